Context: an optimization exercise on an open-source flow, tuned for small area and a short achievable clock period. The choices shown serve that exercise and are no tape-out recipe. At most, simulation tests tie the RTL to the original design; equivalence was not proved. Order is by start time. A run may have started before the one above it ended, and the first run may already hold edits. Some runs may be left out. An edit can pass the tests and still lose a function that they never use. No functional check of the RTL was part of runs 2 to 9, 14, 21 to 27, 30, 32, 34 and 35. No activity file was given, so power comes from the tool's default toggle rates.

==> design/flow/constraint.sdc <==
create_clock -name core_clock -period 8.0 [get_ports {clk}]
set_input_delay 1.6000 -clock core_clock [delete_from_list [all_inputs] [get_ports {clk}]]
set_output_delay 1.6000 -clock core_clock [all_outputs]
set_load 0.01 [all_outputs]
==> design/flow/run.sh <==
#!/bin/bash
# synth_recipe.tcl (not shown) runs the flow's synth.tcl, then flattens the netlist and writes it again
# the make line also repeats each setting of config.mk as NAME=value (left out here)
make -C /OpenROAD-flow-scripts/flow DESIGN_CONFIG=/design/flow/config.mk WORK_HOME=/design/flow/orfs CLKGATE_MAP_FILE= SYNTH_SCRIPT=/design/flow/synth_recipe.tcl finish
==> design/flow/design.v <==
module iq_comp (
	input clk, RESETn,
	input freeze_iqcomp,				 
	input [1:0] op_mode,
	input [3:0] Ix, Qx,
	input signed [12:0] Wr_in, Wj_in,	 
	output reg signed [3:0] Iy, Qy,		 
	output wire settled,				 
	output reg signed [12:0] Wr, Wj
);
localparam BYPASS = 2'b00;
localparam INT_W = 2'b01;
localparam EXT_W = 2'b10;
localparam CONT_W = 2'b11;				 
wire signed [3:0] Ix_s;
wire signed [3:0] Qx_s;
wire [3:0] M;
wire signed [12:0] Wr_use;
wire signed [12:0] Wj_use;
reg signed [3:0] I_math;
reg signed [3:0] Q_math;
wire signed [12:0] Wr_math;
wire signed [12:0] Wj_math;
wire signed [25:0] I_math_intermediate1;
wire signed [25:0] Q_math_intermediate1;
wire signed [4:0] I_math_intermediate2;
wire signed [4:0] Q_math_intermediate2;
wire signed [25:0] Ix_s_shifted;
wire signed [25:0] Qx_s_shifted;
assign settled = freeze_iqcomp;		 
assign M = 4'd9;					 
assign Ix_s = Ix - 4'd8;
assign Qx_s = Qx - 4'd8;
assign Wr_use = (op_mode == INT_W) ? Wr : Wr_in;
assign Wj_use = (op_mode == INT_W) ? Wj : Wj_in;
assign Ix_s_shifted = $signed(Ix_s) <<< M;
assign Qx_s_shifted = $signed(Qx_s) <<< M;
assign I_math_intermediate1 = Ix_s_shifted + $signed(((Wr_use * Ix_s) + (Wj_use * Qx_s)));
assign Q_math_intermediate1 = Qx_s_shifted + $signed(((Wj_use * Ix_s) - (Wr_use * Qx_s)));
assign I_math_intermediate2 = $signed(I_math_intermediate1) >>> M;
assign Q_math_intermediate2 = $signed(Q_math_intermediate1) >>> M;
always @(*) begin
	if($signed(I_math_intermediate2) < $signed(0-5'd8)) begin
		I_math = $signed(-4'd8);
	end
	else if($signed(I_math_intermediate2) > $signed(5'd7)) begin
		I_math = $signed(4'd7);
	end
	else begin
		I_math = $signed(I_math_intermediate2);
	end
	if($signed(Q_math_intermediate2) < $signed(0-5'd8)) begin
		Q_math = $signed(-4'd8);
	end
	else if($signed(Q_math_intermediate2) > $signed(5'd7)) begin
		Q_math = $signed(4'd7);
	end
	else begin
		Q_math = $signed(Q_math_intermediate2);
	end
end
assign Wr_math = $signed(Wr - ((Iy + Qy) * (Iy - Qy)));
assign Wj_math = $signed(Wj - 2 * Iy * Qy);
always @(posedge clk) begin
	if(~RESETn) begin
		Iy <= 0;
		Qy <= 0;
		Wr <= 0;
		Wj <= 0;
	end else begin
		case (op_mode)
			BYPASS: begin
				Iy <= Ix_s;
				Qy <= Qx_s;
				Wr <= 0;
				Wj <= 0;
			end
			INT_W: begin 
				Iy <= I_math;
				Qy <= Q_math;
				if(freeze_iqcomp) begin 
					Wr <= Wr;
					Wj <= Wj;
				end else begin
					Wr <= Wr_math;
					Wj <= Wj_math;
				end
			end
			EXT_W: begin
				Iy <= I_math;
				Qy <= Q_math;
				Wr <= Wr_use;	 
				Wj <= Wj_use;	 
			end
			CONT_W: begin		 
				Iy <= Ix_s;
				Qy <= Qx_s;
				Wr <= 0;
				Wj <= 0;
			end
			default :  ;
		endcase
	end
end
endmodule  
==> design/flow/config.mk <==
export PLATFORM = sky130hd
export DESIGN_NAME = iq_comp
export DESIGN_NICKNAME = iq_comp
export VERILOG_FILES = /design/flow/design.v
export SDC_FILE = /design/flow/constraint.sdc
export NUM_CORES = 4
export LEC_CHECK = 0
export CAP_MARGIN = 20
export CORE_MARGIN = 2
export CORE_UTILIZATION = 40
export SLEW_MARGIN = 20
==> reports/metrics.cfg, run 1 <==
[global_route]
grt.total_usage = 0.214
global_route.overflow_total = 0
first_global_vias = 8671
antenna_found_initial = 1
grt_first_pass_wirelength_um = 45000
grt_start_max_net_pins = 46

[critical_path]
r2r.worst_path.cells = 22
cp.required_ns = 8.19
worstSetupStartpointType = primary input
regToRegSetupSlack_ns = 2.09
crit_arrival_ns = 7.87
worst-path-max-fanout = 15
regToRegEndpoint = Qy[2]
rr_startpoint = Wr[1]
critPathCaptureType = flip-flop
setup.worst_path.class = in -> reg

[route]
route.detailed.vias_per_inst = 5.10
m1WireLength_um = 12100
detail_route.iter0.violations = 389
met2WireLength_um = 13500
drt.antenna.violating_nets = 0
drt-total-wl_um = 27600
wl_per_cell_um = 16.7
vias = 8426
routed.top_layer = met4
drc = 0
met3WireLength_um = 1120
drt_first_pass_iters = 5

[timing]
fin_skew_ns = 0.00776
max_freq_ghz = 0.130
slew_viol_final = 0
final.hold.worst_slack_ns = 0.550
timing.final.crit_share = 0.960
timing_worst_slew_pin_value_ns = 0.587
fin_ws_ns = 0.316
finalWorstPathRequiredPeriod_ns = 7.68
rsz0062_at_grt = no
slew_headroom = 0.607
timing.final.hold_violations = 0
timing.final.setup_violations = 0

[floorplan]
floorplan.initialDensity = 0.408
floorplan.die.width_um = 164
floorplan.io_pins = 74
die_y_um = 164
floorplan.die_area_mm2 = 0.0270
rows = 58
core-area_mm2 = 0.0252

[logic_synthesis]
synth_enable_flop_cells = 0
synthFlopType = sky130_fd_sc_hd__dfxtp_1
synth_top_cells_by_area = sky130_fd_sc_hd__fa_1, sky130_fd_sc_hd__ha_1, sky130_fd_sc_hd__inv_1, sky130_fd_sc_hd__dfxtp_1, sky130_fd_sc_hd__and2_1
synth_top_area_cell = sky130_fd_sc_hd__fa_1
netlist.area_leader.share = 0.300
synth_async_sr_flop_share = 0
syn_avg_cell_area_um2 = 8.52
seq_area_frac_synth = 0.0663
mappedNetlistArea_mm2 = 0.0103
synthesized_instance_count = 1204
yosys.cell_types.count = 61
synth-warning-count = 1
yosys_register_bits = 34

[finish]
final_design_area_no_fill_mm2 = 0.0121
finalNetCount = 1650
n_antenna_cell = 0
fillers = 2496
final_core_util = 0.481
area.growth.synth_to_final_pct = 18.1
drive_above_1_share = 0.102
mostFrequentLayoutCell = sky130_fd_sc_hd__inv_1
most-common-layout-cells = sky130_fd_sc_hd__inv_1, sky130_fd_sc_hd__fa_1, sky130_fd_sc_hd__ha_1

[place]
placedInstanceArea_mm2 = 0.0119
detailedPlace.worstSlack_ns = -0.298
place.port_buffers = 73
dpl.hpwl_um = 23400
gp_congestion = 0.891

[worst_hold_path]
hold_depth = 2
holdCritPathClass = reg -> reg
hold_path_startpoint = Wj[12]
worst_hold_path.endpoint = Wj[12]

[clocking]
clockRootBuffer = sky130_fd_sc_hd__clkbuf_16
clk_transition_reported_paths_ns = 0.06
cts_max_path_buffers = 2
cts_buffers = 5
cts_tree = yes
cts_max_level = 2
clkLatencyLatePin_ns = 0.29
cts.sink_count = 34
postCtsHoldBufs = 0

[run]
drv.max_cap_violation_count = 0

[run_status]
status = complete, no violations

-- through the flow --
stage	setup TNS, ns	cells
final	0	1653
after detailed placement	-1.14	1644
after floorplan	0	1204
after global routing	0	1653
after global placement	-0.420	1644
after CTS	0	1652
-- worst max-delay path by stage --
stage                     depth (start not counted)    end       start  slack, ns
after CTS                                        28  Qy[1]  op_mode[1]       0.03
after floorplan                                  25  Qy[0]  op_mode[1]       0.19
after detailed placement                         28  Qy[1]  op_mode[1]      -0.30
final                                            27  Qy[3]  op_mode[0]       0.32
after global placement                           28  Qy[0]  op_mode[1]      -0.14
after global routing                             26  Iy[2]  op_mode[0]       0.01
-- worst max-delay path, cell delays in order --
cell and delay, ns:
sky130_fd_sc_hd__clkdlybuf4s50_1 0.48, sky130_fd_sc_hd__ha_2 0.20, sky130_fd_sc_hd__buf_12 0.16, sky130_fd_sc_hd__buf_4 0.21, sky130_fd_sc_hd__mux2_2 0.48, sky130_fd_sc_hd__and2_1 0.22, sky130_fd_sc_hd__fa_1 0.50, sky130_fd_sc_hd__inv_1 0.06
sky130_fd_sc_hd__fa_1 0.47, sky130_fd_sc_hd__fa_1 0.50, sky130_fd_sc_hd__inv_1 0.06, sky130_fd_sc_hd__fa_1 0.48, sky130_fd_sc_hd__ha_1 0.22, sky130_fd_sc_hd__xor2_1 0.16, sky130_fd_sc_hd__xnor2_1 0.25, sky130_fd_sc_hd__xnor2_1 0.12
sky130_fd_sc_hd__buf_4 0.15, sky130_fd_sc_hd__xnor2_1 0.12, sky130_fd_sc_hd__xnor2_1 0.13, sky130_fd_sc_hd__buf_4 0.14, sky130_fd_sc_hd__xnor2_1 0.12, sky130_fd_sc_hd__ha_1 0.29, sky130_fd_sc_hd__inv_1 0.08, sky130_fd_sc_hd__buf_4 0.14
sky130_fd_sc_hd__a21oi_2 0.25, sky130_fd_sc_hd__mux2i_1 0.11, sky130_fd_sc_hd__and2_1 0.16
-- synth_stat cells, types with 3 or more instances --
cell type / instances
sky130_fd_sc_hd__a21oi_1: 49
sky130_fd_sc_hd__xnor2_1: 49
sky130_fd_sc_hd__dfxtp_1: 34
sky130_fd_sc_hd__a21boi_0: 3
sky130_fd_sc_hd__nand3_1: 9
sky130_fd_sc_hd__nor2_1: 63
sky130_fd_sc_hd__o211ai_1: 5
sky130_fd_sc_hd__a22oi_1: 11
sky130_fd_sc_hd__inv_1: 211
sky130_fd_sc_hd__a211oi_1: 8
sky130_fd_sc_hd__mux2i_1: 4
sky130_fd_sc_hd__clkbuf_1: 34
sky130_fd_sc_hd__nor2b_1: 32
sky130_fd_sc_hd__o21bai_1: 3
sky130_fd_sc_hd__and2_1: 75
sky130_fd_sc_hd__a2111oi_0: 4
sky130_fd_sc_hd__o21a_1: 11
sky130_fd_sc_hd__fa_1: 154
sky130_fd_sc_hd__o21ai_0: 46
sky130_fd_sc_hd__o21ai_1: 3
sky130_fd_sc_hd__or2_2: 4
sky130_fd_sc_hd__nor3_1: 7
sky130_fd_sc_hd__a31oi_1: 5
sky130_fd_sc_hd__or3_1: 3
sky130_fd_sc_hd__mux2_2: 26
sky130_fd_sc_hd__nand2_1: 121
sky130_fd_sc_hd__xor2_1: 19
sky130_fd_sc_hd__ha_1: 135
sky130_fd_sc_hd__nand2b_1: 17
sky130_fd_sc_hd__o31ai_1: 5
sky130_fd_sc_hd__a21o_1: 11
sky130_fd_sc_hd__and3b_1: 4
-- area by class of cell --
class,count,area (um^2),share of cell area
clock buffer,7,143,0.0118
clock inverter,1,5.00,0.000413
inverter,212,796,0.0657
multi-input combinational,919,8720,0.720
sequential,34,681,0.0562
tap,330,413,0.0341
timing repair buffer,150,1360,0.112
-- cells by family (layout without fill, tap and decap cells) --
family,after synthesis,count (layout),share of synthesized area
flops,34,34,0.0663
fa+ha+maj,289,289,0.465
compound gates,181,181,0.111
buf+inv,251,370,0.0940
xor+xnor,70,70,0.0618
mux,32,32,0.0352
simple gates,347,347,0.167
-- registers in the layout, summed over array words and instances, names as in the netlist --
signal  cells
Qy          4
Wj         13
Iy          4
Wr         13
-- timing repair --
action                                  in CTS  in global routing
setup buffers                                0                  1
endpoints found under the hold margin        0                  0
resized for setup                            1                 27
endpoints found under the setup margin       2                  8
pin swaps                                    0                 10
-- layer usage --
layer  vias to the layer above  global-route usage
met5                         -                   0
met4                         0              0.0662
met3                        37              0.0245
met2                       161               0.373
met1                      4157               0.278
li1                       4071                   -
Power of run 1 is left out: the tool's default activity adds up to more than one toggle a clock period on the data nets, which glitch-free logic cannot reach.
==> run 2, diff against run 1 <==
==> design/flow/design.v (replaced) <==
module iq_comp (
	input clk, RESETn,
	input freeze_iqcomp,
	input [1:0] op_mode,
	input [3:0] Ix, Qx,
	input signed [12:0] Wr_in, Wj_in,
	output reg signed [3:0] Iy, Qy,
	output wire settled,
	output reg signed [12:0] Wr, Wj
);
assign settled = freeze_iqcomp;
wire [3:0] xi = {~Ix[3], Ix[2:0]};
wire [3:0] xq = {~Qx[3], Qx[2:0]};
wire int_w = ~op_mode[1] & op_mode[0];
wire [12:0] ur = int_w ? Wr : Wr_in;
wire [12:0] uj = int_w ? Wj : Wj_in;
wire [2:0] ei0 = {xi[1], xi[1] & ~xi[0], xi[0]};
wire [2:0] ei1 = {xi[3], (xi[3] ^ xi[2]) & ~(xi[2] ^ xi[1]), xi[2] ^ xi[1]};
wire [2:0] eq0 = {xq[1], xq[1] & ~xq[0], xq[0]};
wire [2:0] eq1 = {xq[3], (xq[3] ^ xq[2]) & ~(xq[2] ^ xq[1]), xq[2] ^ xq[1]};
wire [2:0] nq0 = {~eq0[2], eq0[1:0]};
wire [2:0] nq1 = {~eq1[2], eq1[1:0]};
wire [12:0] ei0_ur;
assign ei0_ur[0] = ((ei0[0] & ur[0]) | (ei0[1] & 1'b0)) ^ ei0[2];
assign ei0_ur[1] = ((ei0[0] & ur[1]) | (ei0[1] & ur[0])) ^ ei0[2];
assign ei0_ur[2] = ((ei0[0] & ur[2]) | (ei0[1] & ur[1])) ^ ei0[2];
assign ei0_ur[3] = ((ei0[0] & ur[3]) | (ei0[1] & ur[2])) ^ ei0[2];
assign ei0_ur[4] = ((ei0[0] & ur[4]) | (ei0[1] & ur[3])) ^ ei0[2];
assign ei0_ur[5] = ((ei0[0] & ur[5]) | (ei0[1] & ur[4])) ^ ei0[2];
assign ei0_ur[6] = ((ei0[0] & ur[6]) | (ei0[1] & ur[5])) ^ ei0[2];
assign ei0_ur[7] = ((ei0[0] & ur[7]) | (ei0[1] & ur[6])) ^ ei0[2];
assign ei0_ur[8] = ((ei0[0] & ur[8]) | (ei0[1] & ur[7])) ^ ei0[2];
assign ei0_ur[9] = ((ei0[0] & ur[9]) | (ei0[1] & ur[8])) ^ ei0[2];
assign ei0_ur[10] = ((ei0[0] & ur[10]) | (ei0[1] & ur[9])) ^ ei0[2];
assign ei0_ur[11] = ((ei0[0] & ur[11]) | (ei0[1] & ur[10])) ^ ei0[2];
assign ei0_ur[12] = ((ei0[0] & ur[12]) | (ei0[1] & ur[11])) ^ ei0[2];
wire [12:0] ei0_uj;
assign ei0_uj[0] = ((ei0[0] & uj[0]) | (ei0[1] & 1'b0)) ^ ei0[2];
assign ei0_uj[1] = ((ei0[0] & uj[1]) | (ei0[1] & uj[0])) ^ ei0[2];
assign ei0_uj[2] = ((ei0[0] & uj[2]) | (ei0[1] & uj[1])) ^ ei0[2];
assign ei0_uj[3] = ((ei0[0] & uj[3]) | (ei0[1] & uj[2])) ^ ei0[2];
assign ei0_uj[4] = ((ei0[0] & uj[4]) | (ei0[1] & uj[3])) ^ ei0[2];
assign ei0_uj[5] = ((ei0[0] & uj[5]) | (ei0[1] & uj[4])) ^ ei0[2];
assign ei0_uj[6] = ((ei0[0] & uj[6]) | (ei0[1] & uj[5])) ^ ei0[2];
assign ei0_uj[7] = ((ei0[0] & uj[7]) | (ei0[1] & uj[6])) ^ ei0[2];
assign ei0_uj[8] = ((ei0[0] & uj[8]) | (ei0[1] & uj[7])) ^ ei0[2];
assign ei0_uj[9] = ((ei0[0] & uj[9]) | (ei0[1] & uj[8])) ^ ei0[2];
assign ei0_uj[10] = ((ei0[0] & uj[10]) | (ei0[1] & uj[9])) ^ ei0[2];
assign ei0_uj[11] = ((ei0[0] & uj[11]) | (ei0[1] & uj[10])) ^ ei0[2];
assign ei0_uj[12] = ((ei0[0] & uj[12]) | (ei0[1] & uj[11])) ^ ei0[2];
wire [10:0] ei1_ur;
assign ei1_ur[0] = ((ei1[0] & ur[0]) | (ei1[1] & 1'b0)) ^ ei1[2];
assign ei1_ur[1] = ((ei1[0] & ur[1]) | (ei1[1] & ur[0])) ^ ei1[2];
assign ei1_ur[2] = ((ei1[0] & ur[2]) | (ei1[1] & ur[1])) ^ ei1[2];
assign ei1_ur[3] = ((ei1[0] & ur[3]) | (ei1[1] & ur[2])) ^ ei1[2];
assign ei1_ur[4] = ((ei1[0] & ur[4]) | (ei1[1] & ur[3])) ^ ei1[2];
assign ei1_ur[5] = ((ei1[0] & ur[5]) | (ei1[1] & ur[4])) ^ ei1[2];
assign ei1_ur[6] = ((ei1[0] & ur[6]) | (ei1[1] & ur[5])) ^ ei1[2];
assign ei1_ur[7] = ((ei1[0] & ur[7]) | (ei1[1] & ur[6])) ^ ei1[2];
assign ei1_ur[8] = ((ei1[0] & ur[8]) | (ei1[1] & ur[7])) ^ ei1[2];
assign ei1_ur[9] = ((ei1[0] & ur[9]) | (ei1[1] & ur[8])) ^ ei1[2];
assign ei1_ur[10] = ((ei1[0] & ur[10]) | (ei1[1] & ur[9])) ^ ei1[2];
wire [10:0] ei1_uj;
assign ei1_uj[0] = ((ei1[0] & uj[0]) | (ei1[1] & 1'b0)) ^ ei1[2];
assign ei1_uj[1] = ((ei1[0] & uj[1]) | (ei1[1] & uj[0])) ^ ei1[2];
assign ei1_uj[2] = ((ei1[0] & uj[2]) | (ei1[1] & uj[1])) ^ ei1[2];
assign ei1_uj[3] = ((ei1[0] & uj[3]) | (ei1[1] & uj[2])) ^ ei1[2];
assign ei1_uj[4] = ((ei1[0] & uj[4]) | (ei1[1] & uj[3])) ^ ei1[2];
assign ei1_uj[5] = ((ei1[0] & uj[5]) | (ei1[1] & uj[4])) ^ ei1[2];
assign ei1_uj[6] = ((ei1[0] & uj[6]) | (ei1[1] & uj[5])) ^ ei1[2];
assign ei1_uj[7] = ((ei1[0] & uj[7]) | (ei1[1] & uj[6])) ^ ei1[2];
assign ei1_uj[8] = ((ei1[0] & uj[8]) | (ei1[1] & uj[7])) ^ ei1[2];
assign ei1_uj[9] = ((ei1[0] & uj[9]) | (ei1[1] & uj[8])) ^ ei1[2];
assign ei1_uj[10] = ((ei1[0] & uj[10]) | (ei1[1] & uj[9])) ^ ei1[2];
wire [12:0] eq0_uj;
assign eq0_uj[0] = ((eq0[0] & uj[0]) | (eq0[1] & 1'b0)) ^ eq0[2];
assign eq0_uj[1] = ((eq0[0] & uj[1]) | (eq0[1] & uj[0])) ^ eq0[2];
assign eq0_uj[2] = ((eq0[0] & uj[2]) | (eq0[1] & uj[1])) ^ eq0[2];
assign eq0_uj[3] = ((eq0[0] & uj[3]) | (eq0[1] & uj[2])) ^ eq0[2];
assign eq0_uj[4] = ((eq0[0] & uj[4]) | (eq0[1] & uj[3])) ^ eq0[2];
assign eq0_uj[5] = ((eq0[0] & uj[5]) | (eq0[1] & uj[4])) ^ eq0[2];
assign eq0_uj[6] = ((eq0[0] & uj[6]) | (eq0[1] & uj[5])) ^ eq0[2];
assign eq0_uj[7] = ((eq0[0] & uj[7]) | (eq0[1] & uj[6])) ^ eq0[2];
assign eq0_uj[8] = ((eq0[0] & uj[8]) | (eq0[1] & uj[7])) ^ eq0[2];
assign eq0_uj[9] = ((eq0[0] & uj[9]) | (eq0[1] & uj[8])) ^ eq0[2];
assign eq0_uj[10] = ((eq0[0] & uj[10]) | (eq0[1] & uj[9])) ^ eq0[2];
assign eq0_uj[11] = ((eq0[0] & uj[11]) | (eq0[1] & uj[10])) ^ eq0[2];
assign eq0_uj[12] = ((eq0[0] & uj[12]) | (eq0[1] & uj[11])) ^ eq0[2];
wire [10:0] eq1_uj;
assign eq1_uj[0] = ((eq1[0] & uj[0]) | (eq1[1] & 1'b0)) ^ eq1[2];
assign eq1_uj[1] = ((eq1[0] & uj[1]) | (eq1[1] & uj[0])) ^ eq1[2];
assign eq1_uj[2] = ((eq1[0] & uj[2]) | (eq1[1] & uj[1])) ^ eq1[2];
assign eq1_uj[3] = ((eq1[0] & uj[3]) | (eq1[1] & uj[2])) ^ eq1[2];
assign eq1_uj[4] = ((eq1[0] & uj[4]) | (eq1[1] & uj[3])) ^ eq1[2];
assign eq1_uj[5] = ((eq1[0] & uj[5]) | (eq1[1] & uj[4])) ^ eq1[2];
assign eq1_uj[6] = ((eq1[0] & uj[6]) | (eq1[1] & uj[5])) ^ eq1[2];
assign eq1_uj[7] = ((eq1[0] & uj[7]) | (eq1[1] & uj[6])) ^ eq1[2];
assign eq1_uj[8] = ((eq1[0] & uj[8]) | (eq1[1] & uj[7])) ^ eq1[2];
assign eq1_uj[9] = ((eq1[0] & uj[9]) | (eq1[1] & uj[8])) ^ eq1[2];
assign eq1_uj[10] = ((eq1[0] & uj[10]) | (eq1[1] & uj[9])) ^ eq1[2];
wire [12:0] nq0_ur;
assign nq0_ur[0] = ((nq0[0] & ur[0]) | (nq0[1] & 1'b0)) ^ nq0[2];
assign nq0_ur[1] = ((nq0[0] & ur[1]) | (nq0[1] & ur[0])) ^ nq0[2];
assign nq0_ur[2] = ((nq0[0] & ur[2]) | (nq0[1] & ur[1])) ^ nq0[2];
assign nq0_ur[3] = ((nq0[0] & ur[3]) | (nq0[1] & ur[2])) ^ nq0[2];
assign nq0_ur[4] = ((nq0[0] & ur[4]) | (nq0[1] & ur[3])) ^ nq0[2];
assign nq0_ur[5] = ((nq0[0] & ur[5]) | (nq0[1] & ur[4])) ^ nq0[2];
assign nq0_ur[6] = ((nq0[0] & ur[6]) | (nq0[1] & ur[5])) ^ nq0[2];
assign nq0_ur[7] = ((nq0[0] & ur[7]) | (nq0[1] & ur[6])) ^ nq0[2];
assign nq0_ur[8] = ((nq0[0] & ur[8]) | (nq0[1] & ur[7])) ^ nq0[2];
assign nq0_ur[9] = ((nq0[0] & ur[9]) | (nq0[1] & ur[8])) ^ nq0[2];
assign nq0_ur[10] = ((nq0[0] & ur[10]) | (nq0[1] & ur[9])) ^ nq0[2];
assign nq0_ur[11] = ((nq0[0] & ur[11]) | (nq0[1] & ur[10])) ^ nq0[2];
assign nq0_ur[12] = ((nq0[0] & ur[12]) | (nq0[1] & ur[11])) ^ nq0[2];
wire [10:0] nq1_ur;
assign nq1_ur[0] = ((nq1[0] & ur[0]) | (nq1[1] & 1'b0)) ^ nq1[2];
assign nq1_ur[1] = ((nq1[0] & ur[1]) | (nq1[1] & ur[0])) ^ nq1[2];
assign nq1_ur[2] = ((nq1[0] & ur[2]) | (nq1[1] & ur[1])) ^ nq1[2];
assign nq1_ur[3] = ((nq1[0] & ur[3]) | (nq1[1] & ur[2])) ^ nq1[2];
assign nq1_ur[4] = ((nq1[0] & ur[4]) | (nq1[1] & ur[3])) ^ nq1[2];
assign nq1_ur[5] = ((nq1[0] & ur[5]) | (nq1[1] & ur[4])) ^ nq1[2];
assign nq1_ur[6] = ((nq1[0] & ur[6]) | (nq1[1] & ur[5])) ^ nq1[2];
assign nq1_ur[7] = ((nq1[0] & ur[7]) | (nq1[1] & ur[6])) ^ nq1[2];
assign nq1_ur[8] = ((nq1[0] & ur[8]) | (nq1[1] & ur[7])) ^ nq1[2];
assign nq1_ur[9] = ((nq1[0] & ur[9]) | (nq1[1] & ur[8])) ^ nq1[2];
assign nq1_ur[10] = ((nq1[0] & ur[10]) | (nq1[1] & ur[9])) ^ nq1[2];
wire ta_1, ta_2; iq_fa u_ta_1 (.a(ei1[2]), .b(eq1[2]), .c(ei0_ur[2]), .s(ta_1), .co(ta_2));
wire ta_3, ta_4; iq_ha u_ta_3 (.a(ei0_ur[3]), .b(ei1_ur[1]), .s(ta_3), .co(ta_4));
wire ta_5, ta_6; iq_ha u_ta_5 (.a(ei0_ur[4]), .b(ei1_ur[2]), .s(ta_5), .co(ta_6));
wire ta_7, ta_8; iq_ha u_ta_7 (.a(ei0_ur[5]), .b(ei1_ur[3]), .s(ta_7), .co(ta_8));
wire ta_9, ta_10; iq_ha u_ta_9 (.a(ei0_ur[6]), .b(ei1_ur[4]), .s(ta_9), .co(ta_10));
wire ta_11, ta_12; iq_ha u_ta_11 (.a(ei0_ur[7]), .b(ei1_ur[5]), .s(ta_11), .co(ta_12));
wire ta_13, ta_14; iq_ha u_ta_13 (.a(ei0_ur[8]), .b(ei1_ur[6]), .s(ta_13), .co(ta_14));
wire ta_15, ta_16; iq_ha u_ta_15 (.a(ei0_ur[9]), .b(ei1_ur[7]), .s(ta_15), .co(ta_16));
wire ta_17, ta_18; iq_ha u_ta_17 (.a(ei0_ur[10]), .b(ei1_ur[8]), .s(ta_17), .co(ta_18));
wire ta_19, ta_20; iq_ha u_ta_19 (.a(ei0_ur[11]), .b(ei1_ur[9]), .s(ta_19), .co(ta_20));
wire ta_21 = ei0_ur[12] ^ ei1_ur[10];
wire ta_23, ta_24; iq_ha u_ta_23 (.a(ei0[2]), .b(eq0[2]), .s(ta_23), .co(ta_24));
wire ta_25, ta_26; iq_ha u_ta_25 (.a(ei1_ur[0]), .b(eq0_uj[2]), .s(ta_25), .co(ta_26));
wire ta_27, ta_28; iq_fa u_ta_27 (.a(eq0_uj[3]), .b(eq1_uj[1]), .c(ta_3), .s(ta_27), .co(ta_28));
wire ta_29, ta_30; iq_fa u_ta_29 (.a(eq0_uj[4]), .b(eq1_uj[2]), .c(ta_5), .s(ta_29), .co(ta_30));
wire ta_31, ta_32; iq_fa u_ta_31 (.a(eq0_uj[5]), .b(eq1_uj[3]), .c(ta_7), .s(ta_31), .co(ta_32));
wire ta_33, ta_34; iq_fa u_ta_33 (.a(eq0_uj[6]), .b(eq1_uj[4]), .c(ta_9), .s(ta_33), .co(ta_34));
wire ta_35, ta_36; iq_fa u_ta_35 (.a(eq0_uj[7]), .b(eq1_uj[5]), .c(ta_11), .s(ta_35), .co(ta_36));
wire ta_37, ta_38; iq_fa u_ta_37 (.a(eq0_uj[8]), .b(eq1_uj[6]), .c(ta_13), .s(ta_37), .co(ta_38));
wire ta_39, ta_40; iq_fa u_ta_39 (.a(eq0_uj[9]), .b(eq1_uj[7]), .c(ta_15), .s(ta_39), .co(ta_40));
wire ta_41, ta_42; iq_fa u_ta_41 (.a(eq0_uj[10]), .b(eq1_uj[8]), .c(ta_17), .s(ta_41), .co(ta_42));
wire ta_43, ta_44; iq_fa u_ta_43 (.a(eq0_uj[11]), .b(eq1_uj[9]), .c(ta_19), .s(ta_43), .co(ta_44));
wire ta_45 = eq0_uj[12] ^ eq1_uj[10] ^ ta_21;
wire ta_47, ta_48; iq_ha u_ta_47 (.a(ta_23), .b(ei0_ur[0]), .s(ta_47), .co(ta_48));
wire ta_49, ta_50; iq_fa u_ta_49 (.a(ta_24), .b(ei0_ur[1]), .c(eq0_uj[1]), .s(ta_49), .co(ta_50));
wire ta_51, ta_52; iq_fa u_ta_51 (.a(eq1_uj[0]), .b(ta_25), .c(ta_1), .s(ta_51), .co(ta_52));
wire ta_53, ta_54; iq_fa u_ta_53 (.a(ta_26), .b(ta_2), .c(ta_27), .s(ta_53), .co(ta_54));
wire ta_55, ta_56; iq_fa u_ta_55 (.a(ta_4), .b(ta_29), .c(ta_28), .s(ta_55), .co(ta_56));
wire ta_57, ta_58; iq_fa u_ta_57 (.a(ta_6), .b(ta_31), .c(ta_30), .s(ta_57), .co(ta_58));
wire ta_59, ta_60; iq_fa u_ta_59 (.a(ta_8), .b(ta_33), .c(ta_32), .s(ta_59), .co(ta_60));
wire ta_61, ta_62; iq_fa u_ta_61 (.a(ta_10), .b(ta_35), .c(ta_34), .s(ta_61), .co(ta_62));
wire ta_63, ta_64; iq_fa u_ta_63 (.a(ta_12), .b(ta_37), .c(ta_36), .s(ta_63), .co(ta_64));
wire ta_65, ta_66; iq_fa u_ta_65 (.a(ta_14), .b(ta_39), .c(ta_38), .s(ta_65), .co(ta_66));
wire ta_67, ta_68; iq_fa u_ta_67 (.a(ta_16), .b(ta_41), .c(ta_40), .s(ta_67), .co(ta_68));
wire ta_69, ta_70; iq_fa u_ta_69 (.a(ta_18), .b(ta_43), .c(ta_42), .s(ta_69), .co(ta_70));
wire ta_71 = ta_20 ^ ta_45 ^ ta_44;
wire [12:0] taA = {ta_71, ta_69, ta_67, ta_65, ta_63, ta_61, ta_59, ta_57, ta_55, ta_52, ta_50, ta_48, eq0_uj[0]};
wire [12:0] taB = {ta_70, ta_68, ta_66, ta_64, ta_62, ta_60, ta_58, ta_56, ta_54, ta_53, ta_51, ta_49, ta_47};
wire tb_1, tb_2; iq_fa u_tb_1 (.a(ei1[2]), .b(nq1[2]), .c(ei0_uj[2]), .s(tb_1), .co(tb_2));
wire tb_3, tb_4; iq_ha u_tb_3 (.a(ei0_uj[3]), .b(ei1_uj[1]), .s(tb_3), .co(tb_4));
wire tb_5, tb_6; iq_ha u_tb_5 (.a(ei0_uj[4]), .b(ei1_uj[2]), .s(tb_5), .co(tb_6));
wire tb_7, tb_8; iq_ha u_tb_7 (.a(ei0_uj[5]), .b(ei1_uj[3]), .s(tb_7), .co(tb_8));
wire tb_9, tb_10; iq_ha u_tb_9 (.a(ei0_uj[6]), .b(ei1_uj[4]), .s(tb_9), .co(tb_10));
wire tb_11, tb_12; iq_ha u_tb_11 (.a(ei0_uj[7]), .b(ei1_uj[5]), .s(tb_11), .co(tb_12));
wire tb_13, tb_14; iq_ha u_tb_13 (.a(ei0_uj[8]), .b(ei1_uj[6]), .s(tb_13), .co(tb_14));
wire tb_15, tb_16; iq_ha u_tb_15 (.a(ei0_uj[9]), .b(ei1_uj[7]), .s(tb_15), .co(tb_16));
wire tb_17, tb_18; iq_ha u_tb_17 (.a(ei0_uj[10]), .b(ei1_uj[8]), .s(tb_17), .co(tb_18));
wire tb_19, tb_20; iq_ha u_tb_19 (.a(ei0_uj[11]), .b(ei1_uj[9]), .s(tb_19), .co(tb_20));
wire tb_21 = ei0_uj[12] ^ ei1_uj[10];
wire tb_23, tb_24; iq_ha u_tb_23 (.a(ei0[2]), .b(nq0[2]), .s(tb_23), .co(tb_24));
wire tb_25, tb_26; iq_ha u_tb_25 (.a(ei1_uj[0]), .b(nq0_ur[2]), .s(tb_25), .co(tb_26));
wire tb_27, tb_28; iq_fa u_tb_27 (.a(nq0_ur[3]), .b(nq1_ur[1]), .c(tb_3), .s(tb_27), .co(tb_28));
wire tb_29, tb_30; iq_fa u_tb_29 (.a(nq0_ur[4]), .b(nq1_ur[2]), .c(tb_5), .s(tb_29), .co(tb_30));
wire tb_31, tb_32; iq_fa u_tb_31 (.a(nq0_ur[5]), .b(nq1_ur[3]), .c(tb_7), .s(tb_31), .co(tb_32));
wire tb_33, tb_34; iq_fa u_tb_33 (.a(nq0_ur[6]), .b(nq1_ur[4]), .c(tb_9), .s(tb_33), .co(tb_34));
wire tb_35, tb_36; iq_fa u_tb_35 (.a(nq0_ur[7]), .b(nq1_ur[5]), .c(tb_11), .s(tb_35), .co(tb_36));
wire tb_37, tb_38; iq_fa u_tb_37 (.a(nq0_ur[8]), .b(nq1_ur[6]), .c(tb_13), .s(tb_37), .co(tb_38));
wire tb_39, tb_40; iq_fa u_tb_39 (.a(nq0_ur[9]), .b(nq1_ur[7]), .c(tb_15), .s(tb_39), .co(tb_40));
wire tb_41, tb_42; iq_fa u_tb_41 (.a(nq0_ur[10]), .b(nq1_ur[8]), .c(tb_17), .s(tb_41), .co(tb_42));
wire tb_43, tb_44; iq_fa u_tb_43 (.a(nq0_ur[11]), .b(nq1_ur[9]), .c(tb_19), .s(tb_43), .co(tb_44));
wire tb_45 = nq0_ur[12] ^ nq1_ur[10] ^ tb_21;
wire tb_47, tb_48; iq_ha u_tb_47 (.a(tb_23), .b(ei0_uj[0]), .s(tb_47), .co(tb_48));
wire tb_49, tb_50; iq_fa u_tb_49 (.a(tb_24), .b(ei0_uj[1]), .c(nq0_ur[1]), .s(tb_49), .co(tb_50));
wire tb_51, tb_52; iq_fa u_tb_51 (.a(nq1_ur[0]), .b(tb_25), .c(tb_1), .s(tb_51), .co(tb_52));
wire tb_53, tb_54; iq_fa u_tb_53 (.a(tb_26), .b(tb_2), .c(tb_27), .s(tb_53), .co(tb_54));
wire tb_55, tb_56; iq_fa u_tb_55 (.a(tb_4), .b(tb_29), .c(tb_28), .s(tb_55), .co(tb_56));
wire tb_57, tb_58; iq_fa u_tb_57 (.a(tb_6), .b(tb_31), .c(tb_30), .s(tb_57), .co(tb_58));
wire tb_59, tb_60; iq_fa u_tb_59 (.a(tb_8), .b(tb_33), .c(tb_32), .s(tb_59), .co(tb_60));
wire tb_61, tb_62; iq_fa u_tb_61 (.a(tb_10), .b(tb_35), .c(tb_34), .s(tb_61), .co(tb_62));
wire tb_63, tb_64; iq_fa u_tb_63 (.a(tb_12), .b(tb_37), .c(tb_36), .s(tb_63), .co(tb_64));
wire tb_65, tb_66; iq_fa u_tb_65 (.a(tb_14), .b(tb_39), .c(tb_38), .s(tb_65), .co(tb_66));
wire tb_67, tb_68; iq_fa u_tb_67 (.a(tb_16), .b(tb_41), .c(tb_40), .s(tb_67), .co(tb_68));
wire tb_69, tb_70; iq_fa u_tb_69 (.a(tb_18), .b(tb_43), .c(tb_42), .s(tb_69), .co(tb_70));
wire tb_71 = tb_20 ^ tb_45 ^ tb_44;
wire [12:0] tbA = {tb_71, tb_69, tb_67, tb_65, tb_63, tb_61, tb_59, tb_57, tb_55, tb_52, tb_50, tb_48, nq0_ur[0]};
wire [12:0] tbB = {tb_70, tb_68, tb_66, tb_64, tb_62, tb_60, tb_58, tb_56, tb_54, tb_53, tb_51, tb_49, tb_47};
wire tr_1, tr_2; iq_fa u_tr_1 (.a(Wr[4]), .b(Qy[2]), .c((Qy[1] & Qy[2])), .s(tr_1), .co(tr_2));
wire tr_3, tr_4; iq_fa u_tr_3 (.a(Wr[2]), .b(Qy[1]), .c((Qy[0] & Qy[1])), .s(tr_3), .co(tr_4));
wire tr_5, tr_6; iq_ha u_tr_5 (.a(Wr[3]), .b((Qy[0] & Qy[2])), .s(tr_5), .co(tr_6));
wire tr_7, tr_8; iq_fa u_tr_7 (.a(~(Qy[0] & Qy[3])), .b(~Iy[2]), .c(~(Iy[1] & Iy[2])), .s(tr_7), .co(tr_8));
wire tr_9, tr_10; iq_ha u_tr_9 (.a((Iy[0] & Iy[3])), .b(tr_1), .s(tr_9), .co(tr_10));
wire tr_11, tr_12; iq_fa u_tr_11 (.a(Wr[5]), .b(~(Qy[1] & Qy[3])), .c((Iy[1] & Iy[3])), .s(tr_11), .co(tr_12));
wire tr_13, tr_14; iq_ha u_tr_13 (.a(Wr[6]), .b((Qy[3] & ~Qy[2])), .s(tr_13), .co(tr_14));
wire tr_15, tr_16; iq_ha u_tr_15 (.a(Wr[0]), .b(Qy[0]), .s(tr_15), .co(tr_16));
wire tr_17, tr_18; iq_ha u_tr_17 (.a(~Iy[1]), .b(~(Iy[0] & Iy[1])), .s(tr_17), .co(tr_18));
wire tr_19, tr_20; iq_fa u_tr_19 (.a(~(Iy[0] & Iy[2])), .b(tr_5), .c(tr_4), .s(tr_19), .co(tr_20));
wire tr_21, tr_22; iq_fa u_tr_21 (.a(tr_6), .b(tr_7), .c(tr_9), .s(tr_21), .co(tr_22));
wire tr_23, tr_24; iq_fa u_tr_23 (.a(tr_11), .b(tr_2), .c(tr_8), .s(tr_23), .co(tr_24));
wire tr_25, tr_26; iq_fa u_tr_25 (.a(~(Iy[3] & ~Iy[2])), .b(tr_13), .c(tr_12), .s(tr_25), .co(tr_26));
wire tr_27, tr_28; iq_ha u_tr_27 (.a(~Iy[0]), .b(tr_15), .s(tr_27), .co(tr_28));
wire tr_29 = ~(Wr[1] ^ tr_16);
wire tr_30 = Wr[1] | tr_16;
wire tr_31 = ~(tr_17 ^ tr_3);
wire tr_32 = tr_17 | tr_3;
wire tr_33 = ~(tr_18 ^ tr_19);
wire tr_34 = tr_18 | tr_19;
wire tr_35 = ~(tr_20 ^ tr_21);
wire tr_36 = tr_20 | tr_21;
wire tr_37, tr_38; iq_fa u_tr_37 (.a(tr_10), .b(tr_23), .c(tr_22), .s(tr_37), .co(tr_38));
wire tr_39 = ~(tr_25 ^ tr_24);
wire tr_40 = tr_25 | tr_24;
wire tr_41, tr_42; iq_fa u_tr_41 (.a(Wr[7]), .b(tr_14), .c(tr_26), .s(tr_41), .co(tr_42));
wire tr_43 = ~Wr[8];
wire tr_44 = Wr[8];
wire tr_45 = ~Wr[9];
wire tr_46 = Wr[9];
wire tr_47 = ~Wr[10];
wire tr_48 = Wr[10];
wire tr_49 = ~Wr[11];
wire tr_50 = Wr[11];
wire tr_51 = ~Wr[12];
wire [12:0] wrA = {tr_51, tr_49, tr_47, tr_45, tr_42, tr_41, tr_38, tr_37, tr_35, tr_33, tr_31, tr_28, tr_27};
wire [12:0] wrB = {tr_50, tr_48, tr_46, tr_44, tr_43, tr_40, tr_39, tr_36, tr_34, tr_32, tr_30, tr_29, 1'b1};
wire tj_1, tj_2; iq_ha u_tj_1 (.a(Wj[3]), .b(~(Iy[0] & Qy[2])), .s(tj_1), .co(tj_2));
wire tj_3, tj_4; iq_fa u_tj_3 (.a(Wj[4]), .b((Iy[0] & Qy[3])), .c(~(Iy[1] & Qy[2])), .s(tj_3), .co(tj_4));
wire tj_5, tj_6; iq_ha u_tj_5 (.a(~(Iy[2] & Qy[1])), .b((Iy[3] & Qy[0])), .s(tj_5), .co(tj_6));
wire tj_7, tj_8; iq_fa u_tj_7 (.a(Wj[5]), .b((Iy[1] & Qy[3])), .c(~(Iy[2] & Qy[2])), .s(tj_7), .co(tj_8));
wire tj_9, tj_10; iq_ha u_tj_9 (.a(Wj[2]), .b(~(Iy[0] & Qy[1])), .s(tj_9), .co(tj_10));
wire tj_11, tj_12; iq_fa u_tj_11 (.a(~(Iy[1] & Qy[1])), .b(~(Iy[2] & Qy[0])), .c(tj_1), .s(tj_11), .co(tj_12));
wire tj_13, tj_14; iq_fa u_tj_13 (.a(tj_5), .b(tj_2), .c(tj_3), .s(tj_13), .co(tj_14));
wire tj_15, tj_16; iq_fa u_tj_15 (.a((Iy[3] & Qy[1])), .b(tj_6), .c(tj_7), .s(tj_15), .co(tj_16));
wire tj_17, tj_18; iq_fa u_tj_17 (.a(Wj[6]), .b((Iy[2] & Qy[3])), .c((Iy[3] & Qy[2])), .s(tj_17), .co(tj_18));
wire tj_19, tj_20; iq_ha u_tj_19 (.a(Wj[1]), .b(~(Iy[0] & Qy[0])), .s(tj_19), .co(tj_20));
wire tj_21 = ~(~(Iy[1] & Qy[0]) ^ tj_9);
wire tj_22 = ~(Iy[1] & Qy[0]) | tj_9;
wire tj_23 = ~(tj_10 ^ tj_11);
wire tj_24 = tj_10 | tj_11;
wire tj_25 = ~(tj_12 ^ tj_13);
wire tj_26 = tj_12 | tj_13;
wire tj_27, tj_28; iq_fa u_tj_27 (.a(tj_4), .b(tj_15), .c(tj_14), .s(tj_27), .co(tj_28));
wire tj_29, tj_30; iq_fa u_tj_29 (.a(tj_17), .b(tj_8), .c(tj_16), .s(tj_29), .co(tj_30));
wire tj_31, tj_32; iq_fa u_tj_31 (.a(Wj[7]), .b(~(Iy[3] & Qy[3])), .c(tj_18), .s(tj_31), .co(tj_32));
wire tj_33 = ~Wj[8];
wire tj_34 = Wj[8];
wire tj_35 = ~Wj[9];
wire tj_36 = Wj[9];
wire tj_37 = ~Wj[10];
wire tj_38 = Wj[10];
wire tj_39 = ~Wj[11];
wire tj_40 = Wj[11];
wire tj_41 = ~Wj[12];
wire [12:0] wjA = {tj_41, tj_39, tj_37, tj_35, tj_32, tj_31, tj_29, tj_27, tj_25, tj_23, tj_20, tj_19, Wj[0]};
wire [12:0] wjB = {tj_40, tj_38, tj_36, tj_34, tj_33, tj_30, tj_28, tj_26, tj_24, tj_22, tj_21, 1'b1, 1'b0};
wire [12:0] a = taA + taB;
wire [12:0] b = tbA + tbB;
wire [12:0] wr_nx = wrA + wrB;
wire [12:0] wj_nx = wjA + wjB;
wire [4:0] ti = {xi[3], xi} + {a[12], a[12:9]};
wire [4:0] tq = {xq[3], xq} + {b[12], b[12:9]};
wire [3:0] ci = (ti[4] != ti[3]) ? {ti[4], {3{~ti[4]}}} : ti[3:0];
wire [3:0] cq = (tq[4] != tq[3]) ? {tq[4], {3{~tq[4]}}} : tq[3:0];
always @(posedge clk) begin
	if (~RESETn) begin
		Iy <= 0; Qy <= 0; Wr <= 0; Wj <= 0;
	end else begin
		if (op_mode[0] ^ op_mode[1]) begin
			Iy <= ci; Qy <= cq;
		end else begin
			Iy <= xi; Qy <= xq;
		end
		case (op_mode)
			2'b01: if (!freeze_iqcomp) begin
				Wr <= wr_nx;
				Wj <= wj_nx;
			end
			2'b10: begin Wr <= Wr_in; Wj <= Wj_in; end
			default: begin Wr <= 0; Wj <= 0; end
		endcase
	end
end
endmodule
module iq_fa (input a, b, c, output s, co);
assign {co, s} = a + b + c;
endmodule
module iq_ha (input a, b, output s, co);
assign {co, s} = a + b;
endmodule
--- a/design/flow/config.mk
+++ b/design/flow/config.mk
@@ -9,3 +9,5 @@
 export CORE_MARGIN = 2
 export CORE_UTILIZATION = 40
 export SLEW_MARGIN = 20
+export SYNTH_HIERARCHICAL = 1
+export SYNTH_MINIMUM_KEEP_SIZE = 0
==> reports/metrics.cfg, run 2 <==
[run_status]
status = complete, no violations

[finish]
drive_above_1_share = 0.0864
most-common-layout-cells = sky130_fd_sc_hd__a21oi_1, sky130_fd_sc_hd__o21ai_0, sky130_fd_sc_hd__nand2_1
fillers = 2237
finalNetCount = 1414
largest_registers_ranked_by_flip_flop_count = Wj x13, Wr x13
final_core_util = 0.462
mostFrequentLayoutCell = sky130_fd_sc_hd__a21oi_1
area.growth.synth_to_final_pct = 12.4

[timing]
slew_viol_final = 0
finalWorstPathRequiredPeriod_ns = 7.39
timing.final.hold_violations = 0
timing_worst_slew_pin_value_ns = 0.944
timing.final.setup_violations = 0
timing.setup.tns_ns = 0
max_freq_ghz = 0.135
timing.final.crit_share = 0.924
slew_headroom = 0.371
fin_skew_ns = 0.00654
rsz0062_at_grt = no

[logic_synthesis]
post-synth-top-count-cell = sky130_fd_sc_hd__a21oi_1
seq_area_frac_synth = 0.0755
yosys-mux-area-fraction = 0.0659
compound_cell_area_share_of_the_yosys_netlist = 0.289
yosys.cell_types.count = 68
netlist.area_leader.share = 0.144
synthesized_instance_count = 1182
leading_cell_types_by_count_after_synthesis = sky130_fd_sc_hd__a21oi_1, sky130_fd_sc_hd__o21ai_0, sky130_fd_sc_hd__nand2_1
synth_enable_flop_cells = 0
mappedNetlistArea_mm2 = 0.00902
synth_top_cells_by_area = sky130_fd_sc_hd__fa_1, sky130_fd_sc_hd__ha_1, sky130_fd_sc_hd__dfxtp_1, sky130_fd_sc_hd__a21oi_1, sky130_fd_sc_hd__o21ai_0
synth_top_family_by_area = adder cells
yosys.area_share.xor_xnor = 0.0535
yosys_register_bits = 34
yosys.area_share.adder = 0.301
synth-warning-count = 7
synth_async_sr_flop_share = 0
synth_simple_gate_area_share = 0.139
syn_avg_cell_area_um2 = 7.63
synth_top_area_cell = sky130_fd_sc_hd__fa_1
synthFlopType = sky130_fd_sc_hd__dfxtp_1

[place]
dpl.hpwl_um = 23100
place.port_buffers = 73
gp_congestion = 0.899

[floorplan]
floorplan.io_pins = 74
floorplan.die.width_um = 154
die_y_um = 154
rows = 54
floorplan.die_area_mm2 = 0.0238
floorplan.initialDensity = 0.411
core-area_mm2 = 0.0220

[critical_path]
critPathCaptureType = flip-flop
regToRegSetupSlack_ns = 2.42
worstSetupStartpointType = primary input
crit_arrival_ns = 7.57
r2r.worst_path.cells = 21
critical_path.endpoint = Qy[3]
worst-path-max-fanout = 33
timing.critical_path.from = op_mode[0]
cp.required_ns = 8.18
rr_startpoint = Wj[2]
regToRegEndpoint = Qy[3]
setup.worst_path.class = in -> reg

[clocking]
post_cts.repair.setup_buffers = 0
cts_resized = 0
cts_buffers = 5
clk_transition_reported_paths_ns = 0.06
cts_max_path_buffers = 2
cts.sink_count = 34
postCtsHoldBufs = 0
clockRootBuffer = sky130_fd_sc_hd__clkbuf_16
clkLatencyLatePin_ns = 0.29
cts_max_level = 2
cts_tree = yes

[global_route]
first_global_vias = 8369
global_route.overflow_total = 0
antenna_found_initial = 1
grt.total_usage = 0.252
grt_first_pass_wirelength_um = 47600
grt_start_max_net_pins = 72

[worst_hold_path]
holdCritPathClass = reg -> reg

[route]
drt-total-wl_um = 30400
wl_per_cell_um = 20.3
drt_first_pass_iters = 6
detail_route.iter0.violations = 903
route.detailed.vias_per_inst = 6.06
drc = 0
drt.antenna.violating_nets = 0
vias = 9063

[pwr]
share_clk_of_total_power = 0.047
switchingPower_mw = 2.31
p_int_mw = 2.09
leakagePower_nw = 4.07
switching_share = 0.526
combinationalPowerShare = 0.879
p_seq_frac = 0.074
total_power_mw = 4.40
worst_ir_drop_vdd_uv = 400
power_density_over_the_cells_mw_per_mm2 = 434

[run]
drv.max_cap_violation_count = 0

run 2: cell count changes in the layout (fill, tap and decap cells not counted), sizes merged, moves of 19 or more:
| cell | change |
|---|---|
| o22ai | +24 |
| inv | -149 |
| and2 | -60 |
| a22oi | +19 |
| a31oi | +32 |
| ha | -39 |
| nor3 | +28 |
| maj3 | +21 |
| buf | -23 |
| o21ai | +67 |
| nand2 | -23 |
| a21oi | +78 |
| fa | -89 |
| mux2i | +24 |
run 2: cell type report:
cell class | count | area [um^2] | share of cell area
diodes | 1 | 2.50 | 0.000247
flip-flops and latches | 34 | 681 | 0.0672
well taps | 280 | 350 | 0.0346
multi-input cells | 989 | 7660 | 0.756
clock buffers | 7 | 143 | 0.0141
clock inverters | 1 | 5.00 | 0.000494
inverters | 65 | 244 | 0.0241
repair buffers | 119 | 1050 | 0.103
run 2: power groups by stage:
stage | Clock (mW) | Sequential, mW | Combinational (mW)
2_1_floorplan | 0 | 0.293 | 2.96
3_3_place_gp | 0 | 0.327 | 3.80
3_5_place_dp | 0 | 0.327 | 3.83
4_1_cts | 0.207 | 0.323 | 3.87
5_1_grt | 0.212 | 0.333 | 4.33
6_report | 0.205 | 0.326 | 3.87
run 2: worst min path at each step:
stage | start | end | slack (ns) | cells after the start
5_1_grt | Wj[6] | Wj[6] | 0.62 | 2
4_1_cts | Wj[6] | Wj[6] | 0.58 | 2
2_1_floorplan | Wj[0] | Wj[0] | 0.51 | 2
6_report | Wj[6] | Wj[6] | 0.58 | 2
3_5_place_dp | Wj[6] | Wj[6] | 0.57 | 2
3_3_place_gp | Wj[6] | Wj[6] | 0.56 | 2
run 2: critical path, stage by stage:
cell and delay, ns:
sky130_fd_sc_hd__clkdlybuf4s50_1 0.51, sky130_fd_sc_hd__ha_2 0.21, sky130_fd_sc_hd__buf_12 0.22, sky130_fd_sc_hd__mux2_2 0.46, sky130_fd_sc_hd__nand2_1 0.11, sky130_fd_sc_hd__o31ai_1 0.09
sky130_fd_sc_hd__a22oi_1 0.16, sky130_fd_sc_hd__o21ai_0 0.11, sky130_fd_sc_hd__ha_1 0.30, sky130_fd_sc_hd__fa_1 0.52, sky130_fd_sc_hd__fa_1 0.44, sky130_fd_sc_hd__ha_1 0.31
sky130_fd_sc_hd__and3_1 0.19, sky130_fd_sc_hd__a221o_1 0.34, sky130_fd_sc_hd__nand2_1 0.14, sky130_fd_sc_hd__a31oi_4 0.13, sky130_fd_sc_hd__nor2_2 0.16, sky130_fd_sc_hd__xnor2_1 0.17
sky130_fd_sc_hd__inv_1 0.09, sky130_fd_sc_hd__fa_1 0.42, sky130_fd_sc_hd__nand2b_1 0.16, sky130_fd_sc_hd__a31oi_1 0.39, sky130_fd_sc_hd__mux2i_1 0.13, sky130_fd_sc_hd__and2_1 0.18
run 2: cells by family after synthesis:
kind of cell,Yosys count
flip-flops,34
XOR/XNOR,53
multiplexers,55
adder cells (fa/ha/maj),182
buffers and inverters,159
AND/OR/NAND/NOR,273
AO/OA/AOI/OAI,426
run 2: layer usage:
layer,GRT usage,up-vias,routed length (um)
li1,-,4344,-
met4,0.0708,0,741
met3,0.0249,44,2040
met1,0.355,4323,13700
met5,0,-,0
met2,0.410,352,14000
run 2: Yosys stat by module (local to each module, per instance):
module / cells inside / cell area [um^2] / flops+latches
iq_comp: 1087 / 7370 / 34
iq_ha: 1 / 12.5 / 0
iq_fa: 1 / 20.0 / 0
run 2: stage by stage:
step	std cells	instance area, um^2	hold WS, ns	setup WS (ns)
global route	1496	10100	0.618	0.245
floorplan	1182	9020	0.508	1.06
CTS	1495	10100	0.577	0.635
global placement	1487	9990	0.559	0.440
finish	1496	10100	0.576	0.608
detailed placement	1487	9990	0.568	0.357
==> run 3, diff against run 2 <==
--- a/design/flow/design.v
+++ b/design/flow/design.v
@@ -21,109 +21,109 @@
 wire [2:0] nq0 = {~eq0[2], eq0[1:0]};
 wire [2:0] nq1 = {~eq1[2], eq1[1:0]};
 wire [12:0] ei0_ur;
-assign ei0_ur[0] = ((ei0[0] & ur[0]) | (ei0[1] & 1'b0)) ^ ei0[2];
-assign ei0_ur[1] = ((ei0[0] & ur[1]) | (ei0[1] & ur[0])) ^ ei0[2];
-assign ei0_ur[2] = ((ei0[0] & ur[2]) | (ei0[1] & ur[1])) ^ ei0[2];
-assign ei0_ur[3] = ((ei0[0] & ur[3]) | (ei0[1] & ur[2])) ^ ei0[2];
-assign ei0_ur[4] = ((ei0[0] & ur[4]) | (ei0[1] & ur[3])) ^ ei0[2];
-assign ei0_ur[5] = ((ei0[0] & ur[5]) | (ei0[1] & ur[4])) ^ ei0[2];
-assign ei0_ur[6] = ((ei0[0] & ur[6]) | (ei0[1] & ur[5])) ^ ei0[2];
-assign ei0_ur[7] = ((ei0[0] & ur[7]) | (ei0[1] & ur[6])) ^ ei0[2];
-assign ei0_ur[8] = ((ei0[0] & ur[8]) | (ei0[1] & ur[7])) ^ ei0[2];
-assign ei0_ur[9] = ((ei0[0] & ur[9]) | (ei0[1] & ur[8])) ^ ei0[2];
-assign ei0_ur[10] = ((ei0[0] & ur[10]) | (ei0[1] & ur[9])) ^ ei0[2];
-assign ei0_ur[11] = ((ei0[0] & ur[11]) | (ei0[1] & ur[10])) ^ ei0[2];
-assign ei0_ur[12] = ((ei0[0] & ur[12]) | (ei0[1] & ur[11])) ^ ei0[2];
+iq_bpp u_ei0_ur_0 (.e(ei0), .u1(ur[0]), .u0(1'b0), .p(ei0_ur[0]));
+iq_bpp u_ei0_ur_1 (.e(ei0), .u1(ur[1]), .u0(ur[0]), .p(ei0_ur[1]));
+iq_bpp u_ei0_ur_2 (.e(ei0), .u1(ur[2]), .u0(ur[1]), .p(ei0_ur[2]));
+iq_bpp u_ei0_ur_3 (.e(ei0), .u1(ur[3]), .u0(ur[2]), .p(ei0_ur[3]));
+iq_bpp u_ei0_ur_4 (.e(ei0), .u1(ur[4]), .u0(ur[3]), .p(ei0_ur[4]));
+iq_bpp u_ei0_ur_5 (.e(ei0), .u1(ur[5]), .u0(ur[4]), .p(ei0_ur[5]));
+iq_bpp u_ei0_ur_6 (.e(ei0), .u1(ur[6]), .u0(ur[5]), .p(ei0_ur[6]));
+iq_bpp u_ei0_ur_7 (.e(ei0), .u1(ur[7]), .u0(ur[6]), .p(ei0_ur[7]));
+iq_bpp u_ei0_ur_8 (.e(ei0), .u1(ur[8]), .u0(ur[7]), .p(ei0_ur[8]));
+iq_bpp u_ei0_ur_9 (.e(ei0), .u1(ur[9]), .u0(ur[8]), .p(ei0_ur[9]));
+iq_bpp u_ei0_ur_10 (.e(ei0), .u1(ur[10]), .u0(ur[9]), .p(ei0_ur[10]));
+iq_bpp u_ei0_ur_11 (.e(ei0), .u1(ur[11]), .u0(ur[10]), .p(ei0_ur[11]));
+iq_bpp u_ei0_ur_12 (.e(ei0), .u1(ur[12]), .u0(ur[11]), .p(ei0_ur[12]));
 wire [12:0] ei0_uj;
-assign ei0_uj[0] = ((ei0[0] & uj[0]) | (ei0[1] & 1'b0)) ^ ei0[2];
-assign ei0_uj[1] = ((ei0[0] & uj[1]) | (ei0[1] & uj[0])) ^ ei0[2];
-assign ei0_uj[2] = ((ei0[0] & uj[2]) | (ei0[1] & uj[1])) ^ ei0[2];
-assign ei0_uj[3] = ((ei0[0] & uj[3]) | (ei0[1] & uj[2])) ^ ei0[2];
-assign ei0_uj[4] = ((ei0[0] & uj[4]) | (ei0[1] & uj[3])) ^ ei0[2];
-assign ei0_uj[5] = ((ei0[0] & uj[5]) | (ei0[1] & uj[4])) ^ ei0[2];
-assign ei0_uj[6] = ((ei0[0] & uj[6]) | (ei0[1] & uj[5])) ^ ei0[2];
-assign ei0_uj[7] = ((ei0[0] & uj[7]) | (ei0[1] & uj[6])) ^ ei0[2];
-assign ei0_uj[8] = ((ei0[0] & uj[8]) | (ei0[1] & uj[7])) ^ ei0[2];
-assign ei0_uj[9] = ((ei0[0] & uj[9]) | (ei0[1] & uj[8])) ^ ei0[2];
-assign ei0_uj[10] = ((ei0[0] & uj[10]) | (ei0[1] & uj[9])) ^ ei0[2];
-assign ei0_uj[11] = ((ei0[0] & uj[11]) | (ei0[1] & uj[10])) ^ ei0[2];
-assign ei0_uj[12] = ((ei0[0] & uj[12]) | (ei0[1] & uj[11])) ^ ei0[2];
+iq_bpp u_ei0_uj_0 (.e(ei0), .u1(uj[0]), .u0(1'b0), .p(ei0_uj[0]));
+iq_bpp u_ei0_uj_1 (.e(ei0), .u1(uj[1]), .u0(uj[0]), .p(ei0_uj[1]));
+iq_bpp u_ei0_uj_2 (.e(ei0), .u1(uj[2]), .u0(uj[1]), .p(ei0_uj[2]));
+iq_bpp u_ei0_uj_3 (.e(ei0), .u1(uj[3]), .u0(uj[2]), .p(ei0_uj[3]));
+iq_bpp u_ei0_uj_4 (.e(ei0), .u1(uj[4]), .u0(uj[3]), .p(ei0_uj[4]));
+iq_bpp u_ei0_uj_5 (.e(ei0), .u1(uj[5]), .u0(uj[4]), .p(ei0_uj[5]));
+iq_bpp u_ei0_uj_6 (.e(ei0), .u1(uj[6]), .u0(uj[5]), .p(ei0_uj[6]));
+iq_bpp u_ei0_uj_7 (.e(ei0), .u1(uj[7]), .u0(uj[6]), .p(ei0_uj[7]));
+iq_bpp u_ei0_uj_8 (.e(ei0), .u1(uj[8]), .u0(uj[7]), .p(ei0_uj[8]));
+iq_bpp u_ei0_uj_9 (.e(ei0), .u1(uj[9]), .u0(uj[8]), .p(ei0_uj[9]));
+iq_bpp u_ei0_uj_10 (.e(ei0), .u1(uj[10]), .u0(uj[9]), .p(ei0_uj[10]));
+iq_bpp u_ei0_uj_11 (.e(ei0), .u1(uj[11]), .u0(uj[10]), .p(ei0_uj[11]));
+iq_bpp u_ei0_uj_12 (.e(ei0), .u1(uj[12]), .u0(uj[11]), .p(ei0_uj[12]));
 wire [10:0] ei1_ur;
-assign ei1_ur[0] = ((ei1[0] & ur[0]) | (ei1[1] & 1'b0)) ^ ei1[2];
-assign ei1_ur[1] = ((ei1[0] & ur[1]) | (ei1[1] & ur[0])) ^ ei1[2];
-assign ei1_ur[2] = ((ei1[0] & ur[2]) | (ei1[1] & ur[1])) ^ ei1[2];
-assign ei1_ur[3] = ((ei1[0] & ur[3]) | (ei1[1] & ur[2])) ^ ei1[2];
-assign ei1_ur[4] = ((ei1[0] & ur[4]) | (ei1[1] & ur[3])) ^ ei1[2];
-assign ei1_ur[5] = ((ei1[0] & ur[5]) | (ei1[1] & ur[4])) ^ ei1[2];
-assign ei1_ur[6] = ((ei1[0] & ur[6]) | (ei1[1] & ur[5])) ^ ei1[2];
-assign ei1_ur[7] = ((ei1[0] & ur[7]) | (ei1[1] & ur[6])) ^ ei1[2];
-assign ei1_ur[8] = ((ei1[0] & ur[8]) | (ei1[1] & ur[7])) ^ ei1[2];
-assign ei1_ur[9] = ((ei1[0] & ur[9]) | (ei1[1] & ur[8])) ^ ei1[2];
-assign ei1_ur[10] = ((ei1[0] & ur[10]) | (ei1[1] & ur[9])) ^ ei1[2];
+iq_bpp u_ei1_ur_0 (.e(ei1), .u1(ur[0]), .u0(1'b0), .p(ei1_ur[0]));
+iq_bpp u_ei1_ur_1 (.e(ei1), .u1(ur[1]), .u0(ur[0]), .p(ei1_ur[1]));
+iq_bpp u_ei1_ur_2 (.e(ei1), .u1(ur[2]), .u0(ur[1]), .p(ei1_ur[2]));
+iq_bpp u_ei1_ur_3 (.e(ei1), .u1(ur[3]), .u0(ur[2]), .p(ei1_ur[3]));
+iq_bpp u_ei1_ur_4 (.e(ei1), .u1(ur[4]), .u0(ur[3]), .p(ei1_ur[4]));
+iq_bpp u_ei1_ur_5 (.e(ei1), .u1(ur[5]), .u0(ur[4]), .p(ei1_ur[5]));
+iq_bpp u_ei1_ur_6 (.e(ei1), .u1(ur[6]), .u0(ur[5]), .p(ei1_ur[6]));
+iq_bpp u_ei1_ur_7 (.e(ei1), .u1(ur[7]), .u0(ur[6]), .p(ei1_ur[7]));
+iq_bpp u_ei1_ur_8 (.e(ei1), .u1(ur[8]), .u0(ur[7]), .p(ei1_ur[8]));
+iq_bpp u_ei1_ur_9 (.e(ei1), .u1(ur[9]), .u0(ur[8]), .p(ei1_ur[9]));
+iq_bpp u_ei1_ur_10 (.e(ei1), .u1(ur[10]), .u0(ur[9]), .p(ei1_ur[10]));
 wire [10:0] ei1_uj;
-assign ei1_uj[0] = ((ei1[0] & uj[0]) | (ei1[1] & 1'b0)) ^ ei1[2];
-assign ei1_uj[1] = ((ei1[0] & uj[1]) | (ei1[1] & uj[0])) ^ ei1[2];
-assign ei1_uj[2] = ((ei1[0] & uj[2]) | (ei1[1] & uj[1])) ^ ei1[2];
-assign ei1_uj[3] = ((ei1[0] & uj[3]) | (ei1[1] & uj[2])) ^ ei1[2];
-assign ei1_uj[4] = ((ei1[0] & uj[4]) | (ei1[1] & uj[3])) ^ ei1[2];
-assign ei1_uj[5] = ((ei1[0] & uj[5]) | (ei1[1] & uj[4])) ^ ei1[2];
-assign ei1_uj[6] = ((ei1[0] & uj[6]) | (ei1[1] & uj[5])) ^ ei1[2];
-assign ei1_uj[7] = ((ei1[0] & uj[7]) | (ei1[1] & uj[6])) ^ ei1[2];
-assign ei1_uj[8] = ((ei1[0] & uj[8]) | (ei1[1] & uj[7])) ^ ei1[2];
-assign ei1_uj[9] = ((ei1[0] & uj[9]) | (ei1[1] & uj[8])) ^ ei1[2];
-assign ei1_uj[10] = ((ei1[0] & uj[10]) | (ei1[1] & uj[9])) ^ ei1[2];
+iq_bpp u_ei1_uj_0 (.e(ei1), .u1(uj[0]), .u0(1'b0), .p(ei1_uj[0]));
+iq_bpp u_ei1_uj_1 (.e(ei1), .u1(uj[1]), .u0(uj[0]), .p(ei1_uj[1]));
+iq_bpp u_ei1_uj_2 (.e(ei1), .u1(uj[2]), .u0(uj[1]), .p(ei1_uj[2]));
+iq_bpp u_ei1_uj_3 (.e(ei1), .u1(uj[3]), .u0(uj[2]), .p(ei1_uj[3]));
+iq_bpp u_ei1_uj_4 (.e(ei1), .u1(uj[4]), .u0(uj[3]), .p(ei1_uj[4]));
+iq_bpp u_ei1_uj_5 (.e(ei1), .u1(uj[5]), .u0(uj[4]), .p(ei1_uj[5]));
+iq_bpp u_ei1_uj_6 (.e(ei1), .u1(uj[6]), .u0(uj[5]), .p(ei1_uj[6]));
+iq_bpp u_ei1_uj_7 (.e(ei1), .u1(uj[7]), .u0(uj[6]), .p(ei1_uj[7]));
+iq_bpp u_ei1_uj_8 (.e(ei1), .u1(uj[8]), .u0(uj[7]), .p(ei1_uj[8]));
+iq_bpp u_ei1_uj_9 (.e(ei1), .u1(uj[9]), .u0(uj[8]), .p(ei1_uj[9]));
+iq_bpp u_ei1_uj_10 (.e(ei1), .u1(uj[10]), .u0(uj[9]), .p(ei1_uj[10]));
 wire [12:0] eq0_uj;
-assign eq0_uj[0] = ((eq0[0] & uj[0]) | (eq0[1] & 1'b0)) ^ eq0[2];
-assign eq0_uj[1] = ((eq0[0] & uj[1]) | (eq0[1] & uj[0])) ^ eq0[2];
-assign eq0_uj[2] = ((eq0[0] & uj[2]) | (eq0[1] & uj[1])) ^ eq0[2];
-assign eq0_uj[3] = ((eq0[0] & uj[3]) | (eq0[1] & uj[2])) ^ eq0[2];
-assign eq0_uj[4] = ((eq0[0] & uj[4]) | (eq0[1] & uj[3])) ^ eq0[2];
-assign eq0_uj[5] = ((eq0[0] & uj[5]) | (eq0[1] & uj[4])) ^ eq0[2];
-assign eq0_uj[6] = ((eq0[0] & uj[6]) | (eq0[1] & uj[5])) ^ eq0[2];
-assign eq0_uj[7] = ((eq0[0] & uj[7]) | (eq0[1] & uj[6])) ^ eq0[2];
-assign eq0_uj[8] = ((eq0[0] & uj[8]) | (eq0[1] & uj[7])) ^ eq0[2];
-assign eq0_uj[9] = ((eq0[0] & uj[9]) | (eq0[1] & uj[8])) ^ eq0[2];
-assign eq0_uj[10] = ((eq0[0] & uj[10]) | (eq0[1] & uj[9])) ^ eq0[2];
-assign eq0_uj[11] = ((eq0[0] & uj[11]) | (eq0[1] & uj[10])) ^ eq0[2];
-assign eq0_uj[12] = ((eq0[0] & uj[12]) | (eq0[1] & uj[11])) ^ eq0[2];
+iq_bpp u_eq0_uj_0 (.e(eq0), .u1(uj[0]), .u0(1'b0), .p(eq0_uj[0]));
+iq_bpp u_eq0_uj_1 (.e(eq0), .u1(uj[1]), .u0(uj[0]), .p(eq0_uj[1]));
+iq_bpp u_eq0_uj_2 (.e(eq0), .u1(uj[2]), .u0(uj[1]), .p(eq0_uj[2]));
+iq_bpp u_eq0_uj_3 (.e(eq0), .u1(uj[3]), .u0(uj[2]), .p(eq0_uj[3]));
+iq_bpp u_eq0_uj_4 (.e(eq0), .u1(uj[4]), .u0(uj[3]), .p(eq0_uj[4]));
+iq_bpp u_eq0_uj_5 (.e(eq0), .u1(uj[5]), .u0(uj[4]), .p(eq0_uj[5]));
+iq_bpp u_eq0_uj_6 (.e(eq0), .u1(uj[6]), .u0(uj[5]), .p(eq0_uj[6]));
+iq_bpp u_eq0_uj_7 (.e(eq0), .u1(uj[7]), .u0(uj[6]), .p(eq0_uj[7]));
+iq_bpp u_eq0_uj_8 (.e(eq0), .u1(uj[8]), .u0(uj[7]), .p(eq0_uj[8]));
+iq_bpp u_eq0_uj_9 (.e(eq0), .u1(uj[9]), .u0(uj[8]), .p(eq0_uj[9]));
+iq_bpp u_eq0_uj_10 (.e(eq0), .u1(uj[10]), .u0(uj[9]), .p(eq0_uj[10]));
+iq_bpp u_eq0_uj_11 (.e(eq0), .u1(uj[11]), .u0(uj[10]), .p(eq0_uj[11]));
+iq_bpp u_eq0_uj_12 (.e(eq0), .u1(uj[12]), .u0(uj[11]), .p(eq0_uj[12]));
 wire [10:0] eq1_uj;
-assign eq1_uj[0] = ((eq1[0] & uj[0]) | (eq1[1] & 1'b0)) ^ eq1[2];
-assign eq1_uj[1] = ((eq1[0] & uj[1]) | (eq1[1] & uj[0])) ^ eq1[2];
-assign eq1_uj[2] = ((eq1[0] & uj[2]) | (eq1[1] & uj[1])) ^ eq1[2];
-assign eq1_uj[3] = ((eq1[0] & uj[3]) | (eq1[1] & uj[2])) ^ eq1[2];
-assign eq1_uj[4] = ((eq1[0] & uj[4]) | (eq1[1] & uj[3])) ^ eq1[2];
-assign eq1_uj[5] = ((eq1[0] & uj[5]) | (eq1[1] & uj[4])) ^ eq1[2];
-assign eq1_uj[6] = ((eq1[0] & uj[6]) | (eq1[1] & uj[5])) ^ eq1[2];
-assign eq1_uj[7] = ((eq1[0] & uj[7]) | (eq1[1] & uj[6])) ^ eq1[2];
-assign eq1_uj[8] = ((eq1[0] & uj[8]) | (eq1[1] & uj[7])) ^ eq1[2];
-assign eq1_uj[9] = ((eq1[0] & uj[9]) | (eq1[1] & uj[8])) ^ eq1[2];
-assign eq1_uj[10] = ((eq1[0] & uj[10]) | (eq1[1] & uj[9])) ^ eq1[2];
+iq_bpp u_eq1_uj_0 (.e(eq1), .u1(uj[0]), .u0(1'b0), .p(eq1_uj[0]));
+iq_bpp u_eq1_uj_1 (.e(eq1), .u1(uj[1]), .u0(uj[0]), .p(eq1_uj[1]));
+iq_bpp u_eq1_uj_2 (.e(eq1), .u1(uj[2]), .u0(uj[1]), .p(eq1_uj[2]));
+iq_bpp u_eq1_uj_3 (.e(eq1), .u1(uj[3]), .u0(uj[2]), .p(eq1_uj[3]));
+iq_bpp u_eq1_uj_4 (.e(eq1), .u1(uj[4]), .u0(uj[3]), .p(eq1_uj[4]));
+iq_bpp u_eq1_uj_5 (.e(eq1), .u1(uj[5]), .u0(uj[4]), .p(eq1_uj[5]));
+iq_bpp u_eq1_uj_6 (.e(eq1), .u1(uj[6]), .u0(uj[5]), .p(eq1_uj[6]));
+iq_bpp u_eq1_uj_7 (.e(eq1), .u1(uj[7]), .u0(uj[6]), .p(eq1_uj[7]));
+iq_bpp u_eq1_uj_8 (.e(eq1), .u1(uj[8]), .u0(uj[7]), .p(eq1_uj[8]));
+iq_bpp u_eq1_uj_9 (.e(eq1), .u1(uj[9]), .u0(uj[8]), .p(eq1_uj[9]));
+iq_bpp u_eq1_uj_10 (.e(eq1), .u1(uj[10]), .u0(uj[9]), .p(eq1_uj[10]));
 wire [12:0] nq0_ur;
-assign nq0_ur[0] = ((nq0[0] & ur[0]) | (nq0[1] & 1'b0)) ^ nq0[2];
-assign nq0_ur[1] = ((nq0[0] & ur[1]) | (nq0[1] & ur[0])) ^ nq0[2];
-assign nq0_ur[2] = ((nq0[0] & ur[2]) | (nq0[1] & ur[1])) ^ nq0[2];
-assign nq0_ur[3] = ((nq0[0] & ur[3]) | (nq0[1] & ur[2])) ^ nq0[2];
-assign nq0_ur[4] = ((nq0[0] & ur[4]) | (nq0[1] & ur[3])) ^ nq0[2];
-assign nq0_ur[5] = ((nq0[0] & ur[5]) | (nq0[1] & ur[4])) ^ nq0[2];
-assign nq0_ur[6] = ((nq0[0] & ur[6]) | (nq0[1] & ur[5])) ^ nq0[2];
-assign nq0_ur[7] = ((nq0[0] & ur[7]) | (nq0[1] & ur[6])) ^ nq0[2];
-assign nq0_ur[8] = ((nq0[0] & ur[8]) | (nq0[1] & ur[7])) ^ nq0[2];
-assign nq0_ur[9] = ((nq0[0] & ur[9]) | (nq0[1] & ur[8])) ^ nq0[2];
-assign nq0_ur[10] = ((nq0[0] & ur[10]) | (nq0[1] & ur[9])) ^ nq0[2];
-assign nq0_ur[11] = ((nq0[0] & ur[11]) | (nq0[1] & ur[10])) ^ nq0[2];
-assign nq0_ur[12] = ((nq0[0] & ur[12]) | (nq0[1] & ur[11])) ^ nq0[2];
+iq_bpp u_nq0_ur_0 (.e(nq0), .u1(ur[0]), .u0(1'b0), .p(nq0_ur[0]));
+iq_bpp u_nq0_ur_1 (.e(nq0), .u1(ur[1]), .u0(ur[0]), .p(nq0_ur[1]));
+iq_bpp u_nq0_ur_2 (.e(nq0), .u1(ur[2]), .u0(ur[1]), .p(nq0_ur[2]));
+iq_bpp u_nq0_ur_3 (.e(nq0), .u1(ur[3]), .u0(ur[2]), .p(nq0_ur[3]));
+iq_bpp u_nq0_ur_4 (.e(nq0), .u1(ur[4]), .u0(ur[3]), .p(nq0_ur[4]));
+iq_bpp u_nq0_ur_5 (.e(nq0), .u1(ur[5]), .u0(ur[4]), .p(nq0_ur[5]));
+iq_bpp u_nq0_ur_6 (.e(nq0), .u1(ur[6]), .u0(ur[5]), .p(nq0_ur[6]));
+iq_bpp u_nq0_ur_7 (.e(nq0), .u1(ur[7]), .u0(ur[6]), .p(nq0_ur[7]));
+iq_bpp u_nq0_ur_8 (.e(nq0), .u1(ur[8]), .u0(ur[7]), .p(nq0_ur[8]));
+iq_bpp u_nq0_ur_9 (.e(nq0), .u1(ur[9]), .u0(ur[8]), .p(nq0_ur[9]));
+iq_bpp u_nq0_ur_10 (.e(nq0), .u1(ur[10]), .u0(ur[9]), .p(nq0_ur[10]));
+iq_bpp u_nq0_ur_11 (.e(nq0), .u1(ur[11]), .u0(ur[10]), .p(nq0_ur[11]));
+iq_bpp u_nq0_ur_12 (.e(nq0), .u1(ur[12]), .u0(ur[11]), .p(nq0_ur[12]));
 wire [10:0] nq1_ur;
-assign nq1_ur[0] = ((nq1[0] & ur[0]) | (nq1[1] & 1'b0)) ^ nq1[2];
-assign nq1_ur[1] = ((nq1[0] & ur[1]) | (nq1[1] & ur[0])) ^ nq1[2];
-assign nq1_ur[2] = ((nq1[0] & ur[2]) | (nq1[1] & ur[1])) ^ nq1[2];
-assign nq1_ur[3] = ((nq1[0] & ur[3]) | (nq1[1] & ur[2])) ^ nq1[2];
-assign nq1_ur[4] = ((nq1[0] & ur[4]) | (nq1[1] & ur[3])) ^ nq1[2];
-assign nq1_ur[5] = ((nq1[0] & ur[5]) | (nq1[1] & ur[4])) ^ nq1[2];
-assign nq1_ur[6] = ((nq1[0] & ur[6]) | (nq1[1] & ur[5])) ^ nq1[2];
-assign nq1_ur[7] = ((nq1[0] & ur[7]) | (nq1[1] & ur[6])) ^ nq1[2];
-assign nq1_ur[8] = ((nq1[0] & ur[8]) | (nq1[1] & ur[7])) ^ nq1[2];
-assign nq1_ur[9] = ((nq1[0] & ur[9]) | (nq1[1] & ur[8])) ^ nq1[2];
-assign nq1_ur[10] = ((nq1[0] & ur[10]) | (nq1[1] & ur[9])) ^ nq1[2];
+iq_bpp u_nq1_ur_0 (.e(nq1), .u1(ur[0]), .u0(1'b0), .p(nq1_ur[0]));
+iq_bpp u_nq1_ur_1 (.e(nq1), .u1(ur[1]), .u0(ur[0]), .p(nq1_ur[1]));
+iq_bpp u_nq1_ur_2 (.e(nq1), .u1(ur[2]), .u0(ur[1]), .p(nq1_ur[2]));
+iq_bpp u_nq1_ur_3 (.e(nq1), .u1(ur[3]), .u0(ur[2]), .p(nq1_ur[3]));
+iq_bpp u_nq1_ur_4 (.e(nq1), .u1(ur[4]), .u0(ur[3]), .p(nq1_ur[4]));
+iq_bpp u_nq1_ur_5 (.e(nq1), .u1(ur[5]), .u0(ur[4]), .p(nq1_ur[5]));
+iq_bpp u_nq1_ur_6 (.e(nq1), .u1(ur[6]), .u0(ur[5]), .p(nq1_ur[6]));
+iq_bpp u_nq1_ur_7 (.e(nq1), .u1(ur[7]), .u0(ur[6]), .p(nq1_ur[7]));
+iq_bpp u_nq1_ur_8 (.e(nq1), .u1(ur[8]), .u0(ur[7]), .p(nq1_ur[8]));
+iq_bpp u_nq1_ur_9 (.e(nq1), .u1(ur[9]), .u0(ur[8]), .p(nq1_ur[9]));
+iq_bpp u_nq1_ur_10 (.e(nq1), .u1(ur[10]), .u0(ur[9]), .p(nq1_ur[10]));
 wire ta_1, ta_2; iq_fa u_ta_1 (.a(ei1[2]), .b(eq1[2]), .c(ei0_ur[2]), .s(ta_1), .co(ta_2));
 wire ta_3, ta_4; iq_ha u_ta_3 (.a(ei0_ur[3]), .b(ei1_ur[1]), .s(ta_3), .co(ta_4));
 wire ta_5, ta_6; iq_ha u_ta_5 (.a(ei0_ur[4]), .b(ei1_ur[2]), .s(ta_5), .co(ta_6));
@@ -267,10 +267,11 @@
 wire tj_41 = ~Wj[12];
 wire [12:0] wjA = {tj_41, tj_39, tj_37, tj_35, tj_32, tj_31, tj_29, tj_27, tj_25, tj_23, tj_20, tj_19, Wj[0]};
 wire [12:0] wjB = {tj_40, tj_38, tj_36, tj_34, tj_33, tj_30, tj_28, tj_26, tj_24, tj_22, tj_21, 1'b1, 1'b0};
-wire [12:0] a = taA + taB;
-wire [12:0] b = tbA + tbB;
-wire [12:0] wr_nx = wrA + wrB;
-wire [12:0] wj_nx = wjA + wjB;
+wire [12:0] a, b, wr_nx, wj_nx;
+iq_add13 u_adda (.x(taA), .y(taB), .s(a));
+iq_add13 u_addb (.x(tbA), .y(tbB), .s(b));
+iq_add13 u_addr (.x(wrA), .y(wrB), .s(wr_nx));
+iq_add13 u_addj (.x(wjA), .y(wjB), .s(wj_nx));
 wire [4:0] ti = {xi[3], xi} + {a[12], a[12:9]};
 wire [4:0] tq = {xq[3], xq} + {b[12], b[12:9]};
 wire [3:0] ci = (ti[4] != ti[3]) ? {ti[4], {3{~ti[4]}}} : ti[3:0];
@@ -298,6 +299,12 @@
 module iq_fa (input a, b, c, output s, co);
 assign {co, s} = a + b + c;
 endmodule
+module iq_bpp (input [2:0] e, input u1, u0, output p);
+assign p = ((e[0] & u1) | (e[1] & u0)) ^ e[2];
+endmodule
+module iq_add13 (input [12:0] x, y, output [12:0] s);
+assign s = x + y;
+endmodule
 module iq_ha (input a, b, output s, co);
 assign {co, s} = a + b;
 endmodule
==> reports/metrics.cfg, run 3 <==
[finish]
final_design_area_no_fill_mm2 = 0.00985
finalNetCount = 1144
largest_registers_ranked_by_flip_flop_count = Wj x13, Wr x13
drive_above_1_share = 0.198
fillers = 2078
ff_latch_area_um2 = 681
combined_area_of_the_multi_input_logic_cells_mm2 = 0.00758
instances_no_fill = 1214
area.growth.synth_to_final_pct = 15.1
n_antenna_cell = 0
final_core_util = 0.469
mostFrequentLayoutCell = sky130_fd_sc_hd__xnor2_1
most-common-layout-cells = sky130_fd_sc_hd__xnor2_1, sky130_fd_sc_hd__ha_1, sky130_fd_sc_hd__a22oi_2

[route]
drc = 0
wl_per_cell_um = 18.2
route.detailed.vias_per_inst = 5.58
drt_first_pass_iters = 4
vias = 6772
detail_route.iter0.violations = 296
met3WireLength_um = 836
routed.top_layer = met4
m1WireLength_um = 10800
drt-total-wl_um = 22000
met2WireLength_um = 10300
drt.antenna.violating_nets = 0

[critical_path]
critical-path-max-stage-delay_ns = 0.55
path_cells = clkdlybuf4s50_1, ha_2, buf_12, mux2_2, a22oi_2, xnor2_1, ha_1, fa_1, fa_1, ha_1, a21o_1, a31oi_1, o21ai_2, a21oi_1, xnor2_1, ha_1, fa_1, or4_1, o2111ai_1, nand3_1
worst-path-max-fanout = 26
r2r.worst_path.cells = 17
critPathCaptureType = flip-flop
regToRegSetupSlack_ns = 2.76
cp.required_ns = 8.17
crit_arrival_ns = 7.49
rr_startpoint = Wr[4]
setup.worst_path.class = in -> reg
regToRegEndpoint = Iy[1]
critical_path.slowest_cell = sky130_fd_sc_hd__ha_2
worstSetupStartpointType = primary input

[timing]
fin_skew_ns = 0.00940
timing.final.hold_violations = 0
timing.final.crit_share = 0.915
timing_worst_slew_pin_value_ns = 0.994
timing.setup.tns_ns = 0
finalWorstPathRequiredPeriod_ns = 7.32
slew_headroom = 0.338
timing.final.setup_violations = 0
max_freq_ghz = 0.137
slew_viol_final = 0
rsz0062_at_grt = no

[logic_synthesis]
synthesized_instance_count = 856
syn_avg_cell_area_um2 = 10.0
synth-warning-count = 7
mappedNetlistArea_mm2 = 0.00856

[clocking]
postCtsHoldBufs = 0
cts_max_path_buffers = 2
cts_tree = yes
cts_max_level = 2
clk_transition_reported_paths_ns = 0.06
cts.sink_count = 34
post_cts.repair.setup_buffers = 0
cts_buffers = 5
clockRootBuffer = sky130_fd_sc_hd__clkbuf_16
clkLatencyLatePin_ns = 0.29
cts_resized = 0

[floorplan]
floorplan.die_area_mm2 = 0.0226
core-area_mm2 = 0.0210
floorplan.initialDensity = 0.407
floorplan.io_pins = 74
floorplan.die.width_um = 150
rows = 53
die_y_um = 150

[place]
place.port_buffers = 73
gp_congestion = 0.841
dpl.hpwl_um = 17500
placedInstanceArea_mm2 = 0.00971
numPlacedInstances = 1206

[global_route]
grt_first_pass_wirelength_um = 35800
first_global_vias = 6614
grt.total_usage = 0.199
antenna_found_initial = 0
global_route.overflow_total = 0
grt_start_max_net_pins = 40

[run_status]
status = complete, no violations

[worst_hold_path]
hold_depth = 2
hold_path_startpoint = Wj[0]
worst_hold_path.endpoint = Wj[0]
holdCritPathClass = reg -> reg

[run]
drv.max_cap_violation_count = 0

-- run 3: stage by stage --
stage	hold WS [ns]	setup slack, ns
5_1_grt	0.635	0.425
3_3_place_gp	0.588	0.394
6_report	0.611	0.681
4_1_cts	0.614	0.690
3_5_place_dp	0.602	0.405
2_1_floorplan	0.571	0.640
-- run 3: worst max-delay path by stage --
| stage | start | to | cells after the start |
|---|---|---|---|
| 2_1_floorplan | Qx[1] | Qy[1] | 17 |
| 3_3_place_gp | op_mode[0] | Iy[1] | 20 |
| 3_5_place_dp | op_mode[0] | Iy[1] | 20 |
| 4_1_cts | op_mode[0] | Iy[1] | 20 |
| 5_1_grt | op_mode[0] | Qy[3] | 20 |
| 6_report | op_mode[0] | Iy[1] | 20 |
-- run 3: cell type report --
class,count,area share
Clock buffer,5,0.0127
Clock inverter,3,0.00216
Inverter,49,0.0187
Multi-Input combinational cell,754,0.769
Sequential cell,34,0.0691
Tap cell,275,0.0349
Timing Repair Buffer,94,0.0937
-- run 3: layer usage --
metal	track usage	up-vias
met5	0	-
met4	0.0330	0
met3	0.0136	11
met2	0.325	150
met1	0.291	3327
li1	-	3284
-- run 3: critical path, delay by kind of cell --
family / cells / cell delay (ns)
adder cells (fa/ha/maj): 7 / 2.83
AND/OR/NAND/NOR: 2 / 0.61
XOR/XNOR: 2 / 0.24
AO/OA/AOI/OAI: 6 / 1.01
buffers and inverters: 2 / 0.71
multiplexers: 1 / 0.46
Power of run 3 is not shown: the default activity estimate is doubtful for this run.
--- run 4: outline of the changes from run 3 ---
design/flow/design.v: 310 -> 528 lines; modules unchanged: 2
  iq_comp: edited, 298 -> 469 lines, shown in part
  iq_a21oi: new, 3 lines
  iq_a22oi: new, 3 lines
  iq_and2: new, 3 lines
  iq_buf4: new, 3 lines
  iq_inv: new, 3 lines
  iq_mux2i: new, 3 lines
  iq_nand2: new, 3 lines
  iq_nor2: new, 3 lines
  iq_xnor2: new, 3 lines
  iq_xor2: new, 3 lines
  iq_benc: new, 14 lines, not shown
  iq_fin: new, 6 lines, not shown
  iq_wfin: new, 3 lines, not shown
  removed: iq_bpp, iq_add13
==> module iq_comp as of run 4, first 23 of 469 lines <==
module iq_comp (
	input clk, RESETn,
	input freeze_iqcomp,
	input [1:0] op_mode,
	input [3:0] Ix, Qx,
	input signed [12:0] Wr_in, Wj_in,
	output reg signed [3:0] Iy, Qy,
	output wire settled,
	output reg signed [12:0] Wr, Wj
);
assign settled = freeze_iqcomp;
wire [3:0] xi = {~Ix[3], Ix[2:0]};
wire [3:0] xq = {~Qx[3], Qx[2:0]};
wire int_w = ~op_mode[1] & op_mode[0];                   
wire sel_c = op_mode[1] ^ op_mode[0];                    
wire upd   = RESETn & int_w & ~freeze_iqcomp;           
wire keep  = RESETn & (op_mode[1] ^ op_mode[0]);        
wire n1; iq_buf4 u_n1 (.a(int_w), .y(n1));
wire n2; iq_buf4 u_n2 (.a(int_w), .y(n2));
wire [12:0] nur, nuj;
iq_mux2i u_nur_0 (.a0(Wr_in[0]), .a1(Wr[0]), .s(n1), .y(nur[0]));
iq_mux2i u_nur_1 (.a0(Wr_in[1]), .a1(Wr[1]), .s(n1), .y(nur[1]));
iq_mux2i u_nur_2 (.a0(Wr_in[2]), .a1(Wr[2]), .s(n1), .y(nur[2]));
==> module iq_a21oi as of run 4 <==
module iq_a21oi (input a, b, c, output y);
assign y = ~((a & b) | c);
endmodule
==> module iq_a22oi as of run 4 <==
module iq_a22oi (input a, b, c, d, output y);
assign y = ~((a & b) | (c & d));
endmodule
==> module iq_and2 as of run 4 <==
module iq_and2 (input a, b, output y);
assign y = a & b;
endmodule
==> module iq_buf4 as of run 4 <==
module iq_buf4 (input a, output y);
assign y = a;
endmodule
==> module iq_inv as of run 4 <==
module iq_inv (input a, output y);
assign y = ~a;
endmodule
==> module iq_mux2i as of run 4 <==
module iq_mux2i (input a0, a1, s, output y);
assign y = ~(s ? a1 : a0);
endmodule
==> module iq_nand2 as of run 4 <==
module iq_nand2 (input a, b, output y);
assign y = ~(a & b);
endmodule
==> module iq_nor2 as of run 4 <==
module iq_nor2 (input a, b, output y);
assign y = ~(a | b);
endmodule
==> module iq_xnor2 as of run 4 <==
module iq_xnor2 (input a, b, output y);
assign y = ~(a ^ b);
endmodule
==> module iq_xor2 as of run 4 <==
module iq_xor2 (input a, b, output y);
assign y = a ^ b;
endmodule
new, not shown: design/flow/flow/cells_map.v
removed: design/flow/run.sh
==> design/flow/flow/run.sh (new file) <==
#!/bin/bash
# Layout flow: the standard flow, with two changes:
#  - synthesis maps the RTL's leaf modules to the cells given in
#    flow/cells_map.v (via ORFS's SYNTH_CANONICALIZE_TCL hook);
#  - port buffers are buf_2 cells.
set -euo pipefail
here=$(pwd)
export SYNTH_CANONICALIZE_TCL="$here/flow/canon.tcl"
export BUFFER_PORTS_ARGS="-buffer_cell sky130_fd_sc_hd__buf_2"
bash standard.sh > "$here/standard.log" 2>&1
==> design/flow/flow/canon.tcl (new file) <==
# Sourced by ORFS's synthesis canonicalize step (SYNTH_CANONICALIZE_TCL):
# replaces the leaf modules of the RTL by their cell-level views in
# cells_map.v (same functions, as sky130 cells).
set here [file dirname [file normalize [info script]]]
set f [open [file join $here leaf_modules.txt] r]
set leaves [string trim [read $f]]
close $f
foreach m $leaves {
  delete =$m
}
read_verilog [file join $here cells_map.v]
hierarchy -check -top $::env(DESIGN_NAME)
==> design/flow/flow/leaf_modules.txt (new file) <==
iq_a21oi iq_a22oi iq_and2 iq_buf4 iq_fa iq_ha iq_inv iq_mux2i iq_nand2 iq_nor2 iq_xnor2 iq_xor2 iq_benc iq_fin iq_wfin
==> design/flow/standard.sh (new file) <==
#!/bin/bash
# synth_recipe.tcl (not shown) runs the flow's synth.tcl, then flattens the netlist and writes it again
# the make line also repeats each setting of config.mk as NAME=value (left out here)
make -C /OpenROAD-flow-scripts/flow DESIGN_CONFIG=/design/flow/config.mk WORK_HOME=/design/flow/orfs CLKGATE_MAP_FILE= SYNTH_SCRIPT=/design/flow/synth_recipe.tcl "${@:-finish}"
==> reports/metrics.cfg, run 4 <==
[run_status]
status = complete, no violations

[run]
drv.max_cap_violation_count = 0

[clocking]
clkLatencyLatePin_ns = 0.30
cts_max_level = 2
cts_resized = 0
cts_tree = yes
clk_transition_reported_paths_ns = 0.06
postCtsHoldBufs = 0
clockRootBuffer = sky130_fd_sc_hd__clkbuf_16
cts.sink_count = 34
post_cts.repair.setup_buffers = 0
cts_max_path_buffers = 2
cts_buffers = 5

[timing]
slew_headroom = 0.319
timing.setup.tns_ns = 0
timing.final.hold_violations = 0
timing.final.setup_violations = 0
rsz0062_at_grt = no
max_freq_ghz = 0.147
finalWorstPathRequiredPeriod_ns = 6.82
timing_worst_slew_pin_value_ns = 1.02
timing.final.crit_share = 0.853
fin_skew_ns = 0.0107
slew_viol_final = 0

[critical_path]
critPathCaptureType = flip-flop
worst-path-max-fanout = 13
cp.required_ns = 8.23
worstSetupStartpointType = primary input
crit_arrival_ns = 7.05
setup.worst_path.class = in -> reg

[finish]
final_core_util = 0.452
largest_registers_ranked_by_flip_flop_count = Wj x13, Wr x13
instances_no_fill = 1072
drive_above_1_share = 0.131
area.growth.synth_to_final_pct = 11.5
n_antenna_cell = 0
most-common-layout-cells = sky130_fd_sc_hd__xor2_1, sky130_fd_sc_hd__a22oi_1, sky130_fd_sc_hd__nor2_1
finalNetCount = 985
mostFrequentLayoutCell = sky130_fd_sc_hd__xor2_1

[global_route]
grt_first_pass_wirelength_um = 29400
grt.total_usage = 0.205
antenna_found_initial = 0
global_route.overflow_total = 0
first_global_vias = 5612
top_usage_layer = met2
global_route.usage.met1 = 0.290
use_met3 = 0.0213
grt_start_max_net_pins = 53
met2_routing_resource_usage_after_global_routing = 0.338

[floorplan]
floorplan.die.width_um = 133
floorplan.die_area_mm2 = 0.0177
floorplan.io_pins = 74
core-area_mm2 = 0.0165
die_y_um = 133
rows = 47
floorplan.initialDensity = 0.406

[logic_synthesis]
synthesized_instance_count = 773
mappedNetlistArea_mm2 = 0.00668
synth-warning-count = 7
syn_avg_cell_area_um2 = 8.64

[route]
vias = 5788
drt-total-wl_um = 17800
drt.antenna.violating_nets = 0
wl_per_cell_um = 16.6
drc = 0
detail_route.iter0.violations = 337
route.detailed.vias_per_inst = 5.40
drt_first_pass_iters = 5

[place]
dpl.hpwl_um = 13000
gp_congestion = 0.824
numPlacedInstances = 1065
place.port_buffers = 73

[pwr]
power_density_over_the_cells_mw_per_mm2 = 411
leakagePower_nw = 3.17
worst_ir_drop_vdd_uv = 227

[worst_hold_path]
holdCritPathClass = reg -> reg

run 4: path summary, 6_finish.rpt:
kind | startpoint | cells past startpoint | slack [ns] | to
worst min register to register | Wj[0] | 2 | 0.61 | Wj[0]
worst min-delay path | Wj[0] | 2 | 0.61 | Wj[0]
worst max register to register | Wj[3] | 17 | 2.85 | Qy[0]
worst max-delay path | op_mode[1] | 20 | 1.18 | Qy[0]
run 4: routing by layer:
metal | part of all wire | vias up
li1 | - | 2830
met1 | 0.47 | 2796
met2 | 0.47 | 148
met3 | 0.044 | 14
met4 | 0.016 | 0
met5 | 0 | -
run 4: power breakdown:
part	switching, mW	internal [mW]	total, mW	leakage, nW
combinational	1.35	1.23	2.58	2.82
clock	0.0905	0.113	0.204	0.0694
sequential	0.0779	0.203	0.281	0.281
run 4: area by class of cell:
type / count / area [um^2]
timing repair buffer: 102 / 583
sequential: 34 / 681
multi-input combinational: 670 / 5630
clock inverter: 2 / 10.0
tap: 220 / 275
inverter: 39 / 146
clock buffer: 5 / 125
fill: 1653 / 9020
run 4: per-stage QoR:
step | total power [mW] | cell area (um^2) | setup slack (ns) | hold slack (ns)
finish | 3.07 | 7450 | 1.18 | 0.613
global route | 3.41 | 7450 | 0.771 | 0.634
CTS | 3.07 | 7450 | 1.24 | 0.608
detailed placement | 2.84 | 7310 | 0.975 | 0.599
global placement | 2.82 | 7310 | 1.04 | 0.582
floorplan | 2.41 | 6680 | 1.98 | 0.603
run 4: critical path, stage by stage:
cell and delay, ns:
sky130_fd_sc_hd__buf_2 0.10, sky130_fd_sc_hd__inv_1 0.05, sky130_fd_sc_hd__ha_2 0.48, sky130_fd_sc_hd__mux2i_1 0.79, sky130_fd_sc_hd__a22oi_1 0.22, sky130_fd_sc_hd__xor2_1 0.20, sky130_fd_sc_hd__ha_1 0.33, sky130_fd_sc_hd__fa_1 0.51
sky130_fd_sc_hd__fa_1 0.43, sky130_fd_sc_hd__o22ai_1 0.13, sky130_fd_sc_hd__a21o_1 0.11, sky130_fd_sc_hd__a21oi_1 0.06, sky130_fd_sc_hd__o21ai_0 0.34, sky130_fd_sc_hd__a311oi_1 0.19, sky130_fd_sc_hd__o21ai_0 0.39, sky130_fd_sc_hd__nand2_1 0.13
sky130_fd_sc_hd__xnor3_1 0.40, sky130_fd_sc_hd__o2111ai_1 0.30, sky130_fd_sc_hd__nand3_1 0.11, sky130_fd_sc_hd__a31oi_1 0.16
==> run 5, diff against run 4 <==
--- a/design/flow/config.mk
+++ b/design/flow/config.mk
@@ -8,6 +8,7 @@
 export CAP_MARGIN = 20
 export CORE_MARGIN = 2
 export CORE_UTILIZATION = 40
+export SETUP_SLACK_MARGIN = 1.5
 export SLEW_MARGIN = 20
 export SYNTH_HIERARCHICAL = 1
 export SYNTH_MINIMUM_KEEP_SIZE = 0
==> reports/metrics.cfg, run 5 <==
[run_status]
status = complete, no violations

[finish]
finalNetCount = 994
fillers = 1649
mostFrequentLayoutCell = sky130_fd_sc_hd__xor2_1
drive_above_1_share = 0.151
most-common-layout-cells = sky130_fd_sc_hd__xor2_1, sky130_fd_sc_hd__a22oi_1, sky130_fd_sc_hd__nor2_1
n_antenna_cell = 0
area.growth.synth_to_final_pct = 13.7
largest_registers_ranked_by_flip_flop_count = Wj x13, Wr x13

[critical_path]
rr_startpoint = Iy[1]
r2r.worst_path.cells = 13
regToRegSetupSlack_ns = 2.97
worst-path-max-fanout = 18
critPathCaptureType = flip-flop
worstSetupStartpointType = primary input
crit_arrival_ns = 6.40
cp.required_ns = 8.22
timing.critical_path.from = Ix[1]
regToRegEndpoint = Wr[12]
critical_path.endpoint = Iy[1]
setup.worst_path.class = in -> reg

[worst_hold_path]
hold_path_startpoint = Wj[0]
hold_depth = 2
holdCritPathClass = reg -> reg

[clocking]
clockRootBuffer = sky130_fd_sc_hd__clkbuf_16
cts_buffers = 5
cts.sink_count = 34
cts_tree = yes
cts_max_path_buffers = 2
cts_max_level = 2
clk_transition_reported_paths_ns = 0.06
clkLatencyLatePin_ns = 0.30

[pwr]
leakagePower_nw = 3.23
worst_ir_drop_vdd_uv = 229
total_power_mw = 3.13
power_density_over_the_cells_mw_per_mm2 = 412

[timing]
rsz0062_at_grt = yes
final.hold.worst_slack_ns = 0.613
timing.final.crit_share = 0.772
timing.final.setup_violations = 0
fin_skew_ns = 0.0102
timing_worst_slew_pin_value_ns = 0.938
slew_headroom = 0.375
slew_viol_final = 0
timing.setup.tns_ns = 0
finalWorstPathRequiredPeriod_ns = 6.17
timing.final.hold_violations = 0
max_freq_ghz = 0.162

[global_route]
grt.total_usage = 0.205
first_global_vias = 5616
global_route.overflow_total = 0
grt_start_max_net_pins = 53
antenna_found_initial = 0
grt_first_pass_wirelength_um = 29400

[logic_synthesis]
synthesized_instance_count = 773
mappedNetlistArea_mm2 = 0.00668
syn_avg_cell_area_um2 = 8.64
synth-warning-count = 7

[place]
place.port_buffers = 73
gp_congestion = 0.824
dpl.hpwl_um = 13000

[route]
drt-total-wl_um = 18200
wl_per_cell_um = 16.8
drt.antenna.violating_nets = 0
route.detailed.vias_per_inst = 5.39
drt_first_pass_iters = 5
vias = 5831
detail_route.iter0.violations = 369
drc = 0

[floorplan]
die_y_um = 133
floorplan.die.width_um = 133
core-area_mm2 = 0.0165
rows = 47
floorplan.initialDensity = 0.406
floorplan.io_pins = 74
floorplan.die_area_mm2 = 0.0177

[run]
drv.max_cap_violation_count = 0

## run 5: what timing repair did
action / CTS / global route
buffers inserted: 0 / 8
cloned: 0 / 1
gates resized for setup: 4 / 19
pin swaps: 0 / 1
hold buffers: 0 / 0
endpoints found under the setup margin: 8 / 8
## run 5: how the worst min path moves through the flow
| stage | end |
|---|---|
| 6_report | Wj[0] |
| 5_1_grt | Wj[0] |
| 4_1_cts | Wj[0] |
| 3_5_place_dp | Wj[0] |
| 3_3_place_gp | Wj[0] |
| 2_1_floorplan | Wj[0] |
## run 5: routing by layer
| layer | share of wire | vias up | track usage |
|---|---|---|---|
| li1 | - | 2851 | - |
| met4 | 0.016 | 0 | 0.0508 |
| met5 | 0 | - | 0 |
| met1 | 0.47 | 2818 | 0.290 |
| met2 | 0.47 | 149 | 0.338 |
| met3 | 0.044 | 13 | 0.0213 |
## run 5: stage by stage
stage	utilization	std cells	setup slack, ns	cell area [um^2]
2_1_floorplan	-	774	1.98	6680
3_3_place_gp	0.444	1065	1.04	7310
3_5_place_dp	0.444	1065	0.975	7310
4_1_cts	0.454	1072	1.51	7470
5_1_grt	0.461	1081	1.48	7590
6_report	0.461	1081	1.83	7590
## run 5: power breakdown
| group | switching (mW) | internal (mW) |
|---|---|---|
| clock | 0.0913 | 0.113 |
| combinational | 1.39 | 1.26 |
| sequential | 0.0786 | 0.203 |
## run 5: worst max-delay path, stage by stage
cell and delay, ns:
sky130_fd_sc_hd__clkbuf_4 0.30, sky130_fd_sc_hd__buf_8 0.25, sky130_fd_sc_hd__clkinv_1 0.10, sky130_fd_sc_hd__nor2_2 0.21
sky130_fd_sc_hd__buf_6 0.22, sky130_fd_sc_hd__a22oi_1 0.10, sky130_fd_sc_hd__xor2_1 0.21, sky130_fd_sc_hd__ha_1 0.33
sky130_fd_sc_hd__fa_1 0.45, sky130_fd_sc_hd__fa_1 0.52, sky130_fd_sc_hd__o22ai_1 0.07, sky130_fd_sc_hd__a21o_1 0.17
sky130_fd_sc_hd__a21oi_1 0.14, sky130_fd_sc_hd__o21ai_1 0.13, sky130_fd_sc_hd__a311oi_1 0.30, sky130_fd_sc_hd__nor2_1 0.09
sky130_fd_sc_hd__xor2_1 0.17, sky130_fd_sc_hd__maj3_1 0.40, sky130_fd_sc_hd__o21ai_0 0.27, sky130_fd_sc_hd__nand2_1 0.15
sky130_fd_sc_hd__a31oi_1 0.19
## run 5: layout make-up
cell class                 count  area [um^2]  share of cell area
multi-input combinational    670         5690               0.749
sequential                    34          681              0.0897
timing repair buffer         111          668              0.0880
tap                          220          275              0.0363
inverter                      39          146              0.0193
clock buffer                   5          125              0.0165
clock inverter                 2         10.0             0.00132
==> run 6, diff against run 5 <==
--- a/design/flow/config.mk
+++ b/design/flow/config.mk
@@ -8,7 +8,7 @@
 export CAP_MARGIN = 20
 export CORE_MARGIN = 2
 export CORE_UTILIZATION = 40
-export SETUP_SLACK_MARGIN = 1.5
+export SETUP_SLACK_MARGIN = 3
 export SLEW_MARGIN = 20
 export SYNTH_HIERARCHICAL = 1
 export SYNTH_MINIMUM_KEEP_SIZE = 0
==> reports/metrics.cfg, run 6 <==
[global_route]
grt.total_usage = 0.230
global_route.usage.met1 = 0.321
use_met3 = 0.0331
antenna_found_initial = 0
global_route.overflow_total = 0
grt_start_max_net_pins = 53
top_usage_layer = met2
first_global_vias = 6250
grt_first_pass_wirelength_um = 33000
met2_routing_resource_usage_after_global_routing = 0.379

[place]
detailedPlace.worstSlack_ns = 1.25
gp_congestion = 0.833
dpl.hpwl_um = 14200
place.port_buffers = 73

[route]
route.detailed.vias_per_inst = 5.52
wl_per_cell_um = 18.1
drt_first_pass_iters = 5
drc = 0
detail_route.iter0.violations = 464
drt.antenna.violating_nets = 0
vias = 6242
drt-total-wl_um = 20500

[critical_path]
worst-path-max-fanout = 5
r2r.worst_path.cells = 12
crit_arrival_ns = 6.04
critPathCaptureType = flip-flop
cp.required_ns = 8.20
setup.worst_path.class = in -> reg
worstSetupStartpointType = primary input

[finish]
area.growth.synth_to_final_pct = 26.4
fillers = 1576
finalNetCount = 1043
ff_latch_area_um2 = 684
most-common-layout-cells = sky130_fd_sc_hd__xor2_1, sky130_fd_sc_hd__a22oi_1, sky130_fd_sc_hd__nor2_1
drive_above_1_share = 0.243
mostFrequentLayoutCell = sky130_fd_sc_hd__xor2_1
combined_area_of_the_multi_input_logic_cells_mm2 = 0.00599
largest_registers_ranked_by_flip_flop_count = Wj x13, Wr x13
n_antenna_cell = 0

[pwr]
leakagePower_nw = 3.56
p_int_mw = 1.87
switchingPower_mw = 1.80
switching_share = 0.491
power_density_over_the_cells_mw_per_mm2 = 435
worst_ir_drop_vdd_uv = 253
p_seq_frac = 0.078
combinationalPowerShare = 0.869
share_clk_of_total_power = 0.053

[timing]
timing_worst_slew_pin_value_ns = 0.944
timing.final.hold_violations = 0
timing.setup.tns_ns = 0
max_freq_ghz = 0.171
timing.final.setup_violations = 0
slew_viol_final = 0
fin_ws_ns = 2.17
fin_skew_ns = 0.00477
rsz0062_at_grt = yes
finalWorstPathRequiredPeriod_ns = 5.83
timing.final.crit_share = 0.729
slew_headroom = 0.371

[clocking]
clockRootBuffer = sky130_fd_sc_hd__clkbuf_16
cts_tree = yes
cts_max_level = 2
clk_transition_reported_paths_ns = 0.06
cts_max_path_buffers = 2
clkLatencyLatePin_ns = 0.28
cts_buffers = 5
cts.sink_count = 34

[worst_hold_path]
holdCritPathClass = reg -> reg
hold_depth = 2

[floorplan]
core-area_mm2 = 0.0165
floorplan.io_pins = 74
rows = 47
floorplan.initialDensity = 0.406
die_y_um = 133
floorplan.die_area_mm2 = 0.0177
floorplan.die.width_um = 133

[logic_synthesis]
synth-warning-count = 7
mappedNetlistArea_mm2 = 0.00668
synthesized_instance_count = 773
syn_avg_cell_area_um2 = 8.64

[run_status]
status = complete, no violations

[run]
drv.max_cap_violation_count = 0

run 6: worst max-delay path, cell delays in order:
cell	delay, ns
sky130_fd_sc_hd__buf_8	0.11
sky130_fd_sc_hd__inv_12	0.04
sky130_fd_sc_hd__ha_4	0.17
sky130_fd_sc_hd__buf_16	0.15
sky130_fd_sc_hd__mux2i_4	0.37
sky130_fd_sc_hd__a22oi_2	0.10
sky130_fd_sc_hd__xor2_1	0.17
sky130_fd_sc_hd__ha_1	0.30
sky130_fd_sc_hd__fa_1	0.48
sky130_fd_sc_hd__fa_1	0.58
sky130_fd_sc_hd__o22ai_2	0.09
sky130_fd_sc_hd__a21o_1	0.17
sky130_fd_sc_hd__a21oi_2	0.18
sky130_fd_sc_hd__o21ai_2	0.10
sky130_fd_sc_hd__a311oi_2	0.26
sky130_fd_sc_hd__nor2_1	0.11
sky130_fd_sc_hd__xor2_1	0.17
sky130_fd_sc_hd__maj3_2	0.38
sky130_fd_sc_hd__o2111ai_4	0.23
sky130_fd_sc_hd__nand3_1	0.10
sky130_fd_sc_hd__a31oi_1	0.18
run 6: through the flow:
stage | instances | hold slack (ns) | instance area [um^2] | power [mW] | util
2_1_floorplan | 774 | 0.603 | 6890 | 2.50 | -
3_3_place_gp | 1059 | 0.629 | 7460 | 2.93 | 0.453
3_5_place_dp | 1059 | 0.621 | 7460 | 2.97 | 0.453
4_1_cts | 1118 | 0.634 | 8250 | 3.45 | 0.501
5_1_grt | 1130 | 0.660 | 8440 | 4.04 | 0.513
6_report | 1130 | 0.642 | 8440 | 3.67 | 0.513
run 6: worst paths after layout:
kind | start | end | slack, ns
worst max-delay path | op_mode[1] | Iy[0] | 2.17
worst min-delay path | Wj[0] | Wj[0] | 0.64
worst max register to register | Iy[0] | Wj[12] | 3.18
worst min register to register | Wj[0] | Wj[0] | 0.64
run 6: repair_timing:
action / in CTS / in global routing
setup endpoints to repair: 9 / 10
buffers inserted: 51 / 11
hold buffers: 0 / 0
cloned: 1 / 1
resized for setup: 30 / 24
pin swaps: 31 / 14
run 6: area by class of cell:
type	count	share of cell area
timing repair buffer	160	0.142
clock buffer	5	0.0148
inverter	39	0.0188
clock inverter	2	0.00119
sequential	34	0.0811
multi-input combinational	670	0.709
tap	220	0.0326
run 6: per-layer routing:
metal	routed length [um]	share of wire	vias up
li1	-	-	2943
met1	9240	0.45	3058
met2	9650	0.47	208
met3	1200	0.059	33
met4	397	0.019	0
met5	0	0	-
run 6: power by group through the flow:
stage                     combinational [mW]  sequential [mW]  clock (mW)
after floorplan                         2.24            0.266           0
after global placement                  2.65            0.286           0
after detailed placement                2.69            0.284           0
after CTS                               2.97            0.282       0.196
after global routing                    3.54            0.290       0.204
final                                   3.19            0.285       0.194
## Run 7: large edit since run 6, in outline
design/flow/design.v: 528 -> 702 lines; modules unchanged: 14
  iq_comp: edited, 469 -> 637 lines, shown in part
  iq_a21o: new, 3 lines
  iq_mux2: new, 3 lines
  iq_o21ai: new, 3 lines
  iq_or2: new, 3 lines
  removed: iq_fin
==> module iq_comp, changes in run 7, first 25 of 363 lines <==
@@ -340,95 +340,263 @@
 wire n359; iq_xor2 u_n359 (.a(tb309), .b(n334), .y(n359));
 wire n360; iq_xor2 u_n360 (.a(n359), .b(tb332), .y(n360));
 wire [3:0] Iy_d, Qy_d;
-iq_fin u_fin_i (.A({n289, ta285, ta283, ta281, ta279, ta277, ta275, ta273, ta271, ta269, ta267, ta265, n42}), .B({ta287, ta286, ta284, ta282, ta280, ta278, ta276, ta274, ta272, ta270, ta268, ta266, ta264}), .x(xi), .sel(sel_c), .rn(RESETn), .d(Iy_d));
-iq_fin u_fin_q (.A({n360, tb356, tb354, tb352, tb350, tb348, tb346, tb344, tb342, tb340, tb338, tb336, n94}), .B({tb358, tb357, tb355, tb353, tb351, tb349, tb347, tb345, tb343, tb341, tb339, tb337, tb335}), .x(xq), .sel(sel_c), .rn(RESETn), .d(Qy_d));
+wire selR = sel_c & RESETn;
+wire nselR = ~selR;
+wire [3:0] Iy_d_s = RESETn ? (sel_c ? {xi[3], {3{~xi[3]}}} : xi) : 4'd0;
+wire [3:0] Qy_d_s = RESETn ? (sel_c ? {xq[3], {3{~xq[3]}}} : xq) : 4'd0;
+wire n361; iq_nand2 u_n361 (.a(n42), .b(ta264), .y(n361));
+wire n362; iq_nor2 u_n362 (.a(n42), .b(ta264), .y(n362));
+wire n363; iq_nand2 u_n363 (.a(ta265), .b(ta266), .y(n363));
+wire n364; iq_nor2 u_n364 (.a(ta265), .b(ta266), .y(n364));
+wire n365; iq_nand2 u_n365 (.a(ta267), .b(ta268), .y(n365));
+wire n366; iq_nor2 u_n366 (.a(ta267), .b(ta268), .y(n366));
+wire n367; iq_nand2 u_n367 (.a(ta269), .b(ta270), .y(n367));
+wire n368; iq_nor2 u_n368 (.a(ta269), .b(ta270), .y(n368));
+wire n369; iq_nand2 u_n369 (.a(ta271), .b(ta272), .y(n369));
+wire n370; iq_nor2 u_n370 (.a(ta271), .b(ta272), .y(n370));
+wire n371; iq_nand2 u_n371 (.a(ta273), .b(ta274), .y(n371));
+wire n372; iq_nor2 u_n372 (.a(ta273), .b(ta274), .y(n372));
+wire n373; iq_nand2 u_n373 (.a(ta275), .b(ta276), .y(n373));
+wire n374; iq_nor2 u_n374 (.a(ta275), .b(ta276), .y(n374));
+wire n375; iq_nand2 u_n375 (.a(ta277), .b(ta278), .y(n375));
==> module iq_a21o as of run 7 <==
module iq_a21o (input a, b, c, output y);
assign y = (a & b) | c;
endmodule
==> module iq_mux2 as of run 7 <==
module iq_mux2 (input a0, a1, s, output y);
assign y = s ? a1 : a0;
endmodule
==> module iq_o21ai as of run 7 <==
module iq_o21ai (input a, b, c, output y);
assign y = ~((a | b) & c);
endmodule
==> module iq_or2 as of run 7 <==
module iq_or2 (input a, b, output y);
assign y = a | b;
endmodule
changed, not shown: design/flow/flow/cells_map.v
==> design/flow/flow/leaf_modules.txt (replaced) <==
iq_a21o iq_a21oi iq_a22oi iq_and2 iq_buf4 iq_fa iq_ha iq_inv iq_mux2 iq_mux2i iq_nand2 iq_nor2 iq_o21ai iq_or2 iq_xnor2 iq_xor2 iq_benc iq_wfin
--- a/design/flow/config.mk
+++ b/design/flow/config.mk
@@ -8,7 +8,6 @@
 export CAP_MARGIN = 20
 export CORE_MARGIN = 2
 export CORE_UTILIZATION = 40
-export SETUP_SLACK_MARGIN = 3
 export SLEW_MARGIN = 20
 export SYNTH_HIERARCHICAL = 1
 export SYNTH_MINIMUM_KEEP_SIZE = 0
==> reports/metrics.cfg, run 7 <==
[finish]
n_antenna_cell = 0
final_design_area_no_fill_mm2 = 0.00783
finalNetCount = 1050
drive_above_1_share = 0.126
mostFrequentLayoutCell = sky130_fd_sc_hd__xor2_1
fillers = 1743
area.growth.synth_to_final_pct = 10.7
most-common-layout-cells = sky130_fd_sc_hd__xor2_1, sky130_fd_sc_hd__nor2_1, sky130_fd_sc_hd__a22oi_1
largest_registers_ranked_by_flip_flop_count = Wj x13, Wr x13

[logic_synthesis]
synth-warning-count = 7
synthesized_instance_count = 838
mappedNetlistArea_mm2 = 0.00707
syn_avg_cell_area_um2 = 8.43

[floorplan]
floorplan.die_area_mm2 = 0.0187
floorplan.initialDensity = 0.409
die_y_um = 137
rows = 48
floorplan.io_pins = 74
core-area_mm2 = 0.0173
floorplan.die.width_um = 137

[clocking]
cts_tree = yes
cts_max_path_buffers = 2
cts_buffers = 5
cts.sink_count = 34
cts_max_level = 2
clockRootBuffer = sky130_fd_sc_hd__clkbuf_16
clk_transition_reported_paths_ns = 0.05
cts_resized = 0
post_cts.repair.setup_buffers = 0
clkLatencyLatePin_ns = 0.29
postCtsHoldBufs = 0

[critical_path]
critical_path.endpoint = Qy[3]
timing.critical_path.from = op_mode[1]
critical-path-max-stage-delay_ns = 0.79
crit_arrival_ns = 6.81
cp.required_ns = 8.16
worst-path-max-fanout = 15
worstSetupStartpointType = primary input
critPathCaptureType = flip-flop
regToRegSetupSlack_ns = 3.01
r2r.worst_path.cells = 13
setup.worst_path.class = in -> reg
rr_startpoint = Iy[1]
regToRegEndpoint = Wr[12]
path_cells = buf_2, inv_1, ha_2, buf_4, mux2i_1, a22oi_1, xor2_1, ha_1, fa_1, fa_1, fa_1, or2_1, and2_1, and2_1, a21o_1, xor2_1, a21o_1, mux2_1
critical_path.slowest_cell = sky130_fd_sc_hd__mux2i_1
timing.critical_path.mode_cell = sky130_fd_sc_hd__fa_1

[timing]
timing.final.setup_violations = 0
fin_skew_ns = 0.0148
rsz0062_at_grt = no
slew_viol_final = 0
max_freq_ghz = 0.150
finalWorstPathRequiredPeriod_ns = 6.65
timing_worst_slew_pin_value_ns = 0.996
slew_headroom = 0.317
timing.setup.tns_ns = 0
timing.final.crit_share = 0.831
timing.final.hold_violations = 0

[place]
placedInstanceArea_mm2 = 0.00766
place.port_buffers = 73
gp_congestion = 0.801
dpl.hpwl_um = 13600

[pwr]
power_density_over_the_cells_mw_per_mm2 = 401
leakagePower_nw = 3.48
worst_ir_drop_vdd_uv = 248

[route]
drc = 0
vias = 5897
route.detailed.vias_per_inst = 5.19
drt.antenna.violating_nets = 0
drt-total-wl_um = 18100
wl_per_cell_um = 15.9
detail_route.iter0.violations = 296
drt_first_pass_iters = 5

[run]
drv.max_cap_violation_count = 0

[global_route]
grt_start_max_net_pins = 53
antenna_found_initial = 0
first_global_vias = 5697
global_route.overflow_total = 0
grt_first_pass_wirelength_um = 29300
grt.total_usage = 0.195

[run_status]
status = complete, no violations

[worst_hold_path]
holdCritPathClass = reg -> reg

[run 7: how the worst min path moves through the flow]
stage / startpoint / depth (start not counted) / slack (ns) / endpoint
2_1_floorplan: Wj[0] / 2 / 0.60 / Wj[0]
3_3_place_gp: Wj[0] / 2 / 0.59 / Wj[0]
3_5_place_dp: Wj[0] / 2 / 0.60 / Wj[0]
4_1_cts: Wj[0] / 2 / 0.61 / Wj[0]
5_1_grt: Wj[0] / 2 / 0.66 / Wj[0]
6_report: Wj[0] / 2 / 0.63 / Wj[0]
[run 7: power by group]
| group | switching, mW | leakage, nW | internal [mW] |
|---|---|---|---|
| clock network | 0.0792 | 0.0739 | 0.124 |
| registers | 0.0783 | 0.281 | 0.206 |
| logic | 1.39 | 3.13 | 1.26 |
| total | 1.55 | 3.48 | 1.59 |
[run 7: routing by layer]
| layer | part of all wire | wire length (um) | vias to the layer above | global-route usage |
|---|---|---|---|---|
| met3 | 0.033 | 604 | 8 | 0.0200 |
| met2 | 0.48 | 8600 | 119 | 0.317 |
| met4 | 0.0094 | 170 | 0 | 0.0315 |
| li1 | - | - | 2937 | - |
| met1 | 0.48 | 8710 | 2833 | 0.283 |
| met5 | 0 | 0 | - | 0 |
[run 7: worst max-delay path, delay by kind of cell]
kind	cells	cell delay, ns
xor gates and xnor gates	2	0.35
and+or+nand+nor	3	0.52
buffers and inverters	3	0.50
adders and majority gates	5	2.09
muxes	2	1.11
AOI/OAI and AO/OA	3	0.60
[run 7: stage by stage]
step / power [mW] / cells / utilization / hold slack (ns) / setup WS, ns
2_1_floorplan: 2.46 / 839 / - / 0.603 / 1.98
3_3_place_gp: 2.89 / 1128 / 0.443 / 0.590 / 1.14
3_5_place_dp: 2.93 / 1128 / 0.443 / 0.601 / 1.10
4_1_cts: 3.15 / 1136 / 0.451 / 0.614 / 1.37
5_1_grt: 3.52 / 1137 / 0.452 / 0.661 / 1.02
6_report: 3.14 / 1137 / 0.452 / 0.628 / 1.35
[run 7: layout make-up]
class | instances | area, um^2 | area share
inverter | 56 | 210 | 0.0269
clock inverter | 1 | 5.00 | 0.000639
timing repair buffer | 97 | 558 | 0.0713
tap | 225 | 282 | 0.0360
sequential | 34 | 681 | 0.0870
multi-input combinational | 717 | 5950 | 0.760
clock buffer | 7 | 143 | 0.0182
==> run 8: too many edits to list; what changed since run 7 <==
design/flow/design.v: 702 -> 689 lines; modules unchanged: 13
  iq_comp: edited, 637 -> 619 lines, not shown
  iq_a22o: new, 3 lines
  iq_mux2x2: new, 3 lines
  iq_nor2b2: new, 3 lines
  iq_nor3: new, 3 lines
  iq_benc: edited, 14 -> 8 lines
  iq_bencn: new, 8 lines
  iq_add13: new, 3 lines
  removed: iq_buf4, iq_mux2i, iq_or2, iq_wfin
==> module iq_a22o as of run 8 <==
module iq_a22o (input a, b, c, d, output y);
assign y = (a & b) | (c & d);
endmodule
==> module iq_mux2x2 as of run 8 <==
module iq_mux2x2 (input a0, a1, s, output y);
assign y = s ? a1 : a0;
endmodule
==> module iq_nor2b2 as of run 8 <==
module iq_nor2b2 (input a, bn, output y);
assign y = ~a & bn;
endmodule
==> module iq_nor3 as of run 8 <==
module iq_nor3 (input a, b, c, output y);
assign y = ~(a | b | c);
endmodule
==> module iq_benc as of run 8 <==
module iq_benc (input [3:0] x, output [5:0] e);
assign e[0] = x[0];
assign e[1] = x[1] & ~x[0];
assign e[2] = x[1];
assign e[3] = x[1] ^ x[2];
assign e[4] = (x[3] & ~x[2] & ~x[1]) | (~x[3] & x[2] & x[1]);
assign e[5] = x[3];
endmodule
==> module iq_bencn as of run 8 <==
module iq_bencn (input [3:0] x, output [5:0] e);
assign e[0] = x[0];
assign e[1] = x[1] & ~x[0];
assign e[2] = ~x[1];
assign e[3] = x[1] ^ x[2];
assign e[4] = (x[3] & ~x[2] & ~x[1]) | (~x[3] & x[2] & x[1]);
assign e[5] = ~x[3];
endmodule
==> module iq_add13 as of run 8 <==
module iq_add13 (input [12:0] A, B, output [12:0] s);
assign s = A + B;
endmodule
changed, not shown: design/flow/flow/cells_map.v
==> design/flow/flow/leaf_modules.txt (replaced) <==
iq_a21o iq_a21oi iq_a22o iq_a22oi iq_and2 iq_fa iq_ha iq_inv iq_mux2 iq_mux2x2 iq_nand2 iq_nor2 iq_nor2b2 iq_nor3 iq_o21ai iq_xnor2 iq_xor2 iq_benc iq_bencn iq_add13
--- a/design/flow/config.mk
+++ b/design/flow/config.mk
@@ -8,6 +8,7 @@
 export CAP_MARGIN = 20
 export CORE_MARGIN = 2
 export CORE_UTILIZATION = 40
+export SETUP_SLACK_MARGIN = 2.0
 export SLEW_MARGIN = 20
 export SYNTH_HIERARCHICAL = 1
 export SYNTH_MINIMUM_KEEP_SIZE = 0
==> reports/metrics.cfg, run 8 <==
[clocking]
clk_transition_reported_paths_ns = 0.06
clkLatencyLatePin_ns = 0.28
postCtsHoldBufs = 0
cts.sink_count = 34
cts_buffers = 5
cts_max_level = 2
cts_max_path_buffers = 2
clockRootBuffer = sky130_fd_sc_hd__clkbuf_16
cts_tree = yes

[finish]
ff_latch_area_um2 = 681
mostFrequentLayoutCell = sky130_fd_sc_hd__xnor2_1
largest_registers_ranked_by_flip_flop_count = Wj x13, Wr x13
n_antenna_cell = 0
drive_above_1_share = 0.165
most-common-layout-cells = sky130_fd_sc_hd__xnor2_1, sky130_fd_sc_hd__a22oi_1, sky130_fd_sc_hd__nand2_1
finalNetCount = 992
area.growth.synth_to_final_pct = 12.8
combined_area_of_the_multi_input_logic_cells_mm2 = 0.00598
fillers = 1670

[global_route]
antenna_found_initial = 0
global_route.overflow_total = 0
grt_first_pass_wirelength_um = 29500
grt.total_usage = 0.206
first_global_vias = 5610
grt_start_max_net_pins = 39

[floorplan]
die_y_um = 135
floorplan.die_area_mm2 = 0.0183
floorplan.io_pins = 74
core-area_mm2 = 0.0167
floorplan.initialDensity = 0.412
rows = 47
floorplan.die.width_um = 135

[logic_synthesis]
yosys_register_bits = 34
netlist.area_leader.share = 0.207
synth_top_cells_by_area = sky130_fd_sc_hd__fa_1, sky130_fd_sc_hd__xnor2_1, sky130_fd_sc_hd__dfxtp_1, sky130_fd_sc_hd__a22oi_1, sky130_fd_sc_hd__xor2_1
synthesized_instance_count = 775
synth-warning-count = 7
post-synth-top-count-cell = sky130_fd_sc_hd__xnor2_1
synth_top_area_cell = sky130_fd_sc_hd__fa_1
syn_avg_cell_area_um2 = 8.88
synth_simple_gate_area_share = 0.115
synthFlopType = sky130_fd_sc_hd__dfxtp_1
synth_async_sr_flop_share = 0
compound_cell_area_share_of_the_yosys_netlist = 0.186
seq_area_frac_synth = 0.0989
synth_enable_flop_cells = 0
mappedNetlistArea_mm2 = 0.00688
yosys-mux-area-fraction = 0.0557
yosys.cell_types.count = 35
yosys.area_share.xor_xnor = 0.229
yosys.area_share.adder = 0.271
synth_top_family_by_area = adder cells
leading_cell_types_by_count_after_synthesis = sky130_fd_sc_hd__xnor2_1, sky130_fd_sc_hd__a22oi_1, sky130_fd_sc_hd__nand2_1

[run_status]
status = complete, no violations

[timing]
timing.final.hold_violations = 0
timing.final.setup_violations = 0
fin_skew_ns = 0.0103
finalWorstPathRequiredPeriod_ns = 5.76
slew_headroom = 0.516
max_freq_ghz = 0.174
slew_viol_final = 0
timing.setup.tns_ns = 0
rsz0062_at_grt = no
fin_ws_ns = 2.24
timing_worst_slew_pin_value_ns = 0.723
timing.final.crit_share = 0.720

[route]
drt-total-wl_um = 18500
wl_per_cell_um = 17.2
drt.antenna.violating_nets = 0
route.detailed.vias_per_inst = 5.38
detail_route.iter0.violations = 277
vias = 5781
drc = 0
drt_first_pass_iters = 5

[critical_path]
timing.critical_path.buf_inv = 1
critPathCaptureType = flip-flop
worst-path-max-fanout = 38
cp.required_ns = 8.16
cpLargestDelayFamily = adder cells
critical_path.slowest_cell = sky130_fd_sc_hd__fa_1
timing.critical_path.mode_cell = sky130_fd_sc_hd__fa_1
crit_arrival_ns = 5.92
worstSetupStartpointType = primary input
critical-path-max-stage-delay_ns = 0.57
setup.worst_path.class = in -> reg
path_cells = buf_4, a21oi_1, nor2_1, a22oi_1, xnor2_1, fa_1, fa_1, fa_1, nor2_1, nor3_1, a21o_1, xor2_1, a21o_1, mux2_1

[place]
detailedPlace.worstSlack_ns = 1.32
dpl.hpwl_um = 14400
gp_congestion = 0.847
place.port_buffers = 73

[worst_hold_path]
holdCritPathClass = reg -> reg

[run]
drv.max_cap_violation_count = 0

run 8: changes by cell type in the layout (fill, tap and decap cells not counted), sizes merged, moves of 26 or more:
cell / delta
mux2i: -26
xor2: -104
a21oi: -33
nor2: -44
xnor2: +108
a22o: +26
mux2: +26
run 8: final cells by class:
cell class	instances	share of cell area
Clock buffer	6	0.0179
Clock inverter	2	0.00161
Inverter	55	0.0273
Multi-Input combinational cell	675	0.771
Sequential cell	34	0.0877
Tap cell	220	0.0355
Timing Repair Buffer	81	0.0587
Timing Repair inverter	1	0.000645
run 8: logic make-up (layout without fill, tap and decap cells):
group,Yosys count,count (layout)
mux,34,34
flops,34,34
simple gates,178,178
buf+inv,67,145
other cells,1,2
compound gates,173,173
xor+xnor,180,180
fa+ha+maj,108,108
run 8: final timing paths:
kind	depth (start not counted)	from	slack (ns)	endpoint
worst max-delay path	14	Ix[1]	2.24	Iy[1]
worst min-delay path	2	Wj[12]	0.72	Wj[12]
worst max register to register	13	Qy[1]	3.27	Wr[12]
worst min register to register	2	Wj[12]	0.72	Wj[12]
run 8: layer usage:
layer / track usage / part of all wire
met5: 0 / 0
met1: 0.293 / 0.46
met2: 0.343 / 0.47
met4: 0.0446 / 0.018
met3: 0.0195 / 0.052
run 8: worst register-to-register path: cells and delay by family, from the launching register on:
family / cells / cell delay, ns
compound gates: 5 / 1.31
simple gates: 1 / 0.20
fa+ha+maj: 6 / 2.39
flops: 1 / 0.59
xor+xnor: 1 / 0.14
run 8: metrics by stage:
step / util / instance area, um^2 / cells / hold slack (ns)
final: 0.464 / 7760 / 1074 / 0.716
after floorplan: - / 6880 / 776 / 0.692
after detailed placement: 0.447 / 7460 / 1061 / 0.701
after global routing: 0.464 / 7760 / 1074 / 0.742
after global placement: 0.447 / 7460 / 1061 / 0.697
after CTS: 0.457 / 7640 / 1070 / 0.715
run 8: Yosys stat by module, one instance, submodules excluded, a selection:
module     cell area [um^2]  flops+latches  copies in the design
iq_fa                  20.0              0                    71
iq_and2                6.26              0                    14
iq_ha                  12.5              0                    28
iq_a21oi               5.00              0                     8
iq_comp                 897             34                     1
iq_add13                357              0                     2
iq_nor3                5.00              0                     2
iq_mux2x2              11.3              0                    26
iq_xnor2               8.76              0                   102
iq_a21o                7.51              0                     8
iq_nor2b2              8.76              0                     2
iq_xor2                8.76              0                    34
iq_benc                53.8              0                     3
iq_nand2               3.75              0                    56
run 8: what timing repair did:
action	CTS	global route
resized for setup	8	12
buffers inserted	0	4
hold endpoints to repair	0	0
gates cloned	1	0
endpoints found under the setup margin	8	8
Power of run 8 is not shown: the default activity estimate is doubtful for this run.
==> run 9, diff against run 8 <==
--- a/design/flow/config.mk
+++ b/design/flow/config.mk
@@ -8,7 +8,6 @@
 export CAP_MARGIN = 20
 export CORE_MARGIN = 2
 export CORE_UTILIZATION = 40
-export SETUP_SLACK_MARGIN = 2.0
 export SLEW_MARGIN = 20
 export SYNTH_HIERARCHICAL = 1
 export SYNTH_MINIMUM_KEEP_SIZE = 0
==> reports/metrics.cfg, run 9 <==
[run_status]
status = complete, no violations

[critical_path]
setup.worst_path.class = in -> reg
regToRegSetupSlack_ns = 3.26
regToRegEndpoint = Wr[12]
cp.required_ns = 8.16
worstSetupStartpointType = primary input
rr_startpoint = Qy[0]
crit_arrival_ns = 6.61
worst-path-max-fanout = 38
critPathCaptureType = flip-flop
r2r.worst_path.cells = 13

[timing]
timing.final.hold_violations = 0
slew_viol_final = 0
timing.setup.tns_ns = 0
finalWorstPathRequiredPeriod_ns = 6.45
timing_worst_slew_pin_value_ns = 1.11
slew_headroom = 0.260
max_freq_ghz = 0.155
rsz0062_at_grt = no
fin_skew_ns = 0.0113
timing.final.crit_share = 0.807
timing.final.setup_violations = 0

[route]
vias = 5712
drt-total-wl_um = 18300
drt.antenna.violating_nets = 0
drc = 0
drt_first_pass_iters = 6
wl_per_cell_um = 17.1
detail_route.iter0.violations = 304
route.detailed.vias_per_inst = 5.34

[floorplan]
floorplan.initialDensity = 0.412
floorplan.die.width_um = 135
core-area_mm2 = 0.0167
rows = 47
floorplan.die_area_mm2 = 0.0183
floorplan.io_pins = 74
die_y_um = 135

[finish]
drive_above_1_share = 0.146
fillers = 1679
finalNetCount = 987
most-common-layout-cells = sky130_fd_sc_hd__xnor2_1, sky130_fd_sc_hd__a22oi_1, sky130_fd_sc_hd__nand2_1
final_design_area_no_fill_mm2 = 0.00761
instances_no_fill = 1069
final_core_util = 0.456
largest_registers_ranked_by_flip_flop_count = Wj x13, Wr x13
ff_latch_area_um2 = 681
mostFrequentLayoutCell = sky130_fd_sc_hd__xnor2_1
n_antenna_cell = 0
area.growth.synth_to_final_pct = 10.7
combined_area_of_the_multi_input_logic_cells_mm2 = 0.00590

[clocking]
clkLatencyLatePin_ns = 0.28
clockRootBuffer = sky130_fd_sc_hd__clkbuf_16
cts_max_path_buffers = 2
cts_buffers = 5
cts_resized = 0
postCtsHoldBufs = 0
cts_max_level = 2
post_cts.repair.setup_buffers = 0
cts_tree = yes
clk_transition_reported_paths_ns = 0.06
cts.sink_count = 34

[worst_hold_path]
worst_hold_path.endpoint = Wj[12]
holdCritPathClass = reg -> reg
hold_path_startpoint = Wj[12]
hold_depth = 2

[logic_synthesis]
synth_top_area_cell = sky130_fd_sc_hd__fa_1
yosys.area_share.adder = 0.271
synthesized_instance_count = 775
synth_top_cells_by_area = sky130_fd_sc_hd__fa_1, sky130_fd_sc_hd__xnor2_1, sky130_fd_sc_hd__dfxtp_1, sky130_fd_sc_hd__a22oi_1, sky130_fd_sc_hd__xor2_1
mappedNetlistArea_mm2 = 0.00688
leading_cell_types_by_count_after_synthesis = sky130_fd_sc_hd__xnor2_1, sky130_fd_sc_hd__a22oi_1, sky130_fd_sc_hd__nand2_1
synth-warning-count = 7
post-synth-top-count-cell = sky130_fd_sc_hd__xnor2_1
synth_simple_gate_area_share = 0.115
synth_enable_flop_cells = 0
yosys-mux-area-fraction = 0.0557
yosys_register_bits = 34
syn_avg_cell_area_um2 = 8.88
compound_cell_area_share_of_the_yosys_netlist = 0.186
synth_top_family_by_area = adder cells
synthFlopType = sky130_fd_sc_hd__dfxtp_1
yosys.area_share.xor_xnor = 0.229
seq_area_frac_synth = 0.0989
synth_async_sr_flop_share = 0
yosys.cell_types.count = 35
netlist.area_leader.share = 0.207

[place]
dpl.hpwl_um = 14400
placedInstanceArea_mm2 = 0.00746
gp_congestion = 0.847
numPlacedInstances = 1061
place.port_buffers = 73

[global_route]
global_route.usage.met1 = 0.290
top_usage_layer = met2
grt_first_pass_wirelength_um = 29300
global_route.overflow_total = 0
first_global_vias = 5597
use_met3 = 0.0191
antenna_found_initial = 1
grt.total_usage = 0.204
grt_start_max_net_pins = 39
met2_routing_resource_usage_after_global_routing = 0.340

[run]
drv.max_cap_violation_count = 0

==> run 9: cell counts after synthesis <==
No cell type changed its count.
==> run 9: routing by layer <==
layer / share of wire / wire length (um) / up-vias
met3: 0.056 / 1020 / 13
li1: - / - / 2789
met2: 0.47 / 8620 / 139
met4: 0.017 / 314 / 2
met1: 0.46 / 8330 / 2769
met5: 0.00071 / 13 / -
==> run 9: worst max-delay path by stage <==
stage / start / end / slack, ns / depth (start not counted)
global route: Ix[1] / Qy[1] / 1.29 / 14
detailed placement: Ix[1] / Qy[2] / 1.32 / 14
finish: Ix[1] / Qy[1] / 1.55 / 14
CTS: Ix[1] / Qy[1] / 1.59 / 14
floorplan: Qx[1] / Qy[0] / 2.18 / 14
global placement: Ix[1] / Qy[1] / 1.34 / 14
==> run 9: metrics by stage <==
stage / setup slack (ns) / hold WS (ns)
final: 1.55 / 0.715
after global routing: 1.29 / 0.742
after floorplan: 2.18 / 0.692
after CTS: 1.59 / 0.715
after global placement: 1.34 / 0.697
after detailed placement: 1.32 / 0.701
==> run 9: cells by family after synthesis <==
family,count (synthesis)
AO/OA/AOI/OAI,173
XOR/XNOR,180
adder cells (fa/ha/maj),108
buffers and inverters,67
flip-flops,34
multiplexers,34
other,1
AND/OR/NAND/NOR,178
==> run 9: area by class of cell <==
| class | instances | area share |
|---|---|---|
| Multi-Input combinational cell | 675 | 0.775 |
| Sequential cell | 34 | 0.0894 |
| Timing Repair Buffer | 77 | 0.0519 |
| Tap cell | 220 | 0.0362 |
| Inverter | 55 | 0.0271 |
| Clock buffer | 6 | 0.0182 |
| Clock inverter | 2 | 0.00164 |
==> run 9: modules after synthesis, one instance, submodules excluded, a selection <==
module     flops+latches  times used  cell area (um^2)  cells
iq_xor2                0          34              8.76      1
iq_and2                0          14              6.26      1
iq_a22oi               0          88              7.51      1
iq_o21ai               0          14              5.00      1
iq_nor2b2              0           2              8.76      1
iq_ha                  0          28              12.5      1
iq_xnor2               0         102              8.76      1
iq_a21oi               0           8              5.00      1
iq_a22o                0          26              8.76      1
iq_inv                 0          47              3.75      1
iq_mux2x2              0          26              11.3      1
iq_benc                0           3              53.8      8
iq_nor3                0           2              5.00      1
==> run 9: critical path: stages <==
cell and delay [ns]:
sky130_fd_sc_hd__buf_2 0.74, sky130_fd_sc_hd__nor2b_1 0.76, sky130_fd_sc_hd__a22oi_1 0.17, sky130_fd_sc_hd__xnor2_1 0.35, sky130_fd_sc_hd__ha_1 0.30, sky130_fd_sc_hd__fa_1 0.50
sky130_fd_sc_hd__fa_1 0.46, sky130_fd_sc_hd__fa_1 0.56, sky130_fd_sc_hd__nor2_1 0.08, sky130_fd_sc_hd__nor3_1 0.18, sky130_fd_sc_hd__a21o_1 0.18, sky130_fd_sc_hd__xor2_1 0.15
sky130_fd_sc_hd__a21o_1 0.22, sky130_fd_sc_hd__mux2_1 0.33
Power of run 9 is not shown: the default activity estimate is doubtful for this run.
==> run 10, diff against run 9 <==
--- a/design/flow/design.v
+++ b/design/flow/design.v
@@ -45,10 +45,10 @@
 iq_mux2x2 u_uj_11 (.a0(Wj_in[11]), .a1(Wj[11]), .s(n2), .y(uj[11]));
 iq_mux2x2 u_uj_12 (.a0(Wj_in[12]), .a1(Wj[12]), .s(n2), .y(uj[12]));
 wire [5:0] e_ia, e_ib, e_qa, e_qb;
-iq_benc u_benc_ia (.x(xi), .e(e_ia));
-iq_benc u_benc_ib (.x(xi), .e(e_ib));
-iq_benc u_benc_qa (.x(xq), .e(e_qa));
-iq_bencn u_benc_qb (.x(xq), .e(e_qb));
+iq_benc u_benc_ia (.I(Ix), .e(e_ia));
+iq_benc u_benc_ib (.I(Ix), .e(e_ib));
+iq_benc u_benc_qa (.I(Qx), .e(e_qa));
+iq_bencn u_benc_qb (.I(Qx), .e(e_qb));
 wire n3; iq_nand2 u_n3 (.a(e_ia[0]), .b(ur[0]), .y(n3));
 wire n4; iq_xnor2 u_n4 (.a(n3), .b(e_ia[2]), .y(n4));
 wire n5; iq_a22oi u_n5 (.a(e_ia[0]), .b(ur[1]), .c(e_ia[1]), .d(ur[0]), .y(n5));
@@ -668,7 +668,8 @@
 module iq_xor2 (input a, b, output y);
 assign y = a ^ b;
 endmodule
-module iq_benc (input [3:0] x, output [5:0] e);
+module iq_benc (input [3:0] I, output [5:0] e);
+wire [3:0] x = {~I[3], I[2:0]};
 assign e[0] = x[0];
 assign e[1] = x[1] & ~x[0];
 assign e[2] = x[1];
@@ -676,7 +677,8 @@
 assign e[4] = (x[3] & ~x[2] & ~x[1]) | (~x[3] & x[2] & x[1]);
 assign e[5] = x[3];
 endmodule
-module iq_bencn (input [3:0] x, output [5:0] e);
+module iq_bencn (input [3:0] I, output [5:0] e);
+wire [3:0] x = {~I[3], I[2:0]};
 assign e[0] = x[0];
 assign e[1] = x[1] & ~x[0];
 assign e[2] = ~x[1];
--- a/design/flow/flow/cells_map.v
+++ b/design/flow/flow/cells_map.v
@@ -1,4 +1,4 @@
-// Generated by gen/gen6.py: cell-level views of the leaf modules of rtl/iq_comp.v
+// Generated by gen/gen7.py: cell-level views of the leaf modules of rtl/iq_comp.v
 
 module iq_a21o (input a, b, c, output y);
 sky130_fd_sc_hd__a21o_1 g (.A1(a), .A2(b), .B1(c), .X(y));
@@ -68,90 +68,33 @@
 sky130_fd_sc_hd__xor2_1 g (.A(a), .B(b), .X(y));
 endmodule
 
-
-
-module iq_benc(x, e);
-  input [3:0] x;
-  wire [3:0] x;
-  output [5:0] e;
-  wire [5:0] e;
-  wire _0_;
-  wire _1_;
-  sky130_fd_sc_hd__o21a_1 _2_ (
-    .A1(x[1]),
-    .A2(x[2]),
-    .B1(x[3]),
-    .X(_1_)
-  );
-  sky130_fd_sc_hd__nor2_1 _3_ (
-    .A(_0_),
-    .B(_1_),
-    .Y(e[4])
-  );
-  sky130_fd_sc_hd__xor2_1 _4_ (
-    .A(x[1]),
-    .B(x[2]),
-    .X(e[3])
-  );
-  sky130_fd_sc_hd__nor2b_1 _5_ (
-    .A(x[0]),
-    .B_N(x[1]),
-    .Y(e[1])
-  );
-  sky130_fd_sc_hd__a21oi_1 _6_ (
-    .A1(x[1]),
-    .A2(x[2]),
-    .B1(x[3]),
-    .Y(_0_)
-  );
-  assign { e[5], e[2], e[0] } = { x[3], x[1:0] };
-endmodule
-
-
-
-module iq_bencn(x, e);
-  input [3:0] x;
-  wire [3:0] x;
-  output [5:0] e;
-  wire [5:0] e;
-  wire _0_;
-  wire _1_;
-  sky130_fd_sc_hd__clkinv_1 _2_ (
-    .A(x[1]),
-    .Y(e[2])
-  );
-  sky130_fd_sc_hd__clkinv_1 _3_ (
-    .A(x[3]),
-    .Y(e[5])
-  );
-  sky130_fd_sc_hd__xor2_1 _4_ (
-    .A(x[1]),
-    .B(x[2]),
-    .X(e[3])
-  );
-  sky130_fd_sc_hd__a21oi_1 _5_ (
-    .A1(x[1]),
-    .A2(x[2]),
-    .B1(x[3]),
-    .Y(_0_)
-  );
-  sky130_fd_sc_hd__o21a_1 _6_ (
-    .A1(x[1]),
-    .A2(x[2]),
-    .B1(x[3]),
-    .X(_1_)
-  );
-  sky130_fd_sc_hd__nor2_1 _7_ (
-    .A(_0_),
-    .B(_1_),
-    .Y(e[4])
-  );
-  sky130_fd_sc_hd__nor2_1 _8_ (
-    .A(e[2]),
-    .B(x[0]),
-    .Y(e[1])
-  );
-  assign e[0] = x[0];
+module iq_benc (input [3:0] I, output [5:0] e);
+wire nI0, nI1, e1n, f;
+sky130_fd_sc_hd__inv_1 g0 (.A(I[0]), .Y(nI0));
+sky130_fd_sc_hd__inv_2 g1 (.A(nI0), .Y(e[0]));
+sky130_fd_sc_hd__inv_1 g2 (.A(I[1]), .Y(nI1));
+sky130_fd_sc_hd__nor2_2 g3 (.A(nI1), .B(I[0]), .Y(e[1]));
+sky130_fd_sc_hd__inv_2 g4 (.A(nI1), .Y(e[2]));
+sky130_fd_sc_hd__xnor2_1 g5 (.A(I[1]), .B(I[2]), .Y(e1n));
+sky130_fd_sc_hd__inv_2 g6 (.A(e1n), .Y(e[3]));
+sky130_fd_sc_hd__xor2_1 g7 (.A(I[3]), .B(I[2]), .X(f));
+sky130_fd_sc_hd__nor2b_2 g8 (.A(f), .B_N(e1n), .Y(e[4]));
+sky130_fd_sc_hd__inv_2 g9 (.A(I[3]), .Y(e[5]));
+endmodule
+
+module iq_bencn (input [3:0] I, output [5:0] e);
+wire nI0, nI1, nI3, e1n, f;
+sky130_fd_sc_hd__inv_1 g0 (.A(I[0]), .Y(nI0));
+sky130_fd_sc_hd__inv_2 g1 (.A(nI0), .Y(e[0]));
+sky130_fd_sc_hd__inv_1 g2 (.A(I[1]), .Y(nI1));
+sky130_fd_sc_hd__nor2_2 g3 (.A(nI1), .B(I[0]), .Y(e[1]));
+sky130_fd_sc_hd__inv_2 g4 (.A(I[1]), .Y(e[2]));
+sky130_fd_sc_hd__xnor2_1 g5 (.A(I[1]), .B(I[2]), .Y(e1n));
+sky130_fd_sc_hd__inv_2 g6 (.A(e1n), .Y(e[3]));
+sky130_fd_sc_hd__xor2_1 g7 (.A(I[3]), .B(I[2]), .X(f));
+sky130_fd_sc_hd__nor2b_2 g8 (.A(f), .B_N(e1n), .Y(e[4]));
+sky130_fd_sc_hd__inv_1 g9 (.A(I[3]), .Y(nI3));
+sky130_fd_sc_hd__inv_2 g10 (.A(nI3), .Y(e[5]));
 endmodule
 
 
--- a/design/flow/config.mk
+++ b/design/flow/config.mk
@@ -8,6 +8,7 @@
 export CAP_MARGIN = 20
 export CORE_MARGIN = 2
 export CORE_UTILIZATION = 40
+export SETUP_SLACK_MARGIN = 2.0
 export SLEW_MARGIN = 20
 export SYNTH_HIERARCHICAL = 1
 export SYNTH_MINIMUM_KEEP_SIZE = 0
==> reports/metrics.cfg, run 10 <==
[floorplan]
floorplan.die_area_mm2 = 0.0183
floorplan.die.width_um = 135
floorplan.io_pins = 74
rows = 48
floorplan.initialDensity = 0.404
core-area_mm2 = 0.0171
die_y_um = 135

[route]
vias = 5845
drc = 0
drt.antenna.violating_nets = 0
route.detailed.vias_per_inst = 5.32
wl_per_cell_um = 17.2
drt-total-wl_um = 18900
drt_first_pass_iters = 5
detail_route.iter0.violations = 421

[finish]
drive_above_1_share = 0.173
n_antenna_cell = 0
mostFrequentLayoutCell = sky130_fd_sc_hd__xnor2_1
largest_registers_ranked_by_flip_flop_count = Wj x13, Wr x13
final_core_util = 0.456
area.growth.synth_to_final_pct = 12.9
most-common-layout-cells = sky130_fd_sc_hd__xnor2_1, sky130_fd_sc_hd__a22oi_1, sky130_fd_sc_hd__nand2_1
final_design_area_no_fill_mm2 = 0.00779
fillers = 1711
finalNetCount = 1011

[critical_path]
critPathCaptureType = flip-flop
timing.critical_path.buf_inv = 2
timing.critical_path.mode_cell = sky130_fd_sc_hd__fa_1
worstSetupStartpointType = primary input
cp.required_ns = 8.16
worst-path-max-fanout = 9
critical-path-max-stage-delay_ns = 0.57
setup.worst_path.class = in -> reg
critical_path.slowest_cell = sky130_fd_sc_hd__fa_1
crit_arrival_ns = 5.89
cpLargestDelayFamily = adder cells
path_cells = buf_2, nor2b_4, buf_4, mux2_2, a22oi_1, xnor2_1, ha_1, fa_1, fa_1, fa_1, nor2_1, nor3_1, a21o_1, xor2_1, a21o_1, mux2_1

[clocking]
postCtsHoldBufs = 0
cts_max_path_buffers = 2
clockRootBuffer = sky130_fd_sc_hd__clkbuf_16
cts.sink_count = 34
clkLatencyLatePin_ns = 0.29
cts_tree = yes
clk_transition_reported_paths_ns = 0.06
cts_buffers = 5
cts_max_level = 2

[worst_hold_path]
holdCritPathClass = reg -> reg

[logic_synthesis]
yosys_register_bits = 34
mappedNetlistArea_mm2 = 0.00690
synth_async_sr_flop_share = 0
leading_cell_types_by_count_after_synthesis = sky130_fd_sc_hd__xnor2_1, sky130_fd_sc_hd__a22oi_1, sky130_fd_sc_hd__nand2_1
seq_area_frac_synth = 0.0987
syn_avg_cell_area_um2 = 8.80
synth-warning-count = 7
yosys.cell_types.count = 35
synth_enable_flop_cells = 0
synthesized_instance_count = 784
synth_top_family_by_area = adder cells
compound_cell_area_share_of_the_yosys_netlist = 0.178
synthFlopType = sky130_fd_sc_hd__dfxtp_1
synth_top_cells_by_area = sky130_fd_sc_hd__fa_1, sky130_fd_sc_hd__xnor2_1, sky130_fd_sc_hd__dfxtp_1, sky130_fd_sc_hd__a22oi_1, sky130_fd_sc_hd__xor2_1
yosys.area_share.xor_xnor = 0.234
post-synth-top-count-cell = sky130_fd_sc_hd__xnor2_1
yosys-mux-area-fraction = 0.0555
synth_top_area_cell = sky130_fd_sc_hd__fa_1
netlist.area_leader.share = 0.206
yosys.area_share.adder = 0.270
synth_simple_gate_area_share = 0.118

[timing]
finalWorstPathRequiredPeriod_ns = 5.72
slew_headroom = 0.600
rsz0062_at_grt = no
timing.setup.tns_ns = 0
timing.final.crit_share = 0.715
timing.final.hold_violations = 0
fin_skew_ns = 0.00996
slew_viol_final = 0
timing.final.setup_violations = 0
max_freq_ghz = 0.175
timing_worst_slew_pin_value_ns = 0.593

[run_status]
status = complete, no violations

[global_route]
first_global_vias = 5660
grt.total_usage = 0.210
antenna_found_initial = 0
global_route.overflow_total = 0
grt_start_max_net_pins = 20
grt_first_pass_wirelength_um = 30200

[place]
place.port_buffers = 73
placedInstanceArea_mm2 = 0.00754
dpl.hpwl_um = 15000
gp_congestion = 0.860

[run]
drv.max_cap_violation_count = 0

[run 10: cells by family after synthesis]
kind of cell | count (synthesis)
DFF | 34
AOI/OAI and AO/OA | 165
xor gates and xnor gates | 184
buffers and inverters | 80
adders and majority gates | 108
muxes | 34
and+or+nand+nor | 178
other | 1
[run 10: area by class of cell]
cell class / instances / area [um^2] / area share
Clock inverter: 2 / 37.5 / 0.00482
Sequential cell: 34 / 681 / 0.0874
Clock buffer: 6 / 129 / 0.0166
Timing Repair Buffer: 82 / 445 / 0.0572
Multi-Input combinational cell: 671 / 5920 / 0.760
Inverter: 78 / 293 / 0.0376
Tap cell: 225 / 282 / 0.0362
[run 10: layer usage]
metal,track usage,share of wire,vias to the layer above
li1,-,-,2828
met1,0.297,0.46,2801
met2,0.339,0.46,191
met3,0.0303,0.059,25
met4,0.0521,0.020,0
met5,0,0,-
[run 10: stage by stage]
step,setup slack [ns],cells,hold WS [ns]
final,2.28,1098,0.704
after global routing,2.04,1098,0.758
after CTS,2.04,1091,0.705
after detailed placement,1.61,1083,0.690
after global placement,1.66,1083,0.688
after floorplan,2.29,785,0.692
[run 10: worst paths after layout]
path	start	endpoint	slack, ns	depth (start not counted)
min reg2reg	Wj[0]	Wj[0]	0.70	2
min	Wj[0]	Wj[0]	0.70	2
max reg2reg	Qy[1]	Wr[12]	3.17	13
max	op_mode[1]	Iy[1]	2.28	16
[run 10: timing repair]
| action | CTS | global route |
|---|---|---|
| buffers inserted | 0 | 7 |
| endpoints found under the setup margin | 8 | 8 |
| resized for setup | 1 | 1 |
[run 10: per-module statistics from Yosys (local to each module, per instance), excerpt]
module	flops+latches	cells inside	copies in the design	cell area (um^2)
iq_a21oi	0	1	8	5.00
iq_a22o	0	1	26	8.76
iq_nand2	0	1	56	3.75
iq_xnor2	0	1	102	8.76
iq_a21o	0	1	8	7.51
iq_mux2	0	1	8	11.3
iq_nor2	0	1	42	3.75
iq_xor2	0	1	34	8.76
iq_mux2x2	0	1	26	11.3
iq_inv	0	1	47	3.75
iq_bencn	0	11	1	58.8
iq_a22oi	0	1	88	7.51
iq_o21ai	0	1	14	5.00
iq_benc	0	10	3	55.1
[run 10: tightest hold or removal path, delay by kind of cell, from the launching register on]
kind / cells / cell delay, ns
AOI/OAI and AO/OA: 1 / 0.14
DFF: 1 / 0.39
xor gates and xnor gates: 1 / 0.15
Power of run 10 is not shown: the default activity estimate is doubtful for this run.
==> run 11, diff against run 10 <==
--- a/design/flow/flow/run.sh
+++ b/design/flow/flow/run.sh
@@ -6,5 +6,5 @@
 set -euo pipefail
 here=$(pwd)
 export SYNTH_CANONICALIZE_TCL="$here/flow/canon.tcl"
-export BUFFER_PORTS_ARGS="-buffer_cell sky130_fd_sc_hd__buf_2"
+export BUFFER_PORTS_ARGS="-buffer_cell sky130_fd_sc_hd__buf_1"
 bash standard.sh > "$here/standard.log" 2>&1
--- a/design/flow/config.mk
+++ b/design/flow/config.mk
@@ -8,7 +8,8 @@
 export CAP_MARGIN = 20
 export CORE_MARGIN = 2
 export CORE_UTILIZATION = 40
-export SETUP_SLACK_MARGIN = 2.0
+export CTS_BUF_LIST = sky130_fd_sc_hd__clkbuf_8
+export SETUP_SLACK_MARGIN = 2.5
 export SLEW_MARGIN = 20
 export SYNTH_HIERARCHICAL = 1
 export SYNTH_MINIMUM_KEEP_SIZE = 0
==> reports/metrics.cfg, run 11 <==
[logic_synthesis]
syn_avg_cell_area_um2 = 8.80
seq_area_frac_synth = 0.0987
post-synth-top-count-cell = sky130_fd_sc_hd__xnor2_1
leading_cell_types_by_count_after_synthesis = sky130_fd_sc_hd__xnor2_1, sky130_fd_sc_hd__a22oi_1, sky130_fd_sc_hd__nand2_1
synthFlopType = sky130_fd_sc_hd__dfxtp_1
synth_top_cells_by_area = sky130_fd_sc_hd__fa_1, sky130_fd_sc_hd__xnor2_1, sky130_fd_sc_hd__dfxtp_1, sky130_fd_sc_hd__a22oi_1, sky130_fd_sc_hd__xor2_1
yosys.cell_types.count = 35
yosys_register_bits = 34
synth_enable_flop_cells = 0
mappedNetlistArea_mm2 = 0.00690
synthesized_instance_count = 784
synth_top_area_cell = sky130_fd_sc_hd__fa_1
synth_async_sr_flop_share = 0
synth-warning-count = 7
netlist.area_leader.share = 0.206

[critical_path]
setup.worst_path.class = in -> reg
critPathCaptureType = flip-flop
worstSetupStartpointType = primary input
critical_path.slowest_cell = sky130_fd_sc_hd__fa_1
regToRegSetupSlack_ns = 3.20
worst-path-max-fanout = 8
critical-path-max-stage-delay_ns = 0.51
cp.required_ns = 8.19
crit_arrival_ns = 5.72
path_cells = buf_8, nor2b_4, buf_6, buf_16, mux2_4, a22oi_2, xnor2_1, ha_1, fa_1, fa_2, nor2_1, nor2_2, a21oi_2, o21ai_2, a21oi_2, inv_2, a21o_1, xor2_1, a21o_1, mux2_1

[route]
drc = 0
drt.antenna.violating_nets = 0
route.detailed.vias_per_inst = 5.39
drt_first_pass_iters = 5
wl_per_cell_um = 18.4
detail_route.iter0.violations = 482
vias = 6070
drt-total-wl_um = 20700

[timing]
timing.setup.tns_ns = 0
fin_ws_ns = 2.47
timing_worst_slew_pin_value_ns = 0.622
fin_skew_ns = 0.0103
timing.final.setup_violations = 0
finalWorstPathRequiredPeriod_ns = 5.53
timing.final.hold_violations = 0
timing.final.crit_share = 0.691
rsz0062_at_grt = yes
slew_viol_final = 0
final.hold.worst_slack_ns = 0.727
slew_headroom = 0.586
max_freq_ghz = 0.181

[floorplan]
floorplan.io_pins = 74
floorplan.die.width_um = 135
rows = 48
floorplan.die_area_mm2 = 0.0183
floorplan.initialDensity = 0.404
die_y_um = 135
core-area_mm2 = 0.0171

[finish]
fillers = 1669
area.growth.synth_to_final_pct = 19.4
ff_latch_area_um2 = 681
drive_above_1_share = 0.189
finalNetCount = 1041
most-common-layout-cells = sky130_fd_sc_hd__xnor2_1, sky130_fd_sc_hd__nand2_1, sky130_fd_sc_hd__a22oi_1
n_antenna_cell = 0
largest_registers_ranked_by_flip_flop_count = Wj x13, Wr x13
combined_area_of_the_multi_input_logic_cells_mm2 = 0.00628
mostFrequentLayoutCell = sky130_fd_sc_hd__xnor2_1

[place]
dpl.hpwl_um = 14700
gp_congestion = 0.841
place.port_buffers = 73
detailedPlace.worstSlack_ns = 1.80

[clocking]
cts_tree = yes
cts_buffers = 5
clk_transition_reported_paths_ns = 0.08
cts.sink_count = 34
clockRootBuffer = sky130_fd_sc_hd__clkbuf_8
postCtsHoldBufs = 0
clkLatencyLatePin_ns = 0.30
cts_max_path_buffers = 2
cts_max_level = 2

[global_route]
global_route.usage.met1 = 0.311
antenna_found_initial = 1
use_met3 = 0.0382
first_global_vias = 5921
grt_first_pass_wirelength_um = 31900
grt.total_usage = 0.225
top_usage_layer = met2
met2_routing_resource_usage_after_global_routing = 0.375
global_route.overflow_total = 0
grt_start_max_net_pins = 27

[run_status]
status = complete, no violations

[worst_hold_path]
holdCritPathClass = reg -> reg

[run]
drv.max_cap_violation_count = 0

-- run 11: cell counts after synthesis --
Identical to the previous run, type by type.
-- run 11: metal layers --
layer	vias to the layer above	routed length (um)
li1	2890	-
met1	2975	9300
met2	184	9900
met3	21	1260
met4	0	226
met5	-	0
-- run 11: Yosys stat by module (local to each module, per instance), a selection --
module / times used / cells / flip-flops and latches / area [um^2]
iq_a21o: 8 / 1 / 0 / 7.51
iq_a21oi: 8 / 1 / 0 / 5.00
iq_add13: 2 / 52 / 0 / 357
iq_and2: 14 / 1 / 0 / 6.26
iq_comp: 1 / 63 / 34 / 897
iq_ha: 28 / 1 / 0 / 12.5
iq_inv: 47 / 1 / 0 / 3.75
iq_mux2: 8 / 1 / 0 / 11.3
iq_nand2: 56 / 1 / 0 / 3.75
iq_nor2: 42 / 1 / 0 / 3.75
iq_nor2b2: 2 / 1 / 0 / 8.76
iq_nor3: 2 / 1 / 0 / 5.00
iq_o21ai: 14 / 1 / 0 / 5.00
iq_xnor2: 102 / 1 / 0 / 8.76
-- run 11: cells by family after synthesis --
group           count (synthesis)  synth area share
compound gates                165             0.178
xor+xnor                      184             0.234
fa+ha+maj                     108             0.270
buf+inv                        80            0.0452
flops                          34            0.0987
mux                            34            0.0555
other cells                     1          0.000544
simple gates                  178             0.118
-- run 11: final timing paths --
| check | startpoint | endpoint | cells after the start |
|---|---|---|---|
| worst min-delay path | Wj[12] | Wj[12] | 2 |
| worst max-delay path | op_mode[1] | Iy[0] | 20 |
| worst min register to register | Wj[12] | Wj[12] | 2 |
| worst max register to register | Qy[1] | Wr[12] | 13 |
-- run 11: layout make-up --
class,count,share of cell area
inverters,78,0.0356
clock buffers,6,0.0100
multi-input cells,675,0.762
well taps,225,0.0342
flip-flops and latches,34,0.0826
repair buffers,108,0.0755
-- run 11: what timing repair did --
| item | 4_1_cts | 5_1_grt |
|---|---|---|
| cloned | 2 | 3 |
| setup endpoints to repair | 8 | 8 |
| resized for setup | 51 | 38 |
| setup buffers | 21 | 12 |
| pin swaps | 29 | 23 |
-- run 11: worst max-delay path: cells and delay by family --
family	cells	cell delay (ns)
adders and majority gates	3	1.22
AOI/OAI and AO/OA	6	1.02
muxes	2	0.70
buffers and inverters	4	0.48
and+or+nand+nor	3	0.37
xor gates and xnor gates	2	0.31
-- run 11: through the flow --
step / instance area [um^2] / util / std cells
floorplan: 6980 / - / 785
global placement: 7520 / 0.441 / 1082
detailed placement: 7520 / 0.441 / 1082
CTS: 8000 / 0.469 / 1111
global route: 8240 / 0.483 / 1126
finish: 8240 / 0.483 / 1126
Power of run 11 is not shown: the default activity estimate is doubtful for this run.
==> run 12, diff against run 11 <==
--- a/design/flow/config.mk
+++ b/design/flow/config.mk
@@ -9,7 +9,7 @@
 export CORE_MARGIN = 2
 export CORE_UTILIZATION = 40
 export CTS_BUF_LIST = sky130_fd_sc_hd__clkbuf_8
-export SETUP_SLACK_MARGIN = 2.5
+export SETUP_SLACK_MARGIN = 2.0
 export SLEW_MARGIN = 20
 export SYNTH_HIERARCHICAL = 1
 export SYNTH_MINIMUM_KEEP_SIZE = 0
==> reports/metrics.cfg, run 12 <==
[logic_synthesis]
seq_area_frac_synth = 0.0987
synth_top_area_cell = sky130_fd_sc_hd__fa_1
leading_cell_types_by_count_after_synthesis = sky130_fd_sc_hd__xnor2_1, sky130_fd_sc_hd__a22oi_1, sky130_fd_sc_hd__nand2_1
post-synth-top-count-cell = sky130_fd_sc_hd__xnor2_1
synthFlopType = sky130_fd_sc_hd__dfxtp_1
synth-warning-count = 7
netlist.area_leader.share = 0.206
syn_avg_cell_area_um2 = 8.80
synth_enable_flop_cells = 0
synth_async_sr_flop_share = 0
yosys_register_bits = 34
mappedNetlistArea_mm2 = 0.00690
yosys.cell_types.count = 35
synthesized_instance_count = 784
synth_top_cells_by_area = sky130_fd_sc_hd__fa_1, sky130_fd_sc_hd__xnor2_1, sky130_fd_sc_hd__dfxtp_1, sky130_fd_sc_hd__a22oi_1, sky130_fd_sc_hd__xor2_1

[clocking]
cts_max_level = 2
postCtsHoldBufs = 0
cts_buffers = 5
clkLatencyLatePin_ns = 0.31
cts_max_path_buffers = 2
cts_tree = yes
clk_transition_reported_paths_ns = 0.09
clockRootBuffer = sky130_fd_sc_hd__clkbuf_8
cts.sink_count = 34

[finish]
instances_no_fill = 1095
most-common-layout-cells = sky130_fd_sc_hd__xnor2_1, sky130_fd_sc_hd__a22oi_1, sky130_fd_sc_hd__nand2_1
drive_above_1_share = 0.0862
mostFrequentLayoutCell = sky130_fd_sc_hd__xnor2_1
n_antenna_cell = 0
area.growth.synth_to_final_pct = 10.7
largest_registers_ranked_by_flip_flop_count = Wj x13, Wr x13
combined_area_of_the_multi_input_logic_cells_mm2 = 0.00592
fillers = 1693
finalNetCount = 1008
ff_latch_area_um2 = 681

[global_route]
antenna_found_initial = 0
first_global_vias = 5601
grt_start_max_net_pins = 20
grt.total_usage = 0.212
global_route.overflow_total = 0
grt_first_pass_wirelength_um = 30300

[route]
wl_per_cell_um = 17.4
drc = 0
drt_first_pass_iters = 5
route.detailed.vias_per_inst = 5.34
detail_route.iter0.violations = 376
vias = 5845
drt.antenna.violating_nets = 0
drt-total-wl_um = 19100

[timing]
timing.setup.tns_ns = 0
max_freq_ghz = 0.172
finalWorstPathRequiredPeriod_ns = 5.82
fin_skew_ns = 0.00636
rsz0062_at_grt = no
timing.final.crit_share = 0.728
slew_headroom = 0.614
slew_viol_final = 0
timing.final.hold_violations = 0
final.hold.worst_slack_ns = 0.719
timing_worst_slew_pin_value_ns = 0.579
timing.final.setup_violations = 0

[worst_hold_path]
hold_path_startpoint = Wj[0]
holdCritPathClass = reg -> reg

[critical_path]
rr_startpoint = Qy[1]
critPathCaptureType = flip-flop
crit_arrival_ns = 6.02
setup.worst_path.class = in -> reg
worst-path-max-fanout = 12
cp.required_ns = 8.20
worstSetupStartpointType = primary input
timing.critical_path.from = Ix[1]

[run_status]
status = complete, no violations

[floorplan]
floorplan.initialDensity = 0.404
floorplan.die_area_mm2 = 0.0183
floorplan.die.width_um = 135
die_y_um = 135
floorplan.io_pins = 74
core-area_mm2 = 0.0171
rows = 48

[place]
dpl.hpwl_um = 14900
numPlacedInstances = 1083
gp_congestion = 0.866
place.port_buffers = 73

[run]
drv.max_cap_violation_count = 0

run 12: worst paths after layout:
kind	endpoint	slack, ns	depth (start not counted)
min reg2reg	Wj[0]	0.72	2
max	Iy[1]	2.18	15
max reg2reg	Wr[12]	3.17	13
min	Wj[0]	0.72	2
run 12: cell type report:
type / count / area share
clock buffers: 5 / 0.00901
flip-flops and latches: 34 / 0.0892
repair buffers: 79 / 0.0451
multi-input cells: 671 / 0.776
inverters: 78 / 0.0384
clock inverters: 3 / 0.00541
well taps: 225 / 0.0369
run 12: per-stage QoR:
stage | utilization | cell area [um^2] | worst slack [ns]
after global placement | 0.437 | 7450 | 1.64
after floorplan | - | 6900 | 2.29
final | 0.448 | 7630 | 2.18
after CTS | 0.444 | 7570 | 2.06
after detailed placement | 0.437 | 7450 | 1.62
after global routing | 0.448 | 7630 | 2.01
run 12: critical path: stages:
cell and delay (ns):
sky130_fd_sc_hd__buf_1 0.39, sky130_fd_sc_hd__inv_1 0.15, sky130_fd_sc_hd__nor2_2 0.49, sky130_fd_sc_hd__a22oi_1 0.16, sky130_fd_sc_hd__xnor2_1 0.17, sky130_fd_sc_hd__ha_1 0.33
sky130_fd_sc_hd__fa_1 0.51, sky130_fd_sc_hd__fa_1 0.46, sky130_fd_sc_hd__fa_1 0.56, sky130_fd_sc_hd__nor2_1 0.08, sky130_fd_sc_hd__nor3_1 0.20, sky130_fd_sc_hd__a21o_1 0.19
sky130_fd_sc_hd__xor2_1 0.16, sky130_fd_sc_hd__a21o_1 0.22, sky130_fd_sc_hd__mux2_1 0.34
run 12: cells by family (layout without fill, tap and decap cells):
| kind of cell | after synthesis | in the layout | share of synthesized area |
|---|---|---|---|
| xor gates and xnor gates | 184 | 184 | 0.234 |
| buffers and inverters | 80 | 165 | 0.0452 |
| DFF | 34 | 34 | 0.0987 |
| adders and majority gates | 108 | 108 | 0.270 |
| muxes | 34 | 34 | 0.0555 |
| other | 1 | 2 | 0.000544 |
| and+or+nand+nor | 178 | 178 | 0.118 |
| AOI/OAI and AO/OA | 165 | 165 | 0.178 |
run 12: routing by layer:
metal | routed length [um] | track usage
met1 | 8860 | 0.306
met2 | 8830 | 0.342
met3 | 1040 | 0.0236
met4 | 354 | 0.0492
met5 | 0 | 0
run 12: modules after synthesis, one instance, submodules excluded, a selection:
module | cells | times used
iq_mux2 | 1 | 8
iq_a21oi | 1 | 8
iq_nor3 | 1 | 2
iq_fa | 1 | 71
iq_add13 | 52 | 2
iq_ha | 1 | 28
iq_a22o | 1 | 26
iq_nor2b2 | 1 | 2
iq_bencn | 11 | 1
iq_comp | 63 | 1
iq_mux2x2 | 1 | 26
iq_nor2 | 1 | 42
iq_o21ai | 1 | 14
iq_a21o | 1 | 8
iq_benc | 10 | 3
run 12: timing repair:
item	4_1_cts	5_1_grt
setup endpoints to repair	8	8
resized for setup	1	2
buffers inserted	0	4
Power of run 12 is not shown: the default activity estimate is doubtful for this run.
## Run 13: large edit since run 12, in outline
design/flow/design.v: 691 -> 706 lines; modules unchanged: 20
  iq_comp: edited, 619 -> 631 lines, not shown
  iq_maj3: new, 3 lines, not shown
--- a/design/flow/flow/cells_map.v
+++ b/design/flow/flow/cells_map.v
@@ -1,4 +1,4 @@
-// Generated by gen/gen7.py: cell-level views of the leaf modules of rtl/iq_comp.v
+// Generated by gen/gen8.py: cell-level views of the leaf modules of rtl/iq_comp.v
 
 module iq_a21o (input a, b, c, output y);
 sky130_fd_sc_hd__a21o_1 g (.A1(a), .A2(b), .B1(c), .X(y));
@@ -32,6 +32,10 @@
 sky130_fd_sc_hd__inv_1 g (.A(a), .Y(y));
 endmodule
 
+module iq_maj3 (input a, b, c, output y);
+sky130_fd_sc_hd__maj3_1 g (.A(a), .B(b), .C(c), .X(y));
+endmodule
+
 module iq_mux2 (input a0, a1, s, output y);
 sky130_fd_sc_hd__mux2_1 g (.A0(a0), .A1(a1), .S(s), .X(y));
 endmodule
@@ -71,30 +75,30 @@
 module iq_benc (input [3:0] I, output [5:0] e);
 wire nI0, nI1, e1n, f;
 sky130_fd_sc_hd__inv_1 g0 (.A(I[0]), .Y(nI0));
-sky130_fd_sc_hd__inv_2 g1 (.A(nI0), .Y(e[0]));
+sky130_fd_sc_hd__inv_4 g1 (.A(nI0), .Y(e[0]));
 sky130_fd_sc_hd__inv_1 g2 (.A(I[1]), .Y(nI1));
-sky130_fd_sc_hd__nor2_2 g3 (.A(nI1), .B(I[0]), .Y(e[1]));
-sky130_fd_sc_hd__inv_2 g4 (.A(nI1), .Y(e[2]));
+sky130_fd_sc_hd__nor2_4 g3 (.A(nI1), .B(I[0]), .Y(e[1]));
+sky130_fd_sc_hd__inv_4 g4 (.A(nI1), .Y(e[2]));
 sky130_fd_sc_hd__xnor2_1 g5 (.A(I[1]), .B(I[2]), .Y(e1n));
-sky130_fd_sc_hd__inv_2 g6 (.A(e1n), .Y(e[3]));
+sky130_fd_sc_hd__inv_4 g6 (.A(e1n), .Y(e[3]));
 sky130_fd_sc_hd__xor2_1 g7 (.A(I[3]), .B(I[2]), .X(f));
-sky130_fd_sc_hd__nor2b_2 g8 (.A(f), .B_N(e1n), .Y(e[4]));
-sky130_fd_sc_hd__inv_2 g9 (.A(I[3]), .Y(e[5]));
+sky130_fd_sc_hd__nor2b_4 g8 (.A(f), .B_N(e1n), .Y(e[4]));
+sky130_fd_sc_hd__inv_4 g9 (.A(I[3]), .Y(e[5]));
 endmodule
 
 module iq_bencn (input [3:0] I, output [5:0] e);
 wire nI0, nI1, nI3, e1n, f;
 sky130_fd_sc_hd__inv_1 g0 (.A(I[0]), .Y(nI0));
-sky130_fd_sc_hd__inv_2 g1 (.A(nI0), .Y(e[0]));
+sky130_fd_sc_hd__inv_4 g1 (.A(nI0), .Y(e[0]));
 sky130_fd_sc_hd__inv_1 g2 (.A(I[1]), .Y(nI1));
-sky130_fd_sc_hd__nor2_2 g3 (.A(nI1), .B(I[0]), .Y(e[1]));
-sky130_fd_sc_hd__inv_2 g4 (.A(I[1]), .Y(e[2]));
+sky130_fd_sc_hd__nor2_4 g3 (.A(nI1), .B(I[0]), .Y(e[1]));
+sky130_fd_sc_hd__inv_4 g4 (.A(I[1]), .Y(e[2]));
 sky130_fd_sc_hd__xnor2_1 g5 (.A(I[1]), .B(I[2]), .Y(e1n));
-sky130_fd_sc_hd__inv_2 g6 (.A(e1n), .Y(e[3]));
+sky130_fd_sc_hd__inv_4 g6 (.A(e1n), .Y(e[3]));
 sky130_fd_sc_hd__xor2_1 g7 (.A(I[3]), .B(I[2]), .X(f));
-sky130_fd_sc_hd__nor2b_2 g8 (.A(f), .B_N(e1n), .Y(e[4]));
+sky130_fd_sc_hd__nor2b_4 g8 (.A(f), .B_N(e1n), .Y(e[4]));
 sky130_fd_sc_hd__inv_1 g9 (.A(I[3]), .Y(nI3));
-sky130_fd_sc_hd__inv_2 g10 (.A(nI3), .Y(e[5]));
+sky130_fd_sc_hd__inv_4 g10 (.A(nI3), .Y(e[5]));
 endmodule
 
 
==> design/flow/flow/leaf_modules.txt (replaced) <==
iq_a21o iq_a21oi iq_a22o iq_a22oi iq_and2 iq_fa iq_ha iq_inv iq_maj3 iq_mux2 iq_mux2x2 iq_nand2 iq_nor2 iq_nor2b2 iq_nor3 iq_o21ai iq_xnor2 iq_xor2 iq_benc iq_bencn iq_add13
--- a/design/flow/config.mk
+++ b/design/flow/config.mk
@@ -7,7 +7,7 @@
 export LEC_CHECK = 0
 export CAP_MARGIN = 20
 export CORE_MARGIN = 2
-export CORE_UTILIZATION = 40
+export CORE_UTILIZATION = 65
 export CTS_BUF_LIST = sky130_fd_sc_hd__clkbuf_8
 export SETUP_SLACK_MARGIN = 2.0
 export SLEW_MARGIN = 20
==> reports/metrics.cfg, run 13 <==
[place]
placedInstanceArea_mm2 = 0.00746
numPlacedInstances = 1005
place.port_buffers = 73
gp_congestion = 0.928
dpl.hpwl_um = 15200
detailedPlace.worstSlack_ns = 1.59

[clocking]
clk_transition_reported_paths_ns = 0.08
cts_buffers = 5
cts_max_level = 2
clkLatencyLatePin_ns = 0.29
cts_max_path_buffers = 2
cts.sink_count = 34
clockRootBuffer = sky130_fd_sc_hd__clkbuf_8
postCtsHoldBufs = 0
cts_tree = yes

[critical_path]
cp.required_ns = 8.17
worst-path-max-fanout = 13
setup.worst_path.class = in -> reg
critPathCaptureType = flip-flop
critical_path.slowest_cell = sky130_fd_sc_hd__fa_1
worstSetupStartpointType = primary input
timing.critical_path.mode_cell = sky130_fd_sc_hd__xor2_1
critical-path-max-stage-delay_ns = 0.58
path_cells = buf_1, nor2b_4, buf_12, mux2_2, a22oi_1, xnor2_1, ha_1, fa_1, fa_1, xor2_1, xor2_1, nand2_1, o21ai_0, a21o_1, xor2_1, a21o_1, mux2_1
crit_arrival_ns = 5.97

[global_route]
grt_first_pass_wirelength_um = 31000
grt_start_max_net_pins = 27
grt.total_usage = 0.338
global_route.overflow_total = 0
first_global_vias = 6391
antenna_found_initial = 0

[finish]
area.growth.synth_to_final_pct = 9.41
mostFrequentLayoutCell = sky130_fd_sc_hd__xnor2_1
instances_no_fill = 1021
finalNetCount = 1017
drive_above_1_share = 0.0972
most-common-layout-cells = sky130_fd_sc_hd__xnor2_1, sky130_fd_sc_hd__a22oi_1, sky130_fd_sc_hd__nand2_1
n_antenna_cell = 0
final_design_area_no_fill_mm2 = 0.00768
largest_registers_ranked_by_flip_flop_count = Wj x13, Wr x13

[timing]
timing.final.hold_violations = 0
timing.final.crit_share = 0.724
timing.final.setup_violations = 0
timing_worst_slew_pin_value_ns = 1.02
fin_ws_ns = 2.20
timing.setup.tns_ns = 0
finalWorstPathRequiredPeriod_ns = 5.80
fin_skew_ns = 0.0112
slew_viol_final = 0
slew_headroom = 0.319
max_freq_ghz = 0.173
rsz0062_at_grt = no

[floorplan]
rows = 37
die_y_um = 108
floorplan.io_pins = 74
floorplan.initialDensity = 0.674
floorplan.die_area_mm2 = 0.0117
core-area_mm2 = 0.0104
floorplan.die.width_um = 108

[logic_synthesis]
synth-warning-count = 7
seq_area_frac_synth = 0.0969
synthesized_instance_count = 796
mappedNetlistArea_mm2 = 0.00702
leading_cell_types_by_count_after_synthesis = sky130_fd_sc_hd__xnor2_1, sky130_fd_sc_hd__a22oi_1, sky130_fd_sc_hd__nand2_1
post-synth-top-count-cell = sky130_fd_sc_hd__xnor2_1
synth_async_sr_flop_share = 0
yosys.cell_types.count = 36
yosys_register_bits = 34
synthFlopType = sky130_fd_sc_hd__dfxtp_1
synth_enable_flop_cells = 0
syn_avg_cell_area_um2 = 8.82
netlist.area_leader.share = 0.185
synth_top_cells_by_area = sky130_fd_sc_hd__fa_1, sky130_fd_sc_hd__xnor2_1, sky130_fd_sc_hd__dfxtp_1, sky130_fd_sc_hd__a22oi_1, sky130_fd_sc_hd__xor2_1
synth_top_area_cell = sky130_fd_sc_hd__fa_1

[route]
vias = 6169
drt-total-wl_um = 19200
drt_first_pass_iters = 5
wl_per_cell_um = 18.8
drt.antenna.violating_nets = 0
drc = 0
route.detailed.vias_per_inst = 6.04
detail_route.iter0.violations = 436

[run]
drv.max_cap_violation_count = 0

[run_status]
status = complete, no violations

[worst_hold_path]
holdCritPathClass = reg -> reg

-- run 13: cell types whose count changed in the layout (fill, tap and decap cells not counted), sizes merged --
| cell | previous run | this run |
|---|---|---|
| buf | 79 | 81 |
| bufinv | 1 | 0 |
| clkbuf | 5 | 7 |
| clkinv | 0 | 1 |
| clkinvlp | 1 | 0 |
| fa | 71 | 65 |
| maj3 | 8 | 14 |
| xor2 | 44 | 56 |
-- run 13: cells by family (layout without fill, tap and decap cells) --
group                    Yosys count  after routing  share of synthesized area
other                              1              2                   0.000534
buffers and inverters             80            168                     0.0501
adder cells (fa/ha/maj)          108            108                      0.257
AND/OR/NAND/NOR                  178            178                      0.122
multiplexers                      34             34                     0.0545
XOR/XNOR                         196            196                      0.244
AO/OA/AOI/OAI                    165            165                      0.175
flip-flops                        34             34                     0.0969
-- run 13: worst paths after layout --
check | slack, ns | cells after the start | start | endpoint
max | 2.20 | 17 | op_mode[0] | Iy[1]
min reg2reg | 0.70 | 2 | Wj[0] | Wj[0]
max reg2reg | 3.19 | 13 | Qy[1] | Wr[12]
min | 0.70 | 2 | Wj[0] | Wj[0]
-- run 13: timing repair --
| action | in CTS | in global routing |
|---|---|---|
| hold endpoints to repair | 0 | 0 |
| setup buffers | 0 | 8 |
| gates resized for setup | 2 | 10 |
| setup endpoints to repair | 8 | 8 |
| pin swaps | 0 | 2 |
-- run 13: Yosys stat by module, one instance, submodules excluded, excerpt --
module     flops+latches  area [um^2]
iq_bencn               0         78.8
iq_a21oi               0         5.00
iq_ha                  0         12.5
iq_nor2                0         3.75
iq_a22oi               0         7.51
iq_nor3                0         5.00
iq_comp               34          897
iq_a21o                0         7.51
iq_mux2x2              0         11.3
iq_and2                0         6.26
iq_xnor2               0         8.76
-- run 13: layout make-up --
type	instances	area, um^2
clock buffer	6	82.6
clock inverter	2	8.76
fill	832	2730
inverter	78	333
multi-input combinational	683	6040
sequential	34	681
tap	136	170
timing repair buffer	82	368
-- run 13: through the flow --
step            util  hold slack [ns]
3_5_place_dp   0.716            0.685
6_report       0.738            0.703
3_3_place_gp   0.716            0.675
2_1_floorplan      -            0.692
5_1_grt        0.738            0.763
4_1_cts        0.726            0.709
-- run 13: per-layer routing --
metal,track usage,wire length (um),vias up
met3,0.0440,1140,34
met4,0.113,429,0
met2,0.605,9600,229
met5,0,0,-
li1,-,-,2869
met1,0.419,8010,3037
-- run 13: worst max-delay path, delay by kind of cell --
family	cells	cell delay, ns
adders and majority gates	3	1.30
AOI/OAI and AO/OA	4	0.85
xor gates and xnor gates	4	0.83
muxes	2	0.79
and+or+nand+nor	2	0.29
buffers and inverters	2	0.27
Power of run 13 is not shown: the default activity estimate is doubtful for this run.
==> run 14, diff against run 13 <==
--- a/design/flow/design.v
+++ b/design/flow/design.v
@@ -15,35 +15,35 @@
 wire sel_c = op_mode[1] ^ op_mode[0];                    
 wire upd   = RESETn & int_w & ~freeze_iqcomp;           
 wire keep  = RESETn & (op_mode[1] ^ op_mode[0]);        
-wire n1; iq_nor2b2 u_n1 (.a(op_mode[1]), .bn(op_mode[0]), .y(n1));
-wire n2; iq_nor2b2 u_n2 (.a(op_mode[1]), .bn(op_mode[0]), .y(n2));
+wire n1; iq_nor2b4 u_n1 (.a(op_mode[1]), .bn(op_mode[0]), .y(n1));
+wire n2; iq_nand2b4 u_n2 (.an(op_mode[1]), .b(op_mode[0]), .y(n2));
 wire [12:0] ur, uj;
-iq_mux2x2 u_ur_0 (.a0(Wr_in[0]), .a1(Wr[0]), .s(n1), .y(ur[0]));
-iq_mux2x2 u_ur_1 (.a0(Wr_in[1]), .a1(Wr[1]), .s(n1), .y(ur[1]));
-iq_mux2x2 u_ur_2 (.a0(Wr_in[2]), .a1(Wr[2]), .s(n1), .y(ur[2]));
-iq_mux2x2 u_ur_3 (.a0(Wr_in[3]), .a1(Wr[3]), .s(n1), .y(ur[3]));
-iq_mux2x2 u_ur_4 (.a0(Wr_in[4]), .a1(Wr[4]), .s(n1), .y(ur[4]));
-iq_mux2x2 u_ur_5 (.a0(Wr_in[5]), .a1(Wr[5]), .s(n1), .y(ur[5]));
-iq_mux2x2 u_ur_6 (.a0(Wr_in[6]), .a1(Wr[6]), .s(n1), .y(ur[6]));
-iq_mux2x2 u_ur_7 (.a0(Wr_in[7]), .a1(Wr[7]), .s(n1), .y(ur[7]));
-iq_mux2x2 u_ur_8 (.a0(Wr_in[8]), .a1(Wr[8]), .s(n1), .y(ur[8]));
-iq_mux2x2 u_ur_9 (.a0(Wr_in[9]), .a1(Wr[9]), .s(n1), .y(ur[9]));
-iq_mux2x2 u_ur_10 (.a0(Wr_in[10]), .a1(Wr[10]), .s(n1), .y(ur[10]));
-iq_mux2x2 u_ur_11 (.a0(Wr_in[11]), .a1(Wr[11]), .s(n1), .y(ur[11]));
-iq_mux2x2 u_ur_12 (.a0(Wr_in[12]), .a1(Wr[12]), .s(n1), .y(ur[12]));
-iq_mux2x2 u_uj_0 (.a0(Wj_in[0]), .a1(Wj[0]), .s(n2), .y(uj[0]));
-iq_mux2x2 u_uj_1 (.a0(Wj_in[1]), .a1(Wj[1]), .s(n2), .y(uj[1]));
-iq_mux2x2 u_uj_2 (.a0(Wj_in[2]), .a1(Wj[2]), .s(n2), .y(uj[2]));
-iq_mux2x2 u_uj_3 (.a0(Wj_in[3]), .a1(Wj[3]), .s(n2), .y(uj[3]));
-iq_mux2x2 u_uj_4 (.a0(Wj_in[4]), .a1(Wj[4]), .s(n2), .y(uj[4]));
-iq_mux2x2 u_uj_5 (.a0(Wj_in[5]), .a1(Wj[5]), .s(n2), .y(uj[5]));
-iq_mux2x2 u_uj_6 (.a0(Wj_in[6]), .a1(Wj[6]), .s(n2), .y(uj[6]));
-iq_mux2x2 u_uj_7 (.a0(Wj_in[7]), .a1(Wj[7]), .s(n2), .y(uj[7]));
-iq_mux2x2 u_uj_8 (.a0(Wj_in[8]), .a1(Wj[8]), .s(n2), .y(uj[8]));
-iq_mux2x2 u_uj_9 (.a0(Wj_in[9]), .a1(Wj[9]), .s(n2), .y(uj[9]));
-iq_mux2x2 u_uj_10 (.a0(Wj_in[10]), .a1(Wj[10]), .s(n2), .y(uj[10]));
-iq_mux2x2 u_uj_11 (.a0(Wj_in[11]), .a1(Wj[11]), .s(n2), .y(uj[11]));
-iq_mux2x2 u_uj_12 (.a0(Wj_in[12]), .a1(Wj[12]), .s(n2), .y(uj[12]));
+iq_a22ox2 u_ur_0 (.a(Wr[0]), .b(n1), .c(Wr_in[0]), .d(n2), .y(ur[0]));
+iq_a22ox2 u_ur_1 (.a(Wr[1]), .b(n1), .c(Wr_in[1]), .d(n2), .y(ur[1]));
+iq_a22ox2 u_ur_2 (.a(Wr[2]), .b(n1), .c(Wr_in[2]), .d(n2), .y(ur[2]));
+iq_a22ox2 u_ur_3 (.a(Wr[3]), .b(n1), .c(Wr_in[3]), .d(n2), .y(ur[3]));
+iq_a22ox2 u_ur_4 (.a(Wr[4]), .b(n1), .c(Wr_in[4]), .d(n2), .y(ur[4]));
+iq_a22ox2 u_ur_5 (.a(Wr[5]), .b(n1), .c(Wr_in[5]), .d(n2), .y(ur[5]));
+iq_a22ox2 u_ur_6 (.a(Wr[6]), .b(n1), .c(Wr_in[6]), .d(n2), .y(ur[6]));
+iq_a22ox2 u_ur_7 (.a(Wr[7]), .b(n1), .c(Wr_in[7]), .d(n2), .y(ur[7]));
+iq_a22ox2 u_ur_8 (.a(Wr[8]), .b(n1), .c(Wr_in[8]), .d(n2), .y(ur[8]));
+iq_a22ox2 u_ur_9 (.a(Wr[9]), .b(n1), .c(Wr_in[9]), .d(n2), .y(ur[9]));
+iq_a22ox2 u_ur_10 (.a(Wr[10]), .b(n1), .c(Wr_in[10]), .d(n2), .y(ur[10]));
+iq_a22ox2 u_ur_11 (.a(Wr[11]), .b(n1), .c(Wr_in[11]), .d(n2), .y(ur[11]));
+iq_a22ox2 u_ur_12 (.a(Wr[12]), .b(n1), .c(Wr_in[12]), .d(n2), .y(ur[12]));
+iq_a22ox2 u_uj_0 (.a(Wj[0]), .b(n1), .c(Wj_in[0]), .d(n2), .y(uj[0]));
+iq_a22ox2 u_uj_1 (.a(Wj[1]), .b(n1), .c(Wj_in[1]), .d(n2), .y(uj[1]));
+iq_a22ox2 u_uj_2 (.a(Wj[2]), .b(n1), .c(Wj_in[2]), .d(n2), .y(uj[2]));
+iq_a22ox2 u_uj_3 (.a(Wj[3]), .b(n1), .c(Wj_in[3]), .d(n2), .y(uj[3]));
+iq_a22ox2 u_uj_4 (.a(Wj[4]), .b(n1), .c(Wj_in[4]), .d(n2), .y(uj[4]));
+iq_a22ox2 u_uj_5 (.a(Wj[5]), .b(n1), .c(Wj_in[5]), .d(n2), .y(uj[5]));
+iq_a22ox2 u_uj_6 (.a(Wj[6]), .b(n1), .c(Wj_in[6]), .d(n2), .y(uj[6]));
+iq_a22ox2 u_uj_7 (.a(Wj[7]), .b(n1), .c(Wj_in[7]), .d(n2), .y(uj[7]));
+iq_a22ox2 u_uj_8 (.a(Wj[8]), .b(n1), .c(Wj_in[8]), .d(n2), .y(uj[8]));
+iq_a22ox2 u_uj_9 (.a(Wj[9]), .b(n1), .c(Wj_in[9]), .d(n2), .y(uj[9]));
+iq_a22ox2 u_uj_10 (.a(Wj[10]), .b(n1), .c(Wj_in[10]), .d(n2), .y(uj[10]));
+iq_a22ox2 u_uj_11 (.a(Wj[11]), .b(n1), .c(Wj_in[11]), .d(n2), .y(uj[11]));
+iq_a22ox2 u_uj_12 (.a(Wj[12]), .b(n1), .c(Wj_in[12]), .d(n2), .y(uj[12]));
 wire [5:0] e_ia, e_ib, e_qa, e_qb;
 iq_benc u_benc_ia (.I(Ix), .e(e_ia));
 iq_benc u_benc_ib (.I(Ix), .e(e_ib));
@@ -641,6 +641,9 @@
 module iq_a22oi (input a, b, c, d, output y);
 assign y = ~((a & b) | (c & d));
 endmodule
+module iq_a22ox2 (input a, b, c, d, output y);
+assign y = (a & b) | (c & d);
+endmodule
 module iq_and2 (input a, b, output y);
 assign y = a & b;
 endmodule
@@ -659,16 +662,16 @@
 module iq_mux2 (input a0, a1, s, output y);
 assign y = s ? a1 : a0;
 endmodule
-module iq_mux2x2 (input a0, a1, s, output y);
-assign y = s ? a1 : a0;
-endmodule
 module iq_nand2 (input a, b, output y);
 assign y = ~(a & b);
 endmodule
+module iq_nand2b4 (input an, b, output y);
+assign y = an | ~b;
+endmodule
 module iq_nor2 (input a, b, output y);
 assign y = ~(a | b);
 endmodule
-module iq_nor2b2 (input a, bn, output y);
+module iq_nor2b4 (input a, bn, output y);
 assign y = ~a & bn;
 endmodule
 module iq_nor3 (input a, b, c, output y);
--- a/design/flow/flow/cells_map.v
+++ b/design/flow/flow/cells_map.v
@@ -1,4 +1,4 @@
-// Generated by gen/gen8.py: cell-level views of the leaf modules of rtl/iq_comp.v
+// Generated by gen/gen9.py: cell-level views of the leaf modules of rtl/iq_comp.v
 
 module iq_a21o (input a, b, c, output y);
 sky130_fd_sc_hd__a21o_1 g (.A1(a), .A2(b), .B1(c), .X(y));
@@ -16,6 +16,10 @@
 sky130_fd_sc_hd__a22oi_1 g (.A1(a), .A2(b), .B1(c), .B2(d), .Y(y));
 endmodule
 
+module iq_a22ox2 (input a, b, c, d, output y);
+sky130_fd_sc_hd__a22o_2 g (.A1(a), .A2(b), .B1(c), .B2(d), .X(y));
+endmodule
+
 module iq_and2 (input a, b, output y);
 sky130_fd_sc_hd__and2_1 g (.A(a), .B(b), .X(y));
 endmodule
@@ -40,20 +44,20 @@
 sky130_fd_sc_hd__mux2_1 g (.A0(a0), .A1(a1), .S(s), .X(y));
 endmodule
 
-module iq_mux2x2 (input a0, a1, s, output y);
-sky130_fd_sc_hd__mux2_2 g (.A0(a0), .A1(a1), .S(s), .X(y));
-endmodule
-
 module iq_nand2 (input a, b, output y);
 sky130_fd_sc_hd__nand2_1 g (.A(a), .B(b), .Y(y));
 endmodule
 
+module iq_nand2b4 (input an, b, output y);
+sky130_fd_sc_hd__nand2b_4 g (.A_N(an), .B(b), .Y(y));
+endmodule
+
 module iq_nor2 (input a, b, output y);
 sky130_fd_sc_hd__nor2_1 g (.A(a), .B(b), .Y(y));
 endmodule
 
-module iq_nor2b2 (input a, bn, output y);
-sky130_fd_sc_hd__nor2b_2 g (.A(a), .B_N(bn), .Y(y));
+module iq_nor2b4 (input a, bn, output y);
+sky130_fd_sc_hd__nor2b_4 g (.A(a), .B_N(bn), .Y(y));
 endmodule
 
 module iq_nor3 (input a, b, c, output y);
==> design/flow/flow/leaf_modules.txt (replaced) <==
iq_a21o iq_a21oi iq_a22o iq_a22oi iq_a22ox2 iq_and2 iq_fa iq_ha iq_inv iq_maj3 iq_mux2 iq_nand2 iq_nand2b4 iq_nor2 iq_nor2b4 iq_nor3 iq_o21ai iq_xnor2 iq_xor2 iq_benc iq_bencn iq_add13
--- a/design/flow/config.mk
+++ b/design/flow/config.mk
@@ -7,7 +7,7 @@
 export LEC_CHECK = 0
 export CAP_MARGIN = 20
 export CORE_MARGIN = 2
-export CORE_UTILIZATION = 65
+export CORE_UTILIZATION = 40
 export CTS_BUF_LIST = sky130_fd_sc_hd__clkbuf_8
 export SETUP_SLACK_MARGIN = 2.0
 export SLEW_MARGIN = 20
==> reports/metrics.cfg, run 14 <==
[floorplan]
rows = 48
die_y_um = 136
floorplan.die_area_mm2 = 0.0186
core-area_mm2 = 0.0172
floorplan.die.width_um = 136
floorplan.initialDensity = 0.408
floorplan.io_pins = 74

[logic_synthesis]
synth-warning-count = 7
synth_top_cells_by_area = sky130_fd_sc_hd__fa_1, sky130_fd_sc_hd__xnor2_1, sky130_fd_sc_hd__dfxtp_1, sky130_fd_sc_hd__a22oi_1, sky130_fd_sc_hd__xor2_1
seq_area_frac_synth = 0.0972
leading_cell_types_by_count_after_synthesis = sky130_fd_sc_hd__xnor2_1, sky130_fd_sc_hd__a22oi_1, sky130_fd_sc_hd__nand2_1
synth_async_sr_flop_share = 0
yosys.cell_types.count = 35
netlist.area_leader.share = 0.186
syn_avg_cell_area_um2 = 8.79
mappedNetlistArea_mm2 = 0.00700
yosys_register_bits = 34
synthesized_instance_count = 796
synthFlopType = sky130_fd_sc_hd__dfxtp_1
synth_enable_flop_cells = 0
post-synth-top-count-cell = sky130_fd_sc_hd__xnor2_1
synth_top_area_cell = sky130_fd_sc_hd__fa_1

[timing]
timing_worst_slew_pin_value_ns = 0.675
slew_headroom = 0.550
rsz0062_at_grt = no
max_freq_ghz = 0.174
finalWorstPathRequiredPeriod_ns = 5.74
slew_viol_final = 0
timing.setup.tns_ns = 0
timing.final.crit_share = 0.718
timing.final.setup_violations = 0
timing.final.hold_violations = 0
fin_skew_ns = 0.0138

[finish]
most-common-layout-cells = sky130_fd_sc_hd__xnor2_1, sky130_fd_sc_hd__a22oi_1, sky130_fd_sc_hd__nand2_1
finalNetCount = 1015
area.growth.synth_to_final_pct = 11.1
drive_above_1_share = 0.0929
largest_registers_ranked_by_flip_flop_count = Wj x13, Wr x13
n_antenna_cell = 0
instances_no_fill = 1108
mostFrequentLayoutCell = sky130_fd_sc_hd__xnor2_1

[critical_path]
regToRegSetupSlack_ns = 2.94
setup.worst_path.class = in -> reg
worst-path-max-fanout = 13
crit_arrival_ns = 5.95
worstSetupStartpointType = primary input
critPathCaptureType = flip-flop
cp.required_ns = 8.21

[run_status]
status = complete, no violations

[global_route]
first_global_vias = 6144
grt_start_max_net_pins = 27
antenna_found_initial = 0
grt.total_usage = 0.226
grt_first_pass_wirelength_um = 32600
global_route.overflow_total = 0

[clocking]
clockRootBuffer = sky130_fd_sc_hd__clkbuf_8
cts_tree = yes
clk_transition_reported_paths_ns = 0.08
clkLatencyLatePin_ns = 0.33
cts_max_level = 2
cts.sink_count = 34
cts_max_path_buffers = 2
cts_buffers = 5

[route]
drt-total-wl_um = 20200
m1WireLength_um = 9290
routed.top_layer = met4
wl_per_cell_um = 18.2
met3WireLength_um = 1310
drt_first_pass_iters = 5
detail_route.iter0.violations = 533
drt.antenna.violating_nets = 0
drc = 0
met2WireLength_um = 9160
route.detailed.vias_per_inst = 5.51
vias = 6110

[place]
numPlacedInstances = 1094
place.port_buffers = 73
dpl.hpwl_um = 15100
gp_congestion = 0.876

[run]
drv.max_cap_violation_count = 0

[worst_hold_path]
holdCritPathClass = reg -> reg

run 14: changes by cell type in the layout (fill, tap and decap cells not counted), moves of 3 or more:
cell / previous run / this run
sky130_fd_sc_hd__a22o_2: 0 / 26
sky130_fd_sc_hd__a22oi_1: 83 / 88
sky130_fd_sc_hd__a22oi_2: 5 / 0
sky130_fd_sc_hd__buf_1: 72 / 69
sky130_fd_sc_hd__buf_4: 7 / 3
sky130_fd_sc_hd__clkbuf_2: 1 / 4
sky130_fd_sc_hd__mux2_2: 25 / 0
run 14: path summary, 6_finish.rpt:
check / endpoint / from / depth (start not counted)
max: Iy[1] / op_mode[0] / 17
min: Wj[0] / Wj[0] / 2
max reg2reg: Wr[12] / Qy[0] / 13
min reg2reg: Wj[0] / Wj[0] / 2
run 14: stage by stage:
step	setup slack [ns]	util	hold slack (ns)	cell area, um^2
final	2.26	0.453	0.714	7770
after global routing	2.01	0.453	0.769	7770
after CTS	2.06	0.448	0.724	7690
after detailed placement	1.74	0.440	0.705	7550
after global placement	1.80	0.439	0.698	7550
after floorplan	2.60	-	0.687	7000
run 14: cell type report:
cell class | count | area [um^2]
fill | 1757 | 9400
clock buffer | 5 | 68.8
clock inverter | 3 | 68.8
sequential | 34 | 681
multi-input combinational | 685 | 6000
timing repair buffer | 78 | 342
tap | 225 | 282
inverter | 78 | 333
run 14: repair_timing:
action,CTS,global route
endpoints found under the setup margin,0,8
buffers inserted,0,4
hold buffers,0,0
gates resized for setup,0,6
run 14: per-layer routing:
metal,vias to the layer above,GRT usage
met5,-,0
met4,0,0.0579
met3,27,0.0418
met2,222,0.363
met1,2967,0.313
li1,2894,-
run 14: per-module statistics from Yosys, one instance, submodules excluded, excerpt:
module     times used  area (um^2)
iq_a21o             8         7.51
iq_ha              28         12.5
iq_a21oi            8         5.00
iq_o21ai           14         5.00
iq_inv             47         3.75
iq_fa              65         20.0
iq_and2            14         6.26
iq_nand2           56         3.75
iq_nor2b4           1         13.8
iq_a22oi           88         7.51
iq_comp             1          897
run 14: kinds of logic after synthesis:
family / after synthesis / share of synthesized area
XOR/XNOR: 196 / 0.245
AO/OA/AOI/OAI: 191 / 0.213
AND/OR/NAND/NOR: 178 / 0.123
adder cells (fa/ha/maj): 108 / 0.258
buffers and inverters: 80 / 0.0502
flip-flops: 34 / 0.0972
multiplexers: 8 / 0.0129
other: 1 / 0.000536
run 14: worst max-delay path, cell delays in order:
cell and delay, ns:
sky130_fd_sc_hd__clkbuf_2 0.20, sky130_fd_sc_hd__nor2b_4 0.18, sky130_fd_sc_hd__buf_12 0.16, sky130_fd_sc_hd__a22o_2 0.32
sky130_fd_sc_hd__a22oi_1 0.23, sky130_fd_sc_hd__xnor2_1 0.16, sky130_fd_sc_hd__ha_1 0.27, sky130_fd_sc_hd__fa_1 0.48
sky130_fd_sc_hd__fa_1 0.64, sky130_fd_sc_hd__xor2_1 0.19, sky130_fd_sc_hd__xor2_1 0.27, sky130_fd_sc_hd__nor2_1 0.11
sky130_fd_sc_hd__nor3_1 0.22, sky130_fd_sc_hd__a21o_1 0.18, sky130_fd_sc_hd__xor2_1 0.17, sky130_fd_sc_hd__a21o_1 0.23
sky130_fd_sc_hd__mux2_1 0.34
Power of run 14 is not shown: the default activity estimate is doubtful for this run.
==> run 15, diff against run 14 <==
==> design/flow/design.v: back to that of run 13 <==
--- a/design/flow/flow/cells_map.v
+++ b/design/flow/flow/cells_map.v
@@ -1,4 +1,4 @@
-// Generated by gen/gen9.py: cell-level views of the leaf modules of rtl/iq_comp.v
+// Generated by gen/gen8.py: cell-level views of the leaf modules of rtl/iq_comp.v
 
 module iq_a21o (input a, b, c, output y);
 sky130_fd_sc_hd__a21o_1 g (.A1(a), .A2(b), .B1(c), .X(y));
@@ -16,10 +16,6 @@
 sky130_fd_sc_hd__a22oi_1 g (.A1(a), .A2(b), .B1(c), .B2(d), .Y(y));
 endmodule
 
-module iq_a22ox2 (input a, b, c, d, output y);
-sky130_fd_sc_hd__a22o_2 g (.A1(a), .A2(b), .B1(c), .B2(d), .X(y));
-endmodule
-
 module iq_and2 (input a, b, output y);
 sky130_fd_sc_hd__and2_1 g (.A(a), .B(b), .X(y));
 endmodule
@@ -44,20 +40,20 @@
 sky130_fd_sc_hd__mux2_1 g (.A0(a0), .A1(a1), .S(s), .X(y));
 endmodule
 
-module iq_nand2 (input a, b, output y);
-sky130_fd_sc_hd__nand2_1 g (.A(a), .B(b), .Y(y));
+module iq_mux2x2 (input a0, a1, s, output y);
+sky130_fd_sc_hd__mux2_2 g (.A0(a0), .A1(a1), .S(s), .X(y));
 endmodule
 
-module iq_nand2b4 (input an, b, output y);
-sky130_fd_sc_hd__nand2b_4 g (.A_N(an), .B(b), .Y(y));
+module iq_nand2 (input a, b, output y);
+sky130_fd_sc_hd__nand2_1 g (.A(a), .B(b), .Y(y));
 endmodule
 
 module iq_nor2 (input a, b, output y);
 sky130_fd_sc_hd__nor2_1 g (.A(a), .B(b), .Y(y));
 endmodule
 
-module iq_nor2b4 (input a, bn, output y);
-sky130_fd_sc_hd__nor2b_4 g (.A(a), .B_N(bn), .Y(y));
+module iq_nor2b2 (input a, bn, output y);
+sky130_fd_sc_hd__nor2b_2 g (.A(a), .B_N(bn), .Y(y));
 endmodule
 
 module iq_nor3 (input a, b, c, output y);
==> design/flow/flow/leaf_modules.txt (replaced) <==
iq_a21o iq_a21oi iq_a22o iq_a22oi iq_and2 iq_fa iq_ha iq_inv iq_maj3 iq_mux2 iq_mux2x2 iq_nand2 iq_nor2 iq_nor2b2 iq_nor3 iq_o21ai iq_xnor2 iq_xor2 iq_benc iq_bencn iq_add13
--- a/design/flow/config.mk
+++ b/design/flow/config.mk
@@ -13,3 +13,4 @@
 export SLEW_MARGIN = 20
 export SYNTH_HIERARCHICAL = 1
 export SYNTH_MINIMUM_KEEP_SIZE = 0
+export TNS_END_PERCENT = 0
==> reports/metrics.cfg, run 15 <==
[timing]
fin_skew_ns = 0.00949
finalWorstPathRequiredPeriod_ns = 5.69
timing.final.setup_violations = 0
slew_headroom = 0.522
rsz0062_at_grt = no
timing.final.hold_violations = 0
slew_viol_final = 0
final.hold.worst_slack_ns = 0.735
timing.final.crit_share = 0.711
timing_worst_slew_pin_value_ns = 0.717
max_freq_ghz = 0.176
timing.setup.tns_ns = 0

[logic_synthesis]
synthFlopType = sky130_fd_sc_hd__dfxtp_1
syn_avg_cell_area_um2 = 8.82
synth_top_area_cell = sky130_fd_sc_hd__fa_1
mappedNetlistArea_mm2 = 0.00702
synthesized_instance_count = 796
synth_async_sr_flop_share = 0
yosys_register_bits = 34
synth_top_cells_by_area = sky130_fd_sc_hd__fa_1, sky130_fd_sc_hd__xnor2_1, sky130_fd_sc_hd__dfxtp_1, sky130_fd_sc_hd__a22oi_1, sky130_fd_sc_hd__xor2_1
post-synth-top-count-cell = sky130_fd_sc_hd__xnor2_1
seq_area_frac_synth = 0.0969
yosys.cell_types.count = 36
netlist.area_leader.share = 0.185
synth_enable_flop_cells = 0
synth-warning-count = 7
leading_cell_types_by_count_after_synthesis = sky130_fd_sc_hd__xnor2_1, sky130_fd_sc_hd__a22oi_1, sky130_fd_sc_hd__nand2_1

[floorplan]
floorplan.die.width_um = 137
die_y_um = 137
floorplan.die_area_mm2 = 0.0186
rows = 48
floorplan.io_pins = 74
floorplan.initialDensity = 0.407
core-area_mm2 = 0.0172

[place]
placedInstanceArea_mm2 = 0.00757
gp_congestion = 0.841
place.port_buffers = 73
dpl.hpwl_um = 14900

[critical_path]
critical_path.slowest_cell = sky130_fd_sc_hd__fa_1
setup.worst_path.class = in -> reg
worst-path-max-fanout = 10
worstSetupStartpointType = primary input
critPathCaptureType = flip-flop
cp.required_ns = 8.21
timing.critical_path.mode_cell = sky130_fd_sc_hd__xor2_1
critical-path-max-stage-delay_ns = 0.64
path_cells = buf_1, nor2b_4, buf_12, mux2_2, a22oi_1, xnor2_1, ha_1, fa_1, fa_1, xor2_1, xor2_1, nor2_1, nor3_1, a21o_1, xor2_1, a21o_1, mux2_1
crit_arrival_ns = 5.89
regToRegSetupSlack_ns = 3.02

[finish]
fillers = 1700
n_antenna_cell = 0
mostFrequentLayoutCell = sky130_fd_sc_hd__xnor2_1
drive_above_1_share = 0.0851
area.growth.synth_to_final_pct = 10.0
largest_registers_ranked_by_flip_flop_count = Wj x13, Wr x13
final_core_util = 0.448
most-common-layout-cells = sky130_fd_sc_hd__xnor2_1, sky130_fd_sc_hd__a22oi_1, sky130_fd_sc_hd__nand2_1
finalNetCount = 1013
combined_area_of_the_multi_input_logic_cells_mm2 = 0.00601
ff_latch_area_um2 = 681
final_design_area_no_fill_mm2 = 0.00773

[clocking]
cts_buffers = 5
clk_transition_reported_paths_ns = 0.08
cts_tree = yes
clkLatencyLatePin_ns = 0.32
cts_max_path_buffers = 2
clockRootBuffer = sky130_fd_sc_hd__clkbuf_8
cts.sink_count = 34
cts_max_level = 2

[route]
drt-total-wl_um = 18400
met2WireLength_um = 8670
drt.antenna.violating_nets = 0
routed.top_layer = met4
met3WireLength_um = 957
route.detailed.vias_per_inst = 5.30
wl_per_cell_um = 16.6
detail_route.iter0.violations = 315
vias = 5863
drt_first_pass_iters = 5
drc = 0
m1WireLength_um = 8470

[global_route]
global_route.overflow_total = 0
grt_start_max_net_pins = 27
grt.total_usage = 0.206
first_global_vias = 5778
grt_first_pass_wirelength_um = 30000
antenna_found_initial = 0

[run]
drv.max_cap_violation_count = 0

[worst_hold_path]
holdCritPathClass = reg -> reg

[run_status]
status = complete, no violations

-- run 15: changes by cell type in the layout (fill, tap and decap cells not counted), moves of 2 or more --
cell / previous run / this run
sky130_fd_sc_hd__a22o_2: 26 / 0
sky130_fd_sc_hd__mux2_2: 0 / 26
sky130_fd_sc_hd__buf_1: 69 / 73
sky130_fd_sc_hd__clkbuf_2: 4 / 0
sky130_fd_sc_hd__bufinv_16: 2 / 0
sky130_fd_sc_hd__nand2b_4: 5 / 3
-- run 15: final timing paths --
path	cells after the start	start	to
setup / recovery	17	op_mode[0]	Qy[1]
hold / removal	2	Wr[12]	Wr[12]
setup reg to reg	13	Qy[1]	Wr[12]
hold reg to reg	2	Wr[12]	Wr[12]
-- run 15: logic make-up (layout without fill, tap and decap cells) --
| group | count (synthesis) | after routing | share of synthesized area |
|---|---|---|---|
| and+or+nand+nor | 178 | 178 | 0.122 |
| DFF | 34 | 34 | 0.0969 |
| other | 1 | 2 | 0.000534 |
| xor gates and xnor gates | 196 | 196 | 0.244 |
| muxes | 34 | 34 | 0.0545 |
| AOI/OAI and AO/OA | 165 | 165 | 0.175 |
| adders and majority gates | 108 | 108 | 0.257 |
| buffers and inverters | 80 | 164 | 0.0501 |
-- run 15: metrics by stage --
step	std cells	worst slack (ns)
3_3_place_gp	1094	1.59
6_report	1106	2.31
4_1_cts	1102	2.11
3_5_place_dp	1094	1.57
5_1_grt	1106	1.99
2_1_floorplan	797	2.33
-- run 15: worst max-delay path: cells and delay by family --
family | cells | cell delay (ns)
and+or+nand+nor | 3 | 0.46
buffers and inverters | 2 | 0.27
muxes | 2 | 0.78
AOI/OAI and AO/OA | 3 | 0.67
adders and majority gates | 3 | 1.36
xor gates and xnor gates | 4 | 0.75
-- run 15: cell type report --
type / instances / area share
Clock buffer: 6 / 0.0107
Timing Repair Buffer: 78 / 0.0435
Tap cell: 225 / 0.0364
Inverter: 78 / 0.0431
Sequential cell: 34 / 0.0881
Clock inverter: 2 / 0.00113
Multi-Input combinational cell: 683 / 0.777
-- run 15: timing repair --
action,4_1_cts,5_1_grt
buffers inserted,0,4
gates resized for setup,2,0
hold buffers,0,0
endpoints found under the setup margin,8,8
-- run 15: Yosys stat by module, one instance, submodules excluded, excerpt --
module     cells inside  times used  flip-flops and latches  cell area [um^2]
iq_and2               1          14                       0              6.26
iq_mux2               1           8                       0              11.3
iq_nor2b2             1           2                       0              8.76
iq_maj3               1           6                       0              10.0
iq_bencn             11           1                       0              78.8
iq_fa                 1          65                       0              20.0
iq_ha                 1          28                       0              12.5
iq_benc              10           3                       0              75.1
iq_a21oi              1           8                       0              5.00
iq_o21ai              1          14                       0              5.00
iq_xnor2              1         102                       0              8.76
iq_nand2              1          56                       0              3.75
iq_nor2               1          42                       0              3.75
iq_a22o               1          26                       0              8.76
iq_mux2x2             1          26                       0              11.3
iq_xor2               1          46                       0              8.76
-- run 15: routing by layer --
| metal | track usage | vias up |
|---|---|---|
| met4 | 0.0602 | 0 |
| met5 | 0 | - |
| met1 | 0.287 | 2819 |
| li1 | - | 2862 |
| met3 | 0.0230 | 21 |
| met2 | 0.336 | 161 |
Power of run 15 is not shown: the default activity estimate is doubtful for this run.
==> run 16, diff against run 15 <==
--- a/design/flow/config.mk
+++ b/design/flow/config.mk
@@ -13,4 +13,4 @@
 export SLEW_MARGIN = 20
 export SYNTH_HIERARCHICAL = 1
 export SYNTH_MINIMUM_KEEP_SIZE = 0
-export TNS_END_PERCENT = 0
+export TNS_END_PERCENT = 25
==> reports/metrics.cfg, run 16 <==
[floorplan]
rows = 48
floorplan.die_area_mm2 = 0.0186
floorplan.initialDensity = 0.407
core-area_mm2 = 0.0172
die_y_um = 137
floorplan.io_pins = 74
floorplan.die.width_um = 137

[logic_synthesis]
syn_avg_cell_area_um2 = 8.82
netlist.area_leader.share = 0.185
seq_area_frac_synth = 0.0969
synth_top_area_cell = sky130_fd_sc_hd__fa_1
synth-warning-count = 7
yosys-mux-area-fraction = 0.0545
yosys.area_share.adder = 0.257
synth_enable_flop_cells = 0
mappedNetlistArea_mm2 = 0.00702
yosys_register_bits = 34
post-synth-top-count-cell = sky130_fd_sc_hd__xnor2_1
compound_cell_area_share_of_the_yosys_netlist = 0.175
synthFlopType = sky130_fd_sc_hd__dfxtp_1
synth_top_family_by_area = adder cells
synth_top_cells_by_area = sky130_fd_sc_hd__fa_1, sky130_fd_sc_hd__xnor2_1, sky130_fd_sc_hd__dfxtp_1, sky130_fd_sc_hd__a22oi_1, sky130_fd_sc_hd__xor2_1
synth_async_sr_flop_share = 0
synthesized_instance_count = 796
yosys.area_share.xor_xnor = 0.244
yosys.cell_types.count = 36
leading_cell_types_by_count_after_synthesis = sky130_fd_sc_hd__xnor2_1, sky130_fd_sc_hd__a22oi_1, sky130_fd_sc_hd__nand2_1
synth_simple_gate_area_share = 0.122

[clocking]
cts_tree = yes
cts_buffers = 5
cts.sink_count = 34
cts_max_level = 2
cts_max_path_buffers = 2
clkLatencyLatePin_ns = 0.32
clk_transition_reported_paths_ns = 0.08
clockRootBuffer = sky130_fd_sc_hd__clkbuf_8

[global_route]
global_route.overflow_total = 0
antenna_found_initial = 0
grt_start_max_net_pins = 27
grt_first_pass_wirelength_um = 30000
first_global_vias = 5778
grt.total_usage = 0.206

[timing]
finalWorstPathRequiredPeriod_ns = 5.69
timing_worst_slew_pin_value_ns = 0.717
timing.setup.tns_ns = 0
rsz0062_at_grt = no
timing.final.setup_violations = 0
slew_viol_final = 0
final.hold.worst_slack_ns = 0.735
timing.final.hold_violations = 0
slew_headroom = 0.522
timing.final.crit_share = 0.711
max_freq_ghz = 0.176
fin_skew_ns = 0.00949

[finish]
area.growth.synth_to_final_pct = 10.0
largest_registers_ranked_by_flip_flop_count = Wj x13, Wr x13
n_antenna_cell = 0
mostFrequentLayoutCell = sky130_fd_sc_hd__xnor2_1
finalNetCount = 1013
most-common-layout-cells = sky130_fd_sc_hd__xnor2_1, sky130_fd_sc_hd__a22oi_1, sky130_fd_sc_hd__nand2_1
drive_above_1_share = 0.0851

[critical_path]
path_cells = buf_1, nor2b_4, buf_12, mux2_2, a22oi_1, xnor2_1, ha_1, fa_1, fa_1, xor2_1, xor2_1, nor2_1, nor3_1, a21o_1, xor2_1, a21o_1, mux2_1
crit_arrival_ns = 5.89
critical_path.slowest_cell = sky130_fd_sc_hd__fa_1
regToRegSetupSlack_ns = 3.02
timing.critical_path.buf_inv = 2
worstSetupStartpointType = primary input
cpLargestDelayFamily = adder cells
regToRegEndpoint = Wr[12]
timing.critical_path.mode_cell = sky130_fd_sc_hd__xor2_1
cp_num_cells = 17
critPathCaptureType = flip-flop
critical-path-max-stage-delay_ns = 0.64
setup.worst_path.class = in -> reg
worst-path-max-fanout = 10
cp.required_ns = 8.21
r2r.worst_path.cells = 13
rr_startpoint = Qy[1]

[worst_hold_path]
hold_depth = 2
worst_hold_path.endpoint = Wr[12]
holdCritPathClass = reg -> reg
hold_path_startpoint = Wr[12]

[route]
drc = 0
drt-total-wl_um = 18400
route.detailed.vias_per_inst = 5.30
wl_per_cell_um = 16.6
detail_route.iter0.violations = 315
vias = 5863
drt.antenna.violating_nets = 0
drt_first_pass_iters = 5

[place]
gp_congestion = 0.841
dpl.hpwl_um = 14900
place.port_buffers = 73

[run_status]
status = complete, no violations

[run]
drv.max_cap_violation_count = 0

==> run 16: cell counts in the layout (fill, tap and decap cells not counted) <==
No cell type changed its count.
==> run 16: worst max path at each step <==
stage                    start    end  slack (ns)
global route        op_mode[0]  Qy[1]        1.99
global placement    op_mode[0]  Qy[2]        1.59
CTS                 op_mode[0]  Qy[1]        2.11
floorplan           op_mode[0]  Iy[0]        2.33
detailed placement  op_mode[0]  Qy[0]        1.57
finish              op_mode[0]  Qy[1]        2.31
==> run 16: cells by family after synthesis <==
family | count (synthesis)
flip-flops | 34
other | 1
adder cells (fa/ha/maj) | 108
XOR/XNOR | 196
AND/OR/NAND/NOR | 178
buffers and inverters | 80
multiplexers | 34
AO/OA/AOI/OAI | 165
==> run 16: layout make-up <==
class	count	area, um^2
timing repair buffer	78	337
clock buffer	6	82.6
inverter	78	333
clock inverter	2	8.76
sequential	34	681
fill	1700	9510
tap	225	282
multi-input combinational	683	6010
==> run 16: repair_timing <==
| item | in CTS | in global routing |
|---|---|---|
| setup buffers | 0 | 4 |
| hold buffers | 0 | 0 |
| pin swaps | 0 | 0 |
| resized for setup | 2 | 0 |
| endpoints found under the setup margin | 8 | 8 |
==> run 16: per-stage QoR <==
stage	cells	utilization	instance area, um^2	setup slack [ns]
6_report	1106	0.448	7730	2.31
5_1_grt	1106	0.448	7730	1.99
4_1_cts	1102	0.445	7670	2.11
3_5_place_dp	1094	0.439	7570	1.57
3_3_place_gp	1094	0.439	7570	1.59
2_1_floorplan	797	-	7030	2.33
==> run 16: per-module statistics from Yosys (local to each module, per instance), a selection <==
module	cells inside	flip-flops and latches	cell area, um^2
iq_comp	63	34	897
iq_add13	52	0	357
iq_bencn	11	0	78.8
iq_benc	10	0	75.1
iq_mux2x2	1	0	11.3
iq_nor2b2	1	0	8.76
iq_a22o	1	0	8.76
iq_xnor2	1	0	8.76
iq_xor2	1	0	8.76
iq_a22oi	1	0	7.51
iq_nor3	1	0	5.00
iq_inv	1	0	3.75
iq_nor2	1	0	3.75
==> run 16: worst register-to-register path: cells and delay by family, from the launching register on <==
kind / cells / cell delay [ns]
flops: 1 / 0.67
xor+xnor: 1 / 0.14
compound gates: 5 / 1.46
simple gates: 1 / 0.22
fa+ha+maj: 6 / 2.38
==> run 16: per-layer routing <==
metal | track usage | wire length, um
met1 | 0.287 | 8470
met2 | 0.336 | 8670
met3 | 0.0230 | 957
met4 | 0.0602 | 311
met5 | 0 | 0
Power of run 16 is not shown: the default activity estimate is doubtful for this run.
==> run 17, diff against run 16 <==
--- a/design/flow/flow/run.sh
+++ b/design/flow/flow/run.sh
@@ -7,4 +7,5 @@
 here=$(pwd)
 export SYNTH_CANONICALIZE_TCL="$here/flow/canon.tcl"
 export BUFFER_PORTS_ARGS="-buffer_cell sky130_fd_sc_hd__buf_1"
+export RECOVER_POWER=100
 bash standard.sh > "$here/standard.log" 2>&1
--- a/design/flow/config.mk
+++ b/design/flow/config.mk
@@ -13,4 +13,3 @@
 export SLEW_MARGIN = 20
 export SYNTH_HIERARCHICAL = 1
 export SYNTH_MINIMUM_KEEP_SIZE = 0
-export TNS_END_PERCENT = 25
==> reports/metrics.cfg, run 17 <==
[floorplan]
rows = 48
die_y_um = 137
floorplan.io_pins = 74
floorplan.die_area_mm2 = 0.0186
floorplan.initialDensity = 0.407
floorplan.die.width_um = 137
core-area_mm2 = 0.0172

[critical_path]
critPathCaptureType = flip-flop
timing.critical_path.buf_inv = 2
worstSetupStartpointType = primary input
critical-path-max-stage-delay_ns = 0.61
regToRegEndpoint = Wr[12]
cp.required_ns = 8.21
rr_startpoint = Qy[1]
path_cells = buf_1, nor2b_2, clkbuf_1, mux2_1, a22oi_1, xnor2_1, ha_1, fa_1, fa_1, xor2_1, xor2_1, nor2_1, nor3_1, a21o_1, xor2_1, a21o_1, mux2_1
critical_path.slowest_cell = sky130_fd_sc_hd__fa_1
regToRegSetupSlack_ns = 3.03
crit_arrival_ns = 6.40
worst-path-max-fanout = 13
cpLargestDelayFamily = adder cells
setup.worst_path.class = in -> reg
r2r.worst_path.cells = 13
timing.critical_path.mode_cell = sky130_fd_sc_hd__xor2_1

[timing]
timing.final.setup_violations = 0
slew_viol_final = 0
finalWorstPathRequiredPeriod_ns = 6.19
fin_skew_ns = 0.00941
timing.final.crit_share = 0.774
rsz0062_at_grt = no
slew_headroom = 0.0678
timing.final.hold_violations = 0
timing.setup.tns_ns = 0
final.hold.worst_slack_ns = 0.739
max_freq_ghz = 0.162
timing_worst_slew_pin_value_ns = 1.40

[worst_hold_path]
hold_path_startpoint = Wr[12]
worst_hold_path.endpoint = Wr[12]
holdCritPathClass = reg -> reg
hold_depth = 2

[route]
vias = 5860
drt.antenna.violating_nets = 0
wl_per_cell_um = 16.6
route.detailed.vias_per_inst = 5.30
detail_route.iter0.violations = 330
drt-total-wl_um = 18400
drc = 0
drt_first_pass_iters = 7

[clocking]
cts_tree = yes
clk_transition_reported_paths_ns = 0.08
clockRootBuffer = sky130_fd_sc_hd__clkbuf_8
cts_max_level = 2
cts_buffers = 5
clkLatencyLatePin_ns = 0.33
cts.sink_count = 34
cts_max_path_buffers = 2

[place]
numPlacedInstances = 1094
place.port_buffers = 73
gp_congestion = 0.841
dpl.hpwl_um = 14900

[global_route]
grt.total_usage = 0.206
global_route.overflow_total = 0
first_global_vias = 5778
grt_start_max_net_pins = 27
grt_first_pass_wirelength_um = 30000
antenna_found_initial = 0

[logic_synthesis]
synth_top_cells_by_area = sky130_fd_sc_hd__fa_1, sky130_fd_sc_hd__xnor2_1, sky130_fd_sc_hd__dfxtp_1, sky130_fd_sc_hd__a22oi_1, sky130_fd_sc_hd__xor2_1
post-synth-top-count-cell = sky130_fd_sc_hd__xnor2_1
seq_area_frac_synth = 0.0969
synthesized_instance_count = 796
yosys_register_bits = 34
netlist.area_leader.share = 0.185
synth_enable_flop_cells = 0
syn_avg_cell_area_um2 = 8.82
synth-warning-count = 7
synth_top_area_cell = sky130_fd_sc_hd__fa_1
synthFlopType = sky130_fd_sc_hd__dfxtp_1
leading_cell_types_by_count_after_synthesis = sky130_fd_sc_hd__xnor2_1, sky130_fd_sc_hd__a22oi_1, sky130_fd_sc_hd__nand2_1
mappedNetlistArea_mm2 = 0.00702
synth_async_sr_flop_share = 0
yosys.cell_types.count = 36

[finish]
most-common-layout-cells = sky130_fd_sc_hd__xnor2_1, sky130_fd_sc_hd__a22oi_1, sky130_fd_sc_hd__nand2_1
finalNetCount = 1013
drive_above_1_share = 0.0806
n_antenna_cell = 0
area.growth.synth_to_final_pct = 9.58
mostFrequentLayoutCell = sky130_fd_sc_hd__xnor2_1
instances_no_fill = 1106
largest_registers_ranked_by_flip_flop_count = Wj x13, Wr x13

[run_status]
status = complete, no violations

[run]
drv.max_cap_violation_count = 0

[run 17: through the flow]
step,util,setup slack (ns),instance area [um^2]
3_3_place_gp,0.439,1.59,7570
6_report,0.447,1.81,7700
3_5_place_dp,0.439,1.57,7570
5_1_grt,0.447,1.42,7700
2_1_floorplan,-,2.33,7030
4_1_cts,0.445,2.11,7670
[run 17: logic make-up (layout without fill, tap and decap cells)]
family	count (synthesis)	count (layout)	share of synthesized area
adders and majority gates	108	108	0.257
DFF	34	34	0.0969
and+or+nand+nor	178	178	0.122
xor gates and xnor gates	196	196	0.244
other	1	2	0.000534
buffers and inverters	80	164	0.0501
AOI/OAI and AO/OA	165	165	0.175
muxes	34	34	0.0545
[run 17: routing by layer]
| layer | global-route usage | up-vias | routed length (um) |
|---|---|---|---|
| li1 | - | 2864 | - |
| met1 | 0.287 | 2815 | 8480 |
| met2 | 0.336 | 160 | 8610 |
| met3 | 0.0230 | 21 | 985 |
| met4 | 0.0602 | 0 | 313 |
| met5 | 0 | - | 0 |
[run 17: worst register-to-register path, stage by stage, from the launching register on]
cell	delay, ns
sky130_fd_sc_hd__dfxtp_1	0.68
sky130_fd_sc_hd__and2_0	0.22
sky130_fd_sc_hd__ha_1	0.24
sky130_fd_sc_hd__fa_1	0.47
sky130_fd_sc_hd__maj3_1	0.40
sky130_fd_sc_hd__maj3_1	0.42
sky130_fd_sc_hd__maj3_1	0.42
sky130_fd_sc_hd__maj3_1	0.44
sky130_fd_sc_hd__a211oi_1	0.52
sky130_fd_sc_hd__o311ai_0	0.26
sky130_fd_sc_hd__a31oi_1	0.30
sky130_fd_sc_hd__o21ai_0	0.14
sky130_fd_sc_hd__xnor2_1	0.14
sky130_fd_sc_hd__a22o_1	0.22
[run 17: final cells by class]
type,instances,area (um^2)
Tap cell,225,282
Clock buffer,6,82.6
Clock inverter,2,8.76
Sequential cell,34,681
Fill cell,1704,9540
Timing Repair Buffer,78,317
Inverter,78,333
Multi-Input combinational cell,683,5990
[run 17: how the worst max path moves through the flow]
| stage | startpoint | to | slack (ns) | cells after the start |
|---|---|---|---|---|
| 3_5_place_dp | op_mode[0] | Qy[0] | 1.57 | 16 |
| 2_1_floorplan | op_mode[0] | Iy[0] | 2.33 | 15 |
| 5_1_grt | op_mode[0] | Qy[1] | 1.42 | 17 |
| 3_3_place_gp | op_mode[0] | Qy[2] | 1.59 | 16 |
| 6_report | op_mode[0] | Qy[1] | 1.81 | 17 |
| 4_1_cts | op_mode[0] | Qy[1] | 2.11 | 16 |
[run 17: per-module statistics from Yosys (local to each module, per instance), a selection]
module,times used,flip-flops and latches,cells,cell area (um^2)
iq_benc,3,0,10,75.1
iq_bencn,1,0,11,78.8
iq_comp,1,34,63,897
iq_ha,28,0,1,12.5
iq_nor3,2,0,1,5.00
iq_xnor2,102,0,1,8.76
[run 17: what timing repair did]
item,in CTS,in global routing
gates cloned,0,0
hold buffers,0,0
buffers inserted,0,4
resized for setup,2,0
setup endpoints to repair,8,8
Power of run 17 is not shown: the default activity estimate is doubtful for this run.
==> run 18, diff against run 17 <==
--- a/design/flow/flow/run.sh
+++ b/design/flow/flow/run.sh
@@ -7,5 +7,4 @@
 here=$(pwd)
 export SYNTH_CANONICALIZE_TCL="$here/flow/canon.tcl"
 export BUFFER_PORTS_ARGS="-buffer_cell sky130_fd_sc_hd__buf_1"
-export RECOVER_POWER=100
 bash standard.sh > "$here/standard.log" 2>&1
--- a/design/flow/config.mk
+++ b/design/flow/config.mk
@@ -9,7 +9,7 @@
 export CORE_MARGIN = 2
 export CORE_UTILIZATION = 40
 export CTS_BUF_LIST = sky130_fd_sc_hd__clkbuf_8
-export SETUP_SLACK_MARGIN = 2.0
+export SETUP_SLACK_MARGIN = 2.25
 export SLEW_MARGIN = 20
 export SYNTH_HIERARCHICAL = 1
 export SYNTH_MINIMUM_KEEP_SIZE = 0
==> reports/metrics.cfg, run 18 <==
[floorplan]
die_y_um = 137
floorplan.initialDensity = 0.407
floorplan.die_area_mm2 = 0.0186
rows = 48
floorplan.io_pins = 74
core-area_mm2 = 0.0172
floorplan.die.width_um = 137

[logic_synthesis]
yosys_register_bits = 34
post-synth-top-count-cell = sky130_fd_sc_hd__xnor2_1
synth-warning-count = 7
netlist.area_leader.share = 0.185
mappedNetlistArea_mm2 = 0.00702
leading_cell_types_by_count_after_synthesis = sky130_fd_sc_hd__xnor2_1, sky130_fd_sc_hd__a22oi_1, sky130_fd_sc_hd__nand2_1
syn_avg_cell_area_um2 = 8.82
synth_top_cells_by_area = sky130_fd_sc_hd__fa_1, sky130_fd_sc_hd__xnor2_1, sky130_fd_sc_hd__dfxtp_1, sky130_fd_sc_hd__a22oi_1, sky130_fd_sc_hd__xor2_1
yosys.cell_types.count = 36
synthesized_instance_count = 796
seq_area_frac_synth = 0.0969
synth_top_area_cell = sky130_fd_sc_hd__fa_1
synth_async_sr_flop_share = 0
synth_enable_flop_cells = 0
synthFlopType = sky130_fd_sc_hd__dfxtp_1

[global_route]
grt.total_usage = 0.206
grt_first_pass_wirelength_um = 30100
first_global_vias = 5800
global_route.overflow_total = 0
antenna_found_initial = 0
grt_start_max_net_pins = 27

[finish]
largest_registers_ranked_by_flip_flop_count = Wj x13, Wr x13
finalNetCount = 1019
final_core_util = 0.462
drive_above_1_share = 0.121
most-common-layout-cells = sky130_fd_sc_hd__xnor2_1, sky130_fd_sc_hd__a22oi_1, sky130_fd_sc_hd__nand2_1
mostFrequentLayoutCell = sky130_fd_sc_hd__xnor2_1
area.growth.synth_to_final_pct = 13.4
n_antenna_cell = 0

[critical_path]
setup.worst_path.class = in -> reg
crit_arrival_ns = 5.80
worst-path-max-fanout = 6
worstSetupStartpointType = primary input
cp.required_ns = 8.21
critPathCaptureType = flip-flop

[timing]
fin_skew_ns = 0.0105
timing.final.setup_violations = 0
timing.final.hold_violations = 0
finalWorstPathRequiredPeriod_ns = 5.59
rsz0062_at_grt = yes
timing.setup.tns_ns = 0
slew_viol_final = 0
max_freq_ghz = 0.179
timing.final.crit_share = 0.699
timing_worst_slew_pin_value_ns = 0.618
slew_headroom = 0.588
final.hold.worst_slack_ns = 0.741

[place]
place.port_buffers = 73
gp_congestion = 0.841
dpl.hpwl_um = 14900

[clocking]
cts_buffers = 5
clkLatencyLatePin_ns = 0.32
cts.sink_count = 34
cts_tree = yes
clk_transition_reported_paths_ns = 0.08
cts_max_path_buffers = 2
clockRootBuffer = sky130_fd_sc_hd__clkbuf_8
cts_max_level = 2

[route]
detail_route.iter0.violations = 346
drt-total-wl_um = 18900
route.detailed.vias_per_inst = 5.32
drt_first_pass_iters = 5
drc = 0
wl_per_cell_um = 17.0
drt.antenna.violating_nets = 0
vias = 5921

[run]
drv.max_cap_violation_count = 0

[worst_hold_path]
holdCritPathClass = reg -> reg

[run_status]
status = complete, no violations

==> run 18: cell counts after synthesis <==
Identical to the previous run, type by type.
==> run 18: per-module statistics from Yosys (local to each module, per instance), excerpt <==
module     copies in the design  cell area [um^2]  cells  flip-flops and latches
iq_and2                      14              6.26      1                       0
iq_a22o                      26              8.76      1                       0
iq_nor2b2                     2              8.76      1                       0
iq_a21o                       8              7.51      1                       0
iq_mux2x2                    26              11.3      1                       0
iq_xor2                      46              8.76      1                       0
iq_comp                       1               897     63                      34
iq_inv                       47              3.75      1                       0
iq_nand2                     56              3.75      1                       0
iq_add13                      2               357     52                       0
iq_a22oi                     88              7.51      1                       0
iq_nor2                      42              3.75      1                       0
iq_bencn                      1              78.8     11                       0
==> run 18: cell type report <==
type                            count  area (um^2)
Fill cell                        1686         9270
Multi-Input combinational cell    683         6160
Sequential cell                    34          681
Timing Repair Buffer               84          419
Inverter                           78          333
Tap cell                          225          282
Clock buffer                        6         82.6
Clock inverter                      2         8.76
==> run 18: cells by family after synthesis <==
kind of cell | Yosys count | synth area share
xor+xnor | 196 | 0.244
simple gates | 178 | 0.122
compound gates | 165 | 0.175
fa+ha+maj | 108 | 0.257
buf+inv | 80 | 0.0501
mux | 34 | 0.0545
flops | 34 | 0.0969
other cells | 1 | 0.000534
==> run 18: path summary, 6_finish.rpt <==
path / startpoint / to / slack, ns / cells after the start
setup / recovery: op_mode[1] / Iy[1] / 2.41 / 17
hold / removal: Wr[12] / Wr[12] / 0.74 / 4
setup reg to reg: Qy[1] / Wr[12] / 3.07 / 13
hold reg to reg: Wr[12] / Wr[12] / 0.74 / 4
==> run 18: layer usage <==
layer	GRT usage	share of wire	vias to the layer above	wire length, um
met5	0	0	-	0
met4	0.0602	0.016	0	294
met3	0.0230	0.049	19	935
met2	0.337	0.47	162	8920
met1	0.288	0.46	2865	8760
li1	-	-	2875	-
==> run 18: metrics by stage <==
| step | cells | area (um^2) | setup slack [ns] |
|---|---|---|---|
| after global routing | 1112 | 7970 | 2.22 |
| after CTS | 1106 | 7730 | 2.30 |
| after global placement | 1094 | 7570 | 1.59 |
| final | 1112 | 7970 | 2.41 |
| after detailed placement | 1094 | 7570 | 1.57 |
| after floorplan | 797 | 7030 | 2.33 |
==> run 18: timing repair <==
action,in CTS,in global routing
gates resized for setup,2,52
hold buffers,0,0
pin swaps,0,7
buffers inserted,4,5
endpoints found under the setup margin,8,8
cloned,0,1
==> run 18: critical path, cell delays in order <==
cell	delay [ns]
sky130_fd_sc_hd__buf_6	0.11
sky130_fd_sc_hd__nor2b_4	0.22
sky130_fd_sc_hd__buf_12	0.17
sky130_fd_sc_hd__mux2_4	0.36
sky130_fd_sc_hd__a22oi_1	0.24
sky130_fd_sc_hd__xnor2_1	0.16
sky130_fd_sc_hd__ha_1	0.26
sky130_fd_sc_hd__fa_1	0.46
sky130_fd_sc_hd__fa_2	0.59
sky130_fd_sc_hd__xor2_1	0.18
sky130_fd_sc_hd__xor2_1	0.27
sky130_fd_sc_hd__nor2_1	0.10
sky130_fd_sc_hd__nor3_1	0.19
sky130_fd_sc_hd__a21o_1	0.18
sky130_fd_sc_hd__xor2_1	0.15
sky130_fd_sc_hd__a21o_1	0.22
sky130_fd_sc_hd__mux2_1	0.35
Power of run 18 is not shown: the default activity estimate is doubtful for this run.
==> run 19, diff against run 18 <==
--- a/design/flow/config.mk
+++ b/design/flow/config.mk
@@ -9,7 +9,7 @@
 export CORE_MARGIN = 2
 export CORE_UTILIZATION = 40
 export CTS_BUF_LIST = sky130_fd_sc_hd__clkbuf_8
-export SETUP_SLACK_MARGIN = 2.25
+export SETUP_SLACK_MARGIN = 2.0
 export SLEW_MARGIN = 20
 export SYNTH_HIERARCHICAL = 1
 export SYNTH_MINIMUM_KEEP_SIZE = 0
==> reports/metrics.cfg, run 19 <==
[timing]
timing.final.crit_share = 0.711
timing_worst_slew_pin_value_ns = 0.717
max_freq_ghz = 0.176
timing.final.setup_violations = 0
slew_headroom = 0.522
fin_skew_ns = 0.00949
finalWorstPathRequiredPeriod_ns = 5.69
timing.setup.tns_ns = 0
rsz0062_at_grt = no
timing.final.hold_violations = 0
slew_viol_final = 0

[critical_path]
r2r.worst_path.cells = 13
worstSetupStartpointType = primary input
cp.required_ns = 8.21
crit_arrival_ns = 5.89
critical_path.slowest_cell = sky130_fd_sc_hd__fa_1
setup.worst_path.class = in -> reg
worst-path-max-fanout = 10
timing.critical_path.mode_cell = sky130_fd_sc_hd__xor2_1
critPathCaptureType = flip-flop
critical-path-max-stage-delay_ns = 0.64
path_cells = buf_1, nor2b_4, buf_12, mux2_2, a22oi_1, xnor2_1, ha_1, fa_1, fa_1, xor2_1, xor2_1, nor2_1, nor3_1, a21o_1, xor2_1, a21o_1, mux2_1

[logic_synthesis]
synth-warning-count = 7
synth_top_family_by_area = adder cells
yosys.cell_types.count = 36
seq_area_frac_synth = 0.0969
synth_simple_gate_area_share = 0.122
synth_top_area_cell = sky130_fd_sc_hd__fa_1
yosys.area_share.xor_xnor = 0.244
synthesized_instance_count = 796
synth_enable_flop_cells = 0
synth_async_sr_flop_share = 0
netlist.area_leader.share = 0.185
syn_avg_cell_area_um2 = 8.82
yosys_register_bits = 34
yosys.area_share.adder = 0.257
yosys-mux-area-fraction = 0.0545
compound_cell_area_share_of_the_yosys_netlist = 0.175
synthFlopType = sky130_fd_sc_hd__dfxtp_1
synth_top_cells_by_area = sky130_fd_sc_hd__fa_1, sky130_fd_sc_hd__xnor2_1, sky130_fd_sc_hd__dfxtp_1, sky130_fd_sc_hd__a22oi_1, sky130_fd_sc_hd__xor2_1
leading_cell_types_by_count_after_synthesis = sky130_fd_sc_hd__xnor2_1, sky130_fd_sc_hd__a22oi_1, sky130_fd_sc_hd__nand2_1
mappedNetlistArea_mm2 = 0.00702
post-synth-top-count-cell = sky130_fd_sc_hd__xnor2_1

[finish]
fillers = 1700
mostFrequentLayoutCell = sky130_fd_sc_hd__xnor2_1
largest_registers_ranked_by_flip_flop_count = Wj x13, Wr x13
finalNetCount = 1013
most-common-layout-cells = sky130_fd_sc_hd__xnor2_1, sky130_fd_sc_hd__a22oi_1, sky130_fd_sc_hd__nand2_1
ff_latch_area_um2 = 681
n_antenna_cell = 0
area.growth.synth_to_final_pct = 10.0
combined_area_of_the_multi_input_logic_cells_mm2 = 0.00601
drive_above_1_share = 0.0851

[route]
route.detailed.vias_per_inst = 5.30
vias = 5863
drt.antenna.violating_nets = 0
wl_per_cell_um = 16.6
detail_route.iter0.violations = 315
drt_first_pass_iters = 5
drc = 0
drt-total-wl_um = 18400

[worst_hold_path]
holdCritPathClass = reg -> reg
hold_depth = 2

[floorplan]
die_y_um = 137
core-area_mm2 = 0.0172
floorplan.die.width_um = 137
rows = 48
floorplan.die_area_mm2 = 0.0186
floorplan.io_pins = 74
floorplan.initialDensity = 0.407

[clocking]
clk_transition_reported_paths_ns = 0.08
postCtsHoldBufs = 0
cts.sink_count = 34
cts_max_level = 2
cts_tree = yes
clkLatencyLatePin_ns = 0.32
clockRootBuffer = sky130_fd_sc_hd__clkbuf_8
cts_max_path_buffers = 2
cts_buffers = 5

[place]
place.port_buffers = 73
gp_congestion = 0.841
dpl.hpwl_um = 14900

[global_route]
grt_first_pass_wirelength_um = 30000
first_global_vias = 5778
grt_start_max_net_pins = 27
global_route.overflow_total = 0
antenna_found_initial = 0
grt.total_usage = 0.206

[run_status]
status = complete, no violations

[run]
drv.max_cap_violation_count = 0

run 19: cell counts after synthesis:
No cell type changed its count.
run 19: layout make-up:
| type | instances | share of cell area |
|---|---|---|
| clock buffers | 6 | 0.0107 |
| clock inverters | 2 | 0.00113 |
| inverters | 78 | 0.0431 |
| multi-input cells | 683 | 0.777 |
| flip-flops and latches | 34 | 0.0881 |
| well taps | 225 | 0.0364 |
| repair buffers | 78 | 0.0435 |
run 19: Yosys stat by module (local to each module, per instance), excerpt:
module     cell area [um^2]  flip-flops and latches  cells  copies in the design
iq_bencn               78.8                       0     11                     1
iq_ha                  12.5                       0      1                    28
iq_nor2b2              8.76                       0      1                     2
iq_a22o                8.76                       0      1                    26
iq_a22oi               7.51                       0      1                    88
iq_nor3                5.00                       0      1                     2
iq_a21oi               5.00                       0      1                     8
iq_inv                 3.75                       0      1                    47
run 19: final timing paths:
check	slack [ns]	from	endpoint
setup / recovery	2.31	op_mode[0]	Qy[1]
hold / removal	0.74	Wr[12]	Wr[12]
setup reg to reg	3.02	Qy[1]	Wr[12]
hold reg to reg	0.74	Wr[12]	Wr[12]
run 19: critical path: cells and delay by family:
kind / cells / cell delay [ns]
xor gates and xnor gates: 4 / 0.75
AOI/OAI and AO/OA: 3 / 0.67
and+or+nand+nor: 3 / 0.46
adders and majority gates: 3 / 1.36
buffers and inverters: 2 / 0.27
muxes: 2 / 0.78
run 19: logic make-up after synthesis:
kind of cell / after synthesis
xor+xnor: 196
simple gates: 178
fa+ha+maj: 108
buf+inv: 80
other cells: 1
compound gates: 165
mux: 34
flops: 34
run 19: what timing repair did:
| action | in CTS | in global routing |
|---|---|---|
| endpoints found under the setup margin | 8 | 8 |
| resized for setup | 2 | 0 |
| cloned | 0 | 0 |
| setup buffers | 0 | 4 |
run 19: routing by layer:
| layer | global-route usage | part of all wire |
|---|---|---|
| met1 | 0.287 | 0.46 |
| met2 | 0.336 | 0.47 |
| met3 | 0.0230 | 0.052 |
| met4 | 0.0602 | 0.017 |
| met5 | 0 | 0 |
run 19: through the flow:
step | hold WS (ns) | utilization | area [um^2] | worst slack [ns] | std cells
6_report | 0.735 | 0.448 | 7730 | 2.31 | 1106
5_1_grt | 0.766 | 0.448 | 7730 | 1.99 | 1106
4_1_cts | 0.736 | 0.445 | 7670 | 2.11 | 1102
3_5_place_dp | 0.719 | 0.439 | 7570 | 1.57 | 1094
3_3_place_gp | 0.715 | 0.439 | 7570 | 1.59 | 1094
2_1_floorplan | 0.692 | - | 7030 | 2.33 | 797
Power of run 19 is not shown: the default activity estimate is doubtful for this run.
==> run 20, diff against run 19 <==
--- a/design/flow/config.mk
+++ b/design/flow/config.mk
@@ -9,7 +9,7 @@
 export CORE_MARGIN = 2
 export CORE_UTILIZATION = 40
 export CTS_BUF_LIST = sky130_fd_sc_hd__clkbuf_8
-export SETUP_SLACK_MARGIN = 2.0
+export SETUP_SLACK_MARGIN = 1.75
 export SLEW_MARGIN = 20
 export SYNTH_HIERARCHICAL = 1
 export SYNTH_MINIMUM_KEEP_SIZE = 0
==> reports/metrics.cfg, run 20 <==
[logic_synthesis]
mappedNetlistArea_mm2 = 0.00702
post-synth-top-count-cell = sky130_fd_sc_hd__xnor2_1
synth_async_sr_flop_share = 0
synth-warning-count = 7
yosys_register_bits = 34
seq_area_frac_synth = 0.0969
synth_top_area_cell = sky130_fd_sc_hd__fa_1
yosys.cell_types.count = 36
synthFlopType = sky130_fd_sc_hd__dfxtp_1
netlist.area_leader.share = 0.185
synth_enable_flop_cells = 0
leading_cell_types_by_count_after_synthesis = sky130_fd_sc_hd__xnor2_1, sky130_fd_sc_hd__a22oi_1, sky130_fd_sc_hd__nand2_1
synthesized_instance_count = 796
synth_top_cells_by_area = sky130_fd_sc_hd__fa_1, sky130_fd_sc_hd__xnor2_1, sky130_fd_sc_hd__dfxtp_1, sky130_fd_sc_hd__a22oi_1, sky130_fd_sc_hd__xor2_1
syn_avg_cell_area_um2 = 8.82

[floorplan]
core-area_mm2 = 0.0172
floorplan.die.width_um = 137
die_y_um = 137
floorplan.die_area_mm2 = 0.0186
rows = 48
floorplan.io_pins = 74
floorplan.initialDensity = 0.407

[clocking]
clockRootBuffer = sky130_fd_sc_hd__clkbuf_8
clk_transition_reported_paths_ns = 0.08
clkLatencyLatePin_ns = 0.32
cts.sink_count = 34
cts_max_level = 2
cts_buffers = 5
cts_max_path_buffers = 2
cts_tree = yes
postCtsHoldBufs = 0

[critical_path]
rr_startpoint = Qy[1]
regToRegSetupSlack_ns = 3.05
regToRegEndpoint = Wr[12]
critPathCaptureType = flip-flop
worstSetupStartpointType = primary input
cp.required_ns = 8.21
crit_arrival_ns = 6.09
setup.worst_path.class = in -> reg
r2r.worst_path.cells = 13
worst-path-max-fanout = 13

[timing]
finalWorstPathRequiredPeriod_ns = 5.89
rsz0062_at_grt = no
timing.final.hold_violations = 0
timing.setup.tns_ns = 0
slew_headroom = 0.529
timing.final.setup_violations = 0
max_freq_ghz = 0.170
slew_viol_final = 0
timing_worst_slew_pin_value_ns = 0.707
timing.final.crit_share = 0.736
fin_skew_ns = 0.0111

[route]
met3WireLength_um = 902
drc = 0
detail_route.iter0.violations = 286
met2WireLength_um = 8570
drt-total-wl_um = 18300
drt.antenna.violating_nets = 0
drt_first_pass_iters = 9
route.detailed.vias_per_inst = 5.30
vias = 5845
wl_per_cell_um = 16.6
m1WireLength_um = 8570
routed.top_layer = met4

[finish]
n_antenna_cell = 0
area.growth.synth_to_final_pct = 9.26
final_core_util = 0.445
drive_above_1_share = 0.0810
most-common-layout-cells = sky130_fd_sc_hd__xnor2_1, sky130_fd_sc_hd__a22oi_1, sky130_fd_sc_hd__nand2_1
largest_registers_ranked_by_flip_flop_count = Wj x13, Wr x13
fillers = 1704
mostFrequentLayoutCell = sky130_fd_sc_hd__xnor2_1
finalNetCount = 1009
ff_latch_area_um2 = 681
combined_area_of_the_multi_input_logic_cells_mm2 = 0.00601

[worst_hold_path]
holdCritPathClass = reg -> reg
hold_depth = 2
hold_path_startpoint = Wr[12]
worst_hold_path.endpoint = Wr[12]

[global_route]
first_global_vias = 5779
grt_start_max_net_pins = 27
grt.total_usage = 0.206
grt_first_pass_wirelength_um = 30000
antenna_found_initial = 0
global_route.overflow_total = 0

[run_status]
status = complete, no violations

[place]
gp_congestion = 0.841
place.port_buffers = 73
dpl.hpwl_um = 14900

[run]
drv.max_cap_violation_count = 0

[run 20: cell counts after synthesis]
No cell type changed its count.
[run 20: logic make-up after synthesis]
group	Yosys count	share of synthesized area
other cells	1	0.000534
flops	34	0.0969
mux	34	0.0545
compound gates	165	0.175
xor+xnor	196	0.244
simple gates	178	0.122
fa+ha+maj	108	0.257
buf+inv	80	0.0501
[run 20: worst max-delay path by stage]
stage	start	to	slack, ns
after global placement	op_mode[0]	Qy[2]	1.59
after floorplan	op_mode[0]	Iy[0]	2.33
final	op_mode[0]	Qy[1]	2.11
after detailed placement	op_mode[0]	Qy[0]	1.57
after global routing	op_mode[0]	Qy[1]	1.80
after CTS	op_mode[0]	Qy[1]	1.87
[run 20: worst max-delay path: stages]
cell                      delay, ns
sky130_fd_sc_hd__buf_1         0.13
sky130_fd_sc_hd__nor2b_4       0.47
sky130_fd_sc_hd__mux2_2        0.50
sky130_fd_sc_hd__a22oi_1       0.27
sky130_fd_sc_hd__xnor2_1       0.12
sky130_fd_sc_hd__ha_1          0.32
sky130_fd_sc_hd__fa_1          0.40
sky130_fd_sc_hd__fa_1          0.64
sky130_fd_sc_hd__xor2_1        0.20
sky130_fd_sc_hd__xor2_1        0.27
sky130_fd_sc_hd__nor2_1        0.10
sky130_fd_sc_hd__nor3_1        0.17
sky130_fd_sc_hd__a21o_1        0.18
sky130_fd_sc_hd__xor2_1        0.16
sky130_fd_sc_hd__a21o_1        0.22
sky130_fd_sc_hd__mux2_1        0.34
[run 20: through the flow]
step | setup WS, ns | hold slack, ns | area, um^2 | cells
4_1_cts | 1.87 | 0.736 | 7660 | 1102
5_1_grt | 1.80 | 0.766 | 7670 | 1102
3_5_place_dp | 1.57 | 0.719 | 7570 | 1094
3_3_place_gp | 1.59 | 0.715 | 7570 | 1094
6_report | 2.11 | 0.737 | 7670 | 1102
2_1_floorplan | 2.33 | 0.692 | 7030 | 797
[run 20: repair_timing]
item	4_1_cts	5_1_grt
setup endpoints to repair	0	8
resized for setup	0	2
setup buffers	0	0
[run 20: final cells by class]
cell class	count	share of cell area
inverters	78	0.0434
clock inverters	2	0.00114
repair buffers	74	0.0367
flip-flops and latches	34	0.0887
well taps	225	0.0367
clock buffers	6	0.0108
multi-input cells	683	0.783
[run 20: per-layer routing]
metal	vias to the layer above	global-route usage
met5	-	0
met4	0	0.0602
met3	21	0.0230
met2	164	0.336
met1	2807	0.287
li1	2853	-
[run 20: modules after synthesis, one instance, submodules excluded, excerpt]
module,cell area [um^2],cells,flip-flops and latches,times used
iq_comp,897,63,34,1
iq_add13,357,52,0,2
iq_bencn,78.8,11,0,1
iq_benc,75.1,10,0,3
iq_fa,20.0,1,0,65
iq_ha,12.5,1,0,28
iq_mux2,11.3,1,0,8
iq_mux2x2,11.3,1,0,26
iq_xnor2,8.76,1,0,102
iq_a22o,8.76,1,0,26
iq_xor2,8.76,1,0,46
iq_a22oi,7.51,1,0,88
iq_nor3,5.00,1,0,2
Power of run 20 is not shown: the default activity estimate is doubtful for this run.
==> run 21, diff against run 20 <==
==> design/flow/design.v: back to that of run 14 <==
--- a/design/flow/flow/cells_map.v
+++ b/design/flow/flow/cells_map.v
@@ -1,4 +1,4 @@
-// Generated by gen/gen8.py: cell-level views of the leaf modules of rtl/iq_comp.v
+// Generated by gen/gen9.py: cell-level views of the leaf modules of rtl/iq_comp.v
 
 module iq_a21o (input a, b, c, output y);
 sky130_fd_sc_hd__a21o_1 g (.A1(a), .A2(b), .B1(c), .X(y));
@@ -16,6 +16,10 @@
 sky130_fd_sc_hd__a22oi_1 g (.A1(a), .A2(b), .B1(c), .B2(d), .Y(y));
 endmodule
 
+module iq_a22ox2 (input a, b, c, d, output y);
+sky130_fd_sc_hd__a22o_2 g (.A1(a), .A2(b), .B1(c), .B2(d), .X(y));
+endmodule
+
 module iq_and2 (input a, b, output y);
 sky130_fd_sc_hd__and2_1 g (.A(a), .B(b), .X(y));
 endmodule
@@ -40,20 +44,20 @@
 sky130_fd_sc_hd__mux2_1 g (.A0(a0), .A1(a1), .S(s), .X(y));
 endmodule
 
-module iq_mux2x2 (input a0, a1, s, output y);
-sky130_fd_sc_hd__mux2_2 g (.A0(a0), .A1(a1), .S(s), .X(y));
-endmodule
-
 module iq_nand2 (input a, b, output y);
 sky130_fd_sc_hd__nand2_1 g (.A(a), .B(b), .Y(y));
 endmodule
 
+module iq_nand2b4 (input an, b, output y);
+sky130_fd_sc_hd__nand2b_4 g (.A_N(an), .B(b), .Y(y));
+endmodule
+
 module iq_nor2 (input a, b, output y);
 sky130_fd_sc_hd__nor2_1 g (.A(a), .B(b), .Y(y));
 endmodule
 
-module iq_nor2b2 (input a, bn, output y);
-sky130_fd_sc_hd__nor2b_2 g (.A(a), .B_N(bn), .Y(y));
+module iq_nor2b4 (input a, bn, output y);
+sky130_fd_sc_hd__nor2b_4 g (.A(a), .B_N(bn), .Y(y));
 endmodule
 
 module iq_nor3 (input a, b, c, output y);
==> design/flow/flow/leaf_modules.txt (replaced) <==
iq_a21o iq_a21oi iq_a22o iq_a22oi iq_a22ox2 iq_and2 iq_fa iq_ha iq_inv iq_maj3 iq_mux2 iq_nand2 iq_nand2b4 iq_nor2 iq_nor2b4 iq_nor3 iq_o21ai iq_xnor2 iq_xor2 iq_benc iq_bencn iq_add13
==> reports/metrics.cfg, run 21 <==
[floorplan]
floorplan.initialDensity = 0.408
floorplan.die.width_um = 136
floorplan.io_pins = 74
core-area_mm2 = 0.0172
rows = 48
die_y_um = 136
floorplan.die_area_mm2 = 0.0186

[logic_synthesis]
post-synth-top-count-cell = sky130_fd_sc_hd__xnor2_1
mappedNetlistArea_mm2 = 0.00700
synth-warning-count = 7
leading_cell_types_by_count_after_synthesis = sky130_fd_sc_hd__xnor2_1, sky130_fd_sc_hd__a22oi_1, sky130_fd_sc_hd__nand2_1
synthFlopType = sky130_fd_sc_hd__dfxtp_1
synth_top_cells_by_area = sky130_fd_sc_hd__fa_1, sky130_fd_sc_hd__xnor2_1, sky130_fd_sc_hd__dfxtp_1, sky130_fd_sc_hd__a22oi_1, sky130_fd_sc_hd__xor2_1
synth_top_area_cell = sky130_fd_sc_hd__fa_1
netlist.area_leader.share = 0.186
synth_enable_flop_cells = 0
synth_async_sr_flop_share = 0
yosys.cell_types.count = 35
syn_avg_cell_area_um2 = 8.79
yosys_register_bits = 34
synthesized_instance_count = 796
seq_area_frac_synth = 0.0972

[clocking]
cts_max_level = 2
clk_transition_reported_paths_ns = 0.08
cts_buffers = 5
cts_max_path_buffers = 2
cts.sink_count = 34
cts_tree = yes
clockRootBuffer = sky130_fd_sc_hd__clkbuf_8
clkLatencyLatePin_ns = 0.33

[route]
vias = 6092
drt.antenna.violating_nets = 0
route.detailed.vias_per_inst = 5.52
drc = 0
wl_per_cell_um = 18.1
detail_route.iter0.violations = 425
drt_first_pass_iters = 5
drt-total-wl_um = 20000

[timing]
timing.final.setup_violations = 0
timing.final.crit_share = 0.746
timing.setup.tns_ns = 0
timing.final.hold_violations = 0
slew_viol_final = 0
rsz0062_at_grt = no
fin_ws_ns = 2.03
finalWorstPathRequiredPeriod_ns = 5.97
timing_worst_slew_pin_value_ns = 0.670
max_freq_ghz = 0.168
slew_headroom = 0.552
fin_skew_ns = 0.0144

[finish]
n_antenna_cell = 0
drive_above_1_share = 0.0842
fillers = 1757
mostFrequentLayoutCell = sky130_fd_sc_hd__xnor2_1
area.growth.synth_to_final_pct = 10.3
instances_no_fill = 1104
most-common-layout-cells = sky130_fd_sc_hd__xnor2_1, sky130_fd_sc_hd__a22oi_1, sky130_fd_sc_hd__nand2_1
finalNetCount = 1011
largest_registers_ranked_by_flip_flop_count = Wj x13, Wr x13

[place]
dpl.hpwl_um = 15100
place.port_buffers = 73
numPlacedInstances = 1094
detailedPlace.worstSlack_ns = 1.74
gp_congestion = 0.876

[critical_path]
critical-path-max-stage-delay_ns = 0.60
path_cells = buf_1, nand2b_4, a22o_2, a22oi_1, xnor2_1, ha_1, fa_1, fa_1, xor2_1, xor2_1, nor2_1, nor3_1, a21o_1, xor2_1, a21o_1, mux2_1
worstSetupStartpointType = primary input
critPathCaptureType = flip-flop
cp.required_ns = 8.21
setup.worst_path.class = in -> reg
critical_path.slowest_cell = sky130_fd_sc_hd__fa_1
crit_arrival_ns = 6.18
timing.critical_path.mode_cell = sky130_fd_sc_hd__xor2_1
worst-path-max-fanout = 26

[run]
drv.max_cap_violation_count = 0

[worst_hold_path]
holdCritPathClass = reg -> reg

[global_route]
grt_first_pass_wirelength_um = 32600
first_global_vias = 6144
grt_start_max_net_pins = 27
antenna_found_initial = 0
global_route.overflow_total = 0
grt.total_usage = 0.226

[run_status]
status = complete, no violations

run 21: cell families (layout without fill, tap and decap cells):
group / Yosys count / in the layout / synth area share
AOI/OAI and AO/OA: 191 / 191 / 0.213
xor gates and xnor gates: 196 / 196 / 0.245
adders and majority gates: 108 / 108 / 0.258
buffers and inverters: 80 / 161 / 0.0502
DFF: 34 / 34 / 0.0972
muxes: 8 / 8 / 0.0129
other: 1 / 2 / 0.000536
and+or+nand+nor: 178 / 179 / 0.123
run 21: metrics by stage:
step	instance area, um^2	utilization	hold WS, ns
CTS	7690	0.448	0.724
finish	7720	0.450	0.711
global placement	7550	0.439	0.698
floorplan	7000	-	0.687
global route	7720	0.450	0.769
detailed placement	7550	0.440	0.705
run 21: final timing paths:
| check | startpoint | end | slack (ns) | depth (start not counted) |
|---|---|---|---|---|
| max reg2reg | Qy[1] | Wr[12] | 2.93 | 13 |
| min reg2reg | Wj[0] | Wj[0] | 0.71 | 2 |
| min | Wj[0] | Wj[0] | 0.71 | 2 |
| max | op_mode[1] | Iy[1] | 2.03 | 16 |
run 21: critical path: cells and delay by family:
family	cells	cell delay, ns
buf+inv	1	0.39
fa+ha+maj	3	1.38
mux	1	0.34
simple gates	3	0.76
compound gates	4	0.89
xor+xnor	4	0.81
run 21: what timing repair did:
action / 4_1_cts / 5_1_grt
buffers inserted: 0 / 1
hold buffers: 0 / 0
gates resized for setup: 0 / 1
setup endpoints to repair: 0 / 4
run 21: final cells by class:
type,count,area (um^2),share of cell area
clock buffers,5,68.8,0.00891
clock inverters,3,68.8,0.00891
inverters,78,333,0.0431
multi-input cells,684,5990,0.775
flip-flops and latches,34,681,0.0882
well taps,225,282,0.0365
repair buffers,75,302,0.0391
run 21: routing by layer:
metal  up-vias  global-route usage  wire length, um
li1       2892                   -                -
met2       190               0.363             8970
met5         -                   0                0
met3        18              0.0418             1300
met4         0              0.0579              375
met1      2992               0.313             9330
run 21: Yosys stat by module (local to each module, per instance), a selection:
module,copies in the design,cells,cell area [um^2],flip-flops and latches
iq_xnor2,102,1,8.76,0
iq_o21ai,14,1,5.00,0
iq_nand2b4,1,1,13.8,0
iq_bencn,1,11,78.8,0
iq_a22oi,88,1,7.51,0
iq_nor2b4,1,1,13.8,0
iq_comp,1,63,897,34
iq_xor2,46,1,8.76,0
iq_nor3,2,1,5.00,0
iq_nor2,42,1,3.75,0
iq_ha,28,1,12.5,0
iq_a22o,26,1,8.76,0
iq_mux2,8,1,11.3,0
Power of run 21 is not shown: the default activity estimate is doubtful for this run.
==> run 22: too many edits to list; what changed since run 21 <==
design/flow/design.v: 709 -> 707 lines; modules unchanged: 22
  iq_comp: edited, 631 -> 629 lines, shown in part
==> module iq_comp as of run 22, first 35 of 629 lines <==
module iq_comp (
	input clk, RESETn,
	input freeze_iqcomp,
	input [1:0] op_mode,
	input [3:0] Ix, Qx,
	input signed [12:0] Wr_in, Wj_in,
	output reg signed [3:0] Iy, Qy,
	output wire settled,
	output reg signed [12:0] Wr, Wj
);
assign settled = freeze_iqcomp;
wire [3:0] xi = {~Ix[3], Ix[2:0]};
wire [3:0] xq = {~Qx[3], Qx[2:0]};
wire int_w = ~op_mode[1] & op_mode[0];                   
wire sel_c = op_mode[1] ^ op_mode[0];                    
wire upd   = RESETn & int_w & ~freeze_iqcomp;           
wire keep  = RESETn & (op_mode[1] ^ op_mode[0]);        
wire n1; iq_nor2b4 u_n1 (.a(op_mode[1]), .bn(op_mode[0]), .y(n1));
wire n2; iq_nand2b4 u_n2 (.an(op_mode[1]), .b(op_mode[0]), .y(n2));
wire [12:0] ur, uj;
iq_a22ox2 u_ur_0 (.a(Wr[0]), .b(n1), .c(Wr_in[0]), .d(n2), .y(ur[0]));
iq_a22ox2 u_ur_1 (.a(Wr[1]), .b(n1), .c(Wr_in[1]), .d(n2), .y(ur[1]));
iq_a22ox2 u_ur_2 (.a(Wr[2]), .b(n1), .c(Wr_in[2]), .d(n2), .y(ur[2]));
iq_a22ox2 u_ur_3 (.a(Wr[3]), .b(n1), .c(Wr_in[3]), .d(n2), .y(ur[3]));
iq_a22ox2 u_ur_4 (.a(Wr[4]), .b(n1), .c(Wr_in[4]), .d(n2), .y(ur[4]));
iq_a22ox2 u_ur_5 (.a(Wr[5]), .b(n1), .c(Wr_in[5]), .d(n2), .y(ur[5]));
iq_a22ox2 u_ur_6 (.a(Wr[6]), .b(n1), .c(Wr_in[6]), .d(n2), .y(ur[6]));
iq_a22ox2 u_ur_7 (.a(Wr[7]), .b(n1), .c(Wr_in[7]), .d(n2), .y(ur[7]));
iq_a22ox2 u_ur_8 (.a(Wr[8]), .b(n1), .c(Wr_in[8]), .d(n2), .y(ur[8]));
iq_a22ox2 u_ur_9 (.a(Wr[9]), .b(n1), .c(Wr_in[9]), .d(n2), .y(ur[9]));
iq_a22ox2 u_ur_10 (.a(Wr[10]), .b(n1), .c(Wr_in[10]), .d(n2), .y(ur[10]));
iq_a22ox2 u_ur_11 (.a(Wr[11]), .b(n1), .c(Wr_in[11]), .d(n2), .y(ur[11]));
iq_a22ox2 u_ur_12 (.a(Wr[12]), .b(n1), .c(Wr_in[12]), .d(n2), .y(ur[12]));
iq_a22ox2 u_uj_0 (.a(Wj[0]), .b(n1), .c(Wj_in[0]), .d(n2), .y(uj[0]));
iq_a22ox2 u_uj_1 (.a(Wj[1]), .b(n1), .c(Wj_in[1]), .d(n2), .y(uj[1]));
--- a/design/flow/flow/run.sh
+++ b/design/flow/flow/run.sh
@@ -2,7 +2,7 @@
 # Layout flow: the standard flow, with two changes:
 #  - synthesis maps the RTL's leaf modules to the cells given in
 #    flow/cells_map.v (via ORFS's SYNTH_CANONICALIZE_TCL hook);
-#  - port buffers are buf_2 cells.
+#  - port buffers are buf_1 cells.
 set -euo pipefail
 here=$(pwd)
 export SYNTH_CANONICALIZE_TCL="$here/flow/canon.tcl"
--- a/design/flow/flow/cells_map.v
+++ b/design/flow/flow/cells_map.v
@@ -1,4 +1,4 @@
-// Generated by gen/gen9.py: cell-level views of the leaf modules of rtl/iq_comp.v
+// Generated by gen/gen10.py: cell-level views of the leaf modules of rtl/iq_comp.v
 
 module iq_a21o (input a, b, c, output y);
 sky130_fd_sc_hd__a21o_1 g (.A1(a), .A2(b), .B1(c), .X(y));
--- a/design/flow/config.mk
+++ b/design/flow/config.mk
@@ -9,7 +9,9 @@
 export CORE_MARGIN = 2
 export CORE_UTILIZATION = 40
 export CTS_BUF_LIST = sky130_fd_sc_hd__clkbuf_8
-export SETUP_SLACK_MARGIN = 1.75
+export CTS_CLUSTER_DIAMETER = 200
+export CTS_CLUSTER_SIZE = 30
+export SETUP_SLACK_MARGIN = 2.0
 export SLEW_MARGIN = 20
 export SYNTH_HIERARCHICAL = 1
 export SYNTH_MINIMUM_KEEP_SIZE = 0
==> reports/metrics.cfg, run 22 <==
[run_status]
status = complete, no violations

[global_route]
first_global_vias = 6085
antenna_found_initial = 0
grt.total_usage = 0.223
global_route.overflow_total = 0
grt_start_max_net_pins = 27
grt_first_pass_wirelength_um = 32500

[clocking]
cts.sink_count = 34
clk_transition_reported_paths_ns = 0.08
cts_buffers = 5
clockRootBuffer = sky130_fd_sc_hd__clkbuf_8
cts_tree = yes
clkLatencyLatePin_ns = 0.31
cts_max_path_buffers = 2
cts_max_level = 2

[critical_path]
setup.worst_path.class = in -> reg
critical_path.slowest_cell = sky130_fd_sc_hd__fa_1
crit_arrival_ns = 5.87
worstSetupStartpointType = primary input
path_cells = clkbuf_2, nor2b_4, buf_12, a22o_2, a22oi_1, xnor2_1, ha_1, fa_1, fa_1, xor2_1, xor2_1, nor2_1, nor3_1, a21o_1, xor2_1, a21o_1, mux2_1
timing.critical_path.mode_cell = sky130_fd_sc_hd__xor2_1
cp.required_ns = 8.20
worst-path-max-fanout = 13
critPathCaptureType = flip-flop
critical-path-max-stage-delay_ns = 0.59

[run]
drv.max_cap_violation_count = 0

[timing]
timing_worst_slew_pin_value_ns = 0.650
slew_viol_final = 0
slew_headroom = 0.566
timing.final.hold_violations = 0
rsz0062_at_grt = no
timing.final.crit_share = 0.709
timing.final.setup_violations = 0
final.hold.worst_slack_ns = 0.726
fin_skew_ns = 0.00580
timing.setup.tns_ns = 0
fin_ws_ns = 2.33
max_freq_ghz = 0.176
finalWorstPathRequiredPeriod_ns = 5.67

[logic_synthesis]
netlist.area_leader.share = 0.186
yosys.cell_types.count = 35
synth_top_cells_by_area = sky130_fd_sc_hd__fa_1, sky130_fd_sc_hd__xnor2_1, sky130_fd_sc_hd__dfxtp_1, sky130_fd_sc_hd__a22oi_1, sky130_fd_sc_hd__xor2_1
synth_top_area_cell = sky130_fd_sc_hd__fa_1
yosys_register_bits = 34
synth-warning-count = 7
synthFlopType = sky130_fd_sc_hd__dfxtp_1
seq_area_frac_synth = 0.0972
leading_cell_types_by_count_after_synthesis = sky130_fd_sc_hd__xnor2_1, sky130_fd_sc_hd__a22oi_1, sky130_fd_sc_hd__nand2_1
synthesized_instance_count = 796
syn_avg_cell_area_um2 = 8.79
synth_async_sr_flop_share = 0
mappedNetlistArea_mm2 = 0.00700
synth_enable_flop_cells = 0
post-synth-top-count-cell = sky130_fd_sc_hd__xnor2_1

[finish]
n_antenna_cell = 0
fillers = 1762
area.growth.synth_to_final_pct = 10.4
largest_registers_ranked_by_flip_flop_count = Wj x13, Wr x13
finalNetCount = 1015
most-common-layout-cells = sky130_fd_sc_hd__xnor2_1, sky130_fd_sc_hd__a22oi_1, sky130_fd_sc_hd__nand2_1
mostFrequentLayoutCell = sky130_fd_sc_hd__xnor2_1
final_core_util = 0.450
drive_above_1_share = 0.0917

[floorplan]
die_y_um = 136
floorplan.initialDensity = 0.408
floorplan.die.width_um = 136
floorplan.die_area_mm2 = 0.0186
rows = 48
core-area_mm2 = 0.0172
floorplan.io_pins = 74

[place]
dpl.hpwl_um = 15000
place.port_buffers = 73
detailedPlace.worstSlack_ns = 1.70
gp_congestion = 0.843

[route]
wl_per_cell_um = 18.2
route.detailed.vias_per_inst = 5.48
detail_route.iter0.violations = 394
drt_first_pass_iters = 5
drc = 0
vias = 6071
drt.antenna.violating_nets = 0
drt-total-wl_um = 20200

[worst_hold_path]
holdCritPathClass = reg -> reg

## run 22: cells by family after synthesis
kind of cell               synth area share
AOI/OAI and AO/OA                     0.213
xor gates and xnor gates              0.245
adders and majority gates             0.258
buffers and inverters                0.0502
DFF                                  0.0972
muxes                                0.0129
other                              0.000536
and+or+nand+nor                       0.123
## run 22: path summary, 6_finish.rpt
kind	cells after the start	end	start	slack [ns]
setup / recovery	17	Iy[1]	op_mode[0]	2.33
setup reg to reg	13	Wr[12]	Qy[1]	3.04
hold reg to reg	2	Wj[0]	Wj[0]	0.73
hold / removal	2	Wj[0]	Wj[0]	0.73
## run 22: metrics by stage
stage	cells	instance area (um^2)
final	1108	7730
after global routing	1108	7730
after CTS	1103	7650
after detailed placement	1095	7560
after global placement	1095	7560
after floorplan	797	7000
## run 22: final cells by class
cell class / count / area, um^2 / share of cell area
Sequential cell: 34 / 681 / 0.0880
Multi-Input combinational cell: 685 / 6000 / 0.777
Tap cell: 225 / 282 / 0.0364
Timing Repair Buffer: 78 / 342 / 0.0442
Clock buffer: 6 / 82.6 / 0.0107
Inverter: 78 / 333 / 0.0430
Clock inverter: 2 / 8.76 / 0.00113
## run 22: timing repair
item	in CTS	in global routing
resized for setup	0	7
setup endpoints to repair	0	8
setup buffers	0	3
hold buffers	0	0
## run 22: critical path, delay by kind of cell
family          cells  cell delay (ns)
compound gates      4             0.95
xor+xnor            4             0.81
fa+ha+maj           3             1.33
buf+inv             2             0.36
mux                 1             0.34
simple gates        3             0.47
## run 22: per-module statistics from Yosys (local to each module, per instance), a selection
module     area (um^2)  copies in the design
iq_benc           75.1                     3
iq_add13           357                     2
iq_mux2           11.3                     8
iq_nor2b4         13.8                     1
iq_a22o           8.76                    26
iq_a22ox2         10.0                    26
iq_xnor2          8.76                   102
iq_nor2           3.75                    42
iq_comp            897                     1
iq_o21ai          5.00                    14
iq_maj3           10.0                     6
iq_ha             12.5                    28
iq_nor3           5.00                     2
iq_a22oi          7.51                    88
## run 22: per-layer routing
layer	vias up	share of wire	GRT usage
met5	-	0	0
met3	26	0.056	0.0224
met1	2953	0.48	0.324
li1	2894	-	-
met2	198	0.44	0.353
met4	0	0.023	0.0602
Power of run 22 is not shown: the default activity estimate is doubtful for this run.
==> run 23, diff against run 22 <==
--- a/design/flow/config.mk
+++ b/design/flow/config.mk
@@ -9,8 +9,6 @@
 export CORE_MARGIN = 2
 export CORE_UTILIZATION = 40
 export CTS_BUF_LIST = sky130_fd_sc_hd__clkbuf_8
-export CTS_CLUSTER_DIAMETER = 200
-export CTS_CLUSTER_SIZE = 30
 export SETUP_SLACK_MARGIN = 2.0
 export SLEW_MARGIN = 20
 export SYNTH_HIERARCHICAL = 1
==> reports/metrics.cfg, run 23 <==
[critical_path]
path_cells = clkbuf_2, nor2b_4, buf_12, a22o_2, a22oi_1, xnor2_1, ha_1, fa_1, fa_1, xor2_1, xor2_1, nor2_1, nor3_1, a21o_1, xor2_1, a21o_1, mux2_1
critPathCaptureType = flip-flop
critical-path-max-stage-delay_ns = 0.59
rr_startpoint = Qy[1]
timing.critical_path.mode_cell = sky130_fd_sc_hd__xor2_1
critical_path.slowest_cell = sky130_fd_sc_hd__fa_1
regToRegSetupSlack_ns = 3.04
crit_arrival_ns = 5.87
setup.worst_path.class = in -> reg
regToRegEndpoint = Wr[12]
timing.critical_path.buf_inv = 2
worst-path-max-fanout = 13
cpLargestDelayFamily = adder cells
r2r.worst_path.cells = 13
cp.required_ns = 8.20
worstSetupStartpointType = primary input

[clocking]
postCtsHoldBufs = 0
clkLatencyLatePin_ns = 0.31
cts_tree = yes
clk_transition_reported_paths_ns = 0.08
cts_max_path_buffers = 2
cts_buffers = 5
cts_max_level = 2
clockRootBuffer = sky130_fd_sc_hd__clkbuf_8
cts.sink_count = 34

[timing]
max_freq_ghz = 0.176
timing_worst_slew_pin_value_ns = 0.650
finalWorstPathRequiredPeriod_ns = 5.67
timing.setup.tns_ns = 0
slew_viol_final = 0
slew_headroom = 0.566
timing.final.crit_share = 0.709
rsz0062_at_grt = no
timing.final.hold_violations = 0
timing.final.setup_violations = 0
fin_skew_ns = 0.00580

[finish]
drive_above_1_share = 0.0917
finalNetCount = 1015
fillers = 1762
largest_registers_ranked_by_flip_flop_count = Wj x13, Wr x13
mostFrequentLayoutCell = sky130_fd_sc_hd__xnor2_1
most-common-layout-cells = sky130_fd_sc_hd__xnor2_1, sky130_fd_sc_hd__a22oi_1, sky130_fd_sc_hd__nand2_1
area.growth.synth_to_final_pct = 10.4
n_antenna_cell = 0

[route]
detail_route.iter0.violations = 394
vias = 6071
drc = 0
drt_first_pass_iters = 5
route.detailed.vias_per_inst = 5.48
drt-total-wl_um = 20200
wl_per_cell_um = 18.2
drt.antenna.violating_nets = 0

[logic_synthesis]
synth_top_area_cell = sky130_fd_sc_hd__fa_1
synthFlopType = sky130_fd_sc_hd__dfxtp_1
synth_top_cells_by_area = sky130_fd_sc_hd__fa_1, sky130_fd_sc_hd__xnor2_1, sky130_fd_sc_hd__dfxtp_1, sky130_fd_sc_hd__a22oi_1, sky130_fd_sc_hd__xor2_1
netlist.area_leader.share = 0.186
syn_avg_cell_area_um2 = 8.79
synth_enable_flop_cells = 0
seq_area_frac_synth = 0.0972
post-synth-top-count-cell = sky130_fd_sc_hd__xnor2_1
synth-warning-count = 7
synth_async_sr_flop_share = 0
leading_cell_types_by_count_after_synthesis = sky130_fd_sc_hd__xnor2_1, sky130_fd_sc_hd__a22oi_1, sky130_fd_sc_hd__nand2_1
yosys.cell_types.count = 35
yosys_register_bits = 34
mappedNetlistArea_mm2 = 0.00700
synthesized_instance_count = 796

[global_route]
first_global_vias = 6085
grt.total_usage = 0.223
antenna_found_initial = 0
grt_first_pass_wirelength_um = 32500
grt_start_max_net_pins = 27
global_route.overflow_total = 0

[worst_hold_path]
holdCritPathClass = reg -> reg
hold_path_startpoint = Wj[0]
worst_hold_path.endpoint = Wj[0]
hold_depth = 2

[floorplan]
floorplan.io_pins = 74
core-area_mm2 = 0.0172
floorplan.die.width_um = 136
die_y_um = 136
floorplan.initialDensity = 0.408
floorplan.die_area_mm2 = 0.0186
rows = 48

[run_status]
status = complete, no violations

[place]
place.port_buffers = 73
gp_congestion = 0.843
dpl.hpwl_um = 15000

[run]
drv.max_cap_violation_count = 0

-- run 23: cell type report --
type | instances | area [um^2] | share of cell area
timing repair buffer | 78 | 342 | 0.0442
multi-input combinational | 685 | 6000 | 0.777
inverter | 78 | 333 | 0.0430
tap | 225 | 282 | 0.0364
clock buffer | 6 | 82.6 | 0.0107
clock inverter | 2 | 8.76 | 0.00113
sequential | 34 | 681 | 0.0880
-- run 23: kinds of logic after synthesis --
group | after synthesis | share of synthesized area
buffers and inverters | 80 | 0.0502
AOI/OAI and AO/OA | 191 | 0.213
xor gates and xnor gates | 196 | 0.245
other | 1 | 0.000536
muxes | 8 | 0.0129
adders and majority gates | 108 | 0.258
and+or+nand+nor | 178 | 0.123
DFF | 34 | 0.0972
-- run 23: what timing repair did --
| item | in CTS | in global routing |
|---|---|---|
| buffers inserted | 0 | 3 |
| gates resized for setup | 0 | 7 |
| endpoints found under the setup margin | 0 | 8 |
-- run 23: worst max-delay path by stage --
stage	start	to	slack (ns)	depth (start not counted)
finish	op_mode[0]	Iy[1]	2.33	17
global route	op_mode[0]	Iy[1]	2.02	17
CTS	op_mode[0]	Iy[1]	2.01	18
detailed placement	op_mode[0]	Iy[1]	1.70	18
global placement	op_mode[0]	Iy[1]	1.75	18
floorplan	op_mode[0]	Iy[0]	2.60	15
-- run 23: per-module statistics from Yosys (local to each module, per instance), excerpt --
module | area [um^2] | copies in the design | flops+latches | cells
iq_comp | 897 | 1 | 34 | 63
iq_add13 | 357 | 2 | 0 | 52
iq_benc | 75.1 | 3 | 0 | 10
iq_fa | 20.0 | 65 | 0 | 1
iq_nand2b4 | 13.8 | 1 | 0 | 1
iq_nor2b4 | 13.8 | 1 | 0 | 1
iq_a22ox2 | 10.0 | 26 | 0 | 1
iq_maj3 | 10.0 | 6 | 0 | 1
iq_a22o | 8.76 | 26 | 0 | 1
iq_a21o | 7.51 | 8 | 0 | 1
iq_and2 | 6.26 | 14 | 0 | 1
iq_a21oi | 5.00 | 8 | 0 | 1
iq_nand2 | 3.75 | 56 | 0 | 1
iq_inv | 3.75 | 47 | 0 | 1
-- run 23: metrics by stage --
stage          setup WS (ns)  hold WS, ns   util  area, um^2  std cells
6_report                2.33        0.726  0.450        7730       1108
5_1_grt                 2.02        0.774  0.450        7730       1108
4_1_cts                 2.01        0.722  0.445        7650       1103
3_5_place_dp            1.70        0.701  0.440        7560       1095
3_3_place_gp            1.75        0.695  0.440        7560       1095
2_1_floorplan           2.60        0.687      -        7000        797
-- run 23: routing by layer --
metal	global-route usage	vias up	wire [um]
met2	0.353	198	8950
met3	0.0224	26	1140
met5	0	-	0
met4	0.0602	0	473
met1	0.324	2953	9640
li1	-	2894	-
-- run 23: worst min-delay path: stages, from the launching register on --
cell and delay (ns):
sky130_fd_sc_hd__dfxtp_1 0.40, sky130_fd_sc_hd__xor2_1 0.16, sky130_fd_sc_hd__a22o_1 0.14
Power of run 23 is not shown: the default activity estimate is doubtful for this run.
==> run 24: too many edits to list; what changed since run 23 <==
design/flow/design.v: 707 -> 699 lines; modules unchanged: 19
  iq_comp: edited, 629 -> 627 lines, not shown
  iq_mux2x2: new, 3 lines
  removed: iq_a22ox2, iq_nand2b4, iq_nor2b4
==> module iq_mux2x2 as of run 24 <==
module iq_mux2x2 (input a0, a1, s, output y);
assign y = s ? a1 : a0;
endmodule
--- a/design/flow/flow/cells_map.v
+++ b/design/flow/flow/cells_map.v
@@ -1,4 +1,4 @@
-// Generated by gen/gen10.py: cell-level views of the leaf modules of rtl/iq_comp.v
+// Generated by gen/gen11.py: cell-level views of the leaf modules of rtl/iq_comp.v
 
 module iq_a21o (input a, b, c, output y);
 sky130_fd_sc_hd__a21o_1 g (.A1(a), .A2(b), .B1(c), .X(y));
@@ -16,10 +16,6 @@
 sky130_fd_sc_hd__a22oi_1 g (.A1(a), .A2(b), .B1(c), .B2(d), .Y(y));
 endmodule
 
-module iq_a22ox2 (input a, b, c, d, output y);
-sky130_fd_sc_hd__a22o_2 g (.A1(a), .A2(b), .B1(c), .B2(d), .X(y));
-endmodule
-
 module iq_and2 (input a, b, output y);
 sky130_fd_sc_hd__and2_1 g (.A(a), .B(b), .X(y));
 endmodule
@@ -44,22 +40,18 @@
 sky130_fd_sc_hd__mux2_1 g (.A0(a0), .A1(a1), .S(s), .X(y));
 endmodule
 
-module iq_nand2 (input a, b, output y);
-sky130_fd_sc_hd__nand2_1 g (.A(a), .B(b), .Y(y));
+module iq_mux2x2 (input a0, a1, s, output y);
+sky130_fd_sc_hd__mux2_2 g (.A0(a0), .A1(a1), .S(s), .X(y));
 endmodule
 
-module iq_nand2b4 (input an, b, output y);
-sky130_fd_sc_hd__nand2b_4 g (.A_N(an), .B(b), .Y(y));
+module iq_nand2 (input a, b, output y);
+sky130_fd_sc_hd__nand2_1 g (.A(a), .B(b), .Y(y));
 endmodule
 
 module iq_nor2 (input a, b, output y);
 sky130_fd_sc_hd__nor2_1 g (.A(a), .B(b), .Y(y));
 endmodule
 
-module iq_nor2b4 (input a, bn, output y);
-sky130_fd_sc_hd__nor2b_4 g (.A(a), .B_N(bn), .Y(y));
-endmodule
-
 module iq_nor3 (input a, b, c, output y);
 sky130_fd_sc_hd__nor3_1 g (.A(a), .B(b), .C(c), .Y(y));
 endmodule
==> design/flow/flow/leaf_modules.txt (replaced) <==
iq_a21o iq_a21oi iq_a22o iq_a22oi iq_and2 iq_fa iq_ha iq_inv iq_maj3 iq_mux2 iq_mux2x2 iq_nand2 iq_nor2 iq_nor3 iq_o21ai iq_xnor2 iq_xor2 iq_benc iq_bencn iq_add13
==> reports/metrics.cfg, run 24 <==
[run_status]
status = complete, no violations

[logic_synthesis]
synth_top_cells_by_area = sky130_fd_sc_hd__fa_1, sky130_fd_sc_hd__xnor2_1, sky130_fd_sc_hd__dfxtp_1, sky130_fd_sc_hd__a22oi_1, sky130_fd_sc_hd__xor2_1
leading_cell_types_by_count_after_synthesis = sky130_fd_sc_hd__xnor2_1, sky130_fd_sc_hd__a22oi_1, sky130_fd_sc_hd__nand2_1
netlist.area_leader.share = 0.186
synth_enable_flop_cells = 0
post-synth-top-count-cell = sky130_fd_sc_hd__xnor2_1
syn_avg_cell_area_um2 = 8.82
synthFlopType = sky130_fd_sc_hd__dfxtp_1
synth_async_sr_flop_share = 0
synth-warning-count = 7
synth_top_area_cell = sky130_fd_sc_hd__fa_1
yosys_register_bits = 34
mappedNetlistArea_mm2 = 0.00701
seq_area_frac_synth = 0.0972
synthesized_instance_count = 794
yosys.cell_types.count = 35

[critical_path]
crit_arrival_ns = 5.90
worst-path-max-fanout = 12
cp.required_ns = 8.20
regToRegSetupSlack_ns = 3.03
worstSetupStartpointType = primary input
critPathCaptureType = flip-flop
setup.worst_path.class = in -> reg

[timing]
timing.final.hold_violations = 0
slew_headroom = 0.509
fin_skew_ns = 0.0123
timing.setup.tns_ns = 0
timing.final.setup_violations = 0
max_freq_ghz = 0.175
timing.final.crit_share = 0.713
finalWorstPathRequiredPeriod_ns = 5.70
rsz0062_at_grt = no
timing_worst_slew_pin_value_ns = 0.736
slew_viol_final = 0

[route]
drc = 0
route.detailed.vias_per_inst = 5.32
detail_route.iter0.violations = 401
drt_first_pass_iters = 7
drt.antenna.violating_nets = 0
drt-total-wl_um = 18700
vias = 5855
wl_per_cell_um = 17.0

[floorplan]
floorplan.die_area_mm2 = 0.0186
die_y_um = 136
core-area_mm2 = 0.0172
rows = 48
floorplan.initialDensity = 0.406
floorplan.die.width_um = 136
floorplan.io_pins = 74

[global_route]
antenna_found_initial = 0
first_global_vias = 5695
grt_first_pass_wirelength_um = 30200
grt.total_usage = 0.207
grt_start_max_net_pins = 28
global_route.overflow_total = 0

[run]
drv.max_cap_violation_count = 0

[clocking]
post_cts.repair.setup_buffers = 0
clk_transition_reported_paths_ns = 0.09
cts.sink_count = 34
cts_tree = yes
clkLatencyLatePin_ns = 0.32
cts_buffers = 5
postCtsHoldBufs = 0
clockRootBuffer = sky130_fd_sc_hd__clkbuf_8
cts_resized = 0
cts_max_path_buffers = 2
cts_max_level = 2

[finish]
finalNetCount = 1008
fillers = 1754
area.growth.synth_to_final_pct = 9.91
most-common-layout-cells = sky130_fd_sc_hd__xnor2_1, sky130_fd_sc_hd__a22oi_1, sky130_fd_sc_hd__nand2_1
combined_area_of_the_multi_input_logic_cells_mm2 = 0.00598
mostFrequentLayoutCell = sky130_fd_sc_hd__xnor2_1
ff_latch_area_um2 = 681
largest_registers_ranked_by_flip_flop_count = Wj x13, Wr x13
drive_above_1_share = 0.0811
n_antenna_cell = 0

[place]
dpl.hpwl_um = 14900
place.port_buffers = 73
gp_congestion = 0.933

[worst_hold_path]
holdCritPathClass = reg -> reg

## run 24: modules after synthesis (local to each module, per instance), a selection
module,cells inside,flip-flops and latches,area (um^2),times used
iq_comp,63,34,897,1
iq_benc,10,0,75.1,3
iq_ha,1,0,12.5,28
iq_mux2x2,1,0,11.3,26
iq_xnor2,1,0,8.76,102
iq_xor2,1,0,8.76,46
iq_a22o,1,0,8.76,26
iq_a21o,1,0,7.51,8
iq_nor3,1,0,5.00,2
iq_nand2,1,0,3.75,56
iq_inv,1,0,3.75,47
## run 24: per-layer routing
metal | part of all wire | up-vias | GRT usage | wire [um]
li1 | - | 2851 | - | -
met2 | 0.46 | 162 | 0.332 | 8530
met4 | 0.0093 | 0 | 0.0411 | 174
met5 | 0 | - | 0 | 0
met3 | 0.047 | 13 | 0.0201 | 873
met1 | 0.49 | 2829 | 0.304 | 9140
## run 24: layout make-up
class / instances / share of cell area
sequential: 34 / 0.0884
clock inverter: 3 / 0.00894
clock buffer: 5 / 0.00894
tap: 225 / 0.0366
multi-input combinational: 681 / 0.776
timing repair buffer: 75 / 0.0375
inverter: 78 / 0.0432
## run 24: cells by family (layout without fill, tap and decap cells)
family                   count (synthesis)  in the layout  share of synthesized area
XOR/XNOR                               196            196                      0.245
AND/OR/NAND/NOR                        176            176                      0.119
AO/OA/AOI/OAI                          165            165                      0.176
adder cells (fa/ha/maj)                108            108                      0.258
buffers and inverters                   80            161                     0.0502
multiplexers                            34             34                     0.0547
flip-flops                              34             34                     0.0972
other                                    1              2                   0.000535
## run 24: final timing paths
| path | end | depth (start not counted) | from |
|---|---|---|---|
| max | Qy[1] | 16 | Ix[1] |
| min | Wj[0] | 2 | Wj[0] |
| max reg2reg | Wr[12] | 13 | Qy[1] |
| min reg2reg | Wj[0] | 2 | Wj[0] |
## run 24: critical path, cell delays in order
cell and delay (ns):
sky130_fd_sc_hd__buf_1 0.39, sky130_fd_sc_hd__inv_1 0.21, sky130_fd_sc_hd__nor2_4 0.34, sky130_fd_sc_hd__a22oi_1 0.14, sky130_fd_sc_hd__xnor2_1 0.16, sky130_fd_sc_hd__ha_1 0.31
sky130_fd_sc_hd__fa_1 0.48, sky130_fd_sc_hd__fa_1 0.59, sky130_fd_sc_hd__xor2_1 0.20, sky130_fd_sc_hd__xor2_1 0.31, sky130_fd_sc_hd__nor2_1 0.10, sky130_fd_sc_hd__nor3_1 0.20
sky130_fd_sc_hd__a21o_1 0.18, sky130_fd_sc_hd__xor2_1 0.15, sky130_fd_sc_hd__a21o_1 0.22, sky130_fd_sc_hd__mux2_1 0.34
## run 24: through the flow
stage               hold slack, ns  utilization  setup WS (ns)  cell area, um^2  cells
CTS                          0.730        0.447           2.31             7700   1101
detailed placement           0.706        0.439           1.99             7560   1093
finish                       0.741        0.447           2.30             7700   1101
floorplan                    0.691            -           2.82             7010    795
global route                 0.791        0.447           2.01             7700   1101
global placement             0.719        0.439           2.02             7560   1093
Power of run 24 is not shown: the default activity estimate is doubtful for this run.
==> run 25, diff against run 24 <==
--- a/design/flow/config.mk
+++ b/design/flow/config.mk
@@ -9,7 +9,7 @@
 export CORE_MARGIN = 2
 export CORE_UTILIZATION = 40
 export CTS_BUF_LIST = sky130_fd_sc_hd__clkbuf_8
-export SETUP_SLACK_MARGIN = 2.0
+export SETUP_SLACK_MARGIN = 2.25
 export SLEW_MARGIN = 20
 export SYNTH_HIERARCHICAL = 1
 export SYNTH_MINIMUM_KEEP_SIZE = 0
==> reports/metrics.cfg, run 25 <==
[finish]
finalNetCount = 1013
most-common-layout-cells = sky130_fd_sc_hd__xnor2_1, sky130_fd_sc_hd__a22oi_1, sky130_fd_sc_hd__nand2_1
area.growth.synth_to_final_pct = 12.0
n_antenna_cell = 0
drive_above_1_share = 0.0976
largest_registers_ranked_by_flip_flop_count = Wj x13, Wr x13
mostFrequentLayoutCell = sky130_fd_sc_hd__xnor2_1
fillers = 1742

[logic_synthesis]
synth_top_area_cell = sky130_fd_sc_hd__fa_1
synth_enable_flop_cells = 0
synthFlopType = sky130_fd_sc_hd__dfxtp_1
synth_async_sr_flop_share = 0
netlist.area_leader.share = 0.186
synthesized_instance_count = 794
post-synth-top-count-cell = sky130_fd_sc_hd__xnor2_1
synth_top_cells_by_area = sky130_fd_sc_hd__fa_1, sky130_fd_sc_hd__xnor2_1, sky130_fd_sc_hd__dfxtp_1, sky130_fd_sc_hd__a22oi_1, sky130_fd_sc_hd__xor2_1
synth-warning-count = 7
yosys_register_bits = 34
syn_avg_cell_area_um2 = 8.82
leading_cell_types_by_count_after_synthesis = sky130_fd_sc_hd__xnor2_1, sky130_fd_sc_hd__a22oi_1, sky130_fd_sc_hd__nand2_1
seq_area_frac_synth = 0.0972
yosys.cell_types.count = 35
mappedNetlistArea_mm2 = 0.00701

[clocking]
cts_max_level = 2
clkLatencyLatePin_ns = 0.32
cts.sink_count = 34
cts_tree = yes
clk_transition_reported_paths_ns = 0.09
cts_max_path_buffers = 2
clockRootBuffer = sky130_fd_sc_hd__clkbuf_8
cts_buffers = 5

[timing]
slew_headroom = 0.577
timing.final.hold_violations = 0
timing.final.setup_violations = 0
slew_viol_final = 0
fin_skew_ns = 0.0124
timing.setup.tns_ns = 0
rsz0062_at_grt = yes
timing_worst_slew_pin_value_ns = 0.633
max_freq_ghz = 0.178
timing.final.crit_share = 0.701
finalWorstPathRequiredPeriod_ns = 5.61

[floorplan]
rows = 48
floorplan.die.width_um = 136
core-area_mm2 = 0.0172
floorplan.die_area_mm2 = 0.0186
floorplan.io_pins = 74
die_y_um = 136
floorplan.initialDensity = 0.406

[critical_path]
critPathCaptureType = flip-flop
worstSetupStartpointType = primary input
crit_arrival_ns = 5.81
cp.required_ns = 8.20
setup.worst_path.class = in -> reg
worst-path-max-fanout = 14
r2r.worst_path.cells = 13
regToRegSetupSlack_ns = 3.05
regToRegEndpoint = Wr[12]
timing.critical_path.from = op_mode[0]
rr_startpoint = Qy[1]

[run_status]
status = complete, no violations

[place]
gp_congestion = 0.933
place.port_buffers = 73
dpl.hpwl_um = 14900

[worst_hold_path]
hold_depth = 2
hold_path_startpoint = Wj[0]
holdCritPathClass = reg -> reg
worst_hold_path.endpoint = Wj[0]

[global_route]
antenna_found_initial = 0
first_global_vias = 5695
global_route.overflow_total = 0
grt_start_max_net_pins = 28
grt_first_pass_wirelength_um = 30200
grt.total_usage = 0.207

[route]
drt.antenna.violating_nets = 0
route.detailed.vias_per_inst = 5.32
vias = 5884
drt_first_pass_iters = 5
detail_route.iter0.violations = 426
wl_per_cell_um = 17.3
drt-total-wl_um = 19200
drc = 0

[run]
drv.max_cap_violation_count = 0

## run 25: cell counts after synthesis
Identical to the previous run, type by type.
## run 25: logic make-up after synthesis
logic type,Yosys count,share of synthesized area
fa+ha+maj,108,0.258
compound gates,165,0.176
flops,34,0.0972
mux,34,0.0547
xor+xnor,196,0.245
buf+inv,80,0.0502
other cells,1,0.000535
simple gates,176,0.119
## run 25: how the worst max path moves through the flow
stage / to / cells after the start / slack (ns)
after floorplan: Iy[0] / 14 / 2.82
after global placement: Qy[2] / 16 / 2.02
after detailed placement: Qy[1] / 16 / 1.99
after CTS: Qy[1] / 16 / 2.31
after global routing: Qy[0] / 16 / 2.20
final: Qy[1] / 16 / 2.39
## run 25: per-layer routing
| metal | share of wire | global-route usage | vias up |
|---|---|---|---|
| met5 | 0 | 0 | - |
| met4 | 0.015 | 0.0411 | 0 |
| li1 | - | - | 2862 |
| met1 | 0.48 | 0.304 | 2844 |
| met2 | 0.46 | 0.332 | 157 |
| met3 | 0.048 | 0.0201 | 21 |
## run 25: layout make-up
cell class | instances | area [um^2] | share of cell area
Timing Repair Buffer | 80 | 364 | 0.0464
Multi-Input combinational cell | 681 | 6050 | 0.771
Sequential cell | 34 | 681 | 0.0867
Clock buffer | 5 | 68.8 | 0.00877
Tap cell | 225 | 282 | 0.0359
Clock inverter | 3 | 68.8 | 0.00877
Inverter | 78 | 333 | 0.0424
## run 25: critical path, stage by stage
cell and delay [ns]:
sky130_fd_sc_hd__clkbuf_2 0.18, sky130_fd_sc_hd__buf_12 0.20, sky130_fd_sc_hd__mux2_2 0.40, sky130_fd_sc_hd__a22oi_1 0.23, sky130_fd_sc_hd__xnor2_1 0.11, sky130_fd_sc_hd__ha_1 0.31, sky130_fd_sc_hd__fa_1 0.48, sky130_fd_sc_hd__fa_2 0.60
sky130_fd_sc_hd__xor2_1 0.19, sky130_fd_sc_hd__xor2_1 0.30, sky130_fd_sc_hd__nor2_1 0.10, sky130_fd_sc_hd__nor3_1 0.21, sky130_fd_sc_hd__a21o_1 0.18, sky130_fd_sc_hd__xor2_1 0.15, sky130_fd_sc_hd__a21o_1 0.21, sky130_fd_sc_hd__mux2_1 0.34
## run 25: per-module statistics from Yosys, one instance, submodules excluded, a selection
| module | cells inside | flip-flops and latches |
|---|---|---|
| iq_a22o | 1 | 0 |
| iq_add13 | 52 | 0 |
| iq_a21oi | 1 | 0 |
| iq_and2 | 1 | 0 |
| iq_mux2x2 | 1 | 0 |
| iq_nor3 | 1 | 0 |
| iq_fa | 1 | 0 |
| iq_xnor2 | 1 | 0 |
## run 25: what timing repair did
item	in CTS	in global routing
hold buffers	0	0
hold endpoints to repair	0	0
buffers inserted	0	4
gates resized for setup	0	30
setup endpoints to repair	0	8
## run 25: per-stage QoR
stage	util	hold WS (ns)	cell area, um^2	instances	setup WS (ns)
6_report	0.455	0.740	7850	1106	2.39
5_1_grt	0.455	0.791	7850	1106	2.20
4_1_cts	0.447	0.730	7700	1101	2.31
3_5_place_dp	0.439	0.706	7560	1093	1.99
3_3_place_gp	0.439	0.719	7560	1093	2.02
2_1_floorplan	-	0.691	7010	795	2.82
Power of run 25 is not shown: the default activity estimate is doubtful for this run.
==> run 26, diff against run 25 <==
--- a/design/flow/flow/cells_map.v
+++ b/design/flow/flow/cells_map.v
@@ -1,4 +1,4 @@
-// Generated by gen/gen11.py: cell-level views of the leaf modules of rtl/iq_comp.v
+// Generated by gen/gen12.py: cell-level views of the leaf modules of rtl/iq_comp.v
 
 module iq_a21o (input a, b, c, output y);
 sky130_fd_sc_hd__a21o_1 g (.A1(a), .A2(b), .B1(c), .X(y));
@@ -73,7 +73,7 @@
 sky130_fd_sc_hd__inv_1 g0 (.A(I[0]), .Y(nI0));
 sky130_fd_sc_hd__inv_4 g1 (.A(nI0), .Y(e[0]));
 sky130_fd_sc_hd__inv_1 g2 (.A(I[1]), .Y(nI1));
-sky130_fd_sc_hd__nor2_4 g3 (.A(nI1), .B(I[0]), .Y(e[1]));
+sky130_fd_sc_hd__and2b_4 g3 (.A_N(I[0]), .B(I[1]), .X(e[1]));
 sky130_fd_sc_hd__inv_4 g4 (.A(nI1), .Y(e[2]));
 sky130_fd_sc_hd__xnor2_1 g5 (.A(I[1]), .B(I[2]), .Y(e1n));
 sky130_fd_sc_hd__inv_4 g6 (.A(e1n), .Y(e[3]));
@@ -83,11 +83,10 @@
 endmodule
 
 module iq_bencn (input [3:0] I, output [5:0] e);
-wire nI0, nI1, nI3, e1n, f;
+wire nI0, nI3, e1n, f;
 sky130_fd_sc_hd__inv_1 g0 (.A(I[0]), .Y(nI0));
 sky130_fd_sc_hd__inv_4 g1 (.A(nI0), .Y(e[0]));
-sky130_fd_sc_hd__inv_1 g2 (.A(I[1]), .Y(nI1));
-sky130_fd_sc_hd__nor2_4 g3 (.A(nI1), .B(I[0]), .Y(e[1]));
+sky130_fd_sc_hd__and2b_4 g3 (.A_N(I[0]), .B(I[1]), .X(e[1]));
 sky130_fd_sc_hd__inv_4 g4 (.A(I[1]), .Y(e[2]));
 sky130_fd_sc_hd__xnor2_1 g5 (.A(I[1]), .B(I[2]), .Y(e1n));
 sky130_fd_sc_hd__inv_4 g6 (.A(e1n), .Y(e[3]));
--- a/design/flow/config.mk
+++ b/design/flow/config.mk
@@ -9,7 +9,7 @@
 export CORE_MARGIN = 2
 export CORE_UTILIZATION = 40
 export CTS_BUF_LIST = sky130_fd_sc_hd__clkbuf_8
-export SETUP_SLACK_MARGIN = 2.25
+export SETUP_SLACK_MARGIN = 2.0
 export SLEW_MARGIN = 20
 export SYNTH_HIERARCHICAL = 1
 export SYNTH_MINIMUM_KEEP_SIZE = 0
==> reports/metrics.cfg, run 26 <==
[finish]
largest_registers_ranked_by_flip_flop_count = Wj x13, Wr x13
drive_above_1_share = 0.0811
combined_area_of_the_multi_input_logic_cells_mm2 = 0.00597
ff_latch_area_um2 = 681
n_antenna_cell = 0
fillers = 1754
mostFrequentLayoutCell = sky130_fd_sc_hd__xnor2_1
most-common-layout-cells = sky130_fd_sc_hd__xnor2_1, sky130_fd_sc_hd__a22oi_1, sky130_fd_sc_hd__nand2_1
finalNetCount = 1008
area.growth.synth_to_final_pct = 10.0

[clocking]
post_cts.repair.setup_buffers = 0
cts_max_path_buffers = 2
cts_tree = yes
cts_max_level = 2
cts_resized = 0
cts.sink_count = 34
cts_buffers = 5
clockRootBuffer = sky130_fd_sc_hd__clkbuf_8
clkLatencyLatePin_ns = 0.31
postCtsHoldBufs = 0
clk_transition_reported_paths_ns = 0.08

[logic_synthesis]
yosys.cell_types.count = 35
mappedNetlistArea_mm2 = 0.00700
netlist.area_leader.share = 0.186
synth_top_cells_by_area = sky130_fd_sc_hd__fa_1, sky130_fd_sc_hd__xnor2_1, sky130_fd_sc_hd__dfxtp_1, sky130_fd_sc_hd__a22oi_1, sky130_fd_sc_hd__xor2_1
yosys_register_bits = 34
synth-warning-count = 7
synthFlopType = sky130_fd_sc_hd__dfxtp_1
seq_area_frac_synth = 0.0973
synth_top_area_cell = sky130_fd_sc_hd__fa_1
synthesized_instance_count = 793
post-synth-top-count-cell = sky130_fd_sc_hd__xnor2_1
leading_cell_types_by_count_after_synthesis = sky130_fd_sc_hd__xnor2_1, sky130_fd_sc_hd__a22oi_1, sky130_fd_sc_hd__nand2_1
syn_avg_cell_area_um2 = 8.82
synth_enable_flop_cells = 0
synth_async_sr_flop_share = 0

[global_route]
first_global_vias = 5792
antenna_found_initial = 0
global_route.overflow_total = 0
grt_start_max_net_pins = 27
grt_first_pass_wirelength_um = 30300
grt.total_usage = 0.209

[route]
vias = 5940
drt_first_pass_iters = 5
drt.antenna.violating_nets = 0
wl_per_cell_um = 17.2
route.detailed.vias_per_inst = 5.40
detail_route.iter0.violations = 381
drc = 0
drt-total-wl_um = 18900

[timing]
timing.final.crit_share = 0.714
timing_worst_slew_pin_value_ns = 1.06
timing.final.setup_violations = 0
slew_headroom = 0.291
slew_viol_final = 0
timing.setup.tns_ns = 0
timing.final.hold_violations = 0
finalWorstPathRequiredPeriod_ns = 5.71
max_freq_ghz = 0.175
rsz0062_at_grt = no
fin_skew_ns = 0.00662

[critical_path]
path_cells = buf_1, buf_4, mux2_2, a22oi_1, xnor2_1, ha_1, fa_1, fa_1, nor2_1, o21ai_0, a21oi_1, inv_1, a21oi_1, inv_1, a21o_1, xor2_1, a21o_1, mux2_1
setup.worst_path.class = in -> reg
critPathCaptureType = flip-flop
cp.required_ns = 8.20
critical-path-max-stage-delay_ns = 0.52
worstSetupStartpointType = primary input
critical_path.slowest_cell = sky130_fd_sc_hd__fa_1
timing.critical_path.buf_inv = 4
cpLargestDelayFamily = adder cells
worst-path-max-fanout = 15
crit_arrival_ns = 5.91

[place]
place.port_buffers = 73
gp_congestion = 0.896
dpl.hpwl_um = 14900

[floorplan]
die_y_um = 136
floorplan.initialDensity = 0.407
rows = 48
core-area_mm2 = 0.0172
floorplan.die_area_mm2 = 0.0186
floorplan.die.width_um = 136
floorplan.io_pins = 74

[run]
drv.max_cap_violation_count = 0

[worst_hold_path]
holdCritPathClass = reg -> reg

[run_status]
status = complete, no violations

## run 26: area by class of cell
class / instances / share of cell area
clock inverters: 3 / 0.00894
flip-flops and latches: 34 / 0.0884
repair buffers: 76 / 0.0385
well taps: 225 / 0.0366
clock buffers: 5 / 0.00894
inverters: 77 / 0.0428
multi-input cells: 681 / 0.776
## run 26: layer usage
metal	part of all wire	GRT usage	vias up
li1	-	-	2840
met1	0.46	0.287	2912
met2	0.48	0.357	169
met3	0.050	0.0205	19
met4	0.013	0.0422	0
met5	0	0	-
## run 26: cell families after synthesis
group,share of synthesized area
AO/OA/AOI/OAI,0.176
XOR/XNOR,0.245
adder cells (fa/ha/maj),0.258
buffers and inverters,0.0497
flip-flops,0.0973
multiplexers,0.0547
other,0.000536
AND/OR/NAND/NOR,0.119
## run 26: path summary, 6_finish.rpt
kind / end / slack (ns) / start / cells after the start
min reg2reg: Wj[12] / 0.71 / Wj[12] / 2
min: Wj[12] / 0.71 / Wj[12] / 2
max: Qy[3] / 2.29 / op_mode[0] / 18
max reg2reg: Wr[12] / 3.12 / Qy[1] / 13
## run 26: per-module statistics from Yosys (local to each module, per instance), excerpt
module,area (um^2),copies in the design,flip-flops and latches,cells inside
iq_bencn,73.8,1,0,10
iq_ha,12.5,28,0,1
iq_mux2x2,11.3,26,0,1
iq_mux2,11.3,8,0,1
iq_maj3,10.0,6,0,1
iq_xnor2,8.76,102,0,1
iq_and2,6.26,14,0,1
iq_nor3,5.00,2,0,1
iq_o21ai,5.00,14,0,1
iq_a21oi,5.00,8,0,1
iq_nor2,3.75,42,0,1
iq_inv,3.75,47,0,1
## run 26: stage by stage
step                      setup WS (ns)  instances  cell area [um^2]  hold slack, ns   util
after global routing               2.05       1101              7700           0.758  0.448
final                              2.29       1101              7700           0.713  0.448
after detailed placement           1.94       1093              7560           0.698  0.440
after floorplan                    2.82        794              7000           0.691      -
after global placement             1.95       1093              7560           0.682  0.440
after CTS                          2.27       1101              7700           0.718  0.448
## run 26: tightest hold or removal path, stage by stage, from the launching register on
cell and delay, ns:
sky130_fd_sc_hd__dfxtp_1 0.35, sky130_fd_sc_hd__mux2_2 0.21, sky130_fd_sc_hd__a22o_1 0.13
Power of run 26 is not shown: the default activity estimate is doubtful for this run.
==> run 27, diff against run 26 <==
--- a/design/flow/config.mk
+++ b/design/flow/config.mk
@@ -9,7 +9,7 @@
 export CORE_MARGIN = 2
 export CORE_UTILIZATION = 40
 export CTS_BUF_LIST = sky130_fd_sc_hd__clkbuf_8
-export SETUP_SLACK_MARGIN = 2.0
+export SETUP_SLACK_MARGIN = 2.25
 export SLEW_MARGIN = 20
 export SYNTH_HIERARCHICAL = 1
 export SYNTH_MINIMUM_KEEP_SIZE = 0
==> reports/metrics.cfg, run 27 <==
[critical_path]
rr_startpoint = Qy[1]
critical-path-max-stage-delay_ns = 0.54
path_cells = clkbuf_2, clkbuf_4, buf_4, mux2_2, a22oi_1, xnor2_1, ha_1, fa_1, fa_1, nand2_1, o21ai_0, inv_1, o21ai_0, a21oi_2, inv_2, a21o_1, xor2_1, a21o_1, mux2_1
critPathCaptureType = flip-flop
worstSetupStartpointType = primary input
cpLargestDelayFamily = adder cells
critical_path.slowest_cell = sky130_fd_sc_hd__fa_1
timing.critical_path.buf_inv = 5
crit_arrival_ns = 5.78
setup.worst_path.class = in -> reg
worst-path-max-fanout = 9
timing.critical_path.from = op_mode[0]
cp.required_ns = 8.20

[logic_synthesis]
mappedNetlistArea_mm2 = 0.00700
yosys.area_share.xor_xnor = 0.245
synth_async_sr_flop_share = 0
synthesized_instance_count = 793
compound_cell_area_share_of_the_yosys_netlist = 0.176
synth_top_area_cell = sky130_fd_sc_hd__fa_1
yosys.cell_types.count = 35
leading_cell_types_by_count_after_synthesis = sky130_fd_sc_hd__xnor2_1, sky130_fd_sc_hd__a22oi_1, sky130_fd_sc_hd__nand2_1
yosys_register_bits = 34
synthFlopType = sky130_fd_sc_hd__dfxtp_1
synth_simple_gate_area_share = 0.119
netlist.area_leader.share = 0.186
synth_top_family_by_area = adder cells
seq_area_frac_synth = 0.0973
synth_enable_flop_cells = 0
yosys.area_share.adder = 0.258
syn_avg_cell_area_um2 = 8.82
synth_top_cells_by_area = sky130_fd_sc_hd__fa_1, sky130_fd_sc_hd__xnor2_1, sky130_fd_sc_hd__dfxtp_1, sky130_fd_sc_hd__a22oi_1, sky130_fd_sc_hd__xor2_1
yosys-mux-area-fraction = 0.0547
post-synth-top-count-cell = sky130_fd_sc_hd__xnor2_1
synth-warning-count = 7

[finish]
n_antenna_cell = 0
fillers = 1748
drive_above_1_share = 0.105
finalNetCount = 1017
area.growth.synth_to_final_pct = 12.0
most-common-layout-cells = sky130_fd_sc_hd__xnor2_1, sky130_fd_sc_hd__a22oi_1, sky130_fd_sc_hd__nand2_1
mostFrequentLayoutCell = sky130_fd_sc_hd__xnor2_1
largest_registers_ranked_by_flip_flop_count = Wj x13, Wr x13

[worst_hold_path]
holdCritPathClass = reg -> reg
hold_path_startpoint = Wj[12]

[clocking]
clkLatencyLatePin_ns = 0.31
postCtsHoldBufs = 0
cts_max_path_buffers = 2
clk_transition_reported_paths_ns = 0.08
cts_tree = yes
cts.sink_count = 34
cts_buffers = 5
cts_max_level = 2
clockRootBuffer = sky130_fd_sc_hd__clkbuf_8

[run]
drv.max_cap_violation_count = 0

[timing]
timing.setup.tns_ns = 0
timing.final.hold_violations = 0
finalWorstPathRequiredPeriod_ns = 5.59
slew_viol_final = 0
timing.final.crit_share = 0.699
timing.final.setup_violations = 0
timing_worst_slew_pin_value_ns = 1.07
slew_headroom = 0.284
rsz0062_at_grt = no
max_freq_ghz = 0.179
fin_skew_ns = 0.00559
final.hold.worst_slack_ns = 0.713

[place]
dpl.hpwl_um = 14900
gp_congestion = 0.896
place.port_buffers = 73

[route]
detail_route.iter0.violations = 337
vias = 5938
drt-total-wl_um = 19200
drc = 0
drt.antenna.violating_nets = 0
drt_first_pass_iters = 6
route.detailed.vias_per_inst = 5.35
wl_per_cell_um = 17.3

[global_route]
grt.total_usage = 0.209
grt_start_max_net_pins = 27
global_route.overflow_total = 0
grt_first_pass_wirelength_um = 30300
first_global_vias = 5792
antenna_found_initial = 0

[floorplan]
floorplan.die.width_um = 136
die_y_um = 136
rows = 48
core-area_mm2 = 0.0172
floorplan.io_pins = 74
floorplan.die_area_mm2 = 0.0186
floorplan.initialDensity = 0.407

[run_status]
status = complete, no violations

run 27: Yosys stat by module, one instance, submodules excluded, a selection:
module,cell area (um^2),cells inside
iq_a21oi,5.00,1
iq_a22o,8.76,1
iq_add13,357,52
iq_and2,6.26,1
iq_benc,73.8,10
iq_bencn,73.8,10
iq_comp,897,63
iq_fa,20.0,1
iq_ha,12.5,1
iq_inv,3.75,1
iq_maj3,10.0,1
iq_mux2x2,11.3,1
iq_nor2,3.75,1
iq_o21ai,5.00,1
iq_xor2,8.76,1
run 27: tightest hold or removal path: cells and delay by family (launching register included):
family | cells | cell delay, ns
AO/OA/AOI/OAI | 1 | 0.13
flip-flops | 1 | 0.35
multiplexers | 1 | 0.21
run 27: worst paths after layout:
check / slack (ns) / cells after the start / end
max: 2.41 / 19 / Qy[3]
min reg2reg: 0.71 / 2 / Wj[12]
min: 0.71 / 2 / Wj[12]
max reg2reg: 3.14 / 13 / Wr[12]
run 27: kinds of logic (layout without fill, tap and decap cells):
| group | after synthesis | after routing |
|---|---|---|
| other | 1 | 2 |
| AOI/OAI and AO/OA | 165 | 165 |
| xor gates and xnor gates | 196 | 196 |
| adders and majority gates | 108 | 108 |
| DFF | 34 | 34 |
| buffers and inverters | 79 | 170 |
| and+or+nand+nor | 176 | 176 |
| muxes | 34 | 34 |
run 27: per-stage QoR:
step           setup slack (ns)  cell area, um^2  instances  utilization
3_5_place_dp               1.94             7560       1093        0.440
4_1_cts                    2.27             7700       1101        0.448
6_report                   2.41             7840       1110        0.456
5_1_grt                    2.25             7840       1110        0.456
3_3_place_gp               1.95             7560       1093        0.440
2_1_floorplan              2.82             7000        794            -
run 27: cell type report:
type,count,area (um^2),area share
clock buffers,5,68.8,0.00878
inverters,77,329,0.0420
repair buffers,85,379,0.0484
flip-flops and latches,34,681,0.0869
clock inverters,3,68.8,0.00878
multi-input cells,681,6030,0.769
well taps,225,282,0.0359
run 27: per-layer routing:
layer	vias to the layer above	share of wire	global-route usage
met5	-	0	0
met4	0	0.011	0.0422
met3	16	0.052	0.0205
met2	157	0.48	0.357
met1	2903	0.45	0.287
li1	2862	-	-
run 27: what timing repair did:
item	4_1_cts	5_1_grt
buffers inserted	0	8
endpoints found under the setup margin	0	8
resized for setup	0	25
Power of run 27 is not shown: the default activity estimate is doubtful for this run.
## Run 28: large edit since run 27, in outline
design/flow/design.v: 699 -> 696 lines; modules unchanged: 19
  iq_comp: edited, 627 -> 621 lines, shown in part
  iq_mux2i: new, 3 lines
  iq_xor3: new, 3 lines
  removed: iq_mux2
==> module iq_comp, changes in run 28, first 31 of 444 lines <==
@@ -318,8 +318,8 @@
 wire [3:0] Iy_d, Qy_d;
 wire selR = sel_c & RESETn;
 wire nselR = ~selR;
-wire [3:0] Iy_d_s = RESETn ? (sel_c ? {xi[3], {3{~xi[3]}}} : xi) : 4'd0;
-wire [3:0] Qy_d_s = RESETn ? (sel_c ? {xq[3], {3{~xq[3]}}} : xq) : 4'd0;
+wire [3:0] Iy_d_ns = ~(RESETn ? (sel_c ? {xi[3], {3{~xi[3]}}} : xi) : 4'd0);
+wire [3:0] Qy_d_ns = ~(RESETn ? (sel_c ? {xq[3], {3{~xq[3]}}} : xq) : 4'd0);
 wire n335; iq_nor2 u_n335 (.a(ta253), .b(ta254), .y(n335));
 wire n336; iq_nor2 u_n336 (.a(ta251), .b(ta252), .y(n336));
 wire n337; iq_nor2 u_n337 (.a(n335), .b(n336), .y(n337));
@@ -374,224 +374,218 @@
 wire n386; iq_xor2 u_n386 (.a(n263), .b(ta261), .y(n386));
 wire n387; iq_xnor2 u_n387 (.a(xi[3]), .b(n386), .y(n387));
 wire n388; iq_xor2 u_n388 (.a(n387), .b(n385), .y(n388));
-wire n389; iq_xor2 u_n389 (.a(ta255), .b(ta256), .y(n389));
-wire n390; iq_xor2 u_n390 (.a(n389), .b(xi[0]), .y(n390));
-wire n391; iq_maj3 u_n391 (.a(ta255), .b(ta256), .c(xi[0]), .y(n391));
-wire n392; iq_xor2 u_n392 (.a(ta257), .b(ta258), .y(n392));
-wire n393; iq_xor2 u_n393 (.a(n392), .b(xi[1]), .y(n393));
-wire n394; iq_maj3 u_n394 (.a(ta257), .b(ta258), .c(xi[1]), .y(n394));
-wire n395; iq_xor2 u_n395 (.a(ta259), .b(ta260), .y(n395));
-wire n396; iq_xor2 u_n396 (.a(n395), .b(xi[2]), .y(n396));
-wire n397; iq_maj3 u_n397 (.a(ta259), .b(ta260), .c(xi[2]), .y(n397));
-wire n398; iq_xor2 u_n398 (.a(xi[3]), .b(n386), .y(n398));
-wire n399; iq_xor2 u_n399 (.a(n393), .b(n391), .y(n399));
-wire n400; iq_xor2 u_n400 (.a(n396), .b(n394), .y(n400));
-wire n401; iq_xor2 u_n401 (.a(n398), .b(n397), .y(n401));
-wire n402; iq_nand2 u_n402 (.a(n393), .b(n391), .y(n402));
-wire n403; iq_nor2 u_n403 (.a(n393), .b(n391), .y(n403));
-wire n404; iq_nand2 u_n404 (.a(n396), .b(n394), .y(n404));
==> module iq_mux2i as of run 28 <==
module iq_mux2i (input a0, a1, s, output y);
assign y = ~(s ? a1 : a0);
endmodule
==> module iq_xor3 as of run 28 <==
module iq_xor3 (input a, b, c, output y);
assign y = a ^ b ^ c;
endmodule
--- a/design/flow/flow/cells_map.v
+++ b/design/flow/flow/cells_map.v
@@ -1,4 +1,4 @@
-// Generated by gen/gen12.py: cell-level views of the leaf modules of rtl/iq_comp.v
+// Generated by gen/gen13.py: cell-level views of the leaf modules of rtl/iq_comp.v
 
 module iq_a21o (input a, b, c, output y);
 sky130_fd_sc_hd__a21o_1 g (.A1(a), .A2(b), .B1(c), .X(y));
@@ -36,8 +36,8 @@
 sky130_fd_sc_hd__maj3_1 g (.A(a), .B(b), .C(c), .X(y));
 endmodule
 
-module iq_mux2 (input a0, a1, s, output y);
-sky130_fd_sc_hd__mux2_1 g (.A0(a0), .A1(a1), .S(s), .X(y));
+module iq_mux2i (input a0, a1, s, output y);
+sky130_fd_sc_hd__mux2i_1 g (.A0(a0), .A1(a1), .S(s), .Y(y));
 endmodule
 
 module iq_mux2x2 (input a0, a1, s, output y);
@@ -68,6 +68,10 @@
 sky130_fd_sc_hd__xor2_1 g (.A(a), .B(b), .X(y));
 endmodule
 
+module iq_xor3 (input a, b, c, output y);
+sky130_fd_sc_hd__xor3_1 g (.A(a), .B(b), .C(c), .X(y));
+endmodule
+
 module iq_benc (input [3:0] I, output [5:0] e);
 wire nI0, nI1, e1n, f;
 sky130_fd_sc_hd__inv_1 g0 (.A(I[0]), .Y(nI0));
==> design/flow/flow/leaf_modules.txt (replaced) <==
iq_a21o iq_a21oi iq_a22o iq_a22oi iq_and2 iq_fa iq_ha iq_inv iq_maj3 iq_mux2i iq_mux2x2 iq_nand2 iq_nor2 iq_nor3 iq_o21ai iq_xnor2 iq_xor2 iq_xor3 iq_benc iq_bencn iq_add13
==> reports/metrics.cfg, run 28 <==
[run_status]
status = complete, no violations

[timing]
timing.final.crit_share = 0.686
timing.final.hold_violations = 0
slew_headroom = 0.253
fin_skew_ns = 0.00616
slew_viol_final = 0
finalWorstPathRequiredPeriod_ns = 5.49
timing.setup.tns_ns = 0
rsz0062_at_grt = no
max_freq_ghz = 0.182
fin_ws_ns = 2.51
timing_worst_slew_pin_value_ns = 1.12
timing.final.setup_violations = 0

[route]
drt_first_pass_iters = 5
detail_route.iter0.violations = 489
drt-total-wl_um = 19100
vias = 5798
wl_per_cell_um = 17.4
drc = 0
route.detailed.vias_per_inst = 5.29
drt.antenna.violating_nets = 0

[logic_synthesis]
yosys.area_share.xor_xnor = 0.252
seq_area_frac_synth = 0.0977
compound_cell_area_share_of_the_yosys_netlist = 0.171
synth_async_sr_flop_share = 0
synth_top_family_by_area = adder cells
synth-warning-count = 7
synth_enable_flop_cells = 0
synth_top_area_cell = sky130_fd_sc_hd__fa_1
post-synth-top-count-cell = sky130_fd_sc_hd__xnor2_1
yosys-mux-area-fraction = 0.0535
synthFlopType = sky130_fd_sc_hd__dfxtp_1
yosys.cell_types.count = 35
synth_top_cells_by_area = sky130_fd_sc_hd__fa_1, sky130_fd_sc_hd__xnor2_1, sky130_fd_sc_hd__dfxtp_1, sky130_fd_sc_hd__a22oi_1, sky130_fd_sc_hd__ha_1
netlist.area_leader.share = 0.187
synth_simple_gate_area_share = 0.118
syn_avg_cell_area_um2 = 8.86
yosys.area_share.adder = 0.259
mappedNetlistArea_mm2 = 0.00697
yosys_register_bits = 34
synthesized_instance_count = 786
leading_cell_types_by_count_after_synthesis = sky130_fd_sc_hd__xnor2_1, sky130_fd_sc_hd__a22oi_1, sky130_fd_sc_hd__nand2_1

[place]
numPlacedInstances = 1087
dpl.hpwl_um = 15200
detailedPlace.worstSlack_ns = 2.05
place.port_buffers = 73
gp_congestion = 0.964

[finish]
instances_no_fill = 1095
drive_above_1_share = 0.0759
n_antenna_cell = 0
largest_registers_ranked_by_flip_flop_count = Wj x13, Wr x13
fillers = 1749
area.growth.synth_to_final_pct = 9.66
mostFrequentLayoutCell = sky130_fd_sc_hd__xnor2_1
most-common-layout-cells = sky130_fd_sc_hd__xnor2_1, sky130_fd_sc_hd__a22oi_1, sky130_fd_sc_hd__nand2_1
finalNetCount = 1002

[critical_path]
cp.required_ns = 8.23
timing.critical_path.from = op_mode[0]
worst-path-max-fanout = 21
worstSetupStartpointType = primary input
regToRegEndpoint = Wr[12]
setup.worst_path.class = in -> reg
crit_arrival_ns = 5.72
rr_startpoint = Qy[1]
critical_path.endpoint = Qy[1]
regToRegSetupSlack_ns = 3.24
r2r.worst_path.cells = 13
critPathCaptureType = flip-flop

[global_route]
first_global_vias = 5672
antenna_found_initial = 0
grt_start_max_net_pins = 27
grt_first_pass_wirelength_um = 30600
grt.total_usage = 0.212
global_route.overflow_total = 0

[clocking]
cts_tree = yes
post_cts.repair.setup_buffers = 0
cts_resized = 0
cts_max_level = 2
postCtsHoldBufs = 0
cts_max_path_buffers = 2
clk_transition_reported_paths_ns = 0.08
clockRootBuffer = sky130_fd_sc_hd__clkbuf_8
clkLatencyLatePin_ns = 0.30
cts_buffers = 5
cts.sink_count = 34

[floorplan]
core-area_mm2 = 0.0172
rows = 48
floorplan.io_pins = 74
floorplan.die_area_mm2 = 0.0185
floorplan.die.width_um = 136
die_y_um = 136
floorplan.initialDensity = 0.406

[run]
drv.max_cap_violation_count = 0

[worst_hold_path]
holdCritPathClass = reg -> reg

run 28: modules after synthesis, one instance, submodules excluded, a selection:
module | copies in the design | flip-flops and latches | cells | cell area [um^2]
iq_fa | 65 | 0 | 1 | 20.0
iq_a21oi | 8 | 0 | 1 | 5.00
iq_comp | 1 | 34 | 62 | 838
iq_inv | 47 | 0 | 1 | 3.75
iq_nor3 | 2 | 0 | 1 | 5.00
iq_mux2x2 | 26 | 0 | 1 | 11.3
iq_a22o | 26 | 0 | 1 | 8.76
iq_a21o | 8 | 0 | 1 | 7.51
iq_ha | 28 | 0 | 1 | 12.5
iq_add13 | 2 | 0 | 52 | 357
iq_mux2i | 8 | 0 | 1 | 10.0
iq_xor2 | 26 | 0 | 1 | 8.76
iq_nand2 | 56 | 0 | 1 | 3.75
iq_benc | 3 | 0 | 10 | 73.8
iq_nor2 | 42 | 0 | 1 | 3.75
iq_xor3 | 6 | 0 | 1 | 23.8
run 28: worst max-delay path, stage by stage:
cell                      delay (ns)
sky130_fd_sc_hd__buf_4          0.28
sky130_fd_sc_hd__mux2_2         0.50
sky130_fd_sc_hd__a22oi_1        0.25
sky130_fd_sc_hd__xnor2_1        0.15
sky130_fd_sc_hd__ha_1           0.26
sky130_fd_sc_hd__fa_1           0.51
sky130_fd_sc_hd__fa_1           0.43
sky130_fd_sc_hd__nor2_1         0.14
sky130_fd_sc_hd__o21ai_0        0.10
sky130_fd_sc_hd__a21oi_1        0.20
sky130_fd_sc_hd__inv_1          0.07
sky130_fd_sc_hd__a21oi_1        0.23
sky130_fd_sc_hd__inv_1          0.15
sky130_fd_sc_hd__a21o_1         0.24
sky130_fd_sc_hd__xor2_1         0.14
sky130_fd_sc_hd__a21o_1         0.25
sky130_fd_sc_hd__mux2i_1        0.20
run 28: worst min-delay path by stage:
| stage | slack, ns | to | startpoint | depth (start not counted) |
|---|---|---|---|---|
| after floorplan | 0.69 | Wj[12] | Wj[12] | 2 |
| after global placement | 0.69 | Wr[12] | Wr[12] | 2 |
| after detailed placement | 0.72 | Wr[12] | Wr[12] | 2 |
| after CTS | 0.73 | Wr[12] | Wr[12] | 2 |
| after global routing | 0.77 | Wr[12] | Wr[12] | 2 |
| final | 0.73 | Wr[12] | Wr[12] | 2 |
run 28: per-stage QoR:
step	util	instance area, um^2	hold slack, ns
floorplan	-	6970	0.691
global placement	0.439	7540	0.694
detailed placement	0.439	7540	0.716
CTS	0.444	7630	0.725
global route	0.445	7640	0.770
finish	0.445	7640	0.726
run 28: cells by family (layout without fill, tap and decap cells):
kind of cell    Yosys count  after routing
mux                      34             34
fa+ha+maj               108            108
simple gates            176            176
buf+inv                  78            161
compound gates          165            165
xor+xnor                190            190
other cells               1              2
flops                    34             34
run 28: final cells by class:
type | instances | area, um^2 | area share
clock inverters | 2 | 8.76 | 0.00115
inverters | 77 | 329 | 0.0431
flip-flops and latches | 34 | 681 | 0.0891
repair buffers | 76 | 304 | 0.0398
clock buffers | 6 | 82.6 | 0.0108
multi-input cells | 675 | 5950 | 0.779
well taps | 225 | 282 | 0.0369
run 28: layer usage:
metal  GRT usage  part of all wire  vias to the layer above
li1            -                 -                     2841
met1       0.305              0.47                     2792
met2       0.354              0.47                      157
met3      0.0276             0.059                        8
met4      0.0191            0.0045                        0
met5           0                 0                        -
Power of run 28 is not shown: the default activity estimate is doubtful for this run.
==> run 29, diff against run 28 <==
--- a/design/flow/config.mk
+++ b/design/flow/config.mk
@@ -9,7 +9,7 @@
 export CORE_MARGIN = 2
 export CORE_UTILIZATION = 40
 export CTS_BUF_LIST = sky130_fd_sc_hd__clkbuf_8
-export SETUP_SLACK_MARGIN = 2.25
+export SETUP_SLACK_MARGIN = 2.0
 export SLEW_MARGIN = 20
 export SYNTH_HIERARCHICAL = 1
 export SYNTH_MINIMUM_KEEP_SIZE = 0
==> reports/metrics.cfg, run 29 <==
[logic_synthesis]
yosys.cell_types.count = 35
synth_top_area_cell = sky130_fd_sc_hd__fa_1
leading_cell_types_by_count_after_synthesis = sky130_fd_sc_hd__xnor2_1, sky130_fd_sc_hd__a22oi_1, sky130_fd_sc_hd__nand2_1
synth_async_sr_flop_share = 0
synth_top_cells_by_area = sky130_fd_sc_hd__fa_1, sky130_fd_sc_hd__xnor2_1, sky130_fd_sc_hd__dfxtp_1, sky130_fd_sc_hd__a22oi_1, sky130_fd_sc_hd__ha_1
synth_enable_flop_cells = 0
mappedNetlistArea_mm2 = 0.00697
post-synth-top-count-cell = sky130_fd_sc_hd__xnor2_1
syn_avg_cell_area_um2 = 8.86
synthesized_instance_count = 786
netlist.area_leader.share = 0.187
synthFlopType = sky130_fd_sc_hd__dfxtp_1
seq_area_frac_synth = 0.0977
synth-warning-count = 7
yosys_register_bits = 34

[timing]
finalWorstPathRequiredPeriod_ns = 5.66
timing_worst_slew_pin_value_ns = 1.12
timing.final.hold_violations = 0
rsz0062_at_grt = no
slew_viol_final = 0
timing.setup.tns_ns = 0
slew_headroom = 0.253
fin_skew_ns = 0.00617
timing.final.setup_violations = 0
max_freq_ghz = 0.177
timing.final.crit_share = 0.707

[critical_path]
timing.critical_path.buf_inv = 3
worstSetupStartpointType = primary input
worst-path-max-fanout = 21
rr_startpoint = Qy[1]
cpLargestDelayFamily = compound AO/OA/AOI/OAI gates
path_cells = buf_2, mux2_2, a22oi_1, xnor2_1, ha_1, fa_1, fa_1, nor2_1, o21ai_0, a21oi_1, inv_1, a21oi_1, inv_1, a21o_1, xor2_1, a21o_1, mux2i_1
critical-path-max-stage-delay_ns = 0.52
critPathCaptureType = flip-flop
cp.required_ns = 8.23
crit_arrival_ns = 5.88
setup.worst_path.class = in -> reg
timing.critical_path.from = op_mode[0]
critical_path.slowest_cell = sky130_fd_sc_hd__mux2_2

[floorplan]
die_y_um = 136
floorplan.io_pins = 74
floorplan.die_area_mm2 = 0.0185
core-area_mm2 = 0.0172
floorplan.initialDensity = 0.406
rows = 48
floorplan.die.width_um = 136

[global_route]
grt_start_max_net_pins = 27
grt_first_pass_wirelength_um = 30600
first_global_vias = 5672
global_route.overflow_total = 0
antenna_found_initial = 0
grt.total_usage = 0.212

[clocking]
clk_transition_reported_paths_ns = 0.08
cts_buffers = 5
cts_resized = 0
cts_max_path_buffers = 2
cts.sink_count = 34
cts_max_level = 2
clkLatencyLatePin_ns = 0.30
postCtsHoldBufs = 0
cts_tree = yes
clockRootBuffer = sky130_fd_sc_hd__clkbuf_8
post_cts.repair.setup_buffers = 0

[run_status]
status = complete, no violations

[finish]
fillers = 1754
mostFrequentLayoutCell = sky130_fd_sc_hd__xnor2_1
largest_registers_ranked_by_flip_flop_count = Wj x13, Wr x13
area.growth.synth_to_final_pct = 9.57
n_antenna_cell = 0
most-common-layout-cells = sky130_fd_sc_hd__xnor2_1, sky130_fd_sc_hd__a22oi_1, sky130_fd_sc_hd__nand2_1, sky130_fd_sc_hd__buf_1, sky130_fd_sc_hd__fa_1
finalNetCount = 1002
drive_above_1_share = 0.0724

[route]
route.detailed.vias_per_inst = 5.29
drt-total-wl_um = 19100
vias = 5798
detail_route.iter0.violations = 489
drt.antenna.violating_nets = 0
wl_per_cell_um = 17.4
drc = 0
drt_first_pass_iters = 6

[worst_hold_path]
holdCritPathClass = reg -> reg
hold_path_startpoint = Wr[12]

[place]
gp_congestion = 0.964
place.port_buffers = 73
dpl.hpwl_um = 15200

[run]
drv.max_cap_violation_count = 0

[run 29: routing by layer]
metal,part of all wire,up-vias,track usage
li1,-,2841,-
met1,0.48,2808,0.305
met2,0.47,141,0.354
met3,0.056,8,0.0276
met4,0.0033,0,0.0191
met5,0,-,0
[run 29: per-module statistics from Yosys (local to each module, per instance), excerpt]
| module | times used | cells | flops+latches |
|---|---|---|---|
| iq_mux2x2 | 26 | 1 | 0 |
| iq_a22o | 26 | 1 | 0 |
| iq_o21ai | 14 | 1 | 0 |
| iq_a21o | 8 | 1 | 0 |
| iq_a22oi | 88 | 1 | 0 |
| iq_and2 | 14 | 1 | 0 |
| iq_xor3 | 6 | 1 | 0 |
| iq_nor2 | 42 | 1 | 0 |
| iq_benc | 3 | 10 | 0 |
| iq_mux2i | 8 | 1 | 0 |
| iq_fa | 65 | 1 | 0 |
| iq_comp | 1 | 62 | 34 |
| iq_nand2 | 56 | 1 | 0 |
| iq_inv | 47 | 1 | 0 |
| iq_maj3 | 6 | 1 | 0 |
[run 29: worst min-delay path, delay by kind of cell (launching register included)]
kind           cells  cell delay [ns]
flip-flops         1             0.37
multiplexers       1             0.21
AO/OA/AOI/OAI      1             0.12
[run 29: cells by family (layout without fill, tap and decap cells)]
| group | Yosys count | after routing | synth area share |
|---|---|---|---|
| and+or+nand+nor | 176 | 176 | 0.118 |
| buffers and inverters | 78 | 161 | 0.0483 |
| other | 1 | 2 | 0.000538 |
| DFF | 34 | 34 | 0.0977 |
| adders and majority gates | 108 | 108 | 0.259 |
| muxes | 34 | 34 | 0.0535 |
| AOI/OAI and AO/OA | 165 | 165 | 0.171 |
| xor gates and xnor gates | 190 | 190 | 0.252 |
[run 29: stage by stage]
| step | std cells | setup slack, ns | util | cell area, um^2 | hold WS [ns] |
|---|---|---|---|---|---|
| after floorplan | 787 | 3.05 | - | 6970 | 0.691 |
| after global routing | 1095 | 2.08 | 0.444 | 7630 | 0.770 |
| after detailed placement | 1087 | 2.05 | 0.439 | 7540 | 0.716 |
| after CTS | 1095 | 2.34 | 0.444 | 7630 | 0.725 |
| after global placement | 1087 | 1.58 | 0.439 | 7540 | 0.694 |
| final | 1095 | 2.34 | 0.444 | 7630 | 0.726 |
[run 29: final timing paths]
check	slack [ns]	cells past startpoint	to
worst max-delay path	2.34	17	Qy[1]
worst min-delay path	0.73	2	Wr[12]
worst max register to register	3.24	13	Wr[12]
worst min register to register	0.73	2	Wr[12]
[run 29: layout make-up]
type	count	area (um^2)	area share
multi-input cells	675	5950	0.780
flip-flops and latches	34	681	0.0892
inverters	77	329	0.0431
repair buffers	76	298	0.0390
well taps	225	282	0.0369
clock buffers	6	82.6	0.0108
clock inverters	2	8.76	0.00115
Power of run 29 is not shown: the default activity estimate is doubtful for this run.
==> run 30, diff against run 29 <==
--- a/design/flow/design.v
+++ b/design/flow/design.v
@@ -375,11 +375,11 @@
 wire n387; iq_xnor2 u_n387 (.a(xi[3]), .b(n386), .y(n387));
 wire n388; iq_xor2 u_n388 (.a(n387), .b(n385), .y(n388));
 wire n389; iq_xor3 u_n389 (.a(ta255), .b(ta256), .c(xi[0]), .y(n389));
-wire n390; iq_maj3 u_n390 (.a(ta255), .b(ta256), .c(xi[0]), .y(n390));
+wire n390; iq_mux2i u_n390 (.a0(n374), .a1(n380), .s(xi[0]), .y(n390));
 wire n391; iq_xor3 u_n391 (.a(ta257), .b(ta258), .c(xi[1]), .y(n391));
-wire n392; iq_maj3 u_n392 (.a(ta257), .b(ta258), .c(xi[1]), .y(n392));
+wire n392; iq_mux2i u_n392 (.a0(n376), .a1(n372), .s(xi[1]), .y(n392));
 wire n393; iq_xor3 u_n393 (.a(ta259), .b(ta260), .c(xi[2]), .y(n393));
-wire n394; iq_maj3 u_n394 (.a(ta259), .b(ta260), .c(xi[2]), .y(n394));
+wire n394; iq_mux2i u_n394 (.a0(n377), .a1(n371), .s(xi[2]), .y(n394));
 wire n395; iq_xor2 u_n395 (.a(xi[3]), .b(n386), .y(n395));
 wire n396; iq_xor2 u_n396 (.a(n391), .b(n390), .y(n396));
 wire n397; iq_xor2 u_n397 (.a(n393), .b(n392), .y(n397));
@@ -462,11 +462,11 @@
 wire n470; iq_xnor2 u_n470 (.a(xq[3]), .b(n469), .y(n470));
 wire n471; iq_xor2 u_n471 (.a(n470), .b(n468), .y(n471));
 wire n472; iq_xor3 u_n472 (.a(tb326), .b(tb327), .c(xq[0]), .y(n472));
-wire n473; iq_maj3 u_n473 (.a(tb326), .b(tb327), .c(xq[0]), .y(n473));
+wire n473; iq_mux2i u_n473 (.a0(n457), .a1(n463), .s(xq[0]), .y(n473));
 wire n474; iq_xor3 u_n474 (.a(tb328), .b(tb329), .c(xq[1]), .y(n474));
-wire n475; iq_maj3 u_n475 (.a(tb328), .b(tb329), .c(xq[1]), .y(n475));
+wire n475; iq_mux2i u_n475 (.a0(n459), .a1(n455), .s(xq[1]), .y(n475));
 wire n476; iq_xor3 u_n476 (.a(tb330), .b(tb331), .c(xq[2]), .y(n476));
-wire n477; iq_maj3 u_n477 (.a(tb330), .b(tb331), .c(xq[2]), .y(n477));
+wire n477; iq_mux2i u_n477 (.a0(n460), .a1(n454), .s(xq[2]), .y(n477));
 wire n478; iq_xor2 u_n478 (.a(xq[3]), .b(n469), .y(n478));
 wire n479; iq_xor2 u_n479 (.a(n474), .b(n473), .y(n479));
 wire n480; iq_xor2 u_n480 (.a(n476), .b(n475), .y(n480));
@@ -643,9 +643,6 @@
 module iq_inv (input a, output y);
 assign y = ~a;
 endmodule
-module iq_maj3 (input a, b, c, output y);
-assign y = (a & b) | (a & c) | (b & c);
-endmodule
 module iq_mux2i (input a0, a1, s, output y);
 assign y = ~(s ? a1 : a0);
 endmodule
--- a/design/flow/flow/cells_map.v
+++ b/design/flow/flow/cells_map.v
@@ -1,4 +1,4 @@
-// Generated by gen/gen13.py: cell-level views of the leaf modules of rtl/iq_comp.v
+// Generated by gen/gen14.py: cell-level views of the leaf modules of rtl/iq_comp.v
 
 module iq_a21o (input a, b, c, output y);
 sky130_fd_sc_hd__a21o_1 g (.A1(a), .A2(b), .B1(c), .X(y));
@@ -32,10 +32,6 @@
 sky130_fd_sc_hd__inv_1 g (.A(a), .Y(y));
 endmodule
 
-module iq_maj3 (input a, b, c, output y);
-sky130_fd_sc_hd__maj3_1 g (.A(a), .B(b), .C(c), .X(y));
-endmodule
-
 module iq_mux2i (input a0, a1, s, output y);
 sky130_fd_sc_hd__mux2i_1 g (.A0(a0), .A1(a1), .S(s), .Y(y));
 endmodule
==> design/flow/flow/leaf_modules.txt (replaced) <==
iq_a21o iq_a21oi iq_a22o iq_a22oi iq_and2 iq_fa iq_ha iq_inv iq_mux2i iq_mux2x2 iq_nand2 iq_nor2 iq_nor3 iq_o21ai iq_xnor2 iq_xor2 iq_xor3 iq_benc iq_bencn iq_add13
--- a/design/flow/config.mk
+++ b/design/flow/config.mk
@@ -9,7 +9,7 @@
 export CORE_MARGIN = 2
 export CORE_UTILIZATION = 40
 export CTS_BUF_LIST = sky130_fd_sc_hd__clkbuf_8
-export SETUP_SLACK_MARGIN = 2.0
+export SETUP_SLACK_MARGIN = 2.25
 export SLEW_MARGIN = 20
 export SYNTH_HIERARCHICAL = 1
 export SYNTH_MINIMUM_KEEP_SIZE = 0
==> reports/metrics.cfg, run 30 <==
[global_route]
grt_first_pass_wirelength_um = 30100
first_global_vias = 5728
grt_start_max_net_pins = 28
grt.total_usage = 0.209
antenna_found_initial = 1
global_route.overflow_total = 0

[clocking]
postCtsHoldBufs = 0
clkLatencyLatePin_ns = 0.30
cts_buffers = 5
cts_max_path_buffers = 2
clk_transition_reported_paths_ns = 0.09
cts_tree = yes
post_cts.repair.setup_buffers = 0
cts.sink_count = 34
cts_resized = 0
clockRootBuffer = sky130_fd_sc_hd__clkbuf_8
cts_max_level = 2

[timing]
slew_viol_final = 0
finalWorstPathRequiredPeriod_ns = 5.48
max_freq_ghz = 0.183
timing.final.hold_violations = 0
timing_worst_slew_pin_value_ns = 0.917
slew_headroom = 0.387
fin_ws_ns = 2.52
timing.final.crit_share = 0.685
rsz0062_at_grt = no
timing.final.setup_violations = 0
fin_skew_ns = 0.00713
timing.setup.tns_ns = 0

[floorplan]
floorplan.die_area_mm2 = 0.0185
core-area_mm2 = 0.0172
floorplan.io_pins = 74
floorplan.initialDensity = 0.406
die_y_um = 136
floorplan.die.width_um = 136
rows = 48

[logic_synthesis]
syn_avg_cell_area_um2 = 8.86
synth_async_sr_flop_share = 0
synthFlopType = sky130_fd_sc_hd__dfxtp_1
synthesized_instance_count = 786
synth_top_area_cell = sky130_fd_sc_hd__fa_1
synth_enable_flop_cells = 0
post-synth-top-count-cell = sky130_fd_sc_hd__xnor2_1
synth_top_cells_by_area = sky130_fd_sc_hd__fa_1, sky130_fd_sc_hd__xnor2_1, sky130_fd_sc_hd__dfxtp_1, sky130_fd_sc_hd__a22oi_1, sky130_fd_sc_hd__ha_1
seq_area_frac_synth = 0.0977
yosys_register_bits = 34
mappedNetlistArea_mm2 = 0.00697
yosys.cell_types.count = 35
leading_cell_types_by_count_after_synthesis = sky130_fd_sc_hd__xnor2_1, sky130_fd_sc_hd__a22oi_1, sky130_fd_sc_hd__nand2_1
synth-warning-count = 7
netlist.area_leader.share = 0.187

[route]
drt-total-wl_um = 18800
route.detailed.vias_per_inst = 5.30
drc = 0
drt.antenna.violating_nets = 0
drt_first_pass_iters = 5
wl_per_cell_um = 17.2
vias = 5801
detail_route.iter0.violations = 419

[worst_hold_path]
hold_path_startpoint = Wj[12]
hold_depth = 2
holdCritPathClass = reg -> reg
worst_hold_path.endpoint = Wj[12]

[critical_path]
worst-path-max-fanout = 27
crit_arrival_ns = 5.71
timing.critical_path.buf_inv = 4
regToRegSetupSlack_ns = 3.13
regToRegEndpoint = Wr[12]
critPathCaptureType = flip-flop
critical_path.slowest_cell = sky130_fd_sc_hd__fa_1
cpLargestDelayFamily = adder cells
rr_startpoint = Qy[1]
setup.worst_path.class = in -> reg
critical-path-max-stage-delay_ns = 0.51
path_cells = buf_1, buf_12, mux2_2, a22oi_1, xnor2_1, ha_1, fa_1, fa_1, nor2_1, o21ai_0, a21oi_1, inv_1, a21oi_1, inv_1, a21o_1, xor2_1, a21o_1, mux2i_1
cp.required_ns = 8.23
worstSetupStartpointType = primary input
r2r.worst_path.cells = 13

[finish]
n_antenna_cell = 0
mostFrequentLayoutCell = sky130_fd_sc_hd__xnor2_1
drive_above_1_share = 0.0736
largest_registers_ranked_by_flip_flop_count = Wj x13, Wr x13
area.growth.synth_to_final_pct = 10.5
most-common-layout-cells = sky130_fd_sc_hd__xnor2_1, sky130_fd_sc_hd__a22oi_1, sky130_fd_sc_hd__nand2_1, sky130_fd_sc_hd__buf_1, sky130_fd_sc_hd__fa_1
finalNetCount = 1001

[place]
dpl.hpwl_um = 14500
gp_congestion = 0.829
place.port_buffers = 73
detailedPlace.worstSlack_ns = 2.11

[run]
drv.max_cap_violation_count = 0

[run_status]
status = complete, no violations

run 30: cell count changes after synthesis:
cell	change
sky130_fd_sc_hd__maj3_1	-6
sky130_fd_sc_hd__mux2i_1	+6
run 30: kinds of logic (layout without fill, tap and decap cells):
logic type / count (synthesis) / count (layout) / synth area share
AOI/OAI and AO/OA: 165 / 165 / 0.171
xor gates and xnor gates: 190 / 190 / 0.252
adders and majority gates: 102 / 102 / 0.250
buffers and inverters: 78 / 160 / 0.0483
DFF: 34 / 34 / 0.0977
muxes: 40 / 40 / 0.0622
other: 1 / 2 / 0.000538
and+or+nand+nor: 176 / 176 / 0.118
run 30: how the worst max path moves through the flow:
stage | startpoint | endpoint | slack (ns) | cells past startpoint
2_1_floorplan | op_mode[0] | Iy[0] | 3.07 | 13
3_3_place_gp | op_mode[0] | Qy[1] | 2.14 | 18
3_5_place_dp | op_mode[0] | Qy[1] | 2.11 | 18
4_1_cts | op_mode[0] | Qy[1] | 2.42 | 18
5_1_grt | op_mode[0] | Qy[0] | 2.25 | 18
6_report | op_mode[0] | Qy[1] | 2.52 | 18
run 30: cell type report:
class | instances | area (um^2)
Tap cell | 225 | 282
Multi-Input combinational cell | 675 | 5960
Clock inverter | 3 | 68.8
Timing Repair Buffer | 75 | 303
Fill cell | 1780 | 9480
Inverter | 77 | 329
Clock buffer | 5 | 68.8
Sequential cell | 34 | 681
run 30: metrics by stage:
step,cells,utilization,cell area [um^2],hold WS (ns)
6_report,1094,0.448,7690,0.744
3_3_place_gp,1086,0.439,7540,0.677
2_1_floorplan,787,-,6970,0.691
3_5_place_dp,1086,0.439,7540,0.718
5_1_grt,1094,0.448,7690,0.776
4_1_cts,1094,0.447,7680,0.744
run 30: Yosys stat by module, one instance, submodules excluded, a selection:
module     flip-flops and latches  cells  copies in the design
iq_xor3                         0      1                     6
iq_comp                        34     62                     1
iq_mux2x2                       0      1                    26
iq_benc                         0     10                     3
iq_nor2                         0      1                    42
iq_bencn                        0     10                     1
iq_add13                        0     52                     2
run 30: worst min-delay path: stages (launching register included):
cell and delay [ns]:
sky130_fd_sc_hd__dfxtp_1 0.36, sky130_fd_sc_hd__mux2_2 0.22, sky130_fd_sc_hd__a22o_1 0.14
run 30: routing by layer:
layer	up-vias	share of wire	GRT usage
li1	2836	-	-
met1	2793	0.48	0.297
met2	155	0.46	0.341
met3	17	0.051	0.0283
met4	0	0.014	0.0370
met5	-	0	0
Power of run 30 is not shown: the default activity estimate is doubtful for this run.
==> run 31, diff against run 30 <==
--- a/design/flow/design.v
+++ b/design/flow/design.v
@@ -375,11 +375,11 @@
 wire n387; iq_xnor2 u_n387 (.a(xi[3]), .b(n386), .y(n387));
 wire n388; iq_xor2 u_n388 (.a(n387), .b(n385), .y(n388));
 wire n389; iq_xor3 u_n389 (.a(ta255), .b(ta256), .c(xi[0]), .y(n389));
-wire n390; iq_mux2i u_n390 (.a0(n374), .a1(n380), .s(xi[0]), .y(n390));
+wire n390; iq_maj3 u_n390 (.a(ta255), .b(ta256), .c(xi[0]), .y(n390));
 wire n391; iq_xor3 u_n391 (.a(ta257), .b(ta258), .c(xi[1]), .y(n391));
-wire n392; iq_mux2i u_n392 (.a0(n376), .a1(n372), .s(xi[1]), .y(n392));
+wire n392; iq_maj3 u_n392 (.a(ta257), .b(ta258), .c(xi[1]), .y(n392));
 wire n393; iq_xor3 u_n393 (.a(ta259), .b(ta260), .c(xi[2]), .y(n393));
-wire n394; iq_mux2i u_n394 (.a0(n377), .a1(n371), .s(xi[2]), .y(n394));
+wire n394; iq_maj3 u_n394 (.a(ta259), .b(ta260), .c(xi[2]), .y(n394));
 wire n395; iq_xor2 u_n395 (.a(xi[3]), .b(n386), .y(n395));
 wire n396; iq_xor2 u_n396 (.a(n391), .b(n390), .y(n396));
 wire n397; iq_xor2 u_n397 (.a(n393), .b(n392), .y(n397));
@@ -462,11 +462,11 @@
 wire n470; iq_xnor2 u_n470 (.a(xq[3]), .b(n469), .y(n470));
 wire n471; iq_xor2 u_n471 (.a(n470), .b(n468), .y(n471));
 wire n472; iq_xor3 u_n472 (.a(tb326), .b(tb327), .c(xq[0]), .y(n472));
-wire n473; iq_mux2i u_n473 (.a0(n457), .a1(n463), .s(xq[0]), .y(n473));
+wire n473; iq_maj3 u_n473 (.a(tb326), .b(tb327), .c(xq[0]), .y(n473));
 wire n474; iq_xor3 u_n474 (.a(tb328), .b(tb329), .c(xq[1]), .y(n474));
-wire n475; iq_mux2i u_n475 (.a0(n459), .a1(n455), .s(xq[1]), .y(n475));
+wire n475; iq_maj3 u_n475 (.a(tb328), .b(tb329), .c(xq[1]), .y(n475));
 wire n476; iq_xor3 u_n476 (.a(tb330), .b(tb331), .c(xq[2]), .y(n476));
-wire n477; iq_mux2i u_n477 (.a0(n460), .a1(n454), .s(xq[2]), .y(n477));
+wire n477; iq_maj3 u_n477 (.a(tb330), .b(tb331), .c(xq[2]), .y(n477));
 wire n478; iq_xor2 u_n478 (.a(xq[3]), .b(n469), .y(n478));
 wire n479; iq_xor2 u_n479 (.a(n474), .b(n473), .y(n479));
 wire n480; iq_xor2 u_n480 (.a(n476), .b(n475), .y(n480));
@@ -643,6 +643,9 @@
 module iq_inv (input a, output y);
 assign y = ~a;
 endmodule
+module iq_maj3 (input a, b, c, output y);
+assign y = (a & b) | (a & c) | (b & c);
+endmodule
 module iq_mux2i (input a0, a1, s, output y);
 assign y = ~(s ? a1 : a0);
 endmodule
--- a/design/flow/flow/cells_map.v
+++ b/design/flow/flow/cells_map.v
@@ -1,4 +1,4 @@
-// Generated by gen/gen14.py: cell-level views of the leaf modules of rtl/iq_comp.v
+// Generated by gen/gen13.py: cell-level views of the leaf modules of rtl/iq_comp.v
 
 module iq_a21o (input a, b, c, output y);
 sky130_fd_sc_hd__a21o_1 g (.A1(a), .A2(b), .B1(c), .X(y));
@@ -32,6 +32,10 @@
 sky130_fd_sc_hd__inv_1 g (.A(a), .Y(y));
 endmodule
 
+module iq_maj3 (input a, b, c, output y);
+sky130_fd_sc_hd__maj3_1 g (.A(a), .B(b), .C(c), .X(y));
+endmodule
+
 module iq_mux2i (input a0, a1, s, output y);
 sky130_fd_sc_hd__mux2i_1 g (.A0(a0), .A1(a1), .S(s), .Y(y));
 endmodule
==> design/flow/flow/leaf_modules.txt (replaced) <==
iq_a21o iq_a21oi iq_a22o iq_a22oi iq_and2 iq_fa iq_ha iq_inv iq_maj3 iq_mux2i iq_mux2x2 iq_nand2 iq_nor2 iq_nor3 iq_o21ai iq_xnor2 iq_xor2 iq_xor3 iq_benc iq_bencn iq_add13
--- a/design/flow/config.mk
+++ b/design/flow/config.mk
@@ -9,7 +9,7 @@
 export CORE_MARGIN = 2
 export CORE_UTILIZATION = 40
 export CTS_BUF_LIST = sky130_fd_sc_hd__clkbuf_8
-export SETUP_SLACK_MARGIN = 2.25
+export SETUP_SLACK_MARGIN = 2.75
 export SLEW_MARGIN = 20
 export SYNTH_HIERARCHICAL = 1
 export SYNTH_MINIMUM_KEEP_SIZE = 0
==> reports/metrics.cfg, run 31 <==
[finish]
largest_registers_ranked_by_flip_flop_count = Wj x13, Wr x13
n_antenna_cell = 0
final_design_area_no_fill_mm2 = 0.00820
mostFrequentLayoutCell = sky130_fd_sc_hd__xnor2_1
fillers = 1723
area.growth.synth_to_final_pct = 17.7
most-common-layout-cells = sky130_fd_sc_hd__xnor2_1, sky130_fd_sc_hd__nand2_1, sky130_fd_sc_hd__a22oi_1
drive_above_1_share = 0.155
finalNetCount = 1026

[critical_path]
cpLargestDelayFamily = adder cells
critPathCaptureType = flip-flop
timing.critical_path.buf_inv = 2
timing.critical_path.mode_cell = sky130_fd_sc_hd__a21o_1
critical_path.slowest_cell = sky130_fd_sc_hd__fa_2
worstSetupStartpointType = primary input
cp.required_ns = 8.23
worst-path-max-fanout = 11
setup.worst_path.class = in -> reg
path_cells = buf_16, buf_4, mux2_4, a22oi_1, xnor2_1, ha_1, fa_1, fa_2, xor3_1, nor2_1, nor3_1, a21o_1, xor2_1, a21o_1, mux2i_1
critical-path-max-stage-delay_ns = 0.60
crit_arrival_ns = 5.36

[route]
drt_first_pass_iters = 5
detail_route.iter0.violations = 371
route.detailed.vias_per_inst = 5.31
vias = 5939
wl_per_cell_um = 18.1
drc = 0
drt.antenna.violating_nets = 0
drt-total-wl_um = 20200

[floorplan]
rows = 48
core-area_mm2 = 0.0172
floorplan.initialDensity = 0.406
floorplan.die_area_mm2 = 0.0185
floorplan.io_pins = 74
floorplan.die.width_um = 136
die_y_um = 136

[clocking]
clkLatencyLatePin_ns = 0.30
cts_buffers = 5
cts_tree = yes
clk_transition_reported_paths_ns = 0.08
cts_max_level = 2
postCtsHoldBufs = 0
clockRootBuffer = sky130_fd_sc_hd__clkbuf_8
cts.sink_count = 34
cts_max_path_buffers = 2

[logic_synthesis]
synth_top_area_cell = sky130_fd_sc_hd__fa_1
netlist.area_leader.share = 0.187
yosys_register_bits = 34
synth_enable_flop_cells = 0
synth_top_cells_by_area = sky130_fd_sc_hd__fa_1, sky130_fd_sc_hd__xnor2_1, sky130_fd_sc_hd__dfxtp_1, sky130_fd_sc_hd__a22oi_1, sky130_fd_sc_hd__ha_1
synth-warning-count = 7
leading_cell_types_by_count_after_synthesis = sky130_fd_sc_hd__xnor2_1, sky130_fd_sc_hd__a22oi_1, sky130_fd_sc_hd__nand2_1
synthFlopType = sky130_fd_sc_hd__dfxtp_1
synthesized_instance_count = 786
post-synth-top-count-cell = sky130_fd_sc_hd__xnor2_1
seq_area_frac_synth = 0.0977
synth_async_sr_flop_share = 0
mappedNetlistArea_mm2 = 0.00697
yosys.cell_types.count = 35
syn_avg_cell_area_um2 = 8.86

[global_route]
global_route.overflow_total = 0
antenna_found_initial = 0
grt.total_usage = 0.212
grt_first_pass_wirelength_um = 30700
first_global_vias = 5690
grt_start_max_net_pins = 27

[timing]
final.hold.worst_slack_ns = 0.722
finalWorstPathRequiredPeriod_ns = 5.13
fin_skew_ns = 0.00623
timing.final.crit_share = 0.641
rsz0062_at_grt = yes
timing.setup.tns_ns = 0
slew_headroom = 0.249
slew_viol_final = 0
timing.final.setup_violations = 0
timing_worst_slew_pin_value_ns = 1.13
timing.final.hold_violations = 0
max_freq_ghz = 0.195

[place]
gp_congestion = 0.964
place.port_buffers = 73
placedInstanceArea_mm2 = 0.00754
dpl.hpwl_um = 15200

[worst_hold_path]
holdCritPathClass = reg -> reg

[run]
drv.max_cap_violation_count = 0

[run_status]
status = complete, no violations

-- run 31: changes by cell type after synthesis, sizes merged --
cell   before  now
maj3        8   14
mux2i      14    8
-- run 31: final timing paths --
path | start | endpoint | slack [ns] | cells after the start
worst max-delay path | op_mode[0] | Iy[3] | 2.87 | 15
worst min-delay path | Wr[12] | Wr[12] | 0.72 | 2
worst max register to register | Qy[1] | Wr[12] | 3.21 | 13
worst min register to register | Wr[12] | Wr[12] | 0.72 | 2
-- run 31: routing by layer --
layer | track usage | routed length, um | vias up
met5 | 0 | 0 | -
met4 | 0.0237 | 176 | 0
met3 | 0.0276 | 1250 | 16
met2 | 0.354 | 9580 | 164
met1 | 0.304 | 9230 | 2876
li1 | - | - | 2883
-- run 31: Yosys stat by module (local to each module, per instance), a selection --
module	cells inside	flip-flops and latches	cell area, um^2
iq_and2	1	0	6.26
iq_comp	62	34	838
iq_bencn	10	0	73.8
iq_mux2x2	1	0	11.3
iq_xor3	1	0	23.8
iq_a22o	1	0	8.76
iq_a21oi	1	0	5.00
iq_benc	10	0	73.8
iq_a22oi	1	0	7.51
-- run 31: final cells by class --
class / count / area [um^2] / share of cell area
Inverter: 77 / 329 / 0.0401
Sequential cell: 34 / 681 / 0.0830
Multi-Input combinational cell: 678 / 6290 / 0.767
Clock buffer: 6 / 82.6 / 0.0101
Clock inverter: 2 / 8.76 / 0.00107
Tap cell: 225 / 282 / 0.0343
Timing Repair Buffer: 97 / 529 / 0.0646
-- run 31: kinds of logic after synthesis --
kind of cell / Yosys count / share of synthesized area
adders and majority gates: 108 / 0.259
AOI/OAI and AO/OA: 165 / 0.171
buffers and inverters: 78 / 0.0483
other: 1 / 0.000538
and+or+nand+nor: 176 / 0.118
xor gates and xnor gates: 190 / 0.252
DFF: 34 / 0.0977
muxes: 34 / 0.0535
-- run 31: stage by stage --
| step | utilization | setup WS [ns] | std cells |
|---|---|---|---|
| floorplan | - | 3.05 | 787 |
| global placement | 0.439 | 1.58 | 1087 |
| detailed placement | 0.439 | 2.05 | 1087 |
| CTS | 0.448 | 2.76 | 1095 |
| global route | 0.477 | 2.72 | 1119 |
| finish | 0.477 | 2.87 | 1119 |
-- run 31: tightest hold or removal path: stages (launching register included) --
cell and delay (ns):
sky130_fd_sc_hd__dfxtp_1 0.37, sky130_fd_sc_hd__mux2_2 0.21, sky130_fd_sc_hd__a22o_1 0.12
-- run 31: timing repair --
item,CTS,global route
setup buffers,0,20
gates resized for setup,21,65
setup endpoints to repair,8,8
pin swaps,2,17
gates cloned,0,4
Power of run 31 is not shown: the default activity estimate is doubtful for this run.
## Run 32: large edit since run 31, in outline
design/flow/design.v: 696 -> 680 lines; modules unchanged: 20
  iq_comp: edited, 621 -> 605 lines, not shown
  iq_or2: new, 3 lines
  removed: iq_maj3
==> module iq_or2 as of run 32 <==
module iq_or2 (input a, b, output y);
assign y = a | b;
endmodule
--- a/design/flow/flow/cells_map.v
+++ b/design/flow/flow/cells_map.v
@@ -1,4 +1,4 @@
-// Generated by gen/gen13.py: cell-level views of the leaf modules of rtl/iq_comp.v
+// Generated by gen/gen15.py: cell-level views of the leaf modules of rtl/iq_comp.v
 
 module iq_a21o (input a, b, c, output y);
 sky130_fd_sc_hd__a21o_1 g (.A1(a), .A2(b), .B1(c), .X(y));
@@ -32,10 +32,6 @@
 sky130_fd_sc_hd__inv_1 g (.A(a), .Y(y));
 endmodule
 
-module iq_maj3 (input a, b, c, output y);
-sky130_fd_sc_hd__maj3_1 g (.A(a), .B(b), .C(c), .X(y));
-endmodule
-
 module iq_mux2i (input a0, a1, s, output y);
 sky130_fd_sc_hd__mux2i_1 g (.A0(a0), .A1(a1), .S(s), .Y(y));
 endmodule
@@ -60,6 +56,10 @@
 sky130_fd_sc_hd__o21ai_0 g (.A1(a), .A2(b), .B1(c), .Y(y));
 endmodule
 
+module iq_or2 (input a, b, output y);
+sky130_fd_sc_hd__or2_1 g (.A(a), .B(b), .X(y));
+endmodule
+
 module iq_xnor2 (input a, b, output y);
 sky130_fd_sc_hd__xnor2_1 g (.A(a), .B(b), .Y(y));
 endmodule
==> design/flow/flow/leaf_modules.txt (replaced) <==
iq_a21o iq_a21oi iq_a22o iq_a22oi iq_and2 iq_fa iq_ha iq_inv iq_mux2i iq_mux2x2 iq_nand2 iq_nor2 iq_nor3 iq_o21ai iq_or2 iq_xnor2 iq_xor2 iq_xor3 iq_benc iq_bencn iq_add13
--- a/design/flow/config.mk
+++ b/design/flow/config.mk
@@ -9,7 +9,7 @@
 export CORE_MARGIN = 2
 export CORE_UTILIZATION = 40
 export CTS_BUF_LIST = sky130_fd_sc_hd__clkbuf_8
-export SETUP_SLACK_MARGIN = 2.75
+export SETUP_SLACK_MARGIN = 2.5
 export SLEW_MARGIN = 20
 export SYNTH_HIERARCHICAL = 1
 export SYNTH_MINIMUM_KEEP_SIZE = 0
==> reports/metrics.cfg, run 32 <==
[run]
drv.max_cap_violation_count = 0

[timing]
timing.final.setup_violations = 0
slew_viol_final = 0
timing.final.hold_violations = 0
max_freq_ghz = 0.188
slew_headroom = 0.597
fin_skew_ns = 0.00673
rsz0062_at_grt = no
finalWorstPathRequiredPeriod_ns = 5.32
timing.final.crit_share = 0.665
timing_worst_slew_pin_value_ns = 0.605
timing.setup.tns_ns = 0

[clocking]
cts_max_level = 2
clkLatencyLatePin_ns = 0.30
cts_buffers = 5
clockRootBuffer = sky130_fd_sc_hd__clkbuf_8
cts.sink_count = 34
cts_tree = yes
postCtsHoldBufs = 0
clk_transition_reported_paths_ns = 0.08
cts_max_path_buffers = 2

[logic_synthesis]
synth_enable_flop_cells = 0
yosys.cell_types.count = 36
leading_cell_types_by_count_after_synthesis = sky130_fd_sc_hd__xnor2_1, sky130_fd_sc_hd__a22oi_1, sky130_fd_sc_hd__nand2_1
synthFlopType = sky130_fd_sc_hd__dfxtp_1
post-synth-top-count-cell = sky130_fd_sc_hd__xnor2_1
synth_top_area_cell = sky130_fd_sc_hd__fa_1
synth_async_sr_flop_share = 0
netlist.area_leader.share = 0.187
seq_area_frac_synth = 0.0980
syn_avg_cell_area_um2 = 9.02
synth_top_cells_by_area = sky130_fd_sc_hd__fa_1, sky130_fd_sc_hd__xnor2_1, sky130_fd_sc_hd__dfxtp_1, sky130_fd_sc_hd__a22oi_1, sky130_fd_sc_hd__ha_1
yosys_register_bits = 34
mappedNetlistArea_mm2 = 0.00695
synth-warning-count = 7
synthesized_instance_count = 770

[critical_path]
worst-path-max-fanout = 9
cp.required_ns = 8.23
setup.worst_path.class = in -> reg
critPathCaptureType = flip-flop
crit_arrival_ns = 5.55
worstSetupStartpointType = primary input

[route]
route.detailed.vias_per_inst = 5.42
vias = 5891
drt.antenna.violating_nets = 0
drc = 0
detail_route.iter0.violations = 435
drt_first_pass_iters = 6
drt-total-wl_um = 19400
wl_per_cell_um = 17.8

[place]
place.port_buffers = 73
dpl.hpwl_um = 14300
gp_congestion = 0.832

[floorplan]
floorplan.die_area_mm2 = 0.0184
floorplan.io_pins = 74
floorplan.initialDensity = 0.406
floorplan.die.width_um = 136
core-area_mm2 = 0.0171
die_y_um = 136
rows = 48

[finish]
most-common-layout-cells = sky130_fd_sc_hd__xnor2_1, sky130_fd_sc_hd__a22oi_1, sky130_fd_sc_hd__nand2_1, sky130_fd_sc_hd__buf_1, sky130_fd_sc_hd__fa_1
finalNetCount = 995
fillers = 1728
drive_above_1_share = 0.113
largest_registers_ranked_by_flip_flop_count = Wj x13, Wr x13
n_antenna_cell = 0
area.growth.synth_to_final_pct = 14.2
mostFrequentLayoutCell = sky130_fd_sc_hd__xnor2_1

[global_route]
grt_first_pass_wirelength_um = 30500
antenna_found_initial = 0
grt_start_max_net_pins = 28
global_route.overflow_total = 0
grt.total_usage = 0.211
first_global_vias = 5784

[run_status]
status = complete, no violations

[worst_hold_path]
holdCritPathClass = reg -> reg

[run 32: metrics by stage]
| step | instances | area, um^2 | hold slack [ns] | setup WS [ns] | utilization |
|---|---|---|---|---|---|
| after floorplan | 771 | 6950 | 0.691 | 3.03 | - |
| after global placement | 1070 | 7510 | 0.704 | 2.15 | 0.439 |
| after detailed placement | 1070 | 7510 | 0.702 | 2.16 | 0.439 |
| after CTS | 1077 | 7630 | 0.722 | 2.53 | 0.446 |
| after global routing | 1087 | 7930 | 0.759 | 2.49 | 0.463 |
| final | 1087 | 7930 | 0.725 | 2.68 | 0.463 |
[run 32: cells by family after synthesis]
group	count (synthesis)	share of synthesized area
XOR/XNOR	190	0.253
AND/OR/NAND/NOR	180	0.125
AO/OA/AOI/OAI	165	0.173
adder cells (fa/ha/maj)	102	0.251
buffers and inverters	58	0.0377
multiplexers	40	0.0623
flip-flops	34	0.0980
other	1	0.000540
[run 32: final cells by class]
| type | instances | area [um^2] | share of cell area |
|---|---|---|---|
| Clock buffer | 6 | 82.6 | 0.0104 |
| Multi-Input combinational cell | 679 | 6180 | 0.780 |
| Clock inverter | 1 | 30.0 | 0.00379 |
| Sequential cell | 34 | 681 | 0.0858 |
| Timing Repair Buffer | 85 | 418 | 0.0527 |
| Inverter | 57 | 254 | 0.0320 |
| Tap cell | 225 | 282 | 0.0355 |
[run 32: path summary, 6_finish.rpt]
check	from	to	slack [ns]	cells past startpoint
hold / removal	Wj[12]	Wj[12]	0.73	2
setup reg to reg	Qy[1]	Wr[12]	3.18	13
hold reg to reg	Wj[12]	Wj[12]	0.73	2
setup / recovery	op_mode[0]	Iy[1]	2.68	17
[run 32: per-module statistics from Yosys (local to each module, per instance), a selection]
module	cells	times used	cell area, um^2
iq_and2	1	20	6.26
iq_xor3	1	6	23.8
iq_mux2i	1	14	10.0
iq_a22oi	1	88	7.51
iq_inv	1	27	3.75
iq_a22o	1	26	8.76
iq_add13	52	2	357
iq_mux2x2	1	26	11.3
iq_ha	1	28	12.5
iq_xor2	1	26	8.76
iq_or2	1	6	6.26
iq_nor2	1	38	3.75
iq_benc	10	3	73.8
iq_a21o	1	12	7.51
[run 32: per-layer routing]
layer  GRT usage  up-vias  share of wire
li1            -     2830              -
met1       0.311     2890           0.48
met2       0.339      159           0.46
met3      0.0221       12          0.049
met4      0.0347        0          0.010
met5           0        -              0
[run 32: what timing repair did]
action,in CTS,in global routing
buffers inserted,0,8
endpoints found under the hold margin,0,0
pin swaps,0,3
resized for setup,1,50
setup endpoints to repair,4,8
cloned,0,2
[run 32: critical path: stages]
cell	delay, ns
sky130_fd_sc_hd__buf_2	0.19
sky130_fd_sc_hd__clkbuf_16	0.21
sky130_fd_sc_hd__buf_4	0.21
sky130_fd_sc_hd__mux2_4	0.38
sky130_fd_sc_hd__a22oi_1	0.23
sky130_fd_sc_hd__xnor2_1	0.14
sky130_fd_sc_hd__fa_1	0.56
sky130_fd_sc_hd__fa_1	0.42
sky130_fd_sc_hd__nor2_1	0.14
sky130_fd_sc_hd__o21ai_0	0.10
sky130_fd_sc_hd__a21oi_1	0.18
sky130_fd_sc_hd__o21ai_0	0.13
sky130_fd_sc_hd__a21o_1	0.24
sky130_fd_sc_hd__a21o_1	0.22
sky130_fd_sc_hd__xor2_1	0.15
sky130_fd_sc_hd__a21o_1	0.25
sky130_fd_sc_hd__mux2i_1	0.19
Power of run 32 is not shown: the default activity estimate is doubtful for this run.
==> run 33, diff against run 32 <==
==> design/flow/design.v: back to that of run 28 <==
--- a/design/flow/flow/cells_map.v
+++ b/design/flow/flow/cells_map.v
@@ -1,4 +1,4 @@
-// Generated by gen/gen15.py: cell-level views of the leaf modules of rtl/iq_comp.v
+// Generated by gen/gen13.py: cell-level views of the leaf modules of rtl/iq_comp.v
 
 module iq_a21o (input a, b, c, output y);
 sky130_fd_sc_hd__a21o_1 g (.A1(a), .A2(b), .B1(c), .X(y));
@@ -32,6 +32,10 @@
 sky130_fd_sc_hd__inv_1 g (.A(a), .Y(y));
 endmodule
 
+module iq_maj3 (input a, b, c, output y);
+sky130_fd_sc_hd__maj3_1 g (.A(a), .B(b), .C(c), .X(y));
+endmodule
+
 module iq_mux2i (input a0, a1, s, output y);
 sky130_fd_sc_hd__mux2i_1 g (.A0(a0), .A1(a1), .S(s), .Y(y));
 endmodule
@@ -56,10 +60,6 @@
 sky130_fd_sc_hd__o21ai_0 g (.A1(a), .A2(b), .B1(c), .Y(y));
 endmodule
 
-module iq_or2 (input a, b, output y);
-sky130_fd_sc_hd__or2_1 g (.A(a), .B(b), .X(y));
-endmodule
-
 module iq_xnor2 (input a, b, output y);
 sky130_fd_sc_hd__xnor2_1 g (.A(a), .B(b), .Y(y));
 endmodule
==> design/flow/flow/leaf_modules.txt (replaced) <==
iq_a21o iq_a21oi iq_a22o iq_a22oi iq_and2 iq_fa iq_ha iq_inv iq_maj3 iq_mux2i iq_mux2x2 iq_nand2 iq_nor2 iq_nor3 iq_o21ai iq_xnor2 iq_xor2 iq_xor3 iq_benc iq_bencn iq_add13
==> reports/metrics.cfg, run 33 <==
[timing]
slew_headroom = 0.263
timing.final.setup_violations = 0
rsz0062_at_grt = yes
slew_viol_final = 0
timing.final.hold_violations = 0
fin_skew_ns = 0.00634
timing.final.crit_share = 0.662
finalWorstPathRequiredPeriod_ns = 5.30
timing_worst_slew_pin_value_ns = 1.11
timing.setup.tns_ns = 0
max_freq_ghz = 0.189

[finish]
combined_area_of_the_multi_input_logic_cells_mm2 = 0.00606
area.growth.synth_to_final_pct = 11.4
fillers = 1750
mostFrequentLayoutCell = sky130_fd_sc_hd__xnor2_1
finalNetCount = 1003
drive_above_1_share = 0.0953
most-common-layout-cells = sky130_fd_sc_hd__xnor2_1, sky130_fd_sc_hd__a22oi_1, sky130_fd_sc_hd__nand2_1
n_antenna_cell = 0
largest_registers_ranked_by_flip_flop_count = Wj x13, Wr x13
ff_latch_area_um2 = 681

[route]
detail_route.iter0.violations = 441
drt.antenna.violating_nets = 0
drc = 0
wl_per_cell_um = 17.7
drt-total-wl_um = 19400
vias = 5778
drt_first_pass_iters = 6
route.detailed.vias_per_inst = 5.27

[logic_synthesis]
leading_cell_types_by_count_after_synthesis = sky130_fd_sc_hd__xnor2_1, sky130_fd_sc_hd__a22oi_1, sky130_fd_sc_hd__nand2_1
post-synth-top-count-cell = sky130_fd_sc_hd__xnor2_1
yosys.cell_types.count = 35
synth_top_area_cell = sky130_fd_sc_hd__fa_1
syn_avg_cell_area_um2 = 8.86
synth_async_sr_flop_share = 0
synth_top_cells_by_area = sky130_fd_sc_hd__fa_1, sky130_fd_sc_hd__xnor2_1, sky130_fd_sc_hd__dfxtp_1, sky130_fd_sc_hd__a22oi_1, sky130_fd_sc_hd__ha_1
yosys_register_bits = 34
synth_enable_flop_cells = 0
synthesized_instance_count = 786
seq_area_frac_synth = 0.0977
synth-warning-count = 7
synthFlopType = sky130_fd_sc_hd__dfxtp_1
mappedNetlistArea_mm2 = 0.00697
netlist.area_leader.share = 0.187

[floorplan]
die_y_um = 136
floorplan.die_area_mm2 = 0.0185
rows = 48
floorplan.die.width_um = 136
core-area_mm2 = 0.0172
floorplan.initialDensity = 0.406
floorplan.io_pins = 74

[clocking]
clk_transition_reported_paths_ns = 0.08
clkLatencyLatePin_ns = 0.30
clockRootBuffer = sky130_fd_sc_hd__clkbuf_8
cts_max_level = 2
postCtsHoldBufs = 0
cts_buffers = 5
cts_max_path_buffers = 2
post_cts.repair.setup_buffers = 0
cts.sink_count = 34
cts_tree = yes

[critical_path]
worstSetupStartpointType = primary input
path_cells = buf_8, buf_4, mux2_2, a22oi_1, xnor2_1, ha_1, fa_1, fa_2, xor3_1, nor2_1, o21ai_0, a21o_1, xor2_1, a21o_1, mux2i_1
cp.required_ns = 8.23
critical-path-max-stage-delay_ns = 0.60
crit_arrival_ns = 5.53
setup.worst_path.class = in -> reg
critical_path.slowest_cell = sky130_fd_sc_hd__fa_2
timing.critical_path.mode_cell = sky130_fd_sc_hd__a21o_1
worst-path-max-fanout = 21
critPathCaptureType = flip-flop

[place]
dpl.hpwl_um = 15200
place.port_buffers = 73
gp_congestion = 0.964

[global_route]
grt_first_pass_wirelength_um = 30600
grt.total_usage = 0.212
grt_start_max_net_pins = 27
first_global_vias = 5672
antenna_found_initial = 0
global_route.overflow_total = 0

[run_status]
status = complete, no violations

[run]
drv.max_cap_violation_count = 0

[worst_hold_path]
holdCritPathClass = reg -> reg

run 33: changes by cell type in the layout (fill, tap and decap cells not counted), sizes merged, moves of 4 or more:
cell	before	now
a21oi	5	9
buf	79	71
or2	10	4
inv	57	78
nor2	54	58
a21o	14	10
nand2	68	72
mux2i	14	8
maj3	8	14
and2	32	26
run 33: worst paths after layout:
path                            startpoint  slack (ns)      to  cells past startpoint
worst min register to register      Wr[12]        0.73  Wr[12]                      2
worst max register to register       Qy[0]        3.23  Wr[12]                     13
worst min-delay path                Wr[12]        0.73  Wr[12]                      2
worst max-delay path            op_mode[0]        2.70   Qy[1]                     15
run 33: timing repair:
item                       CTS  global route
pin swaps                    0             4
setup endpoints to repair    8             8
gates resized for setup      3            30
cloned                       0             1
run 33: worst max-delay path: cells and delay by family:
family	cells	cell delay [ns]
XOR/XNOR	3	0.61
buffers and inverters	2	0.39
adder cells (fa/ha/maj)	3	1.37
multiplexers	2	0.63
AND/OR/NAND/NOR	1	0.16
AO/OA/AOI/OAI	4	0.76
run 33: kinds of logic after synthesis:
family | Yosys count | synth area share
xor+xnor | 190 | 0.252
simple gates | 176 | 0.118
compound gates | 165 | 0.171
fa+ha+maj | 108 | 0.259
buf+inv | 78 | 0.0483
mux | 34 | 0.0535
flops | 34 | 0.0977
other cells | 1 | 0.000538
run 33: routing by layer:
layer / track usage / wire length, um
met1: 0.305 / 9110
met3: 0.0276 / 1100
met4: 0.0191 / 109
met2: 0.354 / 9100
met5: 0 / 0
run 33: per-module statistics from Yosys (local to each module, per instance), a selection:
module,flops+latches,times used
iq_comp,34,1
iq_xor3,0,6
iq_fa,0,65
iq_ha,0,28
iq_mux2i,0,8
iq_xor2,0,26
iq_a22o,0,26
iq_a21o,0,8
iq_a22oi,0,88
iq_nor3,0,2
iq_a21oi,0,8
run 33: area by class of cell:
class,count,share of cell area
clock buffers,6,0.0106
clock inverters,2,0.00113
inverters,77,0.0424
multi-input cells,676,0.781
flip-flops and latches,34,0.0877
well taps,225,0.0363
repair buffers,76,0.0408
run 33: stage by stage:
step	instance area (um^2)	utilization	cells	hold slack [ns]	setup WS [ns]
6_report	7760	0.452	1096	0.729	2.70
5_1_grt	7760	0.452	1096	0.770	2.48
4_1_cts	7640	0.445	1095	0.725	2.51
3_5_place_dp	7540	0.439	1087	0.716	2.05
3_3_place_gp	7540	0.439	1087	0.694	1.58
2_1_floorplan	6970	-	787	0.691	3.05
Power of run 33 is not shown: the default activity estimate is doubtful for this run.
==> run 34: too many edits to list; what changed since run 33 <==
design/flow/design.v: 696 -> 697 lines; modules unchanged: 20
  iq_comp: edited, 621 -> 622 lines, shown in part
  iq_a22ox2: new, 3 lines
  removed: iq_mux2x2
==> module iq_comp as of run 34, first 33 of 622 lines <==
module iq_comp (
	input clk, RESETn,
	input freeze_iqcomp,
	input [1:0] op_mode,
	input [3:0] Ix, Qx,
	input signed [12:0] Wr_in, Wj_in,
	output reg signed [3:0] Iy, Qy,
	output wire settled,
	output reg signed [12:0] Wr, Wj
);
assign settled = freeze_iqcomp;
wire [3:0] xi = {~Ix[3], Ix[2:0]};
wire [3:0] xq = {~Qx[3], Qx[2:0]};
wire int_w = ~op_mode[1] & op_mode[0];                   
wire sel_c = op_mode[1] ^ op_mode[0];                    
wire upd   = RESETn & int_w & ~freeze_iqcomp;           
wire keep  = RESETn & (op_mode[1] ^ op_mode[0]);        
wire [12:0] ur, uj;
wire n1; iq_inv u_n1 (.a(op_mode[0]), .y(n1));
iq_a22ox2 u_ur_0 (.a(Wr[0]), .b(op_mode[0]), .c(Wr_in[0]), .d(n1), .y(ur[0]));
iq_a22ox2 u_ur_1 (.a(Wr[1]), .b(op_mode[0]), .c(Wr_in[1]), .d(n1), .y(ur[1]));
iq_a22ox2 u_ur_2 (.a(Wr[2]), .b(op_mode[0]), .c(Wr_in[2]), .d(n1), .y(ur[2]));
iq_a22ox2 u_ur_3 (.a(Wr[3]), .b(op_mode[0]), .c(Wr_in[3]), .d(n1), .y(ur[3]));
iq_a22ox2 u_ur_4 (.a(Wr[4]), .b(op_mode[0]), .c(Wr_in[4]), .d(n1), .y(ur[4]));
iq_a22ox2 u_ur_5 (.a(Wr[5]), .b(op_mode[0]), .c(Wr_in[5]), .d(n1), .y(ur[5]));
iq_a22ox2 u_ur_6 (.a(Wr[6]), .b(op_mode[0]), .c(Wr_in[6]), .d(n1), .y(ur[6]));
iq_a22ox2 u_ur_7 (.a(Wr[7]), .b(op_mode[0]), .c(Wr_in[7]), .d(n1), .y(ur[7]));
iq_a22ox2 u_ur_8 (.a(Wr[8]), .b(op_mode[0]), .c(Wr_in[8]), .d(n1), .y(ur[8]));
iq_a22ox2 u_ur_9 (.a(Wr[9]), .b(op_mode[0]), .c(Wr_in[9]), .d(n1), .y(ur[9]));
iq_a22ox2 u_ur_10 (.a(Wr[10]), .b(op_mode[0]), .c(Wr_in[10]), .d(n1), .y(ur[10]));
iq_a22ox2 u_ur_11 (.a(Wr[11]), .b(op_mode[0]), .c(Wr_in[11]), .d(n1), .y(ur[11]));
iq_a22ox2 u_ur_12 (.a(Wr[12]), .b(op_mode[0]), .c(Wr_in[12]), .d(n1), .y(ur[12]));
iq_a22ox2 u_uj_0 (.a(Wj[0]), .b(op_mode[0]), .c(Wj_in[0]), .d(n1), .y(uj[0]));
==> module iq_a22ox2 as of run 34 <==
module iq_a22ox2 (input a, b, c, d, output y);
assign y = (a & b) | (c & d);
endmodule
--- a/design/flow/flow/cells_map.v
+++ b/design/flow/flow/cells_map.v
@@ -1,4 +1,4 @@
-// Generated by gen/gen13.py: cell-level views of the leaf modules of rtl/iq_comp.v
+// Generated by gen/gen16.py: cell-level views of the leaf modules of rtl/iq_comp.v
 
 module iq_a21o (input a, b, c, output y);
 sky130_fd_sc_hd__a21o_1 g (.A1(a), .A2(b), .B1(c), .X(y));
@@ -16,6 +16,10 @@
 sky130_fd_sc_hd__a22oi_1 g (.A1(a), .A2(b), .B1(c), .B2(d), .Y(y));
 endmodule
 
+module iq_a22ox2 (input a, b, c, d, output y);
+sky130_fd_sc_hd__a22o_2 g (.A1(a), .A2(b), .B1(c), .B2(d), .X(y));
+endmodule
+
 module iq_and2 (input a, b, output y);
 sky130_fd_sc_hd__and2_1 g (.A(a), .B(b), .X(y));
 endmodule
@@ -40,10 +44,6 @@
 sky130_fd_sc_hd__mux2i_1 g (.A0(a0), .A1(a1), .S(s), .Y(y));
 endmodule
 
-module iq_mux2x2 (input a0, a1, s, output y);
-sky130_fd_sc_hd__mux2_2 g (.A0(a0), .A1(a1), .S(s), .X(y));
-endmodule
-
 module iq_nand2 (input a, b, output y);
 sky130_fd_sc_hd__nand2_1 g (.A(a), .B(b), .Y(y));
 endmodule
==> design/flow/flow/leaf_modules.txt (replaced) <==
iq_a21o iq_a21oi iq_a22o iq_a22oi iq_a22ox2 iq_and2 iq_fa iq_ha iq_inv iq_maj3 iq_mux2i iq_nand2 iq_nor2 iq_nor3 iq_o21ai iq_xnor2 iq_xor2 iq_xor3 iq_benc iq_bencn iq_add13
==> reports/metrics.cfg, run 34 <==
[run_status]
status = complete, no violations

[logic_synthesis]
syn_avg_cell_area_um2 = 8.81
synth_top_cells_by_area = sky130_fd_sc_hd__fa_1, sky130_fd_sc_hd__xnor2_1, sky130_fd_sc_hd__dfxtp_1, sky130_fd_sc_hd__a22oi_1, sky130_fd_sc_hd__ha_1
synth_enable_flop_cells = 0
synth_async_sr_flop_share = 0
synth-warning-count = 7
synth_top_area_cell = sky130_fd_sc_hd__fa_1
seq_area_frac_synth = 0.0981
yosys.cell_types.count = 35
yosys_register_bits = 34
netlist.area_leader.share = 0.188
mappedNetlistArea_mm2 = 0.00694
leading_cell_types_by_count_after_synthesis = sky130_fd_sc_hd__xnor2_1, sky130_fd_sc_hd__a22oi_1, sky130_fd_sc_hd__nand2_1
post-synth-top-count-cell = sky130_fd_sc_hd__xnor2_1
synthesized_instance_count = 787
synthFlopType = sky130_fd_sc_hd__dfxtp_1

[place]
gp_congestion = 0.838
placedInstanceArea_mm2 = 0.00750
dpl.hpwl_um = 14900
detailedPlace.worstSlack_ns = 1.66
place.port_buffers = 73

[route]
vias = 6187
drc = 0
detail_route.iter0.violations = 316
drt_first_pass_iters = 5
route.detailed.vias_per_inst = 5.53
drt.antenna.violating_nets = 0
wl_per_cell_um = 18.1
drt-total-wl_um = 20200

[global_route]
global_route.overflow_total = 0
grt_first_pass_wirelength_um = 32400
grt_start_max_net_pins = 27
antenna_found_initial = 0
grt.total_usage = 0.224
first_global_vias = 6048

[finish]
combined_area_of_the_multi_input_logic_cells_mm2 = 0.00614
n_antenna_cell = 0
fillers = 1705
most-common-layout-cells = sky130_fd_sc_hd__xnor2_1, sky130_fd_sc_hd__a22oi_1, sky130_fd_sc_hd__nand2_1
largest_registers_ranked_by_flip_flop_count = Wj x13, Wr x13
ff_latch_area_um2 = 681
drive_above_1_share = 0.134
mostFrequentLayoutCell = sky130_fd_sc_hd__xnor2_1
finalNetCount = 1026
area.growth.synth_to_final_pct = 17.4
final_design_area_no_fill_mm2 = 0.00814

[timing]
max_freq_ghz = 0.188
fin_ws_ns = 2.68
timing.final.hold_violations = 0
slew_headroom = 0.553
timing.setup.tns_ns = 0
rsz0062_at_grt = no
slew_viol_final = 0
finalWorstPathRequiredPeriod_ns = 5.32
timing.final.setup_violations = 0
final.hold.worst_slack_ns = 0.736
fin_skew_ns = 0.0137
timing_worst_slew_pin_value_ns = 0.670
timing.final.crit_share = 0.665

[clocking]
clk_transition_reported_paths_ns = 0.09
clockRootBuffer = sky130_fd_sc_hd__clkbuf_8
cts_max_path_buffers = 2
cts_tree = yes
cts_buffers = 5
cts.sink_count = 34
cts_max_level = 2
clkLatencyLatePin_ns = 0.32

[floorplan]
die_y_um = 136
floorplan.io_pins = 74
rows = 48
floorplan.initialDensity = 0.405
core-area_mm2 = 0.0171
floorplan.die.width_um = 136
floorplan.die_area_mm2 = 0.0184

[critical_path]
cpLargestDelayFamily = adder cells
setup.worst_path.class = in -> reg
critical_path.slowest_cell = sky130_fd_sc_hd__fa_2
timing.critical_path.buf_inv = 4
crit_arrival_ns = 5.57
worst-path-max-fanout = 9
timing.critical_path.mode_cell = sky130_fd_sc_hd__a21o_1
worstSetupStartpointType = primary input
cp.required_ns = 8.25
critPathCaptureType = flip-flop
path_cells = buf_6, buf_12, buf_4, clkinvlp_4, a22o_4, a22oi_1, xnor2_1, ha_1, fa_1, fa_2, xor3_1, nor2_1, nor3_1, a21o_1, xor2_1, a21o_1, mux2i_1
critical-path-max-stage-delay_ns = 0.60

[worst_hold_path]
holdCritPathClass = reg -> reg

[run]
drv.max_cap_violation_count = 0

-- run 34: per-module statistics from Yosys (local to each module, per instance), excerpt --
module | cells | copies in the design | area (um^2)
iq_a21o | 1 | 8 | 7.51
iq_a21oi | 1 | 8 | 5.00
iq_a22o | 1 | 26 | 8.76
iq_a22oi | 1 | 88 | 7.51
iq_a22ox2 | 1 | 26 | 10.0
iq_add13 | 52 | 2 | 357
iq_and2 | 1 | 14 | 6.26
iq_benc | 10 | 3 | 73.8
iq_bencn | 10 | 1 | 73.8
iq_comp | 62 | 1 | 838
iq_fa | 1 | 65 | 20.0
iq_maj3 | 1 | 6 | 10.0
iq_mux2i | 1 | 8 | 10.0
iq_nor2 | 1 | 42 | 3.75
iq_nor3 | 1 | 2 | 5.00
iq_xor3 | 1 | 6 | 23.8
-- run 34: final cells by class --
| class | count | area share |
|---|---|---|
| clock buffers | 5 | 0.00845 |
| clock inverters | 3 | 0.00845 |
| inverters | 78 | 0.0413 |
| multi-input cells | 675 | 0.754 |
| flip-flops and latches | 34 | 0.0836 |
| well taps | 225 | 0.0346 |
| repair buffers | 97 | 0.0675 |
| repair inverters | 2 | 0.00184 |
-- run 34: worst reg2reg max path, stage by stage, from the launching register on --
cell                       delay [ns]
sky130_fd_sc_hd__dfxtp_1         0.75
sky130_fd_sc_hd__and2_1          0.24
sky130_fd_sc_hd__ha_1            0.24
sky130_fd_sc_hd__fa_1            0.48
sky130_fd_sc_hd__maj3_1          0.40
sky130_fd_sc_hd__maj3_1          0.41
sky130_fd_sc_hd__maj3_1          0.42
sky130_fd_sc_hd__maj3_1          0.44
sky130_fd_sc_hd__a211oi_1        0.51
sky130_fd_sc_hd__o311ai_0        0.24
sky130_fd_sc_hd__a31oi_1         0.30
sky130_fd_sc_hd__o21ai_0         0.13
sky130_fd_sc_hd__xnor2_1         0.14
sky130_fd_sc_hd__a22o_1          0.22
-- run 34: path summary, 6_finish.rpt --
kind,start,slack [ns],cells after the start,endpoint
min,Wj[0],0.74,2,Wj[0]
max reg2reg,Qy[1],3.00,13,Wr[12]
min reg2reg,Wj[0],0.74,2,Wj[0]
max,op_mode[0],2.68,17,Iy[1]
-- run 34: logic make-up (layout without fill, tap and decap cells) --
kind of cell | Yosys count | in the layout | synth area share
fa+ha+maj | 108 | 108 | 0.260
flops | 34 | 34 | 0.0981
other cells | 1 | 2 | 0.000541
compound gates | 191 | 191 | 0.209
simple gates | 176 | 176 | 0.118
xor+xnor | 190 | 190 | 0.253
buf+inv | 79 | 185 | 0.0491
mux | 8 | 8 | 0.0115
-- run 34: timing repair --
item,CTS,global route
pin swaps,1,15
hold buffers,0,0
endpoints found under the setup margin,8,8
cloned,2,3
resized for setup,7,56
buffers inserted,2,17
-- run 34: metal layers --
metal,GRT usage,wire length (um),vias to the layer above,share of wire
li1,-,-,2917,-
met1,0.331,9380,3043,0.46
met2,0.355,9380,202,0.46
met3,0.0239,1110,25,0.055
met4,0.0451,348,0,0.017
met5,0,0,-,0
-- run 34: per-stage QoR --
| step | util | std cells |
|---|---|---|
| final | 0.476 | 1119 |
| after global routing | 0.476 | 1119 |
| after CTS | 0.451 | 1099 |
| after detailed placement | 0.438 | 1087 |
| after global placement | 0.438 | 1087 |
| after floorplan | - | 788 |
Power of run 34 is not shown: the default activity estimate is doubtful for this run.
==> run 35, diff against run 34 <==
==> design/flow/design.v: back to that of run 30 <==
--- a/design/flow/flow/cells_map.v
+++ b/design/flow/flow/cells_map.v
@@ -1,4 +1,4 @@
-// Generated by gen/gen16.py: cell-level views of the leaf modules of rtl/iq_comp.v
+// Generated by gen/gen14.py: cell-level views of the leaf modules of rtl/iq_comp.v
 
 module iq_a21o (input a, b, c, output y);
 sky130_fd_sc_hd__a21o_1 g (.A1(a), .A2(b), .B1(c), .X(y));
@@ -16,10 +16,6 @@
 sky130_fd_sc_hd__a22oi_1 g (.A1(a), .A2(b), .B1(c), .B2(d), .Y(y));
 endmodule
 
-module iq_a22ox2 (input a, b, c, d, output y);
-sky130_fd_sc_hd__a22o_2 g (.A1(a), .A2(b), .B1(c), .B2(d), .X(y));
-endmodule
-
 module iq_and2 (input a, b, output y);
 sky130_fd_sc_hd__and2_1 g (.A(a), .B(b), .X(y));
 endmodule
@@ -36,14 +32,14 @@
 sky130_fd_sc_hd__inv_1 g (.A(a), .Y(y));
 endmodule
 
-module iq_maj3 (input a, b, c, output y);
-sky130_fd_sc_hd__maj3_1 g (.A(a), .B(b), .C(c), .X(y));
-endmodule
-
 module iq_mux2i (input a0, a1, s, output y);
 sky130_fd_sc_hd__mux2i_1 g (.A0(a0), .A1(a1), .S(s), .Y(y));
 endmodule
 
+module iq_mux2x2 (input a0, a1, s, output y);
+sky130_fd_sc_hd__mux2_2 g (.A0(a0), .A1(a1), .S(s), .X(y));
+endmodule
+
 module iq_nand2 (input a, b, output y);
 sky130_fd_sc_hd__nand2_1 g (.A(a), .B(b), .Y(y));
 endmodule
==> design/flow/flow/leaf_modules.txt (replaced) <==
iq_a21o iq_a21oi iq_a22o iq_a22oi iq_and2 iq_fa iq_ha iq_inv iq_mux2i iq_mux2x2 iq_nand2 iq_nor2 iq_nor3 iq_o21ai iq_xnor2 iq_xor2 iq_xor3 iq_benc iq_bencn iq_add13
==> reports/metrics.cfg, run 35 <==
[route]
drc = 0
drt_first_pass_iters = 6
wl_per_cell_um = 17.6
drt.antenna.violating_nets = 0
drt-total-wl_um = 19300
detail_route.iter0.violations = 475
vias = 5868
route.detailed.vias_per_inst = 5.35

[timing]
timing.setup.tns_ns = 0
slew_headroom = 0.419
timing.final.hold_violations = 0
timing.final.crit_share = 0.660
final.hold.worst_slack_ns = 0.739
max_freq_ghz = 0.189
rsz0062_at_grt = no
timing_worst_slew_pin_value_ns = 0.869
timing.final.setup_violations = 0
slew_viol_final = 0
fin_skew_ns = 0.00714
finalWorstPathRequiredPeriod_ns = 5.28

[global_route]
grt_first_pass_wirelength_um = 30100
global_route.overflow_total = 0
grt_start_max_net_pins = 28
antenna_found_initial = 0
first_global_vias = 5728
grt.total_usage = 0.209

[clocking]
cts_max_path_buffers = 2
cts_buffers = 5
cts.sink_count = 34
clockRootBuffer = sky130_fd_sc_hd__clkbuf_8
cts_max_level = 2
clkLatencyLatePin_ns = 0.30
cts_tree = yes
clk_transition_reported_paths_ns = 0.09

[logic_synthesis]
synthFlopType = sky130_fd_sc_hd__dfxtp_1
seq_area_frac_synth = 0.0977
syn_avg_cell_area_um2 = 8.86
yosys.cell_types.count = 35
post-synth-top-count-cell = sky130_fd_sc_hd__xnor2_1
netlist.area_leader.share = 0.187
synth_enable_flop_cells = 0
leading_cell_types_by_count_after_synthesis = sky130_fd_sc_hd__xnor2_1, sky130_fd_sc_hd__a22oi_1, sky130_fd_sc_hd__nand2_1
mappedNetlistArea_mm2 = 0.00697
synth_top_cells_by_area = sky130_fd_sc_hd__fa_1, sky130_fd_sc_hd__xnor2_1, sky130_fd_sc_hd__dfxtp_1, sky130_fd_sc_hd__a22oi_1, sky130_fd_sc_hd__ha_1
yosys_register_bits = 34
synthesized_instance_count = 786
synth_async_sr_flop_share = 0
synth_top_area_cell = sky130_fd_sc_hd__fa_1
synth-warning-count = 7

[finish]
largest_registers_ranked_by_flip_flop_count = Wj x13, Wr x13
ff_latch_area_um2 = 681
area.growth.synth_to_final_pct = 13.3
fillers = 1757
most-common-layout-cells = sky130_fd_sc_hd__xnor2_1, sky130_fd_sc_hd__a22oi_1, sky130_fd_sc_hd__nand2_1
drive_above_1_share = 0.0986
finalNetCount = 1004
mostFrequentLayoutCell = sky130_fd_sc_hd__xnor2_1
combined_area_of_the_multi_input_logic_cells_mm2 = 0.00609
n_antenna_cell = 0

[floorplan]
core-area_mm2 = 0.0172
floorplan.die.width_um = 136
rows = 48
floorplan.initialDensity = 0.406
floorplan.die_area_mm2 = 0.0185
floorplan.io_pins = 74
die_y_um = 136

[run_status]
status = complete, no violations

[critical_path]
crit_arrival_ns = 5.52
worstSetupStartpointType = primary input
critPathCaptureType = flip-flop
setup.worst_path.class = in -> reg
cp.required_ns = 8.24
worst-path-max-fanout = 13

[place]
place.port_buffers = 73
dpl.hpwl_um = 14500
gp_congestion = 0.829

[worst_hold_path]
holdCritPathClass = reg -> reg

[run]
drv.max_cap_violation_count = 0

## run 35: cell types whose count changed after synthesis, sizes merged
cell   change
mux2      +26
inv        -1
mux2i      +6
maj3       -6
a22o      -26
## run 35: worst paths after layout
check,start,endpoint,slack [ns],depth (start not counted)
setup / recovery,op_mode[0],Iy[2],2.72,15
hold / removal,Wj[12],Wj[12],0.74,2
setup reg to reg,Qy[1],Wr[12],3.11,13
hold reg to reg,Wj[12],Wj[12],0.74,2
## run 35: through the flow
step	area (um^2)	instances	utilization	setup WS [ns]
2_1_floorplan	6970	787	-	3.07
4_1_cts	7680	1094	0.447	2.51
5_1_grt	7890	1097	0.459	2.52
6_report	7890	1097	0.459	2.72
3_3_place_gp	7540	1086	0.439	2.14
3_5_place_dp	7540	1086	0.439	2.11
## run 35: logic make-up after synthesis
family,synth area share
xor gates and xnor gates,0.252
and+or+nand+nor,0.118
AOI/OAI and AO/OA,0.171
adders and majority gates,0.250
buffers and inverters,0.0483
muxes,0.0622
DFF,0.0977
other,0.000538
## run 35: what timing repair did
item	4_1_cts	5_1_grt
setup endpoints to repair	4	8
buffers inserted	0	1
hold buffers	0	0
cloned	0	2
pin swaps	0	2
gates resized for setup	2	42
## run 35: critical path, stage by stage
cell and delay, ns:
sky130_fd_sc_hd__clkbuf_4 0.17, sky130_fd_sc_hd__clkbuf_16 0.20, sky130_fd_sc_hd__mux2_2 0.41, sky130_fd_sc_hd__a22oi_1 0.24, sky130_fd_sc_hd__xnor2_1 0.16, sky130_fd_sc_hd__ha_1 0.28, sky130_fd_sc_hd__fa_1 0.53, sky130_fd_sc_hd__fa_1 0.47
sky130_fd_sc_hd__xor3_1 0.42, sky130_fd_sc_hd__nor2_1 0.17, sky130_fd_sc_hd__o21ai_0 0.11, sky130_fd_sc_hd__a21o_1 0.19, sky130_fd_sc_hd__xor2_1 0.13, sky130_fd_sc_hd__a21o_1 0.24, sky130_fd_sc_hd__mux2i_1 0.19
## run 35: layout make-up
cell class | instances | area share
inverters | 77 | 0.0417
flip-flops and latches | 34 | 0.0863
repair buffers | 78 | 0.0466
clock buffers | 5 | 0.00872
clock inverters | 3 | 0.00872
multi-input cells | 675 | 0.772
well taps | 225 | 0.0357
## run 35: layer usage
metal / global-route usage / vias to the layer above / part of all wire
li1: - / 2840 / -
met1: 0.297 / 2844 / 0.46
met2: 0.341 / 167 / 0.46
met3: 0.0283 / 17 / 0.069
met4: 0.0370 / 0 / 0.010
met5: 0 / - / 0
## run 35: Yosys stat by module (local to each module, per instance), a selection
module | times used | cells | flops+latches | area [um^2]
iq_comp | 1 | 62 | 34 | 838
iq_a22o | 26 | 1 | 0 | 8.76
iq_a21oi | 8 | 1 | 0 | 5.00
iq_mux2i | 14 | 1 | 0 | 10.0
iq_bencn | 1 | 10 | 0 | 73.8
iq_xnor2 | 110 | 1 | 0 | 8.76
iq_inv | 47 | 1 | 0 | 3.75
iq_o21ai | 14 | 1 | 0 | 5.00
Power of run 35 is not shown: the default activity estimate is doubtful for this run.
==> run 36, diff against run 35 <==
--- a/design/flow/design.v
+++ b/design/flow/design.v
@@ -375,11 +375,11 @@
 wire n387; iq_xnor2 u_n387 (.a(xi[3]), .b(n386), .y(n387));
 wire n388; iq_xor2 u_n388 (.a(n387), .b(n385), .y(n388));
 wire n389; iq_xor3 u_n389 (.a(ta255), .b(ta256), .c(xi[0]), .y(n389));
-wire n390; iq_mux2i u_n390 (.a0(n374), .a1(n380), .s(xi[0]), .y(n390));
+wire n390; iq_maj3 u_n390 (.a(ta255), .b(ta256), .c(xi[0]), .y(n390));
 wire n391; iq_xor3 u_n391 (.a(ta257), .b(ta258), .c(xi[1]), .y(n391));
-wire n392; iq_mux2i u_n392 (.a0(n376), .a1(n372), .s(xi[1]), .y(n392));
+wire n392; iq_maj3 u_n392 (.a(ta257), .b(ta258), .c(xi[1]), .y(n392));
 wire n393; iq_xor3 u_n393 (.a(ta259), .b(ta260), .c(xi[2]), .y(n393));
-wire n394; iq_mux2i u_n394 (.a0(n377), .a1(n371), .s(xi[2]), .y(n394));
+wire n394; iq_maj3 u_n394 (.a(ta259), .b(ta260), .c(xi[2]), .y(n394));
 wire n395; iq_xor2 u_n395 (.a(xi[3]), .b(n386), .y(n395));
 wire n396; iq_xor2 u_n396 (.a(n391), .b(n390), .y(n396));
 wire n397; iq_xor2 u_n397 (.a(n393), .b(n392), .y(n397));
@@ -462,11 +462,11 @@
 wire n470; iq_xnor2 u_n470 (.a(xq[3]), .b(n469), .y(n470));
 wire n471; iq_xor2 u_n471 (.a(n470), .b(n468), .y(n471));
 wire n472; iq_xor3 u_n472 (.a(tb326), .b(tb327), .c(xq[0]), .y(n472));
-wire n473; iq_mux2i u_n473 (.a0(n457), .a1(n463), .s(xq[0]), .y(n473));
+wire n473; iq_maj3 u_n473 (.a(tb326), .b(tb327), .c(xq[0]), .y(n473));
 wire n474; iq_xor3 u_n474 (.a(tb328), .b(tb329), .c(xq[1]), .y(n474));
-wire n475; iq_mux2i u_n475 (.a0(n459), .a1(n455), .s(xq[1]), .y(n475));
+wire n475; iq_maj3 u_n475 (.a(tb328), .b(tb329), .c(xq[1]), .y(n475));
 wire n476; iq_xor3 u_n476 (.a(tb330), .b(tb331), .c(xq[2]), .y(n476));
-wire n477; iq_mux2i u_n477 (.a0(n460), .a1(n454), .s(xq[2]), .y(n477));
+wire n477; iq_maj3 u_n477 (.a(tb330), .b(tb331), .c(xq[2]), .y(n477));
 wire n478; iq_xor2 u_n478 (.a(xq[3]), .b(n469), .y(n478));
 wire n479; iq_xor2 u_n479 (.a(n474), .b(n473), .y(n479));
 wire n480; iq_xor2 u_n480 (.a(n476), .b(n475), .y(n480));
@@ -643,6 +643,9 @@
 module iq_inv (input a, output y);
 assign y = ~a;
 endmodule
+module iq_maj3 (input a, b, c, output y);
+assign y = (a & b) | (a & c) | (b & c);
+endmodule
 module iq_mux2i (input a0, a1, s, output y);
 assign y = ~(s ? a1 : a0);
 endmodule
--- a/design/flow/flow/cells_map.v
+++ b/design/flow/flow/cells_map.v
@@ -1,4 +1,4 @@
-// Generated by gen/gen14.py: cell-level views of the leaf modules of rtl/iq_comp.v
+// Generated by gen/gen13.py: cell-level views of the leaf modules of rtl/iq_comp.v
 
 module iq_a21o (input a, b, c, output y);
 sky130_fd_sc_hd__a21o_1 g (.A1(a), .A2(b), .B1(c), .X(y));
@@ -32,6 +32,10 @@
 sky130_fd_sc_hd__inv_1 g (.A(a), .Y(y));
 endmodule
 
+module iq_maj3 (input a, b, c, output y);
+sky130_fd_sc_hd__maj3_1 g (.A(a), .B(b), .C(c), .X(y));
+endmodule
+
 module iq_mux2i (input a0, a1, s, output y);
 sky130_fd_sc_hd__mux2i_1 g (.A0(a0), .A1(a1), .S(s), .Y(y));
 endmodule
==> design/flow/flow/leaf_modules.txt (replaced) <==
iq_a21o iq_a21oi iq_a22o iq_a22oi iq_and2 iq_fa iq_ha iq_inv iq_maj3 iq_mux2i iq_mux2x2 iq_nand2 iq_nor2 iq_nor3 iq_o21ai iq_xnor2 iq_xor2 iq_xor3 iq_benc iq_bencn iq_add13
--- a/design/flow/config.mk
+++ b/design/flow/config.mk
@@ -7,7 +7,7 @@
 export LEC_CHECK = 0
 export CAP_MARGIN = 20
 export CORE_MARGIN = 2
-export CORE_UTILIZATION = 40
+export CORE_UTILIZATION = 50
 export CTS_BUF_LIST = sky130_fd_sc_hd__clkbuf_8
 export SETUP_SLACK_MARGIN = 2.5
 export SLEW_MARGIN = 20
==> reports/metrics.cfg, run 36 <==
[run_status]
status = complete, no violations

[worst_hold_path]
hold_depth = 2
worst_hold_path.endpoint = Wr[12]
holdCritPathClass = reg -> reg
hold_path_startpoint = Wr[12]

[logic_synthesis]
synth_top_cells_by_area = sky130_fd_sc_hd__fa_1, sky130_fd_sc_hd__xnor2_1, sky130_fd_sc_hd__dfxtp_1, sky130_fd_sc_hd__a22oi_1, sky130_fd_sc_hd__ha_1
yosys_register_bits = 34
mappedNetlistArea_mm2 = 0.00697
yosys.cell_types.count = 35
seq_area_frac_synth = 0.0977
synthFlopType = sky130_fd_sc_hd__dfxtp_1
leading_cell_types_by_count_after_synthesis = sky130_fd_sc_hd__xnor2_1, sky130_fd_sc_hd__a22oi_1, sky130_fd_sc_hd__nand2_1
post-synth-top-count-cell = sky130_fd_sc_hd__xnor2_1
syn_avg_cell_area_um2 = 8.86
synth-warning-count = 7
synth_enable_flop_cells = 0
synthesized_instance_count = 786
synth_async_sr_flop_share = 0
netlist.area_leader.share = 0.187
synth_top_area_cell = sky130_fd_sc_hd__fa_1

[clocking]
cts_buffers = 5
cts_max_level = 2
postCtsHoldBufs = 0
clkLatencyLatePin_ns = 0.32
cts_max_path_buffers = 2
cts_tree = yes
clk_transition_reported_paths_ns = 0.08
clockRootBuffer = sky130_fd_sc_hd__clkbuf_8
cts.sink_count = 34

[global_route]
grt.total_usage = 0.278
grt_first_pass_wirelength_um = 31900
global_route.overflow_total = 0
first_global_vias = 6025
grt_start_max_net_pins = 28
antenna_found_initial = 0

[floorplan]
rows = 43
floorplan.initialDensity = 0.508
floorplan.die.width_um = 122
die_y_um = 122
core-area_mm2 = 0.0137
floorplan.die_area_mm2 = 0.0149
floorplan.io_pins = 74

[finish]
largest_registers_ranked_by_flip_flop_count = Wj x13, Wr x13
ff_latch_area_um2 = 681
mostFrequentLayoutCell = sky130_fd_sc_hd__xnor2_1
most-common-layout-cells = sky130_fd_sc_hd__xnor2_1, sky130_fd_sc_hd__a22oi_1, sky130_fd_sc_hd__nand2_1
finalNetCount = 1008
drive_above_1_share = 0.118
final_design_area_no_fill_mm2 = 0.00787
fillers = 1282
combined_area_of_the_multi_input_logic_cells_mm2 = 0.00614
area.growth.synth_to_final_pct = 12.9
n_antenna_cell = 0
instances_no_fill = 1056

[timing]
timing.setup.tns_ns = 0
slew_headroom = 0.596
max_freq_ghz = 0.188
timing.final.hold_violations = 0
fin_skew_ns = 0.0142
timing.final.crit_share = 0.666
timing.final.setup_violations = 0
timing_worst_slew_pin_value_ns = 0.605
fin_ws_ns = 2.67
finalWorstPathRequiredPeriod_ns = 5.33
slew_viol_final = 0
rsz0062_at_grt = yes

[place]
detailedPlace.worstSlack_ns = 2.02
numPlacedInstances = 1041
dpl.hpwl_um = 16100
gp_congestion = 0.931
place.port_buffers = 73
placedInstanceArea_mm2 = 0.00748

[critical_path]
crit_arrival_ns = 5.57
rr_startpoint = Qy[1]
setup.worst_path.class = in -> reg
worst-path-max-fanout = 12
regToRegSetupSlack_ns = 3.06
worstSetupStartpointType = primary input
critPathCaptureType = flip-flop
cp.required_ns = 8.24
regToRegEndpoint = Wr[12]
r2r.worst_path.cells = 13

[route]
drt_first_pass_iters = 6
route.detailed.vias_per_inst = 5.80
drc = 0
drt.antenna.violating_nets = 0
detail_route.iter0.violations = 616
wl_per_cell_um = 19.7
drt-total-wl_um = 20800
vias = 6124

[run]
drv.max_cap_violation_count = 0

run 36: changes by cell type after synthesis, sizes merged:
cell / delta
maj3: +6
mux2i: -6
run 36: layer usage:
metal | wire, um | part of all wire | GRT usage
met1 | 8810 | 0.42 | 0.371
met4 | 610 | 0.029 | 0.103
met3 | 1560 | 0.075 | 0.0384
met5 | 0 | 0 | 0
met2 | 9770 | 0.47 | 0.456
run 36: final cells by class:
| cell class | count | share of cell area |
|---|---|---|
| Multi-Input combinational cell | 675 | 0.780 |
| Tap cell | 180 | 0.0286 |
| Inverter | 77 | 0.0418 |
| Clock inverter | 2 | 0.00159 |
| Clock buffer | 6 | 0.0105 |
| Sequential cell | 34 | 0.0865 |
| Timing Repair Buffer | 82 | 0.0506 |
run 36: metrics by stage:
step,util,hold slack [ns]
3_5_place_dp,0.545,0.699
3_3_place_gp,0.545,0.678
2_1_floorplan,-,0.691
6_report,0.573,0.731
5_1_grt,0.573,0.743
4_1_cts,0.552,0.721
run 36: worst max-delay path by stage:
stage,startpoint,end,slack [ns],cells past startpoint
6_report,op_mode[0],Iy[0],2.67,15
5_1_grt,op_mode[0],Iy[0],2.47,15
4_1_cts,op_mode[0],Iy[2],2.51,15
3_5_place_dp,op_mode[0],Iy[2],2.02,18
3_3_place_gp,op_mode[0],Iy[2],2.09,18
2_1_floorplan,op_mode[0],Iy[0],3.05,13
run 36: cells by family (layout without fill, tap and decap cells):
| group | count (synthesis) | in the layout | synth area share |
|---|---|---|---|
| xor+xnor | 190 | 190 | 0.252 |
| mux | 34 | 34 | 0.0535 |
| other cells | 1 | 2 | 0.000538 |
| fa+ha+maj | 108 | 108 | 0.259 |
| compound gates | 165 | 165 | 0.171 |
| flops | 34 | 34 | 0.0977 |
| buf+inv | 78 | 167 | 0.0483 |
| simple gates | 176 | 176 | 0.118 |
run 36: worst max-delay path, cell delays in order:
cell and delay [ns]:
sky130_fd_sc_hd__clkbuf_4 0.18, sky130_fd_sc_hd__clkbuf_16 0.21, sky130_fd_sc_hd__mux2_2 0.41, sky130_fd_sc_hd__a22oi_2 0.22, sky130_fd_sc_hd__xnor2_1 0.10, sky130_fd_sc_hd__ha_1 0.31, sky130_fd_sc_hd__fa_1 0.48, sky130_fd_sc_hd__fa_2 0.64
sky130_fd_sc_hd__xor3_2 0.38, sky130_fd_sc_hd__nor2_1 0.15, sky130_fd_sc_hd__o21ai_0 0.11, sky130_fd_sc_hd__a21o_1 0.19, sky130_fd_sc_hd__xor2_1 0.13, sky130_fd_sc_hd__a21o_1 0.24, sky130_fd_sc_hd__mux2i_1 0.22
run 36: what timing repair did:
action | 4_1_cts | 5_1_grt
gates cloned | 0 | 2
gates resized for setup | 2 | 57
setup buffers | 0 | 5
endpoints found under the setup margin | 8 | 8
pin swaps | 0 | 6
run 36: per-module statistics from Yosys (local to each module, per instance), a selection:
module | flops+latches | times used | area [um^2] | cells inside
iq_fa | 0 | 65 | 20.0 | 1
iq_o21ai | 0 | 14 | 5.00 | 1
iq_benc | 0 | 3 | 73.8 | 10
iq_add13 | 0 | 2 | 357 | 52
iq_nand2 | 0 | 56 | 3.75 | 1
iq_a22o | 0 | 26 | 8.76 | 1
iq_mux2i | 0 | 8 | 10.0 | 1
iq_xor3 | 0 | 6 | 23.8 | 1
iq_nor2 | 0 | 42 | 3.75 | 1
iq_and2 | 0 | 14 | 6.26 | 1
iq_nor3 | 0 | 2 | 5.00 | 1
iq_mux2x2 | 0 | 26 | 11.3 | 1
iq_a21o | 0 | 8 | 7.51 | 1
iq_bencn | 0 | 1 | 73.8 | 10
iq_a22oi | 0 | 88 | 7.51 | 1
iq_xnor2 | 0 | 110 | 8.76 | 1
Power of run 36 is not shown: the default activity estimate is doubtful for this run.
==> run 37, diff against run 36 <==
--- a/design/flow/config.mk
+++ b/design/flow/config.mk
@@ -7,8 +7,9 @@
 export LEC_CHECK = 0
 export CAP_MARGIN = 20
 export CORE_MARGIN = 2
-export CORE_UTILIZATION = 50
+export CORE_UTILIZATION = 40
 export CTS_BUF_LIST = sky130_fd_sc_hd__clkbuf_8
+export PLACE_DENSITY = 0.7
 export SETUP_SLACK_MARGIN = 2.5
 export SLEW_MARGIN = 20
 export SYNTH_HIERARCHICAL = 1
==> reports/metrics.cfg, run 37 <==
[route]
met3WireLength_um = 847
drt-total-wl_um = 18900
drc = 0
route.detailed.vias_per_inst = 5.42
drt.antenna.violating_nets = 0
met2WireLength_um = 8920
routed.top_layer = met4
vias = 5965
m1WireLength_um = 8650
detail_route.iter0.violations = 454
drt_first_pass_iters = 5
wl_per_cell_um = 17.2

[clocking]
cts_max_path_buffers = 2
cts_max_level = 2
cts_buffers = 5
clk_transition_reported_paths_ns = 0.08
cts.sink_count = 34
postCtsHoldBufs = 0
clockRootBuffer = sky130_fd_sc_hd__clkbuf_8
cts_tree = yes
clkLatencyLatePin_ns = 0.30

[floorplan]
floorplan.initialDensity = 0.406
rows = 48
floorplan.die.width_um = 136
core-area_mm2 = 0.0172
floorplan.die_area_mm2 = 0.0185
floorplan.io_pins = 74
die_y_um = 136

[global_route]
global_route.overflow_total = 0
antenna_found_initial = 0
grt_start_max_net_pins = 28
grt.total_usage = 0.205
first_global_vias = 5781
grt_first_pass_wirelength_um = 30000

[timing]
timing.setup.tns_ns = 0
timing.final.setup_violations = 0
slew_viol_final = 0
timing.final.crit_share = 0.666
timing.final.hold_violations = 0
fin_skew_ns = 0.0113
rsz0062_at_grt = no
final.hold.worst_slack_ns = 0.711
timing_worst_slew_pin_value_ns = 1.07
max_freq_ghz = 0.188
slew_headroom = 0.289
finalWorstPathRequiredPeriod_ns = 5.32

[finish]
n_antenna_cell = 0
final_core_util = 0.458
instances_no_fill = 1100
mostFrequentLayoutCell = sky130_fd_sc_hd__xnor2_1
most-common-layout-cells = sky130_fd_sc_hd__xnor2_1, sky130_fd_sc_hd__a22oi_1, sky130_fd_sc_hd__nand2_1
drive_above_1_share = 0.111
finalNetCount = 1007
area.growth.synth_to_final_pct = 13.0
largest_registers_ranked_by_flip_flop_count = Wj x13, Wr x13

[critical_path]
rr_startpoint = Iy[1]
cpLargestDelayFamily = adder cells
crit_arrival_ns = 5.54
critical-path-max-stage-delay_ns = 0.59
setup.worst_path.class = in -> reg
path_cells = clkbuf_4, clkbuf_16, mux2_2, a22oi_2, xnor2_1, ha_1, fa_1, fa_2, xor3_1, nor2_1, o21ai_0, a21o_1, xor2_1, a21o_1, mux2i_1
timing.critical_path.mode_cell = sky130_fd_sc_hd__a21o_1
timing.critical_path.buf_inv = 2
cp.required_ns = 8.22
regToRegEndpoint = Wr[12]
r2r.worst_path.cells = 13
regToRegSetupSlack_ns = 3.21
worst-path-max-fanout = 13
critical_path.slowest_cell = sky130_fd_sc_hd__fa_2
critPathCaptureType = flip-flop
worstSetupStartpointType = primary input

[worst_hold_path]
holdCritPathClass = reg -> reg
hold_path_startpoint = Wj[0]
worst_hold_path.endpoint = Wj[0]
hold_depth = 2

[place]
gp_congestion = 0.855
place.port_buffers = 73
dpl.hpwl_um = 14500
numPlacedInstances = 1086

[logic_synthesis]
mappedNetlistArea_mm2 = 0.00697
post-synth-top-count-cell = sky130_fd_sc_hd__xnor2_1
yosys_register_bits = 34
syn_avg_cell_area_um2 = 8.86
synthesized_instance_count = 786
netlist.area_leader.share = 0.187
synth_enable_flop_cells = 0
synth_async_sr_flop_share = 0
synthFlopType = sky130_fd_sc_hd__dfxtp_1
yosys.cell_types.count = 35
synth-warning-count = 7
leading_cell_types_by_count_after_synthesis = sky130_fd_sc_hd__xnor2_1, sky130_fd_sc_hd__a22oi_1, sky130_fd_sc_hd__nand2_1
seq_area_frac_synth = 0.0977
synth_top_area_cell = sky130_fd_sc_hd__fa_1
synth_top_cells_by_area = sky130_fd_sc_hd__fa_1, sky130_fd_sc_hd__xnor2_1, sky130_fd_sc_hd__dfxtp_1, sky130_fd_sc_hd__a22oi_1, sky130_fd_sc_hd__ha_1

[run_status]
status = complete, no violations

[run]
drv.max_cap_violation_count = 0

-- run 37: cell counts after synthesis --
Identical to the previous run, type by type.
-- run 37: final cells by class --
type / count / area (um^2)
fill: 1660 / 9310
multi-input combinational: 675 / 6080
sequential: 34 / 681
timing repair buffer: 81 / 407
inverter: 77 / 329
tap: 225 / 282
clock buffer: 6 / 82.6
clock inverter: 2 / 12.5
-- run 37: cells by family (layout without fill, tap and decap cells) --
logic type / Yosys count / count (layout) / share of synthesized area
compound gates: 165 / 165 / 0.171
xor+xnor: 190 / 190 / 0.252
fa+ha+maj: 108 / 108 / 0.259
buf+inv: 78 / 166 / 0.0483
flops: 34 / 34 / 0.0977
mux: 34 / 34 / 0.0535
other cells: 1 / 2 / 0.000538
simple gates: 176 / 176 / 0.118
-- run 37: through the flow --
stage | cell area (um^2) | worst slack [ns]
after global placement | 7530 | 2.06
after floorplan | 6970 | 3.05
after global routing | 7870 | 2.49
final | 7870 | 2.68
after CTS | 7650 | 2.56
after detailed placement | 7530 | 2.03
-- run 37: routing by layer --
metal | vias to the layer above | track usage
met5 | - | 0
met1 | 2910 | 0.278
met2 | 172 | 0.350
li1 | 2851 | -
met3 | 32 | 0.0227
met4 | 0 | 0.0486
-- run 37: worst max path at each step --
stage,startpoint,to,cells past startpoint
after floorplan,op_mode[0],Iy[0],13
after global placement,op_mode[0],Qy[2],18
after detailed placement,op_mode[0],Qy[1],18
after CTS,op_mode[0],Qy[1],18
after global routing,op_mode[0],Qy[2],18
final,op_mode[0],Qy[2],15
-- run 37: what timing repair did --
action                     CTS  global route
resized for setup            8            43
pin swaps                    1             5
buffers inserted             0             4
gates cloned                 0             2
setup endpoints to repair    4             8
-- run 37: modules after synthesis, one instance, submodules excluded, excerpt --
module | flops+latches | cells inside | copies in the design | area [um^2]
iq_a21oi | 0 | 1 | 8 | 5.00
iq_xor2 | 0 | 1 | 26 | 8.76
iq_inv | 0 | 1 | 47 | 3.75
iq_mux2i | 0 | 1 | 8 | 10.0
iq_ha | 0 | 1 | 28 | 12.5
iq_nand2 | 0 | 1 | 56 | 3.75
iq_nor2 | 0 | 1 | 42 | 3.75
iq_bencn | 0 | 10 | 1 | 73.8
-- run 37: worst min-delay path: stages (launching register included) --
cell,delay [ns]
sky130_fd_sc_hd__dfxtp_1,0.39
sky130_fd_sc_hd__xor2_1,0.16
sky130_fd_sc_hd__a22o_1,0.14
Power of run 37 is not shown: the default activity estimate is doubtful for this run.
==> run 38, diff against run 37 <==
--- a/design/flow/config.mk
+++ b/design/flow/config.mk
@@ -9,8 +9,7 @@
 export CORE_MARGIN = 2
 export CORE_UTILIZATION = 40
 export CTS_BUF_LIST = sky130_fd_sc_hd__clkbuf_8
-export PLACE_DENSITY = 0.7
-export SETUP_SLACK_MARGIN = 2.5
+export SETUP_SLACK_MARGIN = 2.6
 export SLEW_MARGIN = 20
 export SYNTH_HIERARCHICAL = 1
 export SYNTH_MINIMUM_KEEP_SIZE = 0
==> reports/metrics.cfg, run 38 <==
[critical_path]
worstSetupStartpointType = primary input
setup.worst_path.class = in -> reg
crit_arrival_ns = 5.49
critical_path.endpoint = Iy[3]
worst-path-max-fanout = 21
regToRegSetupSlack_ns = 3.23
regToRegEndpoint = Wr[12]
cp.required_ns = 8.23
critPathCaptureType = flip-flop
timing.critical_path.from = op_mode[0]
rr_startpoint = Qy[0]
r2r.worst_path.cells = 13

[global_route]
global_route.overflow_total = 0
grt.total_usage = 0.212
antenna_found_initial = 0
grt_start_max_net_pins = 27
grt_first_pass_wirelength_um = 30700
first_global_vias = 5684

[place]
gp_congestion = 0.964
detailedPlace.worstSlack_ns = 2.05
dpl.hpwl_um = 15200
numPlacedInstances = 1087
place.port_buffers = 73

[clocking]
clk_transition_reported_paths_ns = 0.08
clockRootBuffer = sky130_fd_sc_hd__clkbuf_8
cts_tree = yes
cts_max_level = 2
cts_buffers = 5
cts_max_path_buffers = 2
postCtsHoldBufs = 0
cts.sink_count = 34
clkLatencyLatePin_ns = 0.30

[route]
drt_first_pass_iters = 5
route.detailed.vias_per_inst = 5.32
drt-total-wl_um = 19500
detail_route.iter0.violations = 341
drt.antenna.violating_nets = 0
wl_per_cell_um = 17.7
vias = 5851
drc = 0

[logic_synthesis]
yosys_register_bits = 34
synth_top_area_cell = sky130_fd_sc_hd__fa_1
leading_cell_types_by_count_after_synthesis = sky130_fd_sc_hd__xnor2_1, sky130_fd_sc_hd__a22oi_1, sky130_fd_sc_hd__nand2_1
synthFlopType = sky130_fd_sc_hd__dfxtp_1
syn_avg_cell_area_um2 = 8.86
post-synth-top-count-cell = sky130_fd_sc_hd__xnor2_1
mappedNetlistArea_mm2 = 0.00697
synth_top_cells_by_area = sky130_fd_sc_hd__fa_1, sky130_fd_sc_hd__xnor2_1, sky130_fd_sc_hd__dfxtp_1, sky130_fd_sc_hd__a22oi_1, sky130_fd_sc_hd__ha_1
synth-warning-count = 7
synthesized_instance_count = 786
yosys.cell_types.count = 35
seq_area_frac_synth = 0.0977
synth_async_sr_flop_share = 0
synth_enable_flop_cells = 0
netlist.area_leader.share = 0.187

[timing]
slew_headroom = 0.250
fin_ws_ns = 2.74
rsz0062_at_grt = no
finalWorstPathRequiredPeriod_ns = 5.26
fin_skew_ns = 0.00340
timing.final.hold_violations = 0
timing_worst_slew_pin_value_ns = 1.12
timing.final.crit_share = 0.657
slew_viol_final = 0
timing.final.setup_violations = 0
max_freq_ghz = 0.190
timing.setup.tns_ns = 0

[floorplan]
rows = 48
floorplan.die.width_um = 136
core-area_mm2 = 0.0172
die_y_um = 136
floorplan.io_pins = 74
floorplan.die_area_mm2 = 0.0185
floorplan.initialDensity = 0.406

[run_status]
status = complete, no violations

[finish]
mostFrequentLayoutCell = sky130_fd_sc_hd__xnor2_1
drive_above_1_share = 0.114
area.growth.synth_to_final_pct = 13.1
largest_registers_ranked_by_flip_flop_count = Wj x13, Wr x13
final_core_util = 0.458
instances_no_fill = 1100
most-common-layout-cells = sky130_fd_sc_hd__xnor2_1, sky130_fd_sc_hd__a22oi_1, sky130_fd_sc_hd__nand2_1
n_antenna_cell = 0
finalNetCount = 1007

[run]
drv.max_cap_violation_count = 0

[worst_hold_path]
holdCritPathClass = reg -> reg

-- run 38: kinds of logic after synthesis --
kind of cell	count (synthesis)	synth area share
XOR/XNOR	190	0.252
AND/OR/NAND/NOR	176	0.118
AO/OA/AOI/OAI	165	0.171
adder cells (fa/ha/maj)	108	0.259
buffers and inverters	78	0.0483
multiplexers	34	0.0535
flip-flops	34	0.0977
other	1	0.000538
-- run 38: area by class of cell --
type / instances / area, um^2
flip-flops and latches: 34 / 681
inverters: 77 / 329
well taps: 225 / 282
clock buffers: 6 / 82.6
fillers: 1741 / 9300
clock inverters: 2 / 8.76
multi-input cells: 676 / 6140
repair buffers: 80 / 353
-- run 38: repair_timing --
| action | 4_1_cts | 5_1_grt |
|---|---|---|
| setup endpoints to repair | 8 | 8 |
| buffers inserted | 0 | 4 |
| gates resized for setup | 11 | 44 |
| pin swaps | 0 | 7 |
| gates cloned | 0 | 1 |
-- run 38: stage by stage --
step | instance area (um^2) | hold slack [ns]
final | 7880 | 0.724
after CTS | 7660 | 0.725
after detailed placement | 7540 | 0.716
after global routing | 7880 | 0.768
after floorplan | 6970 | 0.691
after global placement | 7540 | 0.694
-- run 38: worst min path at each step --
stage	startpoint	endpoint	slack, ns	cells after the start
CTS	Wr[12]	Wr[12]	0.73	2
global placement	Wr[12]	Wr[12]	0.69	2
finish	Wr[12]	Wr[12]	0.72	2
detailed placement	Wr[12]	Wr[12]	0.72	2
global route	Wr[12]	Wr[12]	0.77	2
floorplan	Wj[12]	Wj[12]	0.69	2
-- run 38: per-module statistics from Yosys (local to each module, per instance), excerpt --
module    flops+latches  times used  cell area, um^2  cells
iq_comp              34           1              838     62
iq_add13              0           2              357     52
iq_bencn              0           1             73.8     10
iq_benc               0           3             73.8     10
iq_fa                 0          65             20.0      1
iq_ha                 0          28             12.5      1
iq_maj3               0           6             10.0      1
iq_mux2i              0           8             10.0      1
iq_a22o               0          26             8.76      1
iq_xor2               0          26             8.76      1
iq_xnor2              0         110             8.76      1
iq_a21o               0           8             7.51      1
iq_and2               0          14             6.26      1
iq_o21ai              0          14             5.00      1
iq_a21oi              0           8             5.00      1
iq_nor2               0          42             3.75      1
-- run 38: metal layers --
| metal | up-vias | GRT usage | routed length, um |
|---|---|---|---|
| li1 | 2851 | - | - |
| met1 | 2824 | 0.304 | 9110 |
| met2 | 161 | 0.353 | 9170 |
| met3 | 15 | 0.0276 | 1050 |
| met4 | 0 | 0.0237 | 180 |
| met5 | - | 0 | 0 |
-- run 38: critical path: stages --
cell,delay (ns)
sky130_fd_sc_hd__buf_12,0.17
sky130_fd_sc_hd__buf_4,0.19
sky130_fd_sc_hd__mux2_2,0.42
sky130_fd_sc_hd__a22oi_1,0.23
sky130_fd_sc_hd__xnor2_1,0.14
sky130_fd_sc_hd__ha_1,0.26
sky130_fd_sc_hd__fa_1,0.51
sky130_fd_sc_hd__fa_2,0.48
sky130_fd_sc_hd__maj3_1,0.37
sky130_fd_sc_hd__xor2_1,0.30
sky130_fd_sc_hd__xor2_1,0.20
sky130_fd_sc_hd__xor2_1,0.16
sky130_fd_sc_hd__a21o_1,0.23
sky130_fd_sc_hd__mux2i_1,0.21
Power of run 38 is not shown: the default activity estimate is doubtful for this run.
--- run 39: outline of the changes from run 38 ---
design/flow/design.v: 696 -> 685 lines; modules unchanged: 21
  iq_comp: edited, 621 -> 607 lines, shown in part
  iq_or2: new, 3 lines
==> module iq_comp as of run 39, first 34 of 607 lines <==
module iq_comp (
	input clk, RESETn,
	input freeze_iqcomp,
	input [1:0] op_mode,
	input [3:0] Ix, Qx,
	input signed [12:0] Wr_in, Wj_in,
	output reg signed [3:0] Iy, Qy,
	output wire settled,
	output reg signed [12:0] Wr, Wj
);
assign settled = freeze_iqcomp;
wire [3:0] xi = {~Ix[3], Ix[2:0]};
wire [3:0] xq = {~Qx[3], Qx[2:0]};
wire int_w = ~op_mode[1] & op_mode[0];                   
wire sel_c = op_mode[1] ^ op_mode[0];                    
wire upd   = RESETn & int_w & ~freeze_iqcomp;           
wire keep  = RESETn & (op_mode[1] ^ op_mode[0]);        
wire [12:0] ur, uj;
iq_mux2x2 u_ur_0 (.a0(Wr_in[0]), .a1(Wr[0]), .s(op_mode[0]), .y(ur[0]));
iq_mux2x2 u_ur_1 (.a0(Wr_in[1]), .a1(Wr[1]), .s(op_mode[0]), .y(ur[1]));
iq_mux2x2 u_ur_2 (.a0(Wr_in[2]), .a1(Wr[2]), .s(op_mode[0]), .y(ur[2]));
iq_mux2x2 u_ur_3 (.a0(Wr_in[3]), .a1(Wr[3]), .s(op_mode[0]), .y(ur[3]));
iq_mux2x2 u_ur_4 (.a0(Wr_in[4]), .a1(Wr[4]), .s(op_mode[0]), .y(ur[4]));
iq_mux2x2 u_ur_5 (.a0(Wr_in[5]), .a1(Wr[5]), .s(op_mode[0]), .y(ur[5]));
iq_mux2x2 u_ur_6 (.a0(Wr_in[6]), .a1(Wr[6]), .s(op_mode[0]), .y(ur[6]));
iq_mux2x2 u_ur_7 (.a0(Wr_in[7]), .a1(Wr[7]), .s(op_mode[0]), .y(ur[7]));
iq_mux2x2 u_ur_8 (.a0(Wr_in[8]), .a1(Wr[8]), .s(op_mode[0]), .y(ur[8]));
iq_mux2x2 u_ur_9 (.a0(Wr_in[9]), .a1(Wr[9]), .s(op_mode[0]), .y(ur[9]));
iq_mux2x2 u_ur_10 (.a0(Wr_in[10]), .a1(Wr[10]), .s(op_mode[0]), .y(ur[10]));
iq_mux2x2 u_ur_11 (.a0(Wr_in[11]), .a1(Wr[11]), .s(op_mode[0]), .y(ur[11]));
iq_mux2x2 u_ur_12 (.a0(Wr_in[12]), .a1(Wr[12]), .s(op_mode[0]), .y(ur[12]));
iq_mux2x2 u_uj_0 (.a0(Wj_in[0]), .a1(Wj[0]), .s(op_mode[0]), .y(uj[0]));
iq_mux2x2 u_uj_1 (.a0(Wj_in[1]), .a1(Wj[1]), .s(op_mode[0]), .y(uj[1]));
iq_mux2x2 u_uj_2 (.a0(Wj_in[2]), .a1(Wj[2]), .s(op_mode[0]), .y(uj[2]));
==> module iq_or2 as of run 39 <==
module iq_or2 (input a, b, output y);
assign y = a | b;
endmodule
--- a/design/flow/flow/cells_map.v
+++ b/design/flow/flow/cells_map.v
@@ -1,4 +1,4 @@
-// Generated by gen/gen13.py: cell-level views of the leaf modules of rtl/iq_comp.v
+// Generated by gen/gen17.py: cell-level views of the leaf modules of rtl/iq_comp.v
 
 module iq_a21o (input a, b, c, output y);
 sky130_fd_sc_hd__a21o_1 g (.A1(a), .A2(b), .B1(c), .X(y));
@@ -60,6 +60,10 @@
 sky130_fd_sc_hd__o21ai_0 g (.A1(a), .A2(b), .B1(c), .Y(y));
 endmodule
 
+module iq_or2 (input a, b, output y);
+sky130_fd_sc_hd__or2_1 g (.A(a), .B(b), .X(y));
+endmodule
+
 module iq_xnor2 (input a, b, output y);
 sky130_fd_sc_hd__xnor2_1 g (.A(a), .B(b), .Y(y));
 endmodule
==> design/flow/flow/leaf_modules.txt (replaced) <==
iq_a21o iq_a21oi iq_a22o iq_a22oi iq_and2 iq_fa iq_ha iq_inv iq_maj3 iq_mux2i iq_mux2x2 iq_nand2 iq_nor2 iq_nor3 iq_o21ai iq_or2 iq_xnor2 iq_xor2 iq_xor3 iq_benc iq_bencn iq_add13
--- a/design/flow/config.mk
+++ b/design/flow/config.mk
@@ -9,7 +9,7 @@
 export CORE_MARGIN = 2
 export CORE_UTILIZATION = 40
 export CTS_BUF_LIST = sky130_fd_sc_hd__clkbuf_8
-export SETUP_SLACK_MARGIN = 2.6
+export SETUP_SLACK_MARGIN = 2.5
 export SLEW_MARGIN = 20
 export SYNTH_HIERARCHICAL = 1
 export SYNTH_MINIMUM_KEEP_SIZE = 0
==> reports/metrics.cfg, run 39 <==
[logic_synthesis]
synthFlopType = sky130_fd_sc_hd__dfxtp_1
synth_async_sr_flop_share = 0
yosys_register_bits = 34
yosys.cell_types.count = 36
synth_top_cells_by_area = sky130_fd_sc_hd__fa_1, sky130_fd_sc_hd__xnor2_1, sky130_fd_sc_hd__dfxtp_1, sky130_fd_sc_hd__a22oi_1, sky130_fd_sc_hd__ha_1
post-synth-top-count-cell = sky130_fd_sc_hd__xnor2_1
seq_area_frac_synth = 0.0982
netlist.area_leader.share = 0.188
synth_top_area_cell = sky130_fd_sc_hd__fa_1
synth-warning-count = 7
synth_enable_flop_cells = 0
mappedNetlistArea_mm2 = 0.00693
synthesized_instance_count = 772
syn_avg_cell_area_um2 = 8.97
leading_cell_types_by_count_after_synthesis = sky130_fd_sc_hd__xnor2_1, sky130_fd_sc_hd__a22oi_1, sky130_fd_sc_hd__nand2_1

[global_route]
grt.total_usage = 0.205
grt_start_max_net_pins = 27
grt_first_pass_wirelength_um = 29600
global_route.overflow_total = 0
antenna_found_initial = 0
first_global_vias = 5574

[clocking]
cts_max_level = 2
clkLatencyLatePin_ns = 0.31
clockRootBuffer = sky130_fd_sc_hd__clkbuf_8
cts_tree = yes
cts_buffers = 5
cts.sink_count = 34
clk_transition_reported_paths_ns = 0.07
cts_max_path_buffers = 2

[critical_path]
setup.worst_path.class = in -> reg
critPathCaptureType = flip-flop
worstSetupStartpointType = primary input
crit_arrival_ns = 5.49
cp.required_ns = 8.23
worst-path-max-fanout = 17

[timing]
timing_worst_slew_pin_value_ns = 0.590
rsz0062_at_grt = no
timing.setup.tns_ns = 0
max_freq_ghz = 0.190
slew_headroom = 0.601
fin_skew_ns = 0.00970
timing.final.setup_violations = 0
timing.final.crit_share = 0.658
finalWorstPathRequiredPeriod_ns = 5.26
slew_viol_final = 0
timing.final.hold_violations = 0

[route]
vias = 5924
drc = 0
drt-total-wl_um = 19000
drt.antenna.violating_nets = 0
drt_first_pass_iters = 5
detail_route.iter0.violations = 332
route.detailed.vias_per_inst = 5.42
wl_per_cell_um = 17.4

[worst_hold_path]
holdCritPathClass = reg -> reg

[finish]
largest_registers_ranked_by_flip_flop_count = Wj x13, Wr x13
drive_above_1_share = 0.105
mostFrequentLayoutCell = sky130_fd_sc_hd__xnor2_1
area.growth.synth_to_final_pct = 12.5
n_antenna_cell = 0
finalNetCount = 999
instances_no_fill = 1092
most-common-layout-cells = sky130_fd_sc_hd__xnor2_1, sky130_fd_sc_hd__a22oi_1, sky130_fd_sc_hd__nand2_1
final_core_util = 0.455

[floorplan]
core-area_mm2 = 0.0171
floorplan.die_area_mm2 = 0.0184
die_y_um = 136
floorplan.die.width_um = 136
floorplan.initialDensity = 0.405
rows = 48
floorplan.io_pins = 74

[place]
gp_congestion = 0.872
place.port_buffers = 73
dpl.hpwl_um = 14400
numPlacedInstances = 1074

[run_status]
status = complete, no violations

[run]
drv.max_cap_violation_count = 0

## run 39: metal layers
metal | track usage | up-vias | routed length, um
li1 | - | 2832 | -
met1 | 0.294 | 2899 | 8960
met2 | 0.326 | 175 | 8760
met3 | 0.0239 | 18 | 985
met4 | 0.0579 | 0 | 337
met5 | 0 | - | 0
## run 39: kinds of logic (layout without fill, tap and decap cells)
group	count (synthesis)	count (layout)	share of synthesized area
compound gates	165	165	0.173
xor+xnor	190	190	0.253
fa+ha+maj	108	108	0.260
buf+inv	66	158	0.0421
flops	34	34	0.0982
mux	34	34	0.0538
other cells	1	2	0.000541
simple gates	174	176	0.119
## run 39: worst max-delay path, cell delays in order
cell and delay (ns):
sky130_fd_sc_hd__buf_8 0.16, sky130_fd_sc_hd__buf_6 0.18, sky130_fd_sc_hd__mux2_4 0.38, sky130_fd_sc_hd__a22oi_1 0.28, sky130_fd_sc_hd__xnor2_1 0.12, sky130_fd_sc_hd__ha_1 0.31
sky130_fd_sc_hd__fa_1 0.39, sky130_fd_sc_hd__fa_1 0.63, sky130_fd_sc_hd__xor3_1 0.39, sky130_fd_sc_hd__nor2_1 0.16, sky130_fd_sc_hd__nor3_1 0.07, sky130_fd_sc_hd__a21o_1 0.20
sky130_fd_sc_hd__xor2_1 0.14, sky130_fd_sc_hd__a21o_1 0.24, sky130_fd_sc_hd__mux2i_1 0.23
## run 39: cell type report
type	count	area (um^2)
clock buffer	6	82.6
clock inverter	2	8.76
fill	1731	9320
inverter	65	284
multi-input combinational	675	6070
sequential	34	681
tap	225	282
timing repair buffer	85	385
## run 39: per-module statistics from Yosys, one instance, submodules excluded, a selection
module / cells inside / times used / flops+latches
iq_a21o: 1 / 10 / 0
iq_maj3: 1 / 6 / 0
iq_mux2i: 1 / 8 / 0
iq_nor2: 1 / 38 / 0
iq_xnor2: 1 / 110 / 0
iq_xor2: 1 / 26 / 0
## run 39: stage by stage
stage	setup slack [ns]	hold WS [ns]	area, um^2
floorplan	3.05	0.691	6930
global placement	1.67	0.709	7510
detailed placement	1.57	0.701	7510
CTS	2.51	0.719	7610
global route	2.51	0.748	7790
finish	2.74	0.729	7790
## run 39: repair_timing
item	in CTS	in global routing
setup endpoints to repair	8	8
resized for setup	6	31
pin swaps	1	6
cloned	0	2
setup buffers	0	8
hold buffers	0	0
## run 39: worst paths after layout
path / start / end / slack (ns) / cells after the start
setup / recovery: op_mode[0] / Qy[1] / 2.74 / 15
hold / removal: Wj[12] / Wj[12] / 0.73 / 2
setup reg to reg: Qy[0] / Wr[12] / 3.16 / 13
hold reg to reg: Wj[12] / Wj[12] / 0.73 / 2
Power of run 39 is not shown: the default activity estimate is doubtful for this run.
==> run 40, diff against run 39 <==
--- a/design/flow/config.mk
+++ b/design/flow/config.mk
@@ -9,7 +9,7 @@
 export CORE_MARGIN = 2
 export CORE_UTILIZATION = 40
 export CTS_BUF_LIST = sky130_fd_sc_hd__clkbuf_8
-export SETUP_SLACK_MARGIN = 2.5
+export SETUP_SLACK_MARGIN = 2.4
 export SLEW_MARGIN = 20
 export SYNTH_HIERARCHICAL = 1
 export SYNTH_MINIMUM_KEEP_SIZE = 0
==> reports/metrics.cfg, run 40 <==
[critical_path]
rr_startpoint = Qy[0]
critical_path.endpoint = Qy[1]
critPathCaptureType = flip-flop
worst-path-max-fanout = 17
timing.critical_path.from = op_mode[0]
cp.required_ns = 8.23
crit_arrival_ns = 5.56
r2r.worst_path.cells = 13
worstSetupStartpointType = primary input
regToRegSetupSlack_ns = 3.18
setup.worst_path.class = in -> reg
regToRegEndpoint = Wr[12]

[route]
drt-total-wl_um = 18500
drc = 0
drt.antenna.violating_nets = 0
vias = 5841
routed.top_layer = met4
route.detailed.vias_per_inst = 5.40
m1WireLength_um = 8700
wl_per_cell_um = 17.1
detail_route.iter0.violations = 339
drt_first_pass_iters = 6
met3WireLength_um = 920
met2WireLength_um = 8520

[global_route]
antenna_found_initial = 0
global_route.overflow_total = 0
grt_start_max_net_pins = 27
grt.total_usage = 0.205
first_global_vias = 5574
grt_first_pass_wirelength_um = 29600

[finish]
drive_above_1_share = 0.0840
most-common-layout-cells = sky130_fd_sc_hd__xnor2_1, sky130_fd_sc_hd__a22oi_1, sky130_fd_sc_hd__nand2_1
n_antenna_cell = 0
finalNetCount = 989
mostFrequentLayoutCell = sky130_fd_sc_hd__xnor2_1
area.growth.synth_to_final_pct = 10.4
largest_registers_ranked_by_flip_flop_count = Wj x13, Wr x13

[timing]
finalWorstPathRequiredPeriod_ns = 5.33
slew_viol_final = 0
rsz0062_at_grt = no
slew_headroom = 0.599
max_freq_ghz = 0.188
final.hold.worst_slack_ns = 0.720
timing.setup.tns_ns = 0
timing_worst_slew_pin_value_ns = 0.593
timing.final.hold_violations = 0
fin_ws_ns = 2.67
timing.final.setup_violations = 0
fin_skew_ns = 0.00956
timing.final.crit_share = 0.667

[floorplan]
floorplan.io_pins = 74
die_y_um = 136
floorplan.die.width_um = 136
rows = 48
floorplan.initialDensity = 0.405
floorplan.die_area_mm2 = 0.0184
core-area_mm2 = 0.0171

[run_status]
status = complete, no violations

[clocking]
clk_transition_reported_paths_ns = 0.07
cts_max_level = 2
cts_tree = yes
postCtsHoldBufs = 0
clkLatencyLatePin_ns = 0.31
cts.sink_count = 34
clockRootBuffer = sky130_fd_sc_hd__clkbuf_8
cts_max_path_buffers = 2
cts_buffers = 5
post_cts.repair.setup_buffers = 0

[logic_synthesis]
yosys-mux-area-fraction = 0.0538
synthesized_instance_count = 772
synthFlopType = sky130_fd_sc_hd__dfxtp_1
mappedNetlistArea_mm2 = 0.00693
netlist.area_leader.share = 0.188
synth_simple_gate_area_share = 0.119
syn_avg_cell_area_um2 = 8.97
synth_enable_flop_cells = 0
synth_top_cells_by_area = sky130_fd_sc_hd__fa_1, sky130_fd_sc_hd__xnor2_1, sky130_fd_sc_hd__dfxtp_1, sky130_fd_sc_hd__a22oi_1, sky130_fd_sc_hd__ha_1
synth_top_family_by_area = adder cells
leading_cell_types_by_count_after_synthesis = sky130_fd_sc_hd__xnor2_1, sky130_fd_sc_hd__a22oi_1, sky130_fd_sc_hd__nand2_1
post-synth-top-count-cell = sky130_fd_sc_hd__xnor2_1
synth-warning-count = 7
yosys.area_share.adder = 0.260
yosys_register_bits = 34
yosys.area_share.xor_xnor = 0.253
yosys.cell_types.count = 36
synth_async_sr_flop_share = 0
compound_cell_area_share_of_the_yosys_netlist = 0.173
seq_area_frac_synth = 0.0982
synth_top_area_cell = sky130_fd_sc_hd__fa_1

[place]
detailedPlace.worstSlack_ns = 1.57
gp_congestion = 0.872
place.port_buffers = 73
dpl.hpwl_um = 14400

[worst_hold_path]
holdCritPathClass = reg -> reg

[run]
drv.max_cap_violation_count = 0

==> run 40: area by class of cell <==
type	instances	area, um^2
Clock buffer	6	82.6
Timing Repair Buffer	77	320
Sequential cell	34	681
Clock inverter	2	8.76
Tap cell	225	282
Fill cell	1740	9470
Inverter	65	284
Multi-Input combinational cell	673	5990
==> run 40: worst min path at each step <==
stage                     startpoint  slack, ns  cells past startpoint      to
after floorplan               Wj[12]       0.69                      2  Wj[12]
after global placement        Wj[12]       0.71                      2  Wj[12]
after detailed placement      Wj[12]       0.70                      2  Wj[12]
after CTS                     Wj[12]       0.72                      2  Wj[12]
after global routing          Wj[12]       0.75                      2  Wj[12]
final                         Wj[12]       0.72                      2  Wj[12]
==> run 40: modules after synthesis, one instance, submodules excluded, excerpt <==
module,cell area [um^2],times used
iq_bencn,73.8,1
iq_xor3,23.8,6
iq_fa,20.0,65
iq_xnor2,8.76,110
iq_or2,6.26,2
iq_o21ai,5.00,14
iq_nor2,3.75,38
iq_nand2,3.75,54
==> run 40: logic make-up (layout without fill, tap and decap cells) <==
kind of cell	count (synthesis)	count (layout)
other	1	2
and+or+nand+nor	174	174
DFF	34	34
xor gates and xnor gates	190	190
AOI/OAI and AO/OA	165	165
muxes	34	34
buffers and inverters	66	150
adders and majority gates	108	108
==> run 40: through the flow <==
step,utilization,instance area [um^2],cells
5_1_grt,0.447,7650,1082
2_1_floorplan,-,6930,773
4_1_cts,0.444,7600,1082
3_3_place_gp,0.439,7510,1074
3_5_place_dp,0.439,7510,1074
6_report,0.447,7650,1082
==> run 40: worst max-delay path: stages <==
cell and delay, ns:
sky130_fd_sc_hd__buf_6 0.18, sky130_fd_sc_hd__buf_6 0.18, sky130_fd_sc_hd__mux2_2 0.40, sky130_fd_sc_hd__a22oi_1 0.23
sky130_fd_sc_hd__xnor2_1 0.12, sky130_fd_sc_hd__ha_1 0.33, sky130_fd_sc_hd__fa_1 0.47, sky130_fd_sc_hd__fa_2 0.59
sky130_fd_sc_hd__xor3_1 0.37, sky130_fd_sc_hd__nor2_1 0.16, sky130_fd_sc_hd__o21ai_0 0.10, sky130_fd_sc_hd__a21o_1 0.19
sky130_fd_sc_hd__xor2_1 0.15, sky130_fd_sc_hd__a21o_1 0.25, sky130_fd_sc_hd__mux2i_1 0.23
==> run 40: layer usage <==
layer | GRT usage | vias up
met5 | 0 | -
met4 | 0.0579 | 0
met3 | 0.0239 | 20
met2 | 0.326 | 177
met1 | 0.294 | 2835
li1 | - | 2809
==> run 40: timing repair <==
item,4_1_cts,5_1_grt
endpoints found under the setup margin,8,8
endpoints found under the hold margin,0,0
pin swaps,0,3
resized for setup,5,15
Power of run 40 is not shown: the default activity estimate is doubtful for this run.

-- re-timing with driven ports --
How much do the figures lean on ideal ports? The routed layouts below were timed once more, with nothing changed but the port constraints.
Step 1 sets driving cells, clkbuf_16 on the clock port and buf_2 on the other inputs (assumed; they add their load-dependent delay and slew).
Step 2 adds t to the input delays and takes it off the output delays; t is the mean of the earliest and latest rising clock arrival at the registers after step 1. Input paths then give back, and output paths get back, about the clock's delay inside the block.
Three values: no drivers, after step 1, after step 2; two values: the first two.
| run | t, ns | setup WS [ns] | worst hold slack (ns) | worst setup path after step 2 |
|---|---|---|---|---|
| run 1 | 0.328 | 0.316 / 0.333 / 0.005 | 0.550 / 0.550 / 0.550 | input to register |
| run 2 | 0.327 | 0.608 / 0.627 / 0.300 | 0.576 / 0.576 / 0.576 | input to register |
| run 3 | 0.318 | 0.681 / 0.692 / 0.374 | 0.611 / 0.611 / 0.611 | input to register |
| run 4 | 0.334 | 1.176 / 1.196 / 0.862 | 0.613 / 0.613 / 0.613 | input to register |
| run 5 | 0.335 | 1.825 / 1.838 / 1.503 | 0.613 / 0.613 / 0.613 | input to register |
| run 6 | 0.319 | 2.167 / 2.160 / 1.841 | 0.642 / 0.642 / 0.642 | input to register |
| run 7 | 0.323 | 1.353 / 1.375 / 1.052 | 0.628 / 0.628 / 0.628 | input to register |
| run 8 | 0.318 | 2.237 / 2.217 / 1.899 | 0.716 / 0.716 / 0.716 | input to register |
| run 9 | 0.318 | 1.546 / 1.523 / 1.205 | 0.715 / 0.715 / 0.715 | input to register |
| run 10 | 0.320 | 2.276 / 2.290 / 1.970 | 0.704 / 0.704 / 0.704 | input to register |
| run 11 | 0.332 | 2.472 / 2.461 / 2.129 | 0.727 / 0.727 / 0.727 | input to register |
| run 12 | 0.340 | 2.176 / 2.178 / 1.838 | 0.719 / 0.719 / 0.719 | input to register |
| run 13 | 0.324 | 2.204 / 2.219 / 1.896 | 0.703 / 0.703 / 0.703 | input to register |
| run 14 | 0.357 | 2.258 / 2.276 / 1.919 | 0.714 / 0.714 / 0.714 | input to register |
| run 15 | 0.353 | 2.313 / 2.319 / 1.966 | 0.735 / 0.735 / 0.735 | input to register |
| run 16 | 0.353 | 2.313 / 2.319 / 1.966 | 0.735 / 0.735 / 0.735 | input to register |
| run 17 | 0.356 | 1.809 / 1.816 / 1.459 | 0.739 / 0.739 / 0.739 | input to register |
| run 18 | 0.354 | 2.406 / 2.393 / 2.038 | 0.741 / 0.741 / 0.741 | input to register |
| run 19 | 0.353 | 2.313 / 2.319 / 1.966 | 0.735 / 0.735 / 0.735 | input to register |
| run 20 | 0.353 | 2.114 / 2.121 / 1.767 | 0.737 / 0.737 / 0.737 | input to register |
| run 21 | 0.357 | 2.033 / 2.048 / 1.690 | 0.711 / 0.711 / 0.711 | input to register |
| run 22 | 0.346 | 2.331 / 2.349 / 2.003 | 0.726 / 0.726 / 0.726 | input to register |
| run 23 | 0.346 | 2.331 / 2.349 / 2.003 | 0.726 / 0.726 / 0.726 | input to register |
| run 24 | 0.346 | 2.296 / 2.301 / 1.955 | 0.741 / 0.741 / 0.741 | input to register |
| run 25 | 0.347 | 2.395 / 2.404 / 2.058 | 0.740 / 0.740 / 0.740 | input to register |
| run 26 | 0.341 | 2.285 / 2.294 / 1.953 | 0.713 / 0.713 / 0.713 | input to register |
| run 27 | 0.342 | 2.411 / 2.420 / 2.078 | 0.713 / 0.713 / 0.713 | input to register |
| run 28 | 0.325 | 2.513 / 2.519 / 2.194 | 0.726 / 0.726 / 0.726 | input to register |
| run 29 | 0.325 | 2.345 / 2.355 / 2.030 | 0.726 / 0.726 / 0.726 | input to register |
| run 30 | 0.338 | 2.523 / 2.538 / 2.200 | 0.744 / 0.744 / 0.744 | input to register |
| run 31 | 0.327 | 2.871 / 2.739 / 2.412 | 0.722 / 0.722 / 0.722 | input to register |
| run 32 | 0.334 | 2.679 / 2.693 / 2.359 | 0.725 / 0.725 / 0.725 | input to register |
| run 33 | 0.326 | 2.700 / 2.680 / 2.354 | 0.729 / 0.729 / 0.729 | input to register |
| run 34 | 0.346 | 2.683 / 2.672 / 2.326 | 0.736 / 0.736 / 0.736 | input to register |
| run 35 | 0.339 | 2.719 / 2.734 / 2.396 | 0.739 / 0.739 / 0.739 | input to register |
| run 36 | 0.348 | 2.669 / 2.679 / 2.331 | 0.731 / 0.731 / 0.731 | input to register |
| run 37 | 0.329 | 2.676 / 2.684 / 2.356 | 0.711 / 0.711 / 0.711 | input to register |
| run 38 | 0.327 | 2.740 / 2.706 / 2.380 | 0.724 / 0.724 / 0.724 | input to register |
| run 39 | 0.337 | 2.738 / 2.708 / 2.371 | 0.729 / 0.729 / 0.729 | input to register |
| run 40 | 0.339 | 2.667 / 2.667 / 2.328 | 0.720 / 0.720 / 0.720 | input to register |
After both steps setup and hold are still met in every run listed. For run 31, which loses most, drivers alone change the setup slack by -0.132 ns; drivers and shift together by -0.459 ns.
